What follows belongs to an exercise in optimizing a design on an open flow for small area and a short achievable clock period; a production flow would make more cautious choices. At most, simulation tests tie the RTL to the original design; equivalence was not proved. Order is by start time. A run may have started before the one above it ended, and the first run may already hold edits. The series may have gaps, and a smaller design here may also do less where the tests do not look. The RTL of runs 1 to 5, 8, 11, 16 to 18, 20 and 21 was laid out without a check of its function.

<file path="flow/design.v">
module order_book_poc (
    input wire clk,          
    input wire rst_n,        
    input wire        valid_in,      
    input wire [31:0] price_in,      
    input wire [31:0] size_in,       
    input wire        side_in,       
    output reg [31:0] best_bid_price,  
    output reg [31:0] best_bid_size,   
    output reg [31:0] best_ask_price,  
    output reg [31:0] best_ask_size    
);
    reg [31:0] internal_best_bid_price;
    reg [31:0] internal_best_bid_size;
    reg [31:0] internal_best_ask_price;
    reg [31:0] internal_best_ask_size;
    always @* begin
        best_bid_price = internal_best_bid_price;
        best_bid_size  = internal_best_bid_size;
        best_ask_price = internal_best_ask_price;
        best_ask_size  = internal_best_ask_size;
    end
    always @(posedge clk or negedge rst_n) begin
        if (!rst_n) begin
            internal_best_bid_price <= 32'd0;
            internal_best_bid_size  <= 32'd0;
            internal_best_ask_price <= 32'hFFFFFFFF;
            internal_best_ask_size  <= 32'd0;
        end else begin
            if (valid_in) begin
                if (side_in == 0) begin  
                    if (price_in > internal_best_bid_price) begin
                        internal_best_bid_price <= price_in;
                        internal_best_bid_size  <= size_in;
                    end
                end else begin  
                    if (price_in < internal_best_ask_price) begin
                        internal_best_ask_price <= price_in;
                        internal_best_ask_size  <= size_in;
                    end
                end
            end
        end
    end
endmodule
module hw_feature_engine (
    input wire clk,
    input wire rst_n,
    input wire        event_valid,
    input wire [31:0] event_price,
    input wire [31:0] event_size,
    input wire [1:0]  event_type,  
    output reg [15:0] book_imbalance_fixed,
    output reg [7:0]  trade_intensity
);
    reg [63:0] total_bid_volume;
    reg [63:0] total_ask_volume;
    reg [7:0]  trade_count_window;
    localparam COUNT_DECAY_RATE = 8'd1;  
    localparam CYCLES_PER_DECAY = 1000;  
    reg [15:0] decay_timer;
    always @(posedge clk or negedge rst_n) begin
        if (!rst_n) begin
            trade_count_window <= 8'd0;
            decay_timer <= 0;
        end else begin
            if (event_valid && event_type == 2'b10) begin
                if (trade_count_window < 8'hFF) begin
                    trade_count_window <= trade_count_window + 1;
                end
            end
            if (decay_timer == CYCLES_PER_DECAY - 1) begin
                if (trade_count_window > COUNT_DECAY_RATE) begin
                    trade_count_window <= trade_count_window - COUNT_DECAY_RATE;
                end else begin
                    trade_count_window <= 8'd0;
                end
                decay_timer <= 0;
            end else begin
                decay_timer <= decay_timer + 1;
            end
        end
    end
    always @(posedge clk or negedge rst_n) begin
        if (!rst_n) begin
            total_bid_volume <= 64'd0;
            total_ask_volume <= 64'd0;
            book_imbalance_fixed <= 16'd0;
        end else begin
            if (event_valid) begin
                case (event_type)
                    2'b00: total_bid_volume <= total_bid_volume + event_size;  
                    2'b01: total_ask_volume <= total_ask_volume + event_size;  
                endcase
            end
            if ((total_bid_volume + total_ask_volume) > 0) begin
                book_imbalance_fixed <= (total_bid_volume * 1024) / (total_bid_volume + total_ask_volume);
            end else begin
                book_imbalance_fixed <= 16'd0;
            end
        end
    end
    always @* begin
        trade_intensity = trade_count_window;
    end
endmodule
module fpga_inference_engine (
    input wire clk,
    input wire rst_n,
    input wire [15:0] book_imbalance_fixed,
    input wire [7:0]  trade_intensity,
    output reg prediction
);
    localparam [15:0] IMBALANCE_THRESHOLD = 16'd614;
    localparam [7:0]  INTENSITY_THRESHOLD = 8'd25;
    always @* begin
        prediction = 1'b0;
        if (book_imbalance_fixed > IMBALANCE_THRESHOLD) begin
            if (trade_intensity > INTENSITY_THRESHOLD) begin
                prediction = 1'b1;
            end else begin
                prediction = 1'b0;
            end
        end else begin
            prediction = 1'b0;
        end
    end
endmodule
module fpga_trading_core (
    input wire clk,
    input wire rst_n,
    input wire        market_data_valid,
    input wire [31:0] market_data_price,
    input wire [31:0] market_data_size,
    input wire [1:0]  market_data_type,  
    output reg send_order,
    output wire [31:0] best_bid_price,
    output wire [31:0] best_bid_size,
    output wire [31:0] best_ask_price,
    output wire [31:0] best_ask_size,
    output wire [15:0] book_imbalance_fixed,
    output wire [7:0]  trade_intensity,
    output wire        ai_prediction
);
    localparam SPREAD_THRESHOLD = 32'd5;
    order_book_poc order_book (
        .clk(clk),
        .rst_n(rst_n),
        .valid_in(market_data_valid && (market_data_type == 2'b00 || market_data_type == 2'b01)),
        .price_in(market_data_price),
        .size_in(market_data_size),
        .side_in(market_data_type[0]),  
        .best_bid_price(best_bid_price),
        .best_bid_size(best_bid_size),
        .best_ask_price(best_ask_price),
        .best_ask_size(best_ask_size)
    );
    hw_feature_engine feature_engine (
        .clk(clk),
        .rst_n(rst_n),
        .event_valid(market_data_valid),
        .event_price(market_data_price),
        .event_size(market_data_size),
        .event_type(market_data_type),
        .book_imbalance_fixed(book_imbalance_fixed),
        .trade_intensity(trade_intensity)
    );
    fpga_inference_engine inference_engine (
        .clk(clk),
        .rst_n(rst_n),
        .book_imbalance_fixed(book_imbalance_fixed),
        .trade_intensity(trade_intensity),
        .prediction(ai_prediction)
    );
    always @(posedge clk or negedge rst_n) begin
        if (!rst_n) begin
            send_order <= 1'b0;
        end else begin
            send_order <= 1'b0;
            if ((best_ask_price - best_bid_price) > SPREAD_THRESHOLD) begin
                if (ai_prediction == 1'b1) begin
                    send_order <= 1'b1;
                end
            end
        end
    end
endmodule
</file>
<file path="flow/constraint.sdc">
create_clock -name core_clock -period 320.0 [get_ports {clk}]
set_input_delay 64.0000 -clock core_clock [delete_from_list [all_inputs] [get_ports {clk}]]
set_output_delay 64.0000 -clock core_clock [all_outputs]
set_load 0.01 [all_outputs]
</file>
<file path="flow/run.sh">
#!/bin/bash
# synth_recipe.tcl (not shown) runs the flow's synth.tcl, then flattens the netlist and writes it again
# the make line also repeats each setting of config.mk as NAME=value (left out here)
make -C /OpenROAD-flow-scripts/flow DESIGN_CONFIG=/design/flow/config.mk WORK_HOME=/design/flow/orfs CLKGATE_MAP_FILE= SYNTH_SCRIPT=/design/flow/synth_recipe.tcl finish
</file>
<file path="flow/config.mk">
export PLATFORM = sky130hd
export DESIGN_NAME = fpga_trading_core
export DESIGN_NICKNAME = fpga_trading_core
export VERILOG_FILES = /design/flow/design.v
export SDC_FILE = /design/flow/constraint.sdc
export NUM_CORES = 4
export LEC_CHECK = 0
export CAP_MARGIN = 20
export CORE_MARGIN = 2
export CORE_UTILIZATION = 40
export SLEW_MARGIN = 20
</file>
==> results.sh, run 1 <==
export IMPL_synth_top_family_by_area="compound AO/OA/AOI/OAI gates"
export IMPL_hold_path_end="feature_engine.decay_timer[15]$_DFF_PN0_"
export IMPL_yosys_warnings=4
export IMPL_rsz0062_at_grt="false"
export IMPL_fmax_ghz=0.003786
export IMPL_outcome="no timing/DRC/antenna violations"
export IMPL_grt_usage=0.4122
export IMPL_gp_congestion=1.136
export IMPL_multi_input_comb_area_mm2=0.1265
export IMPL_drv_slew=0
export IMPL_antenna_found_initial=74
export IMPL_layout_drive_gt1_share=0.06358
export IMPL_crit_path_end_kind="register"
export IMPL_dpl_hpwl_um=622900
export IMPL_whs_ns=0.4552
export IMPL_coreArea_mm2=0.3454
export IMPL_tritoncts="built"
export IMPL_cts_hold_buffers=0
export IMPL_vias_per_cell=6.628
export IMPL_worstPathMaxFanout=70
export IMPL_chipWidth_um=592.5
export IMPL_die_area_mm2=0.3510
export IMPL_cap_violations=0
export IMPL_detail_route_wl_per_cell_um=30.35
export IMPL_firstDrtPassIters=9
export IMPL_drc=0
export IMPL_synth_area_per_cell_um2=6.813
export IMPL_fill_cells=36435
export IMPL_root_buffer="clkbuf_16"
export IMPL_synth_compound_area_frac=0.3111
export IMPL_cp_startpoint="feature_engine.total_bid_volume[0]$_DFFE_PN0P_"
export IMPL_slowest_delay_ns=1.09
export IMPL_endpoint="feature_engine.book_imbalance_fixed[0]$_DFF_PN0_"
export IMPL_synth_seq_area_share=0.05394
export IMPL_row_count=216
export IMPL_global_route_overflow_total=0
export IMPL_synthAdderAreaFrac=0.2080
export IMPL_insertion_delay_ns=0.72
export IMPL_grt_pass1_vias=148731
export IMPL_synth_top_area_frac=0.2073
export IMPL_slew_headroom=0.1226
export IMPL_initial_core_util=0.4011
export IMPL_yosysUniqueCellTypes=121
export IMPL_r2r_end="feature_engine.book_imbalance_fixed[0]$_DFF_PN0_"
export IMPL_clock_sinks=297
export IMPL_hold_viol_final=0
export IMPL_final_setup_viol_count=0
export IMPL_antenna_left=0
export IMPL_syn_to_final_growth_pct=8.405
export IMPL_fin_worst_skew_ns=0.08750
export IMPL_period_needed_ns=264.10
export IMPL_rr_worst_depth=936
export IMPL_r2r_setup_slack_ns=55.90
export IMPL_grt_max_degree=95
export IMPL_min_path_cells=1
export IMPL_worstPathRequired_ns=320.60
export IMPL_wirelength_um=759700
export IMPL_htreeDepth=2
export IMPL_num_vias=165936
export IMPL_worstHoldPathType="reg -> reg"
export IMPL_rr_startpoint="feature_engine.total_bid_volume[0]$_DFFE_PN0P_"
export IMPL_cts_resized=0
export IMPL_synth_area_leader_cell="ha_1"
export IMPL_setup_slack_ns=55.90
export IMPL_final_nets=22756
export IMPL_ys_flop_type="dfrtp_1"
export IMPL_synth_edff_count=0
export IMPL_tns_ns=0
export IMPL_clk_pin_slew_ns=0.09
export IMPL_slowest_stage="o21ai_0"
export IMPL_cts_buffers=39
export IMPL_port_buffers=222
export IMPL_seq_area_mm2=0.007472
export IMPL_grt_pass1_wl_um=1066000
export IMPL_path_class="reg -> reg"
export IMPL_synth_area_leaders="ha_1, a21oi_1, xnor2_1"
export IMPL_max_clock_path_buffers=3
export IMPL_min_from="feature_engine.decay_timer[15]$_DFF_PN0_"
export IMPL_synth_simple_area_share=0.2519
export IMPL_fin_crit_sh=0.8253
export IMPL_startpoint_type="register"
export IMPL_drt_iter0_markers=24332
export IMPL_synth_seq_cells=297
export IMPL_synth_xor_area_share=0.1067
export IMPL_dpl_worst_slack_ns=66.22
export IMPL_die_h_um=592.5
export IMPL_tightestPinTransition_ns=1.302
export IMPL_path_depth=861
export IMPL_synth_mux_area_frac=0.02744
export IMPL_cts_setup_buffers=0
export IMPL_pin_count=223
export IMPL_cpLargestDelayFamily="compound AO/OA/AOI/OAI gates"
export IMPL_syn_instance_count=20331
export IMPL_async_flop_share=1.000
export IMPL_netlist_area_mm2=0.1385
export IMPL_arrival_ns=264.69
export IMPL_crit_top_cell="o21ai_0"
export IMPL_critPathBufInv=62
sequential cells by signal (all words and copies together) (netlist names):
name                                 flops
feature_engine.book_imbalance_fixed     16
feature_engine.decay_timer              16
order_book.internal_best_bid_price      32
feature_engine.total_ask_volume         64
order_book.internal_best_bid_size       32
send_order                               1
order_book.internal_best_ask_price      32
order_book.internal_best_ask_size       32
feature_engine.trade_count_window        8
feature_engine.total_bid_volume         64
layout by cell type (no fill, tap or decap), drive strengths merged, types with 135 or more instances in the layout:
master / Yosys / routed
nor2: 2258 / 2258
a31oi: 325 / 325
buf: 196 / 492
nor2b: 344 / 344
nor3: 564 / 564
nand2b: 277 / 277
nand2: 2331 / 2331
a21o: 901 / 901
o21bai: 246 / 246
inv: 781 / 785
dfrtp: 265 / 265
nand4: 301 / 301
xnor2: 1041 / 1041
o31ai: 150 / 150
nor4: 145 / 145
a211oi: 175 / 175
o211ai: 135 / 135
o21a: 532 / 532
and3: 153 / 153
a21oi: 1899 / 1899
mux2: 254 / 254
ha: 2295 / 2295
clkdlybuf4s50: 0 / 221
nand3: 491 / 491
o21ai: 1351 / 1351
xor2: 645 / 645
or3: 192 / 192
metrics by stage:
step | cell area, um^2 | std cells | util
after CTS | 150000 | 24991 | 0.4344
after global routing | 150100 | 24995 | 0.4345
after floorplan | 138500 | 20331 | -
final | 150200 | 25034 | 0.4348
after detailed placement | 148700 | 24922 | 0.4304
after global placement | 148500 | 24913 | 0.4298
cell usage after synthesis (133+ instances only):
| cell type | instances |
|---|---|
| xnor2_1 | 1041 |
| a21oi_1 | 1897 |
| nor3_1 | 558 |
| nor4_1 | 138 |
| nand4_1 | 298 |
| nor2_1 | 2258 |
| nand2b_1 | 277 |
| ha_1 | 2295 |
| inv_1 | 778 |
| and3_1 | 153 |
| xor2_1 | 644 |
| o21a_1 | 532 |
| o211ai_1 | 133 |
| clkbuf_1 | 503 |
| mux2_2 | 254 |
| a31oi_1 | 324 |
| nand3_1 | 490 |
| o21ai_0 | 1275 |
| nor2b_1 | 344 |
| a211oi_1 | 169 |
| o31ai_1 | 147 |
| o21bai_1 | 246 |
| nand2_1 | 2330 |
| a21o_1 | 901 |
| dfrtp_1 | 265 |
| or3_1 | 191 |
kinds of logic (layout without fill, tap and decap cells):
kind of cell / after synthesis / after routing
mux: 348 / 348
compound gates: 6685 / 6685
other cells: 0 / 41
simple gates: 7534 / 7534
flops: 297 / 297
fa+ha+maj: 2300 / 2300
buf+inv: 1481 / 1565
xor+xnor: 1686 / 1686
layout make-up:
type | count | area share
clock inverters | 25 | 0.002325
well taps | 4578 | 0.03814
clock buffers | 44 | 0.006757
repair buffers | 714 | 0.04011
diodes | 41 | 0.0006832
inverters | 782 | 0.01961
multi-input cells | 18553 | 0.8426
flip-flops and latches | 297 | 0.04976
layer usage:
layer | up-vias | GRT usage | share of wire
met5 | - | 0.0002706 | 0.00077
li1 | 74762 | - | -
met2 | 10815 | 0.5636 | 0.38
met3 | 2015 | 0.1295 | 0.14
met1 | 78288 | 0.5662 | 0.41
met4 | 56 | 0.2226 | 0.065
Power of run 1 is not shown: the default activity estimate is doubtful for this run.
## Run 2: large edit since run 1, in outline
flow/design.v: 187 -> 2553 lines; modules unchanged: 0
  order_book_poc: edited, 45 -> 32 lines
  hw_feature_engine: edited, 61 -> 69 lines
  imb_div: new, 2178 lines, shown in part
  vol_add: new, 210 lines, not shown
  fpga_inference_engine: edited, 22 -> 7 lines
  fpga_trading_core: edited, 59 -> 57 lines
==> module order_book_poc as of run 2 <==
module order_book_poc (
    input  wire        clk,
    input  wire        rst_n,
    input  wire        valid_in,
    input  wire [31:0] price_in,
    input  wire [31:0] size_in,
    input  wire        side_in,      
    output reg  [31:0] best_bid_price,
    output reg  [31:0] best_bid_size,
    output reg  [31:0] best_ask_price,
    output reg  [31:0] best_ask_size
);
    wire bid_up = valid_in && !side_in && (price_in > best_bid_price);
    wire ask_up = valid_in &&  side_in && (price_in < best_ask_price);
    always @(posedge clk or negedge rst_n) begin
        if (!rst_n) begin
            best_bid_price <= 32'd0;
            best_bid_size  <= 32'd0;
            best_ask_price <= 32'hFFFFFFFF;
            best_ask_size  <= 32'd0;
        end else begin
            if (bid_up) begin
                best_bid_price <= price_in;
                best_bid_size  <= size_in;
            end
            if (ask_up) begin
                best_ask_price <= price_in;
                best_ask_size  <= size_in;
            end
        end
    end
endmodule
==> module hw_feature_engine as of run 2 <==
module hw_feature_engine (
    input  wire        clk,
    input  wire        rst_n,
    input  wire        event_valid,
    input  wire [31:0] event_size,
    input  wire [1:0]  event_type,  
    output reg  [10:0] book_imbalance,
    output reg  [7:0]  trade_intensity
);
    reg [9:0] decay_timer;
    wire decay = (decay_timer == 10'd999);
    wire trade = event_valid && (event_type == 2'b10);
    always @(posedge clk or negedge rst_n) begin
        if (!rst_n) begin
            decay_timer     <= 10'd0;
            trade_intensity <= 8'd0;
        end else begin
            decay_timer <= decay ? 10'd0 : decay_timer + 10'd1;
            if (decay)
                trade_intensity <= (trade_intensity > 8'd1) ? trade_intensity - 8'd1 : 8'd0;
            else if (trade && trade_intensity != 8'hFF)
                trade_intensity <= trade_intensity + 8'd1;
        end
    end
    reg  [31:0] pend_size;    
    reg         pend_bid;     
    reg         pend_book;    
    always @(posedge clk) pend_size <= event_size;
    always @(posedge clk or negedge rst_n) begin
        if (!rst_n) begin
            pend_bid  <= 1'b0;
            pend_book <= 1'b0;
        end else begin
            pend_bid  <= event_valid && (event_type == 2'b00);
            pend_book <= event_valid && !event_type[1];
        end
    end
    reg  [47:0] bid_vol;     
    reg  [47:0] tot_vol;     
    reg         ask_zero;    
    reg         tot_zero;    
    wire [47:0] bid_cur, tot_cur;
    vol_add add_bid (.a(bid_vol), .b(pend_size & {32{pend_bid}}),  .s(bid_cur));
    vol_add add_tot (.a(tot_vol), .b(pend_size & {32{pend_book}}), .s(tot_cur));
    wire pend_nz  = |pend_size;
    wire ask_zero_cur = ask_zero & ~(pend_book & ~pend_bid & pend_nz);
    wire tot_zero_cur = tot_zero & ~(pend_book & pend_nz);
    always @(posedge clk or negedge rst_n) begin
        if (!rst_n) begin
            bid_vol  <= 48'd0;
            tot_vol  <= 48'd0;
            ask_zero <= 1'b1;
            tot_zero <= 1'b1;
        end else begin
            bid_vol  <= bid_cur;
            tot_vol  <= tot_cur;
            ask_zero <= ask_zero_cur;
            tot_zero <= tot_zero_cur;
        end
    end
    wire [9:0] quo;
    imb_div div (.b(bid_cur), .t(tot_cur), .q(quo));
    always @(posedge clk or negedge rst_n) begin
        if (!rst_n)
            book_imbalance <= 11'd0;
        else
            book_imbalance <= {ask_zero_cur & ~tot_zero_cur, quo & {10{~ask_zero_cur}}};
    end
endmodule
==> module imb_div as of run 2, first 40 of 2178 lines <==
module imb_div (
    input  wire [47:0] b,
    input  wire [47:0] t,
    output wire [9:0]  q
);
  wire [48:0] tn = {1'b1, ~t};
  wire [47:0] r0 = b;
  wire [48:0] s0_x = {r0, 1'b0};
  wire [48:0] s0_d;
  wire q0;
  wire [49:0] s0_c;
  assign s0_c[0] = 1'b1;
  assign s0_d[0] = s0_x[0] ^ tn[0] ^ s0_c[0];
  assign s0_c[1] = (s0_x[0] & tn[0]) | (s0_x[0] & s0_c[0]) | (tn[0] & s0_c[0]);
  assign s0_d[1] = s0_x[1] ^ tn[1] ^ s0_c[1];
  assign s0_c[2] = (s0_x[1] & tn[1]) | (s0_x[1] & s0_c[1]) | (tn[1] & s0_c[1]);
  assign s0_d[2] = s0_x[2] ^ tn[2] ^ s0_c[2];
  assign s0_c[3] = (s0_x[2] & tn[2]) | (s0_x[2] & s0_c[2]) | (tn[2] & s0_c[2]);
  assign s0_d[3] = s0_x[3] ^ tn[3] ^ s0_c[3];
  assign s0_c[4] = (s0_x[3] & tn[3]) | (s0_x[3] & s0_c[3]) | (tn[3] & s0_c[3]);
  assign s0_d[4] = s0_x[4] ^ tn[4] ^ s0_c[4];
  assign s0_c[5] = (s0_x[4] & tn[4]) | (s0_x[4] & s0_c[4]) | (tn[4] & s0_c[4]);
  assign s0_d[5] = s0_x[5] ^ tn[5] ^ s0_c[5];
  assign s0_c[6] = (s0_x[5] & tn[5]) | (s0_x[5] & s0_c[5]) | (tn[5] & s0_c[5]);
  assign s0_d[6] = s0_x[6] ^ tn[6] ^ s0_c[6];
  assign s0_c[7] = (s0_x[6] & tn[6]) | (s0_x[6] & s0_c[6]) | (tn[6] & s0_c[6]);
  assign s0_d[7] = s0_x[7] ^ tn[7] ^ s0_c[7];
  assign s0_c[8] = (s0_x[7] & tn[7]) | (s0_x[7] & s0_c[7]) | (tn[7] & s0_c[7]);
  wire [16:8] s0_k8, s0_a8;
  wire [15:8] s0_s8;
  assign s0_k8[8] = 1'b0;
  assign s0_a8[8] = 1'b1;
  assign s0_s8[8] = s0_x[8] ^ tn[8];
  assign s0_k8[9] = s0_x[8] & tn[8];
  assign s0_a8[9] = s0_a8[8] & s0_s8[8];
  assign s0_d[8] = s0_s8[8] ^ (s0_c[8] & s0_a8[8]);
  assign s0_s8[9] = s0_x[9] ^ tn[9] ^ s0_k8[9];
  assign s0_k8[10] = (s0_x[9] & tn[9]) | (s0_x[9] & s0_k8[9]) | (tn[9] & s0_k8[9]);
  assign s0_a8[10] = s0_a8[9] & s0_s8[9];
  assign s0_d[9] = s0_s8[9] ^ (s0_c[8] & s0_a8[9]);
==> module fpga_inference_engine as of run 2 <==
module fpga_inference_engine (
    input  wire [10:0] book_imbalance,
    input  wire [7:0]  trade_intensity,
    output wire        prediction
);
    assign prediction = (book_imbalance > 11'd614) && (trade_intensity > 8'd25);
endmodule
==> module fpga_trading_core as of run 2 <==
module fpga_trading_core (
    input  wire        clk,
    input  wire        rst_n,
    input  wire        market_data_valid,
    input  wire [31:0] market_data_price,
    input  wire [31:0] market_data_size,
    input  wire [1:0]  market_data_type,  
    output reg         send_order,
    output wire [31:0] best_bid_price,
    output wire [31:0] best_bid_size,
    output wire [31:0] best_ask_price,
    output wire [31:0] best_ask_size,
    output wire [15:0] book_imbalance_fixed,
    output wire [7:0]  trade_intensity,
    output wire        ai_prediction
);
    wire [10:0] imb;
    order_book_poc order_book (
        .clk(clk), .rst_n(rst_n),
        .valid_in(market_data_valid && !market_data_type[1]),
        .price_in(market_data_price),
        .size_in(market_data_size),
        .side_in(market_data_type[0]),
        .best_bid_price(best_bid_price), .best_bid_size(best_bid_size),
        .best_ask_price(best_ask_price), .best_ask_size(best_ask_size)
    );
    hw_feature_engine feature_engine (
        .clk(clk), .rst_n(rst_n),
        .event_valid(market_data_valid),
        .event_size(market_data_size),
        .event_type(market_data_type),
        .book_imbalance(imb),
        .trade_intensity(trade_intensity)
    );
    assign book_imbalance_fixed = {5'd0, imb};
    fpga_inference_engine inference_engine (
        .book_imbalance(imb),
        .trade_intensity(trade_intensity),
        .prediction(ai_prediction)
    );
    wire [31:0] spread;
    wire [32:0] sc;
    assign sc[0] = 1'b1;
    genvar i;
    generate
        for (i = 0; i < 32; i = i + 1) begin : sub
            wire bn = ~best_bid_price[i];
            assign spread[i] = best_ask_price[i] ^ bn ^ sc[i];
            assign sc[i+1]   = (best_ask_price[i] & bn) | (best_ask_price[i] & sc[i]) | (bn & sc[i]);
        end
    endgenerate
    wire spread_wide = |spread[31:3] | (spread[2] & spread[1]);
    always @(posedge clk or negedge rst_n) begin
        if (!rst_n) send_order <= 1'b0;
        else        send_order <= spread_wide & ai_prediction;
    end
endmodule
==> run 2 against run 1 <==
Effect of this change: still clean; non-clock buffer count fell by 453; core utilization is 2.5 points higher; synthesized area is 74% lower; flip-flop and latch count down 7; global-route usage shrank 21 points.
==> results.sh, run 2 <==
export IMPL_outcome="no timing/DRC/antenna violations"
export IMPL_grt_max_degree=146
export IMPL_root_buffer="clkbuf_16"
export IMPL_wirelength_um=91460
export IMPL_drt_iter0_markers=1523
export IMPL_tns_ns=0
export IMPL_fin_crit_sh=0.2183
export IMPL_clock_sinks=290
export IMPL_multi_input_comb_area_mm2=0.02681
export IMPL_startpoint_type="register"
export IMPL_cap_violations=0
export IMPL_num_vias=26683
export IMPL_coreArea_mm2=0.08865
export IMPL_firstDrtPassIters=9
export IMPL_tritoncts="built"
export IMPL_detail_route_wl_per_cell_um=17.79
export IMPL_crit_path_end_kind="register"
export IMPL_whs_ns=0.4856
export IMPL_grt_pass1_wl_um=151000
export IMPL_clk_pin_slew_ns=0.07
export IMPL_cts_hold_buffers=0
export IMPL_hold_viol_final=0
export IMPL_final_setup_viol_count=0
export IMPL_pin_count=223
export IMPL_synth_top_family_by_area="adder cells"
export IMPL_r2r_setup_slack_ns=250.14
export IMPL_synth_mux_area_frac=0.07533
export IMPL_fin_cells=5141
export IMPL_grt_usage=0.2024
export IMPL_global_route_overflow_total=0
export IMPL_slew_headroom=0.3061
export IMPL_die_area_mm2=0.09219
export IMPL_chipWidth_um=303.6
export IMPL_arrival_ns=70.35
export IMPL_synth_xor_area_share=0.09048
export IMPL_rsz0062_at_grt="false"
export IMPL_die_h_um=303.6
export IMPL_path_class="reg -> reg"
export IMPL_syn_to_final_growth_pct=13.59
export IMPL_async_flop_share=0.8897
export IMPL_cts_setup_buffers=0
export IMPL_initial_core_util=0.4051
export IMPL_layout_drive_gt1_share=0.09761
export IMPL_place_inst=5074
export IMPL_slowest_delay_ns=0.75
export IMPL_fin_worst_skew_ns=0.02985
export IMPL_yosysUniqueCellTypes=92
export IMPL_cts_resized=0
export IMPL_synth_area_leaders="fa_1, dfrtp_1, ha_1"
export IMPL_port_buffers=217
export IMPL_synthAdderAreaFrac=0.3409
export IMPL_synth_most_common_cell="fa_1"
export IMPL_crit_top_cell="fa_1"
export IMPL_cts_buffers=37
export IMPL_utilization=0.4601
export IMPL_synth_compound_area_frac=0.08488
export IMPL_row_count=109
export IMPL_insertion_delay_ns=0.57
export IMPL_htreeDepth=2
export IMPL_tightestPinTransition_ns=1.040
export IMPL_netlist_area_mm2=0.03591
export IMPL_fill_cells=8582
export IMPL_ys_flop_type="dfrtp_1"
export IMPL_worstPathMaxFanout=55
export IMPL_yosys_warnings=3
export IMPL_final_common_cell="fa_1"
export IMPL_layout_common_cells="fa_1, inv_1, nand2_1, nor2_1, dfrtp_1"
export IMPL_antenna_left=0
export IMPL_antenna_found_initial=2
export IMPL_slowest_stage="a211oi_1"
export IMPL_seq_area_mm2=0.007139
export IMPL_vias_per_cell=5.190
export IMPL_syn_instance_count=3761
export IMPL_final_nets=4697
export IMPL_max_clock_path_buffers=3
export IMPL_synth_area_per_cell_um2=9.548
export IMPL_dpl_hpwl_um=75960
export IMPL_worstPathRequired_ns=320.48
export IMPL_period_needed_ns=69.86
export IMPL_reg_largest_list="feature_engine.bid_vol (48), feature_engine.tot_vol (48)"
export IMPL_synth_area_leader_cell="fa_1"
export IMPL_drc=0
export IMPL_synth_top_area_frac=0.2765
export IMPL_drv_slew=0
export IMPL_synth_edff_count=0
export IMPL_synthTopCellsByCount="fa_1, inv_1, nand2_1, nor2_1, dfrtp_1"
export IMPL_gp_congestion=0.8753
export IMPL_synth_seq_cells=290
export IMPL_synth_seq_area_share=0.1988
export IMPL_grt_pass1_vias=27435
export IMPL_worstHoldPathType="reg -> reg"
export IMPL_fmax_ghz=0.01431
export IMPL_synth_simple_area_share=0.1503
run 2: changes by cell type in the layout (fill, tap and decap cells not counted), moves of 387 or more:
cell and change:
o21ai_0 -1080, fa_1 +492, nor3_1 -518, xnor2_1 -822
xor2_1 -471, nor2_1 -2000, nand3_1 -387, nand2_1 -1953
o21a_1 -521, ha_1 -2110, a21oi_1 -1696, buf_4 -436
a21o_1 -876
run 2: through the flow:
stage          instance area (um^2)  setup slack, ns
3_3_place_gp                  39580           250.10
2_1_floorplan                 35930           251.67
5_1_grt                       40790           245.79
6_report                      40790           250.14
4_1_cts                       40790           250.18
3_5_place_dp                  39580           250.08
run 2: area by class of cell:
class / count / area share
clock inverter: 12 / 0.002883
tap: 1165 / 0.03574
antenna: 1 / 0.00006135
multi-input combinational: 2918 / 0.6573
inverter: 440 / 0.04049
sequential: 290 / 0.1750
timing repair buffer: 261 / 0.06178
clock buffer: 54 / 0.02675
run 2: path summary, 6_finish.rpt:
kind | from | to | depth (start not counted)
min | feature_engine.tot_vol[37]$_DFF_PN0_ | feature_engine.tot_vol[37]$_DFF_PN0_ | 1
min reg2reg | feature_engine.tot_vol[37]$_DFF_PN0_ | feature_engine.tot_vol[37]$_DFF_PN0_ | 1
max reg2reg | feature_engine.pend_book$_DFF_PN0_ | feature_engine.book_imbalance[0]$_DFF_PN0_ | 225
max | feature_engine.pend_book$_DFF_PN0_ | feature_engine.book_imbalance[0]$_DFF_PN0_ | 225
min in group asynchronous | rst_n | order_book.best_bid_size[16]$_DFFE_PN0P_ | 1
max in group asynchronous | rst_n | feature_engine.tot_vol[46]$_DFF_PN0_ | 2
run 2: metal layers:
metal,up-vias,part of all wire,track usage
met4,0,0.020,0.04350
li1,12839,-,-
met1,13233,0.46,0.2820
met2,520,0.46,0.3305
met5,-,0,0
met3,91,0.051,0.03519
run 2: kinds of logic after synthesis:
kind of cell	Yosys count
and+or+nand+nor	1093
buffers and inverters	557
other	1
DFF	290
xor gates and xnor gates	371
adders and majority gates	681
AOI/OAI and AO/OA	523
muxes	245
run 2: critical path: cells and delay by family, from the launching register on:
kind / cells / cell delay (ns)
compound gates: 42 / 14.83
fa+ha+maj: 87 / 31.84
buf+inv: 29 / 4.74
flops: 1 / 0.32
mux: 7 / 1.48
simple gates: 60 / 16.28
Power of run 2 is not shown: default switching activity piles up to over one toggle a cycle in this logic, so the estimate is an artifact.
==> run 3: changes to the inputs <==
==> flow/flow/run.sh (new file) <==
#!/bin/bash
set -euo pipefail
MARGIN=${MARGIN:-254}
bash standard.sh SETUP_SLACK_MARGIN=$MARGIN finish > standard_flow.log 2>&1
==> flow/standard.sh (new file) <==
#!/bin/bash
# synth_recipe.tcl (not shown) runs the flow's synth.tcl, then flattens the netlist and writes it again
# the make line also repeats each setting of config.mk as NAME=value (left out here)
make -C /OpenROAD-flow-scripts/flow DESIGN_CONFIG=/design/flow/config.mk WORK_HOME=/design/flow/orfs CLKGATE_MAP_FILE= SYNTH_SCRIPT=/design/flow/synth_recipe.tcl "${@:-finish}"
removed: flow/run.sh
==> run 3 against run 2 <==
Effect of this change: cell count is 1.3% higher; fmax grew 3.5%; hold slack improved by 0.0047 ns; sequential share of layout area down 0.86 points; synthesized area unchanged; clock skew rose by 0.011 ns; synthesized cell count stayed put; critical path type is now in -> reg; critical endpoint is now order_book.best_ask_price[10]$_DFFE_PN1P_; largest cell class unchanged.
==> results.sh, run 3 <==
export IMPL_drt_iter0_markers=1490
export IMPL_grt_pass1_wl_um=160200
export IMPL_synth_area_leader_cell="fa_1"
export IMPL_die_h_um=303.6
export IMPL_tns_ns=0
export IMPL_reg_largest_list="feature_engine.bid_vol (48), feature_engine.tot_vol (48)"
export IMPL_antenna_found_initial=3
export IMPL_dpl_hpwl_um=77900
export IMPL_fmax_ghz=0.01481
export IMPL_worstPathRequired_ns=320.52
export IMPL_dpl_worst_slack_ns=248.60
export IMPL_fin_worst_skew_ns=0.04060
export IMPL_drc=0
export IMPL_htreeDepth=2
export IMPL_insertion_delay_ns=0.59
export IMPL_global_route_overflow_total=0
export IMPL_period_needed_ns=67.52
export IMPL_worstPathMaxFanout=4
export IMPL_grt_max_degree=95
export IMPL_yosys_warnings=3
export IMPL_chipWidth_um=303.6
export IMPL_hold_viol_final=0
export IMPL_netlist_area_mm2=0.03591
export IMPL_initial_core_util=0.4051
export IMPL_crit_top_cell="a21o_1"
export IMPL_max_clock_path_buffers=3
export IMPL_detail_route_wl_per_cell_um=19.37
export IMPL_syn_to_final_growth_pct=19.42
export IMPL_slowest_delay_ns=0.29
export IMPL_wirelength_um=100800
export IMPL_slowest_stage="mux2_4"
export IMPL_multi_input_comb_area_mm2=0.02771
export IMPL_path_class="in -> reg"
export IMPL_grt_usage=0.2176
export IMPL_synth_most_common_cell="fa_1"
export IMPL_clock_sinks=290
export IMPL_firstDrtPassIters=6
export IMPL_synth_top_area_frac=0.2765
export IMPL_seq_area_mm2=0.007139
export IMPL_gp_congestion=0.8881
export IMPL_cap_violations=0
export IMPL_cpLargestDelayFamily="compound AO/OA/AOI/OAI gates"
export IMPL_synth_edff_count=0
export IMPL_fin_crit_sh=0.2110
export IMPL_tritoncts="built"
export IMPL_async_flop_share=0.8897
export IMPL_vias_per_cell=5.262
export IMPL_num_vias=27398
export IMPL_fill_cells=8281
export IMPL_layout_drive_gt1_share=0.1282
export IMPL_syn_instance_count=3761
export IMPL_die_area_mm2=0.09219
export IMPL_synth_area_per_cell_um2=9.548
export IMPL_arrival_ns=68.04
export IMPL_worstHoldPathType="reg -> reg"
export IMPL_antenna_left=0
export IMPL_drv_slew=0
export IMPL_rsz0062_at_grt="true"
export IMPL_root_buffer="clkbuf_16"
export IMPL_cts_buffers=38
export IMPL_pin_count=223
export IMPL_coreArea_mm2=0.08865
export IMPL_synth_seq_cells=290
export IMPL_critPathBufInv=5
export IMPL_final_nets=4759
export IMPL_final_setup_viol_count=0
export IMPL_port_buffers=217
export IMPL_synth_seq_area_share=0.1988
export IMPL_layout_common_cells="fa_1, inv_1, nand2_1, nor2_1, dfrtp_1"
export IMPL_slew_headroom=0.2338
export IMPL_yosysUniqueCellTypes=92
export IMPL_synth_area_leaders="fa_1, dfrtp_1, ha_1"
export IMPL_grt_pass1_vias=28493
export IMPL_tightestPinTransition_ns=1.137
export IMPL_synthTopCellsByCount="fa_1, inv_1, nand2_1, nor2_1, dfrtp_1"
export IMPL_outcome="no timing/DRC/antenna violations"
export IMPL_row_count=109
export IMPL_utilization=0.4838
export IMPL_crit_path_end_kind="register"
export IMPL_final_common_cell="fa_1"
export IMPL_ys_flop_type="dfrtp_1"
export IMPL_startpoint_type="input port"
export IMPL_clk_pin_slew_ns=0.06
export IMPL_setup_slack_ns=252.48
run 3: changes by cell type in the layout (fill, tap and decap cells not counted), moves of 8 or more:
cell,before,now
dlygate4sd2_1,0,8
mux2_2,191,64
buf_12,1,13
o21ai_1,4,12
o21ai_0,187,170
clkdlybuf4s50_1,216,197
mux2_4,0,127
buf_6,0,19
buf_16,0,18
run 3: timing repair:
action,in CTS,in global routing
setup buffers,24,11
pin swaps,13,23
gates resized for setup,140,83
hold buffers,0,0
endpoints found under the setup margin,131,161
gates cloned,18,5
endpoints found under the hold margin,0,0
run 3: worst paths after layout:
path,from,to,slack (ns),depth (start not counted)
worst min register to register,feature_engine.decay_timer[0]$_DFF_PN0_,feature_engine.decay_timer[0]$_DFF_PN0_,0.49,1
worst max register to register,feature_engine.pend_book$_DFF_PN0_,feature_engine.book_imbalance[0]$_DFF_PN0_,255.69,228
worst min-delay path,feature_engine.decay_timer[0]$_DFF_PN0_,feature_engine.decay_timer[0]$_DFF_PN0_,0.49,1
worst max-delay path,market_data_price[1],order_book.best_ask_price[10]$_DFFE_PN1P_,252.48,26
min in group asynchronous,rst_n,feature_engine.bid_vol[18]$_DFF_PN0_,63.49,1
max in group asynchronous,rst_n,feature_engine.bid_vol[14]$_DFF_PN0_,254.63,3
run 3: metrics by stage:
step | area (um^2) | cells | hold slack, ns
detailed placement | 40010 | 5077 | 0.4748
floorplan | 36540 | 3765 | 0.4549
CTS | 42410 | 5189 | 0.4894
finish | 42890 | 5207 | 0.4904
global placement | 40010 | 5077 | 0.4747
global route | 42890 | 5207 | 0.5136
run 3: logic make-up after synthesis:
logic type | share of synthesized area
xor+xnor | 0.09048
simple gates | 0.1503
fa+ha+maj | 0.3409
buf+inv | 0.05916
flops | 0.1988
mux | 0.07533
other cells | 0.0001044
compound gates | 0.08488
run 3: per-layer routing:
metal  wire length, um  vias up  track usage  part of all wire
met1             44680    13674       0.2903              0.44
li1                  -    12964            -                 -
met5                 0        -            0                 0
met3              4469      155      0.03073             0.044
met2             48300      605       0.3669              0.48
met4              3390        0      0.06607             0.034
run 3: final cells by class:
cell class | instances | share of cell area
timing repair buffer | 321 | 0.08350
sequential | 290 | 0.1665
clock inverter | 23 | 0.007527
clock buffer | 47 | 0.02366
inverter | 440 | 0.03869
tap | 1165 | 0.03399
multi-input combinational | 2919 | 0.6461
antenna | 2 | 0.0001167
Power of run 3 is left out for the same reason.
==> run 4: changes to the inputs <==
==> flow/flow/run.sh (replaced) <==
#!/bin/bash
set -euo pipefail
bash standard.sh "BUFFER_PORTS_ARGS=-buffer_cell sky130_fd_sc_hd__buf_1" SETUP_SLACK_MARGIN=252 finish > standard_flow.log 2>&1
--- a/flow/config.mk
+++ b/flow/config.mk
@@ -8,4 +8,5 @@
 export CAP_MARGIN = 20
 export CORE_MARGIN = 2
 export CORE_UTILIZATION = 40
+export CTS_BUF_LIST = sky130_fd_sc_hd__clkbuf_4
 export SLEW_MARGIN = 20
==> run 4 against run 3 <==
Effect of this change: still clean on timing, DRC and antenna; synthesized area did not move; sequential share of layout area rose by 1.4 points; hold slack got worse by 0.0065 ns; clock-buffer cell count rose by 69; flip-flop and latch count did not move.
==> results.sh, run 4 <==
export IMPL_outcome="no timing/DRC/antenna violations"
export IMPL_clock_sinks=290
export IMPL_detail_route_wl_per_cell_um=17.49
export IMPL_cts_hold_buffers=0
export IMPL_grt_max_degree=156
export IMPL_root_buffer="clkbuf_4"
export IMPL_dpl_worst_slack_ns=250.50
export IMPL_global_route_overflow_total=0
export IMPL_row_count=109
export IMPL_tns_ns=0
export IMPL_vias_per_cell=5.139
export IMPL_worstHoldPathType="reg -> reg"
export IMPL_yosysUniqueCellTypes=92
export IMPL_coreArea_mm2=0.08865
export IMPL_synth_area_leader_cell="fa_1"
export IMPL_tritoncts="built"
export IMPL_min_from="feature_engine.tot_vol[46]$_DFF_PN0_"
export IMPL_arrival_ns=68.55
export IMPL_drt_iter0_markers=1238
export IMPL_reg_largest_list="feature_engine.bid_vol (48), feature_engine.tot_vol (48)"
export IMPL_synth_top_area_frac=0.2765
export IMPL_synth_area_leaders="fa_1, dfrtp_1, ha_1"
export IMPL_slew_headroom=0.2829
export IMPL_period_needed_ns=67.90
export IMPL_yosys_warnings=3
export IMPL_final_common_cell="fa_1"
export IMPL_die_area_mm2=0.09219
export IMPL_tightestPinTransition_ns=1.064
export IMPL_cp_startpoint="market_data_price[1]"
export IMPL_worstPathMaxFanout=50
export IMPL_fmax_ghz=0.01473
export IMPL_crit_top_cell="a21o_1"
export IMPL_clk_pin_slew_ns=0.06
export IMPL_die_h_um=303.6
export IMPL_synth_most_common_cell="fa_1"
export IMPL_final_setup_viol_count=0
export IMPL_slowest_stage="mux2_2"
export IMPL_insertion_delay_ns=0.87
export IMPL_multi_input_comb_area_mm2=0.02700
export IMPL_hold_viol_final=0
export IMPL_ys_flop_type="dfrtp_1"
export IMPL_fill_cells=8679
export IMPL_synth_seq_cells=290
export IMPL_final_nets=4752
export IMPL_fin_crit_sh=0.2122
export IMPL_antenna_found_initial=5
export IMPL_rr_startpoint="feature_engine.pend_book$_DFF_PN0_"
export IMPL_synth_edff_count=0
export IMPL_syn_to_final_growth_pct=10.27
export IMPL_crit_path_end_kind="register"
export IMPL_r2r_setup_slack_ns=255.56
export IMPL_layout_common_cells="fa_1, inv_1, nand2_1, nor2_1, dfrtp_1"
export IMPL_slowest_delay_ns=0.37
export IMPL_port_buffers=217
export IMPL_netlist_area_mm2=0.03591
export IMPL_min_path_cells=1
export IMPL_initial_core_util=0.4051
export IMPL_pin_count=223
export IMPL_grt_usage=0.2011
export IMPL_path_class="in -> reg"
export IMPL_dpl_hpwl_um=75150
export IMPL_worstPathRequired_ns=320.66
export IMPL_layout_drive_gt1_share=0.1211
export IMPL_synth_seq_area_share=0.1988
export IMPL_fin_worst_skew_ns=0.1086
export IMPL_grt_pass1_vias=27872
export IMPL_drc=0
export IMPL_grt_pass1_wl_um=149300
export IMPL_cap_violations=0
export IMPL_seq_area_mm2=0.007139
export IMPL_antenna_left=0
export IMPL_startpoint_type="input port"
export IMPL_async_flop_share=0.8897
export IMPL_synthTopCellsByCount="fa_1, inv_1, nand2_1, nor2_1, dfrtp_1"
export IMPL_synth_area_per_cell_um2=9.548
export IMPL_firstDrtPassIters=5
export IMPL_path_cells="buf_1, ha_1, a21o_1, a21o_1, a21o_1, a21o_1, a21o_1, a21o_1, a21o_1, a21o_1, a21o_1, a21o_1, a21o_1, a21o_1, a21o_1, a21o_1, a21oi_1, o21ai_0, a21oi_1, o21ai_0, a31oi_4, buf_12, mux2_2"
export IMPL_syn_instance_count=3761
export IMPL_drv_slew=0
export IMPL_cts_buffers=84
export IMPL_num_vias=26918
export IMPL_hold_path_end="feature_engine.tot_vol[46]$_DFF_PN0_"
export IMPL_chipWidth_um=303.6
export IMPL_rr_worst_depth=227
export IMPL_gp_congestion=0.8752
export IMPL_rsz0062_at_grt="false"
export IMPL_max_clock_path_buffers=3
export IMPL_htreeDepth=3
export IMPL_r2r_end="feature_engine.book_imbalance[0]$_DFF_PN0_"
export IMPL_setup_slack_ns=252.10
export IMPL_wirelength_um=91600
run 4: cell types whose count changed in the layout (fill, tap and decap cells not counted), sizes merged:
cell	before	now
clkinv	14	32
clkbuf	52	117
bufinv	5	0
buf	107	267
mux2i	54	53
dlygate4sd2	8	0
a21o	24	25
inv	441	440
diode	2	3
dlymetal6s2s	2	0
clkdlybuf4s15	2	0
clkinvlp	3	5
clkdlybuf4s50	197	0
run 4: what timing repair did:
item,in CTS,in global routing
gates resized for setup,9,53
pin swaps,1,4
buffers inserted,1,6
endpoints found under the setup margin,51,45
gates cloned,0,1
run 4: final cells by class:
cell class	count	share of cell area
tap	1165	0.03681
clock buffer	116	0.02199
sequential	290	0.1803
multi-input combinational	2919	0.6818
inverter	440	0.04190
timing repair buffer	268	0.03267
clock inverter	37	0.004392
antenna	3	0.0001896
run 4: cells by family (layout without fill, tap and decap cells):
family	count (synthesis)	count (layout)	share of synthesized area
other	1	8	0.0001044
adder cells (fa/ha/maj)	681	681	0.3409
AND/OR/NAND/NOR	1093	1093	0.1503
flip-flops	290	290	0.1988
XOR/XNOR	371	371	0.09048
buffers and inverters	557	861	0.05916
multiplexers	245	245	0.07533
AO/OA/AOI/OAI	523	524	0.08488
run 4: per-stage QoR:
stage               utilization  hold slack [ns]  cell area (um^2)  instances
floorplan                     -           0.4549             35950       3765
global placement         0.4311           0.4713             38210       5073
detailed placement       0.4311           0.4769             38210       5073
CTS                      0.4434           0.4921             39310       5227
global route             0.4467           0.5097             39600       5238
finish                   0.4467           0.4839             39600       5238
run 4: worst max-delay path by stage:
| stage | end | slack (ns) | cells past startpoint |
|---|---|---|---|
| after floorplan | order_book.best_ask_size[0]$_DFFE_PN0P_ | 252.00 | 22 |
| after global placement | order_book.best_ask_size[5]$_DFFE_PN0P_ | 250.55 | 23 |
| after detailed placement | feature_engine.book_imbalance[0]$_DFF_PN0_ | 250.50 | 222 |
| after CTS | feature_engine.book_imbalance[0]$_DFF_PN0_ | 251.75 | 226 |
| after global routing | feature_engine.book_imbalance[0]$_DFF_PN0_ | 252.00 | 232 |
| final | order_book.best_ask_size[22]$_DFFE_PN0P_ | 252.10 | 23 |
run 4: critical path: cells and delay by family:
kind	cells	cell delay, ns
muxes	1	0.37
buffers and inverters	2	0.49
AOI/OAI and AO/OA	19	3.38
adders and majority gates	1	0.27
run 4: layer usage:
| layer | share of wire | GRT usage | up-vias |
|---|---|---|---|
| met5 | 0.00036 | 0 | - |
| li1 | - | - | 13028 |
| met3 | 0.056 | 0.04098 | 115 |
| met1 | 0.45 | 0.2736 | 13192 |
| met4 | 0.023 | 0.05102 | 4 |
| met2 | 0.47 | 0.3279 | 579 |
Power of run 4 is left out for the same reason.
==> run 5: changes to the inputs <==
==> flow/flow/run.sh (replaced) <==
#!/bin/bash
# Standard layout; the port buffers are buf_1 cells.
set -euo pipefail
bash standard.sh "BUFFER_PORTS_ARGS=-buffer_cell sky130_fd_sc_hd__buf_1" finish > standard_flow.log 2>&1
==> run 5 against run 4 <==
Effect of this change: still clean on timing, DRC and antenna; wire length shrank 2.1%; synthesized cell count is the same; register-to-register slack lost 5.2 ns; critical path depth grew 202; clock-buffer cell count grew 12; synthesized area is the same; sequential share of layout area grew 0.087 points; global-route usage shrank 0.12 points; fmax shrank 2.5%; via count grew 0.16%; worst setup slack lost 1.8 ns; core utilization shrank 0.21 points; critical endpoint is now feature_engine.book_imbalance[0]$_DFF_PN0_; highest routed layer unchanged.
==> results.sh, run 5 <==
export IMPL_wirelength_um=89670
export IMPL_fin_crit_sh=0.2177
export IMPL_worstHoldPathType="reg -> reg"
export IMPL_yosys_warnings=3
export IMPL_synth_mux_area_frac=0.07533
export IMPL_clk_pin_slew_ns=0.06
export IMPL_grt_pass1_vias=27790
export IMPL_rsz0062_at_grt="false"
export IMPL_final_nets=4746
export IMPL_arrival_ns=70.44
export IMPL_rr_worst_depth=225
export IMPL_synthTopCellsByCount="fa_1, inv_1, nand2_1, nor2_1, dfrtp_1"
export IMPL_cts_buffers=85
export IMPL_global_route_overflow_total=0
export IMPL_top_layer="met5"
export IMPL_insertion_delay_ns=0.89
export IMPL_dpl_worst_slack_ns=250.33
export IMPL_layout_drive_gt1_share=0.1161
export IMPL_r2r_end="feature_engine.book_imbalance[0]$_DFF_PN0_"
export IMPL_synth_top_family_by_area="adder cells"
export IMPL_hold_viol_final=0
export IMPL_antenna_found_initial=4
export IMPL_tns_ns=0
export IMPL_fin_worst_skew_ns=0.1418
export IMPL_tritoncts="built"
export IMPL_firstDrtPassIters=6
export IMPL_ys_flop_type="dfrtp_1"
export IMPL_chipWidth_um=303.6
export IMPL_die_h_um=303.6
export IMPL_max_clock_path_buffers=3
export IMPL_synth_seq_area_share=0.1988
export IMPL_synth_area_per_cell_um2=9.548
export IMPL_period_needed_ns=69.66
export IMPL_outcome="no timing/DRC/antenna violations"
export IMPL_initial_core_util=0.4051
export IMPL_synth_area_leaders="fa_1, dfrtp_1, ha_1"
export IMPL_syn_to_final_growth_pct=9.742
export IMPL_fmax_ghz=0.01436
export IMPL_antenna_left=0
export IMPL_async_flop_share=0.8897
export IMPL_final_setup_viol_count=0
export IMPL_synth_edff_count=0
export IMPL_cts_hold_buffers=0
export IMPL_clock_sinks=290
export IMPL_coreArea_mm2=0.08865
export IMPL_cp_startpoint="feature_engine.pend_book$_DFF_PN0_"
export IMPL_grt_max_degree=155
export IMPL_crit_path_end_kind="register"
export IMPL_cts_resized=0
export IMPL_r2r_setup_slack_ns=250.34
export IMPL_synth_area_leader_cell="fa_1"
export IMPL_synthAdderAreaFrac=0.3409
export IMPL_drt_met1_wl_um=41310
export IMPL_startpoint_type="register"
export IMPL_gp_congestion=0.8588
export IMPL_htreeDepth=3
export IMPL_tightestPinTransition_ns=0.9660
export IMPL_pin_count=223
export IMPL_slowest_delay_ns=0.73
export IMPL_min_from="feature_engine.tot_vol[46]$_DFF_PN0_"
export IMPL_path_class="reg -> reg"
export IMPL_endpoint="feature_engine.book_imbalance[0]$_DFF_PN0_"
export IMPL_routed_wl_met2_um=41910
export IMPL_reg_largest_list="feature_engine.bid_vol (48), feature_engine.tot_vol (48)"
export IMPL_port_buffers=217
export IMPL_synth_xor_area_share=0.09048
export IMPL_worstPathMaxFanout=70
export IMPL_slew_headroom=0.3492
export IMPL_drv_slew=0
export IMPL_drc=0
export IMPL_die_area_mm2=0.09219
export IMPL_grt_usage=0.1999
export IMPL_detail_route_wl_per_cell_um=17.13
export IMPL_num_vias=26960
export IMPL_netlist_area_mm2=0.03591
export IMPL_min_path_cells=1
export IMPL_synth_top_area_frac=0.2765
export IMPL_row_count=109
export IMPL_synth_simple_area_share=0.1503
export IMPL_root_buffer="clkbuf_4"
export IMPL_drt_iter0_markers=1305
export IMPL_setup_slack_ns=250.34
export IMPL_synth_compound_area_frac=0.08488
export IMPL_grt_pass1_wl_um=149300
export IMPL_wl_met3_um=4834
export IMPL_worstPathRequired_ns=320.78
export IMPL_synth_most_common_cell="fa_1"
export IMPL_slowest_stage="a211oi_1"
export IMPL_cap_violations=0
export IMPL_cts_setup_buffers=0
export IMPL_yosysUniqueCellTypes=92
export IMPL_final_common_cell="fa_1"
export IMPL_rr_startpoint="feature_engine.pend_book$_DFF_PN0_"
export IMPL_vias_per_cell=5.150
export IMPL_crit_top_cell="fa_1"
export IMPL_dpl_hpwl_um=75390
export IMPL_syn_instance_count=3761
export IMPL_layout_common_cells="fa_1, inv_1, nand2_1, nor2_1, dfrtp_1"
export IMPL_synth_seq_cells=290
-- run 5: cell types whose count changed in the layout (fill, tap and decap cells not counted), sizes merged --
cell | previous run | this run
clkbuf | 117 | 129
clkinv | 32 | 22
buf | 267 | 261
clkinvlp | 5 | 1
bufinv | 0 | 3
inv | 440 | 442
a21o | 25 | 24
diode | 3 | 4
-- run 5: per-stage QoR --
step / hold slack, ns / util / area (um^2) / cells
finish: 0.4806 / 0.4446 / 39410 / 5235
detailed placement: 0.4722 / 0.4312 / 38230 / 5075
global placement: 0.4709 / 0.4312 / 38230 / 5075
floorplan: 0.4549 / - / 35930 / 3765
CTS: 0.4854 / 0.4444 / 39400 / 5231
global route: 0.5034 / 0.4445 / 39400 / 5233
-- run 5: cell type report --
| class | count | area (um^2) |
|---|---|---|
| Fill cell | 8647 | 49240 |
| Tap cell | 1165 | 1458 |
| Multi-Input combinational cell | 2918 | 26810 |
| Sequential cell | 290 | 7139 |
| Clock inverter | 28 | 210.2 |
| Timing Repair Buffer | 262 | 1169 |
| Inverter | 440 | 1652 |
| Clock buffer | 128 | 960.9 |
| Antenna cell | 4 | 10.01 |
-- run 5: routing by layer --
metal | track usage | vias up
li1 | - | 13013
met1 | 0.2775 | 13276
met2 | 0.3250 | 564
met3 | 0.03680 | 105
met4 | 0.04478 | 2
met5 | 0 | -
-- run 5: how the worst min path moves through the flow --
stage                                                    endpoint  slack, ns
final                        feature_engine.tot_vol[46]$_DFF_PN0_       0.48
after global routing      feature_engine.decay_timer[0]$_DFF_PN0_       0.50
after CTS                    feature_engine.tot_vol[46]$_DFF_PN0_       0.49
after detailed placement     feature_engine.tot_vol[46]$_DFF_PN0_       0.47
after global placement       feature_engine.tot_vol[46]$_DFF_PN0_       0.47
after floorplan           feature_engine.decay_timer[0]$_DFF_PN0_       0.45
-- run 5: kinds of logic after synthesis --
family / Yosys count
other cells: 1
mux: 245
simple gates: 1093
fa+ha+maj: 681
xor+xnor: 371
compound gates: 523
flops: 290
buf+inv: 557
-- run 5: worst max-delay path, delay by kind of cell, from the launching register on --
kind	cells	cell delay [ns]
and+or+nand+nor	62	16.66
adders and majority gates	85	31.31
DFF	1	0.32
buffers and inverters	32	5.44
muxes	7	2.03
AOI/OAI and AO/OA	39	13.46
Power of run 5 is left out for the same reason.
--- run 6: outline of the changes from run 5 ---
flow/design.v: 2553 -> 2823 lines; modules unchanged: 3
  hw_feature_engine: edited, 69 -> 2727 lines, shown in part
  removed: imb_div, vol_add
==> module hw_feature_engine, changes in run 6, first 34 of 2682 lines <==
@@ -39,9 +39,9 @@
     reg  [47:0] tot_vol;     
     reg         ask_zero;    
     reg         tot_zero;    
-    wire [47:0] bid_cur, tot_cur;
-    vol_add add_bid (.a(bid_vol), .b(pend_size & {32{pend_bid}}),  .s(bid_cur));
-    vol_add add_tot (.a(tot_vol), .b(pend_size & {32{pend_book}}), .s(tot_cur));
+    wire [31:0] add_b = pend_size & {32{pend_bid}};
+    wire [31:0] add_t = pend_size & {32{pend_book}};
+    wire [47:0] bid_cur, tot_cur;    
     wire pend_nz  = |pend_size;
     wire ask_zero_cur = ask_zero & ~(pend_book & ~pend_bid & pend_nz);
     wire tot_zero_cur = tot_zero & ~(pend_book & pend_nz);
@@ -58,8 +58,2666 @@
             tot_zero <= tot_zero_cur;
         end
     end
-    wire [9:0] quo;
-    imb_div div (.b(bid_cur), .t(tot_cur), .q(quo));
+    wire [47:0] ab_y = {16'd0, add_b};
+    wire [48:0] ab_c;
+    assign ab_c[0] = 1'b0;
+    assign bid_cur[0] = bid_vol[0] ^ ab_y[0] ^ ab_c[0];
+    assign ab_c[1] = (bid_vol[0] & ab_y[0]) | (bid_vol[0] & ab_c[0]) | (ab_y[0] & ab_c[0]);
+    assign bid_cur[1] = bid_vol[1] ^ ab_y[1] ^ ab_c[1];
+    assign ab_c[2] = (bid_vol[1] & ab_y[1]) | (bid_vol[1] & ab_c[1]) | (ab_y[1] & ab_c[1]);
+    assign bid_cur[2] = bid_vol[2] ^ ab_y[2] ^ ab_c[2];
+    assign ab_c[3] = (bid_vol[2] & ab_y[2]) | (bid_vol[2] & ab_c[2]) | (ab_y[2] & ab_c[2]);
+    assign bid_cur[3] = bid_vol[3] ^ ab_y[3] ^ ab_c[3];
+    assign ab_c[4] = (bid_vol[3] & ab_y[3]) | (bid_vol[3] & ab_c[3]) | (ab_y[3] & ab_c[3]);
+    assign bid_cur[4] = bid_vol[4] ^ ab_y[4] ^ ab_c[4];
+    assign ab_c[5] = (bid_vol[4] & ab_y[4]) | (bid_vol[4] & ab_c[4]) | (ab_y[4] & ab_c[4]);
+    assign bid_cur[5] = bid_vol[5] ^ ab_y[5] ^ ab_c[5];
+    assign ab_c[6] = (bid_vol[5] & ab_y[5]) | (bid_vol[5] & ab_c[5]) | (ab_y[5] & ab_c[5]);
==> flow/flow/run.sh (replaced) <==
#!/bin/bash
# The standard layout (bash standard.sh), with two settings passed to its make:
#  - the port buffers are buf_1 cells;
set -euo pipefail
bash standard.sh "BUFFER_PORTS_ARGS=-buffer_cell sky130_fd_sc_hd__buf_1" SETUP_SLACK_MARGIN=254 finish > standard_flow.log 2>&1
==> run 6 against run 5 <==
Effect of this change: fmax grew 4.2%; worst setup slack improved by 2.8 ns; synthesized cell count increased by 0.11%; core utilization up 0.91 points; sequential share of layout area decreased by 0.63 points; cell count rose by 1.1%; critical endpoint is now order_book.best_ask_size[0]$_DFFE_PN0P_; clock skew decreased by 0.042 ns; synthesized area up 1.2%; largest cell class unchanged; still clean on timing, DRC and antenna; die area is 1.2% higher.
==> results.sh, run 6 <==
export IMPL_outcome="no timing/DRC/antenna violations"
export IMPL_cap_violations=0
export IMPL_rr_worst_depth=219
export IMPL_syn_to_final_growth_pct=12.35
export IMPL_fin_crit_sh=0.2090
export IMPL_initial_core_util=0.4038
export IMPL_clock_sinks=290
export IMPL_ys_flop_type="dfrtp_1"
export IMPL_period_needed_ns=66.88
export IMPL_clk_pin_slew_ns=0.06
export IMPL_layout_drive_gt1_share=0.1320
export IMPL_reg_largest_list="feature_engine.bid_vol (48), feature_engine.tot_vol (48)"
export IMPL_synth_most_common_cell="fa_1"
export IMPL_yosys_warnings=3
export IMPL_crit_path_end_kind="register"
export IMPL_synth_top_area_frac=0.2704
export IMPL_num_vias=27565
export IMPL_synth_top_family_by_area="adder cells"
export IMPL_drv_slew=0
export IMPL_tns_ns=0
export IMPL_synth_area_per_cell_um2=9.654
export IMPL_row_count=110
export IMPL_r2r_end="feature_engine.book_imbalance[0]$_DFF_PN0_"
export IMPL_port_buffers=217
export IMPL_slew_headroom=0.3154
export IMPL_layout_common_cells="fa_1, inv_1, nand2_1, nor2_1, dfrtp_1"
export IMPL_yosysUniqueCellTypes=95
export IMPL_syn_instance_count=3765
export IMPL_hold_path_end="feature_engine.decay_timer[0]$_DFF_PN0_"
export IMPL_fin_worst_skew_ns=0.1001
export IMPL_worstPathRequired_ns=320.68
export IMPL_vias_per_cell=5.206
export IMPL_fin_cells=5295
export IMPL_tightestPinTransition_ns=1.020
export IMPL_min_from="feature_engine.decay_timer[0]$_DFF_PN0_"
export IMPL_dpl_instance_area_mm2=0.03898
export IMPL_max_clock_path_buffers=3
export IMPL_detail_route_wl_per_cell_um=17.87
export IMPL_dpl_worst_slack_ns=251.67
export IMPL_r2r_setup_slack_ns=257.16
export IMPL_synthTopCellsByCount="fa_1, inv_1, nand2_1, nor2_1, dfrtp_1"
export IMPL_final_setup_viol_count=0
export IMPL_async_flop_share=0.8897
export IMPL_worstPathMaxFanout=7
export IMPL_synth_seq_cells=290
export IMPL_synth_xor_area_share=0.09205
export IMPL_startpoint_type="input port"
export IMPL_wirelength_um=94620
export IMPL_hold_viol_final=0
export IMPL_synth_simple_area_share=0.1438
export IMPL_synth_area_leader_cell="fa_1"
export IMPL_synth_compound_area_frac=0.08634
export IMPL_fmax_ghz=0.01495
export IMPL_insertion_delay_ns=0.87
export IMPL_antenna_left=0
export IMPL_die_h_um=305.4
export IMPL_grt_usage=0.2094
export IMPL_coreArea_mm2=0.09001
export IMPL_place_inst=5105
export IMPL_grt_pass1_vias=28551
export IMPL_chipWidth_um=305.4
export IMPL_cts_hold_buffers=0
export IMPL_synth_area_leaders="fa_1, dfrtp_1, mux2_2"
export IMPL_gp_congestion=0.9170
export IMPL_drt_iter0_markers=1432
export IMPL_drc=0
export IMPL_grt_pass1_wl_um=156000
export IMPL_worstHoldPathType="reg -> reg"
export IMPL_htreeDepth=3
export IMPL_antenna_found_initial=5
export IMPL_global_route_overflow_total=0
export IMPL_rr_startpoint="feature_engine.pend_book$_DFF_PN0_"
export IMPL_fill_cells=8744
export IMPL_grt_max_degree=74
export IMPL_synthAdderAreaFrac=0.3385
export IMPL_rsz0062_at_grt="true"
export IMPL_synth_edff_count=0
export IMPL_netlist_area_mm2=0.03635
export IMPL_path_class="in -> reg"
export IMPL_root_buffer="clkbuf_4"
export IMPL_synth_seq_area_share=0.1964
export IMPL_tritoncts="built"
export IMPL_synth_mux_area_frac=0.08486
export IMPL_final_area_mm2=0.04084
export IMPL_firstDrtPassIters=7
export IMPL_final_nets=4804
export IMPL_arrival_ns=67.56
export IMPL_setup_slack_ns=253.12
export IMPL_cts_buffers=83
export IMPL_final_common_cell="fa_1"
export IMPL_min_path_cells=1
export IMPL_die_area_mm2=0.09329
export IMPL_pin_count=223
export IMPL_dpl_hpwl_um=77200
==> run 6: changes by cell type in the layout (fill, tap and decap cells not counted), moves of 10 or more <==
cell      delta
and2_1      -18
mux2_4      +66
clkbuf_4    -19
nand3_1     +12
a21oi_1     -29
buf_16      +10
o21ai_0     -19
nand2_1     -22
mux2_2      -33
ha_1        +10
clkinv_1    +15
buf_6       +15
nor2_1      -15
==> run 6: final cells by class <==
type	instances	area, um^2	area share
Antenna cell	5	12.51	0.0003064
Clock buffer	109	818.3	0.02004
Clock inverter	43	220.2	0.005393
Inverter	441	1655	0.04054
Multi-Input combinational cell	2933	27660	0.6774
Sequential cell	290	7141	0.1749
Tap cell	1176	1471	0.03603
Timing Repair Buffer	298	1857	0.04547
==> run 6: how the worst max path moves through the flow <==
stage	startpoint	end	slack (ns)	cells past startpoint
after floorplan	market_data_price[1]	order_book.best_ask_size[0]$_DFFE_PN0P_	252.69	20
after global placement	market_data_price[1]	order_book.best_ask_size[0]$_DFFE_PN0P_	251.70	21
after detailed placement	market_data_price[1]	order_book.best_ask_size[0]$_DFFE_PN0P_	251.67	21
after CTS	market_data_price[1]	order_book.best_ask_size[0]$_DFFE_PN0P_	253.21	22
after global routing	feature_engine.pend_book$_DFF_PN0_	feature_engine.book_imbalance[0]$_DFF_PN0_	253.02	221
final	market_data_price[1]	order_book.best_ask_size[0]$_DFFE_PN0P_	253.12	22
==> run 6: metrics by stage <==
| stage | utilization | hold WS, ns |
|---|---|---|
| floorplan | - | 0.4479 |
| global route | 0.4536 | 0.4944 |
| finish | 0.4537 | 0.4758 |
| global placement | 0.4330 | 0.4686 |
| detailed placement | 0.4330 | 0.4693 |
| CTS | 0.4513 | 0.4771 |
==> run 6: cells by family after synthesis <==
logic type | Yosys count
compound gates | 513
xor+xnor | 382
buf+inv | 547
other cells | 1
simple gates | 1064
flops | 290
mux | 279
fa+ha+maj | 689
==> run 6: metal layers <==
metal	global-route usage	part of all wire
met5	0	0.00014
met4	0.05579	0.023
met3	0.02877	0.046
met2	0.3475	0.47
met1	0.2873	0.46
==> run 6: what timing repair did <==
action	CTS	global route
hold endpoints to repair	0	0
setup endpoints to repair	129	179
resized for setup	43	27
gates cloned	10	2
setup buffers	19	2
pin swaps	5	12
==> run 6: critical path: stages <==
cell and delay, ns:
buf_8 0.10, ha_4 0.19, a21o_1 0.17, a21o_1 0.15, a21o_1 0.15, a21o_1 0.14
a21o_1 0.15, a21o_1 0.15, a21o_1 0.15, a21o_1 0.14, a21o_1 0.15, a21o_1 0.15
a21o_1 0.15, a21o_1 0.15, a21o_1 0.16, a21o_1 0.16, a21oi_2 0.13, o31a_1 0.18
o2111ai_4 0.17, buf_12 0.23, buf_12 0.14, mux2_4 0.29
Power of run 6 is left out for the same reason.
==> run 7: changes to the inputs <==
--- a/flow/config.mk
+++ b/flow/config.mk
@@ -10,3 +10,4 @@
 export CORE_UTILIZATION = 40
 export CTS_BUF_LIST = sky130_fd_sc_hd__clkbuf_4
 export SLEW_MARGIN = 20
+export SYNTH_HIERARCHICAL = 1
==> run 7 against run 6 <==
Effect of this change: still clean on timing, DRC and antenna; flip-flop and latch count stayed put; first-iteration DRC count is 16% higher; clock-buffer cell count is 15 higher; critical endpoint is now ai_prediction; largest cell class unchanged.
==> results.sh, run 7 <==
export IMPL_synth_seq_area_share=0.1962
export IMPL_outcome="no timing/DRC/antenna violations"
export IMPL_root_buffer="clkbuf_4"
export IMPL_synthTopCellsByCount="fa_1, inv_1, nand2_1, dfrtp_1, nor2_1"
export IMPL_fin_worst_skew_ns=0.08936
export IMPL_hold_path_end="feature_engine.tot_vol[34]$_DFF_PN0_"
export IMPL_rr_startpoint="feature_engine.pend_book$_DFF_PN0_"
export IMPL_gp_congestion=0.8985
export IMPL_antenna_left=0
export IMPL_critPathBufInv=2
export IMPL_synth_top_area_frac=0.2701
export IMPL_startpoint_type="register"
export IMPL_yosysUniqueCellTypes=102
export IMPL_synth_seq_cells=290
export IMPL_dpl_hpwl_um=80110
export IMPL_antenna_found_initial=3
export IMPL_tritoncts="built"
export IMPL_cap_violations=0
export IMPL_initial_core_util=0.4037
export IMPL_final_nets=4770
export IMPL_die_h_um=305.6
export IMPL_clk_pin_slew_ns=0.06
export IMPL_rr_worst_depth=210
export IMPL_worstPathRequired_ns=256.00
export IMPL_crit_path_end_kind="primary output"
export IMPL_async_flop_share=0.8897
export IMPL_syn_instance_count=3758
export IMPL_vias_per_cell=5.260
export IMPL_worstPathMaxFanout=2
export IMPL_final_setup_viol_count=0
export IMPL_arrival_ns=2.25
export IMPL_synth_area_per_cell_um2=9.684
export IMPL_fin_crit_sh=0.2070
export IMPL_hold_viol_final=0
export IMPL_grt_pass1_wl_um=159000
export IMPL_htreeDepth=3
export IMPL_wirelength_um=99120
export IMPL_drt_iter0_markers=1667
export IMPL_path_class="reg -> out"
export IMPL_firstDrtPassIters=5
export IMPL_tightestPinTransition_ns=1.208
export IMPL_path_cells="o211a_1, nor4_4, a211oi_4, buf_12, buf_6"
export IMPL_syn_to_final_growth_pct=10.96
export IMPL_max_clock_path_buffers=3
export IMPL_coreArea_mm2=0.09015
export IMPL_cts_buffers=84
export IMPL_grt_max_degree=66
export IMPL_grt_usage=0.2162
export IMPL_fill_cells=8714
export IMPL_chipWidth_um=305.6
export IMPL_global_route_overflow_total=0
export IMPL_insertion_delay_ns=0.92
export IMPL_drc=0
export IMPL_min_path_cells=1
export IMPL_worstHoldPathType="reg -> reg"
export IMPL_detail_route_wl_per_cell_um=18.82
export IMPL_slowest_stage="dfrtp_2"
export IMPL_pin_count=223
export IMPL_cts_hold_buffers=0
export IMPL_yosys_warnings=9
export IMPL_synth_area_leader_cell="fa_1"
export IMPL_synth_edff_count=0
export IMPL_num_vias=27699
export IMPL_multi_input_comb_area_mm2=0.02774
export IMPL_synth_most_common_cell="fa_1"
export IMPL_r2r_setup_slack_ns=257.50
export IMPL_tns_ns=0
export IMPL_rsz0062_at_grt="true"
export IMPL_slew_headroom=0.1914
export IMPL_reg_largest_list="feature_engine.bid_vol (48), feature_engine.tot_vol (48)"
export IMPL_slowest_delay_ns=0.41
export IMPL_grt_pass1_vias=28918
export IMPL_seq_area_mm2=0.007146
export IMPL_drv_slew=0
export IMPL_layout_common_cells="fa_1, inv_1, nand2_1, nor2_1, dfrtp_1"
export IMPL_fmax_ghz=0.01509
export IMPL_min_from="feature_engine.tot_vol[34]$_DFF_PN0_"
export IMPL_synth_area_leaders="fa_1, dfrtp_1, ha_1"
export IMPL_final_common_cell="fa_1"
export IMPL_netlist_area_mm2=0.03639
export IMPL_ys_flop_type="dfrtp_1"
export IMPL_period_needed_ns=66.25
export IMPL_cpLargestDelayFamily="flip-flops"
export IMPL_row_count=110
export IMPL_layout_drive_gt1_share=0.1264
export IMPL_r2r_end="feature_engine.book_imbalance[0]$_DFF_PN0_"
export IMPL_port_buffers=217
export IMPL_clock_sinks=290
export IMPL_die_area_mm2=0.09341
run 7: stage by stage:
step / cell area (um^2) / instances / worst slack [ns] / utilization / hold WS (ns)
floorplan: 36750 / 3762 / 253.98 / - / 0.4445
global placement: 38820 / 5089 / 252.43 / 0.4306 / 0.4688
detailed placement: 38820 / 5089 / 252.45 / 0.4306 / 0.4756
CTS: 40150 / 5255 / 253.67 / 0.4453 / 0.4841
global route: 40370 / 5261 / 253.67 / 0.4478 / 0.5049
finish: 40380 / 5266 / 253.75 / 0.4479 / 0.4821
run 7: per-layer routing:
layer  GRT usage  wire, um
met1      0.2825     43400
met2      0.3499     45660
met3     0.04402      6000
met4     0.08924      4058
met5           0         0
run 7: logic make-up after synthesis:
group                    Yosys count  share of synthesized area
buffers and inverters            525                    0.05800
AO/OA/AOI/OAI                    508                    0.08523
other                              1                  0.0001030
multiplexers                     277                    0.08416
flip-flops                       290                     0.1962
adder cells (fa/ha/maj)          688                     0.3378
AND/OR/NAND/NOR                 1078                     0.1444
XOR/XNOR                         391                    0.09410
run 7: worst max-delay path by stage:
stage	start	endpoint	slack, ns	cells past startpoint
global route	feature_engine.book_imbalance[6]$_DFF_PN0_	ai_prediction	253.67	5
CTS	feature_engine.trade_intensity[2]$_DFFE_PN0P_	ai_prediction	253.67	5
global placement	market_data_price[5]	order_book.best_ask_size[10]$_DFFE_PN0P_	252.43	9
floorplan	market_data_price[1]	order_book.best_ask_price[19]$_DFFE_PN1P_	253.98	7
detailed placement	market_data_price[1]	order_book.best_ask_size[5]$_DFFE_PN0P_	252.45	8
finish	feature_engine.trade_intensity[2]$_DFFE_PN0P_	ai_prediction	253.75	5
run 7: per-module statistics from Yosys, one instance, submodules excluded:
module | cell area, um^2 | times used | flops+latches | cells
hw_feature_engine | 28960 | 1 | 161 | 3164
order_book_poc | 6447 | 1 | 128 | 497
fpga_trading_core | 902.1 | 1 | 1 | 86
fpga_inference_engine | 88.84 | 1 | 0 | 11
run 7: layout make-up:
| type | instances | area share |
|---|---|---|
| diodes | 7 | 0.0004338 |
| clock buffers | 124 | 0.02305 |
| clock inverters | 32 | 0.004958 |
| inverters | 419 | 0.03907 |
| multi-input cells | 2949 | 0.6871 |
| flip-flops and latches | 290 | 0.1770 |
| well taps | 1176 | 0.03644 |
| repair buffers | 269 | 0.03204 |
run 7: worst reg2reg max path, delay by kind of cell (launching register included):
family,cells,cell delay (ns)
flip-flops,1,0.47
buffers and inverters,27,4.40
AND/OR/NAND/NOR,56,14.01
multiplexers,4,1.09
adder cells (fa/ha/maj),77,31.79
XOR/XNOR,1,0.23
AO/OA/AOI/OAI,45,10.47
run 7: what timing repair did:
item,in CTS,in global routing
setup endpoints to repair,99,96
pin swaps,6,5
buffers inserted,8,4
cloned,2,0
endpoints found under the hold margin,0,0
gates resized for setup,21,43
Power of run 7 is left out for the same reason.
## Run 8: large edit since run 7, in outline
flow/design.v: 2823 -> 2823 lines; modules unchanged: 3
  hw_feature_engine: edited, 2727 -> 2727 lines, shown in part
==> module hw_feature_engine as of run 8, first 47 of 2727 lines <==
module hw_feature_engine (
    input  wire        clk,
    input  wire        rst_n,
    input  wire        event_valid,
    input  wire [31:0] event_size,
    input  wire [1:0]  event_type,  
    output reg  [10:0] book_imbalance,
    output reg  [7:0]  trade_intensity
);
    reg [9:0] decay_timer;
    wire decay = (decay_timer == 10'd999);
    wire trade = event_valid && (event_type == 2'b10);
    always @(posedge clk or negedge rst_n) begin
        if (!rst_n) begin
            decay_timer     <= 10'd0;
            trade_intensity <= 8'd0;
        end else begin
            decay_timer <= decay ? 10'd0 : decay_timer + 10'd1;
            if (decay)
                trade_intensity <= (trade_intensity > 8'd1) ? trade_intensity - 8'd1 : 8'd0;
            else if (trade && trade_intensity != 8'hFF)
                trade_intensity <= trade_intensity + 8'd1;
        end
    end
    reg  [31:0] pend_size;    
    reg         pend_bid;     
    reg         pend_book;    
    always @(posedge clk) pend_size <= event_size;
    always @(posedge clk or negedge rst_n) begin
        if (!rst_n) begin
            pend_bid  <= 1'b0;
            pend_book <= 1'b0;
        end else begin
            pend_bid  <= event_valid && (event_type == 2'b00);
            pend_book <= event_valid && !event_type[1];
        end
    end
    reg  [47:0] bid_vol;     
    reg  [47:0] tot_vol;     
    reg         ask_zero;    
    reg         tot_zero;    
    wire [31:0] add_b = pend_size & {32{pend_bid}};
    wire [31:0] add_t = pend_size & {32{pend_book}};
    wire [47:0] bid_cur, tot_cur;    
    wire pend_nz  = |pend_size;
    wire ask_zero_cur = ask_zero & ~(pend_book & ~pend_bid & pend_nz);
    wire tot_zero_cur = tot_zero & ~(pend_book & pend_nz);
==> flow/flow/run.sh (replaced) <==
#!/bin/bash
# The standard layout (bash standard.sh), with these settings passed to its make:
#  - the port buffers are buf_1 cells;
#  - clock tree: clkbuf_8 cells, sink clusters of up to 20 flip-flops, no dummy loads.
# The make output goes to standard_flow.log; each tool's log is under orfs/logs/.
set -euo pipefail
MARGIN=254
bash standard.sh \
  "BUFFER_PORTS_ARGS=-buffer_cell sky130_fd_sc_hd__buf_1" \
  SETUP_SLACK_MARGIN=$MARGIN \
  "CTS_ARGS=-sink_clustering_enable -repair_clock_nets -buf_list sky130_fd_sc_hd__clkbuf_8 -sink_clustering_size 20 -sink_clustering_max_diameter 60 -dont_use_dummy_load" \
  finish > standard_flow.log 2>&1
--- a/flow/config.mk
+++ b/flow/config.mk
@@ -7,7 +7,6 @@
 export LEC_CHECK = 0
 export CAP_MARGIN = 20
 export CORE_MARGIN = 2
-export CORE_UTILIZATION = 40
-export CTS_BUF_LIST = sky130_fd_sc_hd__clkbuf_4
+export CORE_UTILIZATION = 55
 export SLEW_MARGIN = 20
 export SYNTH_HIERARCHICAL = 1
==> run 8 against run 7 <==
Effect of this change: synthesized area up 0.46%; via count up 2.6%; largest cell class unchanged; synthesized cell count up 1.2%; die area down 27%; fmax up 0.46%; critical path depth up 4.
==> results.sh, run 8 <==
export IMPL_die_h_um=261.8
export IMPL_chipWidth_um=261.8
export IMPL_rsz0062_at_grt="true"
export IMPL_final_nets=4775
export IMPL_cts_hold_buffers=0
export IMPL_grt_max_degree=74
export IMPL_worstPathMaxFanout=64
export IMPL_synthTopCellsByCount="fa_1, inv_1, nand2_1, nor2_1, dfrtp_1"
export IMPL_tritoncts="built"
export IMPL_grt_pass1_wl_um=167100
export IMPL_hold_viol_final=0
export IMPL_detail_route_wl_per_cell_um=21.75
export IMPL_syn_instance_count=3802
export IMPL_min_from="feature_engine.tot_vol[44]$_DFF_PN0_"
export IMPL_die_area_mm2=0.06855
export IMPL_fin_worst_skew_ns=0.1284
export IMPL_global_route_overflow_total=0
export IMPL_min_path_cells=1
export IMPL_antenna_left=0
export IMPL_syn_to_final_growth_pct=8.764
export IMPL_slew_headroom=0.3777
export IMPL_path_cells="buf_1, ha_4, nand4_1, nor2_1, a221o_1, a211o_1, a31oi_4, clkbuf_16, mux2_2"
export IMPL_synth_top_area_frac=0.2683
export IMPL_num_vias=28411
export IMPL_insertion_delay_ns=0.66
export IMPL_worstHoldPathType="reg -> reg"
export IMPL_firstDrtPassIters=5
export IMPL_worstPathRequired_ns=320.48
export IMPL_rr_worst_depth=214
export IMPL_fmax_ghz=0.01516
export IMPL_path_depth=9
export IMPL_wirelength_um=106100
export IMPL_row_count=94
export IMPL_fin_crit_sh=0.2061
export IMPL_synth_seq_cells=290
export IMPL_initial_core_util=0.5561
export IMPL_tns_ns=0
export IMPL_netlist_area_mm2=0.03656
export IMPL_cp_startpoint="market_data_price[12]"
export IMPL_yosysUniqueCellTypes=105
export IMPL_final_setup_viol_count=0
export IMPL_grt_usage=0.3145
export IMPL_critPathBufInv=2
export IMPL_clk_pin_slew_ns=0.06
export IMPL_gp_congestion=0.9394
export IMPL_port_buffers=217
export IMPL_synth_area_leaders="fa_1, dfrtp_1, ha_1"
export IMPL_max_clock_path_buffers=3
export IMPL_drt_iter0_markers=1748
export IMPL_cap_violations=0
export IMPL_dpl_hpwl_um=85570
export IMPL_final_common_cell="fa_1"
export IMPL_layout_common_cells="fa_1, inv_1, nand2_1, nor2_1, dfrtp_1"
export IMPL_cts_buffers=35
export IMPL_yosys_warnings=9
export IMPL_pin_count=223
export IMPL_drc=0
export IMPL_r2r_setup_slack_ns=257.12
export IMPL_antenna_found_initial=1
export IMPL_synth_seq_area_share=0.1953
export IMPL_root_buffer="clkbuf_8"
export IMPL_slowest_stage="mux2_2"
export IMPL_reg_largest_list="feature_engine.bid_vol (48), feature_engine.tot_vol (48)"
export IMPL_slowest_delay_ns=0.39
export IMPL_synth_area_per_cell_um2=9.617
export IMPL_synth_edff_count=0
export IMPL_synth_area_leader_cell="fa_1"
export IMPL_startpoint_type="input port"
export IMPL_async_flop_share=0.8897
export IMPL_layout_drive_gt1_share=0.1133
export IMPL_crit_path_end_kind="register"
export IMPL_drv_slew=0
export IMPL_path_class="in -> reg"
export IMPL_period_needed_ns=65.95
export IMPL_cpLargestDelayFamily="compound AO/OA/AOI/OAI gates"
export IMPL_outcome="no timing/DRC/antenna violations"
export IMPL_rr_startpoint="feature_engine.pend_book$_DFF_PN0_"
export IMPL_clock_sinks=290
export IMPL_vias_per_cell=5.821
export IMPL_grt_pass1_vias=30049
export IMPL_synth_most_common_cell="fa_1"
export IMPL_coreArea_mm2=0.06575
export IMPL_arrival_ns=66.43
export IMPL_ys_flop_type="dfrtp_1"
export IMPL_tightestPinTransition_ns=0.9325
export IMPL_htreeDepth=2
run 8: layer usage:
| metal | part of all wire | global-route usage | vias up | wire, um |
|---|---|---|---|---|
| li1 | - | - | 13053 | - |
| met1 | 0.43 | 0.4161 | 14353 | 45260 |
| met2 | 0.48 | 0.5279 | 802 | 50750 |
| met3 | 0.053 | 0.03983 | 203 | 5607 |
| met4 | 0.043 | 0.1229 | 0 | 4528 |
| met5 | 0 | 0 | - | 0 |
run 8: final timing paths:
kind / to
max: order_book.best_bid_price[3]$_DFFE_PN0P_
min: feature_engine.tot_vol[44]$_DFF_PN0_
max reg2reg: feature_engine.book_imbalance[0]$_DFF_PN0_
min reg2reg: feature_engine.tot_vol[44]$_DFF_PN0_
max in group asynchronous: feature_engine.book_imbalance[2]$_DFF_PN0_
min in group asynchronous: feature_engine.bid_vol[29]$_DFF_PN0_
run 8: layout make-up:
cell class | count | area (um^2)
Clock buffer | 35 | 481.7
Multi-Input combinational cell | 2933 | 27820
Inverter | 483 | 1818
Tap cell | 864 | 1081
Timing Repair Buffer | 275 | 1421
Antenna cell | 1 | 2.502
Fill cell | 5747 | 25980
Sequential cell | 290 | 7142
run 8: kinds of logic (layout without fill, tap and decap cells):
family | count (synthesis) | count (layout) | synth area share
mux | 277 | 277 | 0.08357
buf+inv | 584 | 793 | 0.06338
simple gates | 1057 | 1058 | 0.1389
xor+xnor | 381 | 381 | 0.09127
fa+ha+maj | 689 | 689 | 0.3364
flops | 290 | 290 | 0.1953
other cells | 1 | 6 | 0.0001026
compound gates | 523 | 523 | 0.09117
run 8: modules after synthesis (local to each module, per instance):
module / area, um^2 / cells / copies in the design / flip-flops and latches
hw_feature_engine: 29120 / 3208 / 1 / 161
fpga_inference_engine: 88.84 / 11 / 1 / 0
fpga_trading_core: 902.1 / 86 / 1 / 1
order_book_poc: 6447 / 497 / 1 / 128
run 8: repair_timing:
action	in CTS	in global routing
endpoints found under the setup margin	202	88
buffers inserted	5	8
gates resized for setup	36	59
cloned	1	3
pin swaps	3	7
run 8: worst reg2reg max path, delay by kind of cell, from the launching register on:
kind / cells / cell delay, ns
buf+inv: 34 / 5.19
compound gates: 57 / 12.93
xor+xnor: 1 / 0.21
simple gates: 42 / 11.82
flops: 1 / 0.33
fa+ha+maj: 75 / 30.64
mux: 5 / 1.63
run 8: through the flow:
step | hold WS, ns | cell area, um^2 | setup WS (ns) | cells | utilization
final | 0.4780 | 39770 | 254.05 | 4881 | 0.6049
after global routing | 0.4898 | 39770 | 253.79 | 4881 | 0.6049
after CTS | 0.4807 | 39400 | 253.91 | 4869 | 0.5992
after detailed placement | 0.4675 | 38660 | 249.91 | 4828 | 0.5881
after global placement | 0.4661 | 38660 | 251.30 | 4828 | 0.5881
after floorplan | 0.4445 | 36910 | 253.98 | 3806 | -
Power of run 8 is left out for the same reason.
==> run 9: changes to the inputs <==
==> flow/design.v: back to that of run 6 <==
==> flow/flow/run.sh (replaced) <==
#!/bin/bash
# The standard layout (bash standard.sh), with these settings passed to its make:
#  - the port buffers are buf_1 cells;
#  - clock tree: clkbuf_8 cells, sink clusters of up to 16 flip-flops, no dummy loads.
# The make output goes to standard_flow.log; each tool's log is under orfs/logs/.
set -euo pipefail
MARGIN=254
bash standard.sh \
  "BUFFER_PORTS_ARGS=-buffer_cell sky130_fd_sc_hd__buf_1" \
  SETUP_SLACK_MARGIN=$MARGIN \
  "CTS_ARGS=-sink_clustering_enable -repair_clock_nets -buf_list sky130_fd_sc_hd__clkbuf_8 -sink_clustering_size 16 -sink_clustering_max_diameter 50 -dont_use_dummy_load" \
  finish > standard_flow.log 2>&1
--- a/flow/config.mk
+++ b/flow/config.mk
@@ -7,6 +7,6 @@
 export LEC_CHECK = 0
 export CAP_MARGIN = 20
 export CORE_MARGIN = 2
-export CORE_UTILIZATION = 55
+export CORE_UTILIZATION = 40
 export SLEW_MARGIN = 20
 export SYNTH_HIERARCHICAL = 1
==> run 9 against run 8 <==
Effect of this change: critical path depth down 4; wire length is 7.4% lower; critical path type is now reg -> out; die area grew 36%; fmax about the same; clock-buffer cell count rose by 7; clock skew down 0.034 ns; hold slack about the same; sequential share of layout area about the same; via count down 3.8%; synthesized cell count is 1.2% lower; highest routed layer unchanged; design area is 0.21% higher; first-iteration DRC count down 6.3%.
==> results.sh, run 9 <==
export IMPL_outcome="no timing/DRC/antenna violations"
export IMPL_tritoncts="built"
export IMPL_fin_cells=5144
export IMPL_insertion_delay_ns=0.67
export IMPL_fin_crit_sh=0.2062
export IMPL_fmax_ghz=0.01516
export IMPL_grt_max_degree=66
export IMPL_cap_violations=0
export IMPL_chipWidth_um=305.6
export IMPL_hold_path_end="feature_engine.tot_vol[34]$_DFF_PN0_"
export IMPL_ys_flop_type="dfrtp_1"
export IMPL_fin_worst_skew_ns=0.09424
export IMPL_layout_common_cells="fa_1, inv_1, nand2_1, nor2_1, dfrtp_1"
export IMPL_cts_buffers=42
export IMPL_grt_pass1_wl_um=157600
export IMPL_place_inst=5089
export IMPL_synth_most_common_cell="fa_1"
export IMPL_antenna_left=0
export IMPL_max_clock_path_buffers=3
export IMPL_detail_route_wl_per_cell_um=19.11
export IMPL_wirelength_um=98290
export IMPL_synthAdderAreaFrac=0.3378
export IMPL_startpoint_type="register"
export IMPL_die_h_um=305.6
export IMPL_final_setup_viol_count=0
export IMPL_pin_count=223
export IMPL_yosys_warnings=9
export IMPL_rr_worst_depth=210
export IMPL_port_buffers=217
export IMPL_synth_edff_count=0
export IMPL_root_buffer="clkbuf_8"
export IMPL_rr_startpoint="feature_engine.pend_book$_DFF_PN0_"
export IMPL_worstPathRequired_ns=256.00
export IMPL_hold_viol_final=0
export IMPL_drc=0
export IMPL_htreeDepth=2
export IMPL_drt_iter0_markers=1638
export IMPL_synth_mux_area_frac=0.08416
export IMPL_vias_per_cell=5.311
export IMPL_async_flop_share=0.8897
export IMPL_clock_sinks=290
export IMPL_synth_area_per_cell_um2=9.684
export IMPL_final_area_mm2=0.03985
export IMPL_worstPathMaxFanout=2
export IMPL_synthTopCellsByCount="fa_1, inv_1, nand2_1, dfrtp_1, nor2_1"
export IMPL_min_path_cells=1
export IMPL_synth_simple_area_share=0.1444
export IMPL_syn_to_final_growth_pct=9.499
export IMPL_synth_top_family_by_area="adder cells"
export IMPL_die_area_mm2=0.09341
export IMPL_crit_path_end_kind="primary output"
export IMPL_row_count=110
export IMPL_yosysUniqueCellTypes=102
export IMPL_tns_ns=0
export IMPL_coreArea_mm2=0.09015
export IMPL_synth_seq_cells=290
export IMPL_whs_ns=0.4778
export IMPL_antenna_found_initial=1
export IMPL_clk_pin_slew_ns=0.07
export IMPL_synth_compound_area_frac=0.08523
export IMPL_min_from="feature_engine.tot_vol[34]$_DFF_PN0_"
export IMPL_initial_core_util=0.4037
export IMPL_final_nets=4726
export IMPL_slew_headroom=0.2318
export IMPL_syn_instance_count=3758
export IMPL_firstDrtPassIters=5
export IMPL_path_class="reg -> out"
export IMPL_synth_xor_area_share=0.09410
export IMPL_gp_congestion=0.8985
export IMPL_synth_seq_area_share=0.1962
export IMPL_global_route_overflow_total=0
export IMPL_tightestPinTransition_ns=1.148
export IMPL_dpl_instance_area_mm2=0.03882
export IMPL_grt_pass1_vias=28290
export IMPL_final_common_cell="fa_1"
export IMPL_reg_largest_list="feature_engine.bid_vol (48), feature_engine.tot_vol (48)"
export IMPL_r2r_end="feature_engine.book_imbalance[0]$_DFF_PN0_"
export IMPL_grt_usage=0.2137
export IMPL_fill_cells=8706
export IMPL_cts_hold_buffers=0
export IMPL_synth_top_area_frac=0.2701
export IMPL_synth_area_leader_cell="fa_1"
export IMPL_period_needed_ns=65.98
export IMPL_drv_slew=0
export IMPL_layout_drive_gt1_share=0.1064
export IMPL_rsz0062_at_grt="true"
export IMPL_arrival_ns=1.98
export IMPL_worstHoldPathType="reg -> reg"
export IMPL_synth_area_leaders="fa_1, dfrtp_1, ha_1"
export IMPL_dpl_hpwl_um=80110
export IMPL_num_vias=27320
export IMPL_r2r_setup_slack_ns=257.57
export IMPL_netlist_area_mm2=0.03639
==> run 9: per-stage QoR <==
| stage | setup WS, ns | utilization |
|---|---|---|
| 2_1_floorplan | 253.98 | - |
| 3_3_place_gp | 252.43 | 0.4306 |
| 3_5_place_dp | 252.45 | 0.4306 |
| 4_1_cts | 253.88 | 0.4394 |
| 5_1_grt | 253.76 | 0.4421 |
| 6_report | 254.02 | 0.4421 |
==> run 9: worst max-delay path by stage <==
stage / startpoint / end / slack [ns] / cells after the start
3_3_place_gp: market_data_price[5] / order_book.best_ask_size[10]$_DFFE_PN0P_ / 252.43 / 9
6_report: feature_engine.trade_intensity[2]$_DFFE_PN0P_ / ai_prediction / 254.02 / 5
3_5_place_dp: market_data_price[1] / order_book.best_ask_size[5]$_DFFE_PN0P_ / 252.45 / 8
5_1_grt: feature_engine.pend_book$_DFF_PN0_ / feature_engine.book_imbalance[0]$_DFF_PN0_ / 253.76 / 213
4_1_cts: feature_engine.trade_intensity[2]$_DFFE_PN0P_ / ai_prediction / 253.88 / 5
2_1_floorplan: market_data_price[1] / order_book.best_ask_price[19]$_DFFE_PN1P_ / 253.98 / 7
==> run 9: layer usage <==
| layer | global-route usage | share of wire |
|---|---|---|
| met3 | 0.03959 | 0.058 |
| met5 | 0 | 0 |
| met2 | 0.3518 | 0.47 |
| met1 | 0.2836 | 0.44 |
| met4 | 0.07023 | 0.034 |
==> run 9: layout make-up <==
cell class,count,area [um^2],share of cell area
Timing Repair Buffer,267,1319,0.03309
Antenna cell,1,2.502,0.00006279
Clock buffer,42,578.1,0.01451
Sequential cell,290,7144,0.1793
Tap cell,1176,1471,0.03692
Inverter,419,1578,0.03959
Multi-Input combinational cell,2949,27760,0.6965
==> run 9: cells by family after synthesis <==
family / Yosys count
adder cells (fa/ha/maj): 688
flip-flops: 290
multiplexers: 277
AND/OR/NAND/NOR: 1078
XOR/XNOR: 391
buffers and inverters: 525
other: 1
AO/OA/AOI/OAI: 508
==> run 9: repair_timing <==
action | 4_1_cts | 5_1_grt
pin swaps | 6 | 6
buffers inserted | 7 | 2
resized for setup | 25 | 42
cloned | 2 | 1
setup endpoints to repair | 186 | 131
==> run 9: critical path, stage by stage, from the launching register on <==
cell	delay [ns]
dfrtp_2	0.42
o211a_1	0.24
nor4_4	0.35
a211oi_4	0.07
buf_12	0.17
buf_6	0.12
==> run 9: per-module statistics from Yosys, one instance, submodules excluded <==
module / flip-flops and latches / area [um^2] / times used / cells
order_book_poc: 128 / 6447 / 1 / 497
fpga_trading_core: 1 / 902.1 / 1 / 86
hw_feature_engine: 161 / 28960 / 1 / 3164
fpga_inference_engine: 0 / 88.84 / 1 / 11
Power of run 9 is left out for the same reason.
==> run 10: changes to the inputs <==
==> flow/flow/run.sh (replaced) <==
#!/bin/bash
# The standard layout (bash standard.sh), with these settings passed to its make:
#  - the port buffers are buf_1 cells;
#  - clock tree: clkbuf_8 cells, sink clusters of up to 20 flip-flops, no dummy loads.
# The make output goes to standard_flow.log; each tool's log is under orfs/logs/.
set -euo pipefail
MARGIN=254
bash standard.sh \
  "BUFFER_PORTS_ARGS=-buffer_cell sky130_fd_sc_hd__buf_1" \
  SETUP_SLACK_MARGIN=$MARGIN \
  "CTS_ARGS=-sink_clustering_enable -repair_clock_nets -buf_list sky130_fd_sc_hd__clkbuf_8 -sink_clustering_size 20 -sink_clustering_max_diameter 60 -dont_use_dummy_load" \
  finish > standard_flow.log 2>&1
==> run 10 against run 9 <==
Effect of this change: first-iteration DRC count shrank 1.4%; clock skew grew 0.035 ns; register-to-register slack lost 0.08 ns; fmax is essentially flat; largest cell class unchanged.
==> results.sh, run 10 <==
export IMPL_outcome="no timing/DRC/antenna violations"
export IMPL_die_area_mm2=0.09341
export IMPL_root_buffer="clkbuf_8"
export IMPL_die_h_um=305.6
export IMPL_synth_area_leaders="fa_1, dfrtp_1, ha_1"
export IMPL_num_vias=27391
export IMPL_clk_pin_slew_ns=0.04
export IMPL_arrival_ns=2.01
export IMPL_worstPathMaxFanout=2
export IMPL_synth_seq_cells=290
export IMPL_initial_core_util=0.4037
export IMPL_synth_top_area_frac=0.2701
export IMPL_yosys_warnings=9
export IMPL_worstHoldPathType="reg -> reg"
export IMPL_reg_largest_list="feature_engine.bid_vol (48), feature_engine.tot_vol (48)"
export IMPL_startpoint_type="register"
export IMPL_fill_cells=8706
export IMPL_final_common_cell="fa_1"
export IMPL_max_clock_path_buffers=3
export IMPL_worstPathRequired_ns=256.00
export IMPL_setup_slack_ns=253.99
export IMPL_chipWidth_um=305.6
export IMPL_hold_viol_final=0
export IMPL_layout_drive_gt1_share=0.1048
export IMPL_antenna_found_initial=1
export IMPL_ys_flop_type="dfrtp_1"
export IMPL_tightestPinTransition_ns=1.209
export IMPL_grt_max_degree=66
export IMPL_async_flop_share=0.8897
export IMPL_cts_buffers=34
export IMPL_synth_seq_area_share=0.1962
export IMPL_fmax_ghz=0.01515
export IMPL_grt_pass1_vias=28319
export IMPL_whs_ns=0.4768
export IMPL_period_needed_ns=66.01
export IMPL_dpl_hpwl_um=80110
export IMPL_htreeDepth=2
export IMPL_fin_crit_sh=0.2063
export IMPL_vias_per_cell=5.332
export IMPL_row_count=110
export IMPL_detail_route_wl_per_cell_um=19.11
export IMPL_insertion_delay_ns=0.68
export IMPL_gp_congestion=0.8985
export IMPL_fin_worst_skew_ns=0.1296
export IMPL_global_route_overflow_total=0
export IMPL_tns_ns=0
export IMPL_synthTopCellsByCount="fa_1, inv_1, nand2_1, dfrtp_1, nor2_1"
export IMPL_rsz0062_at_grt="true"
export IMPL_port_buffers=217
export IMPL_antenna_left=0
export IMPL_synth_edff_count=0
export IMPL_pin_count=223
export IMPL_grt_usage=0.2138
export IMPL_cap_violations=0
export IMPL_drc=0
export IMPL_synth_area_per_cell_um2=9.684
export IMPL_drt_iter0_markers=1615
export IMPL_clock_sinks=290
export IMPL_dpl_worst_slack_ns=252.45
export IMPL_layout_common_cells="fa_1, inv_1, nand2_1, nor2_1, dfrtp_1"
export IMPL_crit_path_end_kind="primary output"
export IMPL_wirelength_um=98190
export IMPL_drv_slew=0
export IMPL_tritoncts="built"
export IMPL_final_setup_viol_count=0
export IMPL_coreArea_mm2=0.09015
export IMPL_netlist_area_mm2=0.03639
export IMPL_syn_to_final_growth_pct=9.224
export IMPL_utilization=0.4409
export IMPL_final_nets=4718
export IMPL_slew_headroom=0.1908
export IMPL_grt_pass1_wl_um=157500
export IMPL_synth_most_common_cell="fa_1"
export IMPL_syn_instance_count=3758
export IMPL_synth_area_leader_cell="fa_1"
export IMPL_path_class="reg -> out"
export IMPL_firstDrtPassIters=5
export IMPL_yosysUniqueCellTypes=102
run 10: cell count changes in the layout (fill, tap and decap cells not counted), sizes merged:
| cell | change |
|---|---|
| clkbuf | -7 |
| buf | -1 |
| diode | +1 |
run 10: worst max-delay path: stages, from the launching register on:
cell	delay, ns
dfrtp_1	0.58
nor3_1	0.09
and4_2	0.27
a211oi_4	0.24
buf_12	0.17
buf_6	0.10
run 10: area by class of cell:
| cell class | count | area [um^2] | area share |
|---|---|---|---|
| Clock buffer | 34 | 467.9 | 0.01177 |
| Sequential cell | 290 | 7143 | 0.1797 |
| Inverter | 419 | 1578 | 0.03969 |
| Multi-Input combinational cell | 2949 | 27760 | 0.6983 |
| Timing Repair Buffer | 267 | 1328 | 0.03340 |
| Antenna cell | 2 | 5.005 | 0.0001259 |
| Tap cell | 1176 | 1471 | 0.03702 |
run 10: repair_timing:
action                                  CTS  global route
endpoints found under the setup margin  186           130
hold buffers                              0             0
resized for setup                        25            45
pin swaps                                 7             5
cloned                                    3             0
buffers inserted                          7             2
run 10: cells by family (layout without fill, tap and decap cells):
kind of cell | count (synthesis) | after routing | share of synthesized area
adders and majority gates | 688 | 688 | 0.3378
DFF | 290 | 290 | 0.1962
and+or+nand+nor | 1078 | 1078 | 0.1444
xor gates and xnor gates | 391 | 391 | 0.09410
muxes | 277 | 277 | 0.08416
AOI/OAI and AO/OA | 508 | 510 | 0.08523
buffers and inverters | 525 | 720 | 0.05800
other | 1 | 7 | 0.0001030
run 10: path summary, 6_finish.rpt:
check	start	to	slack, ns	cells after the start
worst max-delay path	feature_engine.book_imbalance[0]$_DFF_PN0_	ai_prediction	253.99	5
worst min-delay path	feature_engine.tot_vol[34]$_DFF_PN0_	feature_engine.tot_vol[34]$_DFF_PN0_	0.48	1
worst max register to register	feature_engine.pend_book$_DFF_PN0_	feature_engine.book_imbalance[0]$_DFF_PN0_	257.49	211
worst min register to register	feature_engine.tot_vol[34]$_DFF_PN0_	feature_engine.tot_vol[34]$_DFF_PN0_	0.48	1
max in group asynchronous	rst_n	order_book.best_ask_size[25]$_DFFE_PN0P_	254.41	4
min in group asynchronous	rst_n	feature_engine.tot_vol[44]$_DFF_PN0_	63.32	1
run 10: metal layers:
| layer | track usage | part of all wire |
|---|---|---|
| met2 | 0.3484 | 0.46 |
| met5 | 0 | 0 |
| met1 | 0.2821 | 0.44 |
| met3 | 0.04160 | 0.060 |
| met4 | 0.07893 | 0.039 |
run 10: per-module statistics from Yosys, one instance, submodules excluded:
module | times used | area (um^2)
order_book_poc | 1 | 6447
fpga_trading_core | 1 | 902.1
fpga_inference_engine | 1 | 88.84
hw_feature_engine | 1 | 28960
run 10: stage by stage:
| stage | cells | instance area (um^2) |
|---|---|---|
| CTS | 5133 | 39540 |
| global route | 5137 | 39750 |
| global placement | 5089 | 38820 |
| detailed placement | 5089 | 38820 |
| floorplan | 3762 | 36750 |
| finish | 5137 | 39750 |
Power of run 10 is left out for the same reason.
--- run 11: outline of the changes from run 10 ---
flow/design.v: 2823 -> 2255 lines; modules unchanged: 3
  hw_feature_engine: edited, 2727 -> 2159 lines, shown in part
==> module hw_feature_engine as of run 11, first 48 of 2159 lines <==
module hw_feature_engine (
    input  wire        clk,
    input  wire        rst_n,
    input  wire        event_valid,
    input  wire [31:0] event_size,
    input  wire [1:0]  event_type,  
    output reg  [10:0] book_imbalance,
    output reg  [7:0]  trade_intensity
);
    reg [9:0] decay_timer;
    wire decay = (decay_timer == 10'd999);
    wire trade = event_valid && (event_type == 2'b10);
    always @(posedge clk or negedge rst_n) begin
        if (!rst_n) begin
            decay_timer     <= 10'd0;
            trade_intensity <= 8'd0;
        end else begin
            decay_timer <= decay ? 10'd0 : decay_timer + 10'd1;
            if (decay)
                trade_intensity <= (trade_intensity > 8'd1) ? trade_intensity - 8'd1 : 8'd0;
            else if (trade && trade_intensity != 8'hFF)
                trade_intensity <= trade_intensity + 8'd1;
        end
    end
    reg  [31:0] pend_size;    
    reg         pend_bid;     
    reg         pend_book;    
    always @(posedge clk) pend_size <= event_size;
    always @(posedge clk or negedge rst_n) begin
        if (!rst_n) begin
            pend_bid  <= 1'b0;
            pend_book <= 1'b0;
        end else begin
            pend_bid  <= event_valid && (event_type == 2'b00);
            pend_book <= event_valid && !event_type[1];
        end
    end
    reg  [47:0] tot_vol;     
    reg         ask_zero;    
    reg         tot_zero;    
    wire [31:0] add_b = pend_size & {32{pend_bid}};
    wire [31:0] add_t = pend_size & {32{pend_book}};
    wire [47:0] tot_cur;    
    wire pend_nz  = |pend_size;
    wire ask_zero_cur = ask_zero & ~(pend_book & ~pend_bid & pend_nz);
    wire tot_zero_cur = tot_zero & ~(pend_book & pend_nz);
    always @(posedge clk or negedge rst_n) begin
        if (!rst_n) begin
==> flow/flow/run.sh (replaced) <==
#!/bin/bash
# The standard layout (bash standard.sh), with these settings passed to its make:
#  - the port buffers are buf_1 cells;
#  - clock tree: clkbuf_8 cells, sink clusters of up to 16 flip-flops, no dummy loads.
# The make output goes to standard_flow.log; each tool's log is under orfs/logs/.
set -euo pipefail
MARGIN=254
bash standard.sh \
  "BUFFER_PORTS_ARGS=-buffer_cell sky130_fd_sc_hd__buf_1" \
  SETUP_SLACK_MARGIN=$MARGIN \
  "CTS_ARGS=-sink_clustering_enable -repair_clock_nets -buf_list sky130_fd_sc_hd__clkbuf_8 -sink_clustering_size 16 -sink_clustering_max_diameter 50 -dont_use_dummy_load" \
  finish > standard_flow.log 2>&1
==> run 11 against run 10 <==
Effect of this change: critical path type unchanged; synthesized area down 7.6%; design area down 7.4%; hold slack improved by 0.011 ns; critical endpoint unchanged.
==> results.sh, run 11 <==
export IMPL_rr_startpoint="feature_engine.pend_book$_DFF_PN0_"
export IMPL_synth_top_family_by_area="adder cells"
export IMPL_period_needed_ns=66.01
export IMPL_arrival_ns=2.01
export IMPL_synth_seq_area_share=0.2175
export IMPL_synth_compound_area_frac=0.05949
export IMPL_clock_sinks=297
export IMPL_drv_slew=0
export IMPL_clk_pin_slew_ns=0.08
export IMPL_synth_mux_area_frac=0.1924
export IMPL_synthTopCellsByCount="fa_1, mux2_2, inv_1, dfrtp_1, nand2_1"
export IMPL_synth_area_per_cell_um2=11.52
export IMPL_insertion_delay_ns=0.70
export IMPL_yosysUniqueCellTypes=97
export IMPL_drt_iter0_markers=1229
export IMPL_wirelength_um=84470
export IMPL_r2r_end="feature_engine.book_imbalance[0]$_DFF_PN0_"
export IMPL_hold_path_end="feature_engine.decay_timer[9]$_DFF_PN0_"
export IMPL_crit_path_end_kind="primary output"
export IMPL_fin_crit_sh=0.2063
export IMPL_fin_worst_skew_ns=0.1356
export IMPL_r2r_setup_slack_ns=257.62
export IMPL_synth_top_area_frac=0.3286
export IMPL_startpoint_type="register"
export IMPL_synth_edff_count=0
export IMPL_path_class="reg -> out"
export IMPL_worstHoldPathType="reg -> reg"
export IMPL_synthAdderAreaFrac=0.3716
export IMPL_final_nets=3870
export IMPL_worstPathMaxFanout=2
export IMPL_die_h_um=294.0
export IMPL_layout_common_cells="fa_1, mux2_2, inv_1, dfrtp_1, buf_1"
export IMPL_row_count=106
export IMPL_grt_max_degree=77
export IMPL_synth_area_leader_cell="fa_1"
export IMPL_synth_area_leaders="fa_1, dfrtp_1, mux2_2"
export IMPL_rr_worst_depth=190
export IMPL_coreArea_mm2=0.08342
export IMPL_drc=0
export IMPL_netlist_area_mm2=0.03363
export IMPL_grt_pass1_vias=24225
export IMPL_tightestPinTransition_ns=1.087
export IMPL_hold_viol_final=0
export IMPL_worstPathRequired_ns=256.00
export IMPL_cts_buffers=48
export IMPL_outcome="no timing/DRC/antenna violations"
export IMPL_final_common_cell="fa_1"
export IMPL_final_setup_viol_count=0
export IMPL_cts_hold_buffers=0
export IMPL_async_flop_share=0.8923
export IMPL_tritoncts="built"
export IMPL_syn_to_final_growth_pct=9.405
export IMPL_grt_pass1_wl_um=137900
export IMPL_synth_seq_cells=297
export IMPL_pin_count=223
export IMPL_synth_simple_area_share=0.08896
export IMPL_htreeDepth=2
export IMPL_gp_congestion=0.8652
export IMPL_initial_core_util=0.4031
export IMPL_global_route_overflow_total=0
export IMPL_tns_ns=0
export IMPL_grt_usage=0.2032
export IMPL_synth_most_common_cell="fa_1"
export IMPL_die_area_mm2=0.08641
export IMPL_min_path_cells=1
export IMPL_port_buffers=217
export IMPL_firstDrtPassIters=6
export IMPL_cap_violations=0
export IMPL_syn_instance_count=2919
export IMPL_dpl_hpwl_um=70550
export IMPL_slew_headroom=0.2565
export IMPL_reg_largest_list="feature_engine.bid_s (48), feature_engine.tot_vol (48)"
export IMPL_yosys_warnings=9
export IMPL_ys_flop_type="dfrtp_1"
export IMPL_antenna_found_initial=3
export IMPL_chipWidth_um=294.0
export IMPL_layout_drive_gt1_share=0.2119
export IMPL_root_buffer="clkbuf_8"
export IMPL_vias_per_cell=5.280
export IMPL_rsz0062_at_grt="true"
export IMPL_num_vias=22315
export IMPL_max_clock_path_buffers=3
export IMPL_antenna_left=0
export IMPL_fmax_ghz=0.01515
export IMPL_min_from="feature_engine.decay_timer[9]$_DFF_PN0_"
export IMPL_detail_route_wl_per_cell_um=19.99
export IMPL_synth_xor_area_share=0.01224
run 11: timing repair:
action	in CTS	in global routing
pin swaps	4	2
gates resized for setup	12	6
buffers inserted	5	4
gates cloned	1	1
setup endpoints to repair	129	46
run 11: metrics by stage:
| step | area (um^2) | worst slack [ns] | cells | hold slack, ns | utilization |
|---|---|---|---|---|---|
| finish | 36790 | 254.00 | 4226 | 0.4883 | 0.4410 |
| global placement | 35950 | 252.44 | 4164 | 0.4672 | 0.4309 |
| global route | 36790 | 253.86 | 4226 | 0.5111 | 0.4410 |
| detailed placement | 35950 | 252.41 | 4164 | 0.4767 | 0.4309 |
| floorplan | 33980 | 253.98 | 2923 | 0.4445 | - |
| CTS | 36700 | 253.73 | 4218 | 0.4916 | 0.4399 |
run 11: cells by family (layout without fill, tap and decap cells):
kind of cell / after synthesis / count (layout)
fa+ha+maj: 670 / 670
compound gates: 289 / 290
flops: 297 / 297
simple gates: 586 / 586
other cells: 1 / 8
buf+inv: 469 / 688
xor+xnor: 47 / 47
mux: 560 / 560
run 11: critical path, cell delays in order (launching register included):
cell and delay [ns]:
dfrtp_2 0.42, o211a_1 0.24, nor4_4 0.46, a211oi_2 0.08
buf_2 0.17
run 11: cell type report:
type / instances / area (um^2)
Antenna cell: 3 / 7.507
Clock buffer: 48 / 660.6
Fill cell: 7880 / 46630
Inverter: 382 / 1434
Multi-Input combinational cell: 2158 / 24830
Sequential cell: 297 / 7323
Tap cell: 1080 / 1351
Timing Repair Buffer: 258 / 1184
run 11: modules after synthesis (local to each module, per instance):
| module | cells | times used | cell area, um^2 |
|---|---|---|---|
| order_book_poc | 497 | 1 | 6447 |
| fpga_trading_core | 86 | 1 | 902.1 |
| hw_feature_engine | 2325 | 1 | 26190 |
| fpga_inference_engine | 11 | 1 | 88.84 |
run 11: how the worst max path moves through the flow:
stage / from / end / slack [ns]
2_1_floorplan: market_data_price[1] / order_book.best_ask_price[19]$_DFFE_PN1P_ / 253.98
3_3_place_gp: market_data_price[5] / order_book.best_ask_size[29]$_DFFE_PN0P_ / 252.44
3_5_place_dp: market_data_price[5] / order_book.best_ask_size[27]$_DFFE_PN0P_ / 252.41
4_1_cts: feature_engine.trade_intensity[2]$_DFFE_PN0P_ / ai_prediction / 253.73
5_1_grt: feature_engine.trade_intensity[2]$_DFFE_PN0P_ / ai_prediction / 253.86
6_report: feature_engine.trade_intensity[2]$_DFFE_PN0P_ / ai_prediction / 254.00
run 11: per-layer routing:
| layer | wire length (um) | vias to the layer above | global-route usage |
|---|---|---|---|
| li1 | - | 10382 | - |
| met1 | 37470 | 11421 | 0.2734 |
| met2 | 40790 | 403 | 0.3379 |
| met3 | 3198 | 109 | 0.02689 |
| met4 | 3013 | 0 | 0.06969 |
| met5 | 0 | - | 0 |
Power of run 11 is left out for the same reason.
==> run 12: changes to the inputs <==
--- a/flow/design.v
+++ b/flow/design.v
@@ -67,145 +67,228 @@
             pend_book <= event_valid && !event_type[1];
         end
     end
+    reg  [47:0] bid_vol;     
     reg  [47:0] tot_vol;     
     reg         ask_zero;    
     reg         tot_zero;    
     wire [31:0] add_b = pend_size & {32{pend_bid}};
     wire [31:0] add_t = pend_size & {32{pend_book}};
-    wire [47:0] tot_cur;    
+    wire [47:0] bid_cur, tot_cur;    
     wire pend_nz  = |pend_size;
     wire ask_zero_cur = ask_zero & ~(pend_book & ~pend_bid & pend_nz);
     wire tot_zero_cur = tot_zero & ~(pend_book & pend_nz);
     always @(posedge clk or negedge rst_n) begin
         if (!rst_n) begin
+            bid_vol  <= 48'd0;
             tot_vol  <= 48'd0;
             ask_zero <= 1'b1;
             tot_zero <= 1'b1;
         end else begin
+            bid_vol  <= bid_cur;
             tot_vol  <= tot_cur;
             ask_zero <= ask_zero_cur;
             tot_zero <= tot_zero_cur;
         end
     end
-    reg  [47:0] bid_s;      
-    reg  [6:0] bid_k;      
-    wire [47:0] bid_s_cur;
-    wire [6:0] bid_k_cur;
-    wire [31:0] bv_c;
-    assign bv_c[0] = 1'b0;
-    assign bid_s_cur[0] = bid_s[0] ^ add_b[0] ^ bv_c[0];
-    assign bv_c[1] = (bid_s[0] & add_b[0]) | (bid_s[0] & bv_c[0]) | (add_b[0] & bv_c[0]);
-    assign bid_s_cur[1] = bid_s[1] ^ add_b[1] ^ bv_c[1];
-    assign bv_c[2] = (bid_s[1] & add_b[1]) | (bid_s[1] & bv_c[1]) | (add_b[1] & bv_c[1]);
-    assign bid_s_cur[2] = bid_s[2] ^ add_b[2] ^ bv_c[2];
-    assign bv_c[3] = (bid_s[2] & add_b[2]) | (bid_s[2] & bv_c[2]) | (add_b[2] & bv_c[2]);
-    assign bid_s_cur[3] = bid_s[3] ^ add_b[3] ^ bv_c[3];
-    assign bid_k_cur[0] = (bid_s[3] & add_b[3]) | (bid_s[3] & bv_c[3]) | (add_b[3] & bv_c[3]);
-    assign bv_c[4] = bid_k[0];
-    assign bid_s_cur[4] = bid_s[4] ^ add_b[4] ^ bv_c[4];
-    assign bv_c[5] = (bid_s[4] & add_b[4]) | (bid_s[4] & bv_c[4]) | (add_b[4] & bv_c[4]);
-    assign bid_s_cur[5] = bid_s[5] ^ add_b[5] ^ bv_c[5];
-    assign bv_c[6] = (bid_s[5] & add_b[5]) | (bid_s[5] & bv_c[5]) | (add_b[5] & bv_c[5]);
-    assign bid_s_cur[6] = bid_s[6] ^ add_b[6] ^ bv_c[6];
-    assign bv_c[7] = (bid_s[6] & add_b[6]) | (bid_s[6] & bv_c[6]) | (add_b[6] & bv_c[6]);
-    assign bid_s_cur[7] = bid_s[7] ^ add_b[7] ^ bv_c[7];
-    assign bv_c[8] = (bid_s[7] & add_b[7]) | (bid_s[7] & bv_c[7]) | (add_b[7] & bv_c[7]);
-    assign bid_s_cur[8] = bid_s[8] ^ add_b[8] ^ bv_c[8];
-    assign bid_k_cur[1] = (bid_s[8] & add_b[8]) | (bid_s[8] & bv_c[8]) | (add_b[8] & bv_c[8]);
-    assign bv_c[9] = bid_k[1];
-    assign bid_s_cur[9] = bid_s[9] ^ add_b[9] ^ bv_c[9];
-    assign bv_c[10] = (bid_s[9] & add_b[9]) | (bid_s[9] & bv_c[9]) | (add_b[9] & bv_c[9]);
-    assign bid_s_cur[10] = bid_s[10] ^ add_b[10] ^ bv_c[10];
-    assign bv_c[11] = (bid_s[10] & add_b[10]) | (bid_s[10] & bv_c[10]) | (add_b[10] & bv_c[10]);
-    assign bid_s_cur[11] = bid_s[11] ^ add_b[11] ^ bv_c[11];
-    assign bv_c[12] = (bid_s[11] & add_b[11]) | (bid_s[11] & bv_c[11]) | (add_b[11] & bv_c[11]);
-    assign bid_s_cur[12] = bid_s[12] ^ add_b[12] ^ bv_c[12];
-    assign bv_c[13] = (bid_s[12] & add_b[12]) | (bid_s[12] & bv_c[12]) | (add_b[12] & bv_c[12]);
-    assign bid_s_cur[13] = bid_s[13] ^ add_b[13] ^ bv_c[13];
-    assign bid_k_cur[2] = (bid_s[13] & add_b[13]) | (bid_s[13] & bv_c[13]) | (add_b[13] & bv_c[13]);
-    assign bv_c[14] = bid_k[2];
-    assign bid_s_cur[14] = bid_s[14] ^ add_b[14] ^ bv_c[14];
-    assign bv_c[15] = (bid_s[14] & add_b[14]) | (bid_s[14] & bv_c[14]) | (add_b[14] & bv_c[14]);
-    assign bid_s_cur[15] = bid_s[15] ^ add_b[15] ^ bv_c[15];
-    assign bv_c[16] = (bid_s[15] & add_b[15]) | (bid_s[15] & bv_c[15]) | (add_b[15] & bv_c[15]);
-    assign bid_s_cur[16] = bid_s[16] ^ add_b[16] ^ bv_c[16];
-    assign bv_c[17] = (bid_s[16] & add_b[16]) | (bid_s[16] & bv_c[16]) | (add_b[16] & bv_c[16]);
-    assign bid_s_cur[17] = bid_s[17] ^ add_b[17] ^ bv_c[17];
-    assign bv_c[18] = (bid_s[17] & add_b[17]) | (bid_s[17] & bv_c[17]) | (add_b[17] & bv_c[17]);
-    assign bid_s_cur[18] = bid_s[18] ^ add_b[18] ^ bv_c[18];
-    assign bid_k_cur[3] = (bid_s[18] & add_b[18]) | (bid_s[18] & bv_c[18]) | (add_b[18] & bv_c[18]);
-    assign bv_c[19] = bid_k[3];
-    assign bid_s_cur[19] = bid_s[19] ^ add_b[19] ^ bv_c[19];
-    assign bv_c[20] = (bid_s[19] & add_b[19]) | (bid_s[19] & bv_c[19]) | (add_b[19] & bv_c[19]);
-    assign bid_s_cur[20] = bid_s[20] ^ add_b[20] ^ bv_c[20];
-    assign bv_c[21] = (bid_s[20] & add_b[20]) | (bid_s[20] & bv_c[20]) | (add_b[20] & bv_c[20]);
-    assign bid_s_cur[21] = bid_s[21] ^ add_b[21] ^ bv_c[21];
-    assign bv_c[22] = (bid_s[21] & add_b[21]) | (bid_s[21] & bv_c[21]) | (add_b[21] & bv_c[21]);
-    assign bid_s_cur[22] = bid_s[22] ^ add_b[22] ^ bv_c[22];
-    assign bv_c[23] = (bid_s[22] & add_b[22]) | (bid_s[22] & bv_c[22]) | (add_b[22] & bv_c[22]);
-    assign bid_s_cur[23] = bid_s[23] ^ add_b[23] ^ bv_c[23];
-    assign bid_k_cur[4] = (bid_s[23] & add_b[23]) | (bid_s[23] & bv_c[23]) | (add_b[23] & bv_c[23]);
-    assign bv_c[24] = bid_k[4];
-    assign bid_s_cur[24] = bid_s[24] ^ add_b[24] ^ bv_c[24];
-    assign bv_c[25] = (bid_s[24] & add_b[24]) | (bid_s[24] & bv_c[24]) | (add_b[24] & bv_c[24]);
-    assign bid_s_cur[25] = bid_s[25] ^ add_b[25] ^ bv_c[25];
-    assign bv_c[26] = (bid_s[25] & add_b[25]) | (bid_s[25] & bv_c[25]) | (add_b[25] & bv_c[25]);
-    assign bid_s_cur[26] = bid_s[26] ^ add_b[26] ^ bv_c[26];
-    assign bv_c[27] = (bid_s[26] & add_b[26]) | (bid_s[26] & bv_c[26]) | (add_b[26] & bv_c[26]);
-    assign bid_s_cur[27] = bid_s[27] ^ add_b[27] ^ bv_c[27];
-    assign bv_c[28] = (bid_s[27] & add_b[27]) | (bid_s[27] & bv_c[27]) | (add_b[27] & bv_c[27]);
-    assign bid_s_cur[28] = bid_s[28] ^ add_b[28] ^ bv_c[28];
-    assign bid_k_cur[5] = (bid_s[28] & add_b[28]) | (bid_s[28] & bv_c[28]) | (add_b[28] & bv_c[28]);
-    assign bv_c[29] = bid_k[5];
-    assign bid_s_cur[29] = bid_s[29] ^ add_b[29] ^ bv_c[29];
-    assign bv_c[30] = (bid_s[29] & add_b[29]) | (bid_s[29] & bv_c[29]) | (add_b[29] & bv_c[29]);
-    assign bid_s_cur[30] = bid_s[30] ^ add_b[30] ^ bv_c[30];
-    assign bv_c[31] = (bid_s[30] & add_b[30]) | (bid_s[30] & bv_c[30]) | (add_b[30] & bv_c[30]);
-    assign bid_s_cur[31] = bid_s[31] ^ add_b[31] ^ bv_c[31];
-    assign bid_k_cur[6] = (bid_s[31] & add_b[31]) | (bid_s[31] & bv_c[31]) | (add_b[31] & bv_c[31]);
-    wire [48:32] bv_u;    
-    assign bv_u[32] = bid_k[6];
-    assign bid_s_cur[32] = bid_s[32] ^ bv_u[32];
-    assign bv_u[33] = bid_s[32] & bv_u[32];
-    assign bid_s_cur[33] = bid_s[33] ^ bv_u[33];
-    assign bv_u[34] = bid_s[33] & bv_u[33];
-    assign bid_s_cur[34] = bid_s[34] ^ bv_u[34];
-    assign bv_u[35] = bid_s[34] & bv_u[34];
-    assign bid_s_cur[35] = bid_s[35] ^ bv_u[35];
-    assign bv_u[36] = bid_s[35] & bv_u[35];
-    assign bid_s_cur[36] = bid_s[36] ^ bv_u[36];
-    assign bv_u[37] = bid_s[36] & bv_u[36];
-    assign bid_s_cur[37] = bid_s[37] ^ bv_u[37];
-    assign bv_u[38] = bid_s[37] & bv_u[37];
-    assign bid_s_cur[38] = bid_s[38] ^ bv_u[38];
-    assign bv_u[39] = bid_s[38] & bv_u[38];
-    assign bid_s_cur[39] = bid_s[39] ^ bv_u[39];
-    assign bv_u[40] = bid_s[39] & bv_u[39];
-    assign bid_s_cur[40] = bid_s[40] ^ bv_u[40];
-    assign bv_u[41] = bid_s[40] & bv_u[40];
-    assign bid_s_cur[41] = bid_s[41] ^ bv_u[41];
-    assign bv_u[42] = bid_s[41] & bv_u[41];
-    assign bid_s_cur[42] = bid_s[42] ^ bv_u[42];
-    assign bv_u[43] = bid_s[42] & bv_u[42];
-    assign bid_s_cur[43] = bid_s[43] ^ bv_u[43];
-    assign bv_u[44] = bid_s[43] & bv_u[43];
-    assign bid_s_cur[44] = bid_s[44] ^ bv_u[44];
-    assign bv_u[45] = bid_s[44] & bv_u[44];
-    assign bid_s_cur[45] = bid_s[45] ^ bv_u[45];
-    assign bv_u[46] = bid_s[45] & bv_u[45];
-    assign bid_s_cur[46] = bid_s[46] ^ bv_u[46];
-    assign bv_u[47] = bid_s[46] & bv_u[46];
-    assign bid_s_cur[47] = bid_s[47] ^ bv_u[47];
-    assign bv_u[48] = bid_s[47] & bv_u[47];
-    always @(posedge clk or negedge rst_n) begin
-        if (!rst_n) begin
-            bid_s <= 48'd0;
-            bid_k <= 7'd0;
-        end else begin
-            bid_s <= bid_s_cur;
-            bid_k <= bid_k_cur;
-        end
-    end
+    wire [47:0] ab_y = {16'd0, add_b};
+    wire [48:0] ab_c;
+    assign ab_c[0] = 1'b0;
+    assign bid_cur[0] = bid_vol[0] ^ ab_y[0] ^ ab_c[0];
+    assign ab_c[1] = (bid_vol[0] & ab_y[0]) | (bid_vol[0] & ab_c[0]) | (ab_y[0] & ab_c[0]);
+    assign bid_cur[1] = bid_vol[1] ^ ab_y[1] ^ ab_c[1];
+    assign ab_c[2] = (bid_vol[1] & ab_y[1]) | (bid_vol[1] & ab_c[1]) | (ab_y[1] & ab_c[1]);
+    assign bid_cur[2] = bid_vol[2] ^ ab_y[2] ^ ab_c[2];
+    assign ab_c[3] = (bid_vol[2] & ab_y[2]) | (bid_vol[2] & ab_c[2]) | (ab_y[2] & ab_c[2]);
+    assign bid_cur[3] = bid_vol[3] ^ ab_y[3] ^ ab_c[3];
+    assign ab_c[4] = (bid_vol[3] & ab_y[3]) | (bid_vol[3] & ab_c[3]) | (ab_y[3] & ab_c[3]);
+    assign bid_cur[4] = bid_vol[4] ^ ab_y[4] ^ ab_c[4];
+    assign ab_c[5] = (bid_vol[4] & ab_y[4]) | (bid_vol[4] & ab_c[4]) | (ab_y[4] & ab_c[4]);
+    assign bid_cur[5] = bid_vol[5] ^ ab_y[5] ^ ab_c[5];
+    assign ab_c[6] = (bid_vol[5] & ab_y[5]) | (bid_vol[5] & ab_c[5]) | (ab_y[5] & ab_c[5]);
+    assign bid_cur[6] = bid_vol[6] ^ ab_y[6] ^ ab_c[6];
+    assign ab_c[7] = (bid_vol[6] & ab_y[6]) | (bid_vol[6] & ab_c[6]) | (ab_y[6] & ab_c[6]);
+    assign bid_cur[7] = bid_vol[7] ^ ab_y[7] ^ ab_c[7];
+    assign ab_c[8] = (bid_vol[7] & ab_y[7]) | (bid_vol[7] & ab_c[7]) | (ab_y[7] & ab_c[7]);
+    wire [16:8] ab_k8, ab_a8;
+    wire [15:8] ab_s8;
+    assign ab_k8[8] = 1'b0;
+    assign ab_a8[8] = 1'b1;
+    assign ab_s8[8] = bid_vol[8] ^ ab_y[8];
+    assign ab_k8[9] = bid_vol[8] & ab_y[8];
+    assign ab_a8[9] = ab_a8[8] & ab_s8[8];
+    assign bid_cur[8] = ab_s8[8] ^ (ab_c[8] & ab_a8[8]);
+    assign ab_s8[9] = bid_vol[9] ^ ab_y[9] ^ ab_k8[9];
+    assign ab_k8[10] = (bid_vol[9] & ab_y[9]) | (bid_vol[9] & ab_k8[9]) | (ab_y[9] & ab_k8[9]);
+    assign ab_a8[10] = ab_a8[9] & ab_s8[9];
+    assign bid_cur[9] = ab_s8[9] ^ (ab_c[8] & ab_a8[9]);
+    assign ab_s8[10] = bid_vol[10] ^ ab_y[10] ^ ab_k8[10];
+    assign ab_k8[11] = (bid_vol[10] & ab_y[10]) | (bid_vol[10] & ab_k8[10]) | (ab_y[10] & ab_k8[10]);
+    assign ab_a8[11] = ab_a8[10] & ab_s8[10];
+    assign bid_cur[10] = ab_s8[10] ^ (ab_c[8] & ab_a8[10]);
+    assign ab_s8[11] = bid_vol[11] ^ ab_y[11] ^ ab_k8[11];
+    assign ab_k8[12] = (bid_vol[11] & ab_y[11]) | (bid_vol[11] & ab_k8[11]) | (ab_y[11] & ab_k8[11]);
+    assign ab_a8[12] = ab_a8[11] & ab_s8[11];
+    assign bid_cur[11] = ab_s8[11] ^ (ab_c[8] & ab_a8[11]);
+    assign ab_s8[12] = bid_vol[12] ^ ab_y[12] ^ ab_k8[12];
+    assign ab_k8[13] = (bid_vol[12] & ab_y[12]) | (bid_vol[12] & ab_k8[12]) | (ab_y[12] & ab_k8[12]);
+    assign ab_a8[13] = ab_a8[12] & ab_s8[12];
+    assign bid_cur[12] = ab_s8[12] ^ (ab_c[8] & ab_a8[12]);
+    assign ab_s8[13] = bid_vol[13] ^ ab_y[13] ^ ab_k8[13];
+    assign ab_k8[14] = (bid_vol[13] & ab_y[13]) | (bid_vol[13] & ab_k8[13]) | (ab_y[13] & ab_k8[13]);
+    assign ab_a8[14] = ab_a8[13] & ab_s8[13];
+    assign bid_cur[13] = ab_s8[13] ^ (ab_c[8] & ab_a8[13]);
+    assign ab_s8[14] = bid_vol[14] ^ ab_y[14] ^ ab_k8[14];
+    assign ab_k8[15] = (bid_vol[14] & ab_y[14]) | (bid_vol[14] & ab_k8[14]) | (ab_y[14] & ab_k8[14]);
+    assign ab_a8[15] = ab_a8[14] & ab_s8[14];
+    assign bid_cur[14] = ab_s8[14] ^ (ab_c[8] & ab_a8[14]);
+    assign ab_s8[15] = bid_vol[15] ^ ab_y[15] ^ ab_k8[15];
+    assign ab_k8[16] = (bid_vol[15] & ab_y[15]) | (bid_vol[15] & ab_k8[15]) | (ab_y[15] & ab_k8[15]);
+    assign ab_a8[16] = ab_a8[15] & ab_s8[15];
+    assign bid_cur[15] = ab_s8[15] ^ (ab_c[8] & ab_a8[15]);
+    assign ab_c[16] = ab_k8[16] | (ab_c[8] & ab_a8[16]);
+    wire [24:16] ab_k16, ab_a16;
+    wire [23:16] ab_s16;
+    assign ab_k16[16] = 1'b0;
+    assign ab_a16[16] = 1'b1;
+    assign ab_s16[16] = bid_vol[16] ^ ab_y[16];
+    assign ab_k16[17] = bid_vol[16] & ab_y[16];
+    assign ab_a16[17] = ab_a16[16] & ab_s16[16];
+    assign bid_cur[16] = ab_s16[16] ^ (ab_c[16] & ab_a16[16]);
+    assign ab_s16[17] = bid_vol[17] ^ ab_y[17] ^ ab_k16[17];
+    assign ab_k16[18] = (bid_vol[17] & ab_y[17]) | (bid_vol[17] & ab_k16[17]) | (ab_y[17] & ab_k16[17]);
+    assign ab_a16[18] = ab_a16[17] & ab_s16[17];
+    assign bid_cur[17] = ab_s16[17] ^ (ab_c[16] & ab_a16[17]);
+    assign ab_s16[18] = bid_vol[18] ^ ab_y[18] ^ ab_k16[18];
+    assign ab_k16[19] = (bid_vol[18] & ab_y[18]) | (bid_vol[18] & ab_k16[18]) | (ab_y[18] & ab_k16[18]);
+    assign ab_a16[19] = ab_a16[18] & ab_s16[18];
+    assign bid_cur[18] = ab_s16[18] ^ (ab_c[16] & ab_a16[18]);
+    assign ab_s16[19] = bid_vol[19] ^ ab_y[19] ^ ab_k16[19];
+    assign ab_k16[20] = (bid_vol[19] & ab_y[19]) | (bid_vol[19] & ab_k16[19]) | (ab_y[19] & ab_k16[19]);
+    assign ab_a16[20] = ab_a16[19] & ab_s16[19];
+    assign bid_cur[19] = ab_s16[19] ^ (ab_c[16] & ab_a16[19]);
+    assign ab_s16[20] = bid_vol[20] ^ ab_y[20] ^ ab_k16[20];
+    assign ab_k16[21] = (bid_vol[20] & ab_y[20]) | (bid_vol[20] & ab_k16[20]) | (ab_y[20] & ab_k16[20]);
+    assign ab_a16[21] = ab_a16[20] & ab_s16[20];
+    assign bid_cur[20] = ab_s16[20] ^ (ab_c[16] & ab_a16[20]);
+    assign ab_s16[21] = bid_vol[21] ^ ab_y[21] ^ ab_k16[21];
+    assign ab_k16[22] = (bid_vol[21] & ab_y[21]) | (bid_vol[21] & ab_k16[21]) | (ab_y[21] & ab_k16[21]);
+    assign ab_a16[22] = ab_a16[21] & ab_s16[21];
+    assign bid_cur[21] = ab_s16[21] ^ (ab_c[16] & ab_a16[21]);
+    assign ab_s16[22] = bid_vol[22] ^ ab_y[22] ^ ab_k16[22];
+    assign ab_k16[23] = (bid_vol[22] & ab_y[22]) | (bid_vol[22] & ab_k16[22]) | (ab_y[22] & ab_k16[22]);
+    assign ab_a16[23] = ab_a16[22] & ab_s16[22];
+    assign bid_cur[22] = ab_s16[22] ^ (ab_c[16] & ab_a16[22]);
+    assign ab_s16[23] = bid_vol[23] ^ ab_y[23] ^ ab_k16[23];
+    assign ab_k16[24] = (bid_vol[23] & ab_y[23]) | (bid_vol[23] & ab_k16[23]) | (ab_y[23] & ab_k16[23]);
+    assign ab_a16[24] = ab_a16[23] & ab_s16[23];
+    assign bid_cur[23] = ab_s16[23] ^ (ab_c[16] & ab_a16[23]);
+    assign ab_c[24] = ab_k16[24] | (ab_c[16] & ab_a16[24]);
+    wire [32:24] ab_k24, ab_a24;
+    wire [31:24] ab_s24;
+    assign ab_k24[24] = 1'b0;
+    assign ab_a24[24] = 1'b1;
+    assign ab_s24[24] = bid_vol[24] ^ ab_y[24];
+    assign ab_k24[25] = bid_vol[24] & ab_y[24];
+    assign ab_a24[25] = ab_a24[24] & ab_s24[24];
+    assign bid_cur[24] = ab_s24[24] ^ (ab_c[24] & ab_a24[24]);
+    assign ab_s24[25] = bid_vol[25] ^ ab_y[25] ^ ab_k24[25];
+    assign ab_k24[26] = (bid_vol[25] & ab_y[25]) | (bid_vol[25] & ab_k24[25]) | (ab_y[25] & ab_k24[25]);
+    assign ab_a24[26] = ab_a24[25] & ab_s24[25];
+    assign bid_cur[25] = ab_s24[25] ^ (ab_c[24] & ab_a24[25]);
+    assign ab_s24[26] = bid_vol[26] ^ ab_y[26] ^ ab_k24[26];
+    assign ab_k24[27] = (bid_vol[26] & ab_y[26]) | (bid_vol[26] & ab_k24[26]) | (ab_y[26] & ab_k24[26]);
+    assign ab_a24[27] = ab_a24[26] & ab_s24[26];
+    assign bid_cur[26] = ab_s24[26] ^ (ab_c[24] & ab_a24[26]);
+    assign ab_s24[27] = bid_vol[27] ^ ab_y[27] ^ ab_k24[27];
+    assign ab_k24[28] = (bid_vol[27] & ab_y[27]) | (bid_vol[27] & ab_k24[27]) | (ab_y[27] & ab_k24[27]);
+    assign ab_a24[28] = ab_a24[27] & ab_s24[27];
+    assign bid_cur[27] = ab_s24[27] ^ (ab_c[24] & ab_a24[27]);
+    assign ab_s24[28] = bid_vol[28] ^ ab_y[28] ^ ab_k24[28];
+    assign ab_k24[29] = (bid_vol[28] & ab_y[28]) | (bid_vol[28] & ab_k24[28]) | (ab_y[28] & ab_k24[28]);
+    assign ab_a24[29] = ab_a24[28] & ab_s24[28];
+    assign bid_cur[28] = ab_s24[28] ^ (ab_c[24] & ab_a24[28]);
+    assign ab_s24[29] = bid_vol[29] ^ ab_y[29] ^ ab_k24[29];
+    assign ab_k24[30] = (bid_vol[29] & ab_y[29]) | (bid_vol[29] & ab_k24[29]) | (ab_y[29] & ab_k24[29]);
+    assign ab_a24[30] = ab_a24[29] & ab_s24[29];
+    assign bid_cur[29] = ab_s24[29] ^ (ab_c[24] & ab_a24[29]);
+    assign ab_s24[30] = bid_vol[30] ^ ab_y[30] ^ ab_k24[30];
+    assign ab_k24[31] = (bid_vol[30] & ab_y[30]) | (bid_vol[30] & ab_k24[30]) | (ab_y[30] & ab_k24[30]);
+    assign ab_a24[31] = ab_a24[30] & ab_s24[30];
+    assign bid_cur[30] = ab_s24[30] ^ (ab_c[24] & ab_a24[30]);
+    assign ab_s24[31] = bid_vol[31] ^ ab_y[31] ^ ab_k24[31];
+    assign ab_k24[32] = (bid_vol[31] & ab_y[31]) | (bid_vol[31] & ab_k24[31]) | (ab_y[31] & ab_k24[31]);
+    assign ab_a24[32] = ab_a24[31] & ab_s24[31];
+    assign bid_cur[31] = ab_s24[31] ^ (ab_c[24] & ab_a24[31]);
+    assign ab_c[32] = ab_k24[32] | (ab_c[24] & ab_a24[32]);
+    wire [48:32] ab_k32, ab_a32;
+    wire [47:32] ab_s32;
+    assign ab_k32[32] = 1'b0;
+    assign ab_a32[32] = 1'b1;
+    assign ab_s32[32] = bid_vol[32] ^ ab_y[32];
+    assign ab_k32[33] = bid_vol[32] & ab_y[32];
+    assign ab_a32[33] = ab_a32[32] & ab_s32[32];
+    assign bid_cur[32] = ab_s32[32] ^ (ab_c[32] & ab_a32[32]);
+    assign ab_s32[33] = bid_vol[33] ^ ab_y[33] ^ ab_k32[33];
+    assign ab_k32[34] = (bid_vol[33] & ab_y[33]) | (bid_vol[33] & ab_k32[33]) | (ab_y[33] & ab_k32[33]);
+    assign ab_a32[34] = ab_a32[33] & ab_s32[33];
+    assign bid_cur[33] = ab_s32[33] ^ (ab_c[32] & ab_a32[33]);
+    assign ab_s32[34] = bid_vol[34] ^ ab_y[34] ^ ab_k32[34];
+    assign ab_k32[35] = (bid_vol[34] & ab_y[34]) | (bid_vol[34] & ab_k32[34]) | (ab_y[34] & ab_k32[34]);
+    assign ab_a32[35] = ab_a32[34] & ab_s32[34];
+    assign bid_cur[34] = ab_s32[34] ^ (ab_c[32] & ab_a32[34]);
+    assign ab_s32[35] = bid_vol[35] ^ ab_y[35] ^ ab_k32[35];
+    assign ab_k32[36] = (bid_vol[35] & ab_y[35]) | (bid_vol[35] & ab_k32[35]) | (ab_y[35] & ab_k32[35]);
+    assign ab_a32[36] = ab_a32[35] & ab_s32[35];
+    assign bid_cur[35] = ab_s32[35] ^ (ab_c[32] & ab_a32[35]);
+    assign ab_s32[36] = bid_vol[36] ^ ab_y[36] ^ ab_k32[36];
+    assign ab_k32[37] = (bid_vol[36] & ab_y[36]) | (bid_vol[36] & ab_k32[36]) | (ab_y[36] & ab_k32[36]);
+    assign ab_a32[37] = ab_a32[36] & ab_s32[36];
+    assign bid_cur[36] = ab_s32[36] ^ (ab_c[32] & ab_a32[36]);
+    assign ab_s32[37] = bid_vol[37] ^ ab_y[37] ^ ab_k32[37];
+    assign ab_k32[38] = (bid_vol[37] & ab_y[37]) | (bid_vol[37] & ab_k32[37]) | (ab_y[37] & ab_k32[37]);
+    assign ab_a32[38] = ab_a32[37] & ab_s32[37];
+    assign bid_cur[37] = ab_s32[37] ^ (ab_c[32] & ab_a32[37]);
+    assign ab_s32[38] = bid_vol[38] ^ ab_y[38] ^ ab_k32[38];
+    assign ab_k32[39] = (bid_vol[38] & ab_y[38]) | (bid_vol[38] & ab_k32[38]) | (ab_y[38] & ab_k32[38]);
+    assign ab_a32[39] = ab_a32[38] & ab_s32[38];
+    assign bid_cur[38] = ab_s32[38] ^ (ab_c[32] & ab_a32[38]);
+    assign ab_s32[39] = bid_vol[39] ^ ab_y[39] ^ ab_k32[39];
+    assign ab_k32[40] = (bid_vol[39] & ab_y[39]) | (bid_vol[39] & ab_k32[39]) | (ab_y[39] & ab_k32[39]);
+    assign ab_a32[40] = ab_a32[39] & ab_s32[39];
+    assign bid_cur[39] = ab_s32[39] ^ (ab_c[32] & ab_a32[39]);
+    assign ab_s32[40] = bid_vol[40] ^ ab_y[40] ^ ab_k32[40];
+    assign ab_k32[41] = (bid_vol[40] & ab_y[40]) | (bid_vol[40] & ab_k32[40]) | (ab_y[40] & ab_k32[40]);
+    assign ab_a32[41] = ab_a32[40] & ab_s32[40];
+    assign bid_cur[40] = ab_s32[40] ^ (ab_c[32] & ab_a32[40]);
+    assign ab_s32[41] = bid_vol[41] ^ ab_y[41] ^ ab_k32[41];
+    assign ab_k32[42] = (bid_vol[41] & ab_y[41]) | (bid_vol[41] & ab_k32[41]) | (ab_y[41] & ab_k32[41]);
+    assign ab_a32[42] = ab_a32[41] & ab_s32[41];
+    assign bid_cur[41] = ab_s32[41] ^ (ab_c[32] & ab_a32[41]);
+    assign ab_s32[42] = bid_vol[42] ^ ab_y[42] ^ ab_k32[42];
+    assign ab_k32[43] = (bid_vol[42] & ab_y[42]) | (bid_vol[42] & ab_k32[42]) | (ab_y[42] & ab_k32[42]);
+    assign ab_a32[43] = ab_a32[42] & ab_s32[42];
+    assign bid_cur[42] = ab_s32[42] ^ (ab_c[32] & ab_a32[42]);
+    assign ab_s32[43] = bid_vol[43] ^ ab_y[43] ^ ab_k32[43];
+    assign ab_k32[44] = (bid_vol[43] & ab_y[43]) | (bid_vol[43] & ab_k32[43]) | (ab_y[43] & ab_k32[43]);
+    assign ab_a32[44] = ab_a32[43] & ab_s32[43];
+    assign bid_cur[43] = ab_s32[43] ^ (ab_c[32] & ab_a32[43]);
+    assign ab_s32[44] = bid_vol[44] ^ ab_y[44] ^ ab_k32[44];
+    assign ab_k32[45] = (bid_vol[44] & ab_y[44]) | (bid_vol[44] & ab_k32[44]) | (ab_y[44] & ab_k32[44]);
+    assign ab_a32[45] = ab_a32[44] & ab_s32[44];
+    assign bid_cur[44] = ab_s32[44] ^ (ab_c[32] & ab_a32[44]);
+    assign ab_s32[45] = bid_vol[45] ^ ab_y[45] ^ ab_k32[45];
+    assign ab_k32[46] = (bid_vol[45] & ab_y[45]) | (bid_vol[45] & ab_k32[45]) | (ab_y[45] & ab_k32[45]);
+    assign ab_a32[46] = ab_a32[45] & ab_s32[45];
+    assign bid_cur[45] = ab_s32[45] ^ (ab_c[32] & ab_a32[45]);
+    assign ab_s32[46] = bid_vol[46] ^ ab_y[46] ^ ab_k32[46];
+    assign ab_k32[47] = (bid_vol[46] & ab_y[46]) | (bid_vol[46] & ab_k32[46]) | (ab_y[46] & ab_k32[46]);
+    assign ab_a32[47] = ab_a32[46] & ab_s32[46];
+    assign bid_cur[46] = ab_s32[46] ^ (ab_c[32] & ab_a32[46]);
+    assign ab_s32[47] = bid_vol[47] ^ ab_y[47] ^ ab_k32[47];
+    assign ab_k32[48] = (bid_vol[47] & ab_y[47]) | (bid_vol[47] & ab_k32[47]) | (ab_y[47] & ab_k32[47]);
+    assign ab_a32[48] = ab_a32[47] & ab_s32[47];
+    assign bid_cur[47] = ab_s32[47] ^ (ab_c[32] & ab_a32[47]);
+    assign ab_c[48] = ab_k32[48] | (ab_c[32] & ab_a32[48]);
     wire [47:0] at_y = {16'd0, add_t};
     wire [48:0] at_c;
     assign at_c[0] = 1'b0;
@@ -407,7 +490,7 @@
     assign at_c[48] = at_k32[48] | (at_c[32] & at_a32[48]);
     wire [9:0] quo;
     wire [48:0] dv_y = {1'b1, ~tot_cur};    
-    wire [47:0] dv_s0 = bid_s_cur;
+    wire [47:0] dv_s0 = bid_cur;
     wire dv_w0 = 1'b0;
     wire [48:0] d0_x = {dv_s0, 1'b0};
     wire [48:0] d0_s;
@@ -426,7 +509,7 @@
     assign d0_k_0 = (d0_x[4] & dv_y[4]) | (d0_x[4] & d0_c[4]) | (dv_y[4] & d0_c[4]);
     wire d0_p1_0 = &d0_s[4:0];
     wire d0_p2_0 = &d0_s[4:1];
-    assign d0_c[5] = bid_k_cur[0];
+    assign d0_c[5] = 1'b0;
     assign d0_s[5] = d0_x[5] ^ dv_y[5] ^ d0_c[5];
     assign d0_c[6] = (d0_x[5] & dv_y[5]) | (d0_x[5] & d0_c[5]) | (dv_y[5] & d0_c[5]);
     assign d0_s[6] = d0_x[6] ^ dv_y[6] ^ d0_c[6];
@@ -440,7 +523,7 @@
     assign d0_k_1 = (d0_x[9] & dv_y[9]) | (d0_x[9] & d0_c[9]) | (dv_y[9] & d0_c[9]);
     wire d0_p1_1 = &d0_s[9:5];
     wire d0_p2_1 = &d0_s[9:6];
-    assign d0_c[10] = bid_k_cur[1];
+    assign d0_c[10] = 1'b0;
     assign d0_s[10] = d0_x[10] ^ dv_y[10] ^ d0_c[10];
     assign d0_c[11] = (d0_x[10] & dv_y[10]) | (d0_x[10] & d0_c[10]) | (dv_y[10] & d0_c[10]);
     assign d0_s[11] = d0_x[11] ^ dv_y[11] ^ d0_c[11];
@@ -454,7 +537,7 @@
     assign d0_k_2 = (d0_x[14] & dv_y[14]) | (d0_x[14] & d0_c[14]) | (dv_y[14] & d0_c[14]);
     wire d0_p1_2 = &d0_s[14:10];
     wire d0_p2_2 = &d0_s[14:11];
-    assign d0_c[15] = bid_k_cur[2];
+    assign d0_c[15] = 1'b0;
     assign d0_s[15] = d0_x[15] ^ dv_y[15] ^ d0_c[15];
     assign d0_c[16] = (d0_x[15] & dv_y[15]) | (d0_x[15] & d0_c[15]) | (dv_y[15] & d0_c[15]);
     assign d0_s[16] = d0_x[16] ^ dv_y[16] ^ d0_c[16];
@@ -468,7 +551,7 @@
     assign d0_k_3 = (d0_x[19] & dv_y[19]) | (d0_x[19] & d0_c[19]) | (dv_y[19] & d0_c[19]);
     wire d0_p1_3 = &d0_s[19:15];
     wire d0_p2_3 = &d0_s[19:16];
-    assign d0_c[20] = bid_k_cur[3];
+    assign d0_c[20] = 1'b0;
     assign d0_s[20] = d0_x[20] ^ dv_y[20] ^ d0_c[20];
     assign d0_c[21] = (d0_x[20] & dv_y[20]) | (d0_x[20] & d0_c[20]) | (dv_y[20] & d0_c[20]);
     assign d0_s[21] = d0_x[21] ^ dv_y[21] ^ d0_c[21];
@@ -482,7 +565,7 @@
     assign d0_k_4 = (d0_x[24] & dv_y[24]) | (d0_x[24] & d0_c[24]) | (dv_y[24] & d0_c[24]);
     wire d0_p1_4 = &d0_s[24:20];
     wire d0_p2_4 = &d0_s[24:21];
-    assign d0_c[25] = bid_k_cur[4];
+    assign d0_c[25] = 1'b0;
     assign d0_s[25] = d0_x[25] ^ dv_y[25] ^ d0_c[25];
     assign d0_c[26] = (d0_x[25] & dv_y[25]) | (d0_x[25] & d0_c[25]) | (dv_y[25] & d0_c[25]);
     assign d0_s[26] = d0_x[26] ^ dv_y[26] ^ d0_c[26];
@@ -496,19 +579,19 @@
     assign d0_k_5 = (d0_x[29] & dv_y[29]) | (d0_x[29] & d0_c[29]) | (dv_y[29] & d0_c[29]);
     wire d0_p1_5 = &d0_s[29:25];
     wire d0_p2_5 = &d0_s[29:26];
-    assign d0_c[30] = bid_k_cur[5];
+    assign d0_c[30] = 1'b0;
     assign d0_s[30] = d0_x[30] ^ dv_y[30] ^ d0_c[30];
     assign d0_c[31] = (d0_x[30] & dv_y[30]) | (d0_x[30] & d0_c[30]) | (dv_y[30] & d0_c[30]);
     assign d0_s[31] = d0_x[31] ^ dv_y[31] ^ d0_c[31];
     assign d0_c[32] = (d0_x[31] & dv_y[31]) | (d0_x[31] & d0_c[31]) | (dv_y[31] & d0_c[31]);
     assign d0_s[32] = d0_x[32] ^ dv_y[32] ^ d0_c[32];
-    wire d0_k_6;    
-    assign d0_k_6 = (d0_x[32] & dv_y[32]) | (d0_x[32] & d0_c[32]) | (dv_y[32] & d0_c[32]);
-    wire d0_p1_6 = &d0_s[32:30];
-    wire d0_p2_6 = &d0_s[32:31];
-    assign d0_c[33] = bid_k_cur[6];
+    assign d0_c[33] = (d0_x[32] & dv_y[32]) | (d0_x[32] & d0_c[32]) | (dv_y[32] & d0_c[32]);
     assign d0_s[33] = d0_x[33] ^ dv_y[33] ^ d0_c[33];
-    assign d0_c[34] = (d0_x[33] & dv_y[33]) | (d0_x[33] & d0_c[33]) | (dv_y[33] & d0_c[33]);
+    wire d0_k_6;    
+    assign d0_k_6 = (d0_x[33] & dv_y[33]) | (d0_x[33] & d0_c[33]) | (dv_y[33] & d0_c[33]);
+    wire d0_p1_6 = &d0_s[33:30];
+    wire d0_p2_6 = &d0_s[33:31];
+    assign d0_c[34] = 1'b0;
     assign d0_s[34] = d0_x[34] ^ dv_y[34] ^ d0_c[34];
     assign d0_c[35] = (d0_x[34] & dv_y[34]) | (d0_x[34] & d0_c[34]) | (dv_y[34] & d0_c[34]);
     assign d0_s[35] = d0_x[35] ^ dv_y[35] ^ d0_c[35];
@@ -518,8 +601,8 @@
     assign d0_s[37] = d0_x[37] ^ dv_y[37] ^ d0_c[37];
     wire d0_k_7;    
     assign d0_k_7 = (d0_x[37] & dv_y[37]) | (d0_x[37] & d0_c[37]) | (dv_y[37] & d0_c[37]);
-    wire d0_p1_7 = &d0_s[37:33];
-    wire d0_p2_7 = &d0_s[37:34];
+    wire d0_p1_7 = &d0_s[37:34];
+    wire d0_p2_7 = &d0_s[37:35];
     assign d0_c[38] = 1'b0;
     assign d0_s[38] = d0_x[38] ^ dv_y[38] ^ d0_c[38];
     assign d0_c[39] = (d0_x[38] & dv_y[38]) | (d0_x[38] & d0_c[38]) | (dv_y[38] & d0_c[38]);
@@ -573,13 +656,13 @@
     wire d0_q = dv_w0 ? (d0_k_8 & d0_u_8) : (d0_k_8 | d0_u_8);
     wire [47:0] dv_s1 = d0_q ? d0_s[47:0] : d0_x[47:0];
     wire dv_w1 = d0_q ? d0_s[48] : dv_w0;
-    wire dv_k1_5 = d0_q ? d0_k_0 : bid_k_cur[0];
-    wire dv_k1_10 = d0_q ? d0_k_1 : bid_k_cur[1];
-    wire dv_k1_15 = d0_q ? d0_k_2 : bid_k_cur[2];
-    wire dv_k1_20 = d0_q ? d0_k_3 : bid_k_cur[3];
-    wire dv_k1_25 = d0_q ? d0_k_4 : bid_k_cur[4];
-    wire dv_k1_30 = d0_q ? d0_k_5 : bid_k_cur[5];
-    wire dv_k1_33 = d0_q ? d0_k_6 : bid_k_cur[6];
+    wire dv_k1_5 = d0_q ? d0_k_0 : 1'b0;
+    wire dv_k1_10 = d0_q ? d0_k_1 : 1'b0;
+    wire dv_k1_15 = d0_q ? d0_k_2 : 1'b0;
+    wire dv_k1_20 = d0_q ? d0_k_3 : 1'b0;
+    wire dv_k1_25 = d0_q ? d0_k_4 : 1'b0;
+    wire dv_k1_30 = d0_q ? d0_k_5 : 1'b0;
+    wire dv_k1_34 = d0_q ? d0_k_6 : 1'b0;
     wire dv_k1_38 = d0_q ? d0_k_7 : 1'b0;
     wire [48:0] d1_x = {dv_s1, 1'b0};
     wire [48:0] d1_s;
@@ -676,13 +759,13 @@
     assign d1_s[32] = d1_x[32] ^ dv_y[32] ^ d1_c[32];
     assign d1_c[33] = (d1_x[32] & dv_y[32]) | (d1_x[32] & d1_c[32]) | (dv_y[32] & d1_c[32]);
     assign d1_s[33] = d1_x[33] ^ dv_y[33] ^ d1_c[33];
-    wire d1_k_6;    
-    assign d1_k_6 = (d1_x[33] & dv_y[33]) | (d1_x[33] & d1_c[33]) | (dv_y[33] & d1_c[33]);
-    wire d1_p1_6 = &d1_s[33:31];
-    wire d1_p2_6 = &d1_s[33:32];
-    assign d1_c[34] = dv_k1_33;
+    assign d1_c[34] = (d1_x[33] & dv_y[33]) | (d1_x[33] & d1_c[33]) | (dv_y[33] & d1_c[33]);
     assign d1_s[34] = d1_x[34] ^ dv_y[34] ^ d1_c[34];
-    assign d1_c[35] = (d1_x[34] & dv_y[34]) | (d1_x[34] & d1_c[34]) | (dv_y[34] & d1_c[34]);
+    wire d1_k_6;    
+    assign d1_k_6 = (d1_x[34] & dv_y[34]) | (d1_x[34] & d1_c[34]) | (dv_y[34] & d1_c[34]);
+    wire d1_p1_6 = &d1_s[34:31];
+    wire d1_p2_6 = &d1_s[34:32];
+    assign d1_c[35] = dv_k1_34;
     assign d1_s[35] = d1_x[35] ^ dv_y[35] ^ d1_c[35];
     assign d1_c[36] = (d1_x[35] & dv_y[35]) | (d1_x[35] & d1_c[35]) | (dv_y[35] & d1_c[35]);
     assign d1_s[36] = d1_x[36] ^ dv_y[36] ^ d1_c[36];
@@ -692,8 +775,8 @@
     assign d1_s[38] = d1_x[38] ^ dv_y[38] ^ d1_c[38];
     wire d1_k_7;    
     assign d1_k_7 = (d1_x[38] & dv_y[38]) | (d1_x[38] & d1_c[38]) | (dv_y[38] & d1_c[38]);
-    wire d1_p1_7 = &d1_s[38:34];
-    wire d1_p2_7 = &d1_s[38:35];
+    wire d1_p1_7 = &d1_s[38:35];
+    wire d1_p2_7 = &d1_s[38:36];
     assign d1_c[39] = dv_k1_38;
     assign d1_s[39] = d1_x[39] ^ dv_y[39] ^ d1_c[39];
     assign d1_c[40] = (d1_x[39] & dv_y[39]) | (d1_x[39] & d1_c[39]) | (dv_y[39] & d1_c[39]);
@@ -751,7 +834,7 @@
     wire dv_k2_21 = d1_q ? d1_k_3 : dv_k1_20;
     wire dv_k2_26 = d1_q ? d1_k_4 : dv_k1_25;
     wire dv_k2_31 = d1_q ? d1_k_5 : dv_k1_30;
-    wire dv_k2_34 = d1_q ? d1_k_6 : dv_k1_33;
+    wire dv_k2_35 = d1_q ? d1_k_6 : dv_k1_34;
     wire dv_k2_39 = d1_q ? d1_k_7 : dv_k1_38;
     wire [48:0] d2_x = {dv_s2, 1'b0};
     wire [48:0] d2_s;
@@ -850,13 +933,13 @@
     assign d2_s[33] = d2_x[33] ^ dv_y[33] ^ d2_c[33];
     assign d2_c[34] = (d2_x[33] & dv_y[33]) | (d2_x[33] & d2_c[33]) | (dv_y[33] & d2_c[33]);
     assign d2_s[34] = d2_x[34] ^ dv_y[34] ^ d2_c[34];
-    wire d2_k_6;    
-    assign d2_k_6 = (d2_x[34] & dv_y[34]) | (d2_x[34] & d2_c[34]) | (dv_y[34] & d2_c[34]);
-    wire d2_p1_6 = &d2_s[34:32];
-    wire d2_p2_6 = &d2_s[34:33];
-    assign d2_c[35] = dv_k2_34;
+    assign d2_c[35] = (d2_x[34] & dv_y[34]) | (d2_x[34] & d2_c[34]) | (dv_y[34] & d2_c[34]);
     assign d2_s[35] = d2_x[35] ^ dv_y[35] ^ d2_c[35];
-    assign d2_c[36] = (d2_x[35] & dv_y[35]) | (d2_x[35] & d2_c[35]) | (dv_y[35] & d2_c[35]);
+    wire d2_k_6;    
+    assign d2_k_6 = (d2_x[35] & dv_y[35]) | (d2_x[35] & d2_c[35]) | (dv_y[35] & d2_c[35]);
+    wire d2_p1_6 = &d2_s[35:32];
+    wire d2_p2_6 = &d2_s[35:33];
+    assign d2_c[36] = dv_k2_35;
     assign d2_s[36] = d2_x[36] ^ dv_y[36] ^ d2_c[36];
     assign d2_c[37] = (d2_x[36] & dv_y[36]) | (d2_x[36] & d2_c[36]) | (dv_y[36] & d2_c[36]);
     assign d2_s[37] = d2_x[37] ^ dv_y[37] ^ d2_c[37];
@@ -866,8 +949,8 @@
     assign d2_s[39] = d2_x[39] ^ dv_y[39] ^ d2_c[39];
     wire d2_k_7;    
     assign d2_k_7 = (d2_x[39] & dv_y[39]) | (d2_x[39] & d2_c[39]) | (dv_y[39] & d2_c[39]);
-    wire d2_p1_7 = &d2_s[39:35];
-    wire d2_p2_7 = &d2_s[39:36];
+    wire d2_p1_7 = &d2_s[39:36];
+    wire d2_p2_7 = &d2_s[39:37];
     assign d2_c[40] = dv_k2_39;
     assign d2_s[40] = d2_x[40] ^ dv_y[40] ^ d2_c[40];
     assign d2_c[41] = (d2_x[40] & dv_y[40]) | (d2_x[40] & d2_c[40]) | (dv_y[40] & d2_c[40]);
@@ -923,7 +1006,7 @@
     wire dv_k3_22 = d2_q ? d2_k_3 : dv_k2_21;
     wire dv_k3_27 = d2_q ? d2_k_4 : dv_k2_26;
     wire dv_k3_32 = d2_q ? d2_k_5 : dv_k2_31;
-    wire dv_k3_35 = d2_q ? d2_k_6 : dv_k2_34;
+    wire dv_k3_36 = d2_q ? d2_k_6 : dv_k2_35;
     wire dv_k3_40 = d2_q ? d2_k_7 : dv_k2_39;
     wire [48:0] d3_x = {dv_s3, 1'b0};
     wire [48:0] d3_s;
@@ -1024,13 +1107,13 @@
     assign d3_s[34] = d3_x[34] ^ dv_y[34] ^ d3_c[34];
     assign d3_c[35] = (d3_x[34] & dv_y[34]) | (d3_x[34] & d3_c[34]) | (dv_y[34] & d3_c[34]);
     assign d3_s[35] = d3_x[35] ^ dv_y[35] ^ d3_c[35];
-    wire d3_k_6;    
-    assign d3_k_6 = (d3_x[35] & dv_y[35]) | (d3_x[35] & d3_c[35]) | (dv_y[35] & d3_c[35]);
-    wire d3_p1_6 = &d3_s[35:33];
-    wire d3_p2_6 = &d3_s[35:34];
-    assign d3_c[36] = dv_k3_35;
+    assign d3_c[36] = (d3_x[35] & dv_y[35]) | (d3_x[35] & d3_c[35]) | (dv_y[35] & d3_c[35]);
     assign d3_s[36] = d3_x[36] ^ dv_y[36] ^ d3_c[36];
-    assign d3_c[37] = (d3_x[36] & dv_y[36]) | (d3_x[36] & d3_c[36]) | (dv_y[36] & d3_c[36]);
+    wire d3_k_6;    
+    assign d3_k_6 = (d3_x[36] & dv_y[36]) | (d3_x[36] & d3_c[36]) | (dv_y[36] & d3_c[36]);
+    wire d3_p1_6 = &d3_s[36:33];
+    wire d3_p2_6 = &d3_s[36:34];
+    assign d3_c[37] = dv_k3_36;
     assign d3_s[37] = d3_x[37] ^ dv_y[37] ^ d3_c[37];
     assign d3_c[38] = (d3_x[37] & dv_y[37]) | (d3_x[37] & d3_c[37]) | (dv_y[37] & d3_c[37]);
     assign d3_s[38] = d3_x[38] ^ dv_y[38] ^ d3_c[38];
@@ -1040,8 +1123,8 @@
     assign d3_s[40] = d3_x[40] ^ dv_y[40] ^ d3_c[40];
     wire d3_k_7;    
     assign d3_k_7 = (d3_x[40] & dv_y[40]) | (d3_x[40] & d3_c[40]) | (dv_y[40] & d3_c[40]);
-    wire d3_p1_7 = &d3_s[40:36];
-    wire d3_p2_7 = &d3_s[40:37];
+    wire d3_p1_7 = &d3_s[40:37];
+    wire d3_p2_7 = &d3_s[40:38];
     assign d3_c[41] = dv_k3_40;
     assign d3_s[41] = d3_x[41] ^ dv_y[41] ^ d3_c[41];
     assign d3_c[42] = (d3_x[41] & dv_y[41]) | (d3_x[41] & d3_c[41]) | (dv_y[41] & d3_c[41]);
@@ -1095,7 +1178,7 @@
     wire dv_k4_23 = d3_q ? d3_k_3 : dv_k3_22;
     wire dv_k4_28 = d3_q ? d3_k_4 : dv_k3_27;
     wire dv_k4_33 = d3_q ? d3_k_5 : dv_k3_32;
-    wire dv_k4_36 = d3_q ? d3_k_6 : dv_k3_35;
+    wire dv_k4_37 = d3_q ? d3_k_6 : dv_k3_36;
     wire dv_k4_41 = d3_q ? d3_k_7 : dv_k3_40;
     wire [48:0] d4_x = {dv_s4, 1'b0};
     wire [48:0] d4_s;
@@ -1202,13 +1285,13 @@
     assign d4_s[35] = d4_x[35] ^ dv_y[35] ^ d4_c[35];
     assign d4_c[36] = (d4_x[35] & dv_y[35]) | (d4_x[35] & d4_c[35]) | (dv_y[35] & d4_c[35]);
     assign d4_s[36] = d4_x[36] ^ dv_y[36] ^ d4_c[36];
-    wire d4_k_7;    
-    assign d4_k_7 = (d4_x[36] & dv_y[36]) | (d4_x[36] & d4_c[36]) | (dv_y[36] & d4_c[36]);
-    wire d4_p1_7 = &d4_s[36:34];
-    wire d4_p2_7 = &d4_s[36:35];
-    assign d4_c[37] = dv_k4_36;
+    assign d4_c[37] = (d4_x[36] & dv_y[36]) | (d4_x[36] & d4_c[36]) | (dv_y[36] & d4_c[36]);
     assign d4_s[37] = d4_x[37] ^ dv_y[37] ^ d4_c[37];
-    assign d4_c[38] = (d4_x[37] & dv_y[37]) | (d4_x[37] & d4_c[37]) | (dv_y[37] & d4_c[37]);
+    wire d4_k_7;    
+    assign d4_k_7 = (d4_x[37] & dv_y[37]) | (d4_x[37] & d4_c[37]) | (dv_y[37] & d4_c[37]);
+    wire d4_p1_7 = &d4_s[37:34];
+    wire d4_p2_7 = &d4_s[37:35];
+    assign d4_c[38] = dv_k4_37;
     assign d4_s[38] = d4_x[38] ^ dv_y[38] ^ d4_c[38];
     assign d4_c[39] = (d4_x[38] & dv_y[38]) | (d4_x[38] & d4_c[38]) | (dv_y[38] & d4_c[38]);
     assign d4_s[39] = d4_x[39] ^ dv_y[39] ^ d4_c[39];
@@ -1218,8 +1301,8 @@
     assign d4_s[41] = d4_x[41] ^ dv_y[41] ^ d4_c[41];
     wire d4_k_8;    
     assign d4_k_8 = (d4_x[41] & dv_y[41]) | (d4_x[41] & d4_c[41]) | (dv_y[41] & d4_c[41]);
-    wire d4_p1_8 = &d4_s[41:37];
-    wire d4_p2_8 = &d4_s[41:38];
+    wire d4_p1_8 = &d4_s[41:38];
+    wire d4_p2_8 = &d4_s[41:39];
     assign d4_c[42] = dv_k4_41;
     assign d4_s[42] = d4_x[42] ^ dv_y[42] ^ d4_c[42];
     assign d4_c[43] = (d4_x[42] & dv_y[42]) | (d4_x[42] & d4_c[42]) | (dv_y[42] & d4_c[42]);
@@ -1275,7 +1358,7 @@
     wire dv_k5_24 = d4_q ? d4_k_4 : dv_k4_23;
     wire dv_k5_29 = d4_q ? d4_k_5 : dv_k4_28;
     wire dv_k5_34 = d4_q ? d4_k_6 : dv_k4_33;
-    wire dv_k5_37 = d4_q ? d4_k_7 : dv_k4_36;
+    wire dv_k5_38 = d4_q ? d4_k_7 : dv_k4_37;
     wire dv_k5_42 = d4_q ? d4_k_8 : dv_k4_41;
     wire [48:0] d5_x = {dv_s5, 1'b0};
     wire [48:0] d5_s;
@@ -1384,13 +1467,13 @@
     assign d5_s[36] = d5_x[36] ^ dv_y[36] ^ d5_c[36];
     assign d5_c[37] = (d5_x[36] & dv_y[36]) | (d5_x[36] & d5_c[36]) | (dv_y[36] & d5_c[36]);
     assign d5_s[37] = d5_x[37] ^ dv_y[37] ^ d5_c[37];
-    wire d5_k_7;    
-    assign d5_k_7 = (d5_x[37] & dv_y[37]) | (d5_x[37] & d5_c[37]) | (dv_y[37] & d5_c[37]);
-    wire d5_p1_7 = &d5_s[37:35];
-    wire d5_p2_7 = &d5_s[37:36];
-    assign d5_c[38] = dv_k5_37;
+    assign d5_c[38] = (d5_x[37] & dv_y[37]) | (d5_x[37] & d5_c[37]) | (dv_y[37] & d5_c[37]);
     assign d5_s[38] = d5_x[38] ^ dv_y[38] ^ d5_c[38];
-    assign d5_c[39] = (d5_x[38] & dv_y[38]) | (d5_x[38] & d5_c[38]) | (dv_y[38] & d5_c[38]);
+    wire d5_k_7;    
+    assign d5_k_7 = (d5_x[38] & dv_y[38]) | (d5_x[38] & d5_c[38]) | (dv_y[38] & d5_c[38]);
+    wire d5_p1_7 = &d5_s[38:35];
+    wire d5_p2_7 = &d5_s[38:36];
+    assign d5_c[39] = dv_k5_38;
     assign d5_s[39] = d5_x[39] ^ dv_y[39] ^ d5_c[39];
     assign d5_c[40] = (d5_x[39] & dv_y[39]) | (d5_x[39] & d5_c[39]) | (dv_y[39] & d5_c[39]);
     assign d5_s[40] = d5_x[40] ^ dv_y[40] ^ d5_c[40];
@@ -1400,8 +1483,8 @@
     assign d5_s[42] = d5_x[42] ^ dv_y[42] ^ d5_c[42];
     wire d5_k_8;    
     assign d5_k_8 = (d5_x[42] & dv_y[42]) | (d5_x[42] & d5_c[42]) | (dv_y[42] & d5_c[42]);
-    wire d5_p1_8 = &d5_s[42:38];
-    wire d5_p2_8 = &d5_s[42:39];
+    wire d5_p1_8 = &d5_s[42:39];
+    wire d5_p2_8 = &d5_s[42:40];
     assign d5_c[43] = dv_k5_42;
     assign d5_s[43] = d5_x[43] ^ dv_y[43] ^ d5_c[43];
     assign d5_c[44] = (d5_x[43] & dv_y[43]) | (d5_x[43] & d5_c[43]) | (dv_y[43] & d5_c[43]);
@@ -1455,7 +1538,7 @@
     wire dv_k6_25 = d5_q ? d5_k_4 : dv_k5_24;
     wire dv_k6_30 = d5_q ? d5_k_5 : dv_k5_29;
     wire dv_k6_35 = d5_q ? d5_k_6 : dv_k5_34;
-    wire dv_k6_38 = d5_q ? d5_k_7 : dv_k5_37;
+    wire dv_k6_39 = d5_q ? d5_k_7 : dv_k5_38;
     wire dv_k6_43 = d5_q ? d5_k_8 : dv_k5_42;
     wire [48:0] d6_x = {dv_s6, 1'b0};
     wire [48:0] d6_s;
@@ -1566,13 +1649,13 @@
     assign d6_s[37] = d6_x[37] ^ dv_y[37] ^ d6_c[37];
     assign d6_c[38] = (d6_x[37] & dv_y[37]) | (d6_x[37] & d6_c[37]) | (dv_y[37] & d6_c[37]);
     assign d6_s[38] = d6_x[38] ^ dv_y[38] ^ d6_c[38];
-    wire d6_k_7;    
-    assign d6_k_7 = (d6_x[38] & dv_y[38]) | (d6_x[38] & d6_c[38]) | (dv_y[38] & d6_c[38]);
-    wire d6_p1_7 = &d6_s[38:36];
-    wire d6_p2_7 = &d6_s[38:37];
-    assign d6_c[39] = dv_k6_38;
+    assign d6_c[39] = (d6_x[38] & dv_y[38]) | (d6_x[38] & d6_c[38]) | (dv_y[38] & d6_c[38]);
     assign d6_s[39] = d6_x[39] ^ dv_y[39] ^ d6_c[39];
-    assign d6_c[40] = (d6_x[39] & dv_y[39]) | (d6_x[39] & d6_c[39]) | (dv_y[39] & d6_c[39]);
+    wire d6_k_7;    
+    assign d6_k_7 = (d6_x[39] & dv_y[39]) | (d6_x[39] & d6_c[39]) | (dv_y[39] & d6_c[39]);
+    wire d6_p1_7 = &d6_s[39:36];
+    wire d6_p2_7 = &d6_s[39:37];
+    assign d6_c[40] = dv_k6_39;
     assign d6_s[40] = d6_x[40] ^ dv_y[40] ^ d6_c[40];
     assign d6_c[41] = (d6_x[40] & dv_y[40]) | (d6_x[40] & d6_c[40]) | (dv_y[40] & d6_c[40]);
     assign d6_s[41] = d6_x[41] ^ dv_y[41] ^ d6_c[41];
@@ -1582,8 +1665,8 @@
     assign d6_s[43] = d6_x[43] ^ dv_y[43] ^ d6_c[43];
     wire d6_k_8;    
     assign d6_k_8 = (d6_x[43] & dv_y[43]) | (d6_x[43] & d6_c[43]) | (dv_y[43] & d6_c[43]);
-    wire d6_p1_8 = &d6_s[43:39];
-    wire d6_p2_8 = &d6_s[43:40];
+    wire d6_p1_8 = &d6_s[43:40];
+    wire d6_p2_8 = &d6_s[43:41];
     assign d6_c[44] = dv_k6_43;
     assign d6_s[44] = d6_x[44] ^ dv_y[44] ^ d6_c[44];
     assign d6_c[45] = (d6_x[44] & dv_y[44]) | (d6_x[44] & d6_c[44]) | (dv_y[44] & d6_c[44]);
@@ -1635,7 +1718,7 @@
     wire dv_k7_26 = d6_q ? d6_k_4 : dv_k6_25;
     wire dv_k7_31 = d6_q ? d6_k_5 : dv_k6_30;
     wire dv_k7_36 = d6_q ? d6_k_6 : dv_k6_35;
-    wire dv_k7_39 = d6_q ? d6_k_7 : dv_k6_38;
+    wire dv_k7_40 = d6_q ? d6_k_7 : dv_k6_39;
     wire dv_k7_44 = d6_q ? d6_k_8 : dv_k6_43;
     wire [48:0] d7_x = {dv_s7, 1'b0};
     wire [48:0] d7_s;
@@ -1748,13 +1831,13 @@
     assign d7_s[38] = d7_x[38] ^ dv_y[38] ^ d7_c[38];
     assign d7_c[39] = (d7_x[38] & dv_y[38]) | (d7_x[38] & d7_c[38]) | (dv_y[38] & d7_c[38]);
     assign d7_s[39] = d7_x[39] ^ dv_y[39] ^ d7_c[39];
-    wire d7_k_7;    
-    assign d7_k_7 = (d7_x[39] & dv_y[39]) | (d7_x[39] & d7_c[39]) | (dv_y[39] & d7_c[39]);
-    wire d7_p1_7 = &d7_s[39:37];
-    wire d7_p2_7 = &d7_s[39:38];
-    assign d7_c[40] = dv_k7_39;
+    assign d7_c[40] = (d7_x[39] & dv_y[39]) | (d7_x[39] & d7_c[39]) | (dv_y[39] & d7_c[39]);
     assign d7_s[40] = d7_x[40] ^ dv_y[40] ^ d7_c[40];
-    assign d7_c[41] = (d7_x[40] & dv_y[40]) | (d7_x[40] & d7_c[40]) | (dv_y[40] & d7_c[40]);
+    wire d7_k_7;    
+    assign d7_k_7 = (d7_x[40] & dv_y[40]) | (d7_x[40] & d7_c[40]) | (dv_y[40] & d7_c[40]);
+    wire d7_p1_7 = &d7_s[40:37];
+    wire d7_p2_7 = &d7_s[40:38];
+    assign d7_c[41] = dv_k7_40;
     assign d7_s[41] = d7_x[41] ^ dv_y[41] ^ d7_c[41];
     assign d7_c[42] = (d7_x[41] & dv_y[41]) | (d7_x[41] & d7_c[41]) | (dv_y[41] & d7_c[41]);
     assign d7_s[42] = d7_x[42] ^ dv_y[42] ^ d7_c[42];
@@ -1764,8 +1847,8 @@
     assign d7_s[44] = d7_x[44] ^ dv_y[44] ^ d7_c[44];
     wire d7_k_8;    
     assign d7_k_8 = (d7_x[44] & dv_y[44]) | (d7_x[44] & d7_c[44]) | (dv_y[44] & d7_c[44]);
-    wire d7_p1_8 = &d7_s[44:40];
-    wire d7_p2_8 = &d7_s[44:41];
+    wire d7_p1_8 = &d7_s[44:41];
+    wire d7_p2_8 = &d7_s[44:42];
     assign d7_c[45] = dv_k7_44;
     assign d7_s[45] = d7_x[45] ^ dv_y[45] ^ d7_c[45];
     assign d7_c[46] = (d7_x[45] & dv_y[45]) | (d7_x[45] & d7_c[45]) | (dv_y[45] & d7_c[45]);
@@ -1815,7 +1898,7 @@
     wire dv_k8_27 = d7_q ? d7_k_4 : dv_k7_26;
     wire dv_k8_32 = d7_q ? d7_k_5 : dv_k7_31;
     wire dv_k8_37 = d7_q ? d7_k_6 : dv_k7_36;
-    wire dv_k8_40 = d7_q ? d7_k_7 : dv_k7_39;
+    wire dv_k8_41 = d7_q ? d7_k_7 : dv_k7_40;
     wire dv_k8_45 = d7_q ? d7_k_8 : dv_k7_44;
     wire [48:0] d8_x = {dv_s8, 1'b0};
     wire [48:0] d8_s;
@@ -1934,13 +2017,13 @@
     assign d8_s[39] = d8_x[39] ^ dv_y[39] ^ d8_c[39];
     assign d8_c[40] = (d8_x[39] & dv_y[39]) | (d8_x[39] & d8_c[39]) | (dv_y[39] & d8_c[39]);
     assign d8_s[40] = d8_x[40] ^ dv_y[40] ^ d8_c[40];
-    wire d8_k_8;    
-    assign d8_k_8 = (d8_x[40] & dv_y[40]) | (d8_x[40] & d8_c[40]) | (dv_y[40] & d8_c[40]);
-    wire d8_p1_8 = &d8_s[40:38];
-    wire d8_p2_8 = &d8_s[40:39];
-    assign d8_c[41] = dv_k8_40;
+    assign d8_c[41] = (d8_x[40] & dv_y[40]) | (d8_x[40] & d8_c[40]) | (dv_y[40] & d8_c[40]);
     assign d8_s[41] = d8_x[41] ^ dv_y[41] ^ d8_c[41];
-    assign d8_c[42] = (d8_x[41] & dv_y[41]) | (d8_x[41] & d8_c[41]) | (dv_y[41] & d8_c[41]);
+    wire d8_k_8;    
+    assign d8_k_8 = (d8_x[41] & dv_y[41]) | (d8_x[41] & d8_c[41]) | (dv_y[41] & d8_c[41]);
+    wire d8_p1_8 = &d8_s[41:38];
+    wire d8_p2_8 = &d8_s[41:39];
+    assign d8_c[42] = dv_k8_41;
     assign d8_s[42] = d8_x[42] ^ dv_y[42] ^ d8_c[42];
     assign d8_c[43] = (d8_x[42] & dv_y[42]) | (d8_x[42] & d8_c[42]) | (dv_y[42] & d8_c[42]);
     assign d8_s[43] = d8_x[43] ^ dv_y[43] ^ d8_c[43];
@@ -1950,8 +2033,8 @@
     assign d8_s[45] = d8_x[45] ^ dv_y[45] ^ d8_c[45];
     wire d8_k_9;    
     assign d8_k_9 = (d8_x[45] & dv_y[45]) | (d8_x[45] & d8_c[45]) | (dv_y[45] & d8_c[45]);
-    wire d8_p1_9 = &d8_s[45:41];
-    wire d8_p2_9 = &d8_s[45:42];
+    wire d8_p1_9 = &d8_s[45:42];
+    wire d8_p2_9 = &d8_s[45:43];
     assign d8_c[46] = dv_k8_45;
     assign d8_s[46] = d8_x[46] ^ dv_y[46] ^ d8_c[46];
     assign d8_c[47] = (d8_x[46] & dv_y[46]) | (d8_x[46] & d8_c[46]) | (dv_y[46] & d8_c[46]);
@@ -2003,7 +2086,7 @@
     wire dv_k9_28 = d8_q ? d8_k_5 : dv_k8_27;
     wire dv_k9_33 = d8_q ? d8_k_6 : dv_k8_32;
     wire dv_k9_38 = d8_q ? d8_k_7 : dv_k8_37;
-    wire dv_k9_41 = d8_q ? d8_k_8 : dv_k8_40;
+    wire dv_k9_42 = d8_q ? d8_k_8 : dv_k8_41;
     wire dv_k9_46 = d8_q ? d8_k_9 : dv_k8_45;
     wire [48:0] d9_x = {dv_s9, 1'b0};
     wire [48:0] d9_s;
@@ -2124,13 +2207,13 @@
     assign d9_s[40] = d9_x[40] ^ dv_y[40] ^ d9_c[40];
     assign d9_c[41] = (d9_x[40] & dv_y[40]) | (d9_x[40] & d9_c[40]) | (dv_y[40] & d9_c[40]);
     assign d9_s[41] = d9_x[41] ^ dv_y[41] ^ d9_c[41];
-    wire d9_k_8;    
-    assign d9_k_8 = (d9_x[41] & dv_y[41]) | (d9_x[41] & d9_c[41]) | (dv_y[41] & d9_c[41]);
-    wire d9_p1_8 = &d9_s[41:39];
-    wire d9_p2_8 = &d9_s[41:40];
-    assign d9_c[42] = dv_k9_41;
+    assign d9_c[42] = (d9_x[41] & dv_y[41]) | (d9_x[41] & d9_c[41]) | (dv_y[41] & d9_c[41]);
     assign d9_s[42] = d9_x[42] ^ dv_y[42] ^ d9_c[42];
-    assign d9_c[43] = (d9_x[42] & dv_y[42]) | (d9_x[42] & d9_c[42]) | (dv_y[42] & d9_c[42]);
+    wire d9_k_8;    
+    assign d9_k_8 = (d9_x[42] & dv_y[42]) | (d9_x[42] & d9_c[42]) | (dv_y[42] & d9_c[42]);
+    wire d9_p1_8 = &d9_s[42:39];
+    wire d9_p2_8 = &d9_s[42:40];
+    assign d9_c[43] = dv_k9_42;
     assign d9_s[43] = d9_x[43] ^ dv_y[43] ^ d9_c[43];
     assign d9_c[44] = (d9_x[43] & dv_y[43]) | (d9_x[43] & d9_c[43]) | (dv_y[43] & d9_c[43]);
     assign d9_s[44] = d9_x[44] ^ dv_y[44] ^ d9_c[44];
@@ -2140,8 +2223,8 @@
     assign d9_s[46] = d9_x[46] ^ dv_y[46] ^ d9_c[46];
     wire d9_k_9;    
     assign d9_k_9 = (d9_x[46] & dv_y[46]) | (d9_x[46] & d9_c[46]) | (dv_y[46] & d9_c[46]);
-    wire d9_p1_9 = &d9_s[46:42];
-    wire d9_p2_9 = &d9_s[46:43];
+    wire d9_p1_9 = &d9_s[46:43];
+    wire d9_p2_9 = &d9_s[46:44];
     assign d9_c[47] = dv_k9_46;
     assign d9_s[47] = d9_x[47] ^ dv_y[47] ^ d9_c[47];
     assign d9_c[48] = (d9_x[47] & dv_y[47]) | (d9_x[47] & d9_c[47]) | (dv_y[47] & d9_c[47]);
==> run 12 against run 11 <==
Effect of this change: register-to-register slack worse by 0.64 ns; global-route usage increased by 0.10 points; via count increased by 13%; still clean.
==> results.sh, run 12 <==
export IMPL_startpoint_type="register"
export IMPL_final_common_cell="fa_1"
export IMPL_hold_path_end="feature_engine.tot_vol[34]$_DFF_PN0_"
export IMPL_htreeDepth=1
export IMPL_path_cells="o211a_1, nor4_4, a211oi_4, buf_2"
export IMPL_antenna_left=0
export IMPL_synth_seq_cells=290
export IMPL_min_from="feature_engine.tot_vol[34]$_DFF_PN0_"
export IMPL_async_flop_share=0.8897
export IMPL_clk_pin_slew_ns=0.10
export IMPL_min_path_cells=1
export IMPL_slowest_delay_ns=0.53
export IMPL_synth_top_area_frac=0.3102
export IMPL_ys_flop_type="dfrtp_1"
export IMPL_hold_viol_final=0
export IMPL_grt_usage=0.2042
export IMPL_coreArea_mm2=0.08662
export IMPL_setup_slack_ns=253.87
export IMPL_drc=0
export IMPL_port_buffers=217
export IMPL_slowest_stage="nor4_4"
export IMPL_worstPathRequired_ns=256.00
export IMPL_worstPathMaxFanout=8
export IMPL_vias_per_cell=5.364
export IMPL_chipWidth_um=299.5
export IMPL_final_nets=4277
export IMPL_fmax_ghz=0.01512
export IMPL_clock_sinks=290
export IMPL_synthTopCellsByCount="fa_1, inv_1, nand2_1, mux2_2, dfrtp_1"
export IMPL_detail_route_wl_per_cell_um=19.00
export IMPL_netlist_area_mm2=0.03492
export IMPL_final_setup_viol_count=0
export IMPL_syn_instance_count=3394
export IMPL_syn_to_final_growth_pct=8.008
export IMPL_layout_drive_gt1_share=0.1424
export IMPL_rr_startpoint="feature_engine.pend_book$_DFF_PN0_"
export IMPL_synth_seq_area_share=0.2045
export IMPL_cts_hold_buffers=0
export IMPL_worstHoldPathType="reg -> reg"
export IMPL_yosys_warnings=9
export IMPL_tritoncts="built"
export IMPL_synth_area_leaders="fa_1, dfrtp_1, mux2_2"
export IMPL_rsz0062_at_grt="true"
export IMPL_synth_area_leader_cell="fa_1"
export IMPL_antenna_found_initial=4
export IMPL_die_area_mm2=0.08968
export IMPL_grt_pass1_vias=26436
export IMPL_num_vias=25313
export IMPL_dpl_worst_slack_ns=252.80
export IMPL_dpl_hpwl_um=75300
export IMPL_global_route_overflow_total=0
export IMPL_fin_worst_skew_ns=0.1009
export IMPL_path_class="reg -> out"
export IMPL_cts_buffers=30
export IMPL_r2r_end="feature_engine.book_imbalance[0]$_DFF_PN0_"
export IMPL_whs_ns=0.4883
export IMPL_period_needed_ns=66.13
export IMPL_r2r_setup_slack_ns=256.98
export IMPL_pin_count=223
export IMPL_max_clock_path_buffers=3
export IMPL_insertion_delay_ns=0.66
export IMPL_drt_iter0_markers=1300
export IMPL_crit_path_end_kind="primary output"
export IMPL_tns_ns=0
export IMPL_outcome="no timing/DRC/antenna violations"
export IMPL_slew_headroom=0.3783
export IMPL_wirelength_um=89680
export IMPL_initial_core_util=0.4031
export IMPL_grt_max_degree=72
export IMPL_grt_pass1_wl_um=147700
export IMPL_synth_edff_count=0
export IMPL_drv_slew=0
export IMPL_row_count=108
export IMPL_synth_area_per_cell_um2=10.29
export IMPL_layout_common_cells="fa_1, inv_1, nand2_1, mux2_2, dfrtp_1"
export IMPL_cap_violations=0
export IMPL_synth_most_common_cell="fa_1"
export IMPL_die_h_um=299.5
export IMPL_yosysUniqueCellTypes=104
export IMPL_firstDrtPassIters=6
export IMPL_rr_worst_depth=190
export IMPL_tightestPinTransition_ns=0.9294
export IMPL_reg_largest_list="feature_engine.bid_vol (48), feature_engine.tot_vol (48)"
export IMPL_gp_congestion=0.8842
export IMPL_arrival_ns=2.14
export IMPL_fin_crit_sh=0.2067
export IMPL_root_buffer="clkbuf_8"
run 12: Yosys stat by module, one instance, submodules excluded:
module                 cell area [um^2]  flip-flops and latches
fpga_inference_engine             88.84                       0
fpga_trading_core                 902.1                       1
hw_feature_engine                 27480                     161
order_book_poc                     6447                     128
run 12: how the worst max path moves through the flow:
stage	startpoint	slack (ns)	to
floorplan	market_data_price[1]	253.98	order_book.best_ask_price[19]$_DFFE_PN1P_
global placement	market_data_price[1]	252.37	order_book.best_ask_size[3]$_DFFE_PN0P_
detailed placement	market_data_price[1]	252.80	order_book.best_ask_size[13]$_DFFE_PN0P_
CTS	feature_engine.trade_intensity[2]$_DFFE_PN0P_	253.77	ai_prediction
global route	feature_engine.trade_intensity[2]$_DFFE_PN0P_	253.77	ai_prediction
finish	feature_engine.trade_intensity[2]$_DFFE_PN0P_	253.87	ai_prediction
run 12: cell type report:
cell class / count / area, um^2
Fill cell: 8285 / 48900
Antenna cell: 3 / 7.507
Timing Repair Buffer: 264 / 1224
Tap cell: 1155 / 1445
Sequential cell: 290 / 7144
Clock buffer: 30 / 412.9
Multi-Input combinational cell: 2581 / 26000
Inverter: 396 / 1486
run 12: cells by family (layout without fill, tap and decap cells):
group | after synthesis | count (layout) | share of synthesized area
AO/OA/AOI/OAI | 488 | 488 | 0.1012
XOR/XNOR | 80 | 80 | 0.02007
adder cells (fa/ha/maj) | 664 | 664 | 0.3530
buffers and inverters | 527 | 690 | 0.06356
flip-flops | 290 | 290 | 0.2045
multiplexers | 368 | 368 | 0.1201
other | 1 | 8 | 0.0001074
AND/OR/NAND/NOR | 976 | 976 | 0.1376
run 12: worst max-delay path, delay by kind of cell, from the launching register on:
| kind | cells | cell delay, ns |
|---|---|---|
| AO/OA/AOI/OAI | 2 | 0.34 |
| AND/OR/NAND/NOR | 1 | 0.53 |
| buffers and inverters | 1 | 0.18 |
| flip-flops | 1 | 0.46 |
run 12: routing by layer:
layer,vias up,share of wire,track usage
li1,11959,-,-
met1,12756,0.47,0.2940
met2,499,0.47,0.3350
met3,97,0.038,0.01725
met4,2,0.025,0.04810
met5,-,0.00013,0
run 12: what timing repair did:
item | 4_1_cts | 5_1_grt
resized for setup | 4 | 15
setup buffers | 2 | 2
pin swaps | 1 | 3
endpoints found under the setup margin | 54 | 53
run 12: metrics by stage:
stage,instances,area [um^2],utilization
floorplan,3398,35270,-
global placement,4681,37180,0.4292
detailed placement,4682,37200,0.4295
CTS,4714,37650,0.4347
global route,4719,37720,0.4354
finish,4719,37720,0.4354
Power of run 12 is left out for the same reason.
--- run 13: outline of the changes from run 12 ---
flow/design.v: 2338 -> 2273 lines; modules unchanged: 3
  hw_feature_engine: edited, 2242 -> 2177 lines, shown in part
==> module hw_feature_engine as of run 13, first 48 of 2177 lines <==
module hw_feature_engine (
    input  wire        clk,
    input  wire        rst_n,
    input  wire        event_valid,
    input  wire [31:0] event_size,
    input  wire [1:0]  event_type,  
    output reg  [10:0] book_imbalance,
    output reg  [7:0]  trade_intensity
);
    reg [9:0] decay_timer;
    wire decay = (decay_timer == 10'd999);
    wire trade = event_valid && (event_type == 2'b10);
    always @(posedge clk or negedge rst_n) begin
        if (!rst_n) begin
            decay_timer     <= 10'd0;
            trade_intensity <= 8'd0;
        end else begin
            decay_timer <= decay ? 10'd0 : decay_timer + 10'd1;
            if (decay)
                trade_intensity <= (trade_intensity > 8'd1) ? trade_intensity - 8'd1 : 8'd0;
            else if (trade && trade_intensity != 8'hFF)
                trade_intensity <= trade_intensity + 8'd1;
        end
    end
    reg  [31:0] pend_size;    
    reg         pend_bid;     
    reg         pend_book;    
    always @(posedge clk) pend_size <= event_size;
    always @(posedge clk or negedge rst_n) begin
        if (!rst_n) begin
            pend_bid  <= 1'b0;
            pend_book <= 1'b0;
        end else begin
            pend_bid  <= event_valid && (event_type == 2'b00);
            pend_book <= event_valid && !event_type[1];
        end
    end
    reg  [47:0] tot_vol;     
    reg         ask_zero;    
    reg         tot_zero;    
    wire [31:0] add_b = pend_size & {32{pend_bid}};
    wire [31:0] add_t = pend_size & {32{pend_book}};
    wire [47:0] tot_cur;    
    wire pend_nz  = |pend_size;
    wire ask_zero_cur = ask_zero & ~(pend_book & ~pend_bid & pend_nz);
    wire tot_zero_cur = tot_zero & ~(pend_book & pend_nz);
    always @(posedge clk or negedge rst_n) begin
        if (!rst_n) begin
==> run 13 against run 12 <==
Effect of this change: highest routed layer unchanged; non-clock buffer count rose by 27; still clean on timing, DRC and antenna; clock skew rose by 0.0012 ns; register-to-register slack improved by 5.8 ns; sequential share of layout area rose by 1.6 points; synthesized area fell by 7.8%.
==> results.sh, run 13 <==
export IMPL_syn_instance_count=2877
export IMPL_insertion_delay_ns=0.67
export IMPL_antenna_left=0
export IMPL_die_area_mm2=0.08277
export IMPL_seq_area_mm2=0.007318
export IMPL_root_buffer="clkbuf_8"
export IMPL_cts_hold_buffers=0
export IMPL_synth_most_common_cell="fa_1"
export IMPL_rsz0062_at_grt="true"
export IMPL_use_met2=0.3155
export IMPL_syn_to_final_growth_pct=10.84
export IMPL_clock_sinks=297
export IMPL_final_common_cell="fa_1"
export IMPL_cts_buffers=42
export IMPL_grtUsageMet1=0.2729
export IMPL_port_buffers=217
export IMPL_wirelength_um=78030
export IMPL_worstHoldPathType="reg -> reg"
export IMPL_pin_count=223
export IMPL_reg_largest_list="feature_engine.bid_s (48), feature_engine.tot_vol (48)"
export IMPL_path_class="reg -> out"
export IMPL_synth_simple_area_share=0.07847
export IMPL_use_met3=0.03994
export IMPL_clk_pin_slew_ns=0.05
export IMPL_critPathBufInv=2
export IMPL_slowest_stage="nor4_4"
export IMPL_cap_violations=0
export IMPL_slowest_delay_ns=0.57
export IMPL_dpl_hpwl_um=64280
export IMPL_grt_busiest_layer="met2"
export IMPL_synth_xor_area_share=0.1382
export IMPL_tightestPinTransition_ns=1.096
export IMPL_grt_max_degree=72
export IMPL_drv_slew=0
export IMPL_final_nets=3844
export IMPL_global_route_overflow_total=0
export IMPL_period_needed_ns=66.23
export IMPL_synth_seq_cells=297
export IMPL_layout_common_cells="fa_1, inv_1, xnor2_1, dfrtp_1, buf_1"
export IMPL_tns_ns=0
export IMPL_antenna_found_initial=2
export IMPL_outcome="no timing/DRC/antenna violations"
export IMPL_path_cells="o211a_1, nor4_4, a211oi_4, buf_12, buf_6"
export IMPL_synth_area_leaders="fa_1, dfrtp_1, xnor2_1"
export IMPL_worstPathMaxFanout=2
export IMPL_fmax_ghz=0.01510
export IMPL_crit_path_end_kind="primary output"
export IMPL_fin_crit_sh=0.2070
export IMPL_synth_top_area_frac=0.3414
export IMPL_synth_seq_area_share=0.2272
export IMPL_synth_mux_area_frac=0.04575
export IMPL_fin_worst_skew_ns=0.1020
export IMPL_tritoncts="built"
export IMPL_gp_congestion=0.8499
export IMPL_initial_core_util=0.4016
export IMPL_yosys_warnings=9
export IMPL_grt_pass1_vias=22864
export IMPL_die_h_um=287.7
export IMPL_vias_per_cell=4.991
export IMPL_num_vias=20912
export IMPL_slew_headroom=0.2639
export IMPL_synthTopCellsByCount="fa_1, inv_1, xnor2_1, dfrtp_1, mux2_2"
export IMPL_detail_route_wl_per_cell_um=18.62
export IMPL_drt_iter0_markers=826
export IMPL_ys_flop_type="dfrtp_1"
export IMPL_layout_drive_gt1_share=0.1090
export IMPL_synthAdderAreaFrac=0.3828
export IMPL_fill_cells=7758
export IMPL_hold_viol_final=0
export IMPL_max_clock_path_buffers=3
export IMPL_firstDrtPassIters=5
export IMPL_yosysUniqueCellTypes=94
export IMPL_grt_usage=0.1970
export IMPL_synth_area_leader_cell="fa_1"
export IMPL_drc=0
export IMPL_chipWidth_um=287.7
export IMPL_htreeDepth=2
export IMPL_startpoint_type="register"
export IMPL_coreArea_mm2=0.08016
export IMPL_synth_top_family_by_area="adder cells"
export IMPL_multi_input_comb_area_mm2=0.02297
export IMPL_synth_area_per_cell_um2=11.19
export IMPL_async_flop_share=0.8923
export IMPL_synth_compound_area_frac=0.05259
export IMPL_arrival_ns=2.23
export IMPL_worstPathRequired_ns=256.00
export IMPL_grt_pass1_wl_um=128200
export IMPL_row_count=104
export IMPL_cpLargestDelayFamily="simple AND/OR/NAND/NOR gates"
export IMPL_netlist_area_mm2=0.03219
export IMPL_final_setup_viol_count=0
export IMPL_synth_edff_count=0
run 13: worst paths after layout:
kind                                                          startpoint                                          to  slack [ns]  cells after the start
max in group asynchronous                                          rst_n           feature_engine.bid_s[0]$_DFF_PN0_      254.38                      5
max reg2reg                           feature_engine.pend_book$_DFF_PN0_  feature_engine.book_imbalance[0]$_DFF_PN0_      262.75                    193
min in group asynchronous                                          rst_n        feature_engine.tot_vol[39]$_DFF_PN0_       63.41                      1
min                                   feature_engine.bid_s[47]$_DFF_PN0_          feature_engine.bid_s[47]$_DFF_PN0_        0.47                      1
max                        feature_engine.trade_intensity[2]$_DFFE_PN0P_                               ai_prediction      253.77                      5
min reg2reg                           feature_engine.bid_s[47]$_DFF_PN0_          feature_engine.bid_s[47]$_DFF_PN0_        0.47                      1
run 13: metal layers:
layer,vias up,share of wire
met3,92,0.055
li1,9613,-
met4,2,0.026
met2,382,0.46
met1,10823,0.46
met5,-,0.00017
run 13: area by class of cell:
class,instances,area share
Antenna cell,2,0.0001403
Clock buffer,42,0.01620
Inverter,523,0.05502
Multi-Input combinational cell,1975,0.6437
Sequential cell,297,0.2051
Tap cell,1060,0.03717
Timing Repair Buffer,291,0.04271
run 13: cells by family (layout without fill, tap and decap cells):
family	Yosys count	count (layout)
compound gates	237	238
xor+xnor	500	500
fa+ha+maj	658	658
buf+inv	610	856
flops	297	297
mux	131	131
other cells	1	7
simple gates	443	443
run 13: modules after synthesis, one instance, submodules excluded:
module                 area [um^2]  cells
fpga_trading_core            902.1     86
fpga_inference_engine        88.84     11
hw_feature_engine            24750   2283
order_book_poc                6447    497
run 13: what timing repair did:
action,in CTS,in global routing
gates resized for setup,21,9
cloned,1,2
pin swaps,0,2
buffers inserted,6,3
setup endpoints to repair,242,152
run 13: through the flow:
| step | util | cells | area, um^2 | setup WS (ns) | hold WS [ns] |
|---|---|---|---|---|---|
| after floorplan | - | 2881 | 32540 | 253.98 | 0.4445 |
| after global placement | 0.4343 | 4134 | 34810 | 252.28 | 0.4641 |
| after detailed placement | 0.4343 | 4134 | 34810 | 252.24 | 0.4630 |
| after CTS | 0.4437 | 4183 | 35560 | 253.69 | 0.4689 |
| after global routing | 0.4451 | 4190 | 35680 | 253.59 | 0.5017 |
| final | 0.4451 | 4190 | 35680 | 253.77 | 0.4688 |
Power of run 13 is left out for the same reason.
## Run 14: large edit since run 13, in outline
flow/design.v: 2273 -> 2141 lines; modules unchanged: 3
  hw_feature_engine: edited, 2177 -> 2045 lines, shown in part
==> module hw_feature_engine, changes in run 14, first 34 of 2134 lines <==
@@ -56,9 +56,9 @@
         end
     end
     reg  [47:0] bid_s;      
-    reg  [6:0] bid_k;      
+    reg  [5:0] bid_k;      
     wire [47:0] bid_s_cur;
-    wire [6:0] bid_k_cur;
+    wire [5:0] bid_k_cur;
     wire [31:0] bv_c;
     assign bv_c[0] = 1'b0;
     assign bid_s_cur[0] = bid_s[0] ^ add_b[0] ^ bv_c[0];
@@ -68,10 +68,10 @@
     assign bid_s_cur[2] = bid_s[2] ^ add_b[2] ^ bv_c[2];
     assign bv_c[3] = (bid_s[2] & add_b[2]) | (bid_s[2] & bv_c[2]) | (add_b[2] & bv_c[2]);
     assign bid_s_cur[3] = bid_s[3] ^ add_b[3] ^ bv_c[3];
-    assign bid_k_cur[0] = (bid_s[3] & add_b[3]) | (bid_s[3] & bv_c[3]) | (add_b[3] & bv_c[3]);
-    assign bv_c[4] = bid_k[0];
+    assign bv_c[4] = (bid_s[3] & add_b[3]) | (bid_s[3] & bv_c[3]) | (add_b[3] & bv_c[3]);
     assign bid_s_cur[4] = bid_s[4] ^ add_b[4] ^ bv_c[4];
-    assign bv_c[5] = (bid_s[4] & add_b[4]) | (bid_s[4] & bv_c[4]) | (add_b[4] & bv_c[4]);
+    assign bid_k_cur[0] = (bid_s[4] & add_b[4]) | (bid_s[4] & bv_c[4]) | (add_b[4] & bv_c[4]);
+    assign bv_c[5] = bid_k[0];
     assign bid_s_cur[5] = bid_s[5] ^ add_b[5] ^ bv_c[5];
     assign bv_c[6] = (bid_s[5] & add_b[5]) | (bid_s[5] & bv_c[5]) | (add_b[5] & bv_c[5]);
     assign bid_s_cur[6] = bid_s[6] ^ add_b[6] ^ bv_c[6];
@@ -79,30 +79,29 @@
     assign bid_s_cur[7] = bid_s[7] ^ add_b[7] ^ bv_c[7];
     assign bv_c[8] = (bid_s[7] & add_b[7]) | (bid_s[7] & bv_c[7]) | (add_b[7] & bv_c[7]);
     assign bid_s_cur[8] = bid_s[8] ^ add_b[8] ^ bv_c[8];
-    assign bid_k_cur[1] = (bid_s[8] & add_b[8]) | (bid_s[8] & bv_c[8]) | (add_b[8] & bv_c[8]);
-    assign bv_c[9] = bid_k[1];
+    assign bv_c[9] = (bid_s[8] & add_b[8]) | (bid_s[8] & bv_c[8]) | (add_b[8] & bv_c[8]);
     assign bid_s_cur[9] = bid_s[9] ^ add_b[9] ^ bv_c[9];
--- a/flow/config.mk
+++ b/flow/config.mk
@@ -7,6 +7,6 @@
 export LEC_CHECK = 0
 export CAP_MARGIN = 20
 export CORE_MARGIN = 2
-export CORE_UTILIZATION = 40
+export CORE_UTILIZATION = 55
 export SLEW_MARGIN = 20
 export SYNTH_HIERARCHICAL = 1
==> run 14 against run 13 <==
Effect of this change: still clean; worst setup slack gained 0.23 ns; global-route usage grew 7.8 points; cell count shrank 8.2%; wire length grew 0.70%; first-iteration DRC count grew 17%; hold slack gained 0.0096 ns; clock-buffer cell count shrank 5; synthesized area shrank 0.65%; die area shrank 27%; non-clock buffer count shrank 13; via count shrank 0.35%; core utilization grew 16 points.
==> results.sh, run 14 <==
export IMPL_r2r_setup_slack_ns=257.38
export IMPL_fill_cells=4831
export IMPL_hold_viol_final=0
export IMPL_synth_top_area_frac=0.3449
export IMPL_antenna_left=0
export IMPL_tightestPinTransition_ns=1.051
export IMPL_async_flop_share=0.8919
export IMPL_vias_per_cell=5.418
export IMPL_startpoint_type="register"
export IMPL_fin_worst_skew_ns=0.08000
export IMPL_synth_area_per_cell_um2=11.19
export IMPL_tritoncts="built"
export IMPL_max_clock_path_buffers=3
export IMPL_synth_area_leader_cell="fa_1"
export IMPL_min_path_cells=1
export IMPL_fmax_ghz=0.01515
export IMPL_whs_ns=0.4784
export IMPL_synth_edff_count=0
export IMPL_drv_slew=0
export IMPL_htreeDepth=2
export IMPL_ys_flop_type="dfrtp_1"
export IMPL_final_area_mm2=0.03483
export IMPL_top_layer="met5"
export IMPL_detail_route_wl_per_cell_um=20.43
export IMPL_drc=0
export IMPL_grt_max_degree=69
export IMPL_grt_pass1_wl_um=128600
export IMPL_layout_common_cells="fa_1, inv_1, xnor2_1, dfrtp_1, buf_1"
export IMPL_hold_path_end="feature_engine.bid_s[47]$_DFF_PN0_"
export IMPL_worstPathMaxFanout=3
export IMPL_synth_seq_cells=296
export IMPL_synth_seq_area_share=0.2279
export IMPL_fin_crit_sh=0.2062
export IMPL_clock_sinks=296
export IMPL_routed_wl_met2_um=38210
export IMPL_wl_met3_um=4140
export IMPL_tns_ns=0
export IMPL_netlist_area_mm2=0.03198
export IMPL_gp_congestion=0.9073
export IMPL_rr_worst_depth=217
export IMPL_slew_headroom=0.2811
export IMPL_grt_usage=0.2745
export IMPL_syn_to_final_growth_pct=8.900
export IMPL_initial_core_util=0.5554
export IMPL_yosys_warnings=9
export IMPL_outcome="no timing/DRC/antenna violations"
export IMPL_cts_hold_buffers=0
export IMPL_synth_most_common_cell="fa_1"
export IMPL_insertion_delay_ns=0.62
export IMPL_final_setup_viol_count=0
export IMPL_clk_pin_slew_ns=0.08
export IMPL_path_class="reg -> out"
export IMPL_drt_iter0_markers=965
export IMPL_wirelength_um=78580
export IMPL_cts_buffers=37
export IMPL_seq_area_mm2=0.007295
export IMPL_global_route_overflow_total=0
export IMPL_antenna_found_initial=2
export IMPL_synthTopCellsByCount="fa_1, inv_1, xnor2_1, dfrtp_1, mux2_2"
export IMPL_pin_count=223
export IMPL_die_area_mm2=0.06009
export IMPL_r2r_end="feature_engine.book_imbalance[0]$_DFF_PN0_"
export IMPL_min_from="feature_engine.bid_s[47]$_DFF_PN0_"
export IMPL_layout_drive_gt1_share=0.1091
export IMPL_worstHoldPathType="reg -> reg"
export IMPL_grt_pass1_vias=23224
export IMPL_rr_startpoint="feature_engine.pend_book$_DFF_PN0_"
export IMPL_utilization=0.6048
export IMPL_crit_path_end_kind="primary output"
export IMPL_syn_instance_count=2859
export IMPL_dpl_hpwl_um=64610
export IMPL_drt_met1_wl_um=34770
export IMPL_dpl_instance_area_mm2=0.03405
export IMPL_die_h_um=245.1
export IMPL_row_count=88
export IMPL_num_vias=20839
export IMPL_firstDrtPassIters=5
export IMPL_worstPathRequired_ns=256.00
export IMPL_reg_largest_list="feature_engine.bid_s (48), feature_engine.tot_vol (48)"
export IMPL_cap_violations=0
export IMPL_arrival_ns=2.00
export IMPL_synth_area_leaders="fa_1, dfrtp_1, xnor2_1"
export IMPL_final_nets=3797
export IMPL_final_common_cell="fa_1"
export IMPL_yosysUniqueCellTypes=94
export IMPL_period_needed_ns=66.00
export IMPL_coreArea_mm2=0.05759
export IMPL_chipWidth_um=245.1
export IMPL_root_buffer="clkbuf_8"
export IMPL_rsz0062_at_grt="true"
export IMPL_multi_input_comb_area_mm2=0.02281
export IMPL_port_buffers=217
[run 14: cell types whose count changed after synthesis, sizes merged, moves of 10 or more]
cell / previous run / this run
o21ai: 34 / 47
buf: 47 / 62
a21oi: 56 / 46
inv: 518 / 498
nor2: 61 / 85
nor4b: 53 / 14
nor4: 24 / 40
xor2: 109 / 97
o2111ai: 17 / 2
xnor2: 387 / 397
[run 14: worst max path at each step]
stage / startpoint / endpoint
floorplan: market_data_price[1] / order_book.best_ask_price[19]$_DFFE_PN1P_
global placement: market_data_price[5] / order_book.best_bid_size[30]$_DFFE_PN0P_
detailed placement: market_data_price[13] / order_book.best_bid_price[2]$_DFFE_PN0P_
CTS: market_data_price[5] / order_book.best_ask_size[7]$_DFFE_PN0P_
global route: feature_engine.book_imbalance[8]$_DFF_PN0_ / ai_prediction
finish: feature_engine.book_imbalance[6]$_DFF_PN0_ / ai_prediction
[run 14: routing by layer]
| layer | vias up | track usage |
|---|---|---|
| li1 | 9445 | - |
| met1 | 10921 | 0.3746 |
| met2 | 388 | 0.4612 |
| met3 | 83 | 0.05062 |
| met4 | 2 | 0.05631 |
| met5 | - | 0 |
[run 14: timing repair]
item                       4_1_cts  5_1_grt
resized for setup               20        5
cloned                           1        1
pin swaps                        5        4
setup buffers                    7        5
setup endpoints to repair      133      104
[run 14: cell families (layout without fill, tap and decap cells)]
logic type / after synthesis / after routing / share of synthesized area
other cells: 1 / 6 / 0.0001173
compound gates: 221 / 222 / 0.04894
xor+xnor: 499 / 499 / 0.1395
flops: 296 / 296 / 0.2279
buf+inv: 603 / 819 / 0.07500
simple gates: 452 / 452 / 0.07719
fa+ha+maj: 657 / 657 / 0.3855
mux: 130 / 130 / 0.04577
[run 14: metrics by stage]
step / cells / setup slack, ns
global route: 3846 / 253.93
floorplan: 2863 / 253.98
detailed placement: 3794 / 252.03
global placement: 3794 / 252.13
CTS: 3839 / 253.98
finish: 3846 / 254.00
[run 14: layout make-up]
cell class / instances / share of cell area
antenna: 1 / 0.00007185
clock buffer: 37 / 0.01462
inverter: 504 / 0.05432
multi-input combinational: 1965 / 0.6548
sequential: 296 / 0.2094
tap: 765 / 0.02748
timing repair buffer: 278 / 0.03923
[run 14: Yosys stat by module, one instance, submodules excluded]
module,flip-flops and latches,copies in the design,cells,area [um^2]
hw_feature_engine,167,1,2265,24540
order_book_poc,128,1,497,6447
fpga_trading_core,1,1,86,902.1
fpga_inference_engine,0,1,11,88.84
[run 14: critical path, cell delays in order (launching register included)]
cell	delay, ns
dfrtp_1	0.41
and4_1	0.21
and4_2	0.23
a211oi_4	0.36
buf_2	0.21
Power of run 14 is left out for the same reason.
==> run 15: changes to the inputs <==
--- a/flow/config.mk
+++ b/flow/config.mk
@@ -7,6 +7,6 @@
 export LEC_CHECK = 0
 export CAP_MARGIN = 20
 export CORE_MARGIN = 2
-export CORE_UTILIZATION = 55
+export CORE_UTILIZATION = 40
 export SLEW_MARGIN = 20
 export SYNTH_HIERARCHICAL = 1
==> run 15 against run 14 <==
Effect of this change: critical path depth up 1; worst setup slack better by 0.0040 ns; die area up 37%; via count down 1.7%; clock-buffer cell count is 1 higher; first-iteration DRC count is 4.9% higher; critical endpoint unchanged.
==> results.sh, run 15 <==
export IMPL_fmax_ghz=0.01515
export IMPL_drc=0
export IMPL_wirelength_um=75070
export IMPL_rr_worst_depth=212
export IMPL_htreeDepth=2
export IMPL_grt_usage=0.1919
export IMPL_synth_seq_cells=296
export IMPL_fin_crit_sh=0.2062
export IMPL_worstPathRequired_ns=256.00
export IMPL_antenna_found_initial=3
export IMPL_synth_seq_area_share=0.2279
export IMPL_crit_path_end_kind="primary output"
export IMPL_hold_viol_final=0
export IMPL_slew_headroom=0.2644
export IMPL_synth_top_area_frac=0.3449
export IMPL_dpl_worst_slack_ns=253.33
export IMPL_synthAdderAreaFrac=0.3855
export IMPL_drt_iter0_markers=1012
export IMPL_worstHoldPathType="reg -> reg"
export IMPL_layout_common_cells="fa_1, inv_1, xnor2_1, dfrtp_1, buf_1"
export IMPL_hold_path_end="feature_engine.bid_s[47]$_DFF_PN0_"
export IMPL_row_count=103
export IMPL_die_area_mm2=0.08223
export IMPL_final_nets=3791
export IMPL_grt_pass1_wl_um=125400
export IMPL_synth_mux_area_frac=0.04577
export IMPL_ys_flop_type="dfrtp_1"
export IMPL_pin_count=223
export IMPL_root_buffer="clkbuf_8"
export IMPL_synthTopCellsByCount="fa_1, inv_1, xnor2_1, dfrtp_1, mux2_2"
export IMPL_syn_instance_count=2859
export IMPL_vias_per_cell=4.964
export IMPL_synth_most_common_cell="fa_1"
export IMPL_clk_pin_slew_ns=0.09
export IMPL_chipWidth_um=286.8
export IMPL_fin_worst_skew_ns=0.1002
export IMPL_synth_area_leaders="fa_1, dfrtp_1, xnor2_1"
export IMPL_min_path_cells=1
export IMPL_yosys_warnings=9
export IMPL_synth_area_per_cell_um2=11.19
export IMPL_drv_slew=0
export IMPL_startpoint_type="register"
export IMPL_tritoncts="built"
export IMPL_gp_congestion=0.8459
export IMPL_synth_area_leader_cell="fa_1"
export IMPL_path_class="reg -> out"
export IMPL_layout_drive_gt1_share=0.1067
export IMPL_global_route_overflow_total=0
export IMPL_synth_top_family_by_area="adder cells"
export IMPL_initial_core_util=0.4042
export IMPL_setup_slack_ns=254.01
export IMPL_min_from="feature_engine.bid_s[47]$_DFF_PN0_"
export IMPL_cts_buffers=38
export IMPL_tightestPinTransition_ns=1.101
export IMPL_dpl_hpwl_um=62380
export IMPL_cap_violations=0
export IMPL_antenna_left=0
export IMPL_coreArea_mm2=0.07913
export IMPL_final_setup_viol_count=0
export IMPL_arrival_ns=1.99
export IMPL_grt_max_degree=174
export IMPL_num_vias=20487
export IMPL_r2r_setup_slack_ns=258.65
export IMPL_clock_sinks=296
export IMPL_final_common_cell="fa_1"
export IMPL_netlist_area_mm2=0.03198
export IMPL_period_needed_ns=65.99
export IMPL_synth_compound_area_frac=0.04894
export IMPL_insertion_delay_ns=0.62
export IMPL_synth_xor_area_share=0.1395
export IMPL_yosysUniqueCellTypes=94
export IMPL_outcome="no timing/DRC/antenna violations"
export IMPL_rr_startpoint="feature_engine.pend_book$_DFF_PN0_"
export IMPL_detail_route_wl_per_cell_um=18.19
export IMPL_max_clock_path_buffers=3
export IMPL_async_flop_share=0.8919
export IMPL_grt_pass1_vias=22369
export IMPL_rsz0062_at_grt="true"
export IMPL_r2r_end="feature_engine.book_imbalance[0]$_DFF_PN0_"
export IMPL_synth_simple_area_share=0.07719
export IMPL_reg_largest_list="feature_engine.bid_s (48), feature_engine.tot_vol (48)"
export IMPL_syn_to_final_growth_pct=9.632
export IMPL_die_h_um=286.8
export IMPL_tns_ns=0
export IMPL_synth_edff_count=0
export IMPL_worstPathMaxFanout=8
export IMPL_firstDrtPassIters=8
export IMPL_port_buffers=217
-- run 15: cell counts after synthesis --
Identical to the previous run, type by type.
-- run 15: timing repair --
item,CTS,global route
pin swaps,1,0
resized for setup,6,12
setup endpoints to repair,7,89
hold buffers,0,0
setup buffers,2,4
-- run 15: worst max-delay path by stage --
stage | slack (ns) | cells after the start | start | end
after detailed placement | 253.33 | 9 | market_data_price[5] | order_book.best_ask_size[18]$_DFFE_PN0P_
after floorplan | 253.98 | 7 | market_data_price[1] | order_book.best_ask_price[19]$_DFFE_PN1P_
after global placement | 253.37 | 9 | market_data_price[5] | order_book.best_ask_size[27]$_DFFE_PN0P_
after CTS | 253.95 | 5 | feature_engine.trade_intensity[3]$_DFFE_PN0P_ | ai_prediction
after global routing | 253.91 | 5 | feature_engine.trade_intensity[1]$_DFFE_PN0P_ | ai_prediction
final | 254.01 | 5 | feature_engine.trade_intensity[3]$_DFFE_PN0P_ | ai_prediction
-- run 15: cell type report --
cell class	count	area (um^2)
fillers	7631	44070
multi-input cells	1964	22760
flip-flops and latches	296	7295
inverters	504	1892
well taps	1050	1314
repair buffers	272	1276
clock buffers	38	523.0
diodes	3	7.507
-- run 15: through the flow --
step | hold WS (ns) | utilization | instances | instance area, um^2
3_5_place_dp | 0.4652 | 0.4352 | 4080 | 34440
6_report | 0.4741 | 0.4431 | 4127 | 35060
2_1_floorplan | 0.4445 | - | 2863 | 32330
4_1_cts | 0.4775 | 0.4422 | 4120 | 34990
3_3_place_gp | 0.4632 | 0.4352 | 4080 | 34440
5_1_grt | 0.4948 | 0.4430 | 4125 | 35060
-- run 15: per-module statistics from Yosys (local to each module, per instance) --
module	area (um^2)	cells inside	times used	flip-flops and latches
hw_feature_engine	24540	2265	1	167
order_book_poc	6447	497	1	128
fpga_trading_core	902.1	86	1	1
fpga_inference_engine	88.84	11	1	0
-- run 15: worst max-delay path: stages, from the launching register on --
cell	delay, ns
dfrtp_2	0.44
o211a_1	0.19
nor4_2	0.04
buf_4	0.20
a211oi_4	0.29
clkbuf_2	0.20
-- run 15: logic make-up (layout without fill, tap and decap cells) --
kind of cell / after synthesis / count (layout)
adder cells (fa/ha/maj): 657 / 657
buffers and inverters: 603 / 814
XOR/XNOR: 499 / 499
AND/OR/NAND/NOR: 452 / 452
flip-flops: 296 / 296
AO/OA/AOI/OAI: 221 / 221
multiplexers: 130 / 130
other: 1 / 8
-- run 15: per-layer routing --
layer,GRT usage,vias up,wire (um)
met5,0,-,0
met4,0.03151,0,898
met3,0.02719,63,3069
met2,0.3231,338,36430
met1,0.2679,10623,34680
li1,-,9463,-
Power of run 15 is left out for the same reason.
==> run 16: changes to the inputs <==
--- a/flow/design.v
+++ b/flow/design.v
@@ -40,14 +40,14 @@
     output reg  [7:0]  trade_intensity
 );
     reg [9:0] decay_timer;
-    wire decay = (decay_timer == 10'd999);
+    wire decay = (decay_timer == 10'b1010110010);
     wire trade = event_valid && (event_type == 2'b10);
     always @(posedge clk or negedge rst_n) begin
         if (!rst_n) begin
             decay_timer     <= 10'd0;
             trade_intensity <= 8'd0;
         end else begin
-            decay_timer <= decay ? 10'd0 : decay_timer + 10'd1;
+            decay_timer <= decay ? 10'd0 : {decay_timer[8:0], ~(decay_timer[9] ^ decay_timer[6])};
             if (decay)
                 trade_intensity <= (trade_intensity > 8'd1) ? trade_intensity - 8'd1 : 8'd0;
             else if (trade && trade_intensity != 8'hFF)
==> run 16 against run 15 <==
Effect of this change: largest cell class unchanged; highest routed layer unchanged; cell count decreased by 0.48%; critical path type unchanged; design area decreased by 0.23%; clock-buffer cell count increased by 5.
==> results.sh, run 16 <==
export IMPL_gp_congestion=0.8570
export IMPL_grt_busiest_layer="met2"
export IMPL_slowest_delay_ns=0.42
export IMPL_worstPathMaxFanout=2
export IMPL_cp_startpoint="feature_engine.trade_intensity[2]$_DFFE_PN0P_"
export IMPL_rr_startpoint="feature_engine.pend_book$_DFF_PN0_"
export IMPL_async_flop_share=0.8919
export IMPL_initial_core_util=0.4020
export IMPL_grt_pass1_wl_um=126600
export IMPL_synth_edff_count=0
export IMPL_clk_pin_slew_ns=0.07
export IMPL_final_common_cell="fa_1"
export IMPL_global_route_overflow_total=0
export IMPL_num_vias=20458
export IMPL_synth_top_area_frac=0.3490
export IMPL_synth_seq_area_share=0.2306
export IMPL_r2r_end="feature_engine.book_imbalance[0]$_DFF_PN0_"
export IMPL_cts_buffers=43
export IMPL_fill_cells=7578
export IMPL_layout_common_cells="fa_1, inv_1, xnor2_1, dfrtp_1, buf_1"
export IMPL_netlist_area_mm2=0.03161
export IMPL_die_area_mm2=0.08128
export IMPL_grtUsageMet1=0.2697
export IMPL_endpoint="ai_prediction"
export IMPL_rr_worst_depth=212
export IMPL_antenna_found_initial=2
export IMPL_tritoncts="built"
export IMPL_synth_area_leaders="fa_1, dfrtp_1, xnor2_1"
export IMPL_antenna_left=0
export IMPL_hold_viol_final=0
export IMPL_row_count=103
export IMPL_dpl_worst_slack_ns=252.35
export IMPL_synth_most_common_cell="fa_1"
export IMPL_r2r_setup_slack_ns=257.87
export IMPL_ys_flop_type="dfrtp_1"
export IMPL_tns_ns=0
export IMPL_final_nets=3771
export IMPL_grt_max_degree=79
export IMPL_arrival_ns=2.01
export IMPL_yosys_warnings=9
export IMPL_synth_area_leader_cell="fa_1"
export IMPL_period_needed_ns=66.01
export IMPL_path_class="reg -> out"
export IMPL_seq_area_mm2=0.007295
export IMPL_place_inst=4049
export IMPL_startpoint_type="register"
export IMPL_root_buffer="clkbuf_8"
export IMPL_reg_largest_list="feature_engine.bid_s (48), feature_engine.tot_vol (48)"
export IMPL_drt_iter0_markers=885
export IMPL_use_met2=0.3165
export IMPL_worstPathRequired_ns=256.00
export IMPL_worstHoldPathType="reg -> reg"
export IMPL_whs_ns=0.3831
export IMPL_fmax_ghz=0.01515
export IMPL_crit_path_end_kind="primary output"
export IMPL_rsz0062_at_grt="true"
export IMPL_chipWidth_um=285.1
export IMPL_fin_cells=4107
export IMPL_setup_slack_ns=253.99
export IMPL_path_cells="o211a_1, nor4_2, buf_4, a211oi_4, buf_12, buf_6"
export IMPL_final_setup_viol_count=0
export IMPL_grt_usage=0.1976
export IMPL_yosysUniqueCellTypes=88
export IMPL_detail_route_wl_per_cell_um=18.85
export IMPL_outcome="no timing/DRC/antenna violations"
export IMPL_use_met3=0.04448
export IMPL_synth_area_per_cell_um2=11.22
export IMPL_layout_drive_gt1_share=0.1100
export IMPL_synth_seq_cells=296
export IMPL_die_h_um=285.1
export IMPL_max_clock_path_buffers=3
export IMPL_slowest_stage="dfrtp_2"
export IMPL_syn_to_final_growth_pct=10.68
export IMPL_vias_per_cell=4.981
export IMPL_dpl_hpwl_um=63580
export IMPL_port_buffers=217
export IMPL_slew_headroom=0.3673
export IMPL_htreeDepth=2
export IMPL_tightestPinTransition_ns=0.9392
export IMPL_pin_count=223
export IMPL_multi_input_comb_area_mm2=0.02246
export IMPL_insertion_delay_ns=0.65
export IMPL_firstDrtPassIters=5
export IMPL_synthTopCellsByCount="fa_1, inv_1, xnor2_1, dfrtp_1, nand2_1"
export IMPL_wirelength_um=77410
export IMPL_clock_sinks=296
export IMPL_syn_instance_count=2816
export IMPL_grt_pass1_vias=22574
export IMPL_drc=0
export IMPL_coreArea_mm2=0.07861
export IMPL_drv_slew=0
export IMPL_fin_worst_skew_ns=0.1028
export IMPL_fin_crit_sh=0.2063
export IMPL_cap_violations=0
run 16: changes by cell type after synthesis, sizes merged, moves of 7 or more:
cell	change
buf	-22
nor2	-18
clkbuf	+16
o21ai	-16
and2	+9
nor4	+8
nand2	+7
run 16: cell families (layout without fill, tap and decap cells):
kind of cell	Yosys count	in the layout	synth area share
buffers and inverters	599	833	0.07498
and+or+nand+nor	438	438	0.07411
muxes	129	129	0.04592
DFF	296	296	0.2306
AOI/OAI and AO/OA	204	205	0.04588
xor gates and xnor gates	494	494	0.1390
other	1	7	0.0001187
adders and majority gates	655	655	0.3894
run 16: routing by layer:
metal | routed length [um] | vias to the layer above
met1 | 34890 | 10559
li1 | - | 9349
met5 | 0 | -
met2 | 35480 | 442
met4 | 2250 | 0
met3 | 4786 | 108
run 16: modules after synthesis, one instance, submodules excluded:
module,times used,flops+latches
fpga_inference_engine,1,0
hw_feature_engine,1,167
fpga_trading_core,1,1
order_book_poc,1,128
run 16: area by class of cell:
| type | count | share of cell area |
|---|---|---|
| flip-flops and latches | 296 | 0.2085 |
| clock buffers | 43 | 0.01692 |
| multi-input cells | 1926 | 0.6419 |
| inverters | 506 | 0.05430 |
| well taps | 1050 | 0.03756 |
| repair buffers | 284 | 0.04063 |
| diodes | 2 | 0.0001431 |
run 16: metrics by stage:
stage               utilization  area, um^2
floorplan                     -       31960
global placement         0.4342       34140
detailed placement       0.4342       34140
CTS                      0.4432       34840
global route             0.4449       34980
finish                   0.4450       34980
run 16: worst min path at each step:
stage / cells past startpoint / from / endpoint / slack [ns]
6_report: 0 / feature_engine.decay_timer[2]$_DFF_PN0_ / feature_engine.decay_timer[3]$_DFF_PN0_ / 0.38
5_1_grt: 0 / feature_engine.decay_timer[2]$_DFF_PN0_ / feature_engine.decay_timer[3]$_DFF_PN0_ / 0.40
4_1_cts: 0 / feature_engine.decay_timer[2]$_DFF_PN0_ / feature_engine.decay_timer[3]$_DFF_PN0_ / 0.39
3_5_place_dp: 0 / feature_engine.decay_timer[2]$_DFF_PN0_ / feature_engine.decay_timer[3]$_DFF_PN0_ / 0.37
3_3_place_gp: 0 / feature_engine.decay_timer[0]$_DFF_PN0_ / feature_engine.decay_timer[1]$_DFF_PN0_ / 0.36
2_1_floorplan: 1 / feature_engine.decay_timer[8]$_DFF_PN0_ / feature_engine.decay_timer[9]$_DFF_PN0_ / 0.43
run 16: repair_timing:
action,CTS,global route
gates cloned,1,2
hold buffers,0,0
pin swaps,2,5
endpoints found under the setup margin,128,73
resized for setup,12,8
setup buffers,6,4
run 16: worst max-delay path, delay by kind of cell, from the launching register on:
kind / cells / cell delay [ns]
DFF: 1 / 0.42
buffers and inverters: 3 / 0.52
and+or+nand+nor: 1 / 0.15
AOI/OAI and AO/OA: 2 / 0.30
Power of run 16 is left out for the same reason.
==> run 17: changes to the inputs <==
--- a/flow/design.v
+++ b/flow/design.v
@@ -224,45 +224,24 @@
     assign at_c[7] = (tot_vol[6] & at_y[6]) | (tot_vol[6] & at_c[6]) | (at_y[6] & at_c[6]);
     assign tot_cur[7] = tot_vol[7] ^ at_y[7] ^ at_c[7];
     assign at_c[8] = (tot_vol[7] & at_y[7]) | (tot_vol[7] & at_c[7]) | (at_y[7] & at_c[7]);
-    wire [16:8] at_k8, at_a8;
-    wire [15:8] at_s8;
-    assign at_k8[8] = 1'b0;
-    assign at_a8[8] = 1'b1;
-    assign at_s8[8] = tot_vol[8] ^ at_y[8];
-    assign at_k8[9] = tot_vol[8] & at_y[8];
-    assign at_a8[9] = at_a8[8] & at_s8[8];
-    assign tot_cur[8] = at_s8[8] ^ (at_c[8] & at_a8[8]);
-    assign at_s8[9] = tot_vol[9] ^ at_y[9] ^ at_k8[9];
-    assign at_k8[10] = (tot_vol[9] & at_y[9]) | (tot_vol[9] & at_k8[9]) | (at_y[9] & at_k8[9]);
-    assign at_a8[10] = at_a8[9] & at_s8[9];
-    assign tot_cur[9] = at_s8[9] ^ (at_c[8] & at_a8[9]);
-    assign at_s8[10] = tot_vol[10] ^ at_y[10] ^ at_k8[10];
-    assign at_k8[11] = (tot_vol[10] & at_y[10]) | (tot_vol[10] & at_k8[10]) | (at_y[10] & at_k8[10]);
-    assign at_a8[11] = at_a8[10] & at_s8[10];
-    assign tot_cur[10] = at_s8[10] ^ (at_c[8] & at_a8[10]);
-    assign at_s8[11] = tot_vol[11] ^ at_y[11] ^ at_k8[11];
-    assign at_k8[12] = (tot_vol[11] & at_y[11]) | (tot_vol[11] & at_k8[11]) | (at_y[11] & at_k8[11]);
-    assign at_a8[12] = at_a8[11] & at_s8[11];
-    assign tot_cur[11] = at_s8[11] ^ (at_c[8] & at_a8[11]);
-    assign at_s8[12] = tot_vol[12] ^ at_y[12] ^ at_k8[12];
-    assign at_k8[13] = (tot_vol[12] & at_y[12]) | (tot_vol[12] & at_k8[12]) | (at_y[12] & at_k8[12]);
-    assign at_a8[13] = at_a8[12] & at_s8[12];
-    assign tot_cur[12] = at_s8[12] ^ (at_c[8] & at_a8[12]);
-    assign at_s8[13] = tot_vol[13] ^ at_y[13] ^ at_k8[13];
-    assign at_k8[14] = (tot_vol[13] & at_y[13]) | (tot_vol[13] & at_k8[13]) | (at_y[13] & at_k8[13]);
-    assign at_a8[14] = at_a8[13] & at_s8[13];
-    assign tot_cur[13] = at_s8[13] ^ (at_c[8] & at_a8[13]);
-    assign at_s8[14] = tot_vol[14] ^ at_y[14] ^ at_k8[14];
-    assign at_k8[15] = (tot_vol[14] & at_y[14]) | (tot_vol[14] & at_k8[14]) | (at_y[14] & at_k8[14]);
-    assign at_a8[15] = at_a8[14] & at_s8[14];
-    assign tot_cur[14] = at_s8[14] ^ (at_c[8] & at_a8[14]);
-    assign at_s8[15] = tot_vol[15] ^ at_y[15] ^ at_k8[15];
-    assign at_k8[16] = (tot_vol[15] & at_y[15]) | (tot_vol[15] & at_k8[15]) | (at_y[15] & at_k8[15]);
-    assign at_a8[16] = at_a8[15] & at_s8[15];
-    assign tot_cur[15] = at_s8[15] ^ (at_c[8] & at_a8[15]);
-    assign at_c[16] = at_k8[16] | (at_c[8] & at_a8[16]);
-    wire [24:16] at_k16, at_a16;
-    wire [23:16] at_s16;
+    assign tot_cur[8] = tot_vol[8] ^ at_y[8] ^ at_c[8];
+    assign at_c[9] = (tot_vol[8] & at_y[8]) | (tot_vol[8] & at_c[8]) | (at_y[8] & at_c[8]);
+    assign tot_cur[9] = tot_vol[9] ^ at_y[9] ^ at_c[9];
+    assign at_c[10] = (tot_vol[9] & at_y[9]) | (tot_vol[9] & at_c[9]) | (at_y[9] & at_c[9]);
+    assign tot_cur[10] = tot_vol[10] ^ at_y[10] ^ at_c[10];
+    assign at_c[11] = (tot_vol[10] & at_y[10]) | (tot_vol[10] & at_c[10]) | (at_y[10] & at_c[10]);
+    assign tot_cur[11] = tot_vol[11] ^ at_y[11] ^ at_c[11];
+    assign at_c[12] = (tot_vol[11] & at_y[11]) | (tot_vol[11] & at_c[11]) | (at_y[11] & at_c[11]);
+    assign tot_cur[12] = tot_vol[12] ^ at_y[12] ^ at_c[12];
+    assign at_c[13] = (tot_vol[12] & at_y[12]) | (tot_vol[12] & at_c[12]) | (at_y[12] & at_c[12]);
+    assign tot_cur[13] = tot_vol[13] ^ at_y[13] ^ at_c[13];
+    assign at_c[14] = (tot_vol[13] & at_y[13]) | (tot_vol[13] & at_c[13]) | (at_y[13] & at_c[13]);
+    assign tot_cur[14] = tot_vol[14] ^ at_y[14] ^ at_c[14];
+    assign at_c[15] = (tot_vol[14] & at_y[14]) | (tot_vol[14] & at_c[14]) | (at_y[14] & at_c[14]);
+    assign tot_cur[15] = tot_vol[15] ^ at_y[15] ^ at_c[15];
+    assign at_c[16] = (tot_vol[15] & at_y[15]) | (tot_vol[15] & at_c[15]) | (at_y[15] & at_c[15]);
+    wire [32:16] at_k16, at_a16;
+    wire [31:16] at_s16;
     assign at_k16[16] = 1'b0;
     assign at_a16[16] = 1'b1;
     assign at_s16[16] = tot_vol[16] ^ at_y[16];
@@ -297,44 +276,39 @@
     assign at_k16[24] = (tot_vol[23] & at_y[23]) | (tot_vol[23] & at_k16[23]) | (at_y[23] & at_k16[23]);
     assign at_a16[24] = at_a16[23] & at_s16[23];
     assign tot_cur[23] = at_s16[23] ^ (at_c[16] & at_a16[23]);
-    assign at_c[24] = at_k16[24] | (at_c[16] & at_a16[24]);
-    wire [32:24] at_k24, at_a24;
-    wire [31:24] at_s24;
-    assign at_k24[24] = 1'b0;
-    assign at_a24[24] = 1'b1;
-    assign at_s24[24] = tot_vol[24] ^ at_y[24];
-    assign at_k24[25] = tot_vol[24] & at_y[24];
-    assign at_a24[25] = at_a24[24] & at_s24[24];
-    assign tot_cur[24] = at_s24[24] ^ (at_c[24] & at_a24[24]);
-    assign at_s24[25] = tot_vol[25] ^ at_y[25] ^ at_k24[25];
-    assign at_k24[26] = (tot_vol[25] & at_y[25]) | (tot_vol[25] & at_k24[25]) | (at_y[25] & at_k24[25]);
-    assign at_a24[26] = at_a24[25] & at_s24[25];
-    assign tot_cur[25] = at_s24[25] ^ (at_c[24] & at_a24[25]);
-    assign at_s24[26] = tot_vol[26] ^ at_y[26] ^ at_k24[26];
-    assign at_k24[27] = (tot_vol[26] & at_y[26]) | (tot_vol[26] & at_k24[26]) | (at_y[26] & at_k24[26]);
-    assign at_a24[27] = at_a24[26] & at_s24[26];
-    assign tot_cur[26] = at_s24[26] ^ (at_c[24] & at_a24[26]);
-    assign at_s24[27] = tot_vol[27] ^ at_y[27] ^ at_k24[27];
-    assign at_k24[28] = (tot_vol[27] & at_y[27]) | (tot_vol[27] & at_k24[27]) | (at_y[27] & at_k24[27]);
-    assign at_a24[28] = at_a24[27] & at_s24[27];
-    assign tot_cur[27] = at_s24[27] ^ (at_c[24] & at_a24[27]);
-    assign at_s24[28] = tot_vol[28] ^ at_y[28] ^ at_k24[28];
-    assign at_k24[29] = (tot_vol[28] & at_y[28]) | (tot_vol[28] & at_k24[28]) | (at_y[28] & at_k24[28]);
-    assign at_a24[29] = at_a24[28] & at_s24[28];
-    assign tot_cur[28] = at_s24[28] ^ (at_c[24] & at_a24[28]);
-    assign at_s24[29] = tot_vol[29] ^ at_y[29] ^ at_k24[29];
-    assign at_k24[30] = (tot_vol[29] & at_y[29]) | (tot_vol[29] & at_k24[29]) | (at_y[29] & at_k24[29]);
-    assign at_a24[30] = at_a24[29] & at_s24[29];
-    assign tot_cur[29] = at_s24[29] ^ (at_c[24] & at_a24[29]);
-    assign at_s24[30] = tot_vol[30] ^ at_y[30] ^ at_k24[30];
-    assign at_k24[31] = (tot_vol[30] & at_y[30]) | (tot_vol[30] & at_k24[30]) | (at_y[30] & at_k24[30]);
-    assign at_a24[31] = at_a24[30] & at_s24[30];
-    assign tot_cur[30] = at_s24[30] ^ (at_c[24] & at_a24[30]);
-    assign at_s24[31] = tot_vol[31] ^ at_y[31] ^ at_k24[31];
-    assign at_k24[32] = (tot_vol[31] & at_y[31]) | (tot_vol[31] & at_k24[31]) | (at_y[31] & at_k24[31]);
-    assign at_a24[32] = at_a24[31] & at_s24[31];
-    assign tot_cur[31] = at_s24[31] ^ (at_c[24] & at_a24[31]);
-    assign at_c[32] = at_k24[32] | (at_c[24] & at_a24[32]);
+    assign at_s16[24] = tot_vol[24] ^ at_y[24] ^ at_k16[24];
+    assign at_k16[25] = (tot_vol[24] & at_y[24]) | (tot_vol[24] & at_k16[24]) | (at_y[24] & at_k16[24]);
+    assign at_a16[25] = at_a16[24] & at_s16[24];
+    assign tot_cur[24] = at_s16[24] ^ (at_c[16] & at_a16[24]);
+    assign at_s16[25] = tot_vol[25] ^ at_y[25] ^ at_k16[25];
+    assign at_k16[26] = (tot_vol[25] & at_y[25]) | (tot_vol[25] & at_k16[25]) | (at_y[25] & at_k16[25]);
+    assign at_a16[26] = at_a16[25] & at_s16[25];
+    assign tot_cur[25] = at_s16[25] ^ (at_c[16] & at_a16[25]);
+    assign at_s16[26] = tot_vol[26] ^ at_y[26] ^ at_k16[26];
+    assign at_k16[27] = (tot_vol[26] & at_y[26]) | (tot_vol[26] & at_k16[26]) | (at_y[26] & at_k16[26]);
+    assign at_a16[27] = at_a16[26] & at_s16[26];
+    assign tot_cur[26] = at_s16[26] ^ (at_c[16] & at_a16[26]);
+    assign at_s16[27] = tot_vol[27] ^ at_y[27] ^ at_k16[27];
+    assign at_k16[28] = (tot_vol[27] & at_y[27]) | (tot_vol[27] & at_k16[27]) | (at_y[27] & at_k16[27]);
+    assign at_a16[28] = at_a16[27] & at_s16[27];
+    assign tot_cur[27] = at_s16[27] ^ (at_c[16] & at_a16[27]);
+    assign at_s16[28] = tot_vol[28] ^ at_y[28] ^ at_k16[28];
+    assign at_k16[29] = (tot_vol[28] & at_y[28]) | (tot_vol[28] & at_k16[28]) | (at_y[28] & at_k16[28]);
+    assign at_a16[29] = at_a16[28] & at_s16[28];
+    assign tot_cur[28] = at_s16[28] ^ (at_c[16] & at_a16[28]);
+    assign at_s16[29] = tot_vol[29] ^ at_y[29] ^ at_k16[29];
+    assign at_k16[30] = (tot_vol[29] & at_y[29]) | (tot_vol[29] & at_k16[29]) | (at_y[29] & at_k16[29]);
+    assign at_a16[30] = at_a16[29] & at_s16[29];
+    assign tot_cur[29] = at_s16[29] ^ (at_c[16] & at_a16[29]);
+    assign at_s16[30] = tot_vol[30] ^ at_y[30] ^ at_k16[30];
+    assign at_k16[31] = (tot_vol[30] & at_y[30]) | (tot_vol[30] & at_k16[30]) | (at_y[30] & at_k16[30]);
+    assign at_a16[31] = at_a16[30] & at_s16[30];
+    assign tot_cur[30] = at_s16[30] ^ (at_c[16] & at_a16[30]);
+    assign at_s16[31] = tot_vol[31] ^ at_y[31] ^ at_k16[31];
+    assign at_k16[32] = (tot_vol[31] & at_y[31]) | (tot_vol[31] & at_k16[31]) | (at_y[31] & at_k16[31]);
+    assign at_a16[32] = at_a16[31] & at_s16[31];
+    assign tot_cur[31] = at_s16[31] ^ (at_c[16] & at_a16[31]);
+    assign at_c[32] = at_k16[32] | (at_c[16] & at_a16[32]);
     wire [48:32] at_k32, at_a32;
     wire [47:32] at_s32;
     assign at_k32[32] = 1'b0;
==> run 17 against run 16 <==
Effect of this change: critical endpoint is now order_book.best_bid_size[3]$_DFFE_PN0P_; wire length is essentially flat; hold slack gained 0.0073 ns; clock-buffer cell count shrank 4; critical path depth grew 3; clock skew shrank 0.0030 ns; core utilization grew 0.46 points; non-clock buffer count grew 1; register-to-register slack lost 0.58 ns; cell count shrank 1.0%.
==> results.sh, run 17 <==
export IMPL_outcome="no timing/DRC/antenna violations"
export IMPL_global_route_overflow_total=0
export IMPL_slew_headroom=0.2774
export IMPL_drt_iter0_markers=822
export IMPL_period_needed_ns=66.00
export IMPL_insertion_delay_ns=0.64
export IMPL_async_flop_share=0.8919
export IMPL_fin_worst_skew_ns=0.09986
export IMPL_cap_violations=0
export IMPL_port_buffers=217
export IMPL_synth_xor_area_share=0.1392
export IMPL_synth_area_leaders="fa_1, dfrtp_1, xnor2_1"
export IMPL_row_count=102
export IMPL_die_h_um=284.9
export IMPL_final_common_cell="fa_1"
export IMPL_layout_drive_gt1_share=0.1161
export IMPL_path_cells="buf_1, ha_4, nand4_1, nor2_1, a221o_1, a211o_1, a31oi_4, buf_4, mux2_4"
export IMPL_detail_route_wl_per_cell_um=19.06
export IMPL_synthTopCellsByCount="fa_1, inv_1, xnor2_1, dfrtp_1, mux2_2"
export IMPL_worstHoldPathType="reg -> reg"
export IMPL_ys_flop_type="dfrtp_1"
export IMPL_fmax_ghz=0.01515
export IMPL_synth_top_family_by_area="adder cells"
export IMPL_arrival_ns=66.44
export IMPL_synth_simple_area_share=0.07146
export IMPL_yosys_warnings=9
export IMPL_netlist_area_mm2=0.03155
export IMPL_drv_slew=0
export IMPL_vias_per_cell=4.962
export IMPL_tightestPinTransition_ns=1.073
export IMPL_drc=0
export IMPL_wirelength_um=77470
export IMPL_syn_to_final_growth_pct=10.74
export IMPL_firstDrtPassIters=6
export IMPL_layout_common_cells="fa_1, inv_1, xnor2_1, dfrtp_1, buf_1"
export IMPL_cts_buffers=39
export IMPL_worstPathMaxFanout=12
export IMPL_root_buffer="clkbuf_8"
export IMPL_tritoncts="built"
export IMPL_final_nets=3738
export IMPL_die_area_mm2=0.08114
export IMPL_grt_usage=0.1954
export IMPL_synth_compound_area_frac=0.04604
export IMPL_antenna_left=0
export IMPL_antenna_found_initial=1
export IMPL_synth_edff_count=0
export IMPL_num_vias=20169
export IMPL_startpoint_type="input port"
export IMPL_synth_mux_area_frac=0.04667
export IMPL_pin_count=223
export IMPL_synth_area_leader_cell="fa_1"
export IMPL_critPathBufInv=2
export IMPL_grt_pass1_vias=22065
export IMPL_dpl_hpwl_um=62670
export IMPL_worstPathRequired_ns=320.44
export IMPL_grt_max_degree=147
export IMPL_yosysUniqueCellTypes=94
export IMPL_initial_core_util=0.4060
export IMPL_slowest_stage="a211o_1"
export IMPL_gp_congestion=0.8461
export IMPL_cpLargestDelayFamily="compound AO/OA/AOI/OAI gates"
export IMPL_htreeDepth=2
export IMPL_max_clock_path_buffers=3
export IMPL_grt_pass1_wl_um=125200
export IMPL_fin_crit_sh=0.2062
export IMPL_chipWidth_um=284.9
export IMPL_cts_hold_buffers=0
export IMPL_coreArea_mm2=0.07772
export IMPL_slowest_delay_ns=0.41
export IMPL_reg_largest_list="feature_engine.bid_s (48), feature_engine.tot_vol (48)"
export IMPL_tns_ns=0
export IMPL_clock_sinks=296
export IMPL_hold_viol_final=0
export IMPL_path_class="in -> reg"
export IMPL_final_setup_viol_count=0
export IMPL_crit_path_end_kind="register"
export IMPL_clk_pin_slew_ns=0.09
export IMPL_synth_top_area_frac=0.3509
export IMPL_synth_seq_cells=296
export IMPL_synthAdderAreaFrac=0.3905
export IMPL_rsz0062_at_grt="true"
export IMPL_syn_instance_count=2789
export IMPL_synth_seq_area_share=0.2310
export IMPL_synth_area_per_cell_um2=11.31
export IMPL_synth_most_common_cell="fa_1"
run 17: cell types whose count changed after synthesis, sizes merged, moves of 8 or more:
cell,change
buf,+13
clkbuf,-10
inv,-8
nand2,-11
nand3,-8
nor2b,+10
nor3,-9
nor4,-10
o21ai,+11
xnor2,+12
xor2,-15
run 17: worst reg2reg max path: cells and delay by family (launching register included):
kind            cells  cell delay, ns
fa+ha+maj          92           34.49
compound gates     39            9.05
xor+xnor           29            7.31
simple gates       31            6.37
buf+inv            37            4.62
mux                 1            0.40
flops               1            0.34
run 17: logic make-up (layout without fill, tap and decap cells):
group	count (synthesis)	count (layout)
compound gates	205	207
fa+ha+maj	655	655
simple gates	414	414
mux	131	131
buf+inv	595	823
other cells	1	6
flops	296	296
xor+xnor	492	493
run 17: layer usage:
layer	up-vias	GRT usage	part of all wire
li1	9260	-	-
met5	-	0	0
met4	0	0.05250	0.029
met1	10461	0.2593	0.44
met2	356	0.3310	0.49
met3	92	0.03352	0.047
run 17: path summary, 6_finish.rpt:
path	end	cells past startpoint	start	slack, ns
min	feature_engine.decay_timer[1]$_DFF_PN0_	0	feature_engine.decay_timer[0]$_DFF_PN0_	0.39
min reg2reg	feature_engine.decay_timer[1]$_DFF_PN0_	0	feature_engine.decay_timer[0]$_DFF_PN0_	0.39
min in group asynchronous	feature_engine.decay_timer[9]$_DFF_PN0_	1	rst_n	63.52
max	order_book.best_bid_size[3]$_DFFE_PN0P_	9	market_data_price[15]	254.00
max reg2reg	feature_engine.book_imbalance[0]$_DFF_PN0_	229	feature_engine.pend_book$_DFF_PN0_	257.29
max in group asynchronous	feature_engine.tot_vol[3]$_DFF_PN0_	2	rst_n	254.94
run 17: layout make-up:
cell class | count | area (um^2)
Antenna cell | 1 | 2.502
Clock buffer | 39 | 536.8
Inverter | 499 | 1873
Multi-Input combinational cell | 1905 | 22480
Fill cell | 7384 | 42780
Tap cell | 1040 | 1301
Timing Repair Buffer | 285 | 1454
Sequential cell | 296 | 7292
run 17: per-stage QoR:
stage                     cell area, um^2  cells  hold slack, ns    util  setup slack [ns]
after global placement              33950   4001          0.3655  0.4368            252.41
final                               34940   4065          0.3904  0.4495            254.00
after global routing                34940   4065          0.4213  0.4495            253.82
after floorplan                     31900   2793          0.4293       -            253.98
after CTS                           34630   4046          0.3980  0.4456            253.98
after detailed placement            33950   4001          0.3706  0.4368            252.34
run 17: what timing repair did:
| action | in CTS | in global routing |
|---|---|---|
| setup buffers | 3 | 16 |
| endpoints found under the setup margin | 130 | 53 |
| pin swaps | 2 | 10 |
| gates resized for setup | 14 | 29 |
| hold endpoints to repair | 0 | 0 |
| cloned | 3 | 2 |
run 17: modules after synthesis, one instance, submodules excluded:
| module | flip-flops and latches | copies in the design | cell area [um^2] |
|---|---|---|---|
| fpga_inference_engine | 0 | 1 | 88.84 |
| fpga_trading_core | 1 | 1 | 902.1 |
| hw_feature_engine | 167 | 1 | 24110 |
| order_book_poc | 128 | 1 | 6447 |
Power of run 17 is left out for the same reason.
==> run 18: changes to the inputs <==
==> flow/design.v: back to that of run 16 <==
--- a/flow/config.mk
+++ b/flow/config.mk
@@ -5,6 +5,7 @@
 export SDC_FILE = /design/flow/constraint.sdc
 export NUM_CORES = 4
 export LEC_CHECK = 0
+export ABC_AREA = 1
 export CAP_MARGIN = 20
 export CORE_MARGIN = 2
 export CORE_UTILIZATION = 40
==> run 18 against run 17 <==
Effect of this change: still clean; design area increased by 0.68%; non-clock buffer count is 35 lower; flip-flop and latch count did not move; fmax rose by 0.21%; clock skew decreased by 0.0020 ns; critical path depth shrank 1; synthesized area increased by 3.7%; first-iteration DRC count increased by 39%; cell count grew 16%; via count grew 13%; wire length grew 5.3%; largest cell class unchanged.
==> results.sh, run 18 <==
export IMPL_outcome="no timing/DRC/antenna violations"
export IMPL_drt_iter0_markers=1144
export IMPL_clk_pin_slew_ns=0.10
export IMPL_antenna_found_initial=2
export IMPL_fin_crit_sh=0.2058
export IMPL_fmax_ghz=0.01518
export IMPL_firstDrtPassIters=5
export IMPL_r2r_setup_slack_ns=258.25
export IMPL_reg_largest_list="feature_engine.bid_s (48), feature_engine.tot_vol (48)"
export IMPL_syn_to_final_growth_pct=7.518
export IMPL_fill_cells=7884
export IMPL_grt_pass1_vias=24301
export IMPL_drc=0
export IMPL_final_setup_viol_count=0
export IMPL_dpl_hpwl_um=65130
export IMPL_layout_common_cells="nand2_1, inv_1, fa_1, xor2_1, dfrtp_1"
export IMPL_num_vias=22841
export IMPL_coreArea_mm2=0.08081
export IMPL_chipWidth_um=290
export IMPL_cap_violations=0
export IMPL_synth_seq_cells=296
export IMPL_tritoncts="built"
export IMPL_htreeDepth=2
export IMPL_period_needed_ns=65.86
export IMPL_slew_headroom=0.3646
export IMPL_wirelength_um=81580
export IMPL_cts_buffers=38
export IMPL_worstPathMaxFanout=4
export IMPL_yosys_warnings=9
export IMPL_max_clock_path_buffers=3
export IMPL_detail_route_wl_per_cell_um=17.27
export IMPL_clock_sinks=296
export IMPL_synth_edff_count=0
export IMPL_startpoint_type="register"
export IMPL_worstPathRequired_ns=256.00
export IMPL_vias_per_cell=4.834
export IMPL_synth_area_leaders="fa_1, dfrtp_1, xor2_1"
export IMPL_root_buffer="clkbuf_8"
export IMPL_tns_ns=0
export IMPL_cts_hold_buffers=0
export IMPL_yosysUniqueCellTypes=61
export IMPL_synth_top_area_frac=0.3371
export IMPL_pin_count=223
export IMPL_synth_seq_area_share=0.2228
export IMPL_grt_usage=0.1980
export IMPL_ys_flop_type="dfrtp_1"
export IMPL_synth_area_per_cell_um2=9.391
export IMPL_synth_area_leader_cell="fa_1"
export IMPL_drv_slew=0
export IMPL_gp_congestion=0.8690
export IMPL_initial_core_util=0.4049
export IMPL_tightestPinTransition_ns=0.9531
export IMPL_syn_instance_count=3484
export IMPL_arrival_ns=1.86
export IMPL_worstHoldPathType="reg -> reg"
export IMPL_rsz0062_at_grt="false"
export IMPL_grt_max_degree=73
export IMPL_final_common_cell="nand2_1"
export IMPL_die_area_mm2=0.08410
export IMPL_path_class="reg -> out"
export IMPL_grt_pass1_wl_um=133600
export IMPL_synthTopCellsByCount="nand2_1, inv_1, fa_1, xor2_1, dfrtp_1"
export IMPL_async_flop_share=0.8919
export IMPL_fin_worst_skew_ns=0.09782
export IMPL_netlist_area_mm2=0.03272
export IMPL_layout_drive_gt1_share=0.06963
export IMPL_row_count=104
export IMPL_crit_path_end_kind="primary output"
export IMPL_port_buffers=217
export IMPL_die_h_um=290
export IMPL_antenna_left=0
export IMPL_hold_viol_final=0
export IMPL_global_route_overflow_total=0
export IMPL_insertion_delay_ns=0.65
export IMPL_synth_most_common_cell="nand2_1"
export IMPL_final_nets=4378
run 18: changes by cell type after synthesis, sizes merged, moves of 32 or more:
cell   previous run  this run
nand3            17       194
mux2            129         0
buf              53        85
nor2             63       154
xor2             82       420
nand2           111       694
xnor2           407        28
inv             493       675
run 18: kinds of logic after synthesis:
family / count (synthesis) / synth area share
DFF: 296 / 0.2228
adders and majority gates: 645 / 0.3731
other: 1 / 0.0001146
buffers and inverters: 800 / 0.09996
AOI/OAI and AO/OA: 137 / 0.02539
xor gates and xnor gates: 448 / 0.1202
and+or+nand+nor: 1157 / 0.1585
run 18: per-module statistics from Yosys (local to each module, per instance):
module | area, um^2 | times used | cells | flops+latches
fpga_inference_engine | 135.1 | 1 | 30 | 0
order_book_poc | 7000 | 1 | 829 | 128
hw_feature_engine | 24620 | 1 | 2510 | 167
fpga_trading_core | 964.7 | 1 | 115 | 1
run 18: final cells by class:
| class | count | area, um^2 | share of cell area |
|---|---|---|---|
| Multi-Input combinational cell | 2395 | 22340 | 0.6351 |
| Antenna cell | 3 | 7.507 | 0.0002134 |
| Timing Repair Buffer | 250 | 1124 | 0.03194 |
| Clock buffer | 38 | 523.0 | 0.01487 |
| Inverter | 683 | 2566 | 0.07295 |
| Sequential cell | 296 | 7289 | 0.2072 |
| Tap cell | 1060 | 1326 | 0.03770 |
run 18: path summary, 6_finish.rpt:
path,from,to,depth (start not counted)
max in group asynchronous,rst_n,feature_engine.tot_vol[30]$_DFF_PN0_,3
max reg2reg,feature_engine.pend_book$_DFF_PN0_,feature_engine.book_imbalance[0]$_DFF_PN0_,324
min in group asynchronous,rst_n,feature_engine.tot_vol[41]$_DFF_PN0_,1
max,feature_engine.book_imbalance[10]$_DFF_PN0_,ai_prediction,8
min reg2reg,feature_engine.decay_timer[2]$_DFF_PN0_,feature_engine.decay_timer[3]$_DFF_PN0_,0
min,feature_engine.decay_timer[2]$_DFF_PN0_,feature_engine.decay_timer[3]$_DFF_PN0_,0
run 18: repair_timing:
| item | in CTS | in global routing |
|---|---|---|
| endpoints found under the setup margin | 0 | 1 |
| hold endpoints to repair | 0 | 0 |
| buffers inserted | 0 | 6 |
| gates resized for setup | 0 | 39 |
run 18: critical path, cell delays in order, from the launching register on:
cell and delay [ns]:
dfrtp_1 0.42, inv_1 0.06, nand2_1 0.06, nor2_2 0.10
nand3_1 0.09, nand2_1 0.15, inv_1 0.07, nor2_2 0.11
buf_1 0.16
run 18: layer usage:
metal	track usage	routed length, um	vias up	part of all wire
li1	-	-	10764	-
met1	0.2669	36560	11525	0.45
met2	0.3252	38650	438	0.47
met3	0.03393	3811	114	0.047
met4	0.06428	2556	0	0.031
met5	0	0	-	0
run 18: stage by stage:
step	hold WS [ns]	util	instance area (um^2)	std cells	setup WS, ns
2_1_floorplan	0.4251	-	32730	3488	254.65
3_3_place_gp	0.3591	0.4256	34390	4675	253.73
3_5_place_dp	0.3648	0.4256	34390	4675	253.69
4_1_cts	0.3884	0.4321	34910	4713	254.09
5_1_grt	0.4048	0.4353	35170	4723	254.01
6_report	0.3834	0.4353	35180	4725	254.14
Power of run 18 is left out for the same reason.
==> run 19: too many edits to list; what changed since run 18 <==
flow/design.v: 2141 -> 2141 lines; modules unchanged: 3
  hw_feature_engine: edited, 2045 -> 2045 lines, shown in part
==> module hw_feature_engine, changes in run 19, first 26 of 2201 lines <==
@@ -62,74 +62,74 @@
     wire [31:0] bv_c;
     assign bv_c[0] = 1'b0;
     assign bid_s_cur[0] = bid_s[0] ^ add_b[0] ^ bv_c[0];
-    assign bv_c[1] = (bid_s[0] & add_b[0]) | (bid_s[0] & bv_c[0]) | (add_b[0] & bv_c[0]);
+    assign bv_c[1] = (bid_s[0] & add_b[0]) | (bv_c[0] & (bid_s[0] ^ add_b[0]));
     assign bid_s_cur[1] = bid_s[1] ^ add_b[1] ^ bv_c[1];
-    assign bv_c[2] = (bid_s[1] & add_b[1]) | (bid_s[1] & bv_c[1]) | (add_b[1] & bv_c[1]);
+    assign bv_c[2] = (bid_s[1] & add_b[1]) | (bv_c[1] & (bid_s[1] ^ add_b[1]));
     assign bid_s_cur[2] = bid_s[2] ^ add_b[2] ^ bv_c[2];
-    assign bv_c[3] = (bid_s[2] & add_b[2]) | (bid_s[2] & bv_c[2]) | (add_b[2] & bv_c[2]);
+    assign bv_c[3] = (bid_s[2] & add_b[2]) | (bv_c[2] & (bid_s[2] ^ add_b[2]));
     assign bid_s_cur[3] = bid_s[3] ^ add_b[3] ^ bv_c[3];
-    assign bv_c[4] = (bid_s[3] & add_b[3]) | (bid_s[3] & bv_c[3]) | (add_b[3] & bv_c[3]);
+    assign bv_c[4] = (bid_s[3] & add_b[3]) | (bv_c[3] & (bid_s[3] ^ add_b[3]));
     assign bid_s_cur[4] = bid_s[4] ^ add_b[4] ^ bv_c[4];
-    assign bid_k_cur[0] = (bid_s[4] & add_b[4]) | (bid_s[4] & bv_c[4]) | (add_b[4] & bv_c[4]);
+    assign bid_k_cur[0] = (bid_s[4] & add_b[4]) | (bv_c[4] & (bid_s[4] ^ add_b[4]));
     assign bv_c[5] = bid_k[0];
     assign bid_s_cur[5] = bid_s[5] ^ add_b[5] ^ bv_c[5];
-    assign bv_c[6] = (bid_s[5] & add_b[5]) | (bid_s[5] & bv_c[5]) | (add_b[5] & bv_c[5]);
+    assign bv_c[6] = (bid_s[5] & add_b[5]) | (bv_c[5] & (bid_s[5] ^ add_b[5]));
     assign bid_s_cur[6] = bid_s[6] ^ add_b[6] ^ bv_c[6];
-    assign bv_c[7] = (bid_s[6] & add_b[6]) | (bid_s[6] & bv_c[6]) | (add_b[6] & bv_c[6]);
+    assign bv_c[7] = (bid_s[6] & add_b[6]) | (bv_c[6] & (bid_s[6] ^ add_b[6]));
     assign bid_s_cur[7] = bid_s[7] ^ add_b[7] ^ bv_c[7];
--- a/flow/config.mk
+++ b/flow/config.mk
@@ -5,7 +5,6 @@
 export SDC_FILE = /design/flow/constraint.sdc
 export NUM_CORES = 4
 export LEC_CHECK = 0
-export ABC_AREA = 1
 export CAP_MARGIN = 20
 export CORE_MARGIN = 2
 export CORE_UTILIZATION = 40
==> run 19 against run 18 <==
Effect of this change: still clean on timing, DRC and antenna; die area down 4.8%; clock-buffer cell count fell by 1; synthesized area fell by 4.9%.
==> results.sh, run 19 <==
export IMPL_outcome="no timing/DRC/antenna violations"
export IMPL_period_needed_ns=65.98
export IMPL_antenna_found_initial=3
export IMPL_worstPathRequired_ns=320.53
export IMPL_synth_area_leaders="fa_1, dfrtp_1, xnor2_1"
export IMPL_synthTopCellsByCount="fa_1, xnor2_1, inv_1, dfrtp_1, mux2_2"
export IMPL_worstPathMaxFanout=24
export IMPL_seq_area_mm2=0.007295
export IMPL_fin_worst_skew_ns=0.09015
export IMPL_final_common_cell="fa_1"
export IMPL_htreeDepth=2
export IMPL_tns_ns=0
export IMPL_fin_crit_sh=0.2062
export IMPL_synth_top_area_frac=0.3546
export IMPL_syn_to_final_growth_pct=10.09
export IMPL_num_vias=19824
export IMPL_fill_cells=7279
export IMPL_grt_pass1_wl_um=121100
export IMPL_port_buffers=217
export IMPL_tritoncts="built"
export IMPL_yosys_warnings=9
export IMPL_clock_sinks=296
export IMPL_synth_mux_area_frac=0.04734
export IMPL_synth_area_per_cell_um2=11.61
export IMPL_cap_violations=0
export IMPL_grt_usage=0.1927
export IMPL_arrival_ns=66.51
export IMPL_reg_largest_list="feature_engine.bid_s (48), feature_engine.tot_vol (48)"
export IMPL_startpoint_type="input port"
export IMPL_detail_route_wl_per_cell_um=18.81
export IMPL_pin_count=223
export IMPL_insertion_delay_ns=0.62
export IMPL_gp_congestion=0.8689
export IMPL_hold_viol_final=0
export IMPL_setup_slack_ns=254.02
export IMPL_row_count=102
export IMPL_layout_common_cells="fa_1, xnor2_1, inv_1, dfrtp_1, buf_1"
export IMPL_rsz0062_at_grt="true"
export IMPL_firstDrtPassIters=5
export IMPL_dpl_instance_area_mm2=0.03353
export IMPL_synth_seq_area_share=0.2343
export IMPL_layout_drive_gt1_share=0.1082
export IMPL_synth_seq_cells=296
export IMPL_tightestPinTransition_ns=0.9461
export IMPL_final_setup_viol_count=0
export IMPL_path_cells="buf_1, ha_4, a2111oi_4, o311ai_1, a2111o_1, a21oi_4, bufbuf_16, mux2_2"
export IMPL_die_area_mm2=0.08002
export IMPL_dpl_hpwl_um=61760
export IMPL_async_flop_share=0.8919
export IMPL_synthAdderAreaFrac=0.3953
export IMPL_crit_path_end_kind="register"
export IMPL_fmax_ghz=0.01516
export IMPL_grt_max_degree=182
export IMPL_drv_slew=0
export IMPL_netlist_area_mm2=0.03111
export IMPL_drc=0
export IMPL_syn_instance_count=2679
export IMPL_wirelength_um=74170
export IMPL_final_area_mm2=0.03425
export IMPL_coreArea_mm2=0.07721
export IMPL_synth_edff_count=0
export IMPL_antenna_left=0
export IMPL_die_h_um=282.9
export IMPL_ys_flop_type="dfrtp_1"
export IMPL_final_nets=3622
export IMPL_drt_iter0_markers=617
export IMPL_synth_most_common_cell="fa_1"
export IMPL_max_clock_path_buffers=3
export IMPL_cts_buffers=37
export IMPL_path_class="in -> reg"
export IMPL_slew_headroom=0.3626
export IMPL_cts_hold_buffers=0
export IMPL_clk_pin_slew_ns=0.09
export IMPL_synth_simple_area_share=0.07227
export IMPL_cpLargestDelayFamily="compound AO/OA/AOI/OAI gates"
export IMPL_grt_pass1_vias=22473
export IMPL_chipWidth_um=282.9
export IMPL_worstHoldPathType="reg -> reg"
export IMPL_root_buffer="clkbuf_8"
export IMPL_yosysUniqueCellTypes=89
export IMPL_slowest_delay_ns=0.53
export IMPL_initial_core_util=0.4029
export IMPL_synth_compound_area_frac=0.05027
export IMPL_critPathBufInv=2
export IMPL_synth_xor_area_share=0.1410
export IMPL_global_route_overflow_total=0
export IMPL_synth_top_family_by_area="adder cells"
export IMPL_vias_per_cell=5.029
export IMPL_multi_input_comb_area_mm2=0.02243
export IMPL_slowest_stage="a2111o_1"
export IMPL_dpl_worst_slack_ns=252.55
export IMPL_synth_area_leader_cell="fa_1"
[run 19: worst paths after layout]
kind,from,end,slack (ns),depth (start not counted)
max,market_data_price[1],order_book.best_ask_size[8]$_DFFE_PN0P_,254.02,8
min,feature_engine.decay_timer[6]$_DFF_PN0_,feature_engine.decay_timer[7]$_DFF_PN0_,0.38,0
max reg2reg,feature_engine.pend_book$_DFF_PN0_,feature_engine.book_imbalance[0]$_DFF_PN0_,257.17,184
min reg2reg,feature_engine.decay_timer[6]$_DFF_PN0_,feature_engine.decay_timer[7]$_DFF_PN0_,0.38,0
max in group asynchronous,rst_n,feature_engine.trade_intensity[1]$_DFFE_PN0P_,254.44,4
min in group asynchronous,rst_n,feature_engine.tot_vol[42]$_DFF_PN0_,63.39,1
[run 19: logic make-up (layout without fill, tap and decap cells)]
| logic type | count (synthesis) | in the layout |
|---|---|---|
| adders and majority gates | 653 | 653 |
| other | 1 | 6 |
| AOI/OAI and AO/OA | 230 | 230 |
| xor gates and xnor gates | 493 | 493 |
| DFF | 296 | 296 |
| and+or+nand+nor | 428 | 428 |
| muxes | 131 | 131 |
| buffers and inverters | 447 | 665 |
[run 19: through the flow]
step                cells  utilization  hold WS [ns]
CTS                  3938       0.4423        0.3848
floorplan            2683            -        0.4293
global placement     3897       0.4343        0.3579
global route         3942       0.4436        0.3876
detailed placement   3897       0.4343        0.3669
finish               3942       0.4436        0.3802
[run 19: area by class of cell]
type                       instances  share of cell area
antenna                            1          0.00007306
clock buffer                      37             0.01487
inverter                         350             0.03836
multi-input combinational       1940              0.6550
sequential                       296              0.2130
tap                             1040             0.03799
timing repair buffer             278             0.04077
[run 19: per-layer routing]
metal,share of wire,global-route usage
met5,0.00034,0
met1,0.43,0.2422
met3,0.047,0.03886
met4,0.030,0.05752
met2,0.49,0.3351
[run 19: timing repair]
item | in CTS | in global routing
gates cloned | 1 | 1
pin swaps | 3 | 1
endpoints found under the setup margin | 113 | 92
buffers inserted | 3 | 0
gates resized for setup | 13 | 15
[run 19: per-module statistics from Yosys (local to each module, per instance)]
| module | flip-flops and latches | cell area (um^2) | cells inside |
|---|---|---|---|
| fpga_inference_engine | 0 | 88.84 | 11 |
| fpga_trading_core | 1 | 902.1 | 86 |
| order_book_poc | 128 | 6447 | 497 |
| hw_feature_engine | 167 | 23670 | 2085 |
Power of run 19 is left out for the same reason.
==> run 20: changes to the inputs <==
--- a/flow/design.v
+++ b/flow/design.v
@@ -408,7 +408,7 @@
     wire [47:0] dv_s0 = bid_s_cur;
     wire dv_sub0 = 1'b1;    
     wire [48:0] d0_x = {dv_s0, 1'b0};
-    wire [48:0] d0_y = {1'b0, tot_cur} ^ {49{dv_sub0}};    
+    wire [48:0] d0_y = ~({1'b0, tot_cur} ^ {49{~dv_sub0}});    
     wire [48:0] d0_s;
     wire [48:0] d0_c;     
     assign d0_c[0] = dv_sub0;
@@ -573,7 +573,7 @@
     wire [47:0] dv_s1 = d0_s[47:0];
     wire dv_sub1 = d0_q;
     wire [48:0] d1_x = {dv_s1, 1'b0};
-    wire [48:0] d1_y = {1'b0, tot_cur} ^ {49{dv_sub1}};    
+    wire [48:0] d1_y = ~({1'b0, tot_cur} ^ {49{~dv_sub1}});    
     wire [48:0] d1_s;
     wire [48:0] d1_c;     
     assign d1_c[0] = dv_sub1;
@@ -738,7 +738,7 @@
     wire [47:0] dv_s2 = d1_s[47:0];
     wire dv_sub2 = d1_q;
     wire [48:0] d2_x = {dv_s2, 1'b0};
-    wire [48:0] d2_y = {1'b0, tot_cur} ^ {49{dv_sub2}};    
+    wire [48:0] d2_y = ~({1'b0, tot_cur} ^ {49{~dv_sub2}});    
     wire [48:0] d2_s;
     wire [48:0] d2_c;     
     assign d2_c[0] = dv_sub2;
@@ -903,7 +903,7 @@
     wire [47:0] dv_s3 = d2_s[47:0];
     wire dv_sub3 = d2_q;
     wire [48:0] d3_x = {dv_s3, 1'b0};
-    wire [48:0] d3_y = {1'b0, tot_cur} ^ {49{dv_sub3}};    
+    wire [48:0] d3_y = ~({1'b0, tot_cur} ^ {49{~dv_sub3}});    
     wire [48:0] d3_s;
     wire [48:0] d3_c;     
     assign d3_c[0] = dv_sub3;
@@ -1068,7 +1068,7 @@
     wire [47:0] dv_s4 = d3_s[47:0];
     wire dv_sub4 = d3_q;
     wire [48:0] d4_x = {dv_s4, 1'b0};
-    wire [48:0] d4_y = {1'b0, tot_cur} ^ {49{dv_sub4}};    
+    wire [48:0] d4_y = ~({1'b0, tot_cur} ^ {49{~dv_sub4}});    
     wire [48:0] d4_s;
     wire [48:0] d4_c;     
     assign d4_c[0] = dv_sub4;
@@ -1233,7 +1233,7 @@
     wire [47:0] dv_s5 = d4_s[47:0];
     wire dv_sub5 = d4_q;
     wire [48:0] d5_x = {dv_s5, 1'b0};
-    wire [48:0] d5_y = {1'b0, tot_cur} ^ {49{dv_sub5}};    
+    wire [48:0] d5_y = ~({1'b0, tot_cur} ^ {49{~dv_sub5}});    
     wire [48:0] d5_s;
     wire [48:0] d5_c;     
     assign d5_c[0] = dv_sub5;
@@ -1403,7 +1403,7 @@
     wire [47:0] dv_s6 = d5_s[47:0];
     wire dv_sub6 = d5_q;
     wire [48:0] d6_x = {dv_s6, 1'b0};
-    wire [48:0] d6_y = {1'b0, tot_cur} ^ {49{dv_sub6}};    
+    wire [48:0] d6_y = ~({1'b0, tot_cur} ^ {49{~dv_sub6}});    
     wire [48:0] d6_s;
     wire [48:0] d6_c;     
     assign d6_c[0] = dv_sub6;
@@ -1568,7 +1568,7 @@
     wire [47:0] dv_s7 = d6_s[47:0];
     wire dv_sub7 = d6_q;
     wire [48:0] d7_x = {dv_s7, 1'b0};
-    wire [48:0] d7_y = {1'b0, tot_cur} ^ {49{dv_sub7}};    
+    wire [48:0] d7_y = ~({1'b0, tot_cur} ^ {49{~dv_sub7}});    
     wire [48:0] d7_s;
     wire [48:0] d7_c;     
     assign d7_c[0] = dv_sub7;
@@ -1733,7 +1733,7 @@
     wire [47:0] dv_s8 = d7_s[47:0];
     wire dv_sub8 = d7_q;
     wire [48:0] d8_x = {dv_s8, 1'b0};
-    wire [48:0] d8_y = {1'b0, tot_cur} ^ {49{dv_sub8}};    
+    wire [48:0] d8_y = ~({1'b0, tot_cur} ^ {49{~dv_sub8}});    
     wire [48:0] d8_s;
     wire [48:0] d8_c;     
     assign d8_c[0] = dv_sub8;
@@ -1898,7 +1898,7 @@
     wire [47:0] dv_s9 = d8_s[47:0];
     wire dv_sub9 = d8_q;
     wire [48:0] d9_x = {dv_s9, 1'b0};
-    wire [48:0] d9_y = {1'b0, tot_cur} ^ {49{dv_sub9}};    
+    wire [48:0] d9_y = ~({1'b0, tot_cur} ^ {49{~dv_sub9}});    
     wire [48:0] d9_s;
     wire [48:0] d9_c;     
     assign d9_c[0] = dv_sub9;
==> run 20 against run 19 <==
Effect of this change: still clean on timing, DRC and antenna; design area increased by 0.10%; core utilization hardly changed; via count grew 0.12%; clock-buffer cell count unchanged; hold slack worse by 0.035 ns; first-iteration DRC count grew 45%; cell count down 0.76%; clock skew is 0.022 ns higher; die area shrank 0.11%; flip-flop and latch count unchanged; critical path type is now reg -> out.
==> results.sh, run 20 <==
export IMPL_synth_most_common_cell="fa_1"
export IMPL_arrival_ns=2.21
export IMPL_root_buffer="clkbuf_8"
export IMPL_syn_instance_count=2644
export IMPL_final_setup_viol_count=0
export IMPL_startpoint_type="register"
export IMPL_wirelength_um=75940
export IMPL_grt_busiest_layer="met2"
export IMPL_port_buffers=217
export IMPL_max_clock_path_buffers=3
export IMPL_cts_buffers=37
export IMPL_synth_seq_cells=296
export IMPL_synth_area_leader_cell="fa_1"
export IMPL_cap_violations=0
export IMPL_layout_common_cells="fa_1, xnor2_1, inv_1, dfrtp_1, buf_1"
export IMPL_worstPathRequired_ns=256.00
export IMPL_ys_flop_type="dfrtp_1"
export IMPL_initial_core_util=0.4025
export IMPL_final_nets=3591
export IMPL_die_h_um=282.7
export IMPL_detail_route_wl_per_cell_um=19.41
export IMPL_synth_area_leaders="fa_1, dfrtp_1, xnor2_1"
export IMPL_grt_usage=0.1991
export IMPL_netlist_area_mm2=0.03107
export IMPL_clock_sinks=296
export IMPL_synthTopCellsByCount="fa_1, xnor2_1, inv_1, dfrtp_1, mux2_2"
export IMPL_firstDrtPassIters=5
export IMPL_final_common_cell="fa_1"
export IMPL_grtUsageMet1=0.2515
export IMPL_use_met3=0.03441
export IMPL_drv_slew=0
export IMPL_tns_ns=0
export IMPL_htreeDepth=2
export IMPL_fin_worst_skew_ns=0.1119
export IMPL_grt_pass1_wl_um=125100
export IMPL_period_needed_ns=66.21
export IMPL_synth_area_per_cell_um2=11.75
export IMPL_synth_top_area_frac=0.3556
export IMPL_r2r_setup_slack_ns=258.36
export IMPL_hold_viol_final=0
export IMPL_vias_per_cell=5.074
export IMPL_die_area_mm2=0.07993
export IMPL_outcome="no timing/DRC/antenna violations"
export IMPL_rsz0062_at_grt="true"
export IMPL_drc=0
export IMPL_antenna_found_initial=4
export IMPL_yosysUniqueCellTypes=95
export IMPL_gp_congestion=0.8589
export IMPL_fmax_ghz=0.01510
export IMPL_tritoncts="built"
export IMPL_worstPathMaxFanout=6
export IMPL_crit_path_end_kind="primary output"
export IMPL_insertion_delay_ns=0.64
export IMPL_antenna_left=0
export IMPL_row_count=102
export IMPL_num_vias=19848
export IMPL_layout_drive_gt1_share=0.1167
export IMPL_async_flop_share=0.8919
export IMPL_tightestPinTransition_ns=1.144
export IMPL_pin_count=223
export IMPL_drt_iter0_markers=892
export IMPL_grt_pass1_vias=22894
export IMPL_synth_edff_count=0
export IMPL_syn_to_final_growth_pct=10.34
export IMPL_synth_seq_area_share=0.2346
export IMPL_path_class="reg -> out"
export IMPL_global_route_overflow_total=0
export IMPL_use_met2=0.3526
export IMPL_chipWidth_um=282.7
export IMPL_fin_crit_sh=0.2069
export IMPL_dpl_hpwl_um=63200
export IMPL_slew_headroom=0.2375
export IMPL_coreArea_mm2=0.07721
export IMPL_worstHoldPathType="reg -> reg"
export IMPL_yosys_warnings=9
export IMPL_grt_max_degree=166
export IMPL_reg_largest_list="feature_engine.bid_s (48), feature_engine.tot_vol (48)"
export IMPL_clk_pin_slew_ns=0.08
-- run 20: changes by cell type after synthesis, sizes merged, moves of 11 or more --
cell | before | now
nor4 | 54 | 21
xnor2 | 400 | 367
inv | 348 | 316
xor2 | 90 | 120
nand4 | 34 | 62
nand3 | 23 | 42
or4 | 18 | 0
a21oi | 68 | 51
and4 | 6 | 18
a211o | 14 | 3
-- run 20: through the flow --
stage	setup WS (ns)	instance area [um^2]	instances	util	hold WS (ns)
finish	253.79	34290	3912	0.4441	0.3451
global route	253.71	34290	3912	0.4441	0.3625
CTS	253.77	34200	3905	0.4429	0.3281
detailed placement	252.34	33510	3860	0.4340	0.3727
global placement	252.45	33510	3860	0.4340	0.3631
floorplan	253.98	31430	2648	-	0.4293
-- run 20: cell families after synthesis --
kind of cell               after synthesis  synth area share
other                                    1         0.0001207
and+or+nand+nor                        439           0.07517
buffers and inverters                  418           0.05540
AOI/OAI and AO/OA                      215           0.05021
muxes                                  129           0.04671
xor gates and xnor gates               490            0.1409
DFF                                    296            0.2346
adders and majority gates              656            0.3969
-- run 20: critical path: stages (launching register included) --
cell and delay (ns):
dfrtp_2 0.45, o211a_1 0.27, nor4_4 0.55, a211oi_4 0.07, buf_12 0.17, buf_6 0.12
-- run 20: cell type report --
class	count	area, um^2
fill	7204	42920
clock buffer	37	509.2
sequential	296	7296
tap	1040	1301
multi-input combinational	1936	22560
antenna	1	2.502
inverter	317	1190
timing repair buffer	285	1431
-- run 20: path summary, 6_finish.rpt --
check | from | endpoint | depth (start not counted)
worst max-delay path | feature_engine.trade_intensity[1]$_DFFE_PN0P_ | ai_prediction | 5
worst min-delay path | feature_engine.decay_timer[8]$_DFF_PN0_ | feature_engine.decay_timer[9]$_DFF_PN0_ | 0
worst max register to register | feature_engine.pend_book$_DFF_PN0_ | feature_engine.book_imbalance[0]$_DFF_PN0_ | 183
worst min register to register | feature_engine.decay_timer[8]$_DFF_PN0_ | feature_engine.decay_timer[9]$_DFF_PN0_ | 0
max in group asynchronous | rst_n | order_book.best_ask_size[25]$_DFFE_PN0P_ | 2
min in group asynchronous | rst_n | feature_engine.bid_s[8]$_DFF_PN0_ | 1
-- run 20: metal layers --
layer / vias up / share of wire
li1: 8984 / -
met1: 10454 / 0.43
met2: 311 / 0.50
met3: 93 / 0.044
met4: 6 / 0.026
met5: - / 0.00053
-- run 20: Yosys stat by module (local to each module, per instance) --
module                 area, um^2  flops+latches  times used  cells inside
fpga_trading_core           902.1              1           1            86
hw_feature_engine           23640            167           1          2050
order_book_poc               6447            128           1           497
fpga_inference_engine       88.84              0           1            11
-- run 20: repair_timing --
item	CTS	global route
buffers inserted	5	6
setup endpoints to repair	129	88
pin swaps	6	6
resized for setup	17	8
hold buffers	0	0
cloned	3	0
Power of run 20 is left out for the same reason.
==> run 21: changes to the inputs <==
--- a/flow/design.v
+++ b/flow/design.v
@@ -408,7 +408,7 @@
     wire [47:0] dv_s0 = bid_s_cur;
     wire dv_sub0 = 1'b1;    
     wire [48:0] d0_x = {dv_s0, 1'b0};
-    wire [48:0] d0_y = ~({1'b0, tot_cur} ^ {49{~dv_sub0}});    
+    wire [48:0] d0_y = {1'b0, tot_cur} ^ {49{dv_sub0}};    
     wire [48:0] d0_s;
     wire [48:0] d0_c;     
     assign d0_c[0] = dv_sub0;
@@ -573,7 +573,7 @@
     wire [47:0] dv_s1 = d0_s[47:0];
     wire dv_sub1 = d0_q;
     wire [48:0] d1_x = {dv_s1, 1'b0};
-    wire [48:0] d1_y = ~({1'b0, tot_cur} ^ {49{~dv_sub1}});    
+    wire [48:0] d1_y = {1'b0, tot_cur} ^ {49{dv_sub1}};    
     wire [48:0] d1_s;
     wire [48:0] d1_c;     
     assign d1_c[0] = dv_sub1;
@@ -738,7 +738,7 @@
     wire [47:0] dv_s2 = d1_s[47:0];
     wire dv_sub2 = d1_q;
     wire [48:0] d2_x = {dv_s2, 1'b0};
-    wire [48:0] d2_y = ~({1'b0, tot_cur} ^ {49{~dv_sub2}});    
+    wire [48:0] d2_y = {1'b0, tot_cur} ^ {49{dv_sub2}};    
     wire [48:0] d2_s;
     wire [48:0] d2_c;     
     assign d2_c[0] = dv_sub2;
@@ -903,7 +903,7 @@
     wire [47:0] dv_s3 = d2_s[47:0];
     wire dv_sub3 = d2_q;
     wire [48:0] d3_x = {dv_s3, 1'b0};
-    wire [48:0] d3_y = ~({1'b0, tot_cur} ^ {49{~dv_sub3}});    
+    wire [48:0] d3_y = {1'b0, tot_cur} ^ {49{dv_sub3}};    
     wire [48:0] d3_s;
     wire [48:0] d3_c;     
     assign d3_c[0] = dv_sub3;
@@ -1068,7 +1068,7 @@
     wire [47:0] dv_s4 = d3_s[47:0];
     wire dv_sub4 = d3_q;
     wire [48:0] d4_x = {dv_s4, 1'b0};
-    wire [48:0] d4_y = ~({1'b0, tot_cur} ^ {49{~dv_sub4}});    
+    wire [48:0] d4_y = {1'b0, tot_cur} ^ {49{dv_sub4}};    
     wire [48:0] d4_s;
     wire [48:0] d4_c;     
     assign d4_c[0] = dv_sub4;
@@ -1233,7 +1233,7 @@
     wire [47:0] dv_s5 = d4_s[47:0];
     wire dv_sub5 = d4_q;
     wire [48:0] d5_x = {dv_s5, 1'b0};
-    wire [48:0] d5_y = ~({1'b0, tot_cur} ^ {49{~dv_sub5}});    
+    wire [48:0] d5_y = {1'b0, tot_cur} ^ {49{dv_sub5}};    
     wire [48:0] d5_s;
     wire [48:0] d5_c;     
     assign d5_c[0] = dv_sub5;
@@ -1403,7 +1403,7 @@
     wire [47:0] dv_s6 = d5_s[47:0];
     wire dv_sub6 = d5_q;
     wire [48:0] d6_x = {dv_s6, 1'b0};
-    wire [48:0] d6_y = ~({1'b0, tot_cur} ^ {49{~dv_sub6}});    
+    wire [48:0] d6_y = {1'b0, tot_cur} ^ {49{dv_sub6}};    
     wire [48:0] d6_s;
     wire [48:0] d6_c;     
     assign d6_c[0] = dv_sub6;
@@ -1568,7 +1568,7 @@
     wire [47:0] dv_s7 = d6_s[47:0];
     wire dv_sub7 = d6_q;
     wire [48:0] d7_x = {dv_s7, 1'b0};
-    wire [48:0] d7_y = ~({1'b0, tot_cur} ^ {49{~dv_sub7}});    
+    wire [48:0] d7_y = {1'b0, tot_cur} ^ {49{dv_sub7}};    
     wire [48:0] d7_s;
     wire [48:0] d7_c;     
     assign d7_c[0] = dv_sub7;
@@ -1733,7 +1733,7 @@
     wire [47:0] dv_s8 = d7_s[47:0];
     wire dv_sub8 = d7_q;
     wire [48:0] d8_x = {dv_s8, 1'b0};
-    wire [48:0] d8_y = ~({1'b0, tot_cur} ^ {49{~dv_sub8}});    
+    wire [48:0] d8_y = {1'b0, tot_cur} ^ {49{dv_sub8}};    
     wire [48:0] d8_s;
     wire [48:0] d8_c;     
     assign d8_c[0] = dv_sub8;
@@ -1898,7 +1898,7 @@
     wire [47:0] dv_s9 = d8_s[47:0];
     wire dv_sub9 = d8_q;
     wire [48:0] d9_x = {dv_s9, 1'b0};
-    wire [48:0] d9_y = ~({1'b0, tot_cur} ^ {49{~dv_sub9}});    
+    wire [48:0] d9_y = {1'b0, tot_cur} ^ {49{dv_sub9}};    
     wire [48:0] d9_s;
     wire [48:0] d9_c;     
     assign d9_c[0] = dv_sub9;
@@ -2130,7 +2130,7 @@
         for (i = 0; i < 32; i = i + 1) begin : sub
             wire bn = ~best_bid_price[i];
             assign spread[i] = best_ask_price[i] ^ bn ^ sc[i];
-            assign sc[i+1]   = (best_ask_price[i] & bn) | (best_ask_price[i] & sc[i]) | (bn & sc[i]);
+            assign sc[i+1]   = (best_ask_price[i] & bn) | (sc[i] & (best_ask_price[i] ^ bn));
         end
     endgenerate
     wire spread_wide = |spread[31:3] | (spread[2] & spread[1]);
==> flow/flow/run.sh (replaced) <==
#!/bin/bash
# The standard layout (bash standard.sh), with these settings passed to its make:
#  - the port buffers are buf_1 cells;
#  - clock tree: clkbuf_4 cells, sink clusters of up to 10 flip-flops, no dummy loads.
# The make output goes to standard_flow.log; each tool's log is under orfs/logs/.
set -euo pipefail
MARGIN=254
bash standard.sh \
  "BUFFER_PORTS_ARGS=-buffer_cell sky130_fd_sc_hd__buf_1" \
  SETUP_SLACK_MARGIN=$MARGIN \
  "CTS_ARGS=-sink_clustering_enable -repair_clock_nets -buf_list sky130_fd_sc_hd__clkbuf_4 -sink_clustering_size 10 -sink_clustering_max_diameter 40 -dont_use_dummy_load" \
  finish > standard_flow.log 2>&1
==> run 21 against run 20 <==
Effect of this change: global-route usage up 0.69 points; largest cell class unchanged; critical path depth unchanged; register-to-register slack worse by 1.9 ns; highest routed layer unchanged; still clean; flip-flop and latch count unchanged; hold slack better by 0.042 ns; core utilization about the same; synthesized cell count up 1.1%.
==> results.sh, run 21 <==
export IMPL_final_area_mm2=0.03425
export IMPL_clock_sinks=296
export IMPL_synth_seq_cells=296
export IMPL_period_needed_ns=66.46
export IMPL_synth_edff_count=0
export IMPL_worstHoldPathType="reg -> reg"
export IMPL_synth_seq_area_share=0.2341
export IMPL_drv_slew=0
export IMPL_fin_cells=3970
export IMPL_dpl_instance_area_mm2=0.03364
export IMPL_hold_viol_final=0
export IMPL_synth_most_common_cell="fa_1"
export IMPL_num_vias=20419
export IMPL_global_route_overflow_total=0
export IMPL_slew_headroom=0.2384
export IMPL_vias_per_cell=5.143
export IMPL_row_count=102
export IMPL_tritoncts="built"
export IMPL_rsz0062_at_grt="true"
export IMPL_grt_max_degree=59
export IMPL_drc=0
export IMPL_worstPathRequired_ns=256.00
export IMPL_layout_drive_gt1_share=0.1199
export IMPL_gp_congestion=0.8857
export IMPL_tns_ns=0
export IMPL_fin_worst_skew_ns=0.1450
export IMPL_worstPathMaxFanout=6
export IMPL_initial_core_util=0.4033
export IMPL_startpoint_type="register"
export IMPL_insertion_delay_ns=0.86
export IMPL_final_common_cell="fa_1"
export IMPL_drt_iter0_markers=883
export IMPL_outcome="no timing/DRC/antenna violations"
export IMPL_arrival_ns=2.46
export IMPL_crit_path_end_kind="primary output"
export IMPL_pin_count=223
export IMPL_antenna_found_initial=5
export IMPL_firstDrtPassIters=5
export IMPL_reg_largest_list="feature_engine.bid_s (48), feature_engine.tot_vol (48)"
export IMPL_ys_flop_type="dfrtp_1"
export IMPL_dpl_hpwl_um=66480
export IMPL_die_h_um=283.0
export IMPL_grt_pass1_vias=23314
export IMPL_synthTopCellsByCount="fa_1, xnor2_1, inv_1, dfrtp_1, mux2_2"
export IMPL_clk_pin_slew_ns=0.10
export IMPL_synth_area_leader_cell="fa_1"
export IMPL_cap_violations=0
export IMPL_grt_pass1_wl_um=130200
export IMPL_seq_area_mm2=0.007296
export IMPL_antenna_left=0
export IMPL_final_nets=3648
export IMPL_synth_area_per_cell_um2=11.65
export IMPL_yosys_warnings=9
export IMPL_max_clock_path_buffers=3
export IMPL_detail_route_wl_per_cell_um=20.16
export IMPL_syn_to_final_growth_pct=10.00
export IMPL_netlist_area_mm2=0.03114
export IMPL_cts_buffers=56
export IMPL_layout_common_cells="fa_1, xnor2_1, inv_1, dfrtp_1, buf_1"
export IMPL_fin_crit_sh=0.2077
export IMPL_chipWidth_um=283.0
export IMPL_place_inst=3900
export IMPL_die_area_mm2=0.08009
export IMPL_root_buffer="clkbuf_4"
export IMPL_wirelength_um=80040
export IMPL_fmax_ghz=0.01505
export IMPL_syn_instance_count=2673
export IMPL_final_setup_viol_count=0
export IMPL_coreArea_mm2=0.07721
export IMPL_fill_cells=7254
export IMPL_synth_area_leaders="fa_1, dfrtp_1, xnor2_1"
export IMPL_async_flop_share=0.8919
export IMPL_multi_input_comb_area_mm2=0.02252
export IMPL_htreeDepth=2
export IMPL_tightestPinTransition_ns=1.132
export IMPL_path_class="reg -> out"
export IMPL_synth_top_area_frac=0.3543
export IMPL_yosysUniqueCellTypes=84
export IMPL_port_buffers=217
export IMPL_whs_ns=0.3876
export IMPL_grt_usage=0.2060
## run 21: timing repair
item                       4_1_cts  5_1_grt
hold buffers                     0        0
setup buffers                    3        8
resized for setup                2       21
pin swaps                        2        0
setup endpoints to repair       36       31
## run 21: per-module statistics from Yosys, one instance, submodules excluded
module / times used / flops+latches / cells inside
order_book_poc: 1 / 128 / 497
fpga_trading_core: 1 / 1 / 83
hw_feature_engine: 1 / 167 / 2082
fpga_inference_engine: 1 / 0 / 11
## run 21: through the flow
stage,worst slack (ns),utilization
global placement,252.32,0.4353
detailed placement,252.69,0.4357
global route,253.42,0.4436
floorplan,253.98,-
CTS,253.36,0.4418
finish,253.54,0.4436
## run 21: worst paths after layout
path	startpoint	slack, ns	endpoint	depth (start not counted)
max in group asynchronous	rst_n	254.69	feature_engine.tot_vol[7]$_DFF_PN0_	3
min in group asynchronous	rst_n	63.23	feature_engine.trade_intensity[3]$_DFFE_PN0P_	1
max	feature_engine.trade_intensity[2]$_DFFE_PN0P_	253.54	ai_prediction	5
min reg2reg	feature_engine.decay_timer[8]$_DFF_PN0_	0.39	feature_engine.decay_timer[9]$_DFF_PN0_	0
max reg2reg	feature_engine.pend_book$_DFF_PN0_	256.41	feature_engine.book_imbalance[0]$_DFF_PN0_	180
min	feature_engine.decay_timer[8]$_DFF_PN0_	0.39	feature_engine.decay_timer[9]$_DFF_PN0_	0
## run 21: logic make-up (layout without fill, tap and decap cells)
group / after synthesis / in the layout / synth area share
flip-flops: 296 / 296 / 0.2341
adder cells (fa/ha/maj): 659 / 659 / 0.3969
buffers and inverters: 442 / 692 / 0.05859
multiplexers: 132 / 132 / 0.04762
AND/OR/NAND/NOR: 438 / 438 / 0.07297
XOR/XNOR: 493 / 493 / 0.1412
AO/OA/AOI/OAI: 212 / 212 / 0.04850
other: 1 / 8 / 0.0001204
## run 21: final cells by class
cell class | count | share of cell area
inverter | 350 | 0.03836
multi-input combinational | 1939 | 0.6574
timing repair buffer | 286 | 0.04080
tap | 1040 | 0.03799
sequential | 296 | 0.2130
clock buffer | 56 | 0.01227
antenna | 3 | 0.0002192
## run 21: critical path, stage by stage, from the launching register on
cell and delay (ns):
dfrtp_2 0.43, o211a_1 0.27, nor4_4 0.54, a211oi_4 0.06, buf_12 0.18, buf_6 0.12
## run 21: layer usage
| layer | track usage | vias up | wire (um) | part of all wire |
|---|---|---|---|---|
| li1 | - | 9112 | - | - |
| met1 | 0.2691 | 10684 | 34240 | 0.43 |
| met2 | 0.3407 | 491 | 38250 | 0.48 |
| met3 | 0.04404 | 130 | 4843 | 0.061 |
| met4 | 0.06902 | 2 | 2692 | 0.034 |
| met5 | 0 | - | 12 | 0.00015 |
Power of run 21 is left out for the same reason.
==> run 22: changes to the inputs <==
--- a/flow/design.v
+++ b/flow/design.v
@@ -67,22 +67,22 @@
             pend_book <= event_valid && !event_type[1];
         end
     end
-    reg  [47:0] tot_vol;     
+    reg  [47:0] tot_n;       
     reg         ask_zero;    
     reg         tot_zero;    
     wire [31:0] add_b = pend_size & {32{pend_bid}};
-    wire [31:0] add_t = pend_size & {32{pend_book}};
-    wire [47:0] tot_cur;    
+    wire [31:0] add_tn = ~(pend_size & {32{pend_book}});
+    wire [47:0] tot_n_cur;  
     wire pend_nz  = |pend_size;
     wire ask_zero_cur = ask_zero & ~(pend_book & ~pend_bid & pend_nz);
     wire tot_zero_cur = tot_zero & ~(pend_book & pend_nz);
     always @(posedge clk or negedge rst_n) begin
         if (!rst_n) begin
-            tot_vol  <= 48'd0;
+            tot_n    <= {48{1'b1}};
             ask_zero <= 1'b1;
             tot_zero <= 1'b1;
         end else begin
-            tot_vol  <= tot_cur;
+            tot_n    <= tot_n_cur;
             ask_zero <= ask_zero_cur;
             tot_zero <= tot_zero_cur;
         end
@@ -205,210 +205,175 @@
             bid_k <= bid_k_cur;
         end
     end
-    wire [47:0] at_y = {16'd0, add_t};
-    wire [48:0] at_c;
-    assign at_c[0] = 1'b0;
-    assign tot_cur[0] = tot_vol[0] ^ at_y[0] ^ at_c[0];
-    assign at_c[1] = (tot_vol[0] & at_y[0]) | (at_c[0] & (tot_vol[0] ^ at_y[0]));
-    assign tot_cur[1] = tot_vol[1] ^ at_y[1] ^ at_c[1];
-    assign at_c[2] = (tot_vol[1] & at_y[1]) | (at_c[1] & (tot_vol[1] ^ at_y[1]));
-    assign tot_cur[2] = tot_vol[2] ^ at_y[2] ^ at_c[2];
-    assign at_c[3] = (tot_vol[2] & at_y[2]) | (at_c[2] & (tot_vol[2] ^ at_y[2]));
-    assign tot_cur[3] = tot_vol[3] ^ at_y[3] ^ at_c[3];
-    assign at_c[4] = (tot_vol[3] & at_y[3]) | (at_c[3] & (tot_vol[3] ^ at_y[3]));
-    assign tot_cur[4] = tot_vol[4] ^ at_y[4] ^ at_c[4];
-    assign at_c[5] = (tot_vol[4] & at_y[4]) | (at_c[4] & (tot_vol[4] ^ at_y[4]));
-    assign tot_cur[5] = tot_vol[5] ^ at_y[5] ^ at_c[5];
-    assign at_c[6] = (tot_vol[5] & at_y[5]) | (at_c[5] & (tot_vol[5] ^ at_y[5]));
-    assign tot_cur[6] = tot_vol[6] ^ at_y[6] ^ at_c[6];
-    assign at_c[7] = (tot_vol[6] & at_y[6]) | (at_c[6] & (tot_vol[6] ^ at_y[6]));
-    assign tot_cur[7] = tot_vol[7] ^ at_y[7] ^ at_c[7];
-    assign at_c[8] = (tot_vol[7] & at_y[7]) | (at_c[7] & (tot_vol[7] ^ at_y[7]));
+    wire [31:0] at_lo = tot_n[31:0];
+    wire [32:0] at_c;
+    assign at_c[0] = 1'b1;
+    assign tot_n_cur[0] = at_lo[0] ^ add_tn[0] ^ at_c[0];
+    assign at_c[1] = (at_lo[0] & add_tn[0]) | (at_c[0] & (at_lo[0] ^ add_tn[0]));
+    assign tot_n_cur[1] = at_lo[1] ^ add_tn[1] ^ at_c[1];
+    assign at_c[2] = (at_lo[1] & add_tn[1]) | (at_c[1] & (at_lo[1] ^ add_tn[1]));
+    assign tot_n_cur[2] = at_lo[2] ^ add_tn[2] ^ at_c[2];
+    assign at_c[3] = (at_lo[2] & add_tn[2]) | (at_c[2] & (at_lo[2] ^ add_tn[2]));
+    assign tot_n_cur[3] = at_lo[3] ^ add_tn[3] ^ at_c[3];
+    assign at_c[4] = (at_lo[3] & add_tn[3]) | (at_c[3] & (at_lo[3] ^ add_tn[3]));
+    assign tot_n_cur[4] = at_lo[4] ^ add_tn[4] ^ at_c[4];
+    assign at_c[5] = (at_lo[4] & add_tn[4]) | (at_c[4] & (at_lo[4] ^ add_tn[4]));
+    assign tot_n_cur[5] = at_lo[5] ^ add_tn[5] ^ at_c[5];
+    assign at_c[6] = (at_lo[5] & add_tn[5]) | (at_c[5] & (at_lo[5] ^ add_tn[5]));
+    assign tot_n_cur[6] = at_lo[6] ^ add_tn[6] ^ at_c[6];
+    assign at_c[7] = (at_lo[6] & add_tn[6]) | (at_c[6] & (at_lo[6] ^ add_tn[6]));
+    assign tot_n_cur[7] = at_lo[7] ^ add_tn[7] ^ at_c[7];
+    assign at_c[8] = (at_lo[7] & add_tn[7]) | (at_c[7] & (at_lo[7] ^ add_tn[7]));
     wire [16:8] at_k8, at_a8;
     wire [15:8] at_s8;
     assign at_k8[8] = 1'b0;
     assign at_a8[8] = 1'b1;
-    assign at_s8[8] = tot_vol[8] ^ at_y[8];
-    assign at_k8[9] = tot_vol[8] & at_y[8];
+    assign at_s8[8] = at_lo[8] ^ add_tn[8];
+    assign at_k8[9] = at_lo[8] & add_tn[8];
     assign at_a8[9] = at_a8[8] & at_s8[8];
-    assign tot_cur[8] = at_s8[8] ^ (at_c[8] & at_a8[8]);
-    assign at_s8[9] = tot_vol[9] ^ at_y[9] ^ at_k8[9];
-    assign at_k8[10] = (tot_vol[9] & at_y[9]) | (at_k8[9] & (tot_vol[9] ^ at_y[9]));
+    assign tot_n_cur[8] = at_s8[8] ^ (at_c[8] & at_a8[8]);
+    assign at_s8[9] = at_lo[9] ^ add_tn[9] ^ at_k8[9];
+    assign at_k8[10] = (at_lo[9] & add_tn[9]) | (at_k8[9] & (at_lo[9] ^ add_tn[9]));
     assign at_a8[10] = at_a8[9] & at_s8[9];
-    assign tot_cur[9] = at_s8[9] ^ (at_c[8] & at_a8[9]);
-    assign at_s8[10] = tot_vol[10] ^ at_y[10] ^ at_k8[10];
-    assign at_k8[11] = (tot_vol[10] & at_y[10]) | (at_k8[10] & (tot_vol[10] ^ at_y[10]));
+    assign tot_n_cur[9] = at_s8[9] ^ (at_c[8] & at_a8[9]);
+    assign at_s8[10] = at_lo[10] ^ add_tn[10] ^ at_k8[10];
+    assign at_k8[11] = (at_lo[10] & add_tn[10]) | (at_k8[10] & (at_lo[10] ^ add_tn[10]));
     assign at_a8[11] = at_a8[10] & at_s8[10];
-    assign tot_cur[10] = at_s8[10] ^ (at_c[8] & at_a8[10]);
-    assign at_s8[11] = tot_vol[11] ^ at_y[11] ^ at_k8[11];
-    assign at_k8[12] = (tot_vol[11] & at_y[11]) | (at_k8[11] & (tot_vol[11] ^ at_y[11]));
+    assign tot_n_cur[10] = at_s8[10] ^ (at_c[8] & at_a8[10]);
+    assign at_s8[11] = at_lo[11] ^ add_tn[11] ^ at_k8[11];
+    assign at_k8[12] = (at_lo[11] & add_tn[11]) | (at_k8[11] & (at_lo[11] ^ add_tn[11]));
     assign at_a8[12] = at_a8[11] & at_s8[11];
-    assign tot_cur[11] = at_s8[11] ^ (at_c[8] & at_a8[11]);
-    assign at_s8[12] = tot_vol[12] ^ at_y[12] ^ at_k8[12];
-    assign at_k8[13] = (tot_vol[12] & at_y[12]) | (at_k8[12] & (tot_vol[12] ^ at_y[12]));
+    assign tot_n_cur[11] = at_s8[11] ^ (at_c[8] & at_a8[11]);
+    assign at_s8[12] = at_lo[12] ^ add_tn[12] ^ at_k8[12];
+    assign at_k8[13] = (at_lo[12] & add_tn[12]) | (at_k8[12] & (at_lo[12] ^ add_tn[12]));
     assign at_a8[13] = at_a8[12] & at_s8[12];
-    assign tot_cur[12] = at_s8[12] ^ (at_c[8] & at_a8[12]);
-    assign at_s8[13] = tot_vol[13] ^ at_y[13] ^ at_k8[13];
-    assign at_k8[14] = (tot_vol[13] & at_y[13]) | (at_k8[13] & (tot_vol[13] ^ at_y[13]));
+    assign tot_n_cur[12] = at_s8[12] ^ (at_c[8] & at_a8[12]);
+    assign at_s8[13] = at_lo[13] ^ add_tn[13] ^ at_k8[13];
+    assign at_k8[14] = (at_lo[13] & add_tn[13]) | (at_k8[13] & (at_lo[13] ^ add_tn[13]));
     assign at_a8[14] = at_a8[13] & at_s8[13];
-    assign tot_cur[13] = at_s8[13] ^ (at_c[8] & at_a8[13]);
-    assign at_s8[14] = tot_vol[14] ^ at_y[14] ^ at_k8[14];
-    assign at_k8[15] = (tot_vol[14] & at_y[14]) | (at_k8[14] & (tot_vol[14] ^ at_y[14]));
+    assign tot_n_cur[13] = at_s8[13] ^ (at_c[8] & at_a8[13]);
+    assign at_s8[14] = at_lo[14] ^ add_tn[14] ^ at_k8[14];
+    assign at_k8[15] = (at_lo[14] & add_tn[14]) | (at_k8[14] & (at_lo[14] ^ add_tn[14]));
     assign at_a8[15] = at_a8[14] & at_s8[14];
-    assign tot_cur[14] = at_s8[14] ^ (at_c[8] & at_a8[14]);
-    assign at_s8[15] = tot_vol[15] ^ at_y[15] ^ at_k8[15];
-    assign at_k8[16] = (tot_vol[15] & at_y[15]) | (at_k8[15] & (tot_vol[15] ^ at_y[15]));
+    assign tot_n_cur[14] = at_s8[14] ^ (at_c[8] & at_a8[14]);
+    assign at_s8[15] = at_lo[15] ^ add_tn[15] ^ at_k8[15];
+    assign at_k8[16] = (at_lo[15] & add_tn[15]) | (at_k8[15] & (at_lo[15] ^ add_tn[15]));
     assign at_a8[16] = at_a8[15] & at_s8[15];
-    assign tot_cur[15] = at_s8[15] ^ (at_c[8] & at_a8[15]);
+    assign tot_n_cur[15] = at_s8[15] ^ (at_c[8] & at_a8[15]);
     assign at_c[16] = at_k8[16] | (at_c[8] & at_a8[16]);
     wire [24:16] at_k16, at_a16;
     wire [23:16] at_s16;
     assign at_k16[16] = 1'b0;
     assign at_a16[16] = 1'b1;
-    assign at_s16[16] = tot_vol[16] ^ at_y[16];
-    assign at_k16[17] = tot_vol[16] & at_y[16];
+    assign at_s16[16] = at_lo[16] ^ add_tn[16];
+    assign at_k16[17] = at_lo[16] & add_tn[16];
     assign at_a16[17] = at_a16[16] & at_s16[16];
-    assign tot_cur[16] = at_s16[16] ^ (at_c[16] & at_a16[16]);
-    assign at_s16[17] = tot_vol[17] ^ at_y[17] ^ at_k16[17];
-    assign at_k16[18] = (tot_vol[17] & at_y[17]) | (at_k16[17] & (tot_vol[17] ^ at_y[17]));
+    assign tot_n_cur[16] = at_s16[16] ^ (at_c[16] & at_a16[16]);
+    assign at_s16[17] = at_lo[17] ^ add_tn[17] ^ at_k16[17];
+    assign at_k16[18] = (at_lo[17] & add_tn[17]) | (at_k16[17] & (at_lo[17] ^ add_tn[17]));
     assign at_a16[18] = at_a16[17] & at_s16[17];
-    assign tot_cur[17] = at_s16[17] ^ (at_c[16] & at_a16[17]);
-    assign at_s16[18] = tot_vol[18] ^ at_y[18] ^ at_k16[18];
-    assign at_k16[19] = (tot_vol[18] & at_y[18]) | (at_k16[18] & (tot_vol[18] ^ at_y[18]));
+    assign tot_n_cur[17] = at_s16[17] ^ (at_c[16] & at_a16[17]);
+    assign at_s16[18] = at_lo[18] ^ add_tn[18] ^ at_k16[18];
+    assign at_k16[19] = (at_lo[18] & add_tn[18]) | (at_k16[18] & (at_lo[18] ^ add_tn[18]));
     assign at_a16[19] = at_a16[18] & at_s16[18];
-    assign tot_cur[18] = at_s16[18] ^ (at_c[16] & at_a16[18]);
-    assign at_s16[19] = tot_vol[19] ^ at_y[19] ^ at_k16[19];
-    assign at_k16[20] = (tot_vol[19] & at_y[19]) | (at_k16[19] & (tot_vol[19] ^ at_y[19]));
+    assign tot_n_cur[18] = at_s16[18] ^ (at_c[16] & at_a16[18]);
+    assign at_s16[19] = at_lo[19] ^ add_tn[19] ^ at_k16[19];
+    assign at_k16[20] = (at_lo[19] & add_tn[19]) | (at_k16[19] & (at_lo[19] ^ add_tn[19]));
     assign at_a16[20] = at_a16[19] & at_s16[19];
-    assign tot_cur[19] = at_s16[19] ^ (at_c[16] & at_a16[19]);
-    assign at_s16[20] = tot_vol[20] ^ at_y[20] ^ at_k16[20];
-    assign at_k16[21] = (tot_vol[20] & at_y[20]) | (at_k16[20] & (tot_vol[20] ^ at_y[20]));
+    assign tot_n_cur[19] = at_s16[19] ^ (at_c[16] & at_a16[19]);
+    assign at_s16[20] = at_lo[20] ^ add_tn[20] ^ at_k16[20];
+    assign at_k16[21] = (at_lo[20] & add_tn[20]) | (at_k16[20] & (at_lo[20] ^ add_tn[20]));
     assign at_a16[21] = at_a16[20] & at_s16[20];
-    assign tot_cur[20] = at_s16[20] ^ (at_c[16] & at_a16[20]);
-    assign at_s16[21] = tot_vol[21] ^ at_y[21] ^ at_k16[21];
-    assign at_k16[22] = (tot_vol[21] & at_y[21]) | (at_k16[21] & (tot_vol[21] ^ at_y[21]));
+    assign tot_n_cur[20] = at_s16[20] ^ (at_c[16] & at_a16[20]);
+    assign at_s16[21] = at_lo[21] ^ add_tn[21] ^ at_k16[21];
+    assign at_k16[22] = (at_lo[21] & add_tn[21]) | (at_k16[21] & (at_lo[21] ^ add_tn[21]));
     assign at_a16[22] = at_a16[21] & at_s16[21];
-    assign tot_cur[21] = at_s16[21] ^ (at_c[16] & at_a16[21]);
-    assign at_s16[22] = tot_vol[22] ^ at_y[22] ^ at_k16[22];
-    assign at_k16[23] = (tot_vol[22] & at_y[22]) | (at_k16[22] & (tot_vol[22] ^ at_y[22]));
+    assign tot_n_cur[21] = at_s16[21] ^ (at_c[16] & at_a16[21]);
+    assign at_s16[22] = at_lo[22] ^ add_tn[22] ^ at_k16[22];
+    assign at_k16[23] = (at_lo[22] & add_tn[22]) | (at_k16[22] & (at_lo[22] ^ add_tn[22]));
     assign at_a16[23] = at_a16[22] & at_s16[22];
-    assign tot_cur[22] = at_s16[22] ^ (at_c[16] & at_a16[22]);
-    assign at_s16[23] = tot_vol[23] ^ at_y[23] ^ at_k16[23];
-    assign at_k16[24] = (tot_vol[23] & at_y[23]) | (at_k16[23] & (tot_vol[23] ^ at_y[23]));
+    assign tot_n_cur[22] = at_s16[22] ^ (at_c[16] & at_a16[22]);
+    assign at_s16[23] = at_lo[23] ^ add_tn[23] ^ at_k16[23];
+    assign at_k16[24] = (at_lo[23] & add_tn[23]) | (at_k16[23] & (at_lo[23] ^ add_tn[23]));
     assign at_a16[24] = at_a16[23] & at_s16[23];
-    assign tot_cur[23] = at_s16[23] ^ (at_c[16] & at_a16[23]);
+    assign tot_n_cur[23] = at_s16[23] ^ (at_c[16] & at_a16[23]);
     assign at_c[24] = at_k16[24] | (at_c[16] & at_a16[24]);
     wire [32:24] at_k24, at_a24;
     wire [31:24] at_s24;
     assign at_k24[24] = 1'b0;
     assign at_a24[24] = 1'b1;
-    assign at_s24[24] = tot_vol[24] ^ at_y[24];
-    assign at_k24[25] = tot_vol[24] & at_y[24];
+    assign at_s24[24] = at_lo[24] ^ add_tn[24];
+    assign at_k24[25] = at_lo[24] & add_tn[24];
     assign at_a24[25] = at_a24[24] & at_s24[24];
-    assign tot_cur[24] = at_s24[24] ^ (at_c[24] & at_a24[24]);
-    assign at_s24[25] = tot_vol[25] ^ at_y[25] ^ at_k24[25];
-    assign at_k24[26] = (tot_vol[25] & at_y[25]) | (at_k24[25] & (tot_vol[25] ^ at_y[25]));
+    assign tot_n_cur[24] = at_s24[24] ^ (at_c[24] & at_a24[24]);
+    assign at_s24[25] = at_lo[25] ^ add_tn[25] ^ at_k24[25];
+    assign at_k24[26] = (at_lo[25] & add_tn[25]) | (at_k24[25] & (at_lo[25] ^ add_tn[25]));
     assign at_a24[26] = at_a24[25] & at_s24[25];
-    assign tot_cur[25] = at_s24[25] ^ (at_c[24] & at_a24[25]);
-    assign at_s24[26] = tot_vol[26] ^ at_y[26] ^ at_k24[26];
-    assign at_k24[27] = (tot_vol[26] & at_y[26]) | (at_k24[26] & (tot_vol[26] ^ at_y[26]));
+    assign tot_n_cur[25] = at_s24[25] ^ (at_c[24] & at_a24[25]);
+    assign at_s24[26] = at_lo[26] ^ add_tn[26] ^ at_k24[26];
+    assign at_k24[27] = (at_lo[26] & add_tn[26]) | (at_k24[26] & (at_lo[26] ^ add_tn[26]));
     assign at_a24[27] = at_a24[26] & at_s24[26];
-    assign tot_cur[26] = at_s24[26] ^ (at_c[24] & at_a24[26]);
-    assign at_s24[27] = tot_vol[27] ^ at_y[27] ^ at_k24[27];
-    assign at_k24[28] = (tot_vol[27] & at_y[27]) | (at_k24[27] & (tot_vol[27] ^ at_y[27]));
+    assign tot_n_cur[26] = at_s24[26] ^ (at_c[24] & at_a24[26]);
+    assign at_s24[27] = at_lo[27] ^ add_tn[27] ^ at_k24[27];
+    assign at_k24[28] = (at_lo[27] & add_tn[27]) | (at_k24[27] & (at_lo[27] ^ add_tn[27]));
     assign at_a24[28] = at_a24[27] & at_s24[27];
-    assign tot_cur[27] = at_s24[27] ^ (at_c[24] & at_a24[27]);
-    assign at_s24[28] = tot_vol[28] ^ at_y[28] ^ at_k24[28];
-    assign at_k24[29] = (tot_vol[28] & at_y[28]) | (at_k24[28] & (tot_vol[28] ^ at_y[28]));
+    assign tot_n_cur[27] = at_s24[27] ^ (at_c[24] & at_a24[27]);
+    assign at_s24[28] = at_lo[28] ^ add_tn[28] ^ at_k24[28];
+    assign at_k24[29] = (at_lo[28] & add_tn[28]) | (at_k24[28] & (at_lo[28] ^ add_tn[28]));
     assign at_a24[29] = at_a24[28] & at_s24[28];
-    assign tot_cur[28] = at_s24[28] ^ (at_c[24] & at_a24[28]);
-    assign at_s24[29] = tot_vol[29] ^ at_y[29] ^ at_k24[29];
-    assign at_k24[30] = (tot_vol[29] & at_y[29]) | (at_k24[29] & (tot_vol[29] ^ at_y[29]));
+    assign tot_n_cur[28] = at_s24[28] ^ (at_c[24] & at_a24[28]);
+    assign at_s24[29] = at_lo[29] ^ add_tn[29] ^ at_k24[29];
+    assign at_k24[30] = (at_lo[29] & add_tn[29]) | (at_k24[29] & (at_lo[29] ^ add_tn[29]));
     assign at_a24[30] = at_a24[29] & at_s24[29];
-    assign tot_cur[29] = at_s24[29] ^ (at_c[24] & at_a24[29]);
-    assign at_s24[30] = tot_vol[30] ^ at_y[30] ^ at_k24[30];
-    assign at_k24[31] = (tot_vol[30] & at_y[30]) | (at_k24[30] & (tot_vol[30] ^ at_y[30]));
+    assign tot_n_cur[29] = at_s24[29] ^ (at_c[24] & at_a24[29]);
+    assign at_s24[30] = at_lo[30] ^ add_tn[30] ^ at_k24[30];
+    assign at_k24[31] = (at_lo[30] & add_tn[30]) | (at_k24[30] & (at_lo[30] ^ add_tn[30]));
     assign at_a24[31] = at_a24[30] & at_s24[30];
-    assign tot_cur[30] = at_s24[30] ^ (at_c[24] & at_a24[30]);
-    assign at_s24[31] = tot_vol[31] ^ at_y[31] ^ at_k24[31];
-    assign at_k24[32] = (tot_vol[31] & at_y[31]) | (at_k24[31] & (tot_vol[31] ^ at_y[31]));
+    assign tot_n_cur[30] = at_s24[30] ^ (at_c[24] & at_a24[30]);
+    assign at_s24[31] = at_lo[31] ^ add_tn[31] ^ at_k24[31];
+    assign at_k24[32] = (at_lo[31] & add_tn[31]) | (at_k24[31] & (at_lo[31] ^ add_tn[31]));
     assign at_a24[32] = at_a24[31] & at_s24[31];
-    assign tot_cur[31] = at_s24[31] ^ (at_c[24] & at_a24[31]);
+    assign tot_n_cur[31] = at_s24[31] ^ (at_c[24] & at_a24[31]);
     assign at_c[32] = at_k24[32] | (at_c[24] & at_a24[32]);
-    wire [48:32] at_k32, at_a32;
-    wire [47:32] at_s32;
-    assign at_k32[32] = 1'b0;
-    assign at_a32[32] = 1'b1;
-    assign at_s32[32] = tot_vol[32] ^ at_y[32];
-    assign at_k32[33] = tot_vol[32] & at_y[32];
-    assign at_a32[33] = at_a32[32] & at_s32[32];
-    assign tot_cur[32] = at_s32[32] ^ (at_c[32] & at_a32[32]);
-    assign at_s32[33] = tot_vol[33] ^ at_y[33] ^ at_k32[33];
-    assign at_k32[34] = (tot_vol[33] & at_y[33]) | (at_k32[33] & (tot_vol[33] ^ at_y[33]));
-    assign at_a32[34] = at_a32[33] & at_s32[33];
-    assign tot_cur[33] = at_s32[33] ^ (at_c[32] & at_a32[33]);
-    assign at_s32[34] = tot_vol[34] ^ at_y[34] ^ at_k32[34];
-    assign at_k32[35] = (tot_vol[34] & at_y[34]) | (at_k32[34] & (tot_vol[34] ^ at_y[34]));
-    assign at_a32[35] = at_a32[34] & at_s32[34];
-    assign tot_cur[34] = at_s32[34] ^ (at_c[32] & at_a32[34]);
-    assign at_s32[35] = tot_vol[35] ^ at_y[35] ^ at_k32[35];
-    assign at_k32[36] = (tot_vol[35] & at_y[35]) | (at_k32[35] & (tot_vol[35] ^ at_y[35]));
-    assign at_a32[36] = at_a32[35] & at_s32[35];
-    assign tot_cur[35] = at_s32[35] ^ (at_c[32] & at_a32[35]);
-    assign at_s32[36] = tot_vol[36] ^ at_y[36] ^ at_k32[36];
-    assign at_k32[37] = (tot_vol[36] & at_y[36]) | (at_k32[36] & (tot_vol[36] ^ at_y[36]));
-    assign at_a32[37] = at_a32[36] & at_s32[36];
-    assign tot_cur[36] = at_s32[36] ^ (at_c[32] & at_a32[36]);
-    assign at_s32[37] = tot_vol[37] ^ at_y[37] ^ at_k32[37];
-    assign at_k32[38] = (tot_vol[37] & at_y[37]) | (at_k32[37] & (tot_vol[37] ^ at_y[37]));
-    assign at_a32[38] = at_a32[37] & at_s32[37];
-    assign tot_cur[37] = at_s32[37] ^ (at_c[32] & at_a32[37]);
-    assign at_s32[38] = tot_vol[38] ^ at_y[38] ^ at_k32[38];
-    assign at_k32[39] = (tot_vol[38] & at_y[38]) | (at_k32[38] & (tot_vol[38] ^ at_y[38]));
-    assign at_a32[39] = at_a32[38] & at_s32[38];
-    assign tot_cur[38] = at_s32[38] ^ (at_c[32] & at_a32[38]);
-    assign at_s32[39] = tot_vol[39] ^ at_y[39] ^ at_k32[39];
-    assign at_k32[40] = (tot_vol[39] & at_y[39]) | (at_k32[39] & (tot_vol[39] ^ at_y[39]));
-    assign at_a32[40] = at_a32[39] & at_s32[39];
-    assign tot_cur[39] = at_s32[39] ^ (at_c[32] & at_a32[39]);
-    assign at_s32[40] = tot_vol[40] ^ at_y[40] ^ at_k32[40];
-    assign at_k32[41] = (tot_vol[40] & at_y[40]) | (at_k32[40] & (tot_vol[40] ^ at_y[40]));
-    assign at_a32[41] = at_a32[40] & at_s32[40];
-    assign tot_cur[40] = at_s32[40] ^ (at_c[32] & at_a32[40]);
-    assign at_s32[41] = tot_vol[41] ^ at_y[41] ^ at_k32[41];
-    assign at_k32[42] = (tot_vol[41] & at_y[41]) | (at_k32[41] & (tot_vol[41] ^ at_y[41]));
-    assign at_a32[42] = at_a32[41] & at_s32[41];
-    assign tot_cur[41] = at_s32[41] ^ (at_c[32] & at_a32[41]);
-    assign at_s32[42] = tot_vol[42] ^ at_y[42] ^ at_k32[42];
-    assign at_k32[43] = (tot_vol[42] & at_y[42]) | (at_k32[42] & (tot_vol[42] ^ at_y[42]));
-    assign at_a32[43] = at_a32[42] & at_s32[42];
-    assign tot_cur[42] = at_s32[42] ^ (at_c[32] & at_a32[42]);
-    assign at_s32[43] = tot_vol[43] ^ at_y[43] ^ at_k32[43];
-    assign at_k32[44] = (tot_vol[43] & at_y[43]) | (at_k32[43] & (tot_vol[43] ^ at_y[43]));
-    assign at_a32[44] = at_a32[43] & at_s32[43];
-    assign tot_cur[43] = at_s32[43] ^ (at_c[32] & at_a32[43]);
-    assign at_s32[44] = tot_vol[44] ^ at_y[44] ^ at_k32[44];
-    assign at_k32[45] = (tot_vol[44] & at_y[44]) | (at_k32[44] & (tot_vol[44] ^ at_y[44]));
-    assign at_a32[45] = at_a32[44] & at_s32[44];
-    assign tot_cur[44] = at_s32[44] ^ (at_c[32] & at_a32[44]);
-    assign at_s32[45] = tot_vol[45] ^ at_y[45] ^ at_k32[45];
-    assign at_k32[46] = (tot_vol[45] & at_y[45]) | (at_k32[45] & (tot_vol[45] ^ at_y[45]));
-    assign at_a32[46] = at_a32[45] & at_s32[45];
-    assign tot_cur[45] = at_s32[45] ^ (at_c[32] & at_a32[45]);
-    assign at_s32[46] = tot_vol[46] ^ at_y[46] ^ at_k32[46];
-    assign at_k32[47] = (tot_vol[46] & at_y[46]) | (at_k32[46] & (tot_vol[46] ^ at_y[46]));
-    assign at_a32[47] = at_a32[46] & at_s32[46];
-    assign tot_cur[46] = at_s32[46] ^ (at_c[32] & at_a32[46]);
-    assign at_s32[47] = tot_vol[47] ^ at_y[47] ^ at_k32[47];
-    assign at_k32[48] = (tot_vol[47] & at_y[47]) | (at_k32[47] & (tot_vol[47] ^ at_y[47]));
-    assign at_a32[48] = at_a32[47] & at_s32[47];
-    assign tot_cur[47] = at_s32[47] ^ (at_c[32] & at_a32[47]);
-    assign at_c[48] = at_k32[48] | (at_c[32] & at_a32[48]);
+    wire [48:32] at_b;    
+    assign at_b[32] = ~at_c[32];
+    assign tot_n_cur[32] = tot_n[32] ^ at_b[32];
+    assign at_b[33] = at_b[32] & ~tot_n[32];
+    assign tot_n_cur[33] = tot_n[33] ^ at_b[33];
+    assign at_b[34] = at_b[33] & ~tot_n[33];
+    assign tot_n_cur[34] = tot_n[34] ^ at_b[34];
+    assign at_b[35] = at_b[34] & ~tot_n[34];
+    assign tot_n_cur[35] = tot_n[35] ^ at_b[35];
+    assign at_b[36] = at_b[35] & ~tot_n[35];
+    assign tot_n_cur[36] = tot_n[36] ^ at_b[36];
+    assign at_b[37] = at_b[36] & ~tot_n[36];
+    assign tot_n_cur[37] = tot_n[37] ^ at_b[37];
+    assign at_b[38] = at_b[37] & ~tot_n[37];
+    assign tot_n_cur[38] = tot_n[38] ^ at_b[38];
+    assign at_b[39] = at_b[38] & ~tot_n[38];
+    assign tot_n_cur[39] = tot_n[39] ^ at_b[39];
+    assign at_b[40] = at_b[39] & ~tot_n[39];
+    assign tot_n_cur[40] = tot_n[40] ^ at_b[40];
+    assign at_b[41] = at_b[40] & ~tot_n[40];
+    assign tot_n_cur[41] = tot_n[41] ^ at_b[41];
+    assign at_b[42] = at_b[41] & ~tot_n[41];
+    assign tot_n_cur[42] = tot_n[42] ^ at_b[42];
+    assign at_b[43] = at_b[42] & ~tot_n[42];
+    assign tot_n_cur[43] = tot_n[43] ^ at_b[43];
+    assign at_b[44] = at_b[43] & ~tot_n[43];
+    assign tot_n_cur[44] = tot_n[44] ^ at_b[44];
+    assign at_b[45] = at_b[44] & ~tot_n[44];
+    assign tot_n_cur[45] = tot_n[45] ^ at_b[45];
+    assign at_b[46] = at_b[45] & ~tot_n[45];
+    assign tot_n_cur[46] = tot_n[46] ^ at_b[46];
+    assign at_b[47] = at_b[46] & ~tot_n[46];
+    assign tot_n_cur[47] = tot_n[47] ^ at_b[47];
+    assign at_b[48] = at_b[47] & ~tot_n[47];
     wire [9:0] quo;
     wire [47:0] dv_s0 = bid_s_cur;
     wire dv_sub0 = 1'b1;    
     wire [48:0] d0_x = {dv_s0, 1'b0};
-    wire [48:0] d0_y = {1'b0, tot_cur} ^ {49{dv_sub0}};    
+    wire [48:0] d0_y = {1'b1, tot_n_cur} ^ {49{~dv_sub0}};    
     wire [48:0] d0_s;
     wire [48:0] d0_c;     
     assign d0_c[0] = dv_sub0;
@@ -573,7 +538,7 @@
     wire [47:0] dv_s1 = d0_s[47:0];
     wire dv_sub1 = d0_q;
     wire [48:0] d1_x = {dv_s1, 1'b0};
-    wire [48:0] d1_y = {1'b0, tot_cur} ^ {49{dv_sub1}};    
+    wire [48:0] d1_y = {1'b1, tot_n_cur} ^ {49{~dv_sub1}};    
     wire [48:0] d1_s;
     wire [48:0] d1_c;     
     assign d1_c[0] = dv_sub1;
@@ -738,7 +703,7 @@
     wire [47:0] dv_s2 = d1_s[47:0];
     wire dv_sub2 = d1_q;
     wire [48:0] d2_x = {dv_s2, 1'b0};
-    wire [48:0] d2_y = {1'b0, tot_cur} ^ {49{dv_sub2}};    
+    wire [48:0] d2_y = {1'b1, tot_n_cur} ^ {49{~dv_sub2}};    
     wire [48:0] d2_s;
     wire [48:0] d2_c;     
     assign d2_c[0] = dv_sub2;
@@ -903,7 +868,7 @@
     wire [47:0] dv_s3 = d2_s[47:0];
     wire dv_sub3 = d2_q;
     wire [48:0] d3_x = {dv_s3, 1'b0};
-    wire [48:0] d3_y = {1'b0, tot_cur} ^ {49{dv_sub3}};    
+    wire [48:0] d3_y = {1'b1, tot_n_cur} ^ {49{~dv_sub3}};    
     wire [48:0] d3_s;
     wire [48:0] d3_c;     
     assign d3_c[0] = dv_sub3;
@@ -1068,7 +1033,7 @@
     wire [47:0] dv_s4 = d3_s[47:0];
     wire dv_sub4 = d3_q;
     wire [48:0] d4_x = {dv_s4, 1'b0};
-    wire [48:0] d4_y = {1'b0, tot_cur} ^ {49{dv_sub4}};    
+    wire [48:0] d4_y = {1'b1, tot_n_cur} ^ {49{~dv_sub4}};    
     wire [48:0] d4_s;
     wire [48:0] d4_c;     
     assign d4_c[0] = dv_sub4;
@@ -1233,7 +1198,7 @@
     wire [47:0] dv_s5 = d4_s[47:0];
     wire dv_sub5 = d4_q;
     wire [48:0] d5_x = {dv_s5, 1'b0};
-    wire [48:0] d5_y = {1'b0, tot_cur} ^ {49{dv_sub5}};    
+    wire [48:0] d5_y = {1'b1, tot_n_cur} ^ {49{~dv_sub5}};    
     wire [48:0] d5_s;
     wire [48:0] d5_c;     
     assign d5_c[0] = dv_sub5;
@@ -1403,7 +1368,7 @@
     wire [47:0] dv_s6 = d5_s[47:0];
     wire dv_sub6 = d5_q;
     wire [48:0] d6_x = {dv_s6, 1'b0};
-    wire [48:0] d6_y = {1'b0, tot_cur} ^ {49{dv_sub6}};    
+    wire [48:0] d6_y = {1'b1, tot_n_cur} ^ {49{~dv_sub6}};    
     wire [48:0] d6_s;
     wire [48:0] d6_c;     
     assign d6_c[0] = dv_sub6;
@@ -1568,7 +1533,7 @@
     wire [47:0] dv_s7 = d6_s[47:0];
     wire dv_sub7 = d6_q;
     wire [48:0] d7_x = {dv_s7, 1'b0};
-    wire [48:0] d7_y = {1'b0, tot_cur} ^ {49{dv_sub7}};    
+    wire [48:0] d7_y = {1'b1, tot_n_cur} ^ {49{~dv_sub7}};    
     wire [48:0] d7_s;
     wire [48:0] d7_c;     
     assign d7_c[0] = dv_sub7;
@@ -1733,7 +1698,7 @@
     wire [47:0] dv_s8 = d7_s[47:0];
     wire dv_sub8 = d7_q;
     wire [48:0] d8_x = {dv_s8, 1'b0};
-    wire [48:0] d8_y = {1'b0, tot_cur} ^ {49{dv_sub8}};    
+    wire [48:0] d8_y = {1'b1, tot_n_cur} ^ {49{~dv_sub8}};    
     wire [48:0] d8_s;
     wire [48:0] d8_c;     
     assign d8_c[0] = dv_sub8;
@@ -1898,7 +1863,7 @@
     wire [47:0] dv_s9 = d8_s[47:0];
     wire dv_sub9 = d8_q;
     wire [48:0] d9_x = {dv_s9, 1'b0};
-    wire [48:0] d9_y = {1'b0, tot_cur} ^ {49{dv_sub9}};    
+    wire [48:0] d9_y = {1'b1, tot_n_cur} ^ {49{~dv_sub9}};    
     wire [48:0] d9_s;
     wire [48:0] d9_c;     
     assign d9_c[0] = dv_sub9;
@@ -2130,7 +2095,7 @@
         for (i = 0; i < 32; i = i + 1) begin : sub
             wire bn = ~best_bid_price[i];
             assign spread[i] = best_ask_price[i] ^ bn ^ sc[i];
-            assign sc[i+1]   = (best_ask_price[i] & bn) | (sc[i] & (best_ask_price[i] ^ bn));
+            assign sc[i+1]   = (best_ask_price[i] & bn) | (best_ask_price[i] & sc[i]) | (bn & sc[i]);
         end
     endgenerate
     wire spread_wide = |spread[31:3] | (spread[2] & spread[1]);
==> flow/flow/run.sh (replaced) <==
#!/bin/bash
# The standard layout (bash standard.sh), with these settings passed to its make:
#  - the port buffers are buf_1 cells;
#  - clock tree: clkbuf_8 cells, sink clusters of up to 16 flip-flops, no dummy loads.
# The make output goes to standard_flow.log; each tool's log is under orfs/logs/.
set -euo pipefail
MARGIN=254
bash standard.sh \
  "BUFFER_PORTS_ARGS=-buffer_cell sky130_fd_sc_hd__buf_1" \
  SETUP_SLACK_MARGIN=$MARGIN \
  "CTS_ARGS=-sink_clustering_enable -repair_clock_nets -buf_list sky130_fd_sc_hd__clkbuf_8 -sink_clustering_size 16 -sink_clustering_max_diameter 50 -dont_use_dummy_load" \
  finish > standard_flow.log 2>&1
==> run 22 against run 21 <==
Effect of this change: still clean; cell count down 2.9%; wire length grew 4.3%; synthesized cell count fell by 3.0%; critical path type unchanged.
==> results.sh, run 22 <==
export IMPL_final_setup_viol_count=0
export IMPL_drt_iter0_markers=1021
export IMPL_final_common_cell="fa_1"
export IMPL_critPathBufInv=2
export IMPL_netlist_area_mm2=0.03082
export IMPL_detail_route_wl_per_cell_um=21.66
export IMPL_vias_per_cell=5.220
export IMPL_synth_top_area_frac=0.3586
export IMPL_drt_met1_wl_um=35530
export IMPL_outcome="no timing/DRC/antenna violations"
export IMPL_synth_area_leader_cell="fa_1"
export IMPL_yosysUniqueCellTypes=80
export IMPL_arrival_ns=2.03
export IMPL_chipWidth_um=281.6
export IMPL_layout_drive_gt1_share=0.1387
export IMPL_place_inst=3779
export IMPL_r2r_setup_slack_ns=256.62
export IMPL_slowest_delay_ns=0.47
export IMPL_synth_edff_count=0
export IMPL_top_layer="met4"
export IMPL_final_nets=3554
export IMPL_path_cells="o211a_1, nor4_4, buf_4, a211oi_4, buf_2"
export IMPL_period_needed_ns=66.03
export IMPL_tightestPinTransition_ns=1.124
export IMPL_path_class="reg -> out"
export IMPL_wl_met3_um=4948
export IMPL_drc=0
export IMPL_insertion_delay_ns=0.64
export IMPL_root_buffer="clkbuf_8"
export IMPL_grt_pass1_wl_um=130400
export IMPL_reg_largest_list="feature_engine.bid_s (48), feature_engine.tot_n (48)"
export IMPL_global_route_overflow_total=0
export IMPL_max_clock_path_buffers=3
export IMPL_worstPathMaxFanout=9
export IMPL_firstDrtPassIters=6
export IMPL_synth_area_per_cell_um2=11.89
export IMPL_synthTopCellsByCount="fa_1, xnor2_1, inv_1, dfrtp_1, mux2_2"
export IMPL_initial_core_util=0.4051
export IMPL_syn_instance_count=2592
export IMPL_final_area_mm2=0.03430
export IMPL_cpLargestDelayFamily="flip-flops"
export IMPL_rsz0062_at_grt="true"
export IMPL_slew_headroom=0.2480
export IMPL_cap_violations=0
export IMPL_tns_ns=0
export IMPL_coreArea_mm2=0.07608
export IMPL_pin_count=223
export IMPL_antenna_left=0
export IMPL_hold_viol_final=0
export IMPL_die_h_um=281.6
export IMPL_synth_area_leaders="fa_1, dfrtp_1, xnor2_1"
export IMPL_fin_crit_sh=0.2063
export IMPL_crit_path_end_kind="primary output"
export IMPL_gp_congestion=0.9081
export IMPL_num_vias=20112
export IMPL_wirelength_um=83450
export IMPL_clock_sinks=296
export IMPL_layout_common_cells="fa_1, xnor2_1, inv_1, buf_1, dfrtp_1"
export IMPL_die_area_mm2=0.07928
export IMPL_cts_buffers=36
export IMPL_dpl_instance_area_mm2=0.03322
export IMPL_port_buffers=217
export IMPL_worstPathRequired_ns=256.00
export IMPL_dpl_hpwl_um=67800
export IMPL_grt_usage=0.2132
export IMPL_synth_seq_cells=296
export IMPL_yosys_warnings=9
export IMPL_antenna_found_initial=1
export IMPL_grt_pass1_vias=22600
export IMPL_async_flop_share=0.8919
export IMPL_fmax_ghz=0.01514
export IMPL_tritoncts="built"
export IMPL_grt_max_degree=72
export IMPL_row_count=101
export IMPL_drv_slew=0
export IMPL_synth_most_common_cell="fa_1"
export IMPL_clk_pin_slew_ns=0.10
export IMPL_htreeDepth=2
export IMPL_slowest_stage="dfrtp_2"
export IMPL_fin_worst_skew_ns=0.1068
export IMPL_syn_to_final_growth_pct=11.29
export IMPL_routed_wl_met2_um=40040
export IMPL_fin_cells=3853
export IMPL_ys_flop_type="dfrtp_1"
export IMPL_worstHoldPathType="reg -> reg"
export IMPL_startpoint_type="register"
export IMPL_synth_seq_area_share=0.2385
## run 22: changes by cell type in the layout (fill, tap and decap cells not counted), moves of 15 or more
cell / previous run / this run
nand2_1: 116 / 101
dfrtp_1: 225 / 179
dfstp_2: 34 / 82
clkbuf_4: 57 / 1
clkbuf_8: 1 / 36
inv_1: 329 / 303
nor2_1: 79 / 55
buf_4: 62 / 47
xor2_1: 76 / 61
## run 22: path summary, 6_finish.rpt
| kind | from | endpoint | depth (start not counted) |
|---|---|---|---|
| setup reg to reg | feature_engine.pend_book$_DFF_PN0_ | feature_engine.book_imbalance[0]$_DFF_PN0_ | 202 |
| max in group asynchronous | rst_n | feature_engine.book_imbalance[0]$_DFF_PN0_ | 4 |
| setup / recovery | feature_engine.trade_intensity[2]$_DFFE_PN0P_ | ai_prediction | 5 |
| hold / removal | feature_engine.decay_timer[3]$_DFF_PN0_ | feature_engine.decay_timer[4]$_DFF_PN0_ | 0 |
| min in group asynchronous | rst_n | feature_engine.bid_s[46]$_DFF_PN0_ | 1 |
| hold reg to reg | feature_engine.decay_timer[3]$_DFF_PN0_ | feature_engine.decay_timer[4]$_DFF_PN0_ | 0 |
## run 22: through the flow
step / utilization / hold slack [ns] / setup WS (ns)
final: 0.4509 / 0.3415 / 253.97
after detailed placement: 0.4366 / 0.3646 / 252.71
after global placement: 0.4359 / 0.3593 / 252.28
after CTS: 0.4448 / 0.3399 / 253.95
after global routing: 0.4509 / 0.3420 / 253.86
after floorplan: - / 0.4293 / 253.98
## run 22: what timing repair did
item | in CTS | in global routing
setup buffers | 5 | 24
hold buffers | 0 | 0
endpoints found under the setup margin | 237 | 136
pin swaps | 3 | 10
gates cloned | 1 | 5
resized for setup | 16 | 43
## run 22: cell families (layout without fill, tap and decap cells)
| family | after synthesis | after routing | synth area share |
|---|---|---|---|
| adders and majority gates | 677 | 677 | 0.4082 |
| xor gates and xnor gates | 479 | 479 | 0.1375 |
| buffers and inverters | 413 | 637 | 0.05432 |
| and+or+nand+nor | 397 | 397 | 0.06881 |
| DFF | 296 | 296 | 0.2385 |
| AOI/OAI and AO/OA | 198 | 198 | 0.04486 |
| muxes | 131 | 131 | 0.04778 |
| other | 1 | 8 | 0.0001217 |
## run 22: layout make-up
cell class | instances | area [um^2]
fillers | 7165 | 41780
multi-input cells | 1887 | 22410
flip-flops and latches | 296 | 7353
repair buffers | 288 | 1567
well taps | 1030 | 1289
inverters | 313 | 1175
clock buffers | 36 | 495.5
diodes | 3 | 7.507
## run 22: per-module statistics from Yosys (local to each module, per instance)
module / cells / copies in the design / area (um^2) / flip-flops and latches
hw_feature_engine: 1998 / 1 / 23380 / 167
order_book_poc: 497 / 1 / 6447 / 128
fpga_trading_core: 86 / 1 / 902.1 / 1
fpga_inference_engine: 11 / 1 / 88.84 / 0
## run 22: layer usage
| metal | global-route usage | vias up |
|---|---|---|
| li1 | - | 8810 |
| met1 | 0.2817 | 10605 |
| met2 | 0.3544 | 570 |
| met3 | 0.04160 | 127 |
| met4 | 0.06710 | 0 |
| met5 | 0 | - |
Power of run 22 is left out for the same reason.
==> run 23: changes to the inputs <==
==> flow/design.v: back to that of run 19 <==
--- a/flow/flow/run.sh
+++ b/flow/flow/run.sh
@@ -4,7 +4,7 @@
 #  - clock tree: clkbuf_8 cells, sink clusters of up to 16 flip-flops, no dummy loads.
 # The make output goes to standard_flow.log; each tool's log is under orfs/logs/.
 set -euo pipefail
-MARGIN=254
+MARGIN=253.7
 bash standard.sh \
   "BUFFER_PORTS_ARGS=-buffer_cell sky130_fd_sc_hd__buf_1" \
   SETUP_SLACK_MARGIN=$MARGIN \
==> run 23 against run 22 <==
Effect of this change: still clean; cell count rose by 2.4%; clock skew shrank 0.012 ns; via count fell by 3.8%; hold slack got worse by 0.015 ns; clock-buffer cell count is 1 lower; first-iteration DRC count is 39% lower; synthesized cell count up 3.4%; wire length is 17% lower; non-clock buffer count fell by 7; sequential share of layout area rose by 0.096 points; die area up 0.93%; core utilization fell by 1.2 points; critical endpoint is now order_book.best_bid_size[26]$_DFFE_PN0P_.
==> results.sh, run 23 <==
export IMPL_outcome="no timing/DRC/antenna violations"
export IMPL_antenna_found_initial=1
export IMPL_synth_area_leader_cell="fa_1"
export IMPL_endpoint="order_book.best_bid_size[26]$_DFFE_PN0P_"
export IMPL_reg_largest_list="feature_engine.bid_s (48), feature_engine.tot_vol (48)"
export IMPL_period_needed_ns=66.20
export IMPL_synth_area_leaders="fa_1, dfrtp_1, xnor2_1"
export IMPL_worstPathMaxFanout=31
export IMPL_final_setup_viol_count=0
export IMPL_path_cells="buf_1, ha_1, a21oi_1, o21ai_0, a221o_1, a211o_1, a31oi_4, buf_8, mux2_2"
export IMPL_clk_pin_slew_ns=0.09
export IMPL_drt_iter0_markers=625
export IMPL_gp_congestion=0.8581
export IMPL_rsz0062_at_grt="false"
export IMPL_syn_to_final_growth_pct=8.804
export IMPL_worstPathRequired_ns=320.41
export IMPL_final_common_cell="fa_1"
export IMPL_tightestPinTransition_ns=1.061
export IMPL_synthTopCellsByCount="fa_1, xnor2_1, inv_1, dfrtp_1, mux2_2"
export IMPL_grt_usage=0.1835
export IMPL_worstHoldPathType="reg -> reg"
export IMPL_yosysUniqueCellTypes=89
export IMPL_max_clock_path_buffers=3
export IMPL_rr_startpoint="feature_engine.pend_book$_DFF_PN0_"
export IMPL_tns_ns=0
export IMPL_rr_worst_depth=183
export IMPL_layout_drive_gt1_share=0.09886
export IMPL_grt_max_degree=72
export IMPL_synth_most_common_cell="fa_1"
export IMPL_async_flop_share=0.8919
export IMPL_fmax_ghz=0.01510
export IMPL_r2r_setup_slack_ns=257.34
export IMPL_slowest_stage="a221o_1"
export IMPL_cts_hold_buffers=0
export IMPL_crit_path_end_kind="register"
export IMPL_root_buffer="clkbuf_8"
export IMPL_antenna_left=0
export IMPL_ys_flop_type="dfrtp_1"
export IMPL_pin_count=223
export IMPL_dpl_instance_area_mm2=0.03321
export IMPL_port_buffers=217
export IMPL_startpoint_type="input port"
export IMPL_multi_input_comb_area_mm2=0.02210
export IMPL_firstDrtPassIters=5
export IMPL_initial_core_util=0.4029
export IMPL_clock_sinks=296
export IMPL_fill_cells=7403
export IMPL_synth_seq_area_share=0.2343
export IMPL_syn_instance_count=2679
export IMPL_synth_top_area_frac=0.3546
export IMPL_layout_common_cells="fa_1, xnor2_1, inv_1, dfrtp_1, buf_1"
export IMPL_coreArea_mm2=0.07721
export IMPL_path_class="in -> reg"
export IMPL_htreeDepth=2
export IMPL_tritoncts="built"
export IMPL_slew_headroom=0.2830
export IMPL_final_area_mm2=0.03385
export IMPL_cap_violations=0
export IMPL_hold_viol_final=0
export IMPL_seq_area_mm2=0.007289
export IMPL_num_vias=19338
export IMPL_slowest_delay_ns=0.39
export IMPL_final_nets=3624
export IMPL_drv_slew=0
export IMPL_wirelength_um=69390
export IMPL_synth_seq_cells=296
export IMPL_cts_buffers=35
export IMPL_insertion_delay_ns=0.62
export IMPL_grt_pass1_wl_um=115900
export IMPL_arrival_ns=66.61
export IMPL_die_h_um=282.9
export IMPL_global_route_overflow_total=0
export IMPL_row_count=102
export IMPL_chipWidth_um=282.9
export IMPL_synth_area_per_cell_um2=11.61
export IMPL_drc=0
export IMPL_dpl_hpwl_um=58210
export IMPL_netlist_area_mm2=0.03111
export IMPL_vias_per_cell=4.903
export IMPL_die_area_mm2=0.08002
export IMPL_yosys_warnings=9
export IMPL_r2r_end="feature_engine.book_imbalance[0]$_DFF_PN0_"
export IMPL_detail_route_wl_per_cell_um=17.59
export IMPL_synth_edff_count=0
export IMPL_fin_crit_sh=0.2069
export IMPL_cp_startpoint="market_data_price[7]"
export IMPL_grt_pass1_vias=21224
export IMPL_fin_worst_skew_ns=0.09510
[run 23: changes by cell type in the layout (fill, tap and decap cells not counted), sizes merged, moves of 12 or more]
cell and change:
a21oi +21, dfrtp +48, dfstp -48, ha -12
inv +37, nand2 +15, nor2 +14, xor2 +21
[run 23: layer usage]
layer	GRT usage	wire length (um)	vias to the layer above
li1	-	-	9073
met1	0.2456	30960	9898
met2	0.3113	33710	293
met3	0.03211	3195	74
met4	0.04246	1528	0
met5	0	0	-
[run 23: modules after synthesis (local to each module, per instance)]
module	copies in the design	cells inside	area, um^2
hw_feature_engine	1	2085	23670
order_book_poc	1	497	6447
fpga_inference_engine	1	11	88.84
fpga_trading_core	1	86	902.1
[run 23: stage by stage]
step	hold WS (ns)	setup slack [ns]	util	instances
global placement	0.3638	252.39	0.4302	3900
global route	0.3278	253.73	0.4384	3944
detailed placement	0.3653	252.41	0.4302	3900
finish	0.3270	253.80	0.4384	3944
floorplan	0.4293	253.75	-	2683
CTS	0.3158	253.77	0.4370	3937
[run 23: logic make-up after synthesis]
kind of cell,share of synthesized area
simple gates,0.07227
flops,0.2343
fa+ha+maj,0.3953
compound gates,0.05027
mux,0.04734
buf+inv,0.05932
xor+xnor,0.1410
other cells,0.0001205
[run 23: repair_timing]
item / in CTS / in global routing
gates cloned: 1 / 0
endpoints found under the setup margin: 117 / 105
buffers inserted: 1 / 6
pin swaps: 1 / 1
resized for setup: 7 / 16
[run 23: how the worst min path moves through the flow]
stage	startpoint	endpoint	depth (start not counted)
after global placement	feature_engine.decay_timer[3]$_DFF_PN0_	feature_engine.decay_timer[4]$_DFF_PN0_	0
final	feature_engine.decay_timer[8]$_DFF_PN0_	feature_engine.decay_timer[9]$_DFF_PN0_	0
after global routing	feature_engine.decay_timer[0]$_DFF_PN0_	feature_engine.decay_timer[1]$_DFF_PN0_	0
after floorplan	feature_engine.decay_timer[8]$_DFF_PN0_	feature_engine.decay_timer[9]$_DFF_PN0_	1
after CTS	feature_engine.decay_timer[8]$_DFF_PN0_	feature_engine.decay_timer[9]$_DFF_PN0_	0
after detailed placement	feature_engine.decay_timer[8]$_DFF_PN0_	feature_engine.decay_timer[9]$_DFF_PN0_	0
[run 23: worst max-delay path, delay by kind of cell]
family	cells	cell delay [ns]
compound gates	5	1.40
buf+inv	2	0.51
mux	1	0.37
fa+ha+maj	1	0.31
[run 23: area by class of cell]
type / count / share of cell area
repair buffers: 281 / 0.04014
flip-flops and latches: 296 / 0.2153
multi-input cells: 1941 / 0.6530
clock buffers: 35 / 0.01423
well taps: 1040 / 0.03844
diodes: 1 / 0.00007393
inverters: 350 / 0.03881
Power of run 23 is left out for the same reason.
==> run 24: changes to the inputs <==
==> flow/design.v: back to that of run 22 <==
--- a/flow/flow/run.sh
+++ b/flow/flow/run.sh
@@ -4,7 +4,7 @@
 #  - clock tree: clkbuf_8 cells, sink clusters of up to 16 flip-flops, no dummy loads.
 # The make output goes to standard_flow.log; each tool's log is under orfs/logs/.
 set -euo pipefail
-MARGIN=253.7
+MARGIN=252.8
 bash standard.sh \
   "BUFFER_PORTS_ARGS=-buffer_cell sky130_fd_sc_hd__buf_1" \
   SETUP_SLACK_MARGIN=$MARGIN \
==> run 24 against run 23 <==
Effect of this change: design area down 0.78%; clock-buffer cell count increased by 6; core utilization grew 0.31 points; worst setup slack got worse by 0.84 ns; still clean; hold slack gained 0.040 ns; register-to-register slack worse by 1.7 ns; critical path depth unchanged; first-iteration DRC count is 44% higher; synthesized cell count shrank 3.2%; cell count decreased by 2.9%; clock skew is 0.059 ns higher; wire length increased by 15%.
==> results.sh, run 24 <==
export IMPL_outcome="no timing/DRC/antenna violations"
export IMPL_path_cells="buf_1, ha_1, a21o_1, a21o_1, a211oi_1, o221ai_1, a21oi_4, buf_4, mux2_2"
export IMPL_netlist_area_mm2=0.03082
export IMPL_max_clock_path_buffers=3
export IMPL_firstDrtPassIters=5
export IMPL_global_route_overflow_total=0
export IMPL_syn_instance_count=2592
export IMPL_initial_core_util=0.4051
export IMPL_worstPathMaxFanout=42
export IMPL_row_count=101
export IMPL_setup_slack_ns=252.95
export IMPL_synth_area_leaders="fa_1, dfrtp_1, xnor2_1"
export IMPL_die_area_mm2=0.07928
export IMPL_num_vias=19729
export IMPL_synth_area_leader_cell="fa_1"
export IMPL_cts_buffers=41
export IMPL_clock_sinks=296
export IMPL_antenna_left=0
export IMPL_dpl_worst_slack_ns=252.32
export IMPL_synth_edff_count=0
export IMPL_gp_congestion=0.9162
export IMPL_die_h_um=281.6
export IMPL_fin_worst_skew_ns=0.1544
export IMPL_layout_drive_gt1_share=0.1176
export IMPL_synth_top_area_frac=0.3586
export IMPL_layout_common_cells="fa_1, xnor2_1, inv_1, buf_1, dfrtp_1"
export IMPL_crit_top_cell="a21o_1"
export IMPL_grt_pass1_vias=22514
export IMPL_drv_slew=0
export IMPL_slowest_delay_ns=0.80
export IMPL_insertion_delay_ns=0.67
export IMPL_final_area_mm2=0.03359
export IMPL_fin_crit_sh=0.2095
export IMPL_final_setup_viol_count=0
export IMPL_yosys_warnings=9
export IMPL_vias_per_cell=5.154
export IMPL_pin_count=223
export IMPL_htreeDepth=2
export IMPL_antenna_found_initial=3
export IMPL_final_common_cell="fa_1"
export IMPL_final_nets=3531
export IMPL_async_flop_share=0.8919
export IMPL_worstHoldPathType="reg -> reg"
export IMPL_synth_seq_area_share=0.2385
export IMPL_grt_pass1_wl_um=128700
export IMPL_drt_iter0_markers=898
export IMPL_root_buffer="clkbuf_8"
export IMPL_syn_to_final_growth_pct=8.976
export IMPL_reg_largest_list="feature_engine.bid_s (48), feature_engine.tot_n (48)"
export IMPL_crit_path_end_kind="register"
export IMPL_utilization=0.4415
export IMPL_path_class="in -> reg"
export IMPL_period_needed_ns=67.05
export IMPL_startpoint_type="input port"
export IMPL_rsz0062_at_grt="false"
export IMPL_synthTopCellsByCount="fa_1, xnor2_1, inv_1, dfrtp_1, mux2_2"
export IMPL_tns_ns=0
export IMPL_dpl_instance_area_mm2=0.03283
export IMPL_arrival_ns=67.50
export IMPL_dpl_hpwl_um=66550
export IMPL_critPathBufInv=2
export IMPL_worstPathRequired_ns=320.45
export IMPL_wirelength_um=80030
export IMPL_slew_headroom=0.2668
export IMPL_synth_area_per_cell_um2=11.89
export IMPL_port_buffers=217
export IMPL_yosysUniqueCellTypes=80
export IMPL_drc=0
export IMPL_hold_viol_final=0
export IMPL_tritoncts="built"
export IMPL_cap_violations=0
export IMPL_chipWidth_um=281.6
export IMPL_grt_max_degree=171
export IMPL_grt_usage=0.2088
export IMPL_ys_flop_type="dfrtp_1"
export IMPL_coreArea_mm2=0.07608
export IMPL_fmax_ghz=0.01491
export IMPL_synth_seq_cells=296
export IMPL_cpLargestDelayFamily="compound AO/OA/AOI/OAI gates"
export IMPL_synth_most_common_cell="fa_1"
export IMPL_detail_route_wl_per_cell_um=20.91
export IMPL_slowest_stage="a21oi_4"
export IMPL_cts_hold_buffers=0
export IMPL_clk_pin_slew_ns=0.09
export IMPL_tightestPinTransition_ns=1.096
run 24: cells by family after synthesis:
group | share of synthesized area
mux | 0.04778
compound gates | 0.04486
flops | 0.2385
buf+inv | 0.05432
fa+ha+maj | 0.4082
xor+xnor | 0.1375
simple gates | 0.06881
other cells | 0.0001217
run 24: timing repair:
item                                    CTS  global route
buffers inserted                          0            12
endpoints found under the setup margin    0             1
gates resized for setup                   0            13
run 24: worst paths after layout:
check | depth (start not counted) | slack (ns) | startpoint | endpoint
max | 9 | 252.95 | market_data_price[29] | order_book.best_ask_size[2]$_DFFE_PN0P_
max reg2reg | 203 | 255.64 | feature_engine.pend_book$_DFF_PN0_ | feature_engine.book_imbalance[0]$_DFF_PN0_
max in group asynchronous | 3 | 254.41 | rst_n | feature_engine.bid_s[30]$_DFF_PN0_
min in group asynchronous | 1 | 63.40 | rst_n | feature_engine.bid_s[38]$_DFF_PN0_
min reg2reg | 0 | 0.37 | feature_engine.decay_timer[2]$_DFF_PN0_ | feature_engine.decay_timer[3]$_DFF_PN0_
min | 0 | 0.37 | feature_engine.decay_timer[2]$_DFF_PN0_ | feature_engine.decay_timer[3]$_DFF_PN0_
run 24: final cells by class:
class                      count  area (um^2)
sequential                   296         7350
timing repair buffer         260         1205
antenna                        1        2.502
clock buffer                  41        564.3
multi-input combinational   1887        22000
tap                         1030         1289
inverter                     313         1175
fill                        7187        42490
run 24: per-module statistics from Yosys, one instance, submodules excluded:
module / cells / copies in the design
fpga_inference_engine: 11 / 1
hw_feature_engine: 1998 / 1
order_book_poc: 497 / 1
fpga_trading_core: 86 / 1
run 24: metal layers:
layer / GRT usage / wire, um / part of all wire / vias up
li1: - / - / - / 8757
met1: 0.2697 / 33830 / 0.42 / 10374
met2: 0.3568 / 39410 / 0.49 / 474
met3: 0.04301 / 4669 / 0.058 / 120
met4: 0.05619 / 2100 / 0.026 / 4
met5: 0 / 17 / 0.00021 / -
run 24: through the flow:
stage,hold slack [ns],cells
floorplan,0.4293,2596
global placement,0.3631,3773
detailed placement,0.3706,3773
CTS,0.3618,3814
global route,0.3702,3828
finish,0.3672,3828
Power of run 24 is left out for the same reason.
==> run 25: changes to the inputs <==
--- a/flow/flow/run.sh
+++ b/flow/flow/run.sh
@@ -4,7 +4,7 @@
 #  - clock tree: clkbuf_8 cells, sink clusters of up to 16 flip-flops, no dummy loads.
 # The make output goes to standard_flow.log; each tool's log is under orfs/logs/.
 set -euo pipefail
-MARGIN=252.8
+MARGIN=253.3
 bash standard.sh \
   "BUFFER_PORTS_ARGS=-buffer_cell sky130_fd_sc_hd__buf_1" \
   SETUP_SLACK_MARGIN=$MARGIN \
==> run 25 against run 24 <==
Effect of this change: clock-buffer cell count unchanged; design area up 0.18%; synthesized cell count unchanged; still clean on timing, DRC and antenna; sequential share of layout area about the same; fmax up 0.74%; highest routed layer unchanged.
==> results.sh, run 25 <==
export IMPL_outcome="no timing/DRC/antenna violations"
export IMPL_synth_area_leader_cell="fa_1"
export IMPL_grt_pass1_vias=22548
export IMPL_period_needed_ns=66.55
export IMPL_pin_count=223
export IMPL_synth_area_leaders="fa_1, dfrtp_1, xnor2_1"
export IMPL_synth_top_area_frac=0.3586
export IMPL_tns_ns=0
export IMPL_hold_viol_final=0
export IMPL_drc=0
export IMPL_cap_violations=0
export IMPL_drt_iter0_markers=882
export IMPL_grt_max_degree=171
export IMPL_syn_to_final_growth_pct=9.171
export IMPL_final_setup_viol_count=0
export IMPL_dpl_hpwl_um=66550
export IMPL_r2r_setup_slack_ns=256.15
export IMPL_chipWidth_um=281.6
export IMPL_synth_most_common_cell="fa_1"
export IMPL_hold_path_end="feature_engine.decay_timer[3]$_DFF_PN0_"
export IMPL_layout_drive_gt1_share=0.1200
export IMPL_clock_sinks=296
export IMPL_detail_route_wl_per_cell_um=21.01
export IMPL_rsz0062_at_grt="false"
export IMPL_min_path_cells=0
export IMPL_tritoncts="built"
export IMPL_yosysUniqueCellTypes=80
export IMPL_antenna_left=0
export IMPL_die_h_um=281.6
export IMPL_fin_crit_sh=0.2080
export IMPL_clk_pin_slew_ns=0.09
export IMPL_r2r_end="feature_engine.book_imbalance[0]$_DFF_PN0_"
export IMPL_crit_path_end_kind="register"
export IMPL_worstHoldPathType="reg -> reg"
export IMPL_worstPathRequired_ns=320.45
export IMPL_grt_pass1_wl_um=128600
export IMPL_fin_worst_skew_ns=0.1554
export IMPL_htreeDepth=2
export IMPL_gp_congestion=0.9162
export IMPL_layout_common_cells="fa_1, xnor2_1, inv_1, buf_1, dfrtp_1"
export IMPL_synth_edff_count=0
export IMPL_port_buffers=217
export IMPL_fmax_ghz=0.01503
export IMPL_startpoint_type="input port"
export IMPL_rr_startpoint="feature_engine.pend_book$_DFF_PN0_"
export IMPL_global_route_overflow_total=0
export IMPL_rr_worst_depth=203
export IMPL_reg_largest_list="feature_engine.bid_s (48), feature_engine.tot_n (48)"
export IMPL_vias_per_cell=5.140
export IMPL_slew_headroom=0.2628
export IMPL_final_common_cell="fa_1"
export IMPL_synth_seq_cells=296
export IMPL_tightestPinTransition_ns=1.102
export IMPL_synth_seq_area_share=0.2385
export IMPL_insertion_delay_ns=0.67
export IMPL_antenna_found_initial=3
export IMPL_synth_area_per_cell_um2=11.89
export IMPL_arrival_ns=67.00
export IMPL_ys_flop_type="dfrtp_1"
export IMPL_yosys_warnings=9
export IMPL_final_nets=3533
export IMPL_max_clock_path_buffers=3
export IMPL_cts_buffers=41
export IMPL_grt_usage=0.2096
export IMPL_path_class="in -> reg"
export IMPL_drv_slew=0
export IMPL_wirelength_um=80460
export IMPL_synthTopCellsByCount="fa_1, xnor2_1, inv_1, dfrtp_1, mux2_2"
export IMPL_syn_instance_count=2592
export IMPL_worstPathMaxFanout=42
export IMPL_min_from="feature_engine.decay_timer[2]$_DFF_PN0_"
export IMPL_die_area_mm2=0.07928
export IMPL_row_count=101
export IMPL_async_flop_share=0.8919
export IMPL_root_buffer="clkbuf_8"
export IMPL_coreArea_mm2=0.07608
export IMPL_num_vias=19685
export IMPL_netlist_area_mm2=0.03082
export IMPL_cts_hold_buffers=0
export IMPL_initial_core_util=0.4051
export IMPL_firstDrtPassIters=5
[run 25: cells by family after synthesis]
logic type | count (synthesis) | synth area share
multiplexers | 131 | 0.04778
XOR/XNOR | 479 | 0.1375
other | 1 | 0.0001217
adder cells (fa/ha/maj) | 677 | 0.4082
buffers and inverters | 413 | 0.05432
AO/OA/AOI/OAI | 198 | 0.04486
AND/OR/NAND/NOR | 397 | 0.06881
flip-flops | 296 | 0.2385
[run 25: worst max-delay path by stage]
stage / from / end / slack [ns] / cells past startpoint
6_report: market_data_price[29] / order_book.best_ask_size[2]$_DFFE_PN0P_ / 253.45 / 9
3_3_place_gp: market_data_price[29] / order_book.best_ask_size[11]$_DFFE_PN0P_ / 252.33 / 9
2_1_floorplan: market_data_price[30] / order_book.best_bid_price[0]$_DFFE_PN0P_ / 253.75 / 8
4_1_cts: market_data_price[30] / order_book.best_bid_size[2]$_DFFE_PN0P_ / 253.40 / 9
3_5_place_dp: market_data_price[29] / order_book.best_ask_size[11]$_DFFE_PN0P_ / 252.32 / 9
5_1_grt: feature_engine.pend_book$_DFF_PN0_ / feature_engine.book_imbalance[0]$_DFF_PN0_ / 253.31 / 205
[run 25: stage by stage]
stage | setup WS (ns) | util | cells | cell area, um^2 | hold WS, ns
global route | 253.31 | 0.4423 | 3830 | 33650 | 0.3702
CTS | 253.40 | 0.4394 | 3816 | 33420 | 0.3618
global placement | 252.33 | 0.4312 | 3773 | 32800 | 0.3631
detailed placement | 252.32 | 0.4316 | 3773 | 32830 | 0.3706
floorplan | 253.75 | - | 2596 | 30830 | 0.4293
finish | 253.45 | 0.4423 | 3830 | 33650 | 0.3643
[run 25: what timing repair did]
action | 4_1_cts | 5_1_grt
pin swaps | 0 | 4
buffers inserted | 1 | 12
hold endpoints to repair | 0 | 0
setup endpoints to repair | 85 | 3
cloned | 1 | 0
resized for setup | 2 | 20
[run 25: per-layer routing]
| metal | vias to the layer above | part of all wire | track usage |
|---|---|---|---|
| li1 | 8760 | - | - |
| met2 | 511 | 0.49 | 0.3547 |
| met5 | - | 0.00029 | 0 |
| met4 | 4 | 0.029 | 0.06369 |
| met3 | 139 | 0.068 | 0.05328 |
| met1 | 10271 | 0.41 | 0.2642 |
[run 25: worst max-delay path: stages]
cell and delay (ns):
buf_1 0.23, ha_1 0.31, a21o_1 0.19, a21o_1 0.17
a211oi_1 0.30, o221ai_1 0.46, a21oi_4 0.31, buf_4 0.55
mux2_2 0.40
[run 25: modules after synthesis, one instance, submodules excluded]
module,flip-flops and latches,times used
order_book_poc,128,1
hw_feature_engine,167,1
fpga_trading_core,1,1
fpga_inference_engine,0,1
[run 25: layout make-up]
type,count,area (um^2)
Clock buffer,41,564.3
Antenna cell,1,2.502
Fill cell,7184,42430
Inverter,313,1175
Multi-Input combinational cell,1888,22040
Sequential cell,296,7350
Tap cell,1030,1289
Timing Repair Buffer,261,1224
Power of run 25 is left out for the same reason.
==> run 26: changes to the inputs <==
--- a/flow/flow/run.sh
+++ b/flow/flow/run.sh
@@ -4,7 +4,7 @@
 #  - clock tree: clkbuf_8 cells, sink clusters of up to 16 flip-flops, no dummy loads.
 # The make output goes to standard_flow.log; each tool's log is under orfs/logs/.
 set -euo pipefail
-MARGIN=253.3
+MARGIN=253.7
 bash standard.sh \
   "BUFFER_PORTS_ARGS=-buffer_cell sky130_fd_sc_hd__buf_1" \
   SETUP_SLACK_MARGIN=$MARGIN \
==> run 26 against run 25 <==
Effect of this change: wire length barely moved; global-route usage did not move; non-clock buffer count rose by 9; die area did not move; fmax rose by 0.48%; cell count rose by 0.23%; critical path type unchanged; largest cell class unchanged; highest routed layer unchanged.
==> results.sh, run 26 <==
export IMPL_outcome="no timing/DRC/antenna violations"
export IMPL_crit_path_end_kind="register"
export IMPL_row_count=101
export IMPL_rsz0062_at_grt="true"
export IMPL_slowest_stage="nor4_2"
export IMPL_insertion_delay_ns=0.67
export IMPL_syn_to_final_growth_pct=9.565
export IMPL_startpoint_type="input port"
export IMPL_pin_count=223
export IMPL_utilization=0.4439
export IMPL_synth_area_leader_cell="fa_1"
export IMPL_antenna_found_initial=3
export IMPL_fill_cells=7174
export IMPL_hold_viol_final=0
export IMPL_synth_area_leaders="fa_1, dfrtp_1, xnor2_1"
export IMPL_gp_congestion=0.9162
export IMPL_coreArea_mm2=0.07608
export IMPL_synth_seq_cells=296
export IMPL_synthTopCellsByCount="fa_1, xnor2_1, inv_1, dfrtp_1, mux2_2"
export IMPL_tightestPinTransition_ns=1.113
export IMPL_fmax_ghz=0.01510
export IMPL_synth_edff_count=0
export IMPL_cts_buffers=41
export IMPL_slowest_delay_ns=0.60
export IMPL_ys_flop_type="dfrtp_1"
export IMPL_synth_seq_area_share=0.2385
export IMPL_arrival_ns=66.68
export IMPL_netlist_area_mm2=0.03082
export IMPL_antenna_left=0
export IMPL_multi_input_comb_area_mm2=0.02208
export IMPL_grt_pass1_vias=22549
export IMPL_layout_common_cells="fa_1, xnor2_1, inv_1, buf_1, dfrtp_1"
export IMPL_final_common_cell="fa_1"
export IMPL_synth_top_area_frac=0.3586
export IMPL_clock_sinks=296
export IMPL_initial_core_util=0.4051
export IMPL_vias_per_cell=5.139
export IMPL_grt_max_degree=171
export IMPL_yosys_warnings=9
export IMPL_worstPathMaxFanout=64
export IMPL_port_buffers=217
export IMPL_drt_iter0_markers=895
export IMPL_period_needed_ns=66.24
export IMPL_drc=0
export IMPL_cap_violations=0
export IMPL_detail_route_wl_per_cell_um=20.97
export IMPL_firstDrtPassIters=5
export IMPL_syn_instance_count=2592
export IMPL_die_area_mm2=0.07928
export IMPL_global_route_overflow_total=0
export IMPL_worstHoldPathType="reg -> reg"
export IMPL_final_nets=3542
export IMPL_fin_crit_sh=0.2070
export IMPL_dpl_hpwl_um=66550
export IMPL_path_class="in -> reg"
export IMPL_root_buffer="clkbuf_8"
export IMPL_chipWidth_um=281.6
export IMPL_die_h_um=281.6
export IMPL_htreeDepth=2
export IMPL_num_vias=19727
export IMPL_slew_headroom=0.2552
export IMPL_grt_pass1_wl_um=128600
export IMPL_max_clock_path_buffers=3
export IMPL_reg_largest_list="feature_engine.bid_s (48), feature_engine.tot_n (48)"
export IMPL_grt_usage=0.2096
export IMPL_synth_area_per_cell_um2=11.89
export IMPL_clk_pin_slew_ns=0.09
export IMPL_r2r_setup_slack_ns=256.38
export IMPL_synth_most_common_cell="fa_1"
export IMPL_async_flop_share=0.8919
export IMPL_worstPathRequired_ns=320.44
export IMPL_tns_ns=0
export IMPL_layout_drive_gt1_share=0.1243
export IMPL_wirelength_um=80510
export IMPL_tritoncts="built"
export IMPL_drv_slew=0
export IMPL_path_cells="buf_1, ha_1, nand4_1, nor4_2, a21oi_1, a21boi_0, a31oi_4, buf_12, mux2_1"
export IMPL_fin_worst_skew_ns=0.1512
export IMPL_final_setup_viol_count=0
export IMPL_yosysUniqueCellTypes=80
export IMPL_seq_area_mm2=0.007350
run 26: changes by cell type in the layout (fill, tap and decap cells not counted), sizes merged:
| cell | change |
|---|---|
| buf | +8 |
| clkbuf | +1 |
run 26: final cells by class:
cell class              instances  share of cell area
repair buffers                270             0.03880
multi-input cells            1888              0.6538
well taps                    1030             0.03817
inverters                     313             0.03479
diodes                          1          0.00007411
clock buffers                  41             0.01671
flip-flops and latches        296              0.2177
run 26: kinds of logic after synthesis:
group / after synthesis / synth area share
buffers and inverters: 413 / 0.05432
DFF: 296 / 0.2385
muxes: 131 / 0.04778
other: 1 / 0.0001217
xor gates and xnor gates: 479 / 0.1375
AOI/OAI and AO/OA: 198 / 0.04486
adders and majority gates: 677 / 0.4082
and+or+nand+nor: 397 / 0.06881
run 26: worst max-delay path, delay by kind of cell:
kind | cells | cell delay (ns)
compound gates | 3 | 0.52
fa+ha+maj | 1 | 0.35
buf+inv | 2 | 0.52
mux | 1 | 0.37
simple gates | 2 | 0.85
run 26: metal layers:
layer / global-route usage / vias up / part of all wire
li1: - / 8783 / -
met1: 0.2643 / 10302 / 0.42
met2: 0.3516 / 496 / 0.48
met3: 0.05419 / 142 / 0.067
met4: 0.06860 / 4 / 0.033
met5: 0 / - / 0.00029
run 26: per-module statistics from Yosys (local to each module, per instance):
module	flops+latches	cells	area (um^2)	copies in the design
fpga_inference_engine	0	11	88.84	1
fpga_trading_core	1	86	902.1	1
hw_feature_engine	167	1998	23380	1
order_book_poc	128	497	6447	1
run 26: what timing repair did:
item | 4_1_cts | 5_1_grt
setup endpoints to repair | 108 | 27
buffers inserted | 1 | 21
cloned | 1 | 0
hold buffers | 0 | 0
resized for setup | 7 | 25
pin swaps | 0 | 4
endpoints found under the hold margin | 0 | 0
run 26: stage by stage:
| stage | setup slack, ns | hold slack (ns) | cells | cell area, um^2 |
|---|---|---|---|---|
| 2_1_floorplan | 253.75 | 0.4293 | 2596 | 30830 |
| 3_3_place_gp | 252.33 | 0.3631 | 3773 | 32800 |
| 3_5_place_dp | 252.32 | 0.3706 | 3773 | 32830 |
| 4_1_cts | 253.71 | 0.3618 | 3816 | 33450 |
| 5_1_grt | 253.58 | 0.3702 | 3839 | 33770 |
| 6_report | 253.76 | 0.3683 | 3839 | 33770 |
run 26: path summary, 6_finish.rpt:
check	startpoint	endpoint	cells after the start
hold / removal	feature_engine.decay_timer[2]$_DFF_PN0_	feature_engine.decay_timer[3]$_DFF_PN0_	0
setup reg to reg	feature_engine.pend_book$_DFF_PN0_	feature_engine.book_imbalance[0]$_DFF_PN0_	203
min in group asynchronous	rst_n	feature_engine.bid_s[35]$_DFF_PN0_	1
max in group asynchronous	rst_n	feature_engine.bid_s[30]$_DFF_PN0_	3
hold reg to reg	feature_engine.decay_timer[2]$_DFF_PN0_	feature_engine.decay_timer[3]$_DFF_PN0_	0
setup / recovery	market_data_price[30]	order_book.best_bid_size[2]$_DFFE_PN0P_	9
Power of run 26 is left out for the same reason.
==> run 27: changes to the inputs <==
--- a/flow/config.mk
+++ b/flow/config.mk
@@ -5,8 +5,8 @@
 export SDC_FILE = /design/flow/constraint.sdc
 export NUM_CORES = 4
 export LEC_CHECK = 0
-export CAP_MARGIN = 20
+export CAP_MARGIN = 5
 export CORE_MARGIN = 2
 export CORE_UTILIZATION = 40
-export SLEW_MARGIN = 20
+export SLEW_MARGIN = 5
 export SYNTH_HIERARCHICAL = 1
==> run 27 against run 26 <==
Effect of this change: design area decreased by 0.21%; global-route usage increased by 0.060 points; fmax about the same; critical path type unchanged; first-iteration DRC count decreased by 1.8%; synthesized area unchanged; clock-buffer cell count decreased by 1; register-to-register slack improved by 0.37 ns; clock skew decreased by 0.022 ns; critical endpoint is now order_book.best_bid_size[11]$_DFFE_PN0P_; core utilization decreased by 0.094 points.
==> results.sh, run 27 <==
export IMPL_cts_hold_buffers=0
export IMPL_rsz0062_at_grt="true"
export IMPL_hold_viol_final=0
export IMPL_root_buffer="clkbuf_8"
export IMPL_grt_pass1_vias=22615
export IMPL_global_route_overflow_total=0
export IMPL_seq_area_mm2=0.007350
export IMPL_ys_flop_type="dfrtp_1"
export IMPL_synth_edff_count=0
export IMPL_worstHoldPathType="reg -> reg"
export IMPL_rr_worst_depth=203
export IMPL_synth_seq_cells=296
export IMPL_rr_startpoint="feature_engine.pend_book$_DFF_PN0_"
export IMPL_syn_instance_count=2592
export IMPL_multi_input_comb_area_mm2=0.02203
export IMPL_coreArea_mm2=0.07608
export IMPL_synthTopCellsByCount="fa_1, xnor2_1, inv_1, dfrtp_1, mux2_2"
export IMPL_crit_path_end_kind="register"
export IMPL_netlist_area_mm2=0.03082
export IMPL_wirelength_um=80480
export IMPL_htreeDepth=2
export IMPL_firstDrtPassIters=5
export IMPL_gp_congestion=0.9162
export IMPL_drt_iter0_markers=879
export IMPL_reg_largest_list="feature_engine.bid_s (48), feature_engine.tot_n (48)"
export IMPL_outcome="no timing/DRC/antenna violations"
export IMPL_insertion_delay_ns=0.68
export IMPL_port_buffers=217
export IMPL_whs_ns=0.3782
export IMPL_antenna_found_initial=3
export IMPL_synth_area_leaders="fa_1, dfrtp_1, xnor2_1"
export IMPL_utilization=0.4429
export IMPL_yosysUniqueCellTypes=80
export IMPL_num_vias=19671
export IMPL_grt_pass1_wl_um=129100
export IMPL_fill_cells=7208
export IMPL_layout_common_cells="fa_1, xnor2_1, inv_1, buf_1, dfrtp_1"
export IMPL_fmax_ghz=0.01510
export IMPL_cts_buffers=40
export IMPL_grt_max_degree=171
export IMPL_cap_violations=0
export IMPL_hold_path_end="feature_engine.decay_timer[3]$_DFF_PN0_"
export IMPL_async_flop_share=0.8919
export IMPL_clk_pin_slew_ns=0.08
export IMPL_period_needed_ns=66.21
export IMPL_layout_drive_gt1_share=0.1209
export IMPL_drv_slew=0
export IMPL_tightestPinTransition_ns=1.271
export IMPL_final_common_cell="fa_1"
export IMPL_pin_count=223
export IMPL_tns_ns=0
export IMPL_path_class="in -> reg"
export IMPL_arrival_ns=66.69
export IMPL_antenna_left=0
export IMPL_worstPathRequired_ns=320.48
export IMPL_fin_worst_skew_ns=0.1297
export IMPL_fin_crit_sh=0.2069
export IMPL_startpoint_type="input port"
export IMPL_tritoncts="built"
export IMPL_min_path_cells=0
export IMPL_syn_to_final_growth_pct=9.333
export IMPL_dpl_hpwl_um=66560
export IMPL_drc=0
export IMPL_final_setup_viol_count=0
export IMPL_synth_area_leader_cell="fa_1"
export IMPL_max_clock_path_buffers=3
export IMPL_yosys_warnings=9
export IMPL_chipWidth_um=281.6
export IMPL_synth_top_area_frac=0.3586
export IMPL_vias_per_cell=5.129
export IMPL_synth_area_per_cell_um2=11.89
export IMPL_row_count=101
export IMPL_die_h_um=281.6
export IMPL_die_area_mm2=0.07928
export IMPL_synth_most_common_cell="fa_1"
export IMPL_synth_seq_area_share=0.2385
export IMPL_r2r_setup_slack_ns=256.75
export IMPL_grt_usage=0.2102
export IMPL_detail_route_wl_per_cell_um=20.99
export IMPL_clock_sinks=296
export IMPL_worstPathMaxFanout=64
export IMPL_final_nets=3538
export IMPL_r2r_end="feature_engine.book_imbalance[0]$_DFF_PN0_"
export IMPL_min_from="feature_engine.decay_timer[2]$_DFF_PN0_"
export IMPL_slew_headroom=0.1500
export IMPL_initial_core_util=0.4051
==> run 27: cell counts after synthesis <==
No cell type changed its count.
==> run 27: worst max path at each step <==
stage,cells past startpoint,endpoint,from
final,9,order_book.best_bid_size[11]$_DFFE_PN0P_,market_data_price[30]
after global routing,203,feature_engine.book_imbalance[0]$_DFF_PN0_,feature_engine.pend_book$_DFF_PN0_
after CTS,9,order_book.best_bid_price[23]$_DFFE_PN0P_,market_data_price[30]
after detailed placement,9,order_book.best_ask_size[4]$_DFFE_PN0P_,market_data_price[29]
after global placement,9,order_book.best_ask_size[11]$_DFFE_PN0P_,market_data_price[29]
after floorplan,8,order_book.best_bid_price[0]$_DFFE_PN0P_,market_data_price[30]
==> run 27: through the flow <==
stage	std cells	setup slack, ns	area [um^2]
finish	3835	253.79	33700
global route	3834	253.64	33690
CTS	3815	253.73	33410
detailed placement	3773	252.34	32800
global placement	3773	252.33	32800
floorplan	2596	253.75	30830
==> run 27: cell families (layout without fill, tap and decap cells) <==
| group | Yosys count | count (layout) | synth area share |
|---|---|---|---|
| AND/OR/NAND/NOR | 397 | 397 | 0.06881 |
| other | 1 | 6 | 0.0001217 |
| adder cells (fa/ha/maj) | 677 | 677 | 0.4082 |
| AO/OA/AOI/OAI | 198 | 199 | 0.04486 |
| flip-flops | 296 | 296 | 0.2385 |
| buffers and inverters | 413 | 620 | 0.05432 |
| multiplexers | 131 | 131 | 0.04778 |
| XOR/XNOR | 479 | 479 | 0.1375 |
==> run 27: worst max-delay path, cell delays in order <==
cell	delay [ns]
buf_1	0.17
ha_1	0.36
nand4_1	0.26
nor4_2	0.58
a21oi_1	0.13
a21boi_0	0.18
a31oi_4	0.21
buf_12	0.36
mux2_2	0.38
==> run 27: layer usage <==
metal,up-vias,track usage,wire (um)
met1,10298,0.2628,33220
met2,466,0.3543,39080
met5,-,0,12
met3,136,0.05552,5489
li1,8769,-,-
met4,2,0.06888,2671
==> run 27: layout make-up <==
class	count	area share
repair buffers	267	0.03847
diodes	1	0.00007426
multi-input cells	1888	0.6539
flip-flops and latches	296	0.2181
clock buffers	40	0.01634
well taps	1030	0.03825
inverters	313	0.03487
==> run 27: repair_timing <==
item / in CTS / in global routing
setup endpoints to repair: 107 / 30
buffers inserted: 1 / 18
pin swaps: 0 / 4
cloned: 1 / 0
resized for setup: 7 / 32
==> run 27: Yosys stat by module, one instance, submodules excluded <==
module	times used	cell area [um^2]	cells	flops+latches
fpga_inference_engine	1	88.84	11	0
hw_feature_engine	1	23380	1998	167
order_book_poc	1	6447	497	128
fpga_trading_core	1	902.1	86	1
Power of run 27 is left out for the same reason.

[static timing again, ports no longer ideal]
How much do the figures lean on ideal ports? The routed layouts below were timed once more, with nothing changed but the port constraints.
Step 1 assumes that a clkbuf_16 drives the clock port and a buf_2 every other input.
Step 2 also shifts input and output timing later by t, the mid clock arrival at the registers, as if the neighbouring blocks saw the same clock.
Three values: ideal ports, drivers, drivers and shift; two values: the first two.
run | shift t [ns] | slack for setup (ns) | worst setup path after step 2 | clock arrival spread, ns | cell pins on the clock port's net
run 1 | 0.764 | 55.901 / 55.901 / 55.901 | register to register | 0.088 / 0.087 | 1
run 2 | 0.619 | 250.137 / 250.137 / 250.075 | input to register | 0.030 / 0.030 | 1
run 3 | 0.629 | 252.482 / 252.498 / 251.870 | input to register | 0.041 / 0.041 | 1
run 4 | 0.872 | 252.102 / 252.111 / 251.240 | input to register | 0.108 / 0.108 | 1
run 5 | 0.887 | 250.340 / 250.340 / 250.340 | register to register | 0.142 / 0.142 | 1
run 6 | 0.875 | 253.124 / 253.138 / 252.263 | input to register | 0.103 / 0.102 | 1
run 7 | 0.933 | 253.746 / 253.684 / 253.154 | input to register | 0.089 / 0.089 | 1
run 8 | 0.659 | 254.050 / 253.984 / 253.431 | input to register | 0.128 / 0.128 | 1
run 9 | 0.691 | 254.019 / 253.955 / 253.375 | input to register | 0.095 / 0.094 | 1
run 10 | 0.672 | 253.991 / 253.930 / 253.419 | input to register | 0.130 / 0.130 | 1
run 11 | 0.692 | 253.995 / 253.934 / 253.375 | input to register | 0.136 / 0.136 | 1
run 12 | 0.670 | 253.865 / 253.805 / 253.360 | input to register | 0.101 / 0.102 | 1
run 13 | 0.674 | 253.770 / 253.710 / 253.339 | input to register | 0.107 / 0.107 | 1
run 14 | 0.644 | 254.002 / 253.943 / 253.452 | input to register | 0.080 / 0.080 | 1
run 15 | 0.627 | 254.006 / 253.948 / 253.485 | input to register | 0.100 / 0.101 | 1
run 16 | 0.654 | 253.993 / 253.933 / 253.422 | input to register | 0.103 / 0.103 | 1
run 17 | 0.649 | 254.002 / 254.005 / 253.388 | input to register | 0.100 / 0.100 | 1
run 18 | 0.667 | 254.143 / 254.080 / 253.786 | input to register | 0.101 / 0.101 | 1
run 19 | 0.639 | 254.020 / 254.031 / 253.392 | input to register | 0.100 / 0.099 | 1
run 20 | 0.641 | 253.790 / 253.731 / 253.404 | input to register | 0.114 / 0.114 | 1
run 21 | 0.853 | 253.542 / 253.481 / 253.259 | input to register | 0.146 / 0.147 | 1
run 22 | 0.647 | 253.969 / 253.905 / 253.434 | input to register | 0.107 / 0.107 | 1
run 23 | 0.629 | 253.796 / 253.758 / 253.200 | input to register | 0.096 / 0.095 | 1
run 24 | 0.654 | 252.953 / 252.982 / 252.327 | input to register | 0.156 / 0.155 | 1
run 25 | 0.656 | 253.449 / 253.480 / 252.823 | input to register | 0.157 / 0.157 | 1
run 26 | 0.655 | 253.764 / 253.794 / 253.139 | input to register | 0.152 / 0.152 | 1
run 27 | 0.669 | 253.791 / 253.823 / 253.160 | input to register | 0.130 / 0.131 | 1
After both steps setup and hold are still met in every run listed. For run 4, which loses most, drivers alone change the setup slack by +0.009 ns; drivers and shift together by -0.862 ns.
